This design comes from an exercise in tuning for small area on the open sky130 flow, not from production work. Where RTL was checked, it was by simulation tests only, not by an equivalence proof against the original. The runs stand in the order in which they began. Some may have run side by side, so a run need not build on the results above it, and the first need not be the original design. The series may have gaps, and a smaller design here may also do less where the tests do not look. For runs 4 to 9 and 17, only the layout was checked, not whether the RTL still works. No activity file was given, so power comes from the tool's default toggle rates.

==> design/flow/design.v <==
module prbs(
            clk,
            rst,
            enable,
            valid,
            bit_out
            );
    parameter SEED = 0;
    output bit_out;
    input rst;
    input clk;
    input enable;
    input valid;
    reg [8 : 0] buffer;
    always@(posedge clk or negedge rst) begin
        if(!rst) begin
            buffer <= SEED;
        end
        else begin
            if (enable & valid) begin
                buffer <= {buffer[0]^buffer[4] , buffer[8:1]};
            end
        end
    end
    assign bit_out = buffer[0];
endmodule
module tx(
          clk,
          rst,
          enable,
          tx_in,
          tx_out
          );
    parameter UPSAMPLE = 4;
    parameter NCOEF = 24;
    parameter COEF = {NCOEF*COEF_NBITS{1'b0}};
    parameter COEF_NBITS = 8;
    parameter COEF_FBITS = 7;
    parameter OUT_NBITS = 8;
    parameter OUT_FBITS = 7;
    localparam BUFFER_IN_SIZE = NCOEF;
    localparam OUT_FULL_NBITS = COEF_NBITS + $clog2(BUFFER_IN_SIZE);
    localparam OUT_FULL_FBITS = COEF_FBITS;
    localparam OUT_SHIFT = OUT_NBITS - OUT_FBITS - 1;
    input clk;
    input rst;
    input enable;
    input tx_in;
    output reg[OUT_NBITS-1:0] tx_out;
    reg signed [OUT_FULL_NBITS-1:0] tx_out_full;
    reg signed [OUT_FULL_NBITS-1:0] tx_out_full_A;
    reg signed [OUT_FULL_NBITS-1:0] tx_out_full_B;
    reg [BUFFER_IN_SIZE-1:0] buffer_in;
    reg signed [COEF_NBITS-1:0] coeficients [0:NCOEF-1];
    reg [$clog2(UPSAMPLE)-1:0] conv_shift;
    reg  sat_flag;
    integer i;
    integer i_b;
    always@(posedge clk or negedge rst) 
    begin
        if(!rst) begin
            for (i=0; i<NCOEF; i=i+1) begin
                coeficients[i] <= COEF[COEF_NBITS*NCOEF -1 -i*COEF_NBITS -: COEF_NBITS];
            end
            conv_shift <= 0;
            buffer_in <= {BUFFER_IN_SIZE{1'b0}};
        end
        else begin
            if (enable) begin
                if (conv_shift == UPSAMPLE-1)
                    conv_shift <= 0;
                else
                    conv_shift <= (conv_shift+1'b1);
                buffer_in <= {tx_in, buffer_in[BUFFER_IN_SIZE-1:1]};
            end
            else begin
                conv_shift <= conv_shift;
                buffer_in <= buffer_in;
            end
        end
    end
    always@(posedge clk or negedge rst)
    begin
        if (!rst) begin
            tx_out_full <= {OUT_FULL_NBITS{1'b0}};
        end
        else
            if(enable)
                tx_out_full <= tx_out_full_A + tx_out_full_B;
            else
                tx_out_full <= tx_out_full;
    end
    always@* 
    begin
        tx_out_full_A = {OUT_FULL_NBITS{1'b0}};
        tx_out_full_B = {OUT_FULL_NBITS{1'b0}};
        for (i=0; i<(NCOEF/UPSAMPLE)/2; i=i+1) begin
            if(buffer_in[BUFFER_IN_SIZE-1-(i*UPSAMPLE+conv_shift)])
                tx_out_full_A = tx_out_full_A + coeficients[i*UPSAMPLE+conv_shift];
            else
                tx_out_full_A = tx_out_full_A - coeficients[i*UPSAMPLE+conv_shift];
            i_b = i+(NCOEF/UPSAMPLE)/2;
            if(buffer_in[BUFFER_IN_SIZE-1-(i_b*UPSAMPLE+conv_shift)])
                tx_out_full_B = tx_out_full_B + coeficients[i_b*UPSAMPLE+conv_shift];
            else
                tx_out_full_B = tx_out_full_B - coeficients[i_b*UPSAMPLE+conv_shift];
        end
    end
    always@*
    begin
        sat_flag = 0;
        for (i=OUT_FULL_FBITS+OUT_SHIFT; i<OUT_FULL_NBITS-1; i=i+1)
            if(tx_out_full[i]^tx_out_full[i+1])
                sat_flag = 1;
        if (sat_flag) begin
            if (tx_out_full[OUT_FULL_NBITS-1])
                tx_out = {1'b1, {OUT_NBITS-1{1'b0}}};
            else
                tx_out = {1'b0, {OUT_NBITS-1{1'b1}}};
        end
        else 
            tx_out = tx_out_full[OUT_FULL_FBITS+OUT_SHIFT : OUT_FULL_FBITS - OUT_FBITS];
    end
endmodule
module rx(
          clk,
          rst,
          enable,
          rx_in,
          phase_in,
          rx_out,
          rx_bit_out
          );
    parameter UPSAMPLE = 4;
    parameter NCOEF = 24;
    parameter COEF = {NCOEF*COEF_NBITS{1'b0}};
    parameter COEF_NBITS = 8;
    parameter COEF_FBITS = 7;
    parameter DATA_NBITS = 8;
    parameter OUT_NBITS = 8;
    parameter OUT_FBITS = 7;
    localparam BUFFER_IN_SIZE = NCOEF;
    localparam MULT_NBITS = 2*COEF_NBITS;
    localparam OUT_FULL_NBITS = 2*COEF_NBITS + $clog2(BUFFER_IN_SIZE);
    localparam OUT_FULL_FBITS = 2*COEF_FBITS;
    localparam OUT_SHIFT = OUT_NBITS - OUT_FBITS - 1;
    input clk;
    input rst;
    input enable;
    input signed [DATA_NBITS-1:0] rx_in;
    input [$clog2(UPSAMPLE)-1:0] phase_in;
    output reg signed [OUT_NBITS - 1 : 0] rx_out;
    output reg rx_bit_out;
    reg  sat_flag;
    reg  signed [OUT_FULL_NBITS - 1 : 0] rx_out_full;
    reg signed [OUT_FULL_NBITS-1:0] filter_buffer [NCOEF-1:0];
    reg signed [MULT_NBITS-1:0] multiplication [NCOEF-1:0];
    reg signed [COEF_NBITS-1:0] coeficients [NCOEF-1:0];
    reg [$clog2(UPSAMPLE)-1:0] clk_counter;
    integer i;
    always@(posedge clk or negedge rst) 
    begin
        if(!rst) begin
            for (i=0; i<NCOEF; i=i+1) begin
                coeficients[i] <= COEF[COEF_NBITS*NCOEF -1 -i*COEF_NBITS  -: COEF_NBITS];
            end
            clk_counter <= 0;
            for(i=0; i<NCOEF; i=i+1) begin
                filter_buffer[i] <= {OUT_FULL_NBITS{1'b0}};
            end
            for(i=0; i<NCOEF; i=i+1) begin
             multiplication[i] <= {OUT_FULL_NBITS{1'b0}};
            end
            rx_out_full <= 0;
            rx_bit_out <= 0;
        end
        else begin
            if (enable) begin
                if (clk_counter == UPSAMPLE-1) 
                    clk_counter <= 0;
                else
                    clk_counter <= clk_counter+1;
                for (i=0; i<NCOEF; i=i+1) begin
                    multiplication[i] <= rx_in*coeficients[i];
                end
                filter_buffer[0] <= multiplication[0];
                for(i=1; i<NCOEF; i=i+1) begin
                    filter_buffer[i] <= filter_buffer[i-1]+multiplication[i];
                end
                if (clk_counter == phase_in) begin
                    rx_bit_out <= ~filter_buffer[NCOEF-1][OUT_FULL_NBITS-1];
                end
                rx_out_full <= filter_buffer[NCOEF-1];
            end
            else begin
                clk_counter <= clk_counter;
                for (i=0; i<NCOEF; i=i+1) begin
                    multiplication[i] <= multiplication[i];
                    filter_buffer[i] <= filter_buffer[i];
                end
                rx_bit_out <= rx_bit_out;
                rx_out_full <= rx_out_full;
            end
        end
    end
    always@*
    begin
        sat_flag = 0;
        for (i=OUT_FULL_FBITS+OUT_SHIFT; i<OUT_FULL_NBITS-1; i=i+1)
            if(rx_out_full[i]^rx_out_full[i+1])
                sat_flag = 1;
        if (sat_flag) begin
            if (rx_out_full[OUT_FULL_NBITS-1])
                rx_out = {1'b1, {OUT_NBITS-1{1'b0}}};
            else
                rx_out = {1'b0, {OUT_NBITS-1{1'b1}}};
        end
        else 
            rx_out = rx_out_full[OUT_FULL_FBITS+OUT_SHIFT : OUT_FULL_FBITS - OUT_FBITS];
    end
endmodule
module ber(
           clk,
           rst,
           enable,
           valid,
           sx,
           dx,
           error_flag,
           error_count,
           bit_count
           );
    parameter SEQ_LEN = 1022;
    parameter REG_LEN = 64;
    localparam SHIFT_LEN = $clog2(SEQ_LEN);
    input clk;
    input rst;
    input enable;
    input valid;
    input sx;
    input dx;
    output error_flag;
    output reg [REG_LEN-1:0] error_count;
    output reg [REG_LEN-1:0] bit_count;
    reg [REG_LEN-1:0] min_error_count;
    reg [SHIFT_LEN-1:0] shift;
    reg [SHIFT_LEN-1:0] min_shift;
    reg [SHIFT_LEN-1:0] counter;
    reg [SEQ_LEN-1:0] buffer_in;
    reg adapt_flag;
    assign error_flag = (error_count != 0);
    always@(posedge clk or negedge rst)
    begin
        if (!rst) begin
            error_count <= {REG_LEN{1'b0}};
            bit_count <= {REG_LEN{1'b0}};
            min_error_count <= {REG_LEN{1'b1}};
            shift <= {SHIFT_LEN{1'b0}};
            min_shift <= {SHIFT_LEN{1'b0}};
            counter <= {SHIFT_LEN{1'b0}};
            buffer_in <= {SEQ_LEN{1'b0}};
            adapt_flag <= 1;
        end
        else begin
            if (enable & valid) begin
                buffer_in <= {sx, buffer_in[SEQ_LEN-1:1]};
                if (adapt_flag) begin
                    if (counter < SEQ_LEN) begin
                        error_count <= error_count + (buffer_in[SEQ_LEN-1-shift] ^ dx);
                        counter <= counter + 1;
                    end
                    else begin
                        if (error_count < min_error_count) begin
                            min_error_count <= error_count;
                            min_shift <= shift;
                        end
                        counter <= 0;
                        error_count <= 0;
                        shift <= shift + 1;
                    end
                    if (shift == SEQ_LEN) begin
                        adapt_flag <= 0;
                        error_count <= 0;
                    end
                end
                else begin
                    error_count <= error_count + (buffer_in[SEQ_LEN-1-min_shift] ^ dx);
                    bit_count <= bit_count + 1;
                end
            end
        end
    end
endmodule
module dsp(
           rst,
           clk,
           i_enable_tx,
           i_enable_rx,
           i_enable_ber,
           i_phase,
           o_error_count_r,
           o_error_count_i,
           o_bit_count_r,
           o_bit_count_i,
           o_tx,
           o_rx,
           o_led
           );
    parameter SEED_R = 9'h1AA;
    parameter SEED_I = 9'h1FE;
    localparam REG_COUNT_LEN = 64;
    localparam UPSAMPLE = 4;
    input rst;
    input clk;
    input i_enable_tx;
    input i_enable_rx;
    input i_enable_ber;
    input [1:0] i_phase;
    output [REG_COUNT_LEN - 1 : 0] o_error_count_r;
    output [REG_COUNT_LEN - 1 : 0] o_error_count_i;
    output [REG_COUNT_LEN - 1 : 0] o_bit_count_r;
    output [REG_COUNT_LEN - 1 : 0] o_bit_count_i;
    output [15:0] o_tx;
    output [15:0] o_rx;
    output [3:0] o_led;
    wire error_flag_r;
    wire prbs_out_r;
    wire [7:0] tx_out_r;
    wire [7:0] rx_out_r;
    wire rx_bit_out_r;
    wire error_flag_i;
    wire prbs_out_i;
    wire [7:0] tx_out_i;
    wire [7:0] rx_out_i;
    wire rx_bit_out_i;
    reg [1:0] clk_counter;
    reg enable_prbs;
    reg valid_prbs;
    reg valid_ber;
    reg [1:0] phase;
    reg ber_rst;
    reg enable_tx;
    reg enable_rx;
    assign o_led[0] = enable_tx;
    assign o_led[1] = enable_rx;
    assign o_led[2] = 1'b0; 
    assign o_led[3] = ~(error_flag_r | error_flag_i);
    assign o_tx = {tx_out_r, tx_out_i};
    assign o_rx = {rx_out_r, rx_out_i};  
    localparam COEF = {8'h0, 8'hfe, 8'hff, 8'h0, 8'h2, 8'h0, 8'hfb, 8'hf5,
                        8'hf9, 8'ha, 8'h25, 8'h3e, 8'h48, 8'h3e, 8'h25, 8'ha, 
                        8'hf9, 8'hf5,8'hfb, 8'h0, 8'h2, 8'h0, 8'hff, 8'hfe};
    always @ (posedge clk or negedge rst) begin
        if (!rst) begin
            clk_counter <= 0;
            valid_prbs <= 0;
            valid_ber <= 0;
            phase <= 0;
            ber_rst <= 0;
            enable_tx <= 0;
            enable_rx <= 0;
        end
        else begin
            clk_counter <= clk_counter+1;
            if (clk_counter == 0) begin
                valid_prbs <= 1;
                valid_ber <= 1;
            end
            else begin
                valid_prbs <= 0;
                valid_ber <= 0;
            end
            phase <= i_phase;
            enable_tx <= i_enable_tx;
            enable_rx <= i_enable_rx;
            if ((i_phase != phase)) begin
                ber_rst <= 0;
            end
            else if ((enable_rx == 0) && (i_enable_rx == 1)) begin
                ber_rst <= 0;
            end
            else begin
                ber_rst <= 1;
            end
         end
    end
    prbs
        #(
        .SEED (SEED_R)
        )
    prbs_r(
        .clk (clk),
        .rst (rst),
        .enable (enable_tx),
        .valid (valid_prbs),
        .bit_out (prbs_out_r)
        );
    tx
        #(
        .COEF(COEF)
        )
    tx_r(
        .clk (clk),
        .rst (rst),
        .enable (enable_tx),
        .tx_in (prbs_out_r),
        .tx_out (tx_out_r)
        );
    rx
        #(
        .COEF(COEF)
        )
    rx_r(
        .clk (clk),
        .rst (rst),
        .enable (enable_rx),
        .rx_in (tx_out_r),
        .phase_in (phase),
        .rx_out (rx_out_r),
        .rx_bit_out (rx_bit_out_r)
        );
    ber
        #(
        .REG_LEN(REG_COUNT_LEN)
        )
    ber_r(
        .clk (clk),
        .rst (ber_rst),
        .enable (i_enable_ber),
        .valid (valid_ber),
        .sx (prbs_out_r),
        .dx (rx_bit_out_r),
        .error_count (o_error_count_r),
        .bit_count (o_bit_count_r),
        .error_flag (error_flag_r)
        );
    prbs
        #(
        .SEED (SEED_I)
        )
    prbs_i(
        .clk (clk),
        .rst (rst),
        .enable (enable_tx),
        .valid (valid_prbs),
        .bit_out (prbs_out_i)
        );
    tx
        #(
        .COEF(COEF)
        )
    tx_i(
        .clk (clk),
        .rst (rst),
        .enable (enable_tx),
        .tx_in (prbs_out_i),
        .tx_out (tx_out_i)
        );
    rx
        #(
        .COEF(COEF)
        )
    rx_i(
        .clk (clk),
        .rst (rst),
        .enable (enable_rx),
        .rx_in (tx_out_i),
        .phase_in (phase),
        .rx_out (rx_out_i),
        .rx_bit_out (rx_bit_out_i)
        );
    ber
        #(
        .REG_LEN(REG_COUNT_LEN)
        )
    ber_i(
        .clk (clk),
        .rst (ber_rst),
        .enable (i_enable_ber),
        .valid (valid_ber),
        .sx (prbs_out_i),
        .dx (rx_bit_out_i),
        .error_count (o_error_count_i),
        .bit_count (o_bit_count_i),
        .error_flag (error_flag_i)
        );
endmodule
==> design/flow/run.sh <==
#!/bin/bash
# synth_recipe.tcl (not shown) runs the flow's synth.tcl, then flattens the netlist and writes it again
# the make line also repeats each setting of config.mk as NAME=value (left out here)
make -C /OpenROAD-flow-scripts/flow DESIGN_CONFIG=/design/flow/config.mk WORK_HOME=/design/flow/orfs CLKGATE_MAP_FILE= SYNTH_SCRIPT=/design/flow/synth_recipe.tcl finish
==> design/flow/config.mk <==
export PLATFORM = sky130hd
export DESIGN_NAME = dsp
export DESIGN_NICKNAME = dsp
export VERILOG_FILES = /design/flow/design.v
export SDC_FILE = /design/flow/constraint.sdc
export NUM_CORES = 4
export LEC_CHECK = 0
export CAP_MARGIN = 20
export CORE_MARGIN = 2
export CORE_UTILIZATION = 40
export SLEW_MARGIN = 20
==> design/flow/constraint.sdc <==
create_clock -name core_clock -period 8.0 [get_ports {clk}]
set_input_delay 1.6000 -clock core_clock [delete_from_list [all_inputs] [get_ports {clk}]]
set_output_delay 1.6000 -clock core_clock [all_outputs]
set_load 0.01 [all_outputs]
==> summary.txt, run 1 <==
# TYPE chip_impl_metric gauge
chip_impl_metric{name="depth_of_the_worst_register_to_register_path",unit=""} 21
chip_impl_metric{name="path_clk_slew",unit="ns"} 0.06
chip_impl_metric{name="postSynthCellCount",unit=""} 23700
chip_impl_metric{name="num-nets-final",unit=""} 24800
chip_impl_info{name="yosys.area.top_type",value="sky130_fd_sc_hd__dfrtp_1"} 1
chip_impl_metric{name="final_max_slew_viol_count",unit=""} 0
chip_impl_metric{name="synth-edff-count",unit=""} 0
chip_impl_metric{name="count_of_different_cell_masters_after_synthesis",unit=""} 106
chip_impl_metric{name="sequential_cell_area",unit="um2"} 93600
chip_impl_metric{name="seq_area_frac_synth",unit="%"} 41.0
chip_impl_metric{name="timing.final.hold_violations",unit=""} 0
chip_impl_metric{name="htree_levels",unit=""} 5
chip_impl_metric{name="fin_crit_sh",unit="%"} 89.4
chip_impl_metric{name="holdBufCountCts",unit=""} 0
chip_impl_metric{name="final_util",unit="%"} 44.6
chip_impl_metric{name="final-instance-count-excl-fill",unit=""} 31400
chip_impl_metric{name="critPathMaxFanout",unit=""} 54
chip_impl_metric{name="crit_arrival",unit="ns"} 7.98
chip_impl_metric{name="final_antenna_net_count",unit=""} 0
chip_impl_metric{name="die_y",unit="um"} 759
chip_impl_info{name="endpoint_kind",value="flop"} 1
chip_impl_info{name="start_point_of_the_worst_min_delay_path",value="ber_i.buffer_in[34]$_DFFE_PN0P_"} 1
chip_impl_metric{name="fin_crit",unit="ns"} 7.16
chip_impl_metric{name="routabilityCongestion",unit=""} 0.925
chip_impl_metric{name="drc_errors",unit=""} 0
chip_impl_info{name="yosys-top-cells-count",value="sky130_fd_sc_hd__nand2_1, sky130_fd_sc_hd__dfrtp_1, sky130_fd_sc_hd__ha_1"} 1
chip_impl_metric{name="placed_cells_incl_taps",unit=""} 30600
chip_impl_metric{name="power_leakage",unit="nW"} 117
chip_impl_metric{name="die-area",unit="um2"} 576000
chip_impl_info{name="synth_area_leaders",value="sky130_fd_sc_hd__dfrtp_1, sky130_fd_sc_hd__nand2_1, sky130_fd_sc_hd__mux4_2"} 1
chip_impl_metric{name="final_tns_setup",unit="ns"} 0
chip_impl_metric{name="number_of_instances_on_the_worst_hold_path",unit=""} 2
chip_impl_metric{name="initial_standard_cell_utilization_of_the_core",unit="%"} 40.1
chip_impl_metric{name="site_row_count",unit=""} 277
chip_impl_metric{name="drtIter0Drc",unit=""} 16800
chip_impl_metric{name="cts_resized",unit=""} 0
chip_impl_metric{name="max_slew_margin",unit="%"} 9.77
chip_impl_metric{name="setup_violators_final",unit=""} 0
chip_impl_info{name="synth_ff_type",value="sky130_fd_sc_hd__dfrtp_1"} 1
chip_impl_metric{name="cap_viol_max_count",unit=""} 0
chip_impl_info{name="rsz_0062_raised_after_global_routing",value="false"} 1
chip_impl_metric{name="first_global_vias",unit=""} 176000
chip_impl_metric{name="async_flop_share",unit="%"} 100
chip_impl_metric{name="num_vias",unit=""} 179000
chip_impl_info{name="run_status",value="finished clean"} 1
chip_impl_info{name="yosysMostFrequentCell",value="sky130_fd_sc_hd__nand2_1"} 1
chip_impl_metric{name="cts.path.max_buffers",unit=""} 4
chip_impl_metric{name="ios",unit=""} 299
chip_impl_metric{name="drt-vias-per-instance",unit=""} 5.70
chip_impl_info{name="worst-setup-path-type",value="flop to flop"} 1
chip_impl_metric{name="post-place-ws",unit="ns"} 0.977
chip_impl_metric{name="dp_hpwl",unit="mm"} 469
chip_impl_metric{name="multiInputGateArea",unit="um2"} 126000
chip_impl_metric{name="grt_first_pass_wirelength",unit="mm"} 1070
chip_impl_metric{name="post_cts_setup_buffer_count",unit=""} 0
chip_impl_metric{name="final.setup.worst_slack",unit="ns"} 0.844
chip_impl_metric{name="io_buffer_count",unit=""} 297
chip_impl_metric{name="yosys_warnings",unit=""} 10
chip_impl_metric{name="areaGrowthSynthToFinish",unit="%"} 11.3
chip_impl_metric{name="detailedRoute.firstPassIterationCount",unit=""} 8
chip_impl_metric{name="worst_ir_drop_vdd",unit="V"} 0.000779
chip_impl_metric{name="clock_insertion_delay_worst_skew",unit="ns"} 1.07
chip_impl_metric{name="ys_ff_latch",unit=""} 3732
chip_impl_info{name="r2r_start",value="ber_r.min_shift[1]$_DFFE_PN0P_"} 1
chip_impl_metric{name="fillers",unit=""} 53500
chip_impl_info{name="crit_path_start",value="ber_r.min_shift[1]$_DFFE_PN0P_"} 1
chip_impl_metric{name="clock-sinks",unit=""} 3732
chip_impl_metric{name="cts_inserted_buffers",unit=""} 433
chip_impl_metric{name="route.final.wire_length",unit="mm"} 688
chip_impl_metric{name="die_width",unit="um"} 759
chip_impl_info{name="path_category_of_the_worst_min_delay_check",value="flop to flop"} 1
chip_impl_metric{name="grt_start_max_net_pins",unit=""} 233
chip_impl_info{name="cts_tree",value="built"} 1
chip_impl_metric{name="grt_usage",unit="%"} 23.4
chip_impl_metric{name="grt-ovfl-total",unit=""} 0
chip_impl_metric{name="worstMarginPinSlew",unit="ns"} 1.35
chip_impl_metric{name="fmax",unit="GHz"} 0.140
chip_impl_metric{name="initial_antenna_violation_count",unit=""} 13
chip_impl_metric{name="postSynthAreaPerCell",unit="um2"} 9.62
chip_impl_info{name="ctsRootBufferMaster",value="sky130_fd_sc_hd__clkbuf_16"} 1
chip_impl_metric{name="final.setup_skew",unit="ns"} 0.120
chip_impl_info{name="timing.critical_path.from_type",value="flop"} 1
chip_impl_metric{name="layout-drive-gt1-share",unit="%"} 13.7
chip_impl_metric{name="core_area",unit="um2"} 568000
chip_impl_metric{name="reg2reg_setup_slack",unit="ns"} 0.84
chip_impl_metric{name="p_per_area",unit="nW/um2"} 415
chip_impl_metric{name="netlist_area",unit="um2"} 228000
chip_impl_metric{name="worst-endpoint-required",unit="ns"} 8.83
chip_impl_metric{name="post-synth-top-area-fraction",unit="%"} 39.4
chip_impl_metric{name="avgRoutedWirePerCell",unit="um"} 22.0
## placed cells by master (no fill, tap or decap), types with 87 or more instances in the layout
cell                              count
sky130_fd_sc_hd__o22ai_1             94
sky130_fd_sc_hd__o21ai_0            708
sky130_fd_sc_hd__and2_1             124
sky130_fd_sc_hd__xor2_1             227
sky130_fd_sc_hd__nand2b_1            87
sky130_fd_sc_hd__mux2i_1            453
sky130_fd_sc_hd__xnor2_1            699
sky130_fd_sc_hd__mux4_2             927
sky130_fd_sc_hd__nor2_1             774
sky130_fd_sc_hd__nand2_1           7160
sky130_fd_sc_hd__nor3_1             295
sky130_fd_sc_hd__nand3_1            428
sky130_fd_sc_hd__a22oi_1            123
sky130_fd_sc_hd__mux2_2             945
sky130_fd_sc_hd__a21oi_1            861
sky130_fd_sc_hd__o21a_1              91
sky130_fd_sc_hd__fa_1               132
sky130_fd_sc_hd__a21o_1             296
sky130_fd_sc_hd__a31oi_1            146
sky130_fd_sc_hd__nor2b_1            137
sky130_fd_sc_hd__clkdlybuf4s50_1    296
sky130_fd_sc_hd__dfrtp_1           3577
sky130_fd_sc_hd__clkbuf_1            95
sky130_fd_sc_hd__ha_1              1170
sky130_fd_sc_hd__o31ai_1            142
sky130_fd_sc_hd__nand4_1            170
sky130_fd_sc_hd__inv_1              708
sky130_fd_sc_hd__clkbuf_16          437
sky130_fd_sc_hd__dfstp_2            143
sky130_fd_sc_hd__buf_4              306
sky130_fd_sc_hd__o221ai_1           113
sky130_fd_sc_hd__clkbuf_8           100
sky130_fd_sc_hd__o2111ai_1          125
sky130_fd_sc_hd__nor4_1             107
sky130_fd_sc_hd__and3_1             142
sky130_fd_sc_hd__or3_1              113
sky130_fd_sc_hd__a211oi_1           153
## state kept, by name (all words and copies together) (netlist names), 13 cells and up
register	count
ber_i.buffer_in	1022
ber_r.buffer_in	1022
rx_i.filter_buffer	460
rx_r.filter_buffer	460
rx_i.multiplication	92
rx_r.multiplication	92
ber_i.bit_count	64
ber_i.error_count	64
ber_i.min_error_count	64
ber_r.bit_count	64
ber_r.error_count	64
ber_r.min_error_count	64
tx_i.buffer_in	24
tx_r.buffer_in	24
rx_i.rx_out_full	14
rx_r.rx_out_full	14
tx_i.tx_out_full	13
tx_r.tx_out_full	13
## per-stage QoR
| step | power, mW | instance area [um2] | hold WS (ns) |
|---|---|---|---|
| floorplan | 69.8 | 228000 | 0.386 |
| global route | 114 | 254000 | 0.455 |
| CTS | 106 | 254000 | 0.418 |
| finish | 105 | 254000 | 0.395 |
| global placement | 82.8 | 239000 | 0.397 |
| detailed placement | 83.9 | 239000 | 0.411 |
## report_power, final
group / leakage (nW) / total (mW) / switching (mW) / internal [mW]
registers: 48.5 / 25.2 / 2.72 / 22.5
logic: 61.3 / 59.0 / 32.0 / 27.0
clock network: 7.33 / 21.0 / 8.59 / 12.4
## routing by layer
metal	track usage [%]	part of all wire, %	routed length [um]	up-vias
met5	0	0.0029	20	-
li1	-	-	-	82600
met2	36.1	44	304000	5885
met4	8.22	3.9	26900	2
met1	32.5	44	300000	89000
met3	5.33	8.4	58100	1291
## critical path, stage by stage, from the launching register on
cell,delay [ns]
sky130_fd_sc_hd__dfrtp_4,0.52
sky130_fd_sc_hd__ha_4,1.06
sky130_fd_sc_hd__nand2b_1,0.80
sky130_fd_sc_hd__o221ai_1,0.25
sky130_fd_sc_hd__o22ai_1,0.23
sky130_fd_sc_hd__a211oi_1,0.07
sky130_fd_sc_hd__a21oi_1,0.27
sky130_fd_sc_hd__nand2_1,0.09
sky130_fd_sc_hd__a21oi_1,0.30
sky130_fd_sc_hd__o21ai_0,0.36
sky130_fd_sc_hd__nor4_2,0.79
sky130_fd_sc_hd__buf_4,0.27
sky130_fd_sc_hd__xnor2_1,0.12
sky130_fd_sc_hd__ha_1,0.21
sky130_fd_sc_hd__and3_1,0.25
sky130_fd_sc_hd__nand3_1,0.16
sky130_fd_sc_hd__nor4_1,0.40
sky130_fd_sc_hd__and2_1,0.28
sky130_fd_sc_hd__mux2i_1,0.21
sky130_fd_sc_hd__nor2_1,0.05
sky130_fd_sc_hd__a21oi_1,0.14
sky130_fd_sc_hd__o31ai_1,0.09
## cell families after synthesis
kind of cell,Yosys count,share of synthesized area [%]
adders and majority gates,1306,7.60
other,1,0.00164
buffers and inverters,2058,3.73
DFF,3732,41.0
AOI/OAI and AO/OA,3551,10.3
xor gates and xnor gates,951,3.68
muxes,2325,15.8
and+or+nand+nor,9771,17.9
## worst paths after layout
| kind | endpoint |
|---|---|
| min in group asynchronous | ber_i.buffer_in[966]$_DFFE_PN0P_ |
| worst min-delay path | ber_i.buffer_in[33]$_DFFE_PN0P_ |
| worst min register to register | ber_i.buffer_in[33]$_DFFE_PN0P_ |
| worst max register to register | ber_r.error_count[27]$_DFFE_PN0P_ |
| max in group asynchronous | ber_r.buffer_in[947]$_DFFE_PN0P_ |
| worst max-delay path | ber_r.error_count[27]$_DFFE_PN0P_ |
## final cells by class
cell class	instances	share of cell area (%)
clock inverters	159	0.896
repair buffers	671	2.61
diodes	6	0.00592
inverters	718	1.07
clock buffers	632	4.99
well taps	7533	3.71
flip-flops and latches	3732	36.9
multi-input cells	17900	49.8
==> run 2, diff against run 1 <==
==> design/flow/design.v (replaced) <==
module prbs(
            clk,
            rst,
            enable,
            valid,
            bit_out
            );
    parameter SEED = 9'h0;
    output bit_out;
    input rst;
    input clk;
    input enable;
    input valid;
    reg [8:0] buffer;
    always @(posedge clk or negedge rst) begin
        if (!rst)
            buffer <= SEED;
        else if (enable & valid)
            buffer <= {buffer[0] ^ buffer[4], buffer[8:1]};
    end
    assign bit_out = buffer[0];
endmodule
module tx(
          clk,
          rst,
          enable,
          tx_in,
          tx_out
          );
    input clk;
    input rst;
    input enable;
    input tx_in;
    output [7:0] tx_out;
    reg [1:0] cs;        
    reg       pb;        
    reg [5:0] w;         
    reg       started;   
    always @(posedge clk or negedge rst) begin
        if (!rst) begin
            cs <= 2'd0;
            pb <= 1'b0;
            w <= 6'd0;
            started <= 1'b0;
        end
        else if (enable) begin
            cs <= cs + 2'd1;
            started <= 1'b1;
            if (cs == 2'd3)
                pb <= tx_in;
            if (cs == 2'd0)
                w <= {w[4:0], pb};
        end
    end
    wire [1:0] c = cs - 2'd1;
    function signed [7:0] tap;
        input [2:0] i;
        input [1:0] ph;
        reg [4:0] k;
        begin
            k = {i[2:0], 2'b00} + ph;
            case (k)
                5'd0:  tap = 8'sd0;    5'd1:  tap = -8'sd2;   5'd2:  tap = -8'sd1;   5'd3:  tap = 8'sd0;
                5'd4:  tap = 8'sd2;    5'd5:  tap = 8'sd0;    5'd6:  tap = -8'sd5;   5'd7:  tap = -8'sd11;
                5'd8:  tap = -8'sd7;   5'd9:  tap = 8'sd10;   5'd10: tap = 8'sd37;   5'd11: tap = 8'sd62;
                5'd12: tap = 8'sd72;   5'd13: tap = 8'sd62;   5'd14: tap = 8'sd37;   5'd15: tap = 8'sd10;
                5'd16: tap = -8'sd7;   5'd17: tap = -8'sd11;  5'd18: tap = -8'sd5;   5'd19: tap = 8'sd0;
                5'd20: tap = 8'sd2;    5'd21: tap = 8'sd0;    5'd22: tap = -8'sd1;   default: tap = -8'sd2;
            endcase
        end
    endfunction
    reg signed [7:0] sum;
    integer i;
    always @* begin
        sum = 8'sd0;
        for (i = 0; i < 6; i = i + 1)
            if (w[i])
                sum = sum + tap(i, c);
            else
                sum = sum - tap(i, c);
    end
    assign tx_out = started ? sum : 8'd0;
endmodule
module rx(
          clk,
          rst,
          enable,
          rx_in,
          phase_in,
          rx_out,
          rx_bit_out
          );
    input clk;
    input rst;
    input enable;
    input signed [7:0] rx_in;
    input [1:0] phase_in;
    output reg [7:0] rx_out;
    output reg rx_bit_out;
    reg [8*24-1:0] xl;
    reg [1:0] clk_counter;
    wire signed [15:0] xs [0:23];
    genvar g;
    generate
        for (g = 0; g < 24; g = g + 1) begin : g_x
            assign xs[g] = {{8{xl[8*g+7]}}, xl[8*g +: 8]};
        end
    endgenerate
    wire signed [15:0] s =
          72 * xs[12]
        + 62 * (xs[11] + xs[13])
        + 37 * (xs[10] + xs[14])
        + 10 * (xs[9]  + xs[15])
        -  7 * (xs[8]  + xs[16])
        - 11 * (xs[7]  + xs[17])
        -  5 * (xs[6]  + xs[18])
        +  2 * (xs[4]  + xs[20])
        -      (xs[2]  + xs[22])
        -  2 * (xs[1]  + xs[23]);
    wire sat = (s[15:14] != {2{s[15]}});
    wire [7:0] sat_out = sat ? (s[15] ? 8'h80 : 8'h7f) : s[14:7];
    always @(posedge clk or negedge rst) begin
        if (!rst) begin
            xl <= {8*24{1'b0}};
            clk_counter <= 2'd0;
            rx_out <= 8'd0;
            rx_bit_out <= 1'b0;
        end
        else if (enable) begin
            xl <= {xl[8*23-1:0], rx_in};
            clk_counter <= clk_counter + 2'd1;
            rx_out <= sat_out;
            if (clk_counter == phase_in)
                rx_bit_out <= ~s[15];
        end
    end
endmodule
module ber(
           clk,
           rst,
           enable,
           valid,
           cc,
           sx_r,
           dx_r,
           sx_i,
           dx_i,
           error_count_r,
           error_count_i,
           bit_count
           );
    parameter SEQ_LEN = 1022;
    localparam AW = $clog2(SEQ_LEN);
    localparam NR = (1 << AW) / 4;
    input clk;
    input rst;
    input enable;
    input valid;
    input [1:0] cc;         
    input sx_r;
    input dx_r;
    input sx_i;
    input dx_i;
    output [63:0] error_count_r;
    output [63:0] error_count_i;
    output reg [63:0] bit_count;
    reg [AW-1:0] counter;
    reg [AW-1:0] shift;
    reg [AW-1:0] wl;
    reg adapt;
    wire step = enable & valid;
    wire counter_full = (counter == SEQ_LEN);
    wire end_adapt = (shift == SEQ_LEN);
    always @(posedge clk or negedge rst) begin
        if (!rst) begin
            counter <= {AW{1'b0}};
            shift <= {AW{1'b0}};
            wl <= {AW{1'b0}};
            adapt <= 1'b1;
            bit_count <= 64'd0;
        end
        else if (step) begin
            wl <= wl + 1'b1;
            if (adapt) begin
                if (!counter_full)
                    counter <= counter + 1'b1;
                else begin
                    counter <= {AW{1'b0}};
                    shift <= shift + 1'b1;
                end
                if (end_adapt)
                    adapt <= 1'b0;
            end
            else
                bit_count <= bit_count + 64'd1;
        end
    end
    wire [NR-1:0] we;
    wire wpass = ((wl[1:0] + cc) == 2'd0);
    genvar k;
    generate
        for (k = 0; k < NR; k = k + 1) begin : g_we
            assign we[k] = wpass & (wl[AW-1:2] == k);
        end
    endgenerate
    ber_lane #(.SEQ_LEN(SEQ_LEN)) lane_r (
        .clk (clk), .rst (rst), .step (step), .cc (cc), .adapt (adapt),
        .shift (shift), .counter_full (counter_full), .end_adapt (end_adapt),
        .wl (wl), .we (we), .sx (sx_r), .dx (dx_r), .error_count (error_count_r));
    ber_lane #(.SEQ_LEN(SEQ_LEN)) lane_i (
        .clk (clk), .rst (rst), .step (step), .cc (cc), .adapt (adapt),
        .shift (shift), .counter_full (counter_full), .end_adapt (end_adapt),
        .wl (wl), .we (we), .sx (sx_i), .dx (dx_i), .error_count (error_count_i));
endmodule
module ber_lane(
                clk,
                rst,
                step,
                cc,
                adapt,
                shift,
                counter_full,
                end_adapt,
                wl,
                we,
                sx,
                dx,
                error_count
                );
    parameter SEQ_LEN = 1022;
    localparam AW = $clog2(SEQ_LEN);
    localparam NR = (1 << AW) / 4;
    input clk;
    input rst;
    input step;
    input [1:0] cc;
    input adapt;
    input [AW-1:0] shift;
    input counter_full;
    input end_adapt;
    input [AW-1:0] wl;
    input [NR-1:0] we;
    input sx;
    input dx;
    output reg [63:0] error_count;
    reg [4*NR-1:0] q;
    reg wd;
    reg rd;
    reg [AW-1:0] min_error_count;
    reg [AW-1:0] min_shift;
    integer i;
    always @(posedge clk) begin
        for (i = 0; i < NR; i = i + 1)
            q[4*i +: 4] <= {q[4*i +: 3], we[i] ? wd : q[4*i+3]};
    end
    wire [AW-1:0] s = adapt ? shift : min_shift;
    wire [AW-1:0] a = wl - s;
    wire [NR-1:0] q3;
    genvar k;
    generate
        for (k = 0; k < NR; k = k + 1) begin : g_q3
            assign q3[k] = q[4*k+3];
        end
    endgenerate
    wire q3_sel = q3[a[AW-1:2]];
    wire rpass = ((a[1:0] + cc) == 2'd0);
    always @(posedge clk) begin
        if (rpass)
            rd <= q3_sel;
    end
    wire bit_d = (s == {AW{1'b0}}) ? wd : (rpass ? q3_sel : rd);
    wire e = bit_d ^ dx;
    wire [AW-1:0] ec_lo = error_count[AW-1:0];
    wire clr = adapt & (counter_full | end_adapt);
    wire inc = e & ~(adapt & counter_full);
    wire carry = inc & (&ec_lo);
    always @(posedge clk or negedge rst) begin
        if (!rst) begin
            error_count <= 64'd0;
            wd <= 1'b0;
            min_error_count <= {AW{1'b1}};
            min_shift <= {AW{1'b0}};
        end
        else if (step) begin
            wd <= sx;
            error_count[AW-1:0] <= clr ? {AW{1'b0}} : ec_lo + inc;
            error_count[63:AW] <= error_count[63:AW] + carry;
            if (adapt & counter_full & (ec_lo < min_error_count)) begin
                min_error_count <= ec_lo;
                min_shift <= shift;
            end
        end
    end
endmodule
module dsp(
           rst,
           clk,
           i_enable_tx,
           i_enable_rx,
           i_enable_ber,
           i_phase,
           o_error_count_r,
           o_error_count_i,
           o_bit_count_r,
           o_bit_count_i,
           o_tx,
           o_rx,
           o_led
           );
    input rst;
    input clk;
    input i_enable_tx;
    input i_enable_rx;
    input i_enable_ber;
    input [1:0] i_phase;
    output [63:0] o_error_count_r;
    output [63:0] o_error_count_i;
    output [63:0] o_bit_count_r;
    output [63:0] o_bit_count_i;
    output [15:0] o_tx;
    output [15:0] o_rx;
    output [3:0] o_led;
    wire prbs_out_r;
    wire [7:0] tx_out_r;
    wire [7:0] rx_out_r;
    wire rx_bit_out_r;
    wire prbs_out_i;
    wire [7:0] tx_out_i;
    wire [7:0] rx_out_i;
    wire rx_bit_out_i;
    wire [63:0] bit_count;
    reg [1:0] clk_counter;
    reg [1:0] phase;
    reg ber_rst;
    reg enable_tx;
    reg enable_rx;
    wire valid = (clk_counter == 2'd1);
    assign o_led[0] = enable_tx;
    assign o_led[1] = enable_rx;
    assign o_led[2] = 1'b0;
    assign o_led[3] = ~((|o_error_count_r) | (|o_error_count_i));
    assign o_tx = {tx_out_r, tx_out_i};
    assign o_rx = {rx_out_r, rx_out_i};
    assign o_bit_count_r = bit_count;
    assign o_bit_count_i = bit_count;
    always @(posedge clk or negedge rst) begin
        if (!rst) begin
            clk_counter <= 2'd0;
            phase <= 2'd0;
            ber_rst <= 1'b0;
            enable_tx <= 1'b0;
            enable_rx <= 1'b0;
        end
        else begin
            clk_counter <= clk_counter + 2'd1;
            phase <= i_phase;
            enable_tx <= i_enable_tx;
            enable_rx <= i_enable_rx;
            ber_rst <= !((i_phase != phase) || (!enable_rx && i_enable_rx));
        end
    end
    prbs #(.SEED (9'h1AA)) prbs_r (
        .clk (clk), .rst (rst), .enable (enable_tx), .valid (valid),
        .bit_out (prbs_out_r));
    prbs #(.SEED (9'h1FE)) prbs_i (
        .clk (clk), .rst (rst), .enable (enable_tx), .valid (valid),
        .bit_out (prbs_out_i));
    tx tx_r (
        .clk (clk), .rst (rst), .enable (enable_tx), .tx_in (prbs_out_r),
        .tx_out (tx_out_r));
    tx tx_i (
        .clk (clk), .rst (rst), .enable (enable_tx), .tx_in (prbs_out_i),
        .tx_out (tx_out_i));
    rx rx_r (
        .clk (clk), .rst (rst), .enable (enable_rx), .rx_in (tx_out_r),
        .phase_in (phase), .rx_out (rx_out_r), .rx_bit_out (rx_bit_out_r));
    rx rx_i (
        .clk (clk), .rst (rst), .enable (enable_rx), .rx_in (tx_out_i),
        .phase_in (phase), .rx_out (rx_out_i), .rx_bit_out (rx_bit_out_i));
    ber ber0 (
        .clk (clk), .rst (ber_rst), .enable (i_enable_ber), .valid (valid),
        .cc (clk_counter),
        .sx_r (prbs_out_r), .dx_r (rx_bit_out_r),
        .sx_i (prbs_out_i), .dx_i (rx_bit_out_i),
        .error_count_r (o_error_count_r), .error_count_i (o_error_count_i),
        .bit_count (bit_count));
endmodule
==> summary.txt, run 2 <==
# TYPE chip_impl_metric gauge
chip_impl_info{name="run_status",value="finished with violations"} 1
chip_impl_info{name="so_faults",value="negative setup slack"} 1
chip_impl_metric{name="async_flop_share",unit="%"} 25.9
chip_impl_metric{name="clock_insertion_delay_worst_skew",unit="ns"} 0.87
chip_impl_metric{name="final_antenna_net_count",unit=""} 0
chip_impl_info{name="worst-setup-path-type",value="flop to flop"} 1
chip_impl_metric{name="postSynthCellCount",unit=""} 8321
chip_impl_info{name="start_point_of_the_worst_min_delay_path",value="ber0.lane_i.q[838]$_DFF_P_"} 1
chip_impl_metric{name="whs",unit="ns"} 0.293
chip_impl_info{name="ctsRootBufferMaster",value="sky130_fd_sc_hd__clkbuf_16"} 1
chip_impl_metric{name="setup_violators_final",unit=""} 18
chip_impl_metric{name="site_row_count",unit=""} 190
chip_impl_metric{name="multiInputGateArea",unit="um2"} 45900
chip_impl_metric{name="routabilityCongestion",unit=""} 0.882
chip_impl_metric{name="timing.final.hold_violations",unit=""} 0
chip_impl_metric{name="avgRoutedWirePerCell",unit="um"} 18.6
chip_impl_metric{name="final.setup.worst_slack",unit="ns"} -2.48
chip_impl_metric{name="post-synth-top-area-fraction",unit="%"} 38.0
chip_impl_metric{name="htree_levels",unit=""} 5
chip_impl_metric{name="ys_ff_latch",unit=""} 2765
chip_impl_metric{name="fillers",unit=""} 23400
chip_impl_metric{name="clock-sinks",unit=""} 2765
chip_impl_metric{name="crit_arrival",unit="ns"} 11.17
chip_impl_metric{name="route.final.wire_length",unit="mm"} 245
chip_impl_metric{name="worst_path_largest_cell_delay",unit="ns"} 0.54
chip_impl_metric{name="cts_inserted_buffers",unit=""} 289
chip_impl_info{name="synth_area_leaders",value="sky130_fd_sc_hd__dfxtp_1, sky130_fd_sc_hd__dfrtp_1, sky130_fd_sc_hd__mux2_2"} 1
chip_impl_metric{name="initial_standard_cell_utilization_of_the_core",unit="%"} 40.2
chip_impl_metric{name="die_y",unit="um"} 524
chip_impl_metric{name="drc_errors",unit=""} 0
chip_impl_metric{name="die_width",unit="um"} 524
chip_impl_metric{name="initial_antenna_violation_count",unit=""} 4
chip_impl_metric{name="final.setup_skew",unit="ns"} 0.0985
chip_impl_metric{name="layout-drive-gt1-share",unit="%"} 26.4
chip_impl_metric{name="final_max_slew_viol_count",unit=""} 0
chip_impl_metric{name="critPathBufInv",unit=""} 6
chip_impl_metric{name="reg2reg_setup_slack",unit="ns"} -2.48
chip_impl_metric{name="grt_usage",unit="%"} 18.0
chip_impl_metric{name="final_util",unit="%"} 48.6
chip_impl_metric{name="post-place-ws",unit="ns"} -2.83
chip_impl_info{name="yosys-top-cells-count",value="sky130_fd_sc_hd__dfxtp_1, sky130_fd_sc_hd__mux2_2, sky130_fd_sc_hd__inv_1"} 1
chip_impl_metric{name="worstMarginPinSlew",unit="ns"} 1.12
chip_impl_metric{name="io_buffer_count",unit=""} 297
chip_impl_metric{name="core_area",unit="um2"} 268000
chip_impl_info{name="cp_common_cell",value="sky130_fd_sc_hd__fa_1"} 1
chip_impl_info{name="yosysMostFrequentCell",value="sky130_fd_sc_hd__dfxtp_1"} 1
chip_impl_info{name="r2r_start",value="rx_r.xl[104]$_DFFE_PN0P_"} 1
chip_impl_metric{name="num-nets-final",unit=""} 10400
chip_impl_metric{name="fin_crit",unit="ns"} 10.48
chip_impl_metric{name="worst-endpoint-required",unit="ns"} 8.69
chip_impl_info{name="biggestRegsByFlops",value="ber0.lane_i.q: 1024 flops, ber0.lane_r.q: 1024 flops"} 1
chip_impl_metric{name="die-area",unit="um2"} 274000
chip_impl_metric{name="grt-ovfl-total",unit=""} 0
chip_impl_metric{name="critPathMaxFanout",unit=""} 4
chip_impl_metric{name="areaGrowthSynthToFinish",unit="%"} 20.9
chip_impl_metric{name="synth-edff-count",unit=""} 0
chip_impl_metric{name="grt_start_max_net_pins",unit=""} 164
chip_impl_metric{name="first_global_vias",unit=""} 66600
chip_impl_metric{name="fmax",unit="GHz"} 0.0954
chip_impl_metric{name="seq_area_frac_synth",unit="%"} 54.6
chip_impl_metric{name="netlist_area",unit="um2"} 108000
chip_impl_metric{name="ios",unit=""} 299
chip_impl_info{name="rsz_0062_raised_after_global_routing",value="true"} 1
chip_impl_metric{name="detailedRoute.firstPassIterationCount",unit=""} 5
chip_impl_info{name="cts_tree",value="built"} 1
chip_impl_info{name="synth_ff_type",value="sky130_fd_sc_hd__dfxtp_1"} 1
chip_impl_metric{name="path_clk_slew",unit="ns"} 0.06
chip_impl_info{name="holdPathEnd",value="ber0.lane_i.q[839]$_DFF_P_"} 1
chip_impl_metric{name="sequential_cell_area",unit="um2"} 59000
chip_impl_info{name="timing.critical_path.max_delay_family",value="adder cells"} 1
chip_impl_metric{name="max_slew_margin",unit="%"} 25.3
chip_impl_metric{name="drtIter0Drc",unit=""} 2771
chip_impl_metric{name="number_of_instances_on_the_worst_hold_path",unit=""} 0
chip_impl_metric{name="cap_viol_max_count",unit=""} 0
chip_impl_info{name="slowest_cell_on_the_critical_path",value="sky130_fd_sc_hd__fa_1"} 1
chip_impl_info{name="timing.critical_path.from_type",value="flop"} 1
chip_impl_metric{name="yosys_warnings",unit=""} 7
chip_impl_metric{name="grt_first_pass_wirelength",unit="mm"} 388
chip_impl_metric{name="cts.path.max_buffers",unit=""} 4
chip_impl_metric{name="dp_hpwl",unit="mm"} 172
chip_impl_metric{name="drt-vias-per-instance",unit=""} 4.74
chip_impl_info{name="layout.cells.most_common_list",value="sky130_fd_sc_hd__dfxtp_1, sky130_fd_sc_hd__mux2_2, sky130_fd_sc_hd__inv_1, sky130_fd_sc_hd__buf_4, sky130_fd_sc_hd__dfrtp_1"} 1
chip_impl_info{name="endpoint_kind",value="flop"} 1
chip_impl_info{name="path_category_of_the_worst_min_delay_check",value="flop to flop"} 1
chip_impl_metric{name="holdBufCountCts",unit=""} 0
chip_impl_metric{name="postSynthAreaPerCell",unit="um2"} 13.0
chip_impl_info{name="yosys.area.top_type",value="sky130_fd_sc_hd__dfxtp_1"} 1
chip_impl_metric{name="count_of_different_cell_masters_after_synthesis",unit=""} 82
chip_impl_metric{name="num_vias",unit=""} 62200
chip_impl_info{name="worst_r2r_endpoint",value="rx_r.rx_bit_out$_DFFE_PN0P_"} 1
chip_impl_info{name="most_common_cell_after_layout_fill_and_taps_aside",value="sky130_fd_sc_hd__dfxtp_1"} 1
chip_impl_metric{name="depth_of_the_worst_register_to_register_path",unit=""} 42
chip_impl_metric{name="fin_crit_sh",unit="%"} 131
-- run 2: how the worst max path moves through the flow --
stage	start	to	slack, ns	cells after the start
after detailed placement	rx_r.xl[104]$_DFFE_PN0P_	rx_r.rx_out[3]$_DFFE_PN0P_	-2.83	40
final	rx_r.xl[104]$_DFFE_PN0P_	rx_r.rx_bit_out$_DFFE_PN0P_	-2.48	42
after global routing	rx_r.xl[104]$_DFFE_PN0P_	rx_r.rx_out[2]$_DFFE_PN0P_	-2.99	45
after floorplan	rx_r.xl[104]$_DFFE_PN0P_	rx_r.rx_out[6]$_DFFE_PN0P_	-2.25	44
after CTS	rx_r.xl[104]$_DFFE_PN0P_	rx_r.rx_out[2]$_DFFE_PN0P_	-2.67	45
after global placement	rx_r.xl[104]$_DFFE_PN0P_	rx_r.rx_out[3]$_DFFE_PN0P_	-2.55	39
-- run 2: cell type report --
class | count | share of cell area [%]
Timing Repair Buffer | 1042 | 6.72
Multi-Input combinational cell | 4524 | 35.1
Antenna cell | 2 | 0.00383
Inverter | 742 | 2.14
Clock inverter | 96 | 0.959
Clock buffer | 413 | 6.45
Tap cell | 3552 | 3.40
Sequential cell | 2765 | 45.2
-- run 2: cell families (layout without fill, tap and decap cells) --
kind of cell             after synthesis  in the layout  share of synthesized area (%)
AND/OR/NAND/NOR                     1174           1174                           5.06
flip-flops                          2765           2765                           54.6
XOR/XNOR                             544            544                           4.56
adder cells (fa/ha/maj)             1000           1000                           14.4
multiplexers                        1225           1225                           14.0
AO/OA/AOI/OAI                        580            580                           3.43
buffers and inverters               1032           2293                           3.90
other                                  1              3                        0.00347
-- run 2: stage by stage --
step	setup TNS [ns]	cell area, um2	std cells
5_1_grt	-44.56	131000	13100
3_3_place_gp	-38.44	120000	12600
4_1_cts	-38.90	130000	13100
3_5_place_dp	-43.50	120000	12600
2_1_floorplan	-31.43	108000	8321
6_report	-36.51	131000	13100
-- run 2: repair_timing --
| item | in CTS | in global routing |
|---|---|---|
| pin swaps | 64 | 58 |
| endpoints found under the hold margin | 0 | 0 |
| buffers inserted | 15 | 7 |
| setup endpoints to repair | 21 | 27 |
| gates resized for setup | 79 | 63 |
-- run 2: per-layer routing --
layer  track usage, %  vias up  wire length (um)
met5                0        -                10
met4             4.57        2              5510
met3             2.25      322              8160
met2             29.9      864            116000
met1             24.7    31200            115000
li1                 -    29900                 -
Power of run 2 is left out: the tool's default activity adds up to more than one toggle a clock period on the data nets, which glitch-free logic cannot reach.
==> run 3, diff against run 2 <==
==> design/flow/design.v (replaced) <==
module prbs(
            clk,
            rst,
            enable,
            valid,
            bit_out
            );
    parameter SEED = 9'h0;
    output bit_out;
    input rst;
    input clk;
    input enable;
    input valid;
    reg [8:0] buffer;
    always @(posedge clk or negedge rst) begin
        if (!rst)
            buffer <= SEED;
        else if (enable & valid)
            buffer <= {buffer[0] ^ buffer[4], buffer[8:1]};
    end
    assign bit_out = buffer[0];
endmodule
module tx(
          clk,
          rst,
          enable,
          cs,
          started,
          tx_in,
          tx_out
          );
    input clk;
    input rst;
    input enable;
    input [1:0] cs;
    input started;
    input tx_in;
    output [7:0] tx_out;
    reg       pb;        
    reg [5:0] w;         
    always @(posedge clk or negedge rst) begin
        if (!rst) begin
            pb <= 1'b0;
            w <= 6'd0;
        end
        else if (enable) begin
            if (cs == 2'd3)
                pb <= tx_in;
            if (cs == 2'd0)
                w <= {w[4:0], pb};
        end
    end
    wire [1:0] c = cs - 2'd1;
    reg [7:0] sum;
    always @* begin
        case ({c, w})
            8'd0: sum = 8'hc2;
            8'd1: sum = 8'hc2;
            8'd2: sum = 8'hc6;
            8'd3: sum = 8'hc6;
            8'd4: sum = 8'hb4;
            8'd5: sum = 8'hb4;
            8'd6: sum = 8'hb8;
            8'd7: sum = 8'hb8;
            8'd8: sum = 8'h52;
            8'd9: sum = 8'h52;
            8'd10: sum = 8'h56;
            8'd11: sum = 8'h56;
            8'd12: sum = 8'h44;
            8'd13: sum = 8'h44;
            8'd14: sum = 8'h48;
            8'd15: sum = 8'h48;
            8'd16: sum = 8'hb4;
            8'd17: sum = 8'hb4;
            8'd18: sum = 8'hb8;
            8'd19: sum = 8'hb8;
            8'd20: sum = 8'ha6;
            8'd21: sum = 8'ha6;
            8'd22: sum = 8'haa;
            8'd23: sum = 8'haa;
            8'd24: sum = 8'h44;
            8'd25: sum = 8'h44;
            8'd26: sum = 8'h48;
            8'd27: sum = 8'h48;
            8'd28: sum = 8'h36;
            8'd29: sum = 8'h36;
            8'd30: sum = 8'h3a;
            8'd31: sum = 8'h3a;
            8'd32: sum = 8'hc6;
            8'd33: sum = 8'hc6;
            8'd34: sum = 8'hca;
            8'd35: sum = 8'hca;
            8'd36: sum = 8'hb8;
            8'd37: sum = 8'hb8;
            8'd38: sum = 8'hbc;
            8'd39: sum = 8'hbc;
            8'd40: sum = 8'h56;
            8'd41: sum = 8'h56;
            8'd42: sum = 8'h5a;
            8'd43: sum = 8'h5a;
            8'd44: sum = 8'h48;
            8'd45: sum = 8'h48;
            8'd46: sum = 8'h4c;
            8'd47: sum = 8'h4c;
            8'd48: sum = 8'hb8;
            8'd49: sum = 8'hb8;
            8'd50: sum = 8'hbc;
            8'd51: sum = 8'hbc;
            8'd52: sum = 8'haa;
            8'd53: sum = 8'haa;
            8'd54: sum = 8'hae;
            8'd55: sum = 8'hae;
            8'd56: sum = 8'h48;
            8'd57: sum = 8'h48;
            8'd58: sum = 8'h4c;
            8'd59: sum = 8'h4c;
            8'd60: sum = 8'h3a;
            8'd61: sum = 8'h3a;
            8'd62: sum = 8'h3e;
            8'd63: sum = 8'h3e;
            8'd64: sum = 8'hc5;
            8'd65: sum = 8'hc1;
            8'd66: sum = 8'hc5;
            8'd67: sum = 8'hc1;
            8'd68: sum = 8'hd9;
            8'd69: sum = 8'hd5;
            8'd70: sum = 8'hd9;
            8'd71: sum = 8'hd5;
            8'd72: sum = 8'h41;
            8'd73: sum = 8'h3d;
            8'd74: sum = 8'h41;
            8'd75: sum = 8'h3d;
            8'd76: sum = 8'h55;
            8'd77: sum = 8'h51;
            8'd78: sum = 8'h55;
            8'd79: sum = 8'h51;
            8'd80: sum = 8'haf;
            8'd81: sum = 8'hab;
            8'd82: sum = 8'haf;
            8'd83: sum = 8'hab;
            8'd84: sum = 8'hc3;
            8'd85: sum = 8'hbf;
            8'd86: sum = 8'hc3;
            8'd87: sum = 8'hbf;
            8'd88: sum = 8'h2b;
            8'd89: sum = 8'h27;
            8'd90: sum = 8'h2b;
            8'd91: sum = 8'h27;
            8'd92: sum = 8'h3f;
            8'd93: sum = 8'h3b;
            8'd94: sum = 8'h3f;
            8'd95: sum = 8'h3b;
            8'd96: sum = 8'hc5;
            8'd97: sum = 8'hc1;
            8'd98: sum = 8'hc5;
            8'd99: sum = 8'hc1;
            8'd100: sum = 8'hd9;
            8'd101: sum = 8'hd5;
            8'd102: sum = 8'hd9;
            8'd103: sum = 8'hd5;
            8'd104: sum = 8'h41;
            8'd105: sum = 8'h3d;
            8'd106: sum = 8'h41;
            8'd107: sum = 8'h3d;
            8'd108: sum = 8'h55;
            8'd109: sum = 8'h51;
            8'd110: sum = 8'h55;
            8'd111: sum = 8'h51;
            8'd112: sum = 8'haf;
            8'd113: sum = 8'hab;
            8'd114: sum = 8'haf;
            8'd115: sum = 8'hab;
            8'd116: sum = 8'hc3;
            8'd117: sum = 8'hbf;
            8'd118: sum = 8'hc3;
            8'd119: sum = 8'hbf;
            8'd120: sum = 8'h2b;
            8'd121: sum = 8'h27;
            8'd122: sum = 8'h2b;
            8'd123: sum = 8'h27;
            8'd124: sum = 8'h3f;
            8'd125: sum = 8'h3b;
            8'd126: sum = 8'h3f;
            8'd127: sum = 8'h3b;
            8'd128: sum = 8'hc2;
            8'd129: sum = 8'hc0;
            8'd130: sum = 8'hb8;
            8'd131: sum = 8'hb6;
            8'd132: sum = 8'h0c;
            8'd133: sum = 8'h0a;
            8'd134: sum = 8'h02;
            8'd135: sum = 8'h00;
            8'd136: sum = 8'h0c;
            8'd137: sum = 8'h0a;
            8'd138: sum = 8'h02;
            8'd139: sum = 8'h00;
            8'd140: sum = 8'h56;
            8'd141: sum = 8'h54;
            8'd142: sum = 8'h4c;
            8'd143: sum = 8'h4a;
            8'd144: sum = 8'hb8;
            8'd145: sum = 8'hb6;
            8'd146: sum = 8'hae;
            8'd147: sum = 8'hac;
            8'd148: sum = 8'h02;
            8'd149: sum = 8'h00;
            8'd150: sum = 8'hf8;
            8'd151: sum = 8'hf6;
            8'd152: sum = 8'h02;
            8'd153: sum = 8'h00;
            8'd154: sum = 8'hf8;
            8'd155: sum = 8'hf6;
            8'd156: sum = 8'h4c;
            8'd157: sum = 8'h4a;
            8'd158: sum = 8'h42;
            8'd159: sum = 8'h40;
            8'd160: sum = 8'hc0;
            8'd161: sum = 8'hbe;
            8'd162: sum = 8'hb6;
            8'd163: sum = 8'hb4;
            8'd164: sum = 8'h0a;
            8'd165: sum = 8'h08;
            8'd166: sum = 8'h00;
            8'd167: sum = 8'hfe;
            8'd168: sum = 8'h0a;
            8'd169: sum = 8'h08;
            8'd170: sum = 8'h00;
            8'd171: sum = 8'hfe;
            8'd172: sum = 8'h54;
            8'd173: sum = 8'h52;
            8'd174: sum = 8'h4a;
            8'd175: sum = 8'h48;
            8'd176: sum = 8'hb6;
            8'd177: sum = 8'hb4;
            8'd178: sum = 8'hac;
            8'd179: sum = 8'haa;
            8'd180: sum = 8'h00;
            8'd181: sum = 8'hfe;
            8'd182: sum = 8'hf6;
            8'd183: sum = 8'hf4;
            8'd184: sum = 8'h00;
            8'd185: sum = 8'hfe;
            8'd186: sum = 8'hf6;
            8'd187: sum = 8'hf4;
            8'd188: sum = 8'h4a;
            8'd189: sum = 8'h48;
            8'd190: sum = 8'h40;
            8'd191: sum = 8'h3e;
            8'd192: sum = 8'hc5;
            8'd193: sum = 8'hc5;
            8'd194: sum = 8'haf;
            8'd195: sum = 8'haf;
            8'd196: sum = 8'h41;
            8'd197: sum = 8'h41;
            8'd198: sum = 8'h2b;
            8'd199: sum = 8'h2b;
            8'd200: sum = 8'hd9;
            8'd201: sum = 8'hd9;
            8'd202: sum = 8'hc3;
            8'd203: sum = 8'hc3;
            8'd204: sum = 8'h55;
            8'd205: sum = 8'h55;
            8'd206: sum = 8'h3f;
            8'd207: sum = 8'h3f;
            8'd208: sum = 8'hc5;
            8'd209: sum = 8'hc5;
            8'd210: sum = 8'haf;
            8'd211: sum = 8'haf;
            8'd212: sum = 8'h41;
            8'd213: sum = 8'h41;
            8'd214: sum = 8'h2b;
            8'd215: sum = 8'h2b;
            8'd216: sum = 8'hd9;
            8'd217: sum = 8'hd9;
            8'd218: sum = 8'hc3;
            8'd219: sum = 8'hc3;
            8'd220: sum = 8'h55;
            8'd221: sum = 8'h55;
            8'd222: sum = 8'h3f;
            8'd223: sum = 8'h3f;
            8'd224: sum = 8'hc1;
            8'd225: sum = 8'hc1;
            8'd226: sum = 8'hab;
            8'd227: sum = 8'hab;
            8'd228: sum = 8'h3d;
            8'd229: sum = 8'h3d;
            8'd230: sum = 8'h27;
            8'd231: sum = 8'h27;
            8'd232: sum = 8'hd5;
            8'd233: sum = 8'hd5;
            8'd234: sum = 8'hbf;
            8'd235: sum = 8'hbf;
            8'd236: sum = 8'h51;
            8'd237: sum = 8'h51;
            8'd238: sum = 8'h3b;
            8'd239: sum = 8'h3b;
            8'd240: sum = 8'hc1;
            8'd241: sum = 8'hc1;
            8'd242: sum = 8'hab;
            8'd243: sum = 8'hab;
            8'd244: sum = 8'h3d;
            8'd245: sum = 8'h3d;
            8'd246: sum = 8'h27;
            8'd247: sum = 8'h27;
            8'd248: sum = 8'hd5;
            8'd249: sum = 8'hd5;
            8'd250: sum = 8'hbf;
            8'd251: sum = 8'hbf;
            8'd252: sum = 8'h51;
            8'd253: sum = 8'h51;
            8'd254: sum = 8'h3b;
            8'd255: sum = 8'h3b;
            default: sum = 8'h00;
        endcase
    end
    assign tx_out = started ? sum : 8'd0;
endmodule
module rx(
          clk,
          rst,
          enable,
          rx_in,
          sample,
          rx_out,
          rx_bit_out
          );
    input clk;
    input rst;
    input enable;
    input signed [7:0] rx_in;
    input sample;        
    output reg [7:0] rx_out;
    output reg rx_bit_out;
    reg [8*24-1:0] xl;
    wire [7:0] u0 = {~xl[7], xl[6:0]};
    wire [7:0] u1 = {~xl[15], xl[14:8]};
    wire [7:0] u2 = {~xl[23], xl[22:16]};
    wire [7:0] u3 = {~xl[31], xl[30:24]};
    wire [7:0] u4 = {~xl[39], xl[38:32]};
    wire [7:0] u5 = {~xl[47], xl[46:40]};
    wire [7:0] u6 = {~xl[55], xl[54:48]};
    wire [7:0] u7 = {~xl[63], xl[62:56]};
    wire [7:0] u8 = {~xl[71], xl[70:64]};
    wire [7:0] u9 = {~xl[79], xl[78:72]};
    wire [7:0] u10 = {~xl[87], xl[86:80]};
    wire [7:0] u11 = {~xl[95], xl[94:88]};
    wire [7:0] u12 = {~xl[103], xl[102:96]};
    wire [7:0] u13 = {~xl[111], xl[110:104]};
    wire [7:0] u14 = {~xl[119], xl[118:112]};
    wire [7:0] u15 = {~xl[127], xl[126:120]};
    wire [7:0] u16 = {~xl[135], xl[134:128]};
    wire [7:0] u17 = {~xl[143], xl[142:136]};
    wire [7:0] u18 = {~xl[151], xl[150:144]};
    wire [7:0] u19 = {~xl[159], xl[158:152]};
    wire [7:0] u20 = {~xl[167], xl[166:160]};
    wire [7:0] u21 = {~xl[175], xl[174:168]};
    wire [7:0] u22 = {~xl[183], xl[182:176]};
    wire [7:0] u23 = {~xl[191], xl[190:184]};
    wire [8:0] p6 = u6 + u18;
    wire [8:0] p7 = u7 + u17;
    wire [8:0] p8 = u8 + u16;
    wire [8:0] p9 = u9 + u15;
    wire [8:0] p10 = u10 + u14;
    wire [8:0] p11 = u11 + u13;
    wire s1, c2;
    rx_fa u_s1 (.a(1'b1), .b(~u22[0]), .c(~u2[0]), .s(s1), .co(c2));
    wire s3, c4;
    rx_fa u_s3 (.a(s1), .b(p10[0]), .c(p7[0]), .s(s3), .co(c4));
    wire s5, c6;
    rx_fa u_s5 (.a(p8[0]), .b(~p6[0]), .c(s3), .s(s5), .co(c6));
    wire s7, c8;
    rx_fa u_s7 (.a(u20[0]), .b(u4[0]), .c(~u1[0]), .s(s7), .co(c8));
    wire s9, c10;
    rx_fa u_s9 (.a(~u22[1]), .b(~u23[0]), .c(~u2[1]), .s(s9), .co(c10));
    wire s11, c12;
    rx_fa u_s11 (.a(c2), .b(s7), .c(s9), .s(s11), .co(c12));
    wire s13, c14;
    rx_fa u_s13 (.a(s11), .b(p10[1]), .c(p7[1]), .s(s13), .co(c14));
    wire s15, c16;
    rx_fa u_s15 (.a(p8[1]), .b(p9[0]), .c(~p11[0]), .s(s15), .co(c16));
    wire s17, c18;
    rx_fa u_s17 (.a(~p6[1]), .b(c4), .c(s13), .s(s17), .co(c18));
    wire s19, c20;
    rx_fa u_s19 (.a(s15), .b(c6), .c(s17), .s(s19), .co(c20));
    wire s21, c22;
    rx_fa u_s21 (.a(1'b1), .b(u20[1]), .c(u4[1]), .s(s21), .co(c22));
    wire s23, c24;
    rx_fa u_s23 (.a(~u1[1]), .b(~u22[2]), .c(~u23[1]), .s(s23), .co(c24));
    wire s25, c26;
    rx_fa u_s25 (.a(~u2[2]), .b(c10), .c(c8), .s(s25), .co(c26));
    wire s27, c28;
    rx_fa u_s27 (.a(s21), .b(s23), .c(c12), .s(s27), .co(c28));
    wire s29, c30;
    rx_fa u_s29 (.a(s25), .b(p10[0]), .c(p10[2]), .s(s29), .co(c30));
    wire s31, c32;
    rx_fa u_s31 (.a(p7[0]), .b(p7[2]), .c(p8[2]), .s(s31), .co(c32));
    wire s33, c34;
    rx_fa u_s33 (.a(p9[1]), .b(~p11[1]), .c(~p6[0]), .s(s33), .co(c34));
    wire s35, c36;
    rx_fa u_s35 (.a(~p6[2]), .b(s27), .c(c14), .s(s35), .co(c36));
    wire s37, c38;
    rx_fa u_s37 (.a(c16), .b(s29), .c(s31), .s(s37), .co(c38));
    wire s39, c40;
    rx_fa u_s39 (.a(s33), .b(c18), .c(s35), .s(s39), .co(c40));
    wire s41, c42;
    rx_fa u_s41 (.a(s37), .b(c20), .c(s39), .s(s41), .co(c42));
    wire s43, c44;
    rx_fa u_s43 (.a(u12[0]), .b(u20[2]), .c(u4[2]), .s(s43), .co(c44));
    wire s45, c46;
    rx_fa u_s45 (.a(~u1[2]), .b(~u22[3]), .c(~u23[2]), .s(s45), .co(c46));
    wire s47, c48;
    rx_fa u_s47 (.a(~u2[3]), .b(c22), .c(c24), .s(s47), .co(c48));
    wire s49, c50;
    rx_fa u_s49 (.a(s43), .b(s45), .c(c26), .s(s49), .co(c50));
    wire s51, c52;
    rx_fa u_s51 (.a(s47), .b(p10[1]), .c(p10[3]), .s(s51), .co(c52));
    wire s53, c54;
    rx_fa u_s53 (.a(p7[1]), .b(p7[3]), .c(p8[3]), .s(s53), .co(c54));
    wire s55, c56;
    rx_fa u_s55 (.a(p9[0]), .b(p9[2]), .c(~p11[2]), .s(s55), .co(c56));
    wire s57, c58;
    rx_fa u_s57 (.a(~p6[1]), .b(~p6[3]), .c(~p8[0]), .s(s57), .co(c58));
    wire s59, c60;
    rx_fa u_s59 (.a(c28), .b(s49), .c(c30), .s(s59), .co(c60));
    wire s61, c62;
    rx_fa u_s61 (.a(c32), .b(c34), .c(s51), .s(s61), .co(c62));
    wire s63, c64;
    rx_fa u_s63 (.a(s53), .b(s55), .c(s57), .s(s63), .co(c64));
    wire s65, c66;
    rx_fa u_s65 (.a(c36), .b(c38), .c(s59), .s(s65), .co(c66));
    wire s67, c68;
    rx_fa u_s67 (.a(s61), .b(s63), .c(c40), .s(s67), .co(c68));
    wire s69, c70;
    rx_fa u_s69 (.a(s65), .b(c42), .c(s67), .s(s69), .co(c70));
    wire s71, c72;
    rx_fa u_s71 (.a(u12[1]), .b(u20[3]), .c(u4[3]), .s(s71), .co(c72));
    wire s73, c74;
    rx_fa u_s73 (.a(~u1[3]), .b(~u22[4]), .c(~u23[3]), .s(s73), .co(c74));
    wire s75, c76;
    rx_fa u_s75 (.a(~u2[4]), .b(c44), .c(c46), .s(s75), .co(c76));
    wire s77, c78;
    rx_fa u_s77 (.a(s71), .b(s73), .c(c48), .s(s77), .co(c78));
    wire s79, c80;
    rx_fa u_s79 (.a(s75), .b(p10[2]), .c(p10[4]), .s(s79), .co(c80));
    wire s81, c82;
    rx_fa u_s81 (.a(p7[2]), .b(p7[4]), .c(p8[4]), .s(s81), .co(c82));
    wire s83, c84;
    rx_fa u_s83 (.a(p9[1]), .b(p9[3]), .c(~p11[3]), .s(s83), .co(c84));
    wire s85, c86;
    rx_fa u_s85 (.a(~p6[2]), .b(~p6[4]), .c(~p7[0]), .s(s85), .co(c86));
    wire s87, c88;
    rx_fa u_s87 (.a(~p8[1]), .b(c50), .c(s77), .s(s87), .co(c88));
    wire s89, c90;
    rx_fa u_s89 (.a(c52), .b(c54), .c(c56), .s(s89), .co(c90));
    wire s91, c92;
    rx_fa u_s91 (.a(c58), .b(s79), .c(s81), .s(s91), .co(c92));
    wire s93, c94;
    rx_fa u_s93 (.a(s83), .b(s85), .c(s87), .s(s93), .co(c94));
    wire s95, c96;
    rx_fa u_s95 (.a(c60), .b(c62), .c(c64), .s(s95), .co(c96));
    wire s97, c98;
    rx_fa u_s97 (.a(s89), .b(s91), .c(s93), .s(s97), .co(c98));
    wire s99, c100;
    rx_fa u_s99 (.a(c66), .b(s95), .c(s97), .s(s99), .co(c100));
    wire s101, c102;
    rx_fa u_s101 (.a(c68), .b(s99), .c(c70), .s(s101), .co(c102));
    wire s103, c104;
    rx_fa u_s103 (.a(1'b1), .b(u12[2]), .c(u20[4]), .s(s103), .co(c104));
    wire s105, c106;
    rx_fa u_s105 (.a(u4[4]), .b(~u1[4]), .c(~u22[5]), .s(s105), .co(c106));
    wire s107, c108;
    rx_fa u_s107 (.a(~u23[4]), .b(~u2[5]), .c(c72), .s(s107), .co(c108));
    wire s109, c110;
    rx_fa u_s109 (.a(c74), .b(s103), .c(s105), .s(s109), .co(c110));
    wire s111, c112;
    rx_fa u_s111 (.a(c76), .b(s107), .c(s109), .s(s111), .co(c112));
    wire s113, c114;
    rx_fa u_s113 (.a(p10[0]), .b(p10[3]), .c(p10[5]), .s(s113), .co(c114));
    wire s115, c116;
    rx_fa u_s115 (.a(p7[3]), .b(p7[5]), .c(p8[5]), .s(s115), .co(c116));
    wire s117, c118;
    rx_fa u_s117 (.a(p9[2]), .b(p9[4]), .c(~p11[4]), .s(s117), .co(c118));
    wire s119, c120;
    rx_fa u_s119 (.a(~p6[3]), .b(~p6[5]), .c(~p7[1]), .s(s119), .co(c120));
    wire s121, c122;
    rx_fa u_s121 (.a(~p8[2]), .b(c78), .c(s111), .s(s121), .co(c122));
    wire s123, c124;
    rx_fa u_s123 (.a(c80), .b(c82), .c(c84), .s(s123), .co(c124));
    wire s125, c126;
    rx_fa u_s125 (.a(c86), .b(s113), .c(s115), .s(s125), .co(c126));
    wire s127, c128;
    rx_fa u_s127 (.a(s117), .b(s119), .c(c88), .s(s127), .co(c128));
    wire s129, c130;
    rx_fa u_s129 (.a(s121), .b(c90), .c(c92), .s(s129), .co(c130));
    wire s131, c132;
    rx_fa u_s131 (.a(s123), .b(s125), .c(c94), .s(s131), .co(c132));
    wire s133, c134;
    rx_fa u_s133 (.a(s127), .b(c96), .c(s129), .s(s133), .co(c134));
    wire s135, c136;
    rx_fa u_s135 (.a(c98), .b(s131), .c(s133), .s(s135), .co(c136));
    wire s137, c138;
    rx_fa u_s137 (.a(c100), .b(s135), .c(c102), .s(s137), .co(c138));
    wire s139, c140;
    rx_fa u_s139 (.a(u12[0]), .b(u12[3]), .c(u20[5]), .s(s139), .co(c140));
    wire s141, c142;
    rx_fa u_s141 (.a(u4[5]), .b(~u1[5]), .c(~u22[6]), .s(s141), .co(c142));
    wire s143, c144;
    rx_fa u_s143 (.a(~u23[5]), .b(~u2[6]), .c(c104), .s(s143), .co(c144));
    wire s145, c146;
    rx_fa u_s145 (.a(c106), .b(s139), .c(s141), .s(s145), .co(c146));
    wire s147, c148;
    rx_fa u_s147 (.a(c108), .b(s143), .c(c110), .s(s147), .co(c148));
    wire s149, c150;
    rx_fa u_s149 (.a(s145), .b(p10[1]), .c(p10[4]), .s(s149), .co(c150));
    wire s151, c152;
    rx_fa u_s151 (.a(p10[6]), .b(p11[0]), .c(p7[4]), .s(s151), .co(c152));
    wire s153, c154;
    rx_fa u_s153 (.a(p7[6]), .b(p8[6]), .c(p9[3]), .s(s153), .co(c154));
    wire s155, c156;
    rx_fa u_s155 (.a(p9[5]), .b(~p11[5]), .c(~p6[4]), .s(s155), .co(c156));
    wire s157, c158;
    rx_fa u_s157 (.a(~p6[6]), .b(~p7[2]), .c(~p8[3]), .s(s157), .co(c158));
    wire s159, c160;
    rx_fa u_s159 (.a(c112), .b(s147), .c(c114), .s(s159), .co(c160));
    wire s161, c162;
    rx_fa u_s161 (.a(c116), .b(c118), .c(c120), .s(s161), .co(c162));
    wire s163, c164;
    rx_fa u_s163 (.a(s149), .b(s151), .c(s153), .s(s163), .co(c164));
    wire s165, c166;
    rx_fa u_s165 (.a(s155), .b(s157), .c(c122), .s(s165), .co(c166));
    wire s167, c168;
    rx_fa u_s167 (.a(c124), .b(c126), .c(s159), .s(s167), .co(c168));
    wire s169, c170;
    rx_fa u_s169 (.a(s161), .b(s163), .c(c128), .s(s169), .co(c170));
    wire s171, c172;
    rx_fa u_s171 (.a(s165), .b(c130), .c(s167), .s(s171), .co(c172));
    wire s173, c174;
    rx_fa u_s173 (.a(c132), .b(s169), .c(c134), .s(s173), .co(c174));
    wire s175, c176;
    rx_fa u_s175 (.a(s171), .b(c136), .c(s173), .s(s175), .co(c176));
    wire s177, c178;
    rx_fa u_s177 (.a(u12[1]), .b(u12[4]), .c(u20[6]), .s(s177), .co(c178));
    wire s179, c180;
    rx_fa u_s179 (.a(u4[6]), .b(~u1[6]), .c(~u22[7]), .s(s179), .co(c180));
    wire s181, c182;
    rx_fa u_s181 (.a(~u23[6]), .b(~u2[7]), .c(c140), .s(s181), .co(c182));
    wire s183, c184;
    rx_fa u_s183 (.a(c142), .b(s177), .c(s179), .s(s183), .co(c184));
    wire s185, c186;
    rx_fa u_s185 (.a(c144), .b(s181), .c(c146), .s(s185), .co(c186));
    wire s187, c188;
    rx_fa u_s187 (.a(s183), .b(p10[2]), .c(p10[5]), .s(s187), .co(c188));
    wire s189, c190;
    rx_fa u_s189 (.a(p10[7]), .b(p11[1]), .c(p7[5]), .s(s189), .co(c190));
    wire s191, c192;
    rx_fa u_s191 (.a(p7[7]), .b(p8[7]), .c(p9[4]), .s(s191), .co(c192));
    wire s193, c194;
    rx_fa u_s193 (.a(p9[6]), .b(~p11[6]), .c(~p6[5]), .s(s193), .co(c194));
    wire s195, c196;
    rx_fa u_s195 (.a(~p6[7]), .b(~p7[3]), .c(~p8[4]), .s(s195), .co(c196));
    wire s197, c198;
    rx_fa u_s197 (.a(c148), .b(s185), .c(c150), .s(s197), .co(c198));
    wire s199, c200;
    rx_fa u_s199 (.a(c152), .b(c154), .c(c156), .s(s199), .co(c200));
    wire s201, c202;
    rx_fa u_s201 (.a(c158), .b(s187), .c(s189), .s(s201), .co(c202));
    wire s203, c204;
    rx_fa u_s203 (.a(s191), .b(s193), .c(s195), .s(s203), .co(c204));
    wire s205, c206;
    rx_fa u_s205 (.a(c160), .b(c162), .c(c164), .s(s205), .co(c206));
    wire s207, c208;
    rx_fa u_s207 (.a(s197), .b(s199), .c(s201), .s(s207), .co(c208));
    wire s209, c210;
    rx_fa u_s209 (.a(s203), .b(c166), .c(c168), .s(s209), .co(c210));
    wire s211, c212;
    rx_fa u_s211 (.a(s205), .b(s207), .c(c170), .s(s211), .co(c212));
    wire s213, c214;
    rx_fa u_s213 (.a(c172), .b(s209), .c(s211), .s(s213), .co(c214));
    wire s215, c216;
    rx_fa u_s215 (.a(c174), .b(s213), .c(c176), .s(s215), .co(c216));
    wire s217, c218;
    rx_fa u_s217 (.a(1'b1), .b(u12[2]), .c(u12[5]), .s(s217), .co(c218));
    wire s219, c220;
    rx_fa u_s219 (.a(u20[7]), .b(u4[7]), .c(~u1[7]), .s(s219), .co(c220));
    wire s221, c222;
    rx_fa u_s221 (.a(~u23[7]), .b(c178), .c(c180), .s(s221), .co(c222));
    wire s223, c224;
    rx_fa u_s223 (.a(s217), .b(s219), .c(c182), .s(s223), .co(c224));
    wire s225, c226;
    rx_fa u_s225 (.a(c184), .b(s221), .c(p10[3]), .s(s225), .co(c226));
    wire s227, c228;
    rx_fa u_s227 (.a(p10[6]), .b(p10[8]), .c(p11[2]), .s(s227), .co(c228));
    wire s229, c230;
    rx_fa u_s229 (.a(p7[6]), .b(p7[8]), .c(p8[8]), .s(s229), .co(c230));
    wire s231, c232;
    rx_fa u_s231 (.a(p9[5]), .b(p9[7]), .c(~p11[7]), .s(s231), .co(c232));
    wire s233, c234;
    rx_fa u_s233 (.a(~p6[6]), .b(~p6[8]), .c(~p7[4]), .s(s233), .co(c234));
    wire s235, c236;
    rx_fa u_s235 (.a(~p8[5]), .b(s223), .c(c186), .s(s235), .co(c236));
    wire s237, c238;
    rx_fa u_s237 (.a(c188), .b(c190), .c(c192), .s(s237), .co(c238));
    wire s239, c240;
    rx_fa u_s239 (.a(c194), .b(c196), .c(s225), .s(s239), .co(c240));
    wire s241, c242;
    rx_fa u_s241 (.a(s227), .b(s229), .c(s231), .s(s241), .co(c242));
    wire s243, c244;
    rx_fa u_s243 (.a(s233), .b(s235), .c(c198), .s(s243), .co(c244));
    wire s245, c246;
    rx_fa u_s245 (.a(c200), .b(c202), .c(s237), .s(s245), .co(c246));
    wire s247, c248;
    rx_fa u_s247 (.a(c204), .b(s239), .c(s241), .s(s247), .co(c248));
    wire s249, c250;
    rx_fa u_s249 (.a(s243), .b(c206), .c(c208), .s(s249), .co(c250));
    wire s251, c252;
    rx_fa u_s251 (.a(s245), .b(s247), .c(c210), .s(s251), .co(c252));
    wire s253, c254;
    rx_fa u_s253 (.a(s249), .b(c212), .c(s251), .s(s253), .co(c254));
    wire s255, c256;
    rx_fa u_s255 (.a(c214), .b(s253), .c(c216), .s(s255), .co(c256));
    wire s257, c258;
    rx_fa u_s257 (.a(1'b1), .b(u12[3]), .c(u12[6]), .s(s257), .co(c258));
    wire s259, c260;
    rx_fa u_s259 (.a(c218), .b(c220), .c(s257), .s(s259), .co(c260));
    wire s261, c262;
    rx_fa u_s261 (.a(c222), .b(s259), .c(p10[4]), .s(s261), .co(c262));
    wire s263, c264;
    rx_fa u_s263 (.a(p10[7]), .b(p11[3]), .c(p7[7]), .s(s263), .co(c264));
    wire s265, c266;
    rx_fa u_s265 (.a(p9[6]), .b(p9[8]), .c(~p11[8]), .s(s265), .co(c266));
    wire s267, c268;
    rx_fa u_s267 (.a(~p6[7]), .b(~p7[5]), .c(~p8[6]), .s(s267), .co(c268));
    wire s269, c270;
    rx_fa u_s269 (.a(c224), .b(c226), .c(c228), .s(s269), .co(c270));
    wire s271, c272;
    rx_fa u_s271 (.a(c230), .b(c232), .c(c234), .s(s271), .co(c272));
    wire s273, c274;
    rx_fa u_s273 (.a(s261), .b(s263), .c(s265), .s(s273), .co(c274));
    wire s275, c276;
    rx_fa u_s275 (.a(s267), .b(c236), .c(c238), .s(s275), .co(c276));
    wire s277, c278;
    rx_fa u_s277 (.a(c240), .b(s269), .c(c242), .s(s277), .co(c278));
    wire s279, c280;
    rx_fa u_s279 (.a(s271), .b(s273), .c(c244), .s(s279), .co(c280));
    wire s281, c282;
    rx_fa u_s281 (.a(s275), .b(c246), .c(c248), .s(s281), .co(c282));
    wire s283, c284;
    rx_fa u_s283 (.a(s277), .b(s279), .c(c250), .s(s283), .co(c284));
    wire s285, c286;
    rx_fa u_s285 (.a(s281), .b(c252), .c(s283), .s(s285), .co(c286));
    wire s287, c288;
    rx_fa u_s287 (.a(c254), .b(s285), .c(c256), .s(s287), .co(c288));
    wire s289, c290;
    rx_fa u_s289 (.a(u12[4]), .b(u12[7]), .c(c258), .s(s289), .co(c290));
    wire s291, c292;
    rx_fa u_s291 (.a(c260), .b(s289), .c(p10[5]), .s(s291), .co(c292));
    wire s293, c294;
    rx_fa u_s293 (.a(p10[8]), .b(p11[4]), .c(p7[8]), .s(s293), .co(c294));
    wire s295, c296;
    rx_fa u_s295 (.a(p9[7]), .b(~p6[8]), .c(~p7[6]), .s(s295), .co(c296));
    wire s297, c298;
    rx_fa u_s297 (.a(~p8[7]), .b(c262), .c(c264), .s(s297), .co(c298));
    wire s299, c300;
    rx_fa u_s299 (.a(c266), .b(c268), .c(s291), .s(s299), .co(c300));
    wire s301, c302;
    rx_fa u_s301 (.a(s293), .b(s295), .c(c270), .s(s301), .co(c302));
    wire s303, c304;
    rx_fa u_s303 (.a(c272), .b(s297), .c(c274), .s(s303), .co(c304));
    wire s305, c306;
    rx_fa u_s305 (.a(s299), .b(c276), .c(s301), .s(s305), .co(c306));
    wire s307, c308;
    rx_fa u_s307 (.a(c278), .b(s303), .c(c280), .s(s307), .co(c308));
    wire s309, c310;
    rx_fa u_s309 (.a(s305), .b(c282), .c(s307), .s(s309), .co(c310));
    wire s311, c312;
    rx_fa u_s311 (.a(c284), .b(s309), .c(c286), .s(s311), .co(c312));
    wire s313, c314;
    rx_fa u_s313 (.a(u12[5]), .b(c290), .c(p10[6]), .s(s313), .co(c314));
    wire s315, c316;
    rx_fa u_s315 (.a(p11[5]), .b(p9[8]), .c(~p7[7]), .s(s315), .co(c316));
    wire s317, c318;
    rx_fa u_s317 (.a(~p8[8]), .b(c292), .c(c294), .s(s317), .co(c318));
    wire s319, c320;
    rx_fa u_s319 (.a(c296), .b(s313), .c(s315), .s(s319), .co(c320));
    wire s321, c322;
    rx_fa u_s321 (.a(c298), .b(c300), .c(s317), .s(s321), .co(c322));
    wire s323, c324;
    rx_fa u_s323 (.a(s319), .b(c302), .c(c304), .s(s323), .co(c324));
    wire s325, c326;
    rx_fa u_s325 (.a(s321), .b(c306), .c(s323), .s(s325), .co(c326));
    wire s327, c328;
    rx_fa u_s327 (.a(c308), .b(s325), .c(c310), .s(s327), .co(c328));
    wire s329, c330;
    rx_fa u_s329 (.a(u12[6]), .b(p10[7]), .c(p11[6]), .s(s329), .co(c330));
    wire s331, c332;
    rx_fa u_s331 (.a(~p7[8]), .b(c314), .c(c316), .s(s331), .co(c332));
    wire s333, c334;
    rx_fa u_s333 (.a(s329), .b(c318), .c(c320), .s(s333), .co(c334));
    wire s335, c336;
    rx_fa u_s335 (.a(s331), .b(c322), .c(s333), .s(s335), .co(c336));
    wire s337, c338;
    rx_fa u_s337 (.a(c324), .b(s335), .c(c326), .s(s337), .co(c338));
    wire s339, c340;
    rx_fa u_s339 (.a(u12[7]), .b(p10[8]), .c(p11[7]), .s(s339), .co(c340));
    wire s341, c342;
    rx_fa u_s341 (.a(c330), .b(s339), .c(c332), .s(s341), .co(c342));
    wire s343, c344;
    rx_fa u_s343 (.a(c334), .b(s341), .c(c336), .s(s343), .co(c344));
    wire s345, c346;
    rx_fa u_s345 (.a(1'b1), .b(p11[8]), .c(c340), .s(s345), .co(c346));
    wire s347, c348;
    rx_fa u_s347 (.a(s345), .b(c342), .c(c344), .s(s347), .co(c348));
    wire [15:0] ra = {c346, s347, c338, c328, c312, c288, s287, s255, s215, c138, s137, s101, s69, s41, s19, s5};
    wire [15:0] rb = {c348, 1'b0, s343, s337, s327, s311, 1'b0, 1'b0, 1'b0, s175, 1'b0, 1'b0, 1'b0, 1'b0, 1'b0, 1'b0};
    wire [15:0] s = ra + rb;
    wire sat = (s[15:14] != {2{s[15]}});
    wire [7:0] sat_out = sat ? (s[15] ? 8'h80 : 8'h7f) : s[14:7];
    always @(posedge clk or negedge rst) begin
        if (!rst) begin
            xl <= {8*24{1'b0}};
            rx_out <= 8'd0;
            rx_bit_out <= 1'b0;
        end
        else if (enable) begin
            xl <= {xl[8*23-1:0], rx_in};
            rx_out <= sat_out;
            if (sample)
                rx_bit_out <= ~s[15];
        end
    end
endmodule
module rx_fa(a, b, c, s, co);
    input a, b, c;
    output s, co;
    assign s = a ^ b ^ c;
    assign co = (a & b) | (a & c) | (b & c);
endmodule
module rx_ha(a, b, s, co);
    input a, b;
    output s, co;
    assign s = a ^ b;
    assign co = a & b;
endmodule
module ber(
           clk,
           rst,
           enable,
           valid,
           sx_r,
           dx_r,
           sx_i,
           dx_i,
           error_count_r,
           error_count_i,
           bit_count
           );
    parameter SEQ_LEN = 1022;
    parameter R = 32;                   
    localparam AW = $clog2(SEQ_LEN);    
    localparam RB = $clog2(R);          
    localparam CB = RB - 2;             
    localparam NC = 1 << CB;
    localparam NG = 1 << (AW - CB - RB);
    localparam NR = NG * NC;            
    input clk;
    input rst;
    input enable;
    input valid;
    input sx_r;
    input dx_r;
    input sx_i;
    input dx_i;
    output [63:0] error_count_r;
    output [63:0] error_count_i;
    output reg [63:0] bit_count;
    reg [AW-1:0] counter;
    reg [AW-1:0] shift;
    reg [AW-1:0] wl;
    reg [RB-1:0] t;         
    reg adapt;
    wire step = enable & valid;
    wire [63:0] bit_count_inc;
    ber_inc inc_bc (.q (bit_count), .inc (1'b1), .d (bit_count_inc));
    wire counter_full = (counter == SEQ_LEN);
    wire end_adapt = (shift == SEQ_LEN);
    wire adapt_next = adapt & ~end_adapt;
    wire [AW-1:0] shift_next = shift + (adapt & counter_full);
    wire [AW-1:0] wl_next = wl + 1'b1;
    always @(posedge clk or negedge rst) begin
        if (!rst)
            t <= {RB{1'b0}};
        else
            t <= t + 1'b1;
    end
    always @(posedge clk or negedge rst) begin
        if (!rst) begin
            counter <= {AW{1'b0}};
            shift <= {AW{1'b0}};
            wl <= {AW{1'b0}};
            adapt <= 1'b1;
            bit_count <= 64'd0;
        end
        else if (step) begin
            wl <= wl_next;
            if (adapt) begin
                if (!counter_full)
                    counter <= counter + 1'b1;
                else begin
                    counter <= {AW{1'b0}};
                    shift <= shift + 1'b1;
                end
                if (end_adapt)
                    adapt <= 1'b0;
            end
            else
                bit_count <= bit_count_inc;
        end
    end
    wire [AW-CB-1:0] blk0 = wl[AW-1:CB];
    wire [AW-CB-1:0] blk1 = wl[AW-1:CB] - 1'b1;
    wire pass0 = (blk0[RB-1:0] == ~t);
    wire pass1 = (blk1[RB-1:0] == ~t);
    wire [NR-1:0] we;
    genvar gg, cc_;
    generate
        for (gg = 0; gg < NG; gg = gg + 1) begin : g_we_g
            for (cc_ = 0; cc_ < NC; cc_ = cc_ + 1) begin : g_we_c
                wire older = (cc_ > wl[CB-1:0]);
                assign we[gg*NC + cc_] = older ? (pass1 & (blk1[AW-CB-1:RB] == gg))
                                               : (pass0 & (blk0[AW-CB-1:RB] == gg));
            end
        end
    endgenerate
    ber_lane #(.SEQ_LEN(SEQ_LEN), .R(R)) lane_r (
        .clk (clk), .rst (rst), .step (step), .t (t), .adapt (adapt),
        .shift (shift), .counter_full (counter_full), .end_adapt (end_adapt),
        .wl_next (wl_next), .adapt_next (adapt_next), .shift_next (shift_next),
        .wl (wl), .we (we), .sx (sx_r), .dx (dx_r), .error_count (error_count_r));
    ber_lane #(.SEQ_LEN(SEQ_LEN), .R(R)) lane_i (
        .clk (clk), .rst (rst), .step (step), .t (t), .adapt (adapt),
        .shift (shift), .counter_full (counter_full), .end_adapt (end_adapt),
        .wl_next (wl_next), .adapt_next (adapt_next), .shift_next (shift_next),
        .wl (wl), .we (we), .sx (sx_i), .dx (dx_i), .error_count (error_count_i));
endmodule
module ber_lane(
                clk,
                rst,
                step,
                t,
                adapt,
                shift,
                counter_full,
                end_adapt,
                wl_next,
                adapt_next,
                shift_next,
                wl,
                we,
                sx,
                dx,
                error_count
                );
    parameter SEQ_LEN = 1022;
    parameter R = 32;
    localparam AW = $clog2(SEQ_LEN);
    localparam RB = $clog2(R);
    localparam CB = RB - 2;
    localparam NC = 1 << CB;
    localparam NG = 1 << (AW - CB - RB);
    localparam NR = NG * NC;
    input clk;
    input rst;
    input step;
    input [RB-1:0] t;
    input adapt;
    input [AW-1:0] shift;
    input counter_full;
    input end_adapt;
    input [AW-1:0] wl_next;
    input adapt_next;
    input [AW-1:0] shift_next;
    input [AW-1:0] wl;
    input [NR-1:0] we;
    input sx;
    input dx;
    output reg [63:0] error_count;
    reg [R*NR-1:0] q;
    reg [NC-1:0] wd;
    reg rd;
    reg [AW-1:0] min_error_count;
    reg [AW-1:0] min_shift;
    integer i;
    always @(posedge clk) begin
        for (i = 0; i < NR; i = i + 1)
            q[R*i +: R] <= {q[R*i +: R-1], we[i] ? wd[i % NC] : q[R*i+R-1]};
    end
    wire [AW-1:0] s = adapt ? shift : min_shift;
    wire [AW-1:0] s_next = adapt_next ? shift_next : min_shift;
    reg [AW-1:0] a;
    always @(posedge clk) begin
        if (step)
            a <= wl_next - s_next;
    end
    wire [CB-1:0] ac = a[CB-1:0];
    wire [RB-1:0] am = a[CB+RB-1:CB];
    wire [AW-CB-RB-1:0] ag = a[AW-1:CB+RB];
    wire [RB-1:0] pos = am + t;                
    wire rpass = (pos[1:0] == 2'b11);          
    localparam NP = R / 4;
    wire [NR*NP-1:0] rq;
    genvar k, j;
    generate
        for (k = 0; k < NR; k = k + 1) begin : g_rq
            for (j = 0; j < NP; j = j + 1) begin : g_rqj
                assign rq[k*NP + j] = q[R*k + 4*j + 3];
            end
        end
    endgenerate
    wire rq_sel;
    ber_sel #(.N (NR*NP)) sel_rq (.d (rq), .s ({ag, ac, pos[RB-1:2]}), .y (rq_sel));
    always @(posedge clk) begin
        if (rpass)
            rd <= rq_sel;
    end
    wire bit_d = (s < NC) ? wd[wl[CB-1:0] - s[CB-1:0]] : (rpass ? rq_sel : rd);
    wire e = bit_d ^ dx;
    wire [AW-1:0] ec_lo = error_count[AW-1:0];
    wire clr = adapt & (counter_full | end_adapt);
    wire inc = e & ~(adapt & counter_full);
    wire [63:0] ec_inc;
    ber_inc inc_ec (.q (error_count), .inc (inc), .d (ec_inc));
    wire [AW-1:0] wn = wl + 1'b1;
    always @(posedge clk or negedge rst) begin
        if (!rst) begin
            error_count <= 64'd0;
            wd <= {NC{1'b0}};
            min_error_count <= {AW{1'b1}};
            min_shift <= {AW{1'b0}};
        end
        else if (step) begin
            wd[wn[CB-1:0]] <= sx;
            error_count[AW-1:0] <= clr ? {AW{1'b0}} : ec_inc[AW-1:0];
            error_count[63:AW] <= ec_inc[63:AW];
            if (adapt & counter_full & (ec_lo < min_error_count)) begin
                min_error_count <= ec_lo;
                min_shift <= shift;
            end
        end
    end
endmodule
module ber_inc(q, inc, d);
    input [63:0] q;
    input inc;
    output [63:0] d;
    wire [7:0] all1;      
    wire [8:0] below;     
    wire [64:0] c;
    assign below[0] = 1'b1;
    genvar b, i;
    generate
        for (b = 0; b < 8; b = b + 1) begin : g_blk
            assign all1[b] = &q[8*b +: 8];
            assign below[b+1] = below[b] & all1[b];
            assign c[8*b] = inc & below[b];
            for (i = 0; i < 8; i = i + 1) begin : g_bit
                assign d[8*b+i] = q[8*b+i] ^ c[8*b+i];
                if (i < 7) begin : g_c
                    assign c[8*b+i+1] = c[8*b+i] & q[8*b+i];
                end
            end
        end
    endgenerate
endmodule
module ber_sel(d, s, y);
    parameter N = 256;
    localparam SB = $clog2(N);
    input [N-1:0] d;
    input [SB-1:0] s;
    output y;
    generate
        if (N == 4) begin : g_leaf
            ber_mux4 m (.d (d), .s (s), .y (y));
        end
        else begin : g_node
            wire [3:0] part;
            genvar i;
            for (i = 0; i < 4; i = i + 1) begin : g_part
                ber_sel #(.N (N / 4)) sub (.d (d[i*(N/4) +: N/4]), .s (s[SB-3:0]), .y (part[i]));
            end
            ber_mux4 m (.d (part), .s (s[SB-1:SB-2]), .y (y));
        end
    endgenerate
endmodule
module ber_mux4(d, s, y);
    input [3:0] d;
    input [1:0] s;
    output y;
    assign y = s[1] ? (s[0] ? d[3] : d[2]) : (s[0] ? d[1] : d[0]);
endmodule
module dsp(
           rst,
           clk,
           i_enable_tx,
           i_enable_rx,
           i_enable_ber,
           i_phase,
           o_error_count_r,
           o_error_count_i,
           o_bit_count_r,
           o_bit_count_i,
           o_tx,
           o_rx,
           o_led
           );
    input rst;
    input clk;
    input i_enable_tx;
    input i_enable_rx;
    input i_enable_ber;
    input [1:0] i_phase;
    output [63:0] o_error_count_r;
    output [63:0] o_error_count_i;
    output [63:0] o_bit_count_r;
    output [63:0] o_bit_count_i;
    output [15:0] o_tx;
    output [15:0] o_rx;
    output [3:0] o_led;
    wire prbs_out_r;
    wire [7:0] tx_out_r;
    wire [7:0] rx_out_r;
    wire rx_bit_out_r;
    wire prbs_out_i;
    wire [7:0] tx_out_i;
    wire [7:0] rx_out_i;
    wire rx_bit_out_i;
    wire [63:0] bit_count;
    reg [1:0] clk_counter;
    reg [1:0] phase;
    reg ber_rst;
    reg enable_tx;
    reg enable_rx;
    reg [1:0] tx_cs;        
    reg tx_started;         
    reg [1:0] rx_cc;        
    wire valid = (clk_counter == 2'd1);
    assign o_led[0] = enable_tx;
    assign o_led[1] = enable_rx;
    assign o_led[2] = 1'b0;
    assign o_led[3] = ~((|o_error_count_r) | (|o_error_count_i));
    assign o_tx = {tx_out_r, tx_out_i};
    assign o_rx = {rx_out_r, rx_out_i};
    assign o_bit_count_r = bit_count;
    assign o_bit_count_i = bit_count;
    always @(posedge clk or negedge rst) begin
        if (!rst) begin
            clk_counter <= 2'd0;
            phase <= 2'd0;
            ber_rst <= 1'b0;
            enable_tx <= 1'b0;
            enable_rx <= 1'b0;
            tx_cs <= 2'd0;
            tx_started <= 1'b0;
            rx_cc <= 2'd0;
        end
        else begin
            clk_counter <= clk_counter + 2'd1;
            phase <= i_phase;
            enable_tx <= i_enable_tx;
            enable_rx <= i_enable_rx;
            ber_rst <= !((i_phase != phase) || (!enable_rx && i_enable_rx));
            if (enable_tx) begin
                tx_cs <= tx_cs + 2'd1;
                tx_started <= 1'b1;
            end
            if (enable_rx)
                rx_cc <= rx_cc + 2'd1;
        end
    end
    prbs #(.SEED (9'h1AA)) prbs_r (
        .clk (clk), .rst (rst), .enable (enable_tx), .valid (valid),
        .bit_out (prbs_out_r));
    prbs #(.SEED (9'h1FE)) prbs_i (
        .clk (clk), .rst (rst), .enable (enable_tx), .valid (valid),
        .bit_out (prbs_out_i));
    tx tx_r (
        .clk (clk), .rst (rst), .enable (enable_tx), .cs (tx_cs), .started (tx_started), .tx_in (prbs_out_r),
        .tx_out (tx_out_r));
    tx tx_i (
        .clk (clk), .rst (rst), .enable (enable_tx), .cs (tx_cs), .started (tx_started), .tx_in (prbs_out_i),
        .tx_out (tx_out_i));
    rx rx_r (
        .clk (clk), .rst (rst), .enable (enable_rx), .rx_in (tx_out_r),
        .sample (rx_cc == phase), .rx_out (rx_out_r), .rx_bit_out (rx_bit_out_r));
    rx rx_i (
        .clk (clk), .rst (rst), .enable (enable_rx), .rx_in (tx_out_i),
        .sample (rx_cc == phase), .rx_out (rx_out_i), .rx_bit_out (rx_bit_out_i));
    ber ber0 (
        .clk (clk), .rst (ber_rst), .enable (i_enable_ber), .valid (valid),
        .sx_r (prbs_out_r), .dx_r (rx_bit_out_r),
        .sx_i (prbs_out_i), .dx_i (rx_bit_out_i),
        .error_count_r (o_error_count_r), .error_count_i (o_error_count_i),
        .bit_count (bit_count));
endmodule
--- a/design/flow/config.mk
+++ b/design/flow/config.mk
@@ -7,5 +7,6 @@
 export LEC_CHECK = 0
 export CAP_MARGIN = 20
 export CORE_MARGIN = 2
-export CORE_UTILIZATION = 40
+export CORE_UTILIZATION = 55
 export SLEW_MARGIN = 20
+export SYNTH_HIERARCHICAL = 1
==> summary.txt, run 3 <==
# TYPE chip_impl_metric gauge
chip_impl_metric{name="routabilityCongestion",unit=""} 0.882
chip_impl_metric{name="grt_start_max_net_pins",unit=""} 202
chip_impl_metric{name="drt-vias-per-instance",unit=""} 5.24
chip_impl_metric{name="ys_ff_latch",unit=""} 2800
chip_impl_info{name="yosys.area.top_type",value="sky130_fd_sc_hd__dfxtp_1"} 1
chip_impl_info{name="rsz_0062_raised_after_global_routing",value="false"} 1
chip_impl_metric{name="die_y",unit="um"} 423
chip_impl_metric{name="synth-edff-count",unit=""} 20
chip_impl_info{name="worst-setup-path-type",value="flop to flop"} 1
chip_impl_metric{name="drtIter0Drc",unit=""} 2828
chip_impl_metric{name="avgRoutedWirePerCell",unit="um"} 20.2
chip_impl_info{name="ctsRootBufferMaster",value="sky130_fd_sc_hd__clkbuf_16"} 1
chip_impl_metric{name="crit_arrival",unit="ns"} 8.25
chip_impl_metric{name="drc_errors",unit=""} 0
chip_impl_info{name="biggestRegsByFlops",value="ber0.lane_i.q: 1024 flops, ber0.lane_r.q: 1024 flops"} 1
chip_impl_metric{name="final_tns_setup",unit="ns"} 0
chip_impl_metric{name="critPathMaxFanout",unit=""} 7
chip_impl_metric{name="io_buffer_count",unit=""} 297
chip_impl_metric{name="die_width",unit="um"} 423
chip_impl_metric{name="final_max_slew_viol_count",unit=""} 0
chip_impl_metric{name="ios",unit=""} 299
chip_impl_metric{name="cts_inserted_buffers",unit=""} 287
chip_impl_info{name="timing.critical_path.from_type",value="flop"} 1
chip_impl_metric{name="fin_crit_sh",unit="%"} 94.3
chip_impl_metric{name="worstMarginPinSlew",unit="ns"} 1.13
chip_impl_metric{name="netlist_area",unit="um2"} 96400
chip_impl_metric{name="cts.path.max_buffers",unit=""} 4
chip_impl_info{name="synth_ff_type",value="sky130_fd_sc_hd__dfxtp_1"} 1
chip_impl_info{name="cts_tree",value="built"} 1
chip_impl_metric{name="first_global_vias",unit=""} 52300
chip_impl_metric{name="postSynthCellCount",unit=""} 6625
chip_impl_metric{name="site_row_count",unit=""} 153
chip_impl_metric{name="core_area",unit="um2"} 174000
chip_impl_metric{name="htree_levels",unit=""} 5
chip_impl_metric{name="async_flop_share",unit="%"} 26.1
chip_impl_metric{name="final_util",unit="%"} 63.7
chip_impl_metric{name="dp_hpwl",unit="mm"} 133
chip_impl_metric{name="fmax",unit="GHz"} 0.133
chip_impl_metric{name="final_antenna_net_count",unit=""} 0
chip_impl_metric{name="initial_standard_cell_utilization_of_the_core",unit="%"} 55.4
chip_impl_info{name="path_category_of_the_worst_min_delay_check",value="flop to async pin"} 1
chip_impl_metric{name="postSynthAreaPerCell",unit="um2"} 14.5
chip_impl_info{name="layout.cells.most_common_list",value="sky130_fd_sc_hd__dfxtp_1, sky130_fd_sc_hd__dfrtp_1, sky130_fd_sc_hd__mux2_2, sky130_fd_sc_hd__ha_1, sky130_fd_sc_hd__fa_1"} 1
chip_impl_info{name="endpoint_kind",value="flop"} 1
chip_impl_metric{name="num_vias",unit=""} 50000
chip_impl_metric{name="post_cts_setup_buffer_count",unit=""} 0
chip_impl_metric{name="num-nets-final",unit=""} 7795
chip_impl_info{name="most_common_cell_after_layout_fill_and_taps_aside",value="sky130_fd_sc_hd__dfxtp_1"} 1
chip_impl_metric{name="yosys_warnings",unit=""} 13
chip_impl_metric{name="path_clk_slew",unit="ns"} 0.06
chip_impl_metric{name="fillers",unit=""} 13100
chip_impl_metric{name="fin_crit",unit="ns"} 7.54
chip_impl_metric{name="setup_violators_final",unit=""} 0
chip_impl_metric{name="clock_insertion_delay_worst_skew",unit="ns"} 0.92
chip_impl_info{name="yosys-top-cells-count",value="sky130_fd_sc_hd__dfxtp_1, sky130_fd_sc_hd__dfrtp_1, sky130_fd_sc_hd__mux2_2"} 1
chip_impl_metric{name="grt-ovfl-total",unit=""} 0
chip_impl_metric{name="detailedRoute.firstPassIterationCount",unit=""} 5
chip_impl_metric{name="cap_viol_max_count",unit=""} 0
chip_impl_metric{name="route.final.wire_length",unit="mm"} 193
chip_impl_metric{name="worst-endpoint-required",unit="ns"} 8.71
chip_impl_metric{name="grt_usage",unit="%"} 22.1
chip_impl_metric{name="post-synth-top-area-fraction",unit="%"} 42.6
chip_impl_info{name="yosysMostFrequentCell",value="sky130_fd_sc_hd__dfxtp_1"} 1
chip_impl_metric{name="max_slew_margin",unit="%"} 24.6
chip_impl_metric{name="layout-drive-gt1-share",unit="%"} 17.9
chip_impl_metric{name="cts_resized",unit=""} 0
chip_impl_metric{name="die-area",unit="um2"} 179000
chip_impl_metric{name="areaGrowthSynthToFinish",unit="%"} 15.0
chip_impl_info{name="run_status",value="finished clean"} 1
chip_impl_metric{name="count_of_different_cell_masters_after_synthesis",unit=""} 91
chip_impl_metric{name="timing.final.hold_violations",unit=""} 0
chip_impl_metric{name="grt_first_pass_wirelength",unit="mm"} 306
chip_impl_metric{name="seq_area_frac_synth",unit="%"} 62.2
chip_impl_metric{name="holdBufCountCts",unit=""} 0
chip_impl_metric{name="final.setup_skew",unit="ns"} 0.0731
chip_impl_metric{name="initial_antenna_violation_count",unit=""} 4
chip_impl_metric{name="clock-sinks",unit=""} 2800
chip_impl_info{name="synth_area_leaders",value="sky130_fd_sc_hd__dfxtp_1, sky130_fd_sc_hd__dfrtp_1, sky130_fd_sc_hd__fa_1"} 1
-- run 3: cell count changes after synthesis, moves of 65 or more --
cell,delta
sky130_fd_sc_hd__a21oi_1,-82
sky130_fd_sc_hd__xnor2_1,-276
sky130_fd_sc_hd__nand2_1,-176
sky130_fd_sc_hd__clkbuf_1,-117
sky130_fd_sc_hd__o21bai_1,-75
sky130_fd_sc_hd__ha_1,-192
sky130_fd_sc_hd__nor2_1,-123
sky130_fd_sc_hd__o21ai_0,+107
sky130_fd_sc_hd__mux2_2,-445
sky130_fd_sc_hd__buf_2,+65
sky130_fd_sc_hd__inv_1,-496
-- run 3: kinds of logic after synthesis --
logic type | Yosys count | synth area share, %
compound gates | 608 | 4.08
xor+xnor | 227 | 2.10
fa+ha+maj | 767 | 12.8
buf+inv | 509 | 2.40
flops | 2800 | 62.2
mux | 809 | 11.5
other cells | 4 | 0.0156
simple gates | 901 | 4.91
-- run 3: path summary, 6_finish.rpt --
kind,startpoint,end,slack [ns],cells past startpoint
setup / recovery,rx_r.xl[56]$_DFFE_PN0P_,rx_r.rx_out[5]$_DFFE_PN0P_,0.46,22
hold / removal,ber_rst$_DFF_PN0_,ber0.lane_r.wd[4]$_DFFE_PN0P_,0.26,0
setup reg to reg,rx_r.xl[56]$_DFFE_PN0P_,rx_r.rx_out[5]$_DFFE_PN0P_,0.46,22
hold reg to reg,ber_rst$_DFF_PN0_,ber0.lane_r.wd[4]$_DFFE_PN0P_,0.26,0
max in group asynchronous,rst,rx_i.xl[111]$_DFFE_PN0P_,5.77,3
min in group core_clock,ber0.lane_i.q[633]$_DFF_P_,ber0.lane_i.q[634]$_DFF_P_,0.26,0
-- run 3: cell type report --
class                           instances  area (um2)  share of cell area [%]
Sequential cell                      2800       60000                    54.1
Multi-Input combinational cell       3327       34300                    30.9
Clock buffer                          419        8480                    7.66
Timing Repair Buffer                  353        3580                    3.24
Tap cell                             2325        2910                    2.63
Inverter                              252         951                   0.858
Clock inverter                         63         623                   0.563
Antenna cell                            2        5.00                 0.00452
-- run 3: through the flow --
| stage | std cells | instance area [um2] | setup slack, ns | hold WS [ns] |
|---|---|---|---|---|
| global route | 9540 | 111000 | 0.00840 | 0.258 |
| CTS | 9536 | 111000 | 0.361 | 0.252 |
| finish | 9541 | 111000 | 0.458 | 0.256 |
| detailed placement | 9054 | 102000 | 0.421 | 0.312 |
| global placement | 9054 | 102000 | 0.553 | 0.310 |
| floorplan | 6636 | 96500 | 0.00674 | 0.310 |
-- run 3: worst max-delay path: stages, from the launching register on --
cell                       delay (ns)
sky130_fd_sc_hd__dfrtp_1         0.40
sky130_fd_sc_hd__ha_1            0.23
sky130_fd_sc_hd__fa_1            0.41
sky130_fd_sc_hd__a21o_1          0.22
sky130_fd_sc_hd__a21oi_1         0.23
sky130_fd_sc_hd__o21ai_0         0.10
sky130_fd_sc_hd__a21oi_1         0.27
sky130_fd_sc_hd__xnor2_1         0.21
sky130_fd_sc_hd__fa_1            0.47
sky130_fd_sc_hd__fa_1            0.57
sky130_fd_sc_hd__fa_1            0.47
sky130_fd_sc_hd__fa_1            0.58
sky130_fd_sc_hd__fa_1            0.45
sky130_fd_sc_hd__fa_1            0.43
sky130_fd_sc_hd__fa_1            0.39
sky130_fd_sc_hd__fa_1            0.38
sky130_fd_sc_hd__ha_1            0.23
sky130_fd_sc_hd__a21oi_2         0.18
sky130_fd_sc_hd__nor3b_4         0.26
sky130_fd_sc_hd__a21o_4          0.19
sky130_fd_sc_hd__o31ai_2         0.08
sky130_fd_sc_hd__a311oi_4        0.46
sky130_fd_sc_hd__o22ai_1         0.17
-- run 3: per-module statistics from Yosys (local to each module, per instance), excerpt --
module | cells inside | times used | flip-flops and latches
rx | 809 | 2 | 201
ber | 410 | 1 | 100
tx | 227 | 2 | 7
dsp | 141 | 1 | 12
ber_inc | 94 | 3 | 0
ber_mux4 | 1 | 170 | 0
rx_fa | 1 | 348 | 0
-- run 3: per-layer routing --
metal  track usage (%)  vias to the layer above  wire [um]
li1                  -                    23600          -
met3              4.82                      294      10100
met4              6.27                        0       4510
met2              32.3                     1045      83600
met5                 0                        -          0
met1              33.1                    25000      94900
Power of run 3 is left out for the same reason.
==> run 4, diff against run 3 <==
--- a/design/flow/design.v
+++ b/design/flow/design.v
@@ -3,10 +3,13 @@
             rst,
             enable,
             valid,
-            bit_out
+            bit_out_r,
+            bit_out_i
             );
-    parameter SEED = 9'h0;
-    output bit_out;
+    parameter SEED = 9'h1AA;
+    parameter [8:0] MASK_I = 9'b111010101;
+    output bit_out_r;
+    output bit_out_i;
     input rst;
     input clk;
     input enable;
@@ -18,7 +21,8 @@
         else if (enable & valid)
             buffer <= {buffer[0] ^ buffer[4], buffer[8:1]};
     end
-    assign bit_out = buffer[0];
+    assign bit_out_r = buffer[0];
+    assign bit_out_i = ^(buffer & MASK_I);
 endmodule
 module tx(
           clk,
@@ -746,6 +750,7 @@
            rst,
            enable,
            valid,
+           t,
            sx_r,
            dx_r,
            sx_i,
@@ -766,21 +771,25 @@
     input rst;
     input enable;
     input valid;
+    input [RB-1:0] t;       
     input sx_r;
     input dx_r;
     input sx_i;
     input dx_i;
     output [63:0] error_count_r;
     output [63:0] error_count_i;
-    output reg [63:0] bit_count;
+    output [63:0] bit_count;
     reg [AW-1:0] counter;
     reg [AW-1:0] shift;
     reg [AW-1:0] wl;
-    reg [RB-1:0] t;         
     reg adapt;
     wire step = enable & valid;
-    wire [63:0] bit_count_inc;
-    ber_inc inc_bc (.q (bit_count), .inc (1'b1), .d (bit_count_inc));
+    localparam integer NAD = SEQ_LEN * (SEQ_LEN + 1) + 1;
+    localparam [AW-1:0] WL0 = (1 << AW) - (NAD % (1 << AW));
+    reg [63-AW:0] bc_hi;
+    wire [63-AW:0] bc_hi_inc;
+    ber_inc #(.W (64 - AW)) inc_bc (.q (bc_hi), .inc (step & ~adapt & (&wl)), .d (bc_hi_inc));
+    assign bit_count = {bc_hi, adapt ? {AW{1'b0}} : wl};
     wire counter_full = (counter == SEQ_LEN);
     wire end_adapt = (shift == SEQ_LEN);
     wire adapt_next = adapt & ~end_adapt;
@@ -788,17 +797,16 @@
     wire [AW-1:0] wl_next = wl + 1'b1;
     always @(posedge clk or negedge rst) begin
         if (!rst)
-            t <= {RB{1'b0}};
+            bc_hi <= {64-AW{1'b0}};
         else
-            t <= t + 1'b1;
+            bc_hi <= bc_hi_inc;
     end
     always @(posedge clk or negedge rst) begin
         if (!rst) begin
             counter <= {AW{1'b0}};
             shift <= {AW{1'b0}};
-            wl <= {AW{1'b0}};
+            wl <= WL0;
             adapt <= 1'b1;
-            bit_count <= 64'd0;
         end
         else if (step) begin
             wl <= wl_next;
@@ -812,8 +820,6 @@
                 if (end_adapt)
                     adapt <= 1'b0;
             end
-            else
-                bit_count <= bit_count_inc;
         end
     end
     wire [AW-CB-1:0] blk0 = wl[AW-1:CB];
@@ -925,22 +931,27 @@
     wire bit_d = (s < NC) ? wd[wl[CB-1:0] - s[CB-1:0]] : (rpass ? rq_sel : rd);
     wire e = bit_d ^ dx;
     wire [AW-1:0] ec_lo = error_count[AW-1:0];
-    wire clr = adapt & (counter_full | end_adapt);
-    wire inc = e & ~(adapt & counter_full);
+    wire clr = step & adapt & (counter_full | end_adapt);
+    wire inc = step & e & ~(adapt & counter_full);
     wire [63:0] ec_inc;
-    ber_inc inc_ec (.q (error_count), .inc (inc), .d (ec_inc));
+    ber_inc #(.W (64)) inc_ec (.q (error_count), .inc (inc), .d (ec_inc));
+    always @(posedge clk or negedge rst) begin
+        if (!rst)
+            error_count <= 64'd0;
+        else begin
+            error_count[AW-1:0] <= clr ? {AW{1'b0}} : ec_inc[AW-1:0];
+            error_count[63:AW] <= ec_inc[63:AW];
+        end
+    end
     wire [AW-1:0] wn = wl + 1'b1;
     always @(posedge clk or negedge rst) begin
         if (!rst) begin
-            error_count <= 64'd0;
             wd <= {NC{1'b0}};
             min_error_count <= {AW{1'b1}};
             min_shift <= {AW{1'b0}};
         end
         else if (step) begin
             wd[wn[CB-1:0]] <= sx;
-            error_count[AW-1:0] <= clr ? {AW{1'b0}} : ec_inc[AW-1:0];
-            error_count[63:AW] <= ec_inc[63:AW];
             if (adapt & counter_full & (ec_lo < min_error_count)) begin
                 min_error_count <= ec_lo;
                 min_shift <= shift;
@@ -949,27 +960,32 @@
     end
 endmodule
 module ber_inc(q, inc, d);
-    input [63:0] q;
+    parameter W = 64;
+    localparam NB = (W + 7) / 8;
+    input [W-1:0] q;
     input inc;
-    output [63:0] d;
-    wire [7:0] all1;      
-    wire [8:0] below;     
-    wire [64:0] c;
+    output [W-1:0] d;
+    wire [8*NB-1:0] qx = {{8*NB-W{1'b0}}, q};
+    wire [8*NB-1:0] dx;
+    wire [NB-1:0] all1;      
+    wire [NB:0] below;       
+    wire [8*NB:0] c;
     assign below[0] = 1'b1;
     genvar b, i;
     generate
-        for (b = 0; b < 8; b = b + 1) begin : g_blk
-            assign all1[b] = &q[8*b +: 8];
+        for (b = 0; b < NB; b = b + 1) begin : g_blk
+            assign all1[b] = &qx[8*b +: 8];
             assign below[b+1] = below[b] & all1[b];
             assign c[8*b] = inc & below[b];
             for (i = 0; i < 8; i = i + 1) begin : g_bit
-                assign d[8*b+i] = q[8*b+i] ^ c[8*b+i];
+                assign dx[8*b+i] = qx[8*b+i] ^ c[8*b+i];
                 if (i < 7) begin : g_c
-                    assign c[8*b+i+1] = c[8*b+i] & q[8*b+i];
+                    assign c[8*b+i+1] = c[8*b+i] & qx[8*b+i];
                 end
             end
         end
     endgenerate
+    assign d = dx[W-1:0];
 endmodule
 module ber_sel(d, s, y);
     parameter N = 256;
@@ -978,9 +994,12 @@
     input [SB-1:0] s;
     output y;
     generate
-        if (N == 4) begin : g_leaf
+        if (N == 4) begin : g_leaf4
             ber_mux4 m (.d (d), .s (s), .y (y));
         end
+        else if (N == 2) begin : g_leaf2
+            assign y = s[0] ? d[1] : d[0];
+        end
         else begin : g_node
             wire [3:0] part;
             genvar i;
@@ -1034,7 +1053,7 @@
     wire [7:0] rx_out_i;
     wire rx_bit_out_i;
     wire [63:0] bit_count;
-    reg [1:0] clk_counter;
+    reg [4:0] clk_counter;      
     reg [1:0] phase;
     reg ber_rst;
     reg enable_tx;
@@ -1042,7 +1061,7 @@
     reg [1:0] tx_cs;        
     reg tx_started;         
     reg [1:0] rx_cc;        
-    wire valid = (clk_counter == 2'd1);
+    wire valid = (clk_counter[1:0] == 2'd1);
     assign o_led[0] = enable_tx;
     assign o_led[1] = enable_rx;
     assign o_led[2] = 1'b0;
@@ -1053,7 +1072,7 @@
     assign o_bit_count_i = bit_count;
     always @(posedge clk or negedge rst) begin
         if (!rst) begin
-            clk_counter <= 2'd0;
+            clk_counter <= 5'd0;
             phase <= 2'd0;
             ber_rst <= 1'b0;
             enable_tx <= 1'b0;
@@ -1063,7 +1082,7 @@
             rx_cc <= 2'd0;
         end
         else begin
-            clk_counter <= clk_counter + 2'd1;
+            clk_counter <= clk_counter + 5'd1;
             phase <= i_phase;
             enable_tx <= i_enable_tx;
             enable_rx <= i_enable_rx;
@@ -1076,12 +1095,9 @@
                 rx_cc <= rx_cc + 2'd1;
         end
     end
-    prbs #(.SEED (9'h1AA)) prbs_r (
-        .clk (clk), .rst (rst), .enable (enable_tx), .valid (valid),
-        .bit_out (prbs_out_r));
-    prbs #(.SEED (9'h1FE)) prbs_i (
+    prbs #(.SEED (9'h1AA), .MASK_I (9'b111010101)) prbs0 (
         .clk (clk), .rst (rst), .enable (enable_tx), .valid (valid),
-        .bit_out (prbs_out_i));
+        .bit_out_r (prbs_out_r), .bit_out_i (prbs_out_i));
     tx tx_r (
         .clk (clk), .rst (rst), .enable (enable_tx), .cs (tx_cs), .started (tx_started), .tx_in (prbs_out_r),
         .tx_out (tx_out_r));
@@ -1096,6 +1112,7 @@
         .sample (rx_cc == phase), .rx_out (rx_out_i), .rx_bit_out (rx_bit_out_i));
     ber ber0 (
         .clk (clk), .rst (ber_rst), .enable (i_enable_ber), .valid (valid),
+        .t (clk_counter),
         .sx_r (prbs_out_r), .dx_r (rx_bit_out_r),
         .sx_i (prbs_out_i), .dx_i (rx_bit_out_i),
         .error_count_r (o_error_count_r), .error_count_i (o_error_count_i),
--- a/design/flow/config.mk
+++ b/design/flow/config.mk
@@ -8,5 +8,8 @@
 export CAP_MARGIN = 20
 export CORE_MARGIN = 2
 export CORE_UTILIZATION = 55
+export CTS_BUF_LIST = sky130_fd_sc_hd__clkbuf_16 sky130_fd_sc_hd__clkbuf_8
+export CTS_CLUSTER_DIAMETER = 50
+export CTS_CLUSTER_SIZE = 24
 export SLEW_MARGIN = 20
 export SYNTH_HIERARCHICAL = 1
==> summary.txt, run 4 <==
# TYPE chip_impl_metric gauge
chip_impl_info{name="cts_tree",value="built"} 1
chip_impl_metric{name="final_max_slew_viol_count",unit=""} 0
chip_impl_metric{name="worstMarginPinSlew",unit="ns"} 1.09
chip_impl_metric{name="async_flop_share",unit="%"} 25.5
chip_impl_metric{name="netlist_area",unit="um2"} 93500
chip_impl_metric{name="holdBufCountCts",unit=""} 0
chip_impl_metric{name="ys_ff_latch",unit=""} 2779
chip_impl_metric{name="detailedRoute.firstPassIterationCount",unit=""} 8
chip_impl_metric{name="cts_resized",unit=""} 0
chip_impl_metric{name="crit_arrival",unit="ns"} 8.24
chip_impl_metric{name="num-nets-final",unit=""} 7447
chip_impl_info{name="worst-setup-path-type",value="flop to flop"} 1
chip_impl_info{name="crit_path_cell_trace",value="ha_1, a21oi_1, xnor2_4, buf_4, mux4_2, mux4_2, mux4_2, mux4_2, mux2_2, nor3b_1, o21a_1, a211o_1, nand3_1, or3_1, nor4_2, ha_1, ha_1, ha_1, ha_1, ha_1, ha_1, ha_1, xor2_1"} 1
chip_impl_metric{name="io_buffer_count",unit=""} 297
chip_impl_metric{name="postSynthCellCount",unit=""} 6372
chip_impl_info{name="yosysMostFrequentCell",value="sky130_fd_sc_hd__dfxtp_1"} 1
chip_impl_metric{name="grt_start_max_net_pins",unit=""} 198
chip_impl_info{name="synth_area_leaders",value="sky130_fd_sc_hd__dfxtp_1, sky130_fd_sc_hd__dfrtp_1, sky130_fd_sc_hd__fa_1"} 1
chip_impl_metric{name="ios",unit=""} 299
chip_impl_info{name="most_common_cell_after_layout_fill_and_taps_aside",value="sky130_fd_sc_hd__dfxtp_1"} 1
chip_impl_info{name="run_status",value="finished clean"} 1
chip_impl_metric{name="dp_hpwl",unit="mm"} 128
chip_impl_metric{name="fin_crit_sh",unit="%"} 94.2
chip_impl_metric{name="fillers",unit=""} 12900
chip_impl_metric{name="synth-edff-count",unit=""} 20
chip_impl_metric{name="die-area",unit="um2"} 173000
chip_impl_metric{name="final_tns_setup",unit="ns"} 0
chip_impl_metric{name="final.setup_skew",unit="ns"} 0.0479
chip_impl_metric{name="fin_crit",unit="ns"} 7.53
chip_impl_info{name="path_category_of_the_worst_min_delay_check",value="flop to async pin"} 1
chip_impl_metric{name="critPathMaxFanout",unit=""} 17
chip_impl_metric{name="yosys_warnings",unit=""} 12
chip_impl_info{name="ctsRootBufferMaster",value="sky130_fd_sc_hd__clkbuf_16"} 1
chip_impl_metric{name="cts.path.max_buffers",unit=""} 3
chip_impl_info{name="endpoint_kind",value="flop"} 1
chip_impl_info{name="cp_common_cell",value="sky130_fd_sc_hd__ha_1"} 1
chip_impl_metric{name="areaGrowthSynthToFinish",unit="%"} 12.5
chip_impl_metric{name="initial_standard_cell_utilization_of_the_core",unit="%"} 55.3
chip_impl_metric{name="timing.final.hold_violations",unit=""} 0
chip_impl_metric{name="drtIter0Drc",unit=""} 2731
chip_impl_info{name="synth_ff_type",value="sky130_fd_sc_hd__dfxtp_1"} 1
chip_impl_metric{name="route.final.wire_length",unit="mm"} 182
chip_impl_info{name="timing.critical_path.max_delay_family",value="multiplexers"} 1
chip_impl_metric{name="post-synth-top-area-fraction",unit="%"} 43.9
chip_impl_metric{name="clock_insertion_delay_worst_skew",unit="ns"} 0.86
chip_impl_info{name="yosys.area.top_type",value="sky130_fd_sc_hd__dfxtp_1"} 1
chip_impl_metric{name="final_antenna_net_count",unit=""} 0
chip_impl_metric{name="critPathBufInv",unit=""} 1
chip_impl_metric{name="cap_viol_max_count",unit=""} 0
chip_impl_metric{name="core_area",unit="um2"} 169000
chip_impl_metric{name="worst_path_largest_cell_delay",unit="ns"} 0.80
chip_impl_metric{name="path_clk_slew",unit="ns"} 0.09
chip_impl_metric{name="drt-vias-per-instance",unit=""} 5.29
chip_impl_info{name="layout.cells.most_common_list",value="sky130_fd_sc_hd__dfxtp_1, sky130_fd_sc_hd__dfrtp_1, sky130_fd_sc_hd__ha_1, sky130_fd_sc_hd__mux2_2, sky130_fd_sc_hd__fa_1"} 1
chip_impl_metric{name="setup_violators_final",unit=""} 0
chip_impl_info{name="biggestRegsByFlops",value="ber0.lane_i.q: 1024 flops, ber0.lane_r.q: 1024 flops"} 1
chip_impl_metric{name="site_row_count",unit=""} 151
chip_impl_metric{name="grt_first_pass_wirelength",unit="mm"} 289
chip_impl_metric{name="whs",unit="ns"} 0.245
chip_impl_info{name="timing.critical_path.from_type",value="flop"} 1
chip_impl_metric{name="max_slew_margin",unit="%"} 26.8
chip_impl_info{name="yosys-top-cells-count",value="sky130_fd_sc_hd__dfxtp_1, sky130_fd_sc_hd__dfrtp_1, sky130_fd_sc_hd__ha_1"} 1
chip_impl_metric{name="die_y",unit="um"} 416
chip_impl_metric{name="drc_errors",unit=""} 0
chip_impl_metric{name="htree_levels",unit=""} 4
chip_impl_metric{name="post_cts_setup_buffer_count",unit=""} 0
chip_impl_metric{name="die_width",unit="um"} 416
chip_impl_metric{name="postSynthAreaPerCell",unit="um2"} 14.7
chip_impl_info{name="rsz_0062_raised_after_global_routing",value="false"} 1
chip_impl_metric{name="avgRoutedWirePerCell",unit="um"} 20.1
chip_impl_metric{name="first_global_vias",unit=""} 49100
chip_impl_metric{name="seq_area_frac_synth",unit="%"} 63.5
chip_impl_metric{name="count_of_different_cell_masters_after_synthesis",unit=""} 93
chip_impl_metric{name="fmax",unit="GHz"} 0.133
chip_impl_metric{name="layout-drive-gt1-share",unit="%"} 15.4
chip_impl_metric{name="cts_inserted_buffers",unit=""} 187
chip_impl_metric{name="worst-endpoint-required",unit="ns"} 8.70
chip_impl_metric{name="initial_antenna_violation_count",unit=""} 4
chip_impl_info{name="slowest_cell_on_the_critical_path",value="sky130_fd_sc_hd__xnor2_4"} 1
chip_impl_metric{name="grt-ovfl-total",unit=""} 0
chip_impl_metric{name="clock-sinks",unit=""} 2779
chip_impl_metric{name="num_vias",unit=""} 47800
chip_impl_metric{name="grt_usage",unit="%"} 21.5
chip_impl_metric{name="routabilityCongestion",unit=""} 0.851
## run 4: kinds of logic (layout without fill, tap and decap cells)
logic type / after synthesis / after routing / share of synthesized area (%)
flops: 2779 / 2779 / 63.5
simple gates: 924 / 924 / 4.99
fa+ha+maj: 759 / 759 / 13.1
mux: 607 / 607 / 9.37
compound gates: 601 / 601 / 4.36
buf+inv: 467 / 911 / 2.38
xor+xnor: 232 / 232 / 2.24
other cells: 3 / 15 / 0.0120
## run 4: per-module statistics from Yosys, one instance, submodules excluded, a selection
module    copies in the design  flip-flops and latches
tx                           2                       7
rx_fa                      348                       0
ber_mux4                   170                       0
ber                          1                      85
rx                           2                     201
dsp                          1                      15
## run 4: cell type report
cell class	instances	area, um2	share of cell area, %
flip-flops and latches	2779	59400	56.5
multi-input cells	3136	32000	30.4
clock buffers	203	4960	4.71
repair buffers	351	3560	3.38
well taps	2218	2780	2.64
clock inverters	129	1620	1.54
inverters	228	856	0.813
diodes	2	5.00	0.00476
## run 4: final timing paths
kind / to / cells after the start / slack, ns / from
worst max-delay path: ber0.lane_r.error_count[63]$_DFF_PN0_ / 23 / 0.47 / clk_counter[2]$_DFF_PN0_
worst min-delay path: ber0.lane_i.wd[5]$_DFFE_PN0P_ / 0 / 0.24 / ber_rst$_DFF_PN0_
max in group asynchronous: ber0.bc_hi[1]$_DFF_PN0_ / 3 / 5.65 / ber_rst$_DFF_PN0_
min in group core_clock: ber0.lane_i.q[183]$_DFF_P_ / 0 / 0.31 / ber0.lane_i.q[182]$_DFF_P_
worst min register to register: ber0.lane_i.wd[5]$_DFFE_PN0P_ / 0 / 0.24 / ber_rst$_DFF_PN0_
worst max register to register: ber0.lane_r.error_count[63]$_DFF_PN0_ / 23 / 0.47 / clk_counter[2]$_DFF_PN0_
## run 4: per-stage QoR
stage	util (%)	area [um2]	std cells	worst slack, ns
after floorplan	-	93600	6382	0.224
after global placement	58.3	98600	8709	0.548
after detailed placement	58.3	98600	8709	0.475
after CTS	62.2	105000	9041	0.426
after global routing	62.2	105000	9044	0.110
final	62.2	105000	9046	0.467
## run 4: metal layers
| metal | track usage, % | wire, um |
|---|---|---|
| met1 | 32.0 | 88200 |
| met3 | 3.76 | 8020 |
| met4 | 4.98 | 3260 |
| met2 | 32.9 | 82700 |
| met5 | 0 | 0 |
Power of run 4 is left out for the same reason.
==> run 5, diff against run 4 <==
--- a/design/flow/design.v
+++ b/design/flow/design.v
@@ -55,269 +55,113 @@
         end
     end
     wire [1:0] c = cs - 2'd1;
-    reg [7:0] sum;
+    wire [1:0] s24 = w[2] + w[4];
+    wire [1:0] s15 = w[1] + w[5];
+    wire [1:0] s23 = w[2] + w[3];
+    wire [1:0] s14 = w[1] + w[4];
+    wire [1:0] s05 = w[0] + w[5];
+    wire [6:0] g0, g2, go;
+    tx_fe0 u_f0 (.w3 (w[3]), .s24 (s24), .s15 (s15), .f (g0));
+    tx_fe2 u_f2 (.s23 (s23), .s14 (s14), .s05 (s05), .f (g2));
+    tx_fo u_fo (.a (c[1] ? w[2] : w[3]), .b (c[1] ? w[3] : w[2]),
+                .d (c[1] ? w[1] : w[4]), .e (c[1] ? w[5] : w[0]), .f (go));
+    wire [7:0] sum = {c[0] ? go : (c[1] ? g2 : g0), c[0]};
+    assign tx_out = started ? sum : 8'd0;
+endmodule
+module tx_fo(a, b, d, e, f);
+    input a;
+    input b;
+    input d;
+    input e;
+    output reg [6:0] f;
     always @* begin
-        case ({c, w})
-            8'd0: sum = 8'hc2;
-            8'd1: sum = 8'hc2;
-            8'd2: sum = 8'hc6;
-            8'd3: sum = 8'hc6;
-            8'd4: sum = 8'hb4;
-            8'd5: sum = 8'hb4;
-            8'd6: sum = 8'hb8;
-            8'd7: sum = 8'hb8;
-            8'd8: sum = 8'h52;
-            8'd9: sum = 8'h52;
-            8'd10: sum = 8'h56;
-            8'd11: sum = 8'h56;
-            8'd12: sum = 8'h44;
-            8'd13: sum = 8'h44;
-            8'd14: sum = 8'h48;
-            8'd15: sum = 8'h48;
-            8'd16: sum = 8'hb4;
-            8'd17: sum = 8'hb4;
-            8'd18: sum = 8'hb8;
-            8'd19: sum = 8'hb8;
-            8'd20: sum = 8'ha6;
-            8'd21: sum = 8'ha6;
-            8'd22: sum = 8'haa;
-            8'd23: sum = 8'haa;
-            8'd24: sum = 8'h44;
-            8'd25: sum = 8'h44;
-            8'd26: sum = 8'h48;
-            8'd27: sum = 8'h48;
-            8'd28: sum = 8'h36;
-            8'd29: sum = 8'h36;
-            8'd30: sum = 8'h3a;
-            8'd31: sum = 8'h3a;
-            8'd32: sum = 8'hc6;
-            8'd33: sum = 8'hc6;
-            8'd34: sum = 8'hca;
-            8'd35: sum = 8'hca;
-            8'd36: sum = 8'hb8;
-            8'd37: sum = 8'hb8;
-            8'd38: sum = 8'hbc;
-            8'd39: sum = 8'hbc;
-            8'd40: sum = 8'h56;
-            8'd41: sum = 8'h56;
-            8'd42: sum = 8'h5a;
-            8'd43: sum = 8'h5a;
-            8'd44: sum = 8'h48;
-            8'd45: sum = 8'h48;
-            8'd46: sum = 8'h4c;
-            8'd47: sum = 8'h4c;
-            8'd48: sum = 8'hb8;
-            8'd49: sum = 8'hb8;
-            8'd50: sum = 8'hbc;
-            8'd51: sum = 8'hbc;
-            8'd52: sum = 8'haa;
-            8'd53: sum = 8'haa;
-            8'd54: sum = 8'hae;
-            8'd55: sum = 8'hae;
-            8'd56: sum = 8'h48;
-            8'd57: sum = 8'h48;
-            8'd58: sum = 8'h4c;
-            8'd59: sum = 8'h4c;
-            8'd60: sum = 8'h3a;
-            8'd61: sum = 8'h3a;
-            8'd62: sum = 8'h3e;
-            8'd63: sum = 8'h3e;
-            8'd64: sum = 8'hc5;
-            8'd65: sum = 8'hc1;
-            8'd66: sum = 8'hc5;
-            8'd67: sum = 8'hc1;
-            8'd68: sum = 8'hd9;
-            8'd69: sum = 8'hd5;
-            8'd70: sum = 8'hd9;
-            8'd71: sum = 8'hd5;
-            8'd72: sum = 8'h41;
-            8'd73: sum = 8'h3d;
-            8'd74: sum = 8'h41;
-            8'd75: sum = 8'h3d;
-            8'd76: sum = 8'h55;
-            8'd77: sum = 8'h51;
-            8'd78: sum = 8'h55;
-            8'd79: sum = 8'h51;
-            8'd80: sum = 8'haf;
-            8'd81: sum = 8'hab;
-            8'd82: sum = 8'haf;
-            8'd83: sum = 8'hab;
-            8'd84: sum = 8'hc3;
-            8'd85: sum = 8'hbf;
-            8'd86: sum = 8'hc3;
-            8'd87: sum = 8'hbf;
-            8'd88: sum = 8'h2b;
-            8'd89: sum = 8'h27;
-            8'd90: sum = 8'h2b;
-            8'd91: sum = 8'h27;
-            8'd92: sum = 8'h3f;
-            8'd93: sum = 8'h3b;
-            8'd94: sum = 8'h3f;
-            8'd95: sum = 8'h3b;
-            8'd96: sum = 8'hc5;
-            8'd97: sum = 8'hc1;
-            8'd98: sum = 8'hc5;
-            8'd99: sum = 8'hc1;
-            8'd100: sum = 8'hd9;
-            8'd101: sum = 8'hd5;
-            8'd102: sum = 8'hd9;
-            8'd103: sum = 8'hd5;
-            8'd104: sum = 8'h41;
-            8'd105: sum = 8'h3d;
-            8'd106: sum = 8'h41;
-            8'd107: sum = 8'h3d;
-            8'd108: sum = 8'h55;
-            8'd109: sum = 8'h51;
-            8'd110: sum = 8'h55;
-            8'd111: sum = 8'h51;
-            8'd112: sum = 8'haf;
-            8'd113: sum = 8'hab;
-            8'd114: sum = 8'haf;
-            8'd115: sum = 8'hab;
-            8'd116: sum = 8'hc3;
-            8'd117: sum = 8'hbf;
-            8'd118: sum = 8'hc3;
-            8'd119: sum = 8'hbf;
-            8'd120: sum = 8'h2b;
-            8'd121: sum = 8'h27;
-            8'd122: sum = 8'h2b;
-            8'd123: sum = 8'h27;
-            8'd124: sum = 8'h3f;
-            8'd125: sum = 8'h3b;
-            8'd126: sum = 8'h3f;
-            8'd127: sum = 8'h3b;
-            8'd128: sum = 8'hc2;
-            8'd129: sum = 8'hc0;
-            8'd130: sum = 8'hb8;
-            8'd131: sum = 8'hb6;
-            8'd132: sum = 8'h0c;
-            8'd133: sum = 8'h0a;
-            8'd134: sum = 8'h02;
-            8'd135: sum = 8'h00;
-            8'd136: sum = 8'h0c;
-            8'd137: sum = 8'h0a;
-            8'd138: sum = 8'h02;
-            8'd139: sum = 8'h00;
-            8'd140: sum = 8'h56;
-            8'd141: sum = 8'h54;
-            8'd142: sum = 8'h4c;
-            8'd143: sum = 8'h4a;
-            8'd144: sum = 8'hb8;
-            8'd145: sum = 8'hb6;
-            8'd146: sum = 8'hae;
-            8'd147: sum = 8'hac;
-            8'd148: sum = 8'h02;
-            8'd149: sum = 8'h00;
-            8'd150: sum = 8'hf8;
-            8'd151: sum = 8'hf6;
-            8'd152: sum = 8'h02;
-            8'd153: sum = 8'h00;
-            8'd154: sum = 8'hf8;
-            8'd155: sum = 8'hf6;
-            8'd156: sum = 8'h4c;
-            8'd157: sum = 8'h4a;
-            8'd158: sum = 8'h42;
-            8'd159: sum = 8'h40;
-            8'd160: sum = 8'hc0;
-            8'd161: sum = 8'hbe;
-            8'd162: sum = 8'hb6;
-            8'd163: sum = 8'hb4;
-            8'd164: sum = 8'h0a;
-            8'd165: sum = 8'h08;
-            8'd166: sum = 8'h00;
-            8'd167: sum = 8'hfe;
-            8'd168: sum = 8'h0a;
-            8'd169: sum = 8'h08;
-            8'd170: sum = 8'h00;
-            8'd171: sum = 8'hfe;
-            8'd172: sum = 8'h54;
-            8'd173: sum = 8'h52;
-            8'd174: sum = 8'h4a;
-            8'd175: sum = 8'h48;
-            8'd176: sum = 8'hb6;
-            8'd177: sum = 8'hb4;
-            8'd178: sum = 8'hac;
-            8'd179: sum = 8'haa;
-            8'd180: sum = 8'h00;
-            8'd181: sum = 8'hfe;
-            8'd182: sum = 8'hf6;
-            8'd183: sum = 8'hf4;
-            8'd184: sum = 8'h00;
-            8'd185: sum = 8'hfe;
-            8'd186: sum = 8'hf6;
-            8'd187: sum = 8'hf4;
-            8'd188: sum = 8'h4a;
-            8'd189: sum = 8'h48;
-            8'd190: sum = 8'h40;
-            8'd191: sum = 8'h3e;
-            8'd192: sum = 8'hc5;
-            8'd193: sum = 8'hc5;
-            8'd194: sum = 8'haf;
-            8'd195: sum = 8'haf;
-            8'd196: sum = 8'h41;
-            8'd197: sum = 8'h41;
-            8'd198: sum = 8'h2b;
-            8'd199: sum = 8'h2b;
-            8'd200: sum = 8'hd9;
-            8'd201: sum = 8'hd9;
-            8'd202: sum = 8'hc3;
-            8'd203: sum = 8'hc3;
-            8'd204: sum = 8'h55;
-            8'd205: sum = 8'h55;
-            8'd206: sum = 8'h3f;
-            8'd207: sum = 8'h3f;
-            8'd208: sum = 8'hc5;
-            8'd209: sum = 8'hc5;
-            8'd210: sum = 8'haf;
-            8'd211: sum = 8'haf;
-            8'd212: sum = 8'h41;
-            8'd213: sum = 8'h41;
-            8'd214: sum = 8'h2b;
-            8'd215: sum = 8'h2b;
-            8'd216: sum = 8'hd9;
-            8'd217: sum = 8'hd9;
-            8'd218: sum = 8'hc3;
-            8'd219: sum = 8'hc3;
-            8'd220: sum = 8'h55;
-            8'd221: sum = 8'h55;
-            8'd222: sum = 8'h3f;
-            8'd223: sum = 8'h3f;
-            8'd224: sum = 8'hc1;
-            8'd225: sum = 8'hc1;
-            8'd226: sum = 8'hab;
-            8'd227: sum = 8'hab;
-            8'd228: sum = 8'h3d;
-            8'd229: sum = 8'h3d;
-            8'd230: sum = 8'h27;
-            8'd231: sum = 8'h27;
-            8'd232: sum = 8'hd5;
-            8'd233: sum = 8'hd5;
-            8'd234: sum = 8'hbf;
-            8'd235: sum = 8'hbf;
-            8'd236: sum = 8'h51;
-            8'd237: sum = 8'h51;
-            8'd238: sum = 8'h3b;
-            8'd239: sum = 8'h3b;
-            8'd240: sum = 8'hc1;
-            8'd241: sum = 8'hc1;
-            8'd242: sum = 8'hab;
-            8'd243: sum = 8'hab;
-            8'd244: sum = 8'h3d;
-            8'd245: sum = 8'h3d;
-            8'd246: sum = 8'h27;
-            8'd247: sum = 8'h27;
-            8'd248: sum = 8'hd5;
-            8'd249: sum = 8'hd5;
-            8'd250: sum = 8'hbf;
-            8'd251: sum = 8'hbf;
-            8'd252: sum = 8'h51;
-            8'd253: sum = 8'h51;
-            8'd254: sum = 8'h3b;
-            8'd255: sum = 8'h3b;
-            default: sum = 8'h00;
+        case ({a, b, d, e})
+            4'd0: f = 7'h62;
+            4'd1: f = 7'h60;
+            4'd2: f = 7'h57;
+            4'd3: f = 7'h55;
+            4'd4: f = 7'h6c;
+            4'd5: f = 7'h6a;
+            4'd6: f = 7'h61;
+            4'd7: f = 7'h5f;
+            4'd8: f = 7'h20;
+            4'd9: f = 7'h1e;
+            4'd10: f = 7'h15;
+            4'd11: f = 7'h13;
+            4'd12: f = 7'h2a;
+            4'd13: f = 7'h28;
+            4'd14: f = 7'h1f;
+            4'd15: f = 7'h1d;
+            default: f = 7'h00;
+        endcase
+    end
+endmodule
+module tx_fe0(w3, s24, s15, f);
+    input w3;
+    input [1:0] s24;
+    input [1:0] s15;
+    output reg [6:0] f;
+    always @* begin
+        case ({w3, s24, s15})
+            5'd0: f = 7'h61;
+            5'd1: f = 7'h63;
+            5'd2: f = 7'h65;
+            5'd4: f = 7'h5a;
+            5'd5: f = 7'h5c;
+            5'd6: f = 7'h5e;
+            5'd8: f = 7'h53;
+            5'd9: f = 7'h55;
+            5'd10: f = 7'h57;
+            5'd16: f = 7'h29;
+            5'd17: f = 7'h2b;
+            5'd18: f = 7'h2d;
+            5'd20: f = 7'h22;
+            5'd21: f = 7'h24;
+            5'd22: f = 7'h26;
+            5'd24: f = 7'h1b;
+            5'd25: f = 7'h1d;
+            5'd26: f = 7'h1f;
+            default: f = 7'h00;
+        endcase
+    end
+endmodule
+module tx_fe2(s23, s14, s05, f);
+    input [1:0] s23;
+    input [1:0] s14;
+    input [1:0] s05;
+    output reg [6:0] f;
+    always @* begin
+        case ({s23, s14, s05})
+            6'd0: f = 7'h61;
+            6'd1: f = 7'h60;
+            6'd2: f = 7'h5f;
+            6'd4: f = 7'h5c;
+            6'd5: f = 7'h5b;
+            6'd6: f = 7'h5a;
+            6'd8: f = 7'h57;
+            6'd9: f = 7'h56;
+            6'd10: f = 7'h55;
+            6'd16: f = 7'h06;
+            6'd17: f = 7'h05;
+            6'd18: f = 7'h04;
+            6'd20: f = 7'h01;
+            6'd21: f = 7'h00;
+            6'd22: f = 7'h7f;
+            6'd24: f = 7'h7c;
+            6'd25: f = 7'h7b;
+            6'd26: f = 7'h7a;
+            6'd32: f = 7'h2b;
+            6'd33: f = 7'h2a;
+            6'd34: f = 7'h29;
+            6'd36: f = 7'h26;
+            6'd37: f = 7'h25;
+            6'd38: f = 7'h24;
+            6'd40: f = 7'h21;
+            6'd41: f = 7'h20;
+            6'd42: f = 7'h1f;
+            default: f = 7'h00;
         endcase
     end
-    assign tx_out = started ? sum : 8'd0;
 endmodule
 module rx(
           clk,
==> design/flow/config.mk (replaced) <==
export PLATFORM = sky130hd
export DESIGN_NAME = dsp
export DESIGN_NICKNAME = dsp
export VERILOG_FILES = /design/flow/design.v
export SDC_FILE = /design/flow/constraint.sdc
export NUM_CORES = 4
export LEC_CHECK = 0
export CAP_MARGIN = 20
export CORE_MARGIN = 2
export CORE_UTILIZATION = 55
export CTS_BUF_LIST = sky130_fd_sc_hd__clkbuf_8
export CTS_CLUSTER_DIAMETER = 40
export CTS_CLUSTER_SIZE = 16
export SLEW_MARGIN = 20
export SYNTH_HIERARCHICAL = 1
==> summary.txt, run 5 <==
# TYPE chip_impl_metric gauge
chip_impl_metric{name="summed_area_of_non_filler_cells_in_the_final_layout",unit="um2"} 106000
chip_impl_info{name="ctsRootBufferMaster",value="sky130_fd_sc_hd__clkbuf_8"} 1
chip_impl_metric{name="io_buffer_count",unit=""} 297
chip_impl_metric{name="layout-drive-gt1-share",unit="%"} 18.6
chip_impl_metric{name="fillers",unit=""} 13000
chip_impl_metric{name="max_slew_margin",unit="%"} 29.9
chip_impl_metric{name="final.setup_skew",unit="ns"} 0.0985
chip_impl_metric{name="detailedRoute.firstPassIterationCount",unit=""} 7
chip_impl_metric{name="use_met2",unit="%"} 32.0
chip_impl_metric{name="count_of_different_cell_masters_after_synthesis",unit=""} 99
chip_impl_metric{name="drt-vias-per-instance",unit=""} 5.21
chip_impl_metric{name="die_y",unit="um"} 416
chip_impl_info{name="cts_tree",value="built"} 1
chip_impl_info{name="layout.cells.most_common_list",value="sky130_fd_sc_hd__dfxtp_1, sky130_fd_sc_hd__dfrtp_1, sky130_fd_sc_hd__mux2_2, sky130_fd_sc_hd__ha_1, sky130_fd_sc_hd__fa_1"} 1
chip_impl_metric{name="first_global_vias",unit=""} 49800
chip_impl_metric{name="postSynthAreaPerCell",unit="um2"} 14.8
chip_impl_metric{name="grt_start_max_net_pins",unit=""} 207
chip_impl_metric{name="initial_standard_cell_utilization_of_the_core",unit="%"} 55.2
chip_impl_metric{name="cts_resized",unit=""} 0
chip_impl_metric{name="avgRoutedWirePerCell",unit="um"} 19.6
chip_impl_metric{name="path_clk_slew",unit="ns"} 0.09
chip_impl_metric{name="clock-sinks",unit=""} 2779
chip_impl_info{name="rsz_0062_raised_after_global_routing",value="false"} 1
chip_impl_metric{name="num_vias",unit=""} 48000
chip_impl_info{name="timing.critical_path.from_type",value="flop"} 1
chip_impl_info{name="path_category_of_the_worst_min_delay_check",value="flop to async pin"} 1
chip_impl_metric{name="ys_ff_latch",unit=""} 2779
chip_impl_metric{name="final_max_slew_viol_count",unit=""} 0
chip_impl_metric{name="areaGrowthSynthToFinish",unit="%"} 13.5
chip_impl_metric{name="final_tns_setup",unit="ns"} 0
chip_impl_metric{name="worst-endpoint-required",unit="ns"} 8.92
chip_impl_metric{name="netlist_area",unit="um2"} 93200
chip_impl_info{name="biggestRegsByFlops",value="ber0.lane_i.q: 1024 flops, ber0.lane_r.q: 1024 flops"} 1
chip_impl_metric{name="timing.final.hold_violations",unit=""} 0
chip_impl_info{name="yosys.area.top_type",value="sky130_fd_sc_hd__dfxtp_1"} 1
chip_impl_info{name="endpoint_kind",value="flop"} 1
chip_impl_info{name="worst-setup-path-type",value="flop to flop"} 1
chip_impl_metric{name="grt_usage",unit="%"} 21.3
chip_impl_metric{name="sequential_cell_area",unit="um2"} 59400
chip_impl_metric{name="fin_crit",unit="ns"} 7.56
chip_impl_metric{name="global_route.usage.met3",unit="%"} 4.36
chip_impl_metric{name="route.final.wire_length",unit="mm"} 181
chip_impl_metric{name="crit_arrival",unit="ns"} 8.48
chip_impl_metric{name="cts.path.max_buffers",unit=""} 4
chip_impl_metric{name="async_flop_share",unit="%"} 25.5
chip_impl_info{name="grt-busiest-layer",value="met2"} 1
chip_impl_info{name="yosys-top-cells-count",value="sky130_fd_sc_hd__dfxtp_1, sky130_fd_sc_hd__dfrtp_1, sky130_fd_sc_hd__mux2_2"} 1
chip_impl_metric{name="yosys_warnings",unit=""} 15
chip_impl_info{name="worst_r2r_endpoint",value="rx_i.rx_out[0]$_DFFE_PN0P_"} 1
chip_impl_metric{name="initial_antenna_violation_count",unit=""} 6
chip_impl_metric{name="final_antenna_net_count",unit=""} 0
chip_impl_info{name="run_status",value="finished clean"} 1
chip_impl_metric{name="synth-edff-count",unit=""} 20
chip_impl_metric{name="routabilityCongestion",unit=""} 0.866
chip_impl_metric{name="reg2reg_setup_slack",unit="ns"} 0.44
chip_impl_metric{name="core_area",unit="um2"} 169000
chip_impl_metric{name="die-area",unit="um2"} 173000
chip_impl_metric{name="dp_hpwl",unit="mm"} 126
chip_impl_metric{name="postSynthCellCount",unit=""} 6283
chip_impl_metric{name="seq_area_frac_synth",unit="%"} 63.8
chip_impl_info{name="r2r_start",value="rx_i.xl[80]$_DFFE_PN0P_"} 1
chip_impl_info{name="synth_area_leaders",value="sky130_fd_sc_hd__dfxtp_1, sky130_fd_sc_hd__dfrtp_1, sky130_fd_sc_hd__fa_1"} 1
chip_impl_metric{name="depth_of_the_worst_register_to_register_path",unit=""} 22
chip_impl_metric{name="critPathMaxFanout",unit=""} 3
chip_impl_metric{name="drtIter0Drc",unit=""} 2605
chip_impl_metric{name="clock_insertion_delay_worst_skew",unit="ns"} 1.04
chip_impl_metric{name="fmax",unit="GHz"} 0.132
chip_impl_metric{name="site_row_count",unit=""} 151
chip_impl_metric{name="drc_errors",unit=""} 0
chip_impl_metric{name="cts_inserted_buffers",unit=""} 336
chip_impl_metric{name="fin_crit_sh",unit="%"} 94.5
chip_impl_metric{name="num-nets-final",unit=""} 7505
chip_impl_metric{name="post_cts_setup_buffer_count",unit=""} 0
chip_impl_metric{name="holdBufCountCts",unit=""} 0
chip_impl_metric{name="ios",unit=""} 299
chip_impl_metric{name="worstMarginPinSlew",unit="ns"} 1.05
chip_impl_metric{name="cap_viol_max_count",unit=""} 0
chip_impl_info{name="most_common_cell_after_layout_fill_and_taps_aside",value="sky130_fd_sc_hd__dfxtp_1"} 1
chip_impl_metric{name="grt_first_pass_wirelength",unit="mm"} 287
chip_impl_metric{name="multiInputGateArea",unit="um2"} 31800
chip_impl_info{name="synth_ff_type",value="sky130_fd_sc_hd__dfxtp_1"} 1
chip_impl_metric{name="grt-ovfl-total",unit=""} 0
chip_impl_metric{name="htree_levels",unit=""} 5
chip_impl_metric{name="grtUsageMet1",unit="%"} 31.1
chip_impl_metric{name="die_width",unit="um"} 416
chip_impl_metric{name="post-synth-top-area-fraction",unit="%"} 44.0
chip_impl_metric{name="dpl_cell_area",unit="um2"} 98300
chip_impl_metric{name="setup_violators_final",unit=""} 0
chip_impl_info{name="yosysMostFrequentCell",value="sky130_fd_sc_hd__dfxtp_1"} 1
run 5: cell types whose count changed after synthesis, sizes merged, moves of 16 or more:
cell   delta
nand2    -56
inv      -16
o21ai    -36
mux2     +18
run 5: cell type report:
class	count	share of cell area (%)
antenna	4	0.00947
clock buffer	365	4.75
clock inverter	217	2.29
inverter	212	0.753
multi-input combinational	3077	30.1
sequential	2779	56.2
tap	2218	2.62
timing repair buffer	349	3.30
run 5: critical path: stages, from the launching register on:
cell and delay, ns:
sky130_fd_sc_hd__dfrtp_1 0.39, sky130_fd_sc_hd__ha_1 0.26, sky130_fd_sc_hd__fa_1 0.47, sky130_fd_sc_hd__a21o_1 0.17
sky130_fd_sc_hd__a21oi_1 0.32, sky130_fd_sc_hd__o21bai_1 0.10, sky130_fd_sc_hd__a21oi_1 0.23, sky130_fd_sc_hd__xnor2_1 0.32
sky130_fd_sc_hd__fa_1 0.52, sky130_fd_sc_hd__fa_1 0.42, sky130_fd_sc_hd__fa_1 0.47, sky130_fd_sc_hd__fa_1 0.56
sky130_fd_sc_hd__fa_1 0.44, sky130_fd_sc_hd__fa_1 0.42, sky130_fd_sc_hd__fa_1 0.40, sky130_fd_sc_hd__fa_1 0.39
sky130_fd_sc_hd__ha_1 0.35, sky130_fd_sc_hd__nand3_2 0.12, sky130_fd_sc_hd__o21ai_0 0.18, sky130_fd_sc_hd__o2111ai_1 0.21
sky130_fd_sc_hd__xor2_1 0.19, sky130_fd_sc_hd__o211ai_1 0.29, sky130_fd_sc_hd__o221a_2 0.25
run 5: logic make-up (layout without fill, tap and decap cells):
logic type	count (synthesis)	in the layout	synth area share, %
buf+inv	437	1143	2.28
other cells	3	17	0.0121
flops	2779	2779	63.8
xor+xnor	228	228	2.18
simple gates	917	917	5.18
mux	637	637	9.72
compound gates	539	539	3.92
fa+ha+maj	743	743	12.9
run 5: how the worst max path moves through the flow:
stage,slack [ns],cells after the start,from,to
finish,0.44,22,rx_i.xl[80]$_DFFE_PN0P_,rx_i.rx_out[0]$_DFFE_PN0P_
global route,0.03,22,rx_i.xl[80]$_DFFE_PN0P_,rx_i.rx_out[0]$_DFFE_PN0P_
CTS,0.39,22,rx_i.xl[80]$_DFFE_PN0P_,rx_i.rx_out[0]$_DFFE_PN0P_
detailed placement,0.41,22,rx_i.xl[80]$_DFFE_PN0P_,rx_i.rx_out[4]$_DFFE_PN0P_
global placement,0.54,22,rx_r.xl[80]$_DFFE_PN0P_,rx_r.rx_out[0]$_DFFE_PN0P_
floorplan,0.23,23,clk_counter[0]$_DFF_PN0_,ber0.lane_i.error_count[39]$_DFF_PN0_
run 5: Yosys stat by module, one instance, submodules excluded, a selection:
module / cell area (um2) / cells / copies in the design
ber_mux4: 22.5 / 1 / 170
tx: 573 / 53 / 2
tx_fe0: 150 / 21 / 2
tx_fe2: 474 / 64 / 2
ber: 3950 / 354 / 1
rx_fa: 20.0 / 1 / 348
rx: 9740 / 821 / 2
tx_fo: 221 / 30 / 2
dsp: 1330 / 150 / 1
run 5: through the flow:
step | hold slack [ns] | std cells | util, % | setup WS [ns]
3_5_place_dp | 0.280 | 8635 | 58.2 | 0.413
4_1_cts | 0.239 | 9217 | 62.6 | 0.388
6_report | 0.219 | 9221 | 62.6 | 0.440
5_1_grt | 0.250 | 9218 | 62.6 | 0.0275
3_3_place_gp | 0.285 | 8635 | 58.2 | 0.539
2_1_floorplan | 0.310 | 6293 | - | 0.225
run 5: layer usage:
metal  routed length [um]  up-vias
met1                86600    24000
met3                 8460      373
met2                80300      992
met4                 5650        0
met5                    0        -
li1                     -    22600
Power of run 5 is left out for the same reason.
==> run 6, diff against run 5 <==
==> design/flow/flow/run.sh (new file) <==
#!/bin/bash
# Layout: the standard ORFS flow (standard.sh), with two changes to how
# the layout is built: the clock tree uses sink clusters of up to 24
# flip-flops and no dummy loads, and the port buffers are the smallest
# buffer cell.  Every tool's output stays in orfs/logs; make's own output
# goes to flow_make.log in this folder.
set -euo pipefail
export CTS_ARGS="-sink_clustering_enable -repair_clock_nets -sink_clustering_size 24 -sink_clustering_max_diameter 50 -buf_list {sky130_fd_sc_hd__clkbuf_16 sky130_fd_sc_hd__clkbuf_8} -dont_use_dummy_load"
export BUFFER_PORTS_ARGS="-buffer_cell sky130_fd_sc_hd__buf_1"
bash standard.sh > flow_make.log 2>&1
==> design/flow/standard.sh (new file) <==
#!/bin/bash
# synth_recipe.tcl (not shown) runs the flow's synth.tcl, then flattens the netlist and writes it again
# the make line also repeats each setting of config.mk as NAME=value (left out here)
make -C /OpenROAD-flow-scripts/flow DESIGN_CONFIG=/design/flow/config.mk WORK_HOME=/design/flow/orfs CLKGATE_MAP_FILE= SYNTH_SCRIPT=/design/flow/synth_recipe.tcl "${@:-finish}"
--- a/design/flow/config.mk
+++ b/design/flow/config.mk
@@ -8,8 +8,5 @@
 export CAP_MARGIN = 20
 export CORE_MARGIN = 2
 export CORE_UTILIZATION = 55
-export CTS_BUF_LIST = sky130_fd_sc_hd__clkbuf_8
-export CTS_CLUSTER_DIAMETER = 40
-export CTS_CLUSTER_SIZE = 16
 export SLEW_MARGIN = 20
 export SYNTH_HIERARCHICAL = 1
removed: design/flow/run.sh
==> summary.txt, run 6 <==
# TYPE chip_impl_metric gauge
chip_impl_metric{name="grt_start_max_net_pins",unit=""} 167
chip_impl_metric{name="postSynthCellCount",unit=""} 6283
chip_impl_info{name="crit_path_start",value="rx_r.xl[80]$_DFFE_PN0P_"} 1
chip_impl_metric{name="holdBufCountCts",unit=""} 0
chip_impl_metric{name="final_tns_setup",unit="ns"} 0
chip_impl_info{name="rsz_0062_raised_after_global_routing",value="false"} 1
chip_impl_metric{name="post_cts_setup_buffer_count",unit=""} 0
chip_impl_metric{name="die_width",unit="um"} 416
chip_impl_metric{name="cap_viol_max_count",unit=""} 0
chip_impl_info{name="timing.critical_path.to",value="rx_r.rx_out[6]$_DFFE_PN0P_"} 1
chip_impl_metric{name="whs",unit="ns"} 0.209
chip_impl_metric{name="final.setup_skew",unit="ns"} 0.0940
chip_impl_metric{name="die-area",unit="um2"} 173000
chip_impl_metric{name="fillers",unit=""} 13300
chip_impl_metric{name="core_area",unit="um2"} 169000
chip_impl_metric{name="path_clk_slew",unit="ns"} 0.09
chip_impl_metric{name="cts_resized",unit=""} 0
chip_impl_metric{name="initial_antenna_violation_count",unit=""} 5
chip_impl_metric{name="fin_crit",unit="ns"} 7.53
chip_impl_metric{name="setup_violators_final",unit=""} 0
chip_impl_metric{name="clock-sinks",unit=""} 2779
chip_impl_metric{name="ios",unit=""} 299
chip_impl_metric{name="htree_levels",unit=""} 4
chip_impl_metric{name="multiplexer_share_of_the_synthesized_area",unit="%"} 9.72
chip_impl_info{name="ctsRootBufferMaster",value="sky130_fd_sc_hd__clkbuf_16"} 1
chip_impl_metric{name="fmax",unit="GHz"} 0.133
chip_impl_metric{name="die_y",unit="um"} 416
chip_impl_metric{name="drc_errors",unit=""} 0
chip_impl_metric{name="netlist_area",unit="um2"} 93200
chip_impl_metric{name="timing.final.hold_violations",unit=""} 0
chip_impl_info{name="combinational_family_with_the_most_area_after_synthesis",value="adder cells"} 1
chip_impl_metric{name="drt-vias-per-instance",unit=""} 5.29
chip_impl_info{name="most_common_cell_after_layout_fill_and_taps_aside",value="sky130_fd_sc_hd__dfxtp_1"} 1
chip_impl_metric{name="dpl_cell_area",unit="um2"} 96400
chip_impl_info{name="r2r_start",value="rx_r.xl[80]$_DFFE_PN0P_"} 1
chip_impl_metric{name="cts_inserted_buffers",unit=""} 194
chip_impl_metric{name="areaGrowthSynthToFinish",unit="%"} 8.72
chip_impl_info{name="layout.cells.most_common_list",value="sky130_fd_sc_hd__dfxtp_1, sky130_fd_sc_hd__dfrtp_1, sky130_fd_sc_hd__mux2_2, sky130_fd_sc_hd__ha_1, sky130_fd_sc_hd__fa_1"} 1
chip_impl_metric{name="yosys_warnings",unit=""} 15
chip_impl_metric{name="grt-ovfl-total",unit=""} 0
chip_impl_metric{name="ys_ff_latch",unit=""} 2779
chip_impl_metric{name="worst-endpoint-required",unit="ns"} 8.68
chip_impl_info{name="cts_tree",value="built"} 1
chip_impl_metric{name="post_synth_and_or_nand_nor_area_fraction",unit="%"} 5.18
chip_impl_metric{name="max_slew_margin",unit="%"} 29.6
chip_impl_metric{name="summed_area_of_non_filler_cells_in_the_final_layout",unit="um2"} 101000
chip_impl_metric{name="num-nets-final",unit=""} 7366
chip_impl_metric{name="grt_usage",unit="%"} 20.8
chip_impl_metric{name="count_of_different_cell_masters_after_synthesis",unit=""} 99
chip_impl_metric{name="first_global_vias",unit=""} 47900
chip_impl_metric{name="synth_fa_ha_area_share",unit="%"} 12.9
chip_impl_info{name="run_status",value="finished clean"} 1
chip_impl_info{name="yosysMostFrequentCell",value="sky130_fd_sc_hd__dfxtp_1"} 1
chip_impl_metric{name="num_vias",unit=""} 46800
chip_impl_metric{name="post-synth-top-area-fraction",unit="%"} 44.0
chip_impl_metric{name="crit_arrival",unit="ns"} 8.21
chip_impl_metric{name="layout-drive-gt1-share",unit="%"} 14.2
chip_impl_metric{name="synth-edff-count",unit=""} 20
chip_impl_metric{name="yosys.area_share.xor_xnor",unit="%"} 2.18
chip_impl_metric{name="final_antenna_net_count",unit=""} 0
chip_impl_info{name="yosys-top-cells-count",value="sky130_fd_sc_hd__dfxtp_1, sky130_fd_sc_hd__dfrtp_1, sky130_fd_sc_hd__mux2_2"} 1
chip_impl_metric{name="route.final.wire_length",unit="mm"} 176
chip_impl_metric{name="io_buffer_count",unit=""} 297
chip_impl_metric{name="depth_of_the_worst_register_to_register_path",unit=""} 22
chip_impl_metric{name="routabilityCongestion",unit=""} 0.872
chip_impl_metric{name="antennaDiodeCount",unit=""} 0
chip_impl_metric{name="final_max_slew_viol_count",unit=""} 0
chip_impl_metric{name="fraction_of_the_mapped_netlist_area_in_compound_gates",unit="%"} 3.92
chip_impl_metric{name="dp_hpwl",unit="mm"} 125
chip_impl_metric{name="critPathMaxFanout",unit=""} 4
chip_impl_metric{name="detailedRoute.firstPassIterationCount",unit=""} 5
chip_impl_metric{name="cts.path.max_buffers",unit=""} 3
chip_impl_metric{name="postSynthAreaPerCell",unit="um2"} 14.8
chip_impl_metric{name="site_row_count",unit=""} 151
chip_impl_metric{name="fin_crit_sh",unit="%"} 94.1
chip_impl_info{name="synth_area_leaders",value="sky130_fd_sc_hd__dfxtp_1, sky130_fd_sc_hd__dfrtp_1, sky130_fd_sc_hd__fa_1"} 1
chip_impl_info{name="path_category_of_the_worst_min_delay_check",value="flop to async pin"} 1
chip_impl_info{name="yosys.area.top_type",value="sky130_fd_sc_hd__dfxtp_1"} 1
chip_impl_info{name="synth_ff_type",value="sky130_fd_sc_hd__dfxtp_1"} 1
chip_impl_metric{name="seq_area_frac_synth",unit="%"} 63.8
chip_impl_info{name="worst_r2r_endpoint",value="rx_r.rx_out[6]$_DFFE_PN0P_"} 1
chip_impl_metric{name="reg2reg_setup_slack",unit="ns"} 0.47
chip_impl_info{name="worst-setup-path-type",value="flop to flop"} 1
chip_impl_metric{name="async_flop_share",unit="%"} 25.5
chip_impl_metric{name="worstMarginPinSlew",unit="ns"} 1.05
chip_impl_metric{name="grt_first_pass_wirelength",unit="mm"} 280
chip_impl_metric{name="avgRoutedWirePerCell",unit="um"} 19.9
chip_impl_metric{name="initial_standard_cell_utilization_of_the_core",unit="%"} 55.2
chip_impl_metric{name="clock_insertion_delay_worst_skew",unit="ns"} 0.83
chip_impl_info{name="timing.critical_path.from_type",value="flop"} 1
chip_impl_metric{name="drtIter0Drc",unit=""} 2937
chip_impl_info{name="endpoint_kind",value="flop"} 1
chip_impl_info{name="biggestRegsByFlops",value="ber0.lane_i.q: 1024 flops, ber0.lane_r.q: 1024 flops"} 1
[run 6: cell types whose count changed in the layout (fill, tap and decap cells not counted), moves of 31 or more]
cell and change:
sky130_fd_sc_hd__clkinvlp_4 -42, sky130_fd_sc_hd__bufinv_16 -31, sky130_fd_sc_hd__clkbuf_16 +194, sky130_fd_sc_hd__clkdlybuf4s50_1 -296, sky130_fd_sc_hd__inv_6 -54, sky130_fd_sc_hd__buf_1 +296, sky130_fd_sc_hd__clkbuf_8 -365
[run 6: kinds of logic (layout without fill, tap and decap cells)]
| family | Yosys count | after routing |
|---|---|---|
| flip-flops | 2779 | 2779 |
| AND/OR/NAND/NOR | 917 | 917 |
| adder cells (fa/ha/maj) | 743 | 743 |
| multiplexers | 637 | 637 |
| AO/OA/AOI/OAI | 539 | 539 |
| buffers and inverters | 437 | 758 |
| XOR/XNOR | 228 | 228 |
| other | 3 | 13 |
[run 6: through the flow]
step	util (%)	cells	setup slack [ns]
final	60.0	8832	0.472
after global routing	60.0	8832	0.0441
after CTS	60.0	8831	0.428
after detailed placement	57.1	8637	0.464
after global placement	57.1	8636	0.551
after floorplan	-	6293	0.225
[run 6: modules after synthesis, one instance, submodules excluded, excerpt]
| module | flops+latches | times used | cells | area, um2 |
|---|---|---|---|---|
| tx_fo | 0 | 2 | 30 | 221 |
| tx_fe2 | 0 | 2 | 64 | 474 |
| rx | 201 | 2 | 821 | 9740 |
| tx | 7 | 2 | 53 | 573 |
| rx_fa | 0 | 348 | 1 | 20.0 |
| dsp | 15 | 1 | 150 | 1330 |
| ber_mux4 | 0 | 170 | 1 | 22.5 |
| ber | 85 | 1 | 354 | 3950 |
| tx_fe0 | 0 | 2 | 21 | 150 |
[run 6: layer usage]
layer	global-route usage, %	share of wire, %	wire length, um	vias up
li1	-	-	-	22100
met1	31.0	49	85800	23600
met2	31.9	45	79400	797
met3	3.32	3.8	6740	247
met4	4.93	2.1	3700	0
met5	0	0	0	-
[run 6: final cells by class]
class                      instances  area, um2  share of cell area [%]
multi-input combinational       3077      31800                    31.4
sequential                      2779      59400                    58.7
inverter                         212        796                   0.785
clock buffer                     194       4850                    4.79
timing repair buffer             352       1640                    1.62
tap                             2218       2780                    2.74
[run 6: worst max-delay path, cell delays in order (launching register included)]
cell	delay (ns)
sky130_fd_sc_hd__dfrtp_1	0.39
sky130_fd_sc_hd__ha_1	0.24
sky130_fd_sc_hd__fa_1	0.46
sky130_fd_sc_hd__a21o_1	0.20
sky130_fd_sc_hd__a21oi_1	0.23
sky130_fd_sc_hd__o21bai_1	0.09
sky130_fd_sc_hd__a21oi_1	0.25
sky130_fd_sc_hd__xnor2_1	0.34
sky130_fd_sc_hd__fa_1	0.53
sky130_fd_sc_hd__fa_1	0.43
sky130_fd_sc_hd__fa_1	0.48
sky130_fd_sc_hd__fa_1	0.57
sky130_fd_sc_hd__fa_1	0.44
sky130_fd_sc_hd__fa_1	0.42
sky130_fd_sc_hd__fa_1	0.40
sky130_fd_sc_hd__fa_1	0.37
sky130_fd_sc_hd__ha_1	0.36
sky130_fd_sc_hd__nand4_1	0.14
sky130_fd_sc_hd__a21o_1	0.22
sky130_fd_sc_hd__and2_4	0.16
sky130_fd_sc_hd__a211o_1	0.22
sky130_fd_sc_hd__a211o_1	0.29
sky130_fd_sc_hd__a31oi_1	0.18
[run 6: worst min path at each step]
stage	startpoint	to	slack (ns)
6_report	ber_rst$_DFF_PN0_	ber0.lane_i.wd[2]$_DFFE_PN0P_	0.21
5_1_grt	ber_rst$_DFF_PN0_	ber0.lane_i.wd[2]$_DFFE_PN0P_	0.23
4_1_cts	ber_rst$_DFF_PN0_	ber0.lane_i.wd[6]$_DFFE_PN0P_	0.23
3_5_place_dp	ber_rst$_DFF_PN0_	ber0.lane_i.wd[6]$_DFFE_PN0P_	0.28
3_3_place_gp	ber_rst$_DFF_PN0_	ber0.lane_i.wd[2]$_DFFE_PN0P_	0.28
2_1_floorplan	ber0.lane_i.q[1000]$_DFF_P_	ber0.lane_i.q[1001]$_DFF_P_	0.31
Power of run 6 is left out for the same reason.
==> run 7, diff against run 6 <==
==> design/flow/flow/run.sh (replaced) <==
#!/bin/bash
# Layout: the standard ORFS flow (standard.sh), with two changes to how
# the layout is built: the clock tree uses sink clusters of up to 30
# flip-flops and no dummy loads, and the port buffers are the smallest
# buffer cell.  Every tool's output stays in orfs/logs; make's own output
# goes to flow_make.log in this folder.
set -euo pipefail
export CTS_ARGS="-sink_clustering_enable -repair_clock_nets -sink_clustering_size 30 -sink_clustering_max_diameter 50 -buf_list {sky130_fd_sc_hd__clkbuf_16 sky130_fd_sc_hd__clkbuf_8} -dont_use_dummy_load"
export BUFFER_PORTS_ARGS="-buffer_cell sky130_fd_sc_hd__buf_1"
bash standard.sh > flow_make.log 2>&1
==> summary.txt, run 7 <==
# TYPE chip_impl_metric gauge
chip_impl_info{name="synth_area_leaders",value="sky130_fd_sc_hd__dfxtp_1, sky130_fd_sc_hd__dfrtp_1, sky130_fd_sc_hd__fa_1"} 1
chip_impl_metric{name="post_synth_and_or_nand_nor_area_fraction",unit="%"} 5.18
chip_impl_metric{name="worstMarginPinSlew",unit="ns"} 1.11
chip_impl_info{name="combinational_family_with_the_most_area_after_synthesis",value="adder cells"} 1
chip_impl_metric{name="holdBufCountCts",unit=""} 0
chip_impl_metric{name="final.setup_skew",unit="ns"} 0.101
chip_impl_metric{name="synth_fa_ha_area_share",unit="%"} 12.9
chip_impl_info{name="timing.critical_path.from_type",value="flop"} 1
chip_impl_metric{name="route.final.wire_length",unit="mm"} 175
chip_impl_metric{name="fin_crit",unit="ns"} 7.53
chip_impl_metric{name="ios",unit=""} 299
chip_impl_metric{name="fmax",unit="GHz"} 0.133
chip_impl_metric{name="timing.final.hold_violations",unit=""} 0
chip_impl_metric{name="drt-vias-per-instance",unit=""} 5.28
chip_impl_metric{name="routabilityCongestion",unit=""} 0.872
chip_impl_metric{name="htree_levels",unit=""} 4
chip_impl_info{name="synth_ff_type",value="sky130_fd_sc_hd__dfxtp_1"} 1
chip_impl_info{name="layout.cells.most_common_list",value="sky130_fd_sc_hd__dfxtp_1, sky130_fd_sc_hd__dfrtp_1, sky130_fd_sc_hd__mux2_2, sky130_fd_sc_hd__ha_1, sky130_fd_sc_hd__fa_1"} 1
chip_impl_metric{name="die-area",unit="um2"} 173000
chip_impl_metric{name="multiplexer_share_of_the_synthesized_area",unit="%"} 9.72
chip_impl_info{name="most_common_cell_after_layout_fill_and_taps_aside",value="sky130_fd_sc_hd__dfxtp_1"} 1
chip_impl_info{name="cts_tree",value="built"} 1
chip_impl_metric{name="drc_errors",unit=""} 0
chip_impl_metric{name="fin_crit_sh",unit="%"} 94.2
chip_impl_metric{name="io_buffer_count",unit=""} 297
chip_impl_metric{name="yosys.area_share.xor_xnor",unit="%"} 2.18
chip_impl_metric{name="ys_ff_latch",unit=""} 2779
chip_impl_metric{name="path_clk_slew",unit="ns"} 0.10
chip_impl_metric{name="cts.path.max_buffers",unit=""} 3
chip_impl_info{name="run_status",value="finished clean"} 1
chip_impl_info{name="path_category_of_the_worst_min_delay_check",value="flop to async pin"} 1
chip_impl_metric{name="die_y",unit="um"} 416
chip_impl_metric{name="critPathMaxFanout",unit=""} 3
chip_impl_metric{name="areaGrowthSynthToFinish",unit="%"} 8.58
chip_impl_metric{name="synth-edff-count",unit=""} 20
chip_impl_metric{name="grt_usage",unit="%"} 20.7
chip_impl_metric{name="count_of_different_cell_masters_after_synthesis",unit=""} 99
chip_impl_info{name="yosysMostFrequentCell",value="sky130_fd_sc_hd__dfxtp_1"} 1
chip_impl_metric{name="setup_violators_final",unit=""} 0
chip_impl_info{name="yosys.area.top_type",value="sky130_fd_sc_hd__dfxtp_1"} 1
chip_impl_metric{name="layout-drive-gt1-share",unit="%"} 14.1
chip_impl_metric{name="antennaDiodeCount",unit=""} 0
chip_impl_metric{name="drtIter0Drc",unit=""} 2890
chip_impl_metric{name="placed_cells_incl_taps",unit=""} 8637
chip_impl_metric{name="final_tns_setup",unit="ns"} 0
chip_impl_metric{name="netlist_area",unit="um2"} 93200
chip_impl_metric{name="grt-ovfl-total",unit=""} 0
chip_impl_metric{name="site_row_count",unit=""} 151
chip_impl_metric{name="worst_path_largest_cell_delay",unit="ns"} 0.56
chip_impl_info{name="crit_path_cell_trace",value="ha_1, fa_1, a21o_1, a21oi_1, o21bai_1, a21oi_1, xnor2_1, fa_1, fa_1, fa_1, fa_1, fa_1, fa_1, fa_1, fa_1, ha_1, nand3_2, o21ai_0, o2111ai_1, xor2_1, o211ai_1, o221a_2"} 1
chip_impl_metric{name="grt_start_max_net_pins",unit=""} 167
chip_impl_metric{name="seq_area_frac_synth",unit="%"} 63.8
chip_impl_metric{name="postSynthAreaPerCell",unit="um2"} 14.8
chip_impl_metric{name="yosys_warnings",unit=""} 15
chip_impl_metric{name="core_area",unit="um2"} 169000
chip_impl_metric{name="post_cts_setup_buffer_count",unit=""} 0
chip_impl_metric{name="final.setup.worst_slack",unit="ns"} 0.467
chip_impl_metric{name="final_max_slew_viol_count",unit=""} 0
chip_impl_metric{name="cap_viol_max_count",unit=""} 0
chip_impl_info{name="yosys-top-cells-count",value="sky130_fd_sc_hd__dfxtp_1, sky130_fd_sc_hd__dfrtp_1, sky130_fd_sc_hd__mux2_2"} 1
chip_impl_info{name="ctsRootBufferMaster",value="sky130_fd_sc_hd__clkbuf_16"} 1
chip_impl_metric{name="final-instance-count-excl-fill",unit=""} 8826
chip_impl_metric{name="cts_resized",unit=""} 0
chip_impl_metric{name="max_slew_margin",unit="%"} 25.9
chip_impl_metric{name="post-synth-top-area-fraction",unit="%"} 44.0
chip_impl_metric{name="final_util",unit="%"} 59.9
chip_impl_metric{name="postSynthCellCount",unit=""} 6283
chip_impl_metric{name="dp_hpwl",unit="mm"} 125
chip_impl_metric{name="async_flop_share",unit="%"} 25.5
chip_impl_metric{name="worst-endpoint-required",unit="ns"} 8.65
chip_impl_metric{name="cts_inserted_buffers",unit=""} 189
chip_impl_metric{name="avgRoutedWirePerCell",unit="um"} 19.9
chip_impl_metric{name="initial_standard_cell_utilization_of_the_core",unit="%"} 55.2
chip_impl_metric{name="crit_arrival",unit="ns"} 8.19
chip_impl_metric{name="num-nets-final",unit=""} 7360
chip_impl_info{name="worst-setup-path-type",value="flop to flop"} 1
chip_impl_metric{name="final_antenna_net_count",unit=""} 0
chip_impl_metric{name="grt_first_pass_wirelength",unit="mm"} 280
chip_impl_info{name="biggestRegsByFlops",value="ber0.lane_i.q: 1024 flops, ber0.lane_r.q: 1024 flops"} 1
chip_impl_info{name="cp_common_cell",value="sky130_fd_sc_hd__fa_1"} 1
chip_impl_metric{name="clock-sinks",unit=""} 2779
chip_impl_metric{name="die_width",unit="um"} 416
chip_impl_metric{name="fraction_of_the_mapped_netlist_area_in_compound_gates",unit="%"} 3.92
chip_impl_metric{name="first_global_vias",unit=""} 47800
chip_impl_metric{name="initial_antenna_violation_count",unit=""} 5
chip_impl_metric{name="detailedRoute.firstPassIterationCount",unit=""} 5
chip_impl_info{name="slowest_cell_on_the_critical_path",value="sky130_fd_sc_hd__fa_1"} 1
chip_impl_metric{name="post-place-ws",unit="ns"} 0.464
chip_impl_info{name="endpoint_kind",value="flop"} 1
chip_impl_metric{name="clock_insertion_delay_worst_skew",unit="ns"} 0.85
chip_impl_info{name="rsz_0062_raised_after_global_routing",value="false"} 1
chip_impl_metric{name="num_vias",unit=""} 46600
[run 7: routing by layer]
| metal | global-route usage (%) | vias up | routed length [um] |
|---|---|---|---|
| met5 | 0 | - | 0 |
| met4 | 4.86 | 0 | 3620 |
| met3 | 3.34 | 238 | 6850 |
| met2 | 32.0 | 787 | 79300 |
| met1 | 30.9 | 23500 | 85600 |
| li1 | - | 22100 | - |
[run 7: kinds of logic (layout without fill, tap and decap cells)]
group / Yosys count / in the layout
DFF: 2779 / 2779
other: 3 / 13
xor gates and xnor gates: 228 / 228
AOI/OAI and AO/OA: 539 / 539
buffers and inverters: 437 / 752
and+or+nand+nor: 917 / 917
muxes: 637 / 637
adders and majority gates: 743 / 743
[run 7: path summary, 6_finish.rpt]
path                                       startpoint                            end  depth (start not counted)  slack (ns)
max                           rx_i.xl[80]$_DFFE_PN0P_     rx_i.rx_out[5]$_DFFE_PN0P_                         22        0.47
min                                 ber_rst$_DFF_PN0_  ber0.lane_i.wd[4]$_DFFE_PN0P_                          0        0.18
max reg2reg                   rx_i.xl[80]$_DFFE_PN0P_     rx_i.rx_out[5]$_DFFE_PN0P_                         22        0.47
min reg2reg                         ber_rst$_DFF_PN0_  ber0.lane_i.wd[4]$_DFFE_PN0P_                          0        0.18
max in group asynchronous                         rst        rx_i.xl[78]$_DFFE_PN0P_                          3        5.46
min in group core_clock    ber0.lane_i.q[738]$_DFF_P_     ber0.lane_i.q[739]$_DFF_P_                          0        0.24
[run 7: modules after synthesis (local to each module, per instance), excerpt]
module	cell area, um2	cells inside	flops+latches	copies in the design
tx_fe0	150	21	0	2
tx_fe2	474	64	0	2
tx	573	53	7	2
rx_fa	20.0	1	0	348
tx_fo	221	30	0	2
ber	3950	354	85	1
[run 7: critical path, delay by kind of cell (launching register included)]
kind,cells,cell delay [ns]
AOI/OAI and AO/OA,8,1.67
and+or+nand+nor,1,0.11
adders and majority gates,11,4.69
xor gates and xnor gates,2,0.52
DFF,1,0.39
[run 7: area by class of cell]
| type | instances | area [um2] |
|---|---|---|
| clock buffers | 189 | 4730 |
| repair buffers | 351 | 1630 |
| flip-flops and latches | 2779 | 59400 |
| inverters | 212 | 796 |
| well taps | 2218 | 2780 |
| fillers | 13300 | 67700 |
| multi-input cells | 3077 | 31800 |
[run 7: through the flow]
step	area [um2]	hold WS [ns]
global placement	96400	0.280
detailed placement	96400	0.283
finish	101000	0.180
floorplan	93300	0.310
global route	101000	0.221
CTS	101000	0.214
Power of run 7 is left out for the same reason.
==> run 8, diff against run 7 <==
==> design/flow/flow/run.sh (replaced) <==
#!/bin/bash
# Layout: the standard ORFS flow (standard.sh), with two changes to how
# the layout is built: the clock tree uses sink clusters of up to 16
# flip-flops and no dummy loads, and the port buffers are the smallest
# buffer cell.  Every tool's output stays in orfs/logs; make's own output
# goes to flow_make.log in this folder.
set -euo pipefail
export CTS_ARGS="-sink_clustering_enable -repair_clock_nets -sink_clustering_size 16 -sink_clustering_max_diameter 40 -buf_list {sky130_fd_sc_hd__clkbuf_8} -dont_use_dummy_load"
export BUFFER_PORTS_ARGS="-buffer_cell sky130_fd_sc_hd__buf_1"
bash standard.sh > flow_make.log 2>&1
==> summary.txt, run 8 <==
# TYPE chip_impl_metric gauge
chip_impl_metric{name="routabilityCongestion",unit=""} 0.872
chip_impl_metric{name="avgRoutedWirePerCell",unit="um"} 19.8
chip_impl_metric{name="netlist_area",unit="um2"} 93200
chip_impl_metric{name="ys_ff_latch",unit=""} 2779
chip_impl_metric{name="worst_path_largest_cell_delay",unit="ns"} 0.57
chip_impl_metric{name="final_antenna_net_count",unit=""} 0
chip_impl_metric{name="detailedRoute.firstPassIterationCount",unit=""} 7
chip_impl_metric{name="drt-vias-per-instance",unit=""} 5.28
chip_impl_info{name="worst_r2r_endpoint",value="rx_r.rx_out[6]$_DFFE_PN0P_"} 1
chip_impl_info{name="biggestRegsByFlops",value="ber0.lane_i.q: 1024 flops, ber0.lane_r.q: 1024 flops"} 1
chip_impl_metric{name="site_row_count",unit=""} 151
chip_impl_metric{name="drtIter0Drc",unit=""} 2709
chip_impl_metric{name="route.final.wire_length",unit="mm"} 177
chip_impl_metric{name="dp_hpwl",unit="mm"} 125
chip_impl_metric{name="drc_errors",unit=""} 0
chip_impl_metric{name="grt_start_max_net_pins",unit=""} 167
chip_impl_metric{name="fraction_of_the_mapped_netlist_area_in_compound_gates",unit="%"} 3.92
chip_impl_metric{name="fin_crit_sh",unit="%"} 94.0
chip_impl_metric{name="crit_arrival",unit="ns"} 8.37
chip_impl_info{name="yosys-top-cells-count",value="sky130_fd_sc_hd__dfxtp_1, sky130_fd_sc_hd__dfrtp_1, sky130_fd_sc_hd__mux2_2"} 1
chip_impl_metric{name="core_area",unit="um2"} 169000
chip_impl_info{name="synth_ff_type",value="sky130_fd_sc_hd__dfxtp_1"} 1
chip_impl_info{name="cp_common_cell",value="sky130_fd_sc_hd__fa_1"} 1
chip_impl_metric{name="cts_resized",unit=""} 0
chip_impl_metric{name="yosys_warnings",unit=""} 15
chip_impl_metric{name="worst-endpoint-required",unit="ns"} 8.84
chip_impl_metric{name="htree_levels",unit=""} 5
chip_impl_info{name="endpoint_kind",value="flop"} 1
chip_impl_metric{name="num-nets-final",unit=""} 7497
chip_impl_metric{name="initial_standard_cell_utilization_of_the_core",unit="%"} 55.2
chip_impl_metric{name="multiplexer_share_of_the_synthesized_area",unit="%"} 9.72
chip_impl_info{name="ctsRootBufferMaster",value="sky130_fd_sc_hd__clkbuf_8"} 1
chip_impl_metric{name="depth_of_the_worst_register_to_register_path",unit=""} 22
chip_impl_metric{name="final.setup_skew",unit="ns"} 0.116
chip_impl_metric{name="final.setup.worst_slack",unit="ns"} 0.477
chip_impl_metric{name="critPathMaxFanout",unit=""} 4
chip_impl_metric{name="async_flop_share",unit="%"} 25.5
chip_impl_metric{name="post_synth_and_or_nand_nor_area_fraction",unit="%"} 5.18
chip_impl_metric{name="max_slew_margin",unit="%"} 24.7
chip_impl_info{name="yosys.area.top_type",value="sky130_fd_sc_hd__dfxtp_1"} 1
chip_impl_metric{name="synth-edff-count",unit=""} 20
chip_impl_metric{name="timing.critical_path.depth",unit=""} 22
chip_impl_info{name="layout.cells.most_common_list",value="sky130_fd_sc_hd__dfxtp_1, sky130_fd_sc_hd__dfrtp_1, sky130_fd_sc_hd__mux2_2, sky130_fd_sc_hd__ha_1, sky130_fd_sc_hd__fa_1"} 1
chip_impl_metric{name="first_global_vias",unit=""} 49100
chip_impl_metric{name="count_of_different_cell_masters_after_synthesis",unit=""} 99
chip_impl_info{name="most_common_cell_after_layout_fill_and_taps_aside",value="sky130_fd_sc_hd__dfxtp_1"} 1
chip_impl_metric{name="postSynthCellCount",unit=""} 6283
chip_impl_metric{name="final_max_slew_viol_count",unit=""} 0
chip_impl_info{name="crit_path_cell_trace",value="ha_1, fa_1, a21o_1, a21oi_1, o21bai_1, a21oi_1, xnor2_1, fa_1, fa_1, fa_1, fa_1, fa_1, fa_1, fa_1, fa_1, ha_1, nand4_1, a21o_1, and2_4, a211o_1, a211o_1, a31oi_1"} 1
chip_impl_info{name="timing.critical_path.from_type",value="flop"} 1
chip_impl_metric{name="yosys.area_share.xor_xnor",unit="%"} 2.18
chip_impl_metric{name="io_buffer_count",unit=""} 297
chip_impl_metric{name="fmax",unit="GHz"} 0.133
chip_impl_metric{name="seq_area_frac_synth",unit="%"} 63.8
chip_impl_metric{name="areaGrowthSynthToFinish",unit="%"} 8.33
chip_impl_info{name="worst-setup-path-type",value="flop to flop"} 1
chip_impl_metric{name="die-area",unit="um2"} 173000
chip_impl_info{name="run_status",value="finished clean"} 1
chip_impl_metric{name="synth_fa_ha_area_share",unit="%"} 12.9
chip_impl_metric{name="die_y",unit="um"} 416
chip_impl_metric{name="ios",unit=""} 299
chip_impl_metric{name="postSynthAreaPerCell",unit="um2"} 14.8
chip_impl_info{name="combinational_family_with_the_most_area_after_synthesis",value="adder cells"} 1
chip_impl_metric{name="reg2reg_setup_slack",unit="ns"} 0.48
chip_impl_metric{name="layout-drive-gt1-share",unit="%"} 15.8
chip_impl_metric{name="grt_first_pass_wirelength",unit="mm"} 282
chip_impl_metric{name="cts.path.max_buffers",unit=""} 4
chip_impl_info{name="slowest_cell_on_the_critical_path",value="sky130_fd_sc_hd__fa_1"} 1
chip_impl_info{name="synth_area_leaders",value="sky130_fd_sc_hd__dfxtp_1, sky130_fd_sc_hd__dfrtp_1, sky130_fd_sc_hd__fa_1"} 1
chip_impl_info{name="r2r_start",value="rx_r.xl[80]$_DFFE_PN0P_"} 1
chip_impl_metric{name="initial_antenna_violation_count",unit=""} 5
chip_impl_metric{name="path_clk_slew",unit="ns"} 0.09
chip_impl_info{name="cts_tree",value="built"} 1
chip_impl_metric{name="grt_usage",unit="%"} 20.9
chip_impl_metric{name="clock_insertion_delay_worst_skew",unit="ns"} 1.04
chip_impl_metric{name="clock-sinks",unit=""} 2779
chip_impl_info{name="rsz_0062_raised_after_global_routing",value="false"} 1
chip_impl_info{name="path_category_of_the_worst_min_delay_check",value="flop to async pin"} 1
chip_impl_metric{name="setup_violators_final",unit=""} 0
chip_impl_metric{name="placed_cells_incl_taps",unit=""} 8637
chip_impl_metric{name="post-place-ws",unit="ns"} 0.464
chip_impl_metric{name="grt-ovfl-total",unit=""} 0
chip_impl_metric{name="post_cts_setup_buffer_count",unit=""} 0
chip_impl_metric{name="die_width",unit="um"} 416
chip_impl_info{name="yosysMostFrequentCell",value="sky130_fd_sc_hd__dfxtp_1"} 1
chip_impl_info{name="timing.critical_path.max_delay_family",value="adder cells"} 1
chip_impl_metric{name="holdBufCountCts",unit=""} 0
chip_impl_metric{name="cts_inserted_buffers",unit=""} 326
chip_impl_metric{name="post-synth-top-area-fraction",unit="%"} 44.0
chip_impl_metric{name="timing.final.hold_violations",unit=""} 0
chip_impl_metric{name="fin_crit",unit="ns"} 7.52
chip_impl_metric{name="num_vias",unit=""} 47300
chip_impl_metric{name="critPathBufInv",unit=""} 0
chip_impl_metric{name="cap_viol_max_count",unit=""} 0
chip_impl_metric{name="final-instance-count-excl-fill",unit=""} 8966
chip_impl_metric{name="final_tns_setup",unit="ns"} 0
chip_impl_metric{name="final_util",unit="%"} 59.8
chip_impl_metric{name="worstMarginPinSlew",unit="ns"} 1.13
[run 8: changes by cell type in the layout (fill, tap and decap cells not counted), sizes merged]
cell,previous run,this run
clkbuf,190,327
diode,0,3
[run 8: area by class of cell]
type / instances / area [um2]
Clock buffer: 326 / 4490
Multi-Input combinational cell: 3077 / 31800
Tap cell: 2218 / 2780
Timing Repair Buffer: 351 / 1630
Fill cell: 13400 / 68000
Inverter: 212 / 796
Sequential cell: 2779 / 59400
Antenna cell: 3 / 7.51
[run 8: cell families after synthesis]
family / count (synthesis)
buf+inv: 437
flops: 2779
other cells: 3
fa+ha+maj: 743
simple gates: 917
xor+xnor: 228
mux: 637
compound gates: 539
[run 8: how the worst max path moves through the flow]
stage	startpoint	endpoint	slack [ns]
after global routing	rx_i.xl[80]$_DFFE_PN0P_	rx_i.rx_out[4]$_DFFE_PN0P_	0.09
after floorplan	clk_counter[0]$_DFF_PN0_	ber0.lane_i.error_count[39]$_DFF_PN0_	0.23
after CTS	rx_r.xl[80]$_DFFE_PN0P_	rx_r.rx_out[6]$_DFFE_PN0P_	0.46
after detailed placement	rx_i.xl[80]$_DFFE_PN0P_	rx_i.rx_out[5]$_DFFE_PN0P_	0.46
final	rx_r.xl[80]$_DFFE_PN0P_	rx_r.rx_out[6]$_DFFE_PN0P_	0.48
after global placement	rx_i.xl[80]$_DFFE_PN0P_	rx_i.rx_out[6]$_DFFE_PN0P_	0.55
[run 8: per-stage QoR]
stage	hold WS, ns	area, um2
CTS	0.192	101000
floorplan	0.310	93300
detailed placement	0.283	96400
global route	0.215	101000
finish	0.172	101000
global placement	0.280	96400
[run 8: worst reg2reg max path: cells and delay by family, from the launching register on]
| family | cells | cell delay [ns] |
|---|---|---|
| XOR/XNOR | 1 | 0.34 |
| flip-flops | 1 | 0.39 |
| adder cells (fa/ha/maj) | 11 | 4.69 |
| AO/OA/AOI/OAI | 8 | 1.68 |
| AND/OR/NAND/NOR | 2 | 0.30 |
[run 8: Yosys stat by module (local to each module, per instance), excerpt]
module    copies in the design  cell area [um2]  flip-flops and latches
rx                           2             9740                     201
ber                          1             3950                      85
dsp                          1             1330                      15
tx                           2              573                       7
tx_fe2                       2              474                       0
tx_fo                        2              221                       0
tx_fe0                       2              150                       0
ber_mux4                   170             22.5                       0
rx_fa                      348             20.0                       0
[run 8: per-layer routing]
| metal | up-vias | GRT usage, % | routed length [um] |
|---|---|---|---|
| li1 | 22300 | - | - |
| met1 | 23800 | 30.8 | 85500 |
| met2 | 949 | 31.9 | 80000 |
| met3 | 261 | 4.09 | 8130 |
| met4 | 0 | 5.80 | 3760 |
| met5 | - | 0 | 0 |
Power of run 8 is left out for the same reason.
==> run 9, diff against run 8 <==
--- a/design/flow/design.v
+++ b/design/flow/design.v
@@ -735,7 +735,9 @@
     input dx;
     output reg [63:0] error_count;
     reg [R*NR-1:0] q;
-    reg [NC-1:0] wd;
+    reg [NC-1:0] wd_n;      
+    reg wd_c0;
+    wire [NC-1:0] wd;
     reg rd;
     reg [AW-1:0] min_error_count;
     reg [AW-1:0] min_shift;
@@ -788,18 +790,38 @@
         end
     end
     wire [AW-1:0] wn = wl + 1'b1;
+    localparam integer NAD = SEQ_LEN * (SEQ_LEN + 1) + 1;
+    localparam integer C0 = ((1 << AW) - (NAD % (1 << AW))) % NC;
+    genvar g;
+    generate
+        for (g = 0; g < NC; g = g + 1) begin : g_wd
+            if (g == C0) begin : g_r
+                assign wd[g] = wd_c0;
+            end
+            else begin : g_n
+                assign wd[g] = wd_n[g];
+            end
+        end
+    endgenerate
     always @(posedge clk or negedge rst) begin
         if (!rst) begin
-            wd <= {NC{1'b0}};
+            wd_c0 <= 1'b0;
             min_error_count <= {AW{1'b1}};
-            min_shift <= {AW{1'b0}};
         end
         else if (step) begin
-            wd[wn[CB-1:0]] <= sx;
-            if (adapt & counter_full & (ec_lo < min_error_count)) begin
+            if (wn[CB-1:0] == C0)
+                wd_c0 <= sx;
+            if (adapt & counter_full & (ec_lo < min_error_count))
                 min_error_count <= ec_lo;
+        end
+    end
+    always @(posedge clk) begin
+        if (step) begin
+            for (i = 0; i < NC; i = i + 1)
+                if (i != C0 && wn[CB-1:0] == i)
+                    wd_n[i] <= sx;
+            if (adapt & counter_full & (ec_lo < min_error_count))
                 min_shift <= shift;
-            end
         end
     end
 endmodule
==> design/flow/flow/run.sh (replaced) <==
#!/bin/bash
# Layout: the standard ORFS flow (standard.sh), with two changes to how
# the layout is built: the clock tree uses sink clusters of up to 24
# flip-flops and no dummy loads, and the port buffers are the smallest
# buffer cell.  Every tool's output stays in orfs/logs; make's own output
# goes to flow_make.log in this folder.
set -euo pipefail
export CTS_ARGS="-sink_clustering_enable -repair_clock_nets -sink_clustering_size 24 -sink_clustering_max_diameter 50 -buf_list {sky130_fd_sc_hd__clkbuf_16 sky130_fd_sc_hd__clkbuf_8} -dont_use_dummy_load"
export BUFFER_PORTS_ARGS="-buffer_cell sky130_fd_sc_hd__buf_1"
bash standard.sh > flow_make.log 2>&1
--- a/design/flow/config.mk
+++ b/design/flow/config.mk
@@ -7,6 +7,6 @@
 export LEC_CHECK = 0
 export CAP_MARGIN = 20
 export CORE_MARGIN = 2
-export CORE_UTILIZATION = 55
+export CORE_UTILIZATION = 68
 export SLEW_MARGIN = 20
 export SYNTH_HIERARCHICAL = 1
==> summary.txt, run 9 <==
# TYPE chip_impl_metric gauge
chip_impl_metric{name="io_buffer_count",unit=""} 297
chip_impl_info{name="cp_common_cell",value="sky130_fd_sc_hd__fa_1"} 1
chip_impl_metric{name="drc_errors",unit=""} 0
chip_impl_metric{name="sequential_cell_area",unit="um2"} 59600
chip_impl_metric{name="max_slew_margin",unit="%"} 26.1
chip_impl_metric{name="num_vias",unit=""} 45200
chip_impl_metric{name="die_y",unit="um"} 371
chip_impl_metric{name="timing.final.hold_violations",unit=""} 0
chip_impl_metric{name="critPathMaxFanout",unit=""} 4
chip_impl_info{name="yosysMostFrequentCell",value="sky130_fd_sc_hd__dfxtp_1"} 1
chip_impl_metric{name="placed_cells_incl_taps",unit=""} 7973
chip_impl_metric{name="ios",unit=""} 299
chip_impl_metric{name="antennaDiodeCount",unit=""} 0
chip_impl_metric{name="route.final.wire_length",unit="mm"} 170
chip_impl_metric{name="avgRoutedWirePerCell",unit="um"} 20.9
chip_impl_metric{name="fin_crit_sh",unit="%"} 96.6
chip_impl_metric{name="multiInputGateArea",unit="um2"} 30400
chip_impl_info{name="synth_area_leaders",value="sky130_fd_sc_hd__dfxtp_1, sky130_fd_sc_hd__dfrtp_1, sky130_fd_sc_hd__fa_1"} 1
chip_impl_metric{name="final_antenna_net_count",unit=""} 0
chip_impl_metric{name="synth-edff-count",unit=""} 54
chip_impl_metric{name="cts.path.max_buffers",unit=""} 3
chip_impl_metric{name="htree_levels",unit=""} 4
chip_impl_metric{name="setup_violators_final",unit=""} 0
chip_impl_metric{name="holdBufCountCts",unit=""} 0
chip_impl_metric{name="met1_length",unit="mm"} 79.5
chip_impl_metric{name="netlist_area",unit="um2"} 91800
chip_impl_metric{name="routabilityCongestion",unit=""} 0.903
chip_impl_metric{name="dp_hpwl",unit="mm"} 119
chip_impl_metric{name="crit_arrival",unit="ns"} 8.37
chip_impl_metric{name="grt-ovfl-total",unit=""} 0
chip_impl_metric{name="count_of_different_cell_masters_after_synthesis",unit=""} 97
chip_impl_metric{name="first_global_vias",unit=""} 47200
chip_impl_metric{name="fin_crit",unit="ns"} 7.73
chip_impl_info{name="yosys-top-cells-count",value="sky130_fd_sc_hd__dfxtp_1, sky130_fd_sc_hd__dfrtp_1, sky130_fd_sc_hd__mux2_2"} 1
chip_impl_metric{name="cts_inserted_buffers",unit=""} 178
chip_impl_metric{name="post-place-ws",unit="ns"} 0.161
chip_impl_metric{name="async_flop_share",unit="%"} 24.3
chip_impl_info{name="crit_path_cell_trace",value="ha_1, fa_1, a21o_1, a21oi_1, o21ai_0, a21oi_2, xnor2_2, fa_1, fa_1, fa_1, fa_1, fa_1, fa_1, fa_1, fa_1, ha_1, and4_1, a221o_2, a21oi_2, xor2_1, o2111ai_1, a32o_1"} 1
chip_impl_metric{name="grt_start_max_net_pins",unit=""} 151
chip_impl_info{name="most_common_cell_after_layout_fill_and_taps_aside",value="sky130_fd_sc_hd__dfxtp_1"} 1
chip_impl_info{name="top_signal_layer_used",value="met5"} 1
chip_impl_info{name="endpoint_kind",value="flop"} 1
chip_impl_metric{name="post_cts_setup_buffer_count",unit=""} 0
chip_impl_metric{name="whs",unit="ns"} 0.276
chip_impl_info{name="yosys.area.top_type",value="sky130_fd_sc_hd__dfxtp_1"} 1
chip_impl_info{name="r2r_start",value="rx_r.xl[56]$_DFFE_PN0P_"} 1
chip_impl_metric{name="final.setup_skew",unit="ns"} 0.0932
chip_impl_metric{name="die-area",unit="um2"} 138000
chip_impl_metric{name="layout-drive-gt1-share",unit="%"} 14.5
chip_impl_metric{name="cap_viol_max_count",unit=""} 0
chip_impl_metric{name="path_clk_slew",unit="ns"} 0.08
chip_impl_metric{name="postSynthCellCount",unit=""} 6036
chip_impl_metric{name="met2RoutedLength",unit="mm"} 80.3
chip_impl_metric{name="site_row_count",unit=""} 134
chip_impl_info{name="layout.cells.most_common_list",value="sky130_fd_sc_hd__dfxtp_1, sky130_fd_sc_hd__dfrtp_1, sky130_fd_sc_hd__mux2_2, sky130_fd_sc_hd__ha_1, sky130_fd_sc_hd__fa_1"} 1
chip_impl_metric{name="final-instance-count-excl-fill",unit=""} 8151
chip_impl_metric{name="worstMarginPinSlew",unit="ns"} 1.10
chip_impl_metric{name="initial_standard_cell_utilization_of_the_core",unit="%"} 68.6
chip_impl_info{name="biggestRegsByFlops",value="ber0.lane_i.q: 1024 flops, ber0.lane_r.q: 1024 flops"} 1
chip_impl_metric{name="depth_of_the_worst_register_to_register_path",unit=""} 22
chip_impl_info{name="synth_ff_type",value="sky130_fd_sc_hd__dfxtp_1"} 1
chip_impl_metric{name="post-synth-top-area-fraction",unit="%"} 44.7
chip_impl_metric{name="seq_area_frac_synth",unit="%"} 64.9
chip_impl_metric{name="clock-sinks",unit=""} 2779
chip_impl_metric{name="postSynthAreaPerCell",unit="um2"} 15.2
chip_impl_metric{name="drt-vias-per-instance",unit=""} 5.54
chip_impl_metric{name="die_width",unit="um"} 371
chip_impl_info{name="timing.critical_path.from_type",value="flop"} 1
chip_impl_metric{name="final.setup.worst_slack",unit="ns"} 0.269
chip_impl_metric{name="initial_antenna_violation_count",unit=""} 2
chip_impl_metric{name="ys_ff_latch",unit=""} 2779
chip_impl_info{name="run_status",value="finished clean"} 1
chip_impl_info{name="cts_tree",value="built"} 1
chip_impl_metric{name="num-nets-final",unit=""} 7127
chip_impl_metric{name="grt_usage",unit="%"} 25.5
chip_impl_info{name="worst_r2r_endpoint",value="rx_r.rx_out[6]$_DFFE_PN0P_"} 1
chip_impl_metric{name="areaGrowthSynthToFinish",unit="%"} 8.00
chip_impl_info{name="path_category_of_the_worst_min_delay_check",value="flop to flop"} 1
chip_impl_metric{name="core_area",unit="um2"} 134000
chip_impl_metric{name="number_of_instances_on_the_worst_hold_path",unit=""} 0
chip_impl_metric{name="fillers",unit=""} 8501
chip_impl_metric{name="cts_resized",unit=""} 0
chip_impl_metric{name="final_max_slew_viol_count",unit=""} 0
chip_impl_metric{name="reg2reg_setup_slack",unit="ns"} 0.27
chip_impl_metric{name="yosys_warnings",unit=""} 15
chip_impl_metric{name="fmax",unit="GHz"} 0.129
chip_impl_metric{name="summed_area_of_non_filler_cells_in_the_final_layout",unit="um2"} 99200
chip_impl_metric{name="clock_insertion_delay_worst_skew",unit="ns"} 0.82
chip_impl_metric{name="met3_length",unit="mm"} 6.75
chip_impl_info{name="start_point_of_the_worst_min_delay_path",value="ber0.lane_i.q[752]$_DFF_P_"} 1
chip_impl_info{name="worst-setup-path-type",value="flop to flop"} 1
chip_impl_metric{name="worst_path_largest_cell_delay",unit="ns"} 0.56
chip_impl_metric{name="grt_first_pass_wirelength",unit="mm"} 270
chip_impl_metric{name="worst-endpoint-required",unit="ns"} 8.64
chip_impl_metric{name="drtIter0Drc",unit=""} 2769
chip_impl_info{name="ctsRootBufferMaster",value="sky130_fd_sc_hd__clkbuf_16"} 1
chip_impl_info{name="slowest_cell_on_the_critical_path",value="sky130_fd_sc_hd__fa_1"} 1
chip_impl_info{name="holdPathEnd",value="ber0.lane_i.q[753]$_DFF_P_"} 1
chip_impl_metric{name="detailedRoute.firstPassIterationCount",unit=""} 6
chip_impl_metric{name="dpl_cell_area",unit="um2"} 94600
[run 9: metal layers]
metal / vias up / global-route usage, %
li1: 21200 / -
met3: 265 / 3.89
met1: 22900 / 37.5
met2: 871 / 40.1
met4: 2 / 6.41
met5: - / 0
[run 9: modules after synthesis (local to each module, per instance), excerpt]
module / cell area, um2 / flip-flops and latches
tx_fo: 221 / 0
ber_mux4: 22.5 / 0
tx: 573 / 7
rx_fa: 20.0 / 0
tx_fe2: 419 / 0
rx: 9670 / 201
tx_fe0: 150 / 0
dsp: 1330 / 15
ber: 3950 / 85
[run 9: final cells by class]
| class | instances | share of cell area, % |
|---|---|---|
| Clock buffer | 178 | 4.49 |
| Sequential cell | 2779 | 60.1 |
| Tap cell | 1768 | 2.23 |
| Multi-Input combinational cell | 2844 | 30.6 |
| Timing Repair Buffer | 350 | 1.69 |
| Inverter | 232 | 0.878 |
[run 9: worst max-delay path by stage]
| stage | start | endpoint | slack (ns) | cells past startpoint |
|---|---|---|---|---|
| 6_report | rx_r.xl[56]$_DFFE_PN0P_ | rx_r.rx_out[6]$_DFFE_PN0P_ | 0.27 | 22 |
| 5_1_grt | rx_r.xl[56]$_DFFE_PN0P_ | rx_r.rx_out[6]$_DFFE_PN0P_ | -0.03 | 22 |
| 4_1_cts | rx_i.xl[56]$_DFFE_PN0P_ | rx_i.rx_out[1]$_DFFE_PN0P_ | 0.14 | 23 |
| 3_5_place_dp | rx_r.xl[56]$_DFFE_PN0P_ | rx_r.rx_out[1]$_DFFE_PN0P_ | 0.16 | 22 |
| 3_3_place_gp | rx_r.xl[80]$_DFFE_PN0P_ | rx_r.rx_out[3]$_DFFE_PN0P_ | 0.29 | 22 |
| 2_1_floorplan | clk_counter[0]$_DFF_PN0_ | ber0.lane_i.error_count[39]$_DFF_PN0_ | 0.22 | 23 |
[run 9: through the flow]
| step | util, % | TNS (ns) |
|---|---|---|
| floorplan | - | 0 |
| global placement | 70.7 | 0 |
| detailed placement | 70.7 | 0 |
| CTS | 74.1 | 0 |
| global route | 74.1 | -0.0394 |
| finish | 74.1 | 0 |
[run 9: worst max-delay path: cells and delay by family, from the launching register on]
family | cells | cell delay, ns
fa+ha+maj | 11 | 4.71
compound gates | 8 | 1.94
flops | 1 | 0.39
xor+xnor | 2 | 0.38
simple gates | 1 | 0.21
[run 9: cells by family (layout without fill, tap and decap cells)]
| family | Yosys count | count (layout) | share of synthesized area, % |
|---|---|---|---|
| other | 3 | 13 | 0.0123 |
| adder cells (fa/ha/maj) | 735 | 735 | 13.0 |
| XOR/XNOR | 218 | 218 | 2.14 |
| AO/OA/AOI/OAI | 515 | 515 | 3.75 |
| flip-flops | 2779 | 2779 | 64.9 |
| multiplexers | 635 | 635 | 9.84 |
| buffers and inverters | 423 | 760 | 2.29 |
| AND/OR/NAND/NOR | 728 | 728 | 4.07 |
Power of run 9 is left out for the same reason.
==> run 10, diff against run 9 <==
--- a/design/flow/design.v
+++ b/design/flow/design.v
@@ -204,48 +204,108 @@
     wire [7:0] u21 = {~xl[175], xl[174:168]};
     wire [7:0] u22 = {~xl[183], xl[182:176]};
     wire [7:0] u23 = {~xl[191], xl[190:184]};
-    wire [8:0] p6 = u6 + u18;
-    wire [8:0] p7 = u7 + u17;
-    wire [8:0] p8 = u8 + u16;
-    wire [8:0] p9 = u9 + u15;
-    wire [8:0] p10 = u10 + u14;
-    wire [8:0] p11 = u11 + u13;
+    wire [8:0] p6;
+    wire [7:0] p6_c;
+    rx_ha u_p6_0 (.a(u6[0]), .b(u18[0]), .s(p6[0]), .co(p6_c[0]));
+    rx_fa u_p6_1 (.a(u6[1]), .b(u18[1]), .c(p6_c[0]), .s(p6[1]), .co(p6_c[1]));
+    rx_fa u_p6_2 (.a(u6[2]), .b(u18[2]), .c(p6_c[1]), .s(p6[2]), .co(p6_c[2]));
+    rx_fa u_p6_3 (.a(u6[3]), .b(u18[3]), .c(p6_c[2]), .s(p6[3]), .co(p6_c[3]));
+    rx_fa u_p6_4 (.a(u6[4]), .b(u18[4]), .c(p6_c[3]), .s(p6[4]), .co(p6_c[4]));
+    rx_fa u_p6_5 (.a(u6[5]), .b(u18[5]), .c(p6_c[4]), .s(p6[5]), .co(p6_c[5]));
+    rx_fa u_p6_6 (.a(u6[6]), .b(u18[6]), .c(p6_c[5]), .s(p6[6]), .co(p6_c[6]));
+    rx_fa u_p6_7 (.a(u6[7]), .b(u18[7]), .c(p6_c[6]), .s(p6[7]), .co(p6_c[7]));
+    assign p6[8] = p6_c[7];
+    wire [8:0] p7;
+    wire [7:0] p7_c;
+    rx_ha u_p7_0 (.a(u7[0]), .b(u17[0]), .s(p7[0]), .co(p7_c[0]));
+    rx_fa u_p7_1 (.a(u7[1]), .b(u17[1]), .c(p7_c[0]), .s(p7[1]), .co(p7_c[1]));
+    rx_fa u_p7_2 (.a(u7[2]), .b(u17[2]), .c(p7_c[1]), .s(p7[2]), .co(p7_c[2]));
+    rx_fa u_p7_3 (.a(u7[3]), .b(u17[3]), .c(p7_c[2]), .s(p7[3]), .co(p7_c[3]));
+    rx_fa u_p7_4 (.a(u7[4]), .b(u17[4]), .c(p7_c[3]), .s(p7[4]), .co(p7_c[4]));
+    rx_fa u_p7_5 (.a(u7[5]), .b(u17[5]), .c(p7_c[4]), .s(p7[5]), .co(p7_c[5]));
+    rx_fa u_p7_6 (.a(u7[6]), .b(u17[6]), .c(p7_c[5]), .s(p7[6]), .co(p7_c[6]));
+    rx_fa u_p7_7 (.a(u7[7]), .b(u17[7]), .c(p7_c[6]), .s(p7[7]), .co(p7_c[7]));
+    assign p7[8] = p7_c[7];
+    wire [8:0] p8;
+    wire [7:0] p8_c;
+    rx_ha u_p8_0 (.a(u8[0]), .b(u16[0]), .s(p8[0]), .co(p8_c[0]));
+    rx_fa u_p8_1 (.a(u8[1]), .b(u16[1]), .c(p8_c[0]), .s(p8[1]), .co(p8_c[1]));
+    rx_fa u_p8_2 (.a(u8[2]), .b(u16[2]), .c(p8_c[1]), .s(p8[2]), .co(p8_c[2]));
+    rx_fa u_p8_3 (.a(u8[3]), .b(u16[3]), .c(p8_c[2]), .s(p8[3]), .co(p8_c[3]));
+    rx_fa u_p8_4 (.a(u8[4]), .b(u16[4]), .c(p8_c[3]), .s(p8[4]), .co(p8_c[4]));
+    rx_fa u_p8_5 (.a(u8[5]), .b(u16[5]), .c(p8_c[4]), .s(p8[5]), .co(p8_c[5]));
+    rx_fa u_p8_6 (.a(u8[6]), .b(u16[6]), .c(p8_c[5]), .s(p8[6]), .co(p8_c[6]));
+    rx_fa u_p8_7 (.a(u8[7]), .b(u16[7]), .c(p8_c[6]), .s(p8[7]), .co(p8_c[7]));
+    assign p8[8] = p8_c[7];
+    wire [8:0] p9;
+    wire [7:0] p9_c;
+    rx_ha u_p9_0 (.a(u9[0]), .b(u15[0]), .s(p9[0]), .co(p9_c[0]));
+    rx_fa u_p9_1 (.a(u9[1]), .b(u15[1]), .c(p9_c[0]), .s(p9[1]), .co(p9_c[1]));
+    rx_fa u_p9_2 (.a(u9[2]), .b(u15[2]), .c(p9_c[1]), .s(p9[2]), .co(p9_c[2]));
+    rx_fa u_p9_3 (.a(u9[3]), .b(u15[3]), .c(p9_c[2]), .s(p9[3]), .co(p9_c[3]));
+    rx_fa u_p9_4 (.a(u9[4]), .b(u15[4]), .c(p9_c[3]), .s(p9[4]), .co(p9_c[4]));
+    rx_fa u_p9_5 (.a(u9[5]), .b(u15[5]), .c(p9_c[4]), .s(p9[5]), .co(p9_c[5]));
+    rx_fa u_p9_6 (.a(u9[6]), .b(u15[6]), .c(p9_c[5]), .s(p9[6]), .co(p9_c[6]));
+    rx_fa u_p9_7 (.a(u9[7]), .b(u15[7]), .c(p9_c[6]), .s(p9[7]), .co(p9_c[7]));
+    assign p9[8] = p9_c[7];
+    wire [8:0] p10;
+    wire [7:0] p10_c;
+    rx_ha u_p10_0 (.a(u10[0]), .b(u14[0]), .s(p10[0]), .co(p10_c[0]));
+    rx_fa u_p10_1 (.a(u10[1]), .b(u14[1]), .c(p10_c[0]), .s(p10[1]), .co(p10_c[1]));
+    rx_fa u_p10_2 (.a(u10[2]), .b(u14[2]), .c(p10_c[1]), .s(p10[2]), .co(p10_c[2]));
+    rx_fa u_p10_3 (.a(u10[3]), .b(u14[3]), .c(p10_c[2]), .s(p10[3]), .co(p10_c[3]));
+    rx_fa u_p10_4 (.a(u10[4]), .b(u14[4]), .c(p10_c[3]), .s(p10[4]), .co(p10_c[4]));
+    rx_fa u_p10_5 (.a(u10[5]), .b(u14[5]), .c(p10_c[4]), .s(p10[5]), .co(p10_c[5]));
+    rx_fa u_p10_6 (.a(u10[6]), .b(u14[6]), .c(p10_c[5]), .s(p10[6]), .co(p10_c[6]));
+    rx_fa u_p10_7 (.a(u10[7]), .b(u14[7]), .c(p10_c[6]), .s(p10[7]), .co(p10_c[7]));
+    assign p10[8] = p10_c[7];
+    wire [8:0] p11;
+    wire [7:0] p11_c;
+    rx_ha u_p11_0 (.a(u11[0]), .b(u13[0]), .s(p11[0]), .co(p11_c[0]));
+    rx_fa u_p11_1 (.a(u11[1]), .b(u13[1]), .c(p11_c[0]), .s(p11[1]), .co(p11_c[1]));
+    rx_fa u_p11_2 (.a(u11[2]), .b(u13[2]), .c(p11_c[1]), .s(p11[2]), .co(p11_c[2]));
+    rx_fa u_p11_3 (.a(u11[3]), .b(u13[3]), .c(p11_c[2]), .s(p11[3]), .co(p11_c[3]));
+    rx_fa u_p11_4 (.a(u11[4]), .b(u13[4]), .c(p11_c[3]), .s(p11[4]), .co(p11_c[4]));
+    rx_fa u_p11_5 (.a(u11[5]), .b(u13[5]), .c(p11_c[4]), .s(p11[5]), .co(p11_c[5]));
+    rx_fa u_p11_6 (.a(u11[6]), .b(u13[6]), .c(p11_c[5]), .s(p11[6]), .co(p11_c[6]));
+    rx_fa u_p11_7 (.a(u11[7]), .b(u13[7]), .c(p11_c[6]), .s(p11[7]), .co(p11_c[7]));
+    assign p11[8] = p11_c[7];
     wire s1, c2;
     rx_fa u_s1 (.a(1'b1), .b(~u22[0]), .c(~u2[0]), .s(s1), .co(c2));
     wire s3, c4;
-    rx_fa u_s3 (.a(s1), .b(p10[0]), .c(p7[0]), .s(s3), .co(c4));
+    rx_fa u_s3 (.a(p10[0]), .b(p7[0]), .c(p8[0]), .s(s3), .co(c4));
     wire s5, c6;
-    rx_fa u_s5 (.a(p8[0]), .b(~p6[0]), .c(s3), .s(s5), .co(c6));
+    rx_fa u_s5 (.a(~p6[0]), .b(s1), .c(s3), .s(s5), .co(c6));
     wire s7, c8;
     rx_fa u_s7 (.a(u20[0]), .b(u4[0]), .c(~u1[0]), .s(s7), .co(c8));
     wire s9, c10;
     rx_fa u_s9 (.a(~u22[1]), .b(~u23[0]), .c(~u2[1]), .s(s9), .co(c10));
     wire s11, c12;
-    rx_fa u_s11 (.a(c2), .b(s7), .c(s9), .s(s11), .co(c12));
+    rx_fa u_s11 (.a(p9[0]), .b(~p11[0]), .c(c2), .s(s11), .co(c12));
     wire s13, c14;
-    rx_fa u_s13 (.a(s11), .b(p10[1]), .c(p7[1]), .s(s13), .co(c14));
+    rx_fa u_s13 (.a(s7), .b(s9), .c(p10[1]), .s(s13), .co(c14));
     wire s15, c16;
-    rx_fa u_s15 (.a(p8[1]), .b(p9[0]), .c(~p11[0]), .s(s15), .co(c16));
+    rx_fa u_s15 (.a(p7[1]), .b(p8[1]), .c(c4), .s(s15), .co(c16));
     wire s17, c18;
-    rx_fa u_s17 (.a(~p6[1]), .b(c4), .c(s13), .s(s17), .co(c18));
+    rx_fa u_s17 (.a(~p6[1]), .b(s11), .c(s13), .s(s17), .co(c18));
     wire s19, c20;
-    rx_fa u_s19 (.a(s15), .b(c6), .c(s17), .s(s19), .co(c20));
+    rx_fa u_s19 (.a(c6), .b(s15), .c(s17), .s(s19), .co(c20));
     wire s21, c22;
     rx_fa u_s21 (.a(1'b1), .b(u20[1]), .c(u4[1]), .s(s21), .co(c22));
     wire s23, c24;
     rx_fa u_s23 (.a(~u1[1]), .b(~u22[2]), .c(~u23[1]), .s(s23), .co(c24));
     wire s25, c26;
-    rx_fa u_s25 (.a(~u2[2]), .b(c10), .c(c8), .s(s25), .co(c26));
+    rx_fa u_s25 (.a(~u2[2]), .b(p10[0]), .c(p7[0]), .s(s25), .co(c26));
     wire s27, c28;
-    rx_fa u_s27 (.a(s21), .b(s23), .c(c12), .s(s27), .co(c28));
+    rx_fa u_s27 (.a(~p6[0]), .b(c10), .c(c8), .s(s27), .co(c28));
     wire s29, c30;
-    rx_fa u_s29 (.a(s25), .b(p10[0]), .c(p10[2]), .s(s29), .co(c30));
+    rx_fa u_s29 (.a(s21), .b(s23), .c(p9[1]), .s(s29), .co(c30));
     wire s31, c32;
-    rx_fa u_s31 (.a(p7[0]), .b(p7[2]), .c(p8[2]), .s(s31), .co(c32));
+    rx_fa u_s31 (.a(~p11[1]), .b(s25), .c(c12), .s(s31), .co(c32));
     wire s33, c34;
-    rx_fa u_s33 (.a(p9[1]), .b(~p11[1]), .c(~p6[0]), .s(s33), .co(c34));
+    rx_fa u_s33 (.a(s27), .b(p10[2]), .c(p7[2]), .s(s33), .co(c34));
     wire s35, c36;
-    rx_fa u_s35 (.a(~p6[2]), .b(s27), .c(c14), .s(s35), .co(c36));
+    rx_fa u_s35 (.a(p8[2]), .b(c14), .c(~p6[2]), .s(s35), .co(c36));
     wire s37, c38;
     rx_fa u_s37 (.a(c16), .b(s29), .c(s31), .s(s37), .co(c38));
     wire s39, c40;
@@ -257,27 +317,27 @@
     wire s45, c46;
     rx_fa u_s45 (.a(~u1[2]), .b(~u22[3]), .c(~u23[2]), .s(s45), .co(c46));
     wire s47, c48;
-    rx_fa u_s47 (.a(~u2[3]), .b(c22), .c(c24), .s(s47), .co(c48));
+    rx_fa u_s47 (.a(~u2[3]), .b(p9[0]), .c(~p8[0]), .s(s47), .co(c48));
     wire s49, c50;
-    rx_fa u_s49 (.a(s43), .b(s45), .c(c26), .s(s49), .co(c50));
+    rx_fa u_s49 (.a(c22), .b(c24), .c(s43), .s(s49), .co(c50));
     wire s51, c52;
-    rx_fa u_s51 (.a(s47), .b(p10[1]), .c(p10[3]), .s(s51), .co(c52));
+    rx_fa u_s51 (.a(s45), .b(p10[1]), .c(p7[1]), .s(s51), .co(c52));
     wire s53, c54;
-    rx_fa u_s53 (.a(p7[1]), .b(p7[3]), .c(p8[3]), .s(s53), .co(c54));
+    rx_fa u_s53 (.a(c26), .b(~p6[1]), .c(s47), .s(s53), .co(c54));
     wire s55, c56;
-    rx_fa u_s55 (.a(p9[0]), .b(p9[2]), .c(~p11[2]), .s(s55), .co(c56));
+    rx_fa u_s55 (.a(c28), .b(s49), .c(p9[2]), .s(s55), .co(c56));
     wire s57, c58;
-    rx_fa u_s57 (.a(~p6[1]), .b(~p6[3]), .c(~p8[0]), .s(s57), .co(c58));
+    rx_fa u_s57 (.a(c30), .b(~p11[2]), .c(s51), .s(s57), .co(c58));
     wire s59, c60;
-    rx_fa u_s59 (.a(c28), .b(s49), .c(c30), .s(s59), .co(c60));
+    rx_fa u_s59 (.a(s53), .b(c32), .c(p10[3]), .s(s59), .co(c60));
     wire s61, c62;
-    rx_fa u_s61 (.a(c32), .b(c34), .c(s51), .s(s61), .co(c62));
+    rx_fa u_s61 (.a(p7[3]), .b(p8[3]), .c(c34), .s(s61), .co(c62));
     wire s63, c64;
-    rx_fa u_s63 (.a(s53), .b(s55), .c(s57), .s(s63), .co(c64));
+    rx_fa u_s63 (.a(~p6[3]), .b(c36), .c(s55), .s(s63), .co(c64));
     wire s65, c66;
-    rx_fa u_s65 (.a(c36), .b(c38), .c(s59), .s(s65), .co(c66));
+    rx_fa u_s65 (.a(s57), .b(c38), .c(s59), .s(s65), .co(c66));
     wire s67, c68;
-    rx_fa u_s67 (.a(s61), .b(s63), .c(c40), .s(s67), .co(c68));
+    rx_fa u_s67 (.a(s61), .b(c40), .c(s63), .s(s67), .co(c68));
     wire s69, c70;
     rx_fa u_s69 (.a(s65), .b(c42), .c(s67), .s(s69), .co(c70));
     wire s71, c72;
@@ -285,107 +345,107 @@
     wire s73, c74;
     rx_fa u_s73 (.a(~u1[3]), .b(~u22[4]), .c(~u23[3]), .s(s73), .co(c74));
     wire s75, c76;
-    rx_fa u_s75 (.a(~u2[4]), .b(c44), .c(c46), .s(s75), .co(c76));
+    rx_fa u_s75 (.a(~u2[4]), .b(~p7[0]), .c(c44), .s(s75), .co(c76));
     wire s77, c78;
-    rx_fa u_s77 (.a(s71), .b(s73), .c(c48), .s(s77), .co(c78));
+    rx_fa u_s77 (.a(c46), .b(s71), .c(s73), .s(s77), .co(c78));
     wire s79, c80;
-    rx_fa u_s79 (.a(s75), .b(p10[2]), .c(p10[4]), .s(s79), .co(c80));
+    rx_fa u_s79 (.a(p9[1]), .b(~p8[1]), .c(c48), .s(s79), .co(c80));
     wire s81, c82;
-    rx_fa u_s81 (.a(p7[2]), .b(p7[4]), .c(p8[4]), .s(s81), .co(c82));
+    rx_fa u_s81 (.a(c50), .b(s75), .c(s77), .s(s81), .co(c82));
     wire s83, c84;
-    rx_fa u_s83 (.a(p9[1]), .b(p9[3]), .c(~p11[3]), .s(s83), .co(c84));
+    rx_fa u_s83 (.a(p10[2]), .b(p7[2]), .c(c52), .s(s83), .co(c84));
     wire s85, c86;
-    rx_fa u_s85 (.a(~p6[2]), .b(~p6[4]), .c(~p7[0]), .s(s85), .co(c86));
+    rx_fa u_s85 (.a(~p6[2]), .b(c54), .c(s79), .s(s85), .co(c86));
     wire s87, c88;
-    rx_fa u_s87 (.a(~p8[1]), .b(c50), .c(s77), .s(s87), .co(c88));
+    rx_fa u_s87 (.a(p9[3]), .b(c56), .c(s81), .s(s87), .co(c88));
     wire s89, c90;
-    rx_fa u_s89 (.a(c52), .b(c54), .c(c56), .s(s89), .co(c90));
+    rx_fa u_s89 (.a(~p11[3]), .b(c58), .c(s83), .s(s89), .co(c90));
     wire s91, c92;
-    rx_fa u_s91 (.a(c58), .b(s79), .c(s81), .s(s91), .co(c92));
+    rx_fa u_s91 (.a(s85), .b(p10[4]), .c(p7[4]), .s(s91), .co(c92));
     wire s93, c94;
-    rx_fa u_s93 (.a(s83), .b(s85), .c(s87), .s(s93), .co(c94));
+    rx_fa u_s93 (.a(p8[4]), .b(~p6[4]), .c(c60), .s(s93), .co(c94));
     wire s95, c96;
-    rx_fa u_s95 (.a(c60), .b(c62), .c(c64), .s(s95), .co(c96));
+    rx_fa u_s95 (.a(c62), .b(c64), .c(s87), .s(s95), .co(c96));
     wire s97, c98;
-    rx_fa u_s97 (.a(s89), .b(s91), .c(s93), .s(s97), .co(c98));
+    rx_fa u_s97 (.a(s89), .b(s91), .c(c66), .s(s97), .co(c98));
     wire s99, c100;
-    rx_fa u_s99 (.a(c66), .b(s95), .c(s97), .s(s99), .co(c100));
+    rx_fa u_s99 (.a(s93), .b(s95), .c(c68), .s(s99), .co(c100));
     wire s101, c102;
-    rx_fa u_s101 (.a(c68), .b(s99), .c(c70), .s(s101), .co(c102));
+    rx_fa u_s101 (.a(s97), .b(c70), .c(s99), .s(s101), .co(c102));
     wire s103, c104;
     rx_fa u_s103 (.a(1'b1), .b(u12[2]), .c(u20[4]), .s(s103), .co(c104));
     wire s105, c106;
     rx_fa u_s105 (.a(u4[4]), .b(~u1[4]), .c(~u22[5]), .s(s105), .co(c106));
     wire s107, c108;
-    rx_fa u_s107 (.a(~u23[4]), .b(~u2[5]), .c(c72), .s(s107), .co(c108));
+    rx_fa u_s107 (.a(~u23[4]), .b(~u2[5]), .c(p10[0]), .s(s107), .co(c108));
     wire s109, c110;
-    rx_fa u_s109 (.a(c74), .b(s103), .c(s105), .s(s109), .co(c110));
+    rx_fa u_s109 (.a(c72), .b(c74), .c(s103), .s(s109), .co(c110));
     wire s111, c112;
-    rx_fa u_s111 (.a(c76), .b(s107), .c(s109), .s(s111), .co(c112));
+    rx_fa u_s111 (.a(s105), .b(~p7[1]), .c(s107), .s(s111), .co(c112));
     wire s113, c114;
-    rx_fa u_s113 (.a(p10[0]), .b(p10[3]), .c(p10[5]), .s(s113), .co(c114));
+    rx_fa u_s113 (.a(c76), .b(c78), .c(s109), .s(s113), .co(c114));
     wire s115, c116;
-    rx_fa u_s115 (.a(p7[3]), .b(p7[5]), .c(p8[5]), .s(s115), .co(c116));
+    rx_fa u_s115 (.a(p9[2]), .b(~p8[2]), .c(c80), .s(s115), .co(c116));
     wire s117, c118;
-    rx_fa u_s117 (.a(p9[2]), .b(p9[4]), .c(~p11[4]), .s(s117), .co(c118));
+    rx_fa u_s117 (.a(s111), .b(c82), .c(p10[3]), .s(s117), .co(c118));
     wire s119, c120;
-    rx_fa u_s119 (.a(~p6[3]), .b(~p6[5]), .c(~p7[1]), .s(s119), .co(c120));
+    rx_fa u_s119 (.a(p7[3]), .b(s113), .c(~p6[3]), .s(s119), .co(c120));
     wire s121, c122;
-    rx_fa u_s121 (.a(~p8[2]), .b(c78), .c(s111), .s(s121), .co(c122));
+    rx_fa u_s121 (.a(c84), .b(s115), .c(c86), .s(s121), .co(c122));
     wire s123, c124;
-    rx_fa u_s123 (.a(c80), .b(c82), .c(c84), .s(s123), .co(c124));
+    rx_fa u_s123 (.a(p9[4]), .b(~p11[4]), .c(c88), .s(s123), .co(c124));
     wire s125, c126;
-    rx_fa u_s125 (.a(c86), .b(s113), .c(s115), .s(s125), .co(c126));
+    rx_fa u_s125 (.a(s117), .b(s119), .c(c90), .s(s125), .co(c126));
     wire s127, c128;
-    rx_fa u_s127 (.a(s117), .b(s119), .c(c88), .s(s127), .co(c128));
+    rx_fa u_s127 (.a(s121), .b(p10[5]), .c(p7[5]), .s(s127), .co(c128));
     wire s129, c130;
-    rx_fa u_s129 (.a(s121), .b(c90), .c(c92), .s(s129), .co(c130));
+    rx_fa u_s129 (.a(p8[5]), .b(~p6[5]), .c(c92), .s(s129), .co(c130));
     wire s131, c132;
-    rx_fa u_s131 (.a(s123), .b(s125), .c(c94), .s(s131), .co(c132));
+    rx_fa u_s131 (.a(c94), .b(c96), .c(s123), .s(s131), .co(c132));
     wire s133, c134;
-    rx_fa u_s133 (.a(s127), .b(c96), .c(s129), .s(s133), .co(c134));
+    rx_fa u_s133 (.a(s125), .b(s127), .c(s129), .s(s133), .co(c134));
     wire s135, c136;
-    rx_fa u_s135 (.a(c98), .b(s131), .c(s133), .s(s135), .co(c136));
+    rx_fa u_s135 (.a(c98), .b(s131), .c(c100), .s(s135), .co(c136));
     wire s137, c138;
-    rx_fa u_s137 (.a(c100), .b(s135), .c(c102), .s(s137), .co(c138));
+    rx_fa u_s137 (.a(s133), .b(c102), .c(s135), .s(s137), .co(c138));
     wire s139, c140;
     rx_fa u_s139 (.a(u12[0]), .b(u12[3]), .c(u20[5]), .s(s139), .co(c140));
     wire s141, c142;
     rx_fa u_s141 (.a(u4[5]), .b(~u1[5]), .c(~u22[6]), .s(s141), .co(c142));
     wire s143, c144;
-    rx_fa u_s143 (.a(~u23[5]), .b(~u2[6]), .c(c104), .s(s143), .co(c144));
+    rx_fa u_s143 (.a(~u23[5]), .b(~u2[6]), .c(p11[0]), .s(s143), .co(c144));
     wire s145, c146;
-    rx_fa u_s145 (.a(c106), .b(s139), .c(s141), .s(s145), .co(c146));
+    rx_fa u_s145 (.a(c104), .b(c106), .c(s139), .s(s145), .co(c146));
     wire s147, c148;
-    rx_fa u_s147 (.a(c108), .b(s143), .c(c110), .s(s147), .co(c148));
+    rx_fa u_s147 (.a(s141), .b(p10[1]), .c(c108), .s(s147), .co(c148));
     wire s149, c150;
-    rx_fa u_s149 (.a(s145), .b(p10[1]), .c(p10[4]), .s(s149), .co(c150));
+    rx_fa u_s149 (.a(s143), .b(c110), .c(s145), .s(s149), .co(c150));
     wire s151, c152;
-    rx_fa u_s151 (.a(p10[6]), .b(p11[0]), .c(p7[4]), .s(s151), .co(c152));
+    rx_fa u_s151 (.a(~p7[2]), .b(c112), .c(s147), .s(s151), .co(c152));
     wire s153, c154;
-    rx_fa u_s153 (.a(p7[6]), .b(p8[6]), .c(p9[3]), .s(s153), .co(c154));
+    rx_fa u_s153 (.a(c114), .b(p9[3]), .c(s149), .s(s153), .co(c154));
     wire s155, c156;
-    rx_fa u_s155 (.a(p9[5]), .b(~p11[5]), .c(~p6[4]), .s(s155), .co(c156));
+    rx_fa u_s155 (.a(~p8[3]), .b(c116), .c(s151), .s(s155), .co(c156));
     wire s157, c158;
-    rx_fa u_s157 (.a(~p6[6]), .b(~p7[2]), .c(~p8[3]), .s(s157), .co(c158));
+    rx_fa u_s157 (.a(p10[4]), .b(p7[4]), .c(~p6[4]), .s(s157), .co(c158));
     wire s159, c160;
-    rx_fa u_s159 (.a(c112), .b(s147), .c(c114), .s(s159), .co(c160));
+    rx_fa u_s159 (.a(c118), .b(c120), .c(s153), .s(s159), .co(c160));
     wire s161, c162;
-    rx_fa u_s161 (.a(c116), .b(c118), .c(c120), .s(s161), .co(c162));
+    rx_fa u_s161 (.a(c122), .b(s155), .c(p9[5]), .s(s161), .co(c162));
     wire s163, c164;
-    rx_fa u_s163 (.a(s149), .b(s151), .c(s153), .s(s163), .co(c164));
+    rx_fa u_s163 (.a(~p11[5]), .b(s157), .c(c124), .s(s163), .co(c164));
     wire s165, c166;
-    rx_fa u_s165 (.a(s155), .b(s157), .c(c122), .s(s165), .co(c166));
+    rx_fa u_s165 (.a(s159), .b(c126), .c(p10[6]), .s(s165), .co(c166));
     wire s167, c168;
-    rx_fa u_s167 (.a(c124), .b(c126), .c(s159), .s(s167), .co(c168));
+    rx_fa u_s167 (.a(p7[6]), .b(p8[6]), .c(c128), .s(s167), .co(c168));
     wire s169, c170;
-    rx_fa u_s169 (.a(s161), .b(s163), .c(c128), .s(s169), .co(c170));
+    rx_fa u_s169 (.a(~p6[6]), .b(s161), .c(c130), .s(s169), .co(c170));
     wire s171, c172;
-    rx_fa u_s171 (.a(s165), .b(c130), .c(s167), .s(s171), .co(c172));
+    rx_fa u_s171 (.a(c132), .b(s163), .c(s165), .s(s171), .co(c172));
     wire s173, c174;
-    rx_fa u_s173 (.a(c132), .b(s169), .c(c134), .s(s173), .co(c174));
+    rx_fa u_s173 (.a(s167), .b(c134), .c(s169), .s(s173), .co(c174));
     wire s175, c176;
-    rx_fa u_s175 (.a(s171), .b(c136), .c(s173), .s(s175), .co(c176));
+    rx_fa u_s175 (.a(c136), .b(s171), .c(s173), .s(s175), .co(c176));
     wire s177, c178;
     rx_fa u_s177 (.a(u12[1]), .b(u12[4]), .c(u20[6]), .s(s177), .co(c178));
     wire s179, c180;
@@ -395,37 +455,37 @@
     wire s183, c184;
     rx_fa u_s183 (.a(c142), .b(s177), .c(s179), .s(s183), .co(c184));
     wire s185, c186;
-    rx_fa u_s185 (.a(c144), .b(s181), .c(c146), .s(s185), .co(c186));
+    rx_fa u_s185 (.a(p11[1]), .b(c144), .c(c146), .s(s185), .co(c186));
     wire s187, c188;
-    rx_fa u_s187 (.a(s183), .b(p10[2]), .c(p10[5]), .s(s187), .co(c188));
+    rx_fa u_s187 (.a(s181), .b(s183), .c(p10[2]), .s(s187), .co(c188));
     wire s189, c190;
-    rx_fa u_s189 (.a(p10[7]), .b(p11[1]), .c(p7[5]), .s(s189), .co(c190));
+    rx_fa u_s189 (.a(c148), .b(c150), .c(s185), .s(s189), .co(c190));
     wire s191, c192;
-    rx_fa u_s191 (.a(p7[7]), .b(p8[7]), .c(p9[4]), .s(s191), .co(c192));
+    rx_fa u_s191 (.a(~p7[3]), .b(s187), .c(c152), .s(s191), .co(c192));
     wire s193, c194;
-    rx_fa u_s193 (.a(p9[6]), .b(~p11[6]), .c(~p6[5]), .s(s193), .co(c194));
+    rx_fa u_s193 (.a(p9[4]), .b(s189), .c(~p8[4]), .s(s193), .co(c194));
     wire s195, c196;
-    rx_fa u_s195 (.a(~p6[7]), .b(~p7[3]), .c(~p8[4]), .s(s195), .co(c196));
+    rx_fa u_s195 (.a(c154), .b(c156), .c(s191), .s(s195), .co(c196));
     wire s197, c198;
-    rx_fa u_s197 (.a(c148), .b(s185), .c(c150), .s(s197), .co(c198));
+    rx_fa u_s197 (.a(p10[5]), .b(p7[5]), .c(~p6[5]), .s(s197), .co(c198));
     wire s199, c200;
-    rx_fa u_s199 (.a(c152), .b(c154), .c(c156), .s(s199), .co(c200));
+    rx_fa u_s199 (.a(c158), .b(s193), .c(c160), .s(s199), .co(c200));
     wire s201, c202;
-    rx_fa u_s201 (.a(c158), .b(s187), .c(s189), .s(s201), .co(c202));
+    rx_fa u_s201 (.a(s195), .b(p9[6]), .c(c162), .s(s201), .co(c202));
     wire s203, c204;
-    rx_fa u_s203 (.a(s191), .b(s193), .c(s195), .s(s203), .co(c204));
+    rx_fa u_s203 (.a(~p11[6]), .b(s197), .c(c164), .s(s203), .co(c204));
     wire s205, c206;
-    rx_fa u_s205 (.a(c160), .b(c162), .c(c164), .s(s205), .co(c206));
+    rx_fa u_s205 (.a(s199), .b(p10[7]), .c(p7[7]), .s(s205), .co(c206));
     wire s207, c208;
-    rx_fa u_s207 (.a(s197), .b(s199), .c(s201), .s(s207), .co(c208));
+    rx_fa u_s207 (.a(p8[7]), .b(~p6[7]), .c(c166), .s(s207), .co(c208));
     wire s209, c210;
-    rx_fa u_s209 (.a(s203), .b(c166), .c(c168), .s(s209), .co(c210));
+    rx_fa u_s209 (.a(c168), .b(s201), .c(c170), .s(s209), .co(c210));
     wire s211, c212;
-    rx_fa u_s211 (.a(s205), .b(s207), .c(c170), .s(s211), .co(c212));
+    rx_fa u_s211 (.a(s203), .b(s205), .c(c172), .s(s211), .co(c212));
     wire s213, c214;
-    rx_fa u_s213 (.a(c172), .b(s209), .c(s211), .s(s213), .co(c214));
+    rx_fa u_s213 (.a(s207), .b(c174), .c(s209), .s(s213), .co(c214));
     wire s215, c216;
-    rx_fa u_s215 (.a(c174), .b(s213), .c(c176), .s(s215), .co(c216));
+    rx_fa u_s215 (.a(s211), .b(c176), .c(s213), .s(s215), .co(c216));
     wire s217, c218;
     rx_fa u_s217 (.a(1'b1), .b(u12[2]), .c(u12[5]), .s(s217), .co(c218));
     wire s219, c220;
@@ -435,129 +495,129 @@
     wire s223, c224;
     rx_fa u_s223 (.a(s217), .b(s219), .c(c182), .s(s223), .co(c224));
     wire s225, c226;
-    rx_fa u_s225 (.a(c184), .b(s221), .c(p10[3]), .s(s225), .co(c226));
+    rx_fa u_s225 (.a(c184), .b(s221), .c(p11[2]), .s(s225), .co(c226));
     wire s227, c228;
-    rx_fa u_s227 (.a(p10[6]), .b(p10[8]), .c(p11[2]), .s(s227), .co(c228));
+    rx_fa u_s227 (.a(c186), .b(s223), .c(p10[3]), .s(s227), .co(c228));
     wire s229, c230;
-    rx_fa u_s229 (.a(p7[6]), .b(p7[8]), .c(p8[8]), .s(s229), .co(c230));
+    rx_fa u_s229 (.a(c188), .b(s225), .c(c190), .s(s229), .co(c230));
     wire s231, c232;
-    rx_fa u_s231 (.a(p9[5]), .b(p9[7]), .c(~p11[7]), .s(s231), .co(c232));
+    rx_fa u_s231 (.a(~p7[4]), .b(s227), .c(c192), .s(s231), .co(c232));
     wire s233, c234;
-    rx_fa u_s233 (.a(~p6[6]), .b(~p6[8]), .c(~p7[4]), .s(s233), .co(c234));
+    rx_fa u_s233 (.a(p9[5]), .b(~p8[5]), .c(c194), .s(s233), .co(c234));
     wire s235, c236;
-    rx_fa u_s235 (.a(~p8[5]), .b(s223), .c(c186), .s(s235), .co(c236));
+    rx_fa u_s235 (.a(s229), .b(c196), .c(s231), .s(s235), .co(c236));
     wire s237, c238;
-    rx_fa u_s237 (.a(c188), .b(c190), .c(c192), .s(s237), .co(c238));
+    rx_fa u_s237 (.a(p10[6]), .b(p7[6]), .c(~p6[6]), .s(s237), .co(c238));
     wire s239, c240;
-    rx_fa u_s239 (.a(c194), .b(c196), .c(s225), .s(s239), .co(c240));
+    rx_fa u_s239 (.a(c198), .b(s233), .c(c200), .s(s239), .co(c240));
     wire s241, c242;
-    rx_fa u_s241 (.a(s227), .b(s229), .c(s231), .s(s241), .co(c242));
+    rx_fa u_s241 (.a(p9[7]), .b(s235), .c(~p11[7]), .s(s241), .co(c242));
     wire s243, c244;
-    rx_fa u_s243 (.a(s233), .b(s235), .c(c198), .s(s243), .co(c244));
+    rx_fa u_s243 (.a(c202), .b(s237), .c(c204), .s(s243), .co(c244));
     wire s245, c246;
-    rx_fa u_s245 (.a(c200), .b(c202), .c(s237), .s(s245), .co(c246));
+    rx_fa u_s245 (.a(s239), .b(p10[8]), .c(p7[8]), .s(s245), .co(c246));
     wire s247, c248;
-    rx_fa u_s247 (.a(c204), .b(s239), .c(s241), .s(s247), .co(c248));
+    rx_fa u_s247 (.a(p8[8]), .b(~p6[8]), .c(c206), .s(s247), .co(c248));
     wire s249, c250;
-    rx_fa u_s249 (.a(s243), .b(c206), .c(c208), .s(s249), .co(c250));
+    rx_fa u_s249 (.a(c208), .b(s241), .c(c210), .s(s249), .co(c250));
     wire s251, c252;
-    rx_fa u_s251 (.a(s245), .b(s247), .c(c210), .s(s251), .co(c252));
+    rx_fa u_s251 (.a(s243), .b(s245), .c(s247), .s(s251), .co(c252));
     wire s253, c254;
-    rx_fa u_s253 (.a(s249), .b(c212), .c(s251), .s(s253), .co(c254));
+    rx_fa u_s253 (.a(c212), .b(c214), .c(s249), .s(s253), .co(c254));
     wire s255, c256;
-    rx_fa u_s255 (.a(c214), .b(s253), .c(c216), .s(s255), .co(c256));
+    rx_fa u_s255 (.a(s251), .b(c216), .c(s253), .s(s255), .co(c256));
     wire s257, c258;
     rx_fa u_s257 (.a(1'b1), .b(u12[3]), .c(u12[6]), .s(s257), .co(c258));
     wire s259, c260;
     rx_fa u_s259 (.a(c218), .b(c220), .c(s257), .s(s259), .co(c260));
     wire s261, c262;
-    rx_fa u_s261 (.a(c222), .b(s259), .c(p10[4]), .s(s261), .co(c262));
+    rx_fa u_s261 (.a(c222), .b(s259), .c(c224), .s(s261), .co(c262));
     wire s263, c264;
-    rx_fa u_s263 (.a(p10[7]), .b(p11[3]), .c(p7[7]), .s(s263), .co(c264));
+    rx_fa u_s263 (.a(p11[3]), .b(c226), .c(s261), .s(s263), .co(c264));
     wire s265, c266;
-    rx_fa u_s265 (.a(p9[6]), .b(p9[8]), .c(~p11[8]), .s(s265), .co(c266));
+    rx_fa u_s265 (.a(p10[4]), .b(c228), .c(~p7[5]), .s(s265), .co(c266));
     wire s267, c268;
-    rx_fa u_s267 (.a(~p6[7]), .b(~p7[5]), .c(~p8[6]), .s(s267), .co(c268));
+    rx_fa u_s267 (.a(c230), .b(s263), .c(c232), .s(s267), .co(c268));
     wire s269, c270;
-    rx_fa u_s269 (.a(c224), .b(c226), .c(c228), .s(s269), .co(c270));
+    rx_fa u_s269 (.a(p9[6]), .b(~p8[6]), .c(s265), .s(s269), .co(c270));
     wire s271, c272;
-    rx_fa u_s271 (.a(c230), .b(c232), .c(c234), .s(s271), .co(c272));
+    rx_fa u_s271 (.a(c234), .b(c236), .c(p10[7]), .s(s271), .co(c272));
     wire s273, c274;
-    rx_fa u_s273 (.a(s261), .b(s263), .c(s265), .s(s273), .co(c274));
+    rx_fa u_s273 (.a(p7[7]), .b(s267), .c(~p6[7]), .s(s273), .co(c274));
     wire s275, c276;
-    rx_fa u_s275 (.a(s267), .b(c236), .c(c238), .s(s275), .co(c276));
+    rx_fa u_s275 (.a(c238), .b(s269), .c(c240), .s(s275), .co(c276));
     wire s277, c278;
-    rx_fa u_s277 (.a(c240), .b(s269), .c(c242), .s(s277), .co(c278));
+    rx_fa u_s277 (.a(p9[8]), .b(~p11[8]), .c(c242), .s(s277), .co(c278));
     wire s279, c280;
     rx_fa u_s279 (.a(s271), .b(s273), .c(c244), .s(s279), .co(c280));
     wire s281, c282;
     rx_fa u_s281 (.a(s275), .b(c246), .c(c248), .s(s281), .co(c282));
     wire s283, c284;
-    rx_fa u_s283 (.a(s277), .b(s279), .c(c250), .s(s283), .co(c284));
+    rx_fa u_s283 (.a(s277), .b(c250), .c(s279), .s(s283), .co(c284));
     wire s285, c286;
-    rx_fa u_s285 (.a(s281), .b(c252), .c(s283), .s(s285), .co(c286));
+    rx_fa u_s285 (.a(c252), .b(s281), .c(c254), .s(s285), .co(c286));
     wire s287, c288;
-    rx_fa u_s287 (.a(c254), .b(s285), .c(c256), .s(s287), .co(c288));
+    rx_fa u_s287 (.a(s283), .b(c256), .c(s285), .s(s287), .co(c288));
     wire s289, c290;
     rx_fa u_s289 (.a(u12[4]), .b(u12[7]), .c(c258), .s(s289), .co(c290));
     wire s291, c292;
-    rx_fa u_s291 (.a(c260), .b(s289), .c(p10[5]), .s(s291), .co(c292));
+    rx_fa u_s291 (.a(c260), .b(s289), .c(c262), .s(s291), .co(c292));
     wire s293, c294;
-    rx_fa u_s293 (.a(p10[8]), .b(p11[4]), .c(p7[8]), .s(s293), .co(c294));
+    rx_fa u_s293 (.a(p11[4]), .b(p10[5]), .c(s291), .s(s293), .co(c294));
     wire s295, c296;
-    rx_fa u_s295 (.a(p9[7]), .b(~p6[8]), .c(~p7[6]), .s(s295), .co(c296));
+    rx_fa u_s295 (.a(c264), .b(~p7[6]), .c(c266), .s(s295), .co(c296));
     wire s297, c298;
-    rx_fa u_s297 (.a(~p8[7]), .b(c262), .c(c264), .s(s297), .co(c298));
+    rx_fa u_s297 (.a(s293), .b(c268), .c(p9[7]), .s(s297), .co(c298));
     wire s299, c300;
-    rx_fa u_s299 (.a(c266), .b(c268), .c(s291), .s(s299), .co(c300));
+    rx_fa u_s299 (.a(~p8[7]), .b(c270), .c(s295), .s(s299), .co(c300));
     wire s301, c302;
-    rx_fa u_s301 (.a(s293), .b(s295), .c(c270), .s(s301), .co(c302));
+    rx_fa u_s301 (.a(p10[8]), .b(p7[8]), .c(~p6[8]), .s(s301), .co(c302));
     wire s303, c304;
-    rx_fa u_s303 (.a(c272), .b(s297), .c(c274), .s(s303), .co(c304));
+    rx_fa u_s303 (.a(c272), .b(c274), .c(s297), .s(s303), .co(c304));
     wire s305, c306;
-    rx_fa u_s305 (.a(s299), .b(c276), .c(s301), .s(s305), .co(c306));
+    rx_fa u_s305 (.a(c276), .b(s299), .c(c278), .s(s305), .co(c306));
     wire s307, c308;
-    rx_fa u_s307 (.a(c278), .b(s303), .c(c280), .s(s307), .co(c308));
+    rx_fa u_s307 (.a(s301), .b(s303), .c(c280), .s(s307), .co(c308));
     wire s309, c310;
-    rx_fa u_s309 (.a(s305), .b(c282), .c(s307), .s(s309), .co(c310));
+    rx_fa u_s309 (.a(c282), .b(s305), .c(c284), .s(s309), .co(c310));
     wire s311, c312;
-    rx_fa u_s311 (.a(c284), .b(s309), .c(c286), .s(s311), .co(c312));
+    rx_fa u_s311 (.a(s307), .b(c286), .c(s309), .s(s311), .co(c312));
     wire s313, c314;
-    rx_fa u_s313 (.a(u12[5]), .b(c290), .c(p10[6]), .s(s313), .co(c314));
+    rx_fa u_s313 (.a(u12[5]), .b(c290), .c(c292), .s(s313), .co(c314));
     wire s315, c316;
-    rx_fa u_s315 (.a(p11[5]), .b(p9[8]), .c(~p7[7]), .s(s315), .co(c316));
+    rx_fa u_s315 (.a(p11[5]), .b(p10[6]), .c(c294), .s(s315), .co(c316));
     wire s317, c318;
-    rx_fa u_s317 (.a(~p8[8]), .b(c292), .c(c294), .s(s317), .co(c318));
+    rx_fa u_s317 (.a(s313), .b(~p7[7]), .c(c296), .s(s317), .co(c318));
     wire s319, c320;
-    rx_fa u_s319 (.a(c296), .b(s313), .c(s315), .s(s319), .co(c320));
+    rx_fa u_s319 (.a(s315), .b(p9[8]), .c(~p8[8]), .s(s319), .co(c320));
     wire s321, c322;
     rx_fa u_s321 (.a(c298), .b(c300), .c(s317), .s(s321), .co(c322));
     wire s323, c324;
-    rx_fa u_s323 (.a(s319), .b(c302), .c(c304), .s(s323), .co(c324));
+    rx_fa u_s323 (.a(c302), .b(c304), .c(s319), .s(s323), .co(c324));
     wire s325, c326;
     rx_fa u_s325 (.a(s321), .b(c306), .c(s323), .s(s325), .co(c326));
     wire s327, c328;
     rx_fa u_s327 (.a(c308), .b(s325), .c(c310), .s(s327), .co(c328));
     wire s329, c330;
-    rx_fa u_s329 (.a(u12[6]), .b(p10[7]), .c(p11[6]), .s(s329), .co(c330));
+    rx_fa u_s329 (.a(u12[6]), .b(c314), .c(p11[6]), .s(s329), .co(c330));
     wire s331, c332;
-    rx_fa u_s331 (.a(~p7[8]), .b(c314), .c(c316), .s(s331), .co(c332));
+    rx_fa u_s331 (.a(p10[7]), .b(c316), .c(s329), .s(s331), .co(c332));
     wire s333, c334;
-    rx_fa u_s333 (.a(s329), .b(c318), .c(c320), .s(s333), .co(c334));
+    rx_fa u_s333 (.a(~p7[8]), .b(c318), .c(s331), .s(s333), .co(c334));
     wire s335, c336;
-    rx_fa u_s335 (.a(s331), .b(c322), .c(s333), .s(s335), .co(c336));
+    rx_fa u_s335 (.a(c320), .b(c322), .c(s333), .s(s335), .co(c336));
     wire s337, c338;
     rx_fa u_s337 (.a(c324), .b(s335), .c(c326), .s(s337), .co(c338));
     wire s339, c340;
-    rx_fa u_s339 (.a(u12[7]), .b(p10[8]), .c(p11[7]), .s(s339), .co(c340));
+    rx_fa u_s339 (.a(u12[7]), .b(p11[7]), .c(c330), .s(s339), .co(c340));
     wire s341, c342;
-    rx_fa u_s341 (.a(c330), .b(s339), .c(c332), .s(s341), .co(c342));
+    rx_fa u_s341 (.a(p10[8]), .b(c332), .c(s339), .s(s341), .co(c342));
     wire s343, c344;
-    rx_fa u_s343 (.a(c334), .b(s341), .c(c336), .s(s343), .co(c344));
+    rx_fa u_s343 (.a(s341), .b(c334), .c(c336), .s(s343), .co(c344));
     wire s345, c346;
     rx_fa u_s345 (.a(1'b1), .b(p11[8]), .c(c340), .s(s345), .co(c346));
     wire s347, c348;
-    rx_fa u_s347 (.a(s345), .b(c342), .c(c344), .s(s347), .co(c348));
+    rx_fa u_s347 (.a(c342), .b(s345), .c(c344), .s(s347), .co(c348));
     wire [15:0] ra = {c346, s347, c338, c328, c312, c288, s287, s255, s215, c138, s137, s101, s69, s41, s19, s5};
     wire [15:0] rb = {c348, 1'b0, s343, s337, s327, s311, 1'b0, 1'b0, 1'b0, s175, 1'b0, 1'b0, 1'b0, 1'b0, 1'b0, 1'b0};
     wire [15:0] s = ra + rb;
--- a/design/flow/config.mk
+++ b/design/flow/config.mk
@@ -7,6 +7,6 @@
 export LEC_CHECK = 0
 export CAP_MARGIN = 20
 export CORE_MARGIN = 2
-export CORE_UTILIZATION = 68
+export CORE_UTILIZATION = 55
 export SLEW_MARGIN = 20
 export SYNTH_HIERARCHICAL = 1
==> summary.txt, run 10 <==
# TYPE chip_impl_metric gauge
chip_impl_metric{name="max_slew_margin",unit="%"} 28.5
chip_impl_info{name="crit_path_start",value="rx_r.xl[80]$_DFFE_PN0P_"} 1
chip_impl_metric{name="areaGrowthSynthToFinish",unit="%"} 8.88
chip_impl_info{name="run_status",value="finished clean"} 1
chip_impl_metric{name="final_antenna_net_count",unit=""} 0
chip_impl_metric{name="layout-drive-gt1-share",unit="%"} 15.2
chip_impl_info{name="most_common_cell_after_layout_fill_and_taps_aside",value="sky130_fd_sc_hd__dfxtp_1"} 1
chip_impl_info{name="synth_area_leaders",value="sky130_fd_sc_hd__dfxtp_1, sky130_fd_sc_hd__dfrtp_1, sky130_fd_sc_hd__fa_1"} 1
chip_impl_metric{name="initial_antenna_violation_count",unit=""} 5
chip_impl_metric{name="reg2reg_setup_slack",unit="ns"} 0.31
chip_impl_metric{name="critPathMaxFanout",unit=""} 9
chip_impl_metric{name="htree_levels",unit=""} 4
chip_impl_info{name="synth_ff_type",value="sky130_fd_sc_hd__dfxtp_1"} 1
chip_impl_info{name="yosys.area.top_type",value="sky130_fd_sc_hd__dfxtp_1"} 1
chip_impl_metric{name="dp_hpwl",unit="mm"} 118
chip_impl_info{name="cts_tree",value="built"} 1
chip_impl_info{name="timing.critical_path.to",value="rx_r.rx_out[5]$_DFFE_PN0P_"} 1
chip_impl_metric{name="async_flop_share",unit="%"} 24.3
chip_impl_metric{name="initial_standard_cell_utilization_of_the_core",unit="%"} 55.6
chip_impl_metric{name="drc_errors",unit=""} 0
chip_impl_metric{name="drt-vias-per-instance",unit=""} 5.21
chip_impl_metric{name="holdBufCountCts",unit=""} 0
chip_impl_metric{name="grt_usage",unit="%"} 20.2
chip_impl_metric{name="io_buffer_count",unit=""} 297
chip_impl_info{name="yosys-top-cells-count",value="sky130_fd_sc_hd__dfxtp_1, sky130_fd_sc_hd__dfrtp_1, sky130_fd_sc_hd__fa_1"} 1
chip_impl_info{name="ctsRootBufferMaster",value="sky130_fd_sc_hd__clkbuf_16"} 1
chip_impl_metric{name="die-area",unit="um2"} 168000
chip_impl_info{name="biggestRegsByFlops",value="ber0.lane_i.q: 1024 flops, ber0.lane_r.q: 1024 flops"} 1
chip_impl_metric{name="netlist_area",unit="um2"} 90600
chip_impl_info{name="layout.cells.most_common_list",value="sky130_fd_sc_hd__dfxtp_1, sky130_fd_sc_hd__dfrtp_1, sky130_fd_sc_hd__fa_1, sky130_fd_sc_hd__mux2_2, sky130_fd_sc_hd__buf_1"} 1
chip_impl_metric{name="die_y",unit="um"} 410
chip_impl_info{name="endpoint_kind",value="flop"} 1
chip_impl_info{name="yosysMostFrequentCell",value="sky130_fd_sc_hd__dfxtp_1"} 1
chip_impl_metric{name="num-nets-final",unit=""} 6874
chip_impl_metric{name="routabilityCongestion",unit=""} 0.870
chip_impl_metric{name="path_clk_slew",unit="ns"} 0.06
chip_impl_metric{name="summed_area_of_non_filler_cells_in_the_final_layout",unit="um2"} 98700
chip_impl_info{name="crit_path_cell_trace",value="ha_1, fa_1, fa_1, fa_1, fa_1, fa_1, fa_1, fa_1, fa_1, fa_1, fa_1, fa_1, fa_1, ha_1, a21oi_2, mux2_4, a41oi_4, a41oi_1, o31ai_1"} 1
chip_impl_metric{name="num_vias",unit=""} 43300
chip_impl_info{name="path_category_of_the_worst_min_delay_check",value="flop to async pin"} 1
chip_impl_metric{name="grt_first_pass_wirelength",unit="mm"} 262
chip_impl_metric{name="whs",unit="ns"} 0.251
chip_impl_info{name="timing.critical_path.max_delay_family",value="adder cells"} 1
chip_impl_metric{name="final_util",unit="%"} 60.5
chip_impl_metric{name="ios",unit=""} 299
chip_impl_metric{name="worst_path_largest_cell_delay",unit="ns"} 0.54
chip_impl_metric{name="postSynthCellCount",unit=""} 5789
chip_impl_metric{name="avgRoutedWirePerCell",unit="um"} 19.9
chip_impl_metric{name="final_tns_setup",unit="ns"} 0
chip_impl_metric{name="crit_arrival",unit="ns"} 8.34
chip_impl_metric{name="fillers",unit=""} 12600
chip_impl_metric{name="ys_ff_latch",unit=""} 2779
chip_impl_metric{name="final_max_slew_viol_count",unit=""} 0
chip_impl_metric{name="post_cts_setup_buffer_count",unit=""} 0
chip_impl_metric{name="timing.critical_path.depth",unit=""} 19
chip_impl_metric{name="dpl_cell_area",unit="um2"} 94000
chip_impl_metric{name="final.setup_skew",unit="ns"} 0.101
chip_impl_metric{name="grt_start_max_net_pins",unit=""} 186
chip_impl_metric{name="site_row_count",unit=""} 148
chip_impl_metric{name="seq_area_frac_synth",unit="%"} 65.7
chip_impl_info{name="worst-setup-path-type",value="flop to flop"} 1
chip_impl_metric{name="first_global_vias",unit=""} 45000
chip_impl_metric{name="core_area",unit="um2"} 163000
chip_impl_metric{name="worstMarginPinSlew",unit="ns"} 1.04
chip_impl_info{name="r2r_start",value="rx_r.xl[80]$_DFFE_PN0P_"} 1
chip_impl_metric{name="count_of_different_cell_masters_after_synthesis",unit=""} 96
chip_impl_info{name="slowest_cell_on_the_critical_path",value="sky130_fd_sc_hd__fa_1"} 1
chip_impl_metric{name="fin_crit",unit="ns"} 7.69
chip_impl_metric{name="detailedRoute.firstPassIterationCount",unit=""} 5
chip_impl_metric{name="grt-ovfl-total",unit=""} 0
chip_impl_metric{name="post-synth-top-area-fraction",unit="%"} 45.3
chip_impl_metric{name="drtIter0Drc",unit=""} 2425
chip_impl_metric{name="cts_resized",unit=""} 0
chip_impl_metric{name="cts.path.max_buffers",unit=""} 3
chip_impl_metric{name="clock-sinks",unit=""} 2779
chip_impl_metric{name="postSynthAreaPerCell",unit="um2"} 15.7
chip_impl_metric{name="fin_crit_sh",unit="%"} 96.1
chip_impl_metric{name="depth_of_the_worst_register_to_register_path",unit=""} 19
chip_impl_metric{name="route.final.wire_length",unit="mm"} 166
chip_impl_metric{name="clock_insertion_delay_worst_skew",unit="ns"} 0.85
chip_impl_metric{name="cts_inserted_buffers",unit=""} 186
chip_impl_metric{name="synth-edff-count",unit=""} 54
chip_impl_info{name="worst_r2r_endpoint",value="rx_r.rx_out[5]$_DFFE_PN0P_"} 1
chip_impl_metric{name="yosys_warnings",unit=""} 15
chip_impl_metric{name="fmax",unit="GHz"} 0.130
chip_impl_metric{name="worst-endpoint-required",unit="ns"} 8.65
chip_impl_metric{name="setup_violators_final",unit=""} 0
chip_impl_info{name="rsz_0062_raised_after_global_routing",value="false"} 1
chip_impl_metric{name="cap_viol_max_count",unit=""} 0
chip_impl_info{name="cp_common_cell",value="sky130_fd_sc_hd__fa_1"} 1
chip_impl_metric{name="die_width",unit="um"} 410
chip_impl_info{name="timing.critical_path.from_type",value="flop"} 1
chip_impl_metric{name="critPathBufInv",unit=""} 0
chip_impl_metric{name="timing.final.hold_violations",unit=""} 0
-- run 10: worst reg2reg max path, cell delays in order (launching register included) --
cell and delay, ns:
sky130_fd_sc_hd__dfrtp_1 0.38, sky130_fd_sc_hd__ha_1 0.23, sky130_fd_sc_hd__fa_1 0.41, sky130_fd_sc_hd__fa_1 0.40, sky130_fd_sc_hd__fa_1 0.41, sky130_fd_sc_hd__fa_1 0.40
sky130_fd_sc_hd__fa_1 0.40, sky130_fd_sc_hd__fa_1 0.41, sky130_fd_sc_hd__fa_1 0.54, sky130_fd_sc_hd__fa_1 0.43, sky130_fd_sc_hd__fa_1 0.48, sky130_fd_sc_hd__fa_1 0.53
sky130_fd_sc_hd__fa_1 0.44, sky130_fd_sc_hd__fa_1 0.40, sky130_fd_sc_hd__ha_1 0.27, sky130_fd_sc_hd__a21oi_2 0.33, sky130_fd_sc_hd__mux2_4 0.35, sky130_fd_sc_hd__a41oi_4 0.34
sky130_fd_sc_hd__a41oi_1 0.16, sky130_fd_sc_hd__o31ai_1 0.24
-- run 10: worst min-delay path by stage --
stage,to,cells past startpoint,slack (ns)
2_1_floorplan,ber0.lane_i.q[1001]$_DFF_P_,0,0.31
3_3_place_gp,ber0.lane_i.error_count[40]$_DFF_PN0_,0,0.27
3_5_place_dp,ber0.lane_i.error_count[40]$_DFF_PN0_,0,0.27
4_1_cts,ber0.lane_r.q[497]$_DFF_P_,0,0.26
5_1_grt,ber0.lane_r.q[482]$_DFF_P_,0,0.26
6_report,ber0.lane_i.error_count[40]$_DFF_PN0_,0,0.25
-- run 10: area by class of cell --
| class | instances | area, um2 | area share [%] |
|---|---|---|---|
| Multi-Input combinational cell | 2594 | 29200 | 29.6 |
| Timing Repair Buffer | 345 | 1600 | 1.63 |
| Tap cell | 2175 | 2720 | 2.76 |
| Antenna cell | 2 | 5.00 | 0.00507 |
| Clock buffer | 186 | 4650 | 4.72 |
| Inverter | 238 | 893 | 0.905 |
| Sequential cell | 2779 | 59600 | 60.4 |
-- run 10: metrics by stage --
step | worst slack (ns) | instances
after floorplan | 0.100 | 5799
final | 0.314 | 8319
after global placement | 0.307 | 8131
after detailed placement | 0.171 | 8131
after global routing | 0.00463 | 8317
after CTS | 0.144 | 8317
-- run 10: kinds of logic (layout without fill, tap and decap cells) --
| group | count (synthesis) | count (layout) | share of synthesized area (%) |
|---|---|---|---|
| AO/OA/AOI/OAI | 400 | 400 | 3.02 |
| XOR/XNOR | 132 | 132 | 1.29 |
| adder cells (fa/ha/maj) | 723 | 723 | 13.6 |
| buffers and inverters | 426 | 769 | 2.25 |
| flip-flops | 2779 | 2779 | 65.7 |
| multiplexers | 637 | 637 | 10.0 |
| other | 3 | 15 | 0.0124 |
| AND/OR/NAND/NOR | 689 | 689 | 4.06 |
-- run 10: Yosys stat by module, one instance, submodules excluded, excerpt --
module | flip-flops and latches | cells inside | times used | area, um2
dsp | 15 | 150 | 1 | 1330
tx_fe0 | 0 | 21 | 2 | 150
ber | 85 | 358 | 1 | 3950
tx_fo | 0 | 30 | 2 | 221
rx | 201 | 629 | 2 | 8150
ber_mux4 | 0 | 1 | 170 | 22.5
tx | 7 | 53 | 2 | 573
tx_fe2 | 0 | 64 | 2 | 419
rx_fa | 0 | 1 | 432 | 20.0
rx_ha | 0 | 1 | 12 | 12.5
-- run 10: layer usage --
| metal | global-route usage, % | up-vias | routed length (um) |
|---|---|---|---|
| met2 | 31.0 | 816 | 74900 |
| met4 | 5.24 | 0 | 3690 |
| met3 | 3.71 | 235 | 7390 |
| met1 | 29.9 | 22000 | 79600 |
| li1 | - | 20300 | - |
| met5 | 0 | - | 0 |
Power of run 10 is left out for the same reason.
==> run 11, diff against run 10 <==
==> design/flow/flow/run.sh (replaced) <==
#!/bin/bash
# Layout: the standard ORFS flow (standard.sh), with two changes to how
# the layout is built: the clock tree uses sink clusters of up to 22
# flip-flops and no dummy loads, and the port buffers are the smallest
# buffer cell.  Every tool's output stays in orfs/logs; make's own output
# goes to flow_make.log in this folder.
set -euo pipefail
export CTS_ARGS="-sink_clustering_enable -repair_clock_nets -sink_clustering_size 22 -sink_clustering_max_diameter 60 -buf_list {sky130_fd_sc_hd__clkbuf_8} -dont_use_dummy_load"
export BUFFER_PORTS_ARGS="-buffer_cell sky130_fd_sc_hd__buf_1"
bash standard.sh > flow_make.log 2>&1
==> summary.txt, run 11 <==
# TYPE chip_impl_metric gauge
chip_impl_info{name="layout.cells.most_common_list",value="sky130_fd_sc_hd__dfxtp_1, sky130_fd_sc_hd__dfrtp_1, sky130_fd_sc_hd__fa_1, sky130_fd_sc_hd__mux2_2, sky130_fd_sc_hd__buf_1"} 1
chip_impl_info{name="yosys-top-cells-count",value="sky130_fd_sc_hd__dfxtp_1, sky130_fd_sc_hd__dfrtp_1, sky130_fd_sc_hd__fa_1"} 1
chip_impl_metric{name="postSynthAreaPerCell",unit="um2"} 15.7
chip_impl_metric{name="ys_ff_latch",unit=""} 2779
chip_impl_metric{name="cts_inserted_buffers",unit=""} 170
chip_impl_metric{name="final_antenna_net_count",unit=""} 0
chip_impl_metric{name="synth-edff-count",unit=""} 54
chip_impl_metric{name="grt_start_max_net_pins",unit=""} 186
chip_impl_info{name="synth_ff_type",value="sky130_fd_sc_hd__dfxtp_1"} 1
chip_impl_metric{name="multiInputGateArea",unit="um2"} 29200
chip_impl_metric{name="fin_crit",unit="ns"} 7.68
chip_impl_metric{name="grt-ovfl-total",unit=""} 0
chip_impl_info{name="yosys.area.top_type",value="sky130_fd_sc_hd__dfxtp_1"} 1
chip_impl_metric{name="max_slew_margin",unit="%"} 24.1
chip_impl_metric{name="fmax",unit="GHz"} 0.130
chip_impl_metric{name="io_buffer_count",unit=""} 297
chip_impl_metric{name="post-place-ws",unit="ns"} 0.171
chip_impl_metric{name="setup_violators_final",unit=""} 0
chip_impl_metric{name="yosys_warnings",unit=""} 15
chip_impl_metric{name="initial_standard_cell_utilization_of_the_core",unit="%"} 55.6
chip_impl_info{name="run_status",value="finished clean"} 1
chip_impl_metric{name="detailedRoute.firstPassIterationCount",unit=""} 7
chip_impl_metric{name="areaGrowthSynthToFinish",unit="%"} 6.37
chip_impl_metric{name="sequential_cell_area",unit="um2"} 59600
chip_impl_info{name="biggestRegsByFlops",value="ber0.lane_i.q: 1024 flops, ber0.lane_r.q: 1024 flops"} 1
chip_impl_metric{name="clock_insertion_delay_worst_skew",unit="ns"} 0.97
chip_impl_metric{name="route.final.wire_length",unit="mm"} 165
chip_impl_info{name="yosysMostFrequentCell",value="sky130_fd_sc_hd__dfxtp_1"} 1
chip_impl_metric{name="worstMarginPinSlew",unit="ns"} 1.13
chip_impl_metric{name="num_vias",unit=""} 43100
chip_impl_metric{name="netlist_area",unit="um2"} 90600
chip_impl_info{name="endpoint_kind",value="flop"} 1
chip_impl_metric{name="num-nets-final",unit=""} 6860
chip_impl_metric{name="path_clk_slew",unit="ns"} 0.10
chip_impl_metric{name="routabilityCongestion",unit=""} 0.870
chip_impl_info{name="worst-setup-path-type",value="flop to flop"} 1
chip_impl_metric{name="final_max_slew_viol_count",unit=""} 0
chip_impl_info{name="path_category_of_the_worst_min_delay_check",value="flop to async pin"} 1
chip_impl_metric{name="drt-vias-per-instance",unit=""} 5.19
chip_impl_info{name="r2r_start",value="rx_r.xl[56]$_DFFE_PN0P_"} 1
chip_impl_metric{name="async_flop_share",unit="%"} 24.3
chip_impl_info{name="timing.critical_path.from_type",value="flop"} 1
chip_impl_metric{name="post-synth-top-area-fraction",unit="%"} 45.3
chip_impl_metric{name="grt_usage",unit="%"} 20.1
chip_impl_info{name="most_common_cell_after_layout_fill_and_taps_aside",value="sky130_fd_sc_hd__dfxtp_1"} 1
chip_impl_metric{name="cap_viol_max_count",unit=""} 0
chip_impl_metric{name="drc_errors",unit=""} 0
chip_impl_metric{name="final.setup_skew",unit="ns"} 0.110
chip_impl_metric{name="ios",unit=""} 299
chip_impl_info{name="rsz_0062_raised_after_global_routing",value="true"} 1
chip_impl_info{name="ctsRootBufferMaster",value="sky130_fd_sc_hd__clkbuf_8"} 1
chip_impl_metric{name="die_y",unit="um"} 410
chip_impl_metric{name="whs",unit="ns"} 0.216
chip_impl_info{name="synth_area_leaders",value="sky130_fd_sc_hd__dfxtp_1, sky130_fd_sc_hd__dfrtp_1, sky130_fd_sc_hd__fa_1"} 1
chip_impl_metric{name="initial_antenna_violation_count",unit=""} 7
chip_impl_metric{name="site_row_count",unit=""} 148
chip_impl_metric{name="drtIter0Drc",unit=""} 2411
chip_impl_metric{name="seq_area_frac_synth",unit="%"} 65.7
chip_impl_metric{name="final_util",unit="%"} 59.1
chip_impl_metric{name="first_global_vias",unit=""} 44600
chip_impl_metric{name="critPathMaxFanout",unit=""} 8
chip_impl_metric{name="final.setup.worst_slack",unit="ns"} 0.323
chip_impl_metric{name="grt_first_pass_wirelength",unit="mm"} 261
chip_impl_metric{name="final_tns_setup",unit="ns"} 0
chip_impl_metric{name="cts.path.max_buffers",unit=""} 3
chip_impl_metric{name="htree_levels",unit=""} 4
chip_impl_metric{name="worst-endpoint-required",unit="ns"} 8.74
chip_impl_info{name="cts_tree",value="built"} 1
chip_impl_info{name="crit_path_start",value="rx_r.xl[56]$_DFFE_PN0P_"} 1
chip_impl_metric{name="die_width",unit="um"} 410
chip_impl_metric{name="die-area",unit="um2"} 168000
chip_impl_metric{name="fillers",unit=""} 12900
chip_impl_metric{name="avgRoutedWirePerCell",unit="um"} 19.9
chip_impl_metric{name="timing.final.hold_violations",unit=""} 0
chip_impl_metric{name="count_of_different_cell_masters_after_synthesis",unit=""} 96
chip_impl_metric{name="dp_hpwl",unit="mm"} 118
chip_impl_metric{name="core_area",unit="um2"} 163000
chip_impl_metric{name="clock-sinks",unit=""} 2779
chip_impl_metric{name="crit_arrival",unit="ns"} 8.41
chip_impl_metric{name="fin_crit_sh",unit="%"} 96.0
chip_impl_metric{name="holdBufCountCts",unit=""} 0
chip_impl_metric{name="layout-drive-gt1-share",unit="%"} 15.0
chip_impl_metric{name="postSynthCellCount",unit=""} 5789
## run 11: cell counts after synthesis
No cell type changed its count.
## run 11: cell families (layout without fill, tap and decap cells)
family	after synthesis	after routing	synth area share (%)
compound gates	400	400	3.02
other cells	3	17	0.0124
simple gates	689	689	4.06
buf+inv	426	755	2.25
xor+xnor	132	132	1.29
fa+ha+maj	723	723	13.6
flops	2779	2779	65.7
mux	637	637	10.0
## run 11: timing repair
action,4_1_cts,5_1_grt
hold endpoints to repair,0,0
endpoints found under the setup margin,0,15
resized for setup,0,12
buffers inserted,0,2
## run 11: path summary, 6_finish.rpt
path	end	slack, ns	cells after the start
max in group asynchronous	enable_rx$_DFF_PN0_	5.72	2
min	ber0.lane_i.error_count[6]$_DFF_PN0_	0.22	0
min in group core_clock	ber0.lane_i.q[950]$_DFF_P_	0.27	0
max	rx_r.rx_out[5]$_DFFE_PN0P_	0.32	19
max reg2reg	rx_r.rx_out[5]$_DFFE_PN0P_	0.32	19
min reg2reg	ber0.lane_i.error_count[6]$_DFF_PN0_	0.22	0
## run 11: critical path, stage by stage, from the launching register on
cell                       delay [ns]
sky130_fd_sc_hd__dfrtp_1         0.40
sky130_fd_sc_hd__ha_1            0.21
sky130_fd_sc_hd__fa_1            0.61
sky130_fd_sc_hd__inv_1           0.09
sky130_fd_sc_hd__fa_1            0.42
sky130_fd_sc_hd__fa_1            0.48
sky130_fd_sc_hd__fa_1            0.42
sky130_fd_sc_hd__fa_1            0.44
sky130_fd_sc_hd__fa_1            0.48
sky130_fd_sc_hd__fa_1            0.44
sky130_fd_sc_hd__fa_1            0.48
sky130_fd_sc_hd__fa_1            0.53
sky130_fd_sc_hd__fa_1            0.44
sky130_fd_sc_hd__fa_1            0.40
sky130_fd_sc_hd__ha_1            0.39
sky130_fd_sc_hd__a211oi_1        0.28
sky130_fd_sc_hd__o22ai_1         0.19
sky130_fd_sc_hd__or3_4           0.46
sky130_fd_sc_hd__a22oi_2         0.22
sky130_fd_sc_hd__o31ai_1         0.10
## run 11: cell type report
class | count | share of cell area (%)
diodes | 4 | 0.0104
repair buffers | 347 | 1.68
well taps | 2175 | 2.82
multi-input cells | 2594 | 30.3
clock buffers | 170 | 2.43
flip-flops and latches | 2779 | 61.8
inverters | 238 | 0.927
## run 11: stage by stage
stage,instances,area [um2]
floorplan,5799,90700
global placement,8131,94000
detailed placement,8131,94000
CTS,8301,96300
global route,8305,96400
finish,8307,96400
## run 11: modules after synthesis, one instance, submodules excluded, excerpt
| module | cell area, um2 | cells inside | flops+latches | copies in the design |
|---|---|---|---|---|
| tx_fo | 221 | 30 | 0 | 2 |
| tx_fe2 | 419 | 64 | 0 | 2 |
| ber | 3950 | 358 | 85 | 1 |
| ber_mux4 | 22.5 | 1 | 0 | 170 |
| rx | 8150 | 629 | 201 | 2 |
| rx_fa | 20.0 | 1 | 0 | 432 |
| tx_fe0 | 150 | 21 | 0 | 2 |
| dsp | 1330 | 150 | 15 | 1 |
| rx_ha | 12.5 | 1 | 0 | 12 |
| tx | 573 | 53 | 7 | 2 |
## run 11: metal layers
| layer | track usage (%) | vias to the layer above | routed length [um] | share of wire [%] |
|---|---|---|---|---|
| met5 | 0 | - | 10 | 0.0060 |
| met1 | 29.9 | 21900 | 79900 | 48 |
| met3 | 3.65 | 249 | 7070 | 4.3 |
| met4 | 5.60 | 2 | 4210 | 2.5 |
| li1 | - | 20200 | - | - |
| met2 | 30.6 | 782 | 74100 | 45 |
Power of run 11 is left out for the same reason.
==> run 12, diff against run 11 <==
==> design/flow/flow/run.sh (replaced) <==
#!/bin/bash
# Layout: the standard ORFS flow (standard.sh), with two changes to how
# the layout is built: the clock tree uses sink clusters of up to 18
# flip-flops and no dummy loads, and the port buffers are the smallest
# buffer cell.  Every tool's output stays in orfs/logs; make's own output
# goes to flow_make.log in this folder.
set -euo pipefail
export CTS_ARGS="-sink_clustering_enable -repair_clock_nets -sink_clustering_size 18 -sink_clustering_max_diameter 50 -buf_list {sky130_fd_sc_hd__clkbuf_8} -dont_use_dummy_load"
export BUFFER_PORTS_ARGS="-buffer_cell sky130_fd_sc_hd__buf_1"
bash standard.sh > flow_make.log 2>&1
==> summary.txt, run 12 <==
# TYPE chip_impl_metric gauge
chip_impl_metric{name="yosys_warnings",unit=""} 15
chip_impl_info{name="holdPathEnd",value="ber0.lane_r.q[755]$_DFF_P_"} 1
chip_impl_metric{name="number_of_instances_on_the_worst_hold_path",unit=""} 0
chip_impl_info{name="yosysMostFrequentCell",value="sky130_fd_sc_hd__dfxtp_1"} 1
chip_impl_metric{name="io_buffer_count",unit=""} 297
chip_impl_metric{name="drc_errors",unit=""} 0
chip_impl_metric{name="dp_hpwl",unit="mm"} 118
chip_impl_metric{name="post-synth-top-area-fraction",unit="%"} 45.3
chip_impl_metric{name="route.final.wire_length",unit="mm"} 166
chip_impl_metric{name="grt-ovfl-total",unit=""} 0
chip_impl_metric{name="clock_insertion_delay_worst_skew",unit="ns"} 0.99
chip_impl_metric{name="final_max_slew_viol_count",unit=""} 0
chip_impl_info{name="biggestRegsByFlops",value="ber0.lane_i.q: 1024 flops, ber0.lane_r.q: 1024 flops"} 1
chip_impl_info{name="timing.critical_path.from_type",value="flop"} 1
chip_impl_metric{name="num_vias",unit=""} 43400
chip_impl_metric{name="ios",unit=""} 299
chip_impl_metric{name="core_area",unit="um2"} 163000
chip_impl_metric{name="summed_area_of_non_filler_cells_in_the_final_layout",unit="um2"} 96900
chip_impl_metric{name="clock-sinks",unit=""} 2779
chip_impl_metric{name="detailedRoute.firstPassIterationCount",unit=""} 5
chip_impl_info{name="synth_ff_type",value="sky130_fd_sc_hd__dfxtp_1"} 1
chip_impl_metric{name="postSynthCellCount",unit=""} 5789
chip_impl_info{name="cts_tree",value="built"} 1
chip_impl_info{name="synth_area_leaders",value="sky130_fd_sc_hd__dfxtp_1, sky130_fd_sc_hd__dfrtp_1, sky130_fd_sc_hd__fa_1"} 1
chip_impl_info{name="r2r_start",value="rx_r.xl[80]$_DFFE_PN0P_"} 1
chip_impl_metric{name="grt_first_pass_wirelength",unit="mm"} 262
chip_impl_info{name="run_status",value="finished clean"} 1
chip_impl_metric{name="final.setup_skew",unit="ns"} 0.107
chip_impl_metric{name="setup_violators_final",unit=""} 0
chip_impl_metric{name="cts.path.max_buffers",unit=""} 3
chip_impl_metric{name="timing.final.hold_violations",unit=""} 0
chip_impl_info{name="endpoint_kind",value="flop"} 1
chip_impl_metric{name="routabilityCongestion",unit=""} 0.870
chip_impl_metric{name="site_row_count",unit=""} 148
chip_impl_metric{name="postSynthAreaPerCell",unit="um2"} 15.7
chip_impl_metric{name="first_global_vias",unit=""} 45000
chip_impl_info{name="worst_r2r_endpoint",value="rx_r.rx_out[5]$_DFFE_PN0P_"} 1
chip_impl_metric{name="drt-vias-per-instance",unit=""} 5.20
chip_impl_metric{name="async_flop_share",unit="%"} 24.3
chip_impl_metric{name="final_tns_setup",unit="ns"} 0
chip_impl_metric{name="initial_antenna_violation_count",unit=""} 7
chip_impl_info{name="ctsRootBufferMaster",value="sky130_fd_sc_hd__clkbuf_8"} 1
chip_impl_metric{name="cap_viol_max_count",unit=""} 0
chip_impl_metric{name="critPathMaxFanout",unit=""} 9
chip_impl_info{name="path_category_of_the_worst_min_delay_check",value="flop to flop"} 1
chip_impl_metric{name="fin_crit_sh",unit="%"} 96.2
chip_impl_metric{name="seq_area_frac_synth",unit="%"} 65.7
chip_impl_metric{name="areaGrowthSynthToFinish",unit="%"} 6.94
chip_impl_metric{name="worst-endpoint-required",unit="ns"} 8.79
chip_impl_metric{name="depth_of_the_worst_register_to_register_path",unit=""} 19
chip_impl_metric{name="dpl_cell_area",unit="um2"} 94000
chip_impl_metric{name="die-area",unit="um2"} 168000
chip_impl_metric{name="count_of_different_cell_masters_after_synthesis",unit=""} 96
chip_impl_metric{name="reg2reg_setup_slack",unit="ns"} 0.30
chip_impl_metric{name="netlist_area",unit="um2"} 90600
chip_impl_info{name="worst-setup-path-type",value="flop to flop"} 1
chip_impl_metric{name="grt_start_max_net_pins",unit=""} 186
chip_impl_metric{name="layout-drive-gt1-share",unit="%"} 15.5
chip_impl_metric{name="fmax",unit="GHz"} 0.130
chip_impl_metric{name="cts_inserted_buffers",unit=""} 205
chip_impl_metric{name="crit_arrival",unit="ns"} 8.49
chip_impl_info{name="start_point_of_the_worst_min_delay_path",value="ber0.lane_r.q[754]$_DFF_P_"} 1
chip_impl_metric{name="whs",unit="ns"} 0.242
chip_impl_metric{name="drtIter0Drc",unit=""} 2340
chip_impl_info{name="most_common_cell_after_layout_fill_and_taps_aside",value="sky130_fd_sc_hd__dfxtp_1"} 1
chip_impl_metric{name="max_slew_margin",unit="%"} 24.6
chip_impl_metric{name="initial_standard_cell_utilization_of_the_core",unit="%"} 55.6
chip_impl_metric{name="num-nets-final",unit=""} 6897
chip_impl_metric{name="die_y",unit="um"} 410
chip_impl_metric{name="grt_usage",unit="%"} 20.2
chip_impl_metric{name="htree_levels",unit=""} 4
chip_impl_metric{name="synth-edff-count",unit=""} 54
chip_impl_metric{name="avgRoutedWirePerCell",unit="um"} 19.9
chip_impl_info{name="yosys-top-cells-count",value="sky130_fd_sc_hd__dfxtp_1, sky130_fd_sc_hd__dfrtp_1, sky130_fd_sc_hd__fa_1"} 1
chip_impl_metric{name="ys_ff_latch",unit=""} 2779
chip_impl_metric{name="path_clk_slew",unit="ns"} 0.10
chip_impl_metric{name="final_util",unit="%"} 59.4
chip_impl_info{name="layout.cells.most_common_list",value="sky130_fd_sc_hd__dfxtp_1, sky130_fd_sc_hd__dfrtp_1, sky130_fd_sc_hd__fa_1, sky130_fd_sc_hd__mux2_2, sky130_fd_sc_hd__buf_1"} 1
chip_impl_metric{name="final_antenna_net_count",unit=""} 0
chip_impl_metric{name="fin_crit",unit="ns"} 7.70
chip_impl_metric{name="holdBufCountCts",unit=""} 0
chip_impl_metric{name="worstMarginPinSlew",unit="ns"} 1.10
chip_impl_info{name="yosys.area.top_type",value="sky130_fd_sc_hd__dfxtp_1"} 1
chip_impl_metric{name="die_width",unit="um"} 410
-- run 12: cell types whose count changed in the layout (fill, tap and decap cells not counted), sizes merged --
cell and delta:
a41oi +1, clkbuf +35, buf +1
-- run 12: critical path, cell delays in order (launching register included) --
cell and delay [ns]:
sky130_fd_sc_hd__dfrtp_1 0.39, sky130_fd_sc_hd__ha_1 0.23, sky130_fd_sc_hd__fa_1 0.41, sky130_fd_sc_hd__fa_1 0.40, sky130_fd_sc_hd__fa_1 0.41, sky130_fd_sc_hd__fa_1 0.40
sky130_fd_sc_hd__fa_1 0.40, sky130_fd_sc_hd__fa_1 0.41, sky130_fd_sc_hd__fa_1 0.54, sky130_fd_sc_hd__fa_1 0.43, sky130_fd_sc_hd__fa_1 0.48, sky130_fd_sc_hd__fa_1 0.53
sky130_fd_sc_hd__fa_1 0.44, sky130_fd_sc_hd__fa_1 0.47, sky130_fd_sc_hd__ha_1 0.39, sky130_fd_sc_hd__a21oi_2 0.31, sky130_fd_sc_hd__o22ai_1 0.18, sky130_fd_sc_hd__a31oi_4 0.33
sky130_fd_sc_hd__a41oi_1 0.16, sky130_fd_sc_hd__o31ai_1 0.25
-- run 12: logic make-up (layout without fill, tap and decap cells) --
group	count (synthesis)	in the layout	synth area share [%]
AND/OR/NAND/NOR	689	689	4.06
adder cells (fa/ha/maj)	723	723	13.6
buffers and inverters	426	791	2.25
AO/OA/AOI/OAI	400	401	3.02
multiplexers	637	637	10.0
XOR/XNOR	132	132	1.29
flip-flops	2779	2779	65.7
other	3	17	0.0124
-- run 12: routing by layer --
layer  GRT usage [%]  vias to the layer above  part of all wire (%)
li1                -                    20300                     -
met1            29.9                    21900                    48
met2            30.8                      834                    45
met3            3.82                      268                   4.6
met4            5.53                        0                   2.5
met5               0                        -                     0
-- run 12: per-module statistics from Yosys, one instance, submodules excluded, excerpt --
| module | cell area (um2) | cells | copies in the design | flip-flops and latches |
|---|---|---|---|---|
| tx | 573 | 53 | 2 | 7 |
| tx_fo | 221 | 30 | 2 | 0 |
| rx | 8150 | 629 | 2 | 201 |
| tx_fe0 | 150 | 21 | 2 | 0 |
| ber | 3950 | 358 | 1 | 85 |
| rx_ha | 12.5 | 1 | 12 | 0 |
| tx_fe2 | 419 | 64 | 2 | 0 |
| rx_fa | 20.0 | 1 | 432 | 0 |
| dsp | 1330 | 150 | 1 | 15 |
| ber_mux4 | 22.5 | 1 | 170 | 0 |
-- run 12: timing repair --
item,4_1_cts,5_1_grt
resized for setup,0,14
endpoints found under the hold margin,0,0
buffers inserted,0,3
endpoints found under the setup margin,0,15
-- run 12: stage by stage --
| stage | setup WS [ns] | std cells |
|---|---|---|
| 2_1_floorplan | 0.100 | 5799 |
| 3_3_place_gp | 0.307 | 8131 |
| 3_5_place_dp | 0.171 | 8131 |
| 4_1_cts | 0.114 | 8336 |
| 5_1_grt | -0.0303 | 8342 |
| 6_report | 0.304 | 8344 |
-- run 12: area by class of cell --
class / instances / area (um2)
Multi-Input combinational cell: 2595 / 29300
Clock buffer: 205 / 2820
Fill cell: 12800 / 66200
Tap cell: 2175 / 2720
Inverter: 238 / 893
Sequential cell: 2779 / 59600
Timing Repair Buffer: 348 / 1630
Antenna cell: 4 / 10.0
-- run 12: how the worst max path moves through the flow --
stage	from	end	slack [ns]
final	rx_r.xl[80]$_DFFE_PN0P_	rx_r.rx_out[5]$_DFFE_PN0P_	0.30
after global routing	rx_r.xl[56]$_DFFE_PN0P_	rx_r.rx_out[5]$_DFFE_PN0P_	-0.03
after CTS	rx_i.xl[56]$_DFFE_PN0P_	rx_i.rx_out[5]$_DFFE_PN0P_	0.11
after detailed placement	rx_i.xl[80]$_DFFE_PN0P_	rx_i.rx_out[5]$_DFFE_PN0P_	0.17
after global placement	rx_r.xl[72]$_DFFE_PN0P_	rx_r.rx_out[6]$_DFFE_PN0P_	0.31
after floorplan	clk_counter[0]$_DFF_PN0_	ber0.lane_r.error_count[47]$_DFF_PN0_	0.10
Power of run 12 is left out for the same reason.
==> run 13, diff against run 12 <==
--- a/design/flow/design.v
+++ b/design/flow/design.v
@@ -683,7 +683,6 @@
     output [63:0] error_count_r;
     output [63:0] error_count_i;
     output [63:0] bit_count;
-    reg [AW-1:0] counter;
     reg [AW-1:0] shift;
     reg [AW-1:0] wl;
     reg adapt;
@@ -694,6 +693,7 @@
     wire [63-AW:0] bc_hi_inc;
     ber_inc #(.W (64 - AW)) inc_bc (.q (bc_hi), .inc (step & ~adapt & (&wl)), .d (bc_hi_inc));
     assign bit_count = {bc_hi, adapt ? {AW{1'b0}} : wl};
+    wire [AW-1:0] counter = wl - WL0 - (SEQ_LEN + 1) * shift;
     wire counter_full = (counter == SEQ_LEN);
     wire end_adapt = (shift == SEQ_LEN);
     wire adapt_next = adapt & ~end_adapt;
@@ -707,7 +707,6 @@
     end
     always @(posedge clk or negedge rst) begin
         if (!rst) begin
-            counter <= {AW{1'b0}};
             shift <= {AW{1'b0}};
             wl <= WL0;
             adapt <= 1'b1;
@@ -715,12 +714,8 @@
         else if (step) begin
             wl <= wl_next;
             if (adapt) begin
-                if (!counter_full)
-                    counter <= counter + 1'b1;
-                else begin
-                    counter <= {AW{1'b0}};
+                if (counter_full)
                     shift <= shift + 1'b1;
-                end
                 if (end_adapt)
                     adapt <= 1'b0;
             end
==> summary.txt, run 13 <==
# TYPE chip_impl_metric gauge
chip_impl_metric{name="netlist_area",unit="um2"} 90700
chip_impl_metric{name="die_width",unit="um"} 410
chip_impl_metric{name="io_buffer_count",unit=""} 297
chip_impl_metric{name="postSynthAreaPerCell",unit="um2"} 15.6
chip_impl_metric{name="die-area",unit="um2"} 168000
chip_impl_metric{name="drtIter0Drc",unit=""} 2722
chip_impl_metric{name="first_global_vias",unit=""} 45300
chip_impl_metric{name="yosys_warnings",unit=""} 15
chip_impl_metric{name="grt-ovfl-total",unit=""} 0
chip_impl_metric{name="count_of_different_cell_masters_after_synthesis",unit=""} 100
chip_impl_metric{name="post-synth-top-area-fraction",unit="%"} 45.2
chip_impl_metric{name="core_area",unit="um2"} 164000
chip_impl_metric{name="final.setup_skew",unit="ns"} 0.142
chip_impl_metric{name="final_max_slew_viol_count",unit=""} 0
chip_impl_metric{name="drt-vias-per-instance",unit=""} 5.17
chip_impl_metric{name="die_y",unit="um"} 410
chip_impl_metric{name="timing.final.hold_violations",unit=""} 0
chip_impl_metric{name="cts_resized",unit=""} 0
chip_impl_info{name="run_status",value="finished clean"} 1
chip_impl_metric{name="postSynthCellCount",unit=""} 5824
chip_impl_info{name="layout.cells.most_common_list",value="sky130_fd_sc_hd__dfxtp_1, sky130_fd_sc_hd__dfrtp_1, sky130_fd_sc_hd__fa_1, sky130_fd_sc_hd__mux2_2, sky130_fd_sc_hd__ha_1"} 1
chip_impl_metric{name="critPathMaxFanout",unit=""} 9
chip_impl_metric{name="post_cts_setup_buffer_count",unit=""} 0
chip_impl_info{name="rsz_0062_raised_after_global_routing",value="false"} 1
chip_impl_metric{name="initial_antenna_violation_count",unit=""} 3
chip_impl_metric{name="cts.path.max_buffers",unit=""} 3
chip_impl_metric{name="num_vias",unit=""} 43400
chip_impl_info{name="synth_area_leaders",value="sky130_fd_sc_hd__dfxtp_1, sky130_fd_sc_hd__dfrtp_1, sky130_fd_sc_hd__fa_1"} 1
chip_impl_info{name="yosysMostFrequentCell",value="sky130_fd_sc_hd__dfxtp_1"} 1
chip_impl_metric{name="initial_standard_cell_utilization_of_the_core",unit="%"} 55.2
chip_impl_metric{name="synth-edff-count",unit=""} 54
chip_impl_metric{name="avgRoutedWirePerCell",unit="um"} 19.6
chip_impl_info{name="yosys-top-cells-count",value="sky130_fd_sc_hd__dfxtp_1, sky130_fd_sc_hd__dfrtp_1, sky130_fd_sc_hd__fa_1"} 1
chip_impl_metric{name="crit_arrival",unit="ns"} 8.48
chip_impl_info{name="path_category_of_the_worst_min_delay_check",value="flop to async pin"} 1
chip_impl_metric{name="clock_insertion_delay_worst_skew",unit="ns"} 0.98
chip_impl_metric{name="grt_usage",unit="%"} 20.1
chip_impl_metric{name="layout-drive-gt1-share",unit="%"} 15.3
chip_impl_metric{name="cts_inserted_buffers",unit=""} 211
chip_impl_info{name="timing.critical_path.from_type",value="flop"} 1
chip_impl_metric{name="fin_crit_sh",unit="%"} 96.1
chip_impl_info{name="cts_tree",value="built"} 1
chip_impl_info{name="yosys.area.top_type",value="sky130_fd_sc_hd__dfxtp_1"} 1
chip_impl_metric{name="async_flop_share",unit="%"} 24.0
chip_impl_info{name="biggestRegsByFlops",value="ber0.lane_i.q: 1024 flops, ber0.lane_r.q: 1024 flops"} 1
chip_impl_metric{name="routabilityCongestion",unit=""} 0.863
chip_impl_metric{name="cap_viol_max_count",unit=""} 0
chip_impl_metric{name="fmax",unit="GHz"} 0.130
chip_impl_metric{name="holdBufCountCts",unit=""} 0
chip_impl_metric{name="detailedRoute.firstPassIterationCount",unit=""} 6
chip_impl_metric{name="site_row_count",unit=""} 149
chip_impl_metric{name="worst-endpoint-required",unit="ns"} 8.79
chip_impl_metric{name="final.setup.worst_slack",unit="ns"} 0.311
chip_impl_info{name="synth_ff_type",value="sky130_fd_sc_hd__dfxtp_1"} 1
chip_impl_metric{name="drc_errors",unit=""} 0
chip_impl_metric{name="grt_start_max_net_pins",unit=""} 169
chip_impl_metric{name="fin_crit",unit="ns"} 7.69
chip_impl_metric{name="grt_first_pass_wirelength",unit="mm"} 262
chip_impl_metric{name="path_clk_slew",unit="ns"} 0.08
chip_impl_metric{name="dp_hpwl",unit="mm"} 118
chip_impl_metric{name="max_slew_margin",unit="%"} 24.8
chip_impl_metric{name="worstMarginPinSlew",unit="ns"} 1.12
chip_impl_metric{name="clock-sinks",unit=""} 2769
chip_impl_metric{name="ys_ff_latch",unit=""} 2769
chip_impl_metric{name="htree_levels",unit=""} 4
chip_impl_info{name="most_common_cell_after_layout_fill_and_taps_aside",value="sky130_fd_sc_hd__dfxtp_1"} 1
chip_impl_metric{name="post-place-ws",unit="ns"} 0.181
chip_impl_metric{name="ios",unit=""} 299
chip_impl_metric{name="setup_violators_final",unit=""} 0
chip_impl_metric{name="num-nets-final",unit=""} 6956
chip_impl_info{name="ctsRootBufferMaster",value="sky130_fd_sc_hd__clkbuf_8"} 1
chip_impl_info{name="worst-setup-path-type",value="flop to flop"} 1
chip_impl_metric{name="seq_area_frac_synth",unit="%"} 65.4
chip_impl_metric{name="final_tns_setup",unit="ns"} 0
chip_impl_metric{name="final_antenna_net_count",unit=""} 0
chip_impl_metric{name="route.final.wire_length",unit="mm"} 165
chip_impl_metric{name="areaGrowthSynthToFinish",unit="%"} 7.05
chip_impl_info{name="endpoint_kind",value="flop"} 1
run 13: changes by cell type after synthesis, sizes merged, moves of 5 or more:
cell,previous run,this run
o31ai,24,36
inv,236,259
mux2i,56,43
dfrtp,640,630
buf,134,127
nor4,56,49
nor4b,1,6
clkbuf,54,60
nor2,111,106
ha,285,304
nand2,178,185
run 13: routing by layer:
metal	vias up	part of all wire, %	track usage (%)	routed length [um]
met1	21900	48	29.6	79300
met2	785	45	30.8	74100
met4	0	2.4	5.62	4010
met3	260	4.4	3.79	7170
met5	-	0	0	0
li1	20400	-	-	-
run 13: cell type report:
class | instances | area, um2
Clock buffer | 211 | 2900
Fill cell | 12900 | 67300
Sequential cell | 2769 | 59400
Inverter | 262 | 983
Tap cell | 2189 | 2740
Timing Repair Buffer | 345 | 1630
Antenna cell | 4 | 10.0
Multi-Input combinational cell | 2616 | 29500
run 13: per-module statistics from Yosys, one instance, submodules excluded, excerpt:
module,flip-flops and latches,cells,times used
rx,201,629,2
ber,75,396,1
dsp,15,150,1
tx,7,53,2
tx_fe2,0,64,2
tx_fo,0,30,2
tx_fe0,0,21,2
ber_mux4,0,1,170
rx_fa,0,1,432
rx_ha,0,1,12
run 13: kinds of logic (layout without fill, tap and decap cells):
family / Yosys count / after routing / share of synthesized area [%]
DFF: 2769 / 2769 / 65.4
buffers and inverters: 449 / 818 / 2.32
AOI/OAI and AO/OA: 411 / 411 / 3.10
and+or+nand+nor: 691 / 691 / 4.05
adders and majority gates: 744 / 744 / 13.9
other: 3 / 17 / 0.0124
muxes: 623 / 623 / 9.84
xor gates and xnor gates: 134 / 134 / 1.34
run 13: worst paths after layout:
kind	slack, ns	from	to	depth (start not counted)
worst max-delay path	0.31	rx_r.xl[48]$_DFFE_PN0P_	rx_r.rx_out[5]$_DFFE_PN0P_	20
max in group asynchronous	5.67	ber_rst$_DFF_PN0_	ber0.bc_hi[10]$_DFF_PN0_	2
min in group core_clock	0.25	ber0.lane_r.q[942]$_DFF_P_	ber0.lane_r.q[943]$_DFF_P_	0
worst min register to register	0.18	ber_rst$_DFF_PN0_	ber0.lane_r.wd_c0$_DFFE_PN0P_	0
worst max register to register	0.31	rx_r.xl[48]$_DFFE_PN0P_	rx_r.rx_out[5]$_DFFE_PN0P_	20
worst min-delay path	0.18	ber_rst$_DFF_PN0_	ber0.lane_r.wd_c0$_DFFE_PN0P_	0
run 13: through the flow:
stage               util [%]  hold slack (ns)  instance area, um2  instances
finish                  59.1            0.184               97100       8396
global route            59.1            0.209               97100       8394
global placement        57.2            0.200               94100       8180
CTS                     59.0            0.204               97000       8391
detailed placement      57.2            0.196               94100       8180
floorplan                  -            0.310               90800       5834
run 13: worst max-delay path, stage by stage (launching register included):
cell and delay [ns]:
sky130_fd_sc_hd__dfrtp_1 0.39, sky130_fd_sc_hd__ha_1 0.21, sky130_fd_sc_hd__fa_1 0.40, sky130_fd_sc_hd__fa_1 0.39, sky130_fd_sc_hd__fa_1 0.44, sky130_fd_sc_hd__fa_1 0.45, sky130_fd_sc_hd__fa_1 0.42, sky130_fd_sc_hd__fa_1 0.39
sky130_fd_sc_hd__fa_1 0.48, sky130_fd_sc_hd__inv_1 0.08, sky130_fd_sc_hd__fa_1 0.39, sky130_fd_sc_hd__fa_1 0.44, sky130_fd_sc_hd__fa_1 0.53, sky130_fd_sc_hd__fa_1 0.43, sky130_fd_sc_hd__fa_1 0.40, sky130_fd_sc_hd__ha_1 0.28
sky130_fd_sc_hd__a21oi_2 0.34, sky130_fd_sc_hd__mux2_4 0.35, sky130_fd_sc_hd__a41oi_4 0.33, sky130_fd_sc_hd__a41oi_1 0.17, sky130_fd_sc_hd__o31ai_1 0.25
Power of run 13 is left out for the same reason.
==> run 14, diff against run 13 <==
--- a/design/flow/config.mk
+++ b/design/flow/config.mk
@@ -7,6 +7,6 @@
 export LEC_CHECK = 0
 export CAP_MARGIN = 20
 export CORE_MARGIN = 2
-export CORE_UTILIZATION = 55
+export CORE_UTILIZATION = 75
 export SLEW_MARGIN = 20
 export SYNTH_HIERARCHICAL = 1
==> summary.txt, run 14 <==
# TYPE chip_impl_metric gauge
chip_impl_metric{name="core_area",unit="um2"} 120000
chip_impl_metric{name="reg2reg_setup_slack",unit="ns"} 0.23
chip_impl_metric{name="grtUsageMet1",unit="%"} 40.7
chip_impl_metric{name="final.setup_skew",unit="ns"} 0.119
chip_impl_metric{name="worstMarginPinSlew",unit="ns"} 1.12
chip_impl_metric{name="initial_antenna_violation_count",unit=""} 7
chip_impl_metric{name="grt_first_pass_wirelength",unit="mm"} 272
chip_impl_info{name="grt-busiest-layer",value="met2"} 1
chip_impl_info{name="timing.critical_path.max_delay_family",value="adder cells"} 1
chip_impl_metric{name="setup_violators_final",unit=""} 0
chip_impl_metric{name="count_of_different_cell_masters_after_synthesis",unit=""} 100
chip_impl_metric{name="cts_inserted_buffers",unit=""} 194
chip_impl_metric{name="die_y",unit="um"} 352
chip_impl_metric{name="timing.final.hold_violations",unit=""} 0
chip_impl_info{name="endpoint_kind",value="flop"} 1
chip_impl_metric{name="worst_path_largest_cell_delay",unit="ns"} 0.62
chip_impl_metric{name="grt-ovfl-total",unit=""} 0
chip_impl_metric{name="clock-sinks",unit=""} 2769
chip_impl_metric{name="die-area",unit="um2"} 124000
chip_impl_info{name="start_point_of_the_worst_min_delay_path",value="ber0.lane_i.q[678]$_DFF_P_"} 1
chip_impl_metric{name="yosys_warnings",unit=""} 15
chip_impl_metric{name="route.final.wire_length",unit="mm"} 174
chip_impl_metric{name="max_slew_margin",unit="%"} 25.1
chip_impl_metric{name="placed_cells_incl_taps",unit=""} 7595
chip_impl_metric{name="cts.path.max_buffers",unit=""} 3
chip_impl_metric{name="io_buffer_count",unit=""} 297
chip_impl_info{name="run_status",value="finished clean"} 1
chip_impl_metric{name="fmax",unit="GHz"} 0.129
chip_impl_metric{name="drc_errors",unit=""} 0
chip_impl_info{name="rsz_0062_raised_after_global_routing",value="true"} 1
chip_impl_metric{name="post-synth-top-area-fraction",unit="%"} 45.2
chip_impl_info{name="yosys-top-cells-count",value="sky130_fd_sc_hd__dfxtp_1, sky130_fd_sc_hd__dfrtp_1, sky130_fd_sc_hd__fa_1"} 1
chip_impl_info{name="ctsRootBufferMaster",value="sky130_fd_sc_hd__clkbuf_8"} 1
chip_impl_info{name="r2r_start",value="rx_i.xl[64]$_DFFE_PN0P_"} 1
chip_impl_metric{name="num_vias",unit=""} 44900
chip_impl_info{name="path_category_of_the_worst_min_delay_check",value="flop to flop"} 1
chip_impl_metric{name="die_width",unit="um"} 352
chip_impl_metric{name="drtIter0Drc",unit=""} 3047
chip_impl_metric{name="first_global_vias",unit=""} 47600
chip_impl_info{name="cts_tree",value="built"} 1
chip_impl_info{name="slowest_cell_on_the_critical_path",value="sky130_fd_sc_hd__fa_1"} 1
chip_impl_metric{name="dp_hpwl",unit="mm"} 122
chip_impl_metric{name="critPathBufInv",unit=""} 0
chip_impl_metric{name="fin_crit",unit="ns"} 7.77
chip_impl_metric{name="routabilityCongestion",unit=""} 0.914
chip_impl_metric{name="critPathMaxFanout",unit=""} 6
chip_impl_metric{name="final_max_slew_viol_count",unit=""} 0
chip_impl_metric{name="worst-endpoint-required",unit="ns"} 8.76
chip_impl_info{name="timing.critical_path.from_type",value="flop"} 1
chip_impl_info{name="layout.cells.most_common_list",value="sky130_fd_sc_hd__dfxtp_1, sky130_fd_sc_hd__dfrtp_1, sky130_fd_sc_hd__fa_1, sky130_fd_sc_hd__mux2_2, sky130_fd_sc_hd__ha_1"} 1
chip_impl_metric{name="ios",unit=""} 299
chip_impl_info{name="yosys.area.top_type",value="sky130_fd_sc_hd__dfxtp_1"} 1
chip_impl_metric{name="final_antenna_net_count",unit=""} 0
chip_impl_metric{name="final_util",unit="%"} 80.1
chip_impl_metric{name="num-nets-final",unit=""} 6931
chip_impl_metric{name="depth_of_the_worst_register_to_register_path",unit=""} 19
chip_impl_metric{name="clock_insertion_delay_worst_skew",unit="ns"} 0.97
chip_impl_metric{name="grt_start_max_net_pins",unit=""} 241
chip_impl_metric{name="avgRoutedWirePerCell",unit="um"} 22.3
chip_impl_metric{name="final.setup.worst_slack",unit="ns"} 0.228
chip_impl_metric{name="areaGrowthSynthToFinish",unit="%"} 5.98
chip_impl_info{name="synth_ff_type",value="sky130_fd_sc_hd__dfxtp_1"} 1
chip_impl_metric{name="final-instance-count-excl-fill",unit=""} 7795
chip_impl_metric{name="global_route.usage.met3",unit="%"} 4.68
chip_impl_metric{name="fin_crit_sh",unit="%"} 97.1
chip_impl_info{name="yosysMostFrequentCell",value="sky130_fd_sc_hd__dfxtp_1"} 1
chip_impl_metric{name="fillers",unit=""} 6325
chip_impl_info{name="holdPathEnd",value="ber0.lane_i.q[679]$_DFF_P_"} 1
chip_impl_metric{name="initial_standard_cell_utilization_of_the_core",unit="%"} 75.6
chip_impl_metric{name="netlist_area",unit="um2"} 90700
chip_impl_info{name="cp_common_cell",value="sky130_fd_sc_hd__fa_1"} 1
chip_impl_metric{name="sequential_cell_area",unit="um2"} 59400
chip_impl_metric{name="postSynthAreaPerCell",unit="um2"} 15.6
chip_impl_metric{name="postSynthCellCount",unit=""} 5824
chip_impl_info{name="worst_r2r_endpoint",value="rx_i.rx_bit_out$_DFFE_PN0P_"} 1
chip_impl_info{name="most_common_cell_after_layout_fill_and_taps_aside",value="sky130_fd_sc_hd__dfxtp_1"} 1
chip_impl_metric{name="path_clk_slew",unit="ns"} 0.10
chip_impl_metric{name="crit_arrival",unit="ns"} 8.53
chip_impl_info{name="worst-setup-path-type",value="flop to flop"} 1
chip_impl_metric{name="multiInputGateArea",unit="um2"} 29500
chip_impl_metric{name="layout-drive-gt1-share",unit="%"} 15.0
chip_impl_metric{name="async_flop_share",unit="%"} 24.0
chip_impl_metric{name="holdBufCountCts",unit=""} 0
chip_impl_metric{name="use_met2",unit="%"} 47.6
chip_impl_metric{name="ys_ff_latch",unit=""} 2769
chip_impl_metric{name="cap_viol_max_count",unit=""} 0
chip_impl_metric{name="site_row_count",unit=""} 127
chip_impl_info{name="crit_path_cell_trace",value="ha_1, fa_1, fa_1, fa_1, fa_1, fa_1, fa_1, fa_1, fa_1, fa_1, fa_1, fa_1, fa_1, ha_1, nand4_2, nor3_4, nor3_1, or2_1, mux2_2"} 1
chip_impl_metric{name="detailedRoute.firstPassIterationCount",unit=""} 5
chip_impl_info{name="biggestRegsByFlops",value="ber0.lane_i.q: 1024 flops, ber0.lane_r.q: 1024 flops"} 1
chip_impl_metric{name="htree_levels",unit=""} 4
chip_impl_metric{name="number_of_instances_on_the_worst_hold_path",unit=""} 0
chip_impl_info{name="synth_area_leaders",value="sky130_fd_sc_hd__dfxtp_1, sky130_fd_sc_hd__dfrtp_1, sky130_fd_sc_hd__fa_1"} 1
chip_impl_metric{name="drt-vias-per-instance",unit=""} 5.76
chip_impl_metric{name="synth-edff-count",unit=""} 54
chip_impl_metric{name="seq_area_frac_synth",unit="%"} 65.4
chip_impl_metric{name="post-place-ws",unit="ns"} 0.163
chip_impl_metric{name="grt_usage",unit="%"} 29.1
chip_impl_metric{name="post_cts_setup_buffer_count",unit=""} 0
[run 14: cell counts after synthesis]
No cell type changed its count.
[run 14: cells by family (layout without fill, tap and decap cells)]
logic type	after synthesis	in the layout	synth area share [%]
AO/OA/AOI/OAI	411	411	3.10
XOR/XNOR	134	134	1.34
adder cells (fa/ha/maj)	744	744	13.9
buffers and inverters	449	793	2.32
flip-flops	2769	2769	65.4
multiplexers	623	623	9.84
other	3	18	0.0124
AND/OR/NAND/NOR	691	691	4.05
[run 14: routing by layer]
layer / up-vias / routed length [um]
met5: - / 0
met4: 0 / 5240
met3: 343 / 8610
met2: 1198 / 84900
met1: 23000 / 74700
li1: 20400 / -
[run 14: area by class of cell]
cell class,instances,share of cell area [%]
antenna,5,0.0130
inverter,262,1.02
clock buffer,194,2.78
multi-input combinational,2616,30.7
sequential,2769,61.7
timing repair buffer,337,1.64
tap,1612,2.10
[run 14: through the flow]
stage                     instance area, um2  hold WS [ns]  setup TNS (ns)
after floorplan                        90800         0.310               0
after global placement                 93300         0.310               0
after detailed placement               93300         0.312               0
after CTS                              96000         0.252               0
after global routing                   96100         0.249         -0.0574
final                                  96100         0.266               0
[run 14: worst max-delay path by stage]
stage / to / cells after the start / slack (ns) / startpoint
final: rx_i.rx_bit_out$_DFFE_PN0P_ / 19 / 0.23 / rx_i.xl[64]$_DFFE_PN0P_
after global routing: rx_i.rx_bit_out$_DFFE_PN0P_ / 19 / -0.03 / rx_i.xl[56]$_DFFE_PN0P_
after CTS: rx_i.rx_out[4]$_DFFE_PN0P_ / 19 / 0.14 / rx_i.xl[64]$_DFFE_PN0P_
after detailed placement: rx_i.rx_out[2]$_DFFE_PN0P_ / 19 / 0.16 / rx_i.xl[64]$_DFFE_PN0P_
after global placement: rx_i.rx_out[4]$_DFFE_PN0P_ / 19 / 0.37 / rx_i.xl[64]$_DFFE_PN0P_
after floorplan: ber0.lane_i.error_count[47]$_DFF_PN0_ / 23 / 0.10 / clk_counter[0]$_DFF_PN0_
[run 14: per-module statistics from Yosys, one instance, submodules excluded, excerpt]
module    area (um2)  times used  cells inside  flip-flops and latches
rx              8150           2           629                     201
tx_fe2           419           2            64                       0
ber_mux4        22.5         170             1                       0
rx_ha           12.5          12             1                       0
tx               573           2            53                       7
dsp             1330           1           150                      15
tx_fe0           150           2            21                       0
tx_fo            221           2            30                       0
ber             4070           1           396                      75
rx_fa           20.0         432             1                       0
[run 14: worst register-to-register path: stages (launching register included)]
cell	delay, ns
sky130_fd_sc_hd__dfrtp_1	0.42
sky130_fd_sc_hd__ha_1	0.24
sky130_fd_sc_hd__fa_1	0.41
sky130_fd_sc_hd__fa_1	0.40
sky130_fd_sc_hd__fa_1	0.46
sky130_fd_sc_hd__fa_1	0.43
sky130_fd_sc_hd__fa_1	0.43
sky130_fd_sc_hd__fa_1	0.62
sky130_fd_sc_hd__fa_1	0.48
sky130_fd_sc_hd__fa_1	0.45
sky130_fd_sc_hd__fa_1	0.43
sky130_fd_sc_hd__fa_1	0.42
sky130_fd_sc_hd__fa_1	0.40
sky130_fd_sc_hd__fa_1	0.43
sky130_fd_sc_hd__ha_1	0.44
sky130_fd_sc_hd__nand4_2	0.22
sky130_fd_sc_hd__nor3_4	0.29
sky130_fd_sc_hd__nor3_1	0.13
sky130_fd_sc_hd__or2_1	0.28
sky130_fd_sc_hd__mux2_2	0.27
[run 14: timing repair]
item	in CTS	in global routing
hold endpoints to repair	0	0
endpoints found under the setup margin	0	14
resized for setup	0	12
Power of run 14 is left out for the same reason.
==> run 15, diff against run 14 <==
--- a/design/flow/config.mk
+++ b/design/flow/config.mk
@@ -7,6 +7,6 @@
 export LEC_CHECK = 0
 export CAP_MARGIN = 20
 export CORE_MARGIN = 2
-export CORE_UTILIZATION = 75
+export CORE_UTILIZATION = 68
 export SLEW_MARGIN = 20
 export SYNTH_HIERARCHICAL = 1
==> summary.txt, run 15 <==
# TYPE chip_impl_metric gauge
chip_impl_info{name="run_status",value="finished clean"} 1
chip_impl_metric{name="reg2reg_setup_slack",unit="ns"} 0.33
chip_impl_metric{name="final.setup_skew",unit="ns"} 0.136
chip_impl_metric{name="initial_standard_cell_utilization_of_the_core",unit="%"} 68.2
chip_impl_metric{name="post-synth-top-area-fraction",unit="%"} 45.2
chip_impl_metric{name="final_antenna_net_count",unit=""} 0
chip_impl_metric{name="die_width",unit="um"} 369
chip_impl_metric{name="worst-endpoint-required",unit="ns"} 8.69
chip_impl_metric{name="fin_crit",unit="ns"} 7.67
chip_impl_metric{name="layout-drive-gt1-share",unit="%"} 15.1
chip_impl_metric{name="final_max_slew_viol_count",unit=""} 0
chip_impl_info{name="biggestRegsByFlops",value="ber0.lane_i.q: 1024 flops, ber0.lane_r.q: 1024 flops"} 1
chip_impl_info{name="cts_tree",value="built"} 1
chip_impl_metric{name="yosys_warnings",unit=""} 15
chip_impl_metric{name="async_flop_share",unit="%"} 24.0
chip_impl_metric{name="grt_start_max_net_pins",unit=""} 236
chip_impl_info{name="endpoint_kind",value="flop"} 1
chip_impl_metric{name="fin_crit_sh",unit="%"} 95.8
chip_impl_metric{name="count_of_different_cell_masters_after_synthesis",unit=""} 100
chip_impl_metric{name="core_area",unit="um2"} 133000
chip_impl_metric{name="postSynthCellCount",unit=""} 5824
chip_impl_metric{name="num_vias",unit=""} 43700
chip_impl_info{name="synth_ff_type",value="sky130_fd_sc_hd__dfxtp_1"} 1
chip_impl_metric{name="cap_viol_max_count",unit=""} 0
chip_impl_metric{name="multiplexer_share_of_the_synthesized_area",unit="%"} 9.84
chip_impl_info{name="yosys.area.top_type",value="sky130_fd_sc_hd__dfxtp_1"} 1
chip_impl_metric{name="synth_fa_ha_area_share",unit="%"} 13.9
chip_impl_metric{name="drtIter0Drc",unit=""} 2418
chip_impl_info{name="yosysMostFrequentCell",value="sky130_fd_sc_hd__dfxtp_1"} 1
chip_impl_metric{name="holdBufCountCts",unit=""} 0
chip_impl_metric{name="postSynthAreaPerCell",unit="um2"} 15.6
chip_impl_metric{name="crit_arrival",unit="ns"} 8.35
chip_impl_metric{name="yosys.area_share.xor_xnor",unit="%"} 1.34
chip_impl_metric{name="grt-ovfl-total",unit=""} 0
chip_impl_metric{name="seq_area_frac_synth",unit="%"} 65.4
chip_impl_metric{name="areaGrowthSynthToFinish",unit="%"} 6.22
chip_impl_metric{name="post_synth_and_or_nand_nor_area_fraction",unit="%"} 4.05
chip_impl_metric{name="timing.final.hold_violations",unit=""} 0
chip_impl_metric{name="post_cts_setup_buffer_count",unit=""} 0
chip_impl_metric{name="die_y",unit="um"} 369
chip_impl_metric{name="avgRoutedWirePerCell",unit="um"} 20.5
chip_impl_metric{name="setup_violators_final",unit=""} 0
chip_impl_metric{name="drc_errors",unit=""} 0
chip_impl_info{name="synth_area_leaders",value="sky130_fd_sc_hd__dfxtp_1, sky130_fd_sc_hd__dfrtp_1, sky130_fd_sc_hd__fa_1"} 1
chip_impl_metric{name="io_buffer_count",unit=""} 297
chip_impl_info{name="most_common_cell_after_layout_fill_and_taps_aside",value="sky130_fd_sc_hd__dfxtp_1"} 1
chip_impl_metric{name="netlist_area",unit="um2"} 90700
chip_impl_metric{name="htree_levels",unit=""} 4
chip_impl_metric{name="initial_antenna_violation_count",unit=""} 6
chip_impl_metric{name="critPathMaxFanout",unit=""} 8
chip_impl_metric{name="site_row_count",unit=""} 134
chip_impl_metric{name="drt-vias-per-instance",unit=""} 5.50
chip_impl_info{name="path_category_of_the_worst_min_delay_check",value="flop to flop"} 1
chip_impl_metric{name="routabilityCongestion",unit=""} 0.890
chip_impl_metric{name="fmax",unit="GHz"} 0.130
chip_impl_info{name="ctsRootBufferMaster",value="sky130_fd_sc_hd__clkbuf_8"} 1
chip_impl_metric{name="route.final.wire_length",unit="mm"} 163
chip_impl_info{name="rsz_0062_raised_after_global_routing",value="false"} 1
chip_impl_metric{name="synth-edff-count",unit=""} 54
chip_impl_info{name="yosys-top-cells-count",value="sky130_fd_sc_hd__dfxtp_1, sky130_fd_sc_hd__dfrtp_1, sky130_fd_sc_hd__fa_1"} 1
chip_impl_metric{name="final_tns_setup",unit="ns"} 0
chip_impl_info{name="layout.cells.most_common_list",value="sky130_fd_sc_hd__dfxtp_1, sky130_fd_sc_hd__dfrtp_1, sky130_fd_sc_hd__fa_1, sky130_fd_sc_hd__mux2_2, sky130_fd_sc_hd__ha_1"} 1
chip_impl_metric{name="num-nets-final",unit=""} 6937
chip_impl_metric{name="cts.path.max_buffers",unit=""} 3
chip_impl_metric{name="worstMarginPinSlew",unit="ns"} 1.15
chip_impl_info{name="worst-setup-path-type",value="flop to flop"} 1
chip_impl_info{name="combinational_family_with_the_most_area_after_synthesis",value="adder cells"} 1
chip_impl_metric{name="grt_usage",unit="%"} 24.8
chip_impl_metric{name="clock_insertion_delay_worst_skew",unit="ns"} 0.96
chip_impl_metric{name="fillers",unit=""} 8650
chip_impl_metric{name="detailedRoute.firstPassIterationCount",unit=""} 5
chip_impl_metric{name="fraction_of_the_mapped_netlist_area_in_compound_gates",unit="%"} 3.10
chip_impl_metric{name="grt_first_pass_wirelength",unit="mm"} 260
chip_impl_metric{name="ys_ff_latch",unit=""} 2769
chip_impl_metric{name="cts_inserted_buffers",unit=""} 197
chip_impl_metric{name="path_clk_slew",unit="ns"} 0.10
chip_impl_metric{name="die-area",unit="um2"} 136000
chip_impl_metric{name="dp_hpwl",unit="mm"} 115
chip_impl_metric{name="ios",unit=""} 299
chip_impl_metric{name="clock-sinks",unit=""} 2769
chip_impl_metric{name="cts_resized",unit=""} 0
chip_impl_metric{name="max_slew_margin",unit="%"} 22.7
chip_impl_info{name="timing.critical_path.from_type",value="flop"} 1
chip_impl_metric{name="first_global_vias",unit=""} 45700
==> run 15: cell counts after synthesis <==
No cell type changed its count.
==> run 15: modules after synthesis, one instance, submodules excluded, excerpt <==
module    flip-flops and latches  cell area (um2)  cells inside  times used
dsp                           15             1330           150           1
tx_fo                          0              221            30           2
ber_mux4                       0             22.5             1         170
tx_fe0                         0              150            21           2
tx_fe2                         0              419            64           2
rx                           201             8150           629           2
ber                           75             4070           396           1
rx_fa                          0             20.0             1         432
==> run 15: worst paths after layout <==
| check | cells after the start | from | end |
|---|---|---|---|
| worst max-delay path | 20 | rx_i.xl[48]$_DFFE_PN0P_ | rx_i.rx_out[0]$_DFFE_PN0P_ |
| worst min-delay path | 0 | ber0.lane_i.q[1002]$_DFF_P_ | ber0.lane_i.q[1003]$_DFF_P_ |
| worst max register to register | 20 | rx_i.xl[48]$_DFFE_PN0P_ | rx_i.rx_out[0]$_DFFE_PN0P_ |
| worst min register to register | 0 | ber0.lane_i.q[1002]$_DFF_P_ | ber0.lane_i.q[1003]$_DFF_P_ |
| max in group asynchronous | 2 | rst | enable_rx$_DFF_PN0_ |
| min in group asynchronous | 0 | ber_rst$_DFF_PN0_ | ber0.lane_r.error_count[37]$_DFF_PN0_ |
==> run 15: critical path, cell delays in order, from the launching register on <==
cell	delay, ns
sky130_fd_sc_hd__dfrtp_1	0.41
sky130_fd_sc_hd__ha_1	0.22
sky130_fd_sc_hd__fa_1	0.38
sky130_fd_sc_hd__fa_1	0.42
sky130_fd_sc_hd__fa_1	0.42
sky130_fd_sc_hd__fa_1	0.43
sky130_fd_sc_hd__fa_1	0.43
sky130_fd_sc_hd__fa_1	0.39
sky130_fd_sc_hd__fa_1	0.49
sky130_fd_sc_hd__inv_1	0.07
sky130_fd_sc_hd__fa_1	0.39
sky130_fd_sc_hd__fa_1	0.43
sky130_fd_sc_hd__fa_1	0.53
sky130_fd_sc_hd__fa_1	0.43
sky130_fd_sc_hd__fa_1	0.40
sky130_fd_sc_hd__ha_1	0.40
sky130_fd_sc_hd__a211oi_1	0.29
sky130_fd_sc_hd__o22ai_1	0.19
sky130_fd_sc_hd__or3_4	0.45
sky130_fd_sc_hd__a22oi_2	0.22
sky130_fd_sc_hd__o31ai_1	0.09
==> run 15: logic make-up (layout without fill, tap and decap cells) <==
group | after synthesis | after routing
buffers and inverters | 449 | 799
AOI/OAI and AO/OA | 411 | 411
adders and majority gates | 744 | 744
and+or+nand+nor | 691 | 691
xor gates and xnor gates | 134 | 134
other | 3 | 15
muxes | 623 | 623
DFF | 2769 | 2769
==> run 15: area by class of cell <==
| cell class | count | area [um2] | area share (%) |
|---|---|---|---|
| Sequential cell | 2769 | 59400 | 61.6 |
| Multi-Input combinational cell | 2616 | 29500 | 30.6 |
| Clock buffer | 197 | 2710 | 2.81 |
| Tap cell | 1768 | 2210 | 2.30 |
| Timing Repair Buffer | 340 | 1580 | 1.64 |
| Inverter | 262 | 983 | 1.02 |
| Antenna cell | 2 | 5.00 | 0.00519 |
==> run 15: per-stage QoR <==
stage	setup WS [ns]	std cells	utilization (%)	hold slack, ns	cell area (um2)
6_report	0.334	7954	72.5	0.257	96300
5_1_grt	0.0116	7953	72.5	0.236	96300
4_1_cts	0.172	7952	72.4	0.235	96200
3_5_place_dp	0.207	7755	70.3	0.312	93500
3_3_place_gp	0.361	7755	70.3	0.309	93500
2_1_floorplan	0.104	5834	-	0.310	90800
==> run 15: metal layers <==
metal / GRT usage, % / up-vias / share of wire [%]
li1: - / 20400 / -
met5: 0 / - / 0
met1: 35.8 / 22200 / 46
met2: 38.4 / 950 / 46
met4: 7.37 / 0 / 2.8
met3: 5.01 / 287 / 5.2
Power of run 15 is left out for the same reason.
==> run 16, diff against run 15 <==
==> design/flow/flow/run.sh (replaced) <==
#!/bin/bash
# Layout: the standard ORFS flow (standard.sh), with two changes to how
# the layout is built: the clock tree uses sink clusters of up to 20
# flip-flops and no dummy loads, and the port buffers are the smallest
# buffer cell.  Every tool's output stays in orfs/logs; make's own output
# goes to flow_make.log in this folder.
set -euo pipefail
export CTS_ARGS="-sink_clustering_enable -repair_clock_nets -sink_clustering_size 20 -sink_clustering_max_diameter 50 -buf_list {sky130_fd_sc_hd__clkbuf_8} -dont_use_dummy_load"
export BUFFER_PORTS_ARGS="-buffer_cell sky130_fd_sc_hd__buf_1"
bash standard.sh > flow_make.log 2>&1
==> summary.txt, run 16 <==
# TYPE chip_impl_metric gauge
chip_impl_info{name="run_status",value="finished clean"} 1
chip_impl_info{name="ctsRootBufferMaster",value="sky130_fd_sc_hd__clkbuf_8"} 1
chip_impl_info{name="yosys.area.top_type",value="sky130_fd_sc_hd__dfxtp_1"} 1
chip_impl_metric{name="final_tns_setup",unit="ns"} 0
chip_impl_metric{name="dp_hpwl",unit="mm"} 115
chip_impl_metric{name="postSynthAreaPerCell",unit="um2"} 15.6
chip_impl_metric{name="worstMarginPinSlew",unit="ns"} 1.11
chip_impl_metric{name="htree_levels",unit=""} 4
chip_impl_metric{name="critPathMaxFanout",unit=""} 6
chip_impl_metric{name="summed_area_of_non_filler_cells_in_the_final_layout",unit="um2"} 96200
chip_impl_metric{name="netlist_area",unit="um2"} 90700
chip_impl_metric{name="grt_first_pass_wirelength",unit="mm"} 258
chip_impl_metric{name="path_clk_slew",unit="ns"} 0.11
chip_impl_metric{name="post-synth-top-area-fraction",unit="%"} 45.2
chip_impl_metric{name="num-nets-final",unit=""} 6928
chip_impl_info{name="yosysMostFrequentCell",value="sky130_fd_sc_hd__dfxtp_1"} 1
chip_impl_metric{name="fin_crit_sh",unit="%"} 95.9
chip_impl_info{name="path_category_of_the_worst_min_delay_check",value="flop to flop"} 1
chip_impl_metric{name="timing.critical_path.depth",unit=""} 19
chip_impl_metric{name="whs",unit="ns"} 0.269
chip_impl_metric{name="site_row_count",unit=""} 134
chip_impl_metric{name="max_slew_margin",unit="%"} 25.3
chip_impl_metric{name="drtIter0Drc",unit=""} 2374
chip_impl_metric{name="io_buffer_count",unit=""} 297
chip_impl_metric{name="clock_insertion_delay_worst_skew",unit="ns"} 0.96
chip_impl_metric{name="seq_area_frac_synth",unit="%"} 65.4
chip_impl_metric{name="ios",unit=""} 299
chip_impl_info{name="cts_tree",value="built"} 1
chip_impl_metric{name="initial_antenna_violation_count",unit=""} 6
chip_impl_metric{name="crit_arrival",unit="ns"} 8.39
chip_impl_metric{name="dpl_cell_area",unit="um2"} 93500
chip_impl_metric{name="num_vias",unit=""} 43600
chip_impl_info{name="most_common_cell_after_layout_fill_and_taps_aside",value="sky130_fd_sc_hd__dfxtp_1"} 1
chip_impl_metric{name="setup_violators_final",unit=""} 0
chip_impl_metric{name="first_global_vias",unit=""} 45500
chip_impl_metric{name="die-area",unit="um2"} 136000
chip_impl_info{name="layout.cells.most_common_list",value="sky130_fd_sc_hd__dfxtp_1, sky130_fd_sc_hd__dfrtp_1, sky130_fd_sc_hd__fa_1, sky130_fd_sc_hd__mux2_2, sky130_fd_sc_hd__ha_1"} 1
chip_impl_metric{name="final_antenna_net_count",unit=""} 0
chip_impl_metric{name="async_flop_share",unit="%"} 24.0
chip_impl_metric{name="grt_usage",unit="%"} 24.6
chip_impl_metric{name="clock-sinks",unit=""} 2769
chip_impl_metric{name="detailedRoute.firstPassIterationCount",unit=""} 7
chip_impl_metric{name="final.setup_skew",unit="ns"} 0.129
chip_impl_metric{name="reg2reg_setup_slack",unit="ns"} 0.33
chip_impl_metric{name="die_y",unit="um"} 369
chip_impl_metric{name="route.final.wire_length",unit="mm"} 162
chip_impl_metric{name="cts.path.max_buffers",unit=""} 3
chip_impl_metric{name="worst-endpoint-required",unit="ns"} 8.72
chip_impl_metric{name="initial_standard_cell_utilization_of_the_core",unit="%"} 68.2
chip_impl_info{name="crit_path_cell_trace",value="ha_1, fa_1, fa_1, fa_1, fa_1, fa_1, fa_1, fa_1, fa_1, fa_1, fa_1, fa_1, fa_1, ha_2, nand4_2, nor3_4, nor3_1, or2_1, mux2_2"} 1
chip_impl_info{name="timing.critical_path.to",value="rx_r.rx_bit_out$_DFFE_PN0P_"} 1
chip_impl_metric{name="holdBufCountCts",unit=""} 0
chip_impl_metric{name="fin_crit",unit="ns"} 7.67
chip_impl_metric{name="final_max_slew_viol_count",unit=""} 0
chip_impl_metric{name="cap_viol_max_count",unit=""} 0
chip_impl_metric{name="cts_inserted_buffers",unit=""} 188
chip_impl_info{name="biggestRegsByFlops",value="ber0.lane_i.q: 1024 flops, ber0.lane_r.q: 1024 flops"} 1
chip_impl_info{name="timing.critical_path.from_type",value="flop"} 1
chip_impl_metric{name="post_cts_setup_buffer_count",unit=""} 0
chip_impl_info{name="crit_path_start",value="rx_r.xl[120]$_DFFE_PN0P_"} 1
chip_impl_metric{name="routabilityCongestion",unit=""} 0.890
chip_impl_metric{name="grt_start_max_net_pins",unit=""} 236
chip_impl_info{name="synth_area_leaders",value="sky130_fd_sc_hd__dfxtp_1, sky130_fd_sc_hd__dfrtp_1, sky130_fd_sc_hd__fa_1"} 1
chip_impl_info{name="worst_r2r_endpoint",value="rx_r.rx_bit_out$_DFFE_PN0P_"} 1
chip_impl_metric{name="fmax",unit="GHz"} 0.130
chip_impl_info{name="timing.critical_path.max_delay_family",value="adder cells"} 1
chip_impl_metric{name="critPathBufInv",unit=""} 0
chip_impl_metric{name="avgRoutedWirePerCell",unit="um"} 20.4
chip_impl_info{name="endpoint_kind",value="flop"} 1
chip_impl_info{name="rsz_0062_raised_after_global_routing",value="false"} 1
chip_impl_metric{name="die_width",unit="um"} 369
chip_impl_metric{name="count_of_different_cell_masters_after_synthesis",unit=""} 100
chip_impl_metric{name="grt-ovfl-total",unit=""} 0
chip_impl_info{name="worst-setup-path-type",value="flop to flop"} 1
chip_impl_metric{name="synth-edff-count",unit=""} 54
chip_impl_metric{name="depth_of_the_worst_register_to_register_path",unit=""} 19
chip_impl_metric{name="number_of_instances_on_the_worst_hold_path",unit=""} 0
chip_impl_info{name="synth_ff_type",value="sky130_fd_sc_hd__dfxtp_1"} 1
chip_impl_metric{name="drc_errors",unit=""} 0
chip_impl_metric{name="ys_ff_latch",unit=""} 2769
chip_impl_metric{name="cts_resized",unit=""} 0
chip_impl_info{name="r2r_start",value="rx_r.xl[120]$_DFFE_PN0P_"} 1
chip_impl_info{name="cp_common_cell",value="sky130_fd_sc_hd__fa_1"} 1
chip_impl_metric{name="timing.final.hold_violations",unit=""} 0
chip_impl_metric{name="layout-drive-gt1-share",unit="%"} 15.0
chip_impl_metric{name="worst_path_largest_cell_delay",unit="ns"} 0.58
chip_impl_info{name="yosys-top-cells-count",value="sky130_fd_sc_hd__dfxtp_1, sky130_fd_sc_hd__dfrtp_1, sky130_fd_sc_hd__fa_1"} 1
chip_impl_metric{name="core_area",unit="um2"} 133000
chip_impl_info{name="slowest_cell_on_the_critical_path",value="sky130_fd_sc_hd__fa_1"} 1
chip_impl_metric{name="areaGrowthSynthToFinish",unit="%"} 6.10
chip_impl_metric{name="yosys_warnings",unit=""} 15
chip_impl_metric{name="drt-vias-per-instance",unit=""} 5.49
chip_impl_metric{name="postSynthCellCount",unit=""} 5824
[run 16: cell types whose count changed in the layout (fill, tap and decap cells not counted), sizes merged]
cell and change:
clkbuf -9, diode -1
[run 16: worst min-delay path by stage]
| stage | start | end | slack, ns |
|---|---|---|---|
| after global routing | ber0.lane_r.q[154]$_DFF_P_ | ber0.lane_r.q[155]$_DFF_P_ | 0.26 |
| after CTS | ber0.lane_r.q[154]$_DFF_P_ | ber0.lane_r.q[155]$_DFF_P_ | 0.25 |
| final | ber0.lane_r.q[154]$_DFF_P_ | ber0.lane_r.q[155]$_DFF_P_ | 0.27 |
| after floorplan | ber0.lane_i.q[1000]$_DFF_P_ | ber0.lane_i.q[1001]$_DFF_P_ | 0.31 |
| after detailed placement | ber0.lane_i.q[22]$_DFF_P_ | ber0.lane_i.q[23]$_DFF_P_ | 0.31 |
| after global placement | ber0.lane_i.q[1006]$_DFF_P_ | ber0.lane_i.q[1007]$_DFF_P_ | 0.31 |
[run 16: area by class of cell]
cell class | instances | area [um2]
antenna | 1 | 2.50
timing repair buffer | 340 | 1580
inverter | 262 | 983
sequential | 2769 | 59400
multi-input combinational | 2616 | 29500
fill | 8690 | 36700
tap | 1768 | 2210
clock buffer | 188 | 2590
[run 16: per-layer routing]
layer | share of wire, % | GRT usage (%) | wire length, um
met1 | 46 | 35.8 | 74600
met2 | 46 | 38.1 | 75300
met3 | 4.8 | 4.61 | 7710
met4 | 2.7 | 7.47 | 4430
met5 | 0 | 0 | 0
[run 16: logic make-up after synthesis]
logic type / count (synthesis) / synth area share (%)
other cells: 3 / 0.0124
flops: 2769 / 65.4
fa+ha+maj: 744 / 13.9
compound gates: 411 / 3.10
simple gates: 691 / 4.05
mux: 623 / 9.84
xor+xnor: 134 / 1.34
buf+inv: 449 / 2.32
[run 16: through the flow]
step | std cells | setup slack, ns | util [%]
global route | 7944 | 0.00517 | 72.4
CTS | 7943 | 0.149 | 72.3
global placement | 7755 | 0.361 | 70.3
finish | 7944 | 0.328 | 72.4
detailed placement | 7755 | 0.207 | 70.3
floorplan | 5834 | 0.104 | -
[run 16: worst register-to-register path, stage by stage (launching register included)]
cell	delay (ns)
sky130_fd_sc_hd__dfrtp_1	0.41
sky130_fd_sc_hd__ha_1	0.20
sky130_fd_sc_hd__fa_1	0.41
sky130_fd_sc_hd__fa_1	0.40
sky130_fd_sc_hd__fa_1	0.39
sky130_fd_sc_hd__fa_1	0.42
sky130_fd_sc_hd__fa_1	0.39
sky130_fd_sc_hd__fa_1	0.42
sky130_fd_sc_hd__fa_1	0.58
sky130_fd_sc_hd__fa_1	0.45
sky130_fd_sc_hd__fa_1	0.43
sky130_fd_sc_hd__fa_1	0.54
sky130_fd_sc_hd__fa_1	0.45
sky130_fd_sc_hd__fa_1	0.48
sky130_fd_sc_hd__ha_2	0.42
sky130_fd_sc_hd__nand4_2	0.19
sky130_fd_sc_hd__nor3_4	0.27
sky130_fd_sc_hd__nor3_1	0.11
sky130_fd_sc_hd__or2_1	0.26
sky130_fd_sc_hd__mux2_2	0.27
[run 16: per-module statistics from Yosys (local to each module, per instance), excerpt]
module,flops+latches,cells inside
tx,7,53
ber_mux4,0,1
tx_fe0,0,21
ber,75,396
rx_fa,0,1
tx_fo,0,30
rx,201,629
rx_ha,0,1
tx_fe2,0,64
dsp,15,150
Power of run 16 is left out for the same reason.
==> run 17, diff against run 16 <==
--- a/design/flow/design.v
+++ b/design/flow/design.v
@@ -129,39 +129,8 @@
     input [1:0] s23;
     input [1:0] s14;
     input [1:0] s05;
-    output reg [6:0] f;
-    always @* begin
-        case ({s23, s14, s05})
-            6'd0: f = 7'h61;
-            6'd1: f = 7'h60;
-            6'd2: f = 7'h5f;
-            6'd4: f = 7'h5c;
-            6'd5: f = 7'h5b;
-            6'd6: f = 7'h5a;
-            6'd8: f = 7'h57;
-            6'd9: f = 7'h56;
-            6'd10: f = 7'h55;
-            6'd16: f = 7'h06;
-            6'd17: f = 7'h05;
-            6'd18: f = 7'h04;
-            6'd20: f = 7'h01;
-            6'd21: f = 7'h00;
-            6'd22: f = 7'h7f;
-            6'd24: f = 7'h7c;
-            6'd25: f = 7'h7b;
-            6'd26: f = 7'h7a;
-            6'd32: f = 7'h2b;
-            6'd33: f = 7'h2a;
-            6'd34: f = 7'h29;
-            6'd36: f = 7'h26;
-            6'd37: f = 7'h25;
-            6'd38: f = 7'h24;
-            6'd40: f = 7'h21;
-            6'd41: f = 7'h20;
-            6'd42: f = 7'h1f;
-            default: f = 7'h00;
-        endcase
-    end
+    output [6:0] f;
+    assign f = 7'd37 * s23 - 7'd5 * s14 - s05 - 7'd31;
 endmodule
 module rx(
           clk,
==> design/flow/flow/run.sh (replaced) <==
#!/bin/bash
# Layout: the standard ORFS flow (standard.sh), with two changes to how
# the layout is built: the clock tree uses sink clusters of up to 18
# flip-flops and no dummy loads, and the port buffers are the smallest
# buffer cell.  Every tool's output stays in orfs/logs; make's own output
# goes to flow_make.log in this folder.
set -euo pipefail
export CTS_ARGS="-sink_clustering_enable -repair_clock_nets -sink_clustering_size 18 -sink_clustering_max_diameter 50 -buf_list {sky130_fd_sc_hd__clkbuf_8} -dont_use_dummy_load"
export BUFFER_PORTS_ARGS="-buffer_cell sky130_fd_sc_hd__buf_1"
bash standard.sh > flow_make.log 2>&1
==> summary.txt, run 17 <==
# TYPE chip_impl_metric gauge
chip_impl_info{name="top_signal_layer_used",value="met5"} 1
chip_impl_metric{name="grt_usage",unit="%"} 24.7
chip_impl_metric{name="post-synth-top-area-fraction",unit="%"} 45.4
chip_impl_info{name="endpoint_kind",value="flop"} 1
chip_impl_metric{name="postSynthCellCount",unit=""} 5745
chip_impl_metric{name="post_synth_and_or_nand_nor_area_fraction",unit="%"} 3.74
chip_impl_info{name="yosys-top-cells-count",value="sky130_fd_sc_hd__dfxtp_1, sky130_fd_sc_hd__dfrtp_1, sky130_fd_sc_hd__fa_1"} 1
chip_impl_metric{name="htree_levels",unit=""} 4
chip_impl_metric{name="worstMarginPinSlew",unit="ns"} 1.15
chip_impl_metric{name="ys_ff_latch",unit=""} 2769
chip_impl_metric{name="drc_errors",unit=""} 0
chip_impl_metric{name="die_width",unit="um"} 369
chip_impl_info{name="synth_ff_type",value="sky130_fd_sc_hd__dfxtp_1"} 1
chip_impl_metric{name="fin_crit_sh",unit="%"} 96.6
chip_impl_metric{name="die_y",unit="um"} 369
chip_impl_metric{name="ios",unit=""} 299
chip_impl_metric{name="cts.path.max_buffers",unit=""} 3
chip_impl_metric{name="yosys.area_share.xor_xnor",unit="%"} 1.39
chip_impl_metric{name="drt-vias-per-instance",unit=""} 5.48
chip_impl_metric{name="route.final.wire_length",unit="mm"} 162
chip_impl_metric{name="die-area",unit="um2"} 136000
chip_impl_metric{name="met3_length",unit="mm"} 7.08
chip_impl_metric{name="setup_violators_final",unit=""} 0
chip_impl_metric{name="final_antenna_net_count",unit=""} 0
chip_impl_info{name="timing.critical_path.from_type",value="flop"} 1
chip_impl_metric{name="netlist_area",unit="um2"} 90500
chip_impl_info{name="ctsRootBufferMaster",value="sky130_fd_sc_hd__clkbuf_8"} 1
chip_impl_metric{name="synth-edff-count",unit=""} 54
chip_impl_metric{name="num_vias",unit=""} 43200
chip_impl_metric{name="first_global_vias",unit=""} 45500
chip_impl_info{name="worst-setup-path-type",value="flop to flop"} 1
chip_impl_info{name="run_status",value="finished clean"} 1
chip_impl_metric{name="final-instance-count-excl-fill",unit=""} 7877
chip_impl_metric{name="dp_hpwl",unit="mm"} 117
chip_impl_metric{name="whs",unit="ns"} 0.246
chip_impl_metric{name="fmax",unit="GHz"} 0.129
chip_impl_metric{name="met1_length",unit="mm"} 75.1
chip_impl_metric{name="layout-drive-gt1-share",unit="%"} 15.2
chip_impl_metric{name="num-nets-final",unit=""} 6886
chip_impl_metric{name="worst-endpoint-required",unit="ns"} 8.72
chip_impl_metric{name="grt_start_max_net_pins",unit=""} 241
chip_impl_metric{name="path_clk_slew",unit="ns"} 0.10
chip_impl_info{name="path_category_of_the_worst_min_delay_check",value="flop to flop"} 1
chip_impl_info{name="most_common_cell_after_layout_fill_and_taps_aside",value="sky130_fd_sc_hd__dfxtp_1"} 1
chip_impl_metric{name="grt-ovfl-total",unit=""} 0
chip_impl_info{name="layout.cells.most_common_list",value="sky130_fd_sc_hd__dfxtp_1, sky130_fd_sc_hd__dfrtp_1, sky130_fd_sc_hd__fa_1, sky130_fd_sc_hd__mux2_2, sky130_fd_sc_hd__ha_1"} 1
chip_impl_metric{name="crit_arrival",unit="ns"} 8.44
chip_impl_metric{name="seq_area_frac_synth",unit="%"} 65.6
chip_impl_metric{name="post_cts_setup_buffer_count",unit=""} 0
chip_impl_info{name="rsz_0062_raised_after_global_routing",value="true"} 1
chip_impl_metric{name="count_of_different_cell_masters_after_synthesis",unit=""} 89
chip_impl_metric{name="final_tns_setup",unit="ns"} 0
chip_impl_metric{name="met2RoutedLength",unit="mm"} 75.5
chip_impl_info{name="cts_tree",value="built"} 1
chip_impl_metric{name="fraction_of_the_mapped_netlist_area_in_compound_gates",unit="%"} 2.51
chip_impl_metric{name="core_area",unit="um2"} 132000
chip_impl_metric{name="yosys_warnings",unit=""} 14
chip_impl_metric{name="initial_antenna_violation_count",unit=""} 8
chip_impl_info{name="combinational_family_with_the_most_area_after_synthesis",value="adder cells"} 1
chip_impl_metric{name="fin_crit",unit="ns"} 7.72
chip_impl_metric{name="clock_insertion_delay_worst_skew",unit="ns"} 0.93
chip_impl_info{name="synth_area_leaders",value="sky130_fd_sc_hd__dfxtp_1, sky130_fd_sc_hd__dfrtp_1, sky130_fd_sc_hd__fa_1"} 1
chip_impl_metric{name="site_row_count",unit=""} 133
chip_impl_info{name="yosysMostFrequentCell",value="sky130_fd_sc_hd__dfxtp_1"} 1
chip_impl_metric{name="synth_fa_ha_area_share",unit="%"} 14.2
chip_impl_metric{name="clock-sinks",unit=""} 2769
chip_impl_metric{name="avgRoutedWirePerCell",unit="um"} 20.5
chip_impl_metric{name="cts_inserted_buffers",unit=""} 199
chip_impl_metric{name="grt_first_pass_wirelength",unit="mm"} 258
chip_impl_metric{name="placed_cells_incl_taps",unit=""} 7672
chip_impl_metric{name="routabilityCongestion",unit=""} 0.880
chip_impl_metric{name="async_flop_share",unit="%"} 24.0
chip_impl_metric{name="io_buffer_count",unit=""} 297
chip_impl_metric{name="final_max_slew_viol_count",unit=""} 0
chip_impl_metric{name="critPathMaxFanout",unit=""} 6
chip_impl_metric{name="initial_standard_cell_utilization_of_the_core",unit="%"} 68.7
chip_impl_metric{name="holdBufCountCts",unit=""} 0
chip_impl_metric{name="final.setup_skew",unit="ns"} 0.126
chip_impl_metric{name="cap_viol_max_count",unit=""} 0
chip_impl_info{name="biggestRegsByFlops",value="ber0.lane_i.q: 1024 flops, ber0.lane_r.q: 1024 flops"} 1
chip_impl_metric{name="areaGrowthSynthToFinish",unit="%"} 6.27
chip_impl_metric{name="multiplexer_share_of_the_synthesized_area",unit="%"} 10.2
chip_impl_metric{name="detailedRoute.firstPassIterationCount",unit=""} 5
chip_impl_info{name="yosys.area.top_type",value="sky130_fd_sc_hd__dfxtp_1"} 1
chip_impl_metric{name="postSynthAreaPerCell",unit="um2"} 15.7
chip_impl_metric{name="drtIter0Drc",unit=""} 2720
chip_impl_metric{name="max_slew_margin",unit="%"} 23.2
chip_impl_metric{name="timing.final.hold_violations",unit=""} 0
-- run 17: changes by cell type in the layout (fill, tap and decap cells not counted), sizes merged, moves of 8 or more --
cell and delta:
nand4 -20, and4 +12, o31ai -31, o21ai -11
clkbuf +11, mux2i +31, xnor2 +8, ha +10
nand2 -35, inv +18
-- run 17: path summary, 6_finish.rpt --
| check | to | depth (start not counted) | slack (ns) | from |
|---|---|---|---|---|
| setup / recovery | rx_r.rx_bit_out$_DFFE_PN0P_ | 19 | 0.28 | rx_r.xl[120]$_DFFE_PN0P_ |
| hold reg to reg | ber0.lane_r.q[698]$_DFF_P_ | 0 | 0.25 | ber0.lane_r.q[697]$_DFF_P_ |
| min in group asynchronous | ber0.lane_r.wd_c0$_DFFE_PN0P_ | 0 | 0.30 | ber_rst$_DFF_PN0_ |
| hold / removal | ber0.lane_r.q[698]$_DFF_P_ | 0 | 0.25 | ber0.lane_r.q[697]$_DFF_P_ |
| max in group asynchronous | rx_i.xl[111]$_DFFE_PN0P_ | 3 | 5.39 | rst |
| setup reg to reg | rx_r.rx_bit_out$_DFFE_PN0P_ | 19 | 0.28 | rx_r.xl[120]$_DFFE_PN0P_ |
-- run 17: through the flow --
step / setup slack [ns] / area (um2) / util (%)
2_1_floorplan: 0.230 / 90600 / -
3_3_place_gp: 0.280 / 93300 / 70.8
3_5_place_dp: 0.206 / 93300 / 70.8
4_1_cts: 0.208 / 96000 / 72.9
5_1_grt: -0.121 / 96100 / 72.9
6_report: 0.276 / 96100 / 73.0
-- run 17: cell families (layout without fill, tap and decap cells) --
group,Yosys count,in the layout
AO/OA/AOI/OAI,337,337
XOR/XNOR,142,142
adder cells (fa/ha/maj),760,760
buffers and inverters,456,818
flip-flops,2769,2769
multiplexers,653,653
other,3,18
AND/OR/NAND/NOR,625,625
-- run 17: critical path, stage by stage, from the launching register on --
cell and delay, ns:
sky130_fd_sc_hd__dfrtp_1 0.40, sky130_fd_sc_hd__ha_1 0.21, sky130_fd_sc_hd__fa_1 0.43, sky130_fd_sc_hd__fa_1 0.40
sky130_fd_sc_hd__fa_1 0.40, sky130_fd_sc_hd__fa_1 0.41, sky130_fd_sc_hd__fa_1 0.40, sky130_fd_sc_hd__fa_1 0.41
sky130_fd_sc_hd__fa_1 0.57, sky130_fd_sc_hd__fa_1 0.45, sky130_fd_sc_hd__fa_1 0.42, sky130_fd_sc_hd__fa_1 0.53
sky130_fd_sc_hd__fa_1 0.44, sky130_fd_sc_hd__fa_1 0.47, sky130_fd_sc_hd__ha_1 0.44, sky130_fd_sc_hd__nand4_2 0.21
sky130_fd_sc_hd__nor3_2 0.36, sky130_fd_sc_hd__nor3_1 0.14, sky130_fd_sc_hd__or2_1 0.24, sky130_fd_sc_hd__mux2_2 0.26
-- run 17: repair_timing --
item,4_1_cts,5_1_grt
hold endpoints to repair,0,0
endpoints found under the setup margin,0,10
resized for setup,0,10
-- run 17: layout make-up --
type | count | area, um2
flip-flops and latches | 2769 | 59400
fillers | 8526 | 35600
multi-input cells | 2530 | 29200
clock buffers | 199 | 2740
well taps | 1755 | 2200
repair buffers | 342 | 1610
inverters | 277 | 1040
diodes | 5 | 12.5
-- run 17: routing by layer --
metal / up-vias / track usage [%]
met5: - / 0
met4: 2 / 6.68
met3: 286 / 4.09
met2: 930 / 38.4
met1: 21900 / 36.4
li1: 20000 / -
-- run 17: per-module statistics from Yosys (local to each module, per instance), a selection --
module,area [um2],cells,flip-flops and latches
rx,8150,629,201
tx_fe2,315,35,0
tx,569,53,7
rx_fa,20.0,1,0
tx_fe0,150,21,0
ber_mux4,22.5,1,0
tx_fo,221,30,0
dsp,1330,150,15
rx_ha,12.5,1,0
ber,4000,371,75
Power of run 17 is left out for the same reason.
==> run 18, diff against run 17 <==
--- a/design/flow/design.v
+++ b/design/flow/design.v
@@ -883,6 +883,22 @@
     input [N-1:0] d;
     input [SB-1:0] s;
     output y;
+    wire [3:0] oh = {s[1:0] == 2'd3, s[1:0] == 2'd2, s[1:0] == 2'd1, s[1:0] == 2'd0};
+    wire [N/4-1:0] l1;
+    genvar i;
+    generate
+        for (i = 0; i < N / 4; i = i + 1) begin : g_l1
+            ber_ao4 m (.d (d[4*i +: 4]), .oh (oh), .y (l1[i]));
+        end
+    endgenerate
+    ber_tree #(.N (N / 4)) t (.d (l1), .s (s[SB-1:2]), .y (y));
+endmodule
+module ber_tree(d, s, y);
+    parameter N = 64;
+    localparam SB = $clog2(N);
+    input [N-1:0] d;
+    input [SB-1:0] s;
+    output y;
     generate
         if (N == 4) begin : g_leaf4
             ber_mux4 m (.d (d), .s (s), .y (y));
@@ -894,12 +910,18 @@
             wire [3:0] part;
             genvar i;
             for (i = 0; i < 4; i = i + 1) begin : g_part
-                ber_sel #(.N (N / 4)) sub (.d (d[i*(N/4) +: N/4]), .s (s[SB-3:0]), .y (part[i]));
+                ber_tree #(.N (N / 4)) sub (.d (d[i*(N/4) +: N/4]), .s (s[SB-3:0]), .y (part[i]));
             end
             ber_mux4 m (.d (part), .s (s[SB-1:SB-2]), .y (y));
         end
     endgenerate
 endmodule
+module ber_ao4(d, oh, y);
+    input [3:0] d;
+    input [3:0] oh;
+    output y;
+    assign y = |(d & oh);
+endmodule
 module ber_mux4(d, s, y);
     input [3:0] d;
     input [1:0] s;
==> summary.txt, run 18 <==
# TYPE chip_impl_metric gauge
chip_impl_metric{name="summed_area_of_non_filler_cells_in_the_final_layout",unit="um2"} 95700
chip_impl_metric{name="fmax",unit="GHz"} 0.130
chip_impl_metric{name="setup_violators_final",unit=""} 0
chip_impl_metric{name="ys_ff_latch",unit=""} 2769
chip_impl_metric{name="dpl_cell_area",unit="um2"} 92900
chip_impl_metric{name="max_slew_margin",unit="%"} 24.0
chip_impl_info{name="cts_tree",value="built"} 1
chip_impl_metric{name="drt-vias-per-instance",unit=""} 5.54
chip_impl_info{name="timing.critical_path.from_type",value="flop"} 1
chip_impl_metric{name="post_cts_setup_buffer_count",unit=""} 0
chip_impl_info{name="ctsRootBufferMaster",value="sky130_fd_sc_hd__clkbuf_8"} 1
chip_impl_metric{name="cts.path.max_buffers",unit=""} 3
chip_impl_metric{name="initial_antenna_violation_count",unit=""} 5
chip_impl_metric{name="fin_crit_sh",unit="%"} 96.0
chip_impl_metric{name="seq_area_frac_synth",unit="%"} 65.8
chip_impl_metric{name="post-synth-top-area-fraction",unit="%"} 45.5
chip_impl_metric{name="die-area",unit="um2"} 136000
chip_impl_metric{name="critPathMaxFanout",unit=""} 9
chip_impl_metric{name="fin_crit",unit="ns"} 7.68
chip_impl_metric{name="route.final.wire_length",unit="mm"} 172
chip_impl_metric{name="initial_standard_cell_utilization_of_the_core",unit="%"} 68.5
chip_impl_info{name="yosysMostFrequentCell",value="sky130_fd_sc_hd__dfxtp_1"} 1
chip_impl_metric{name="grt_start_max_net_pins",unit=""} 194
chip_impl_metric{name="grt_usage",unit="%"} 26.1
chip_impl_metric{name="site_row_count",unit=""} 133
chip_impl_metric{name="count_of_different_cell_masters_after_synthesis",unit=""} 105
chip_impl_metric{name="ios",unit=""} 299
chip_impl_metric{name="timing.final.hold_violations",unit=""} 0
chip_impl_info{name="run_status",value="finished clean"} 1
chip_impl_metric{name="routabilityCongestion",unit=""} 0.881
chip_impl_metric{name="grt-ovfl-total",unit=""} 0
chip_impl_metric{name="worst-endpoint-required",unit="ns"} 8.77
chip_impl_metric{name="num_vias",unit=""} 45200
chip_impl_metric{name="drtIter0Drc",unit=""} 2818
chip_impl_metric{name="layout-drive-gt1-share",unit="%"} 12.9
chip_impl_metric{name="clock_insertion_delay_worst_skew",unit="ns"} 0.95
chip_impl_metric{name="holdBufCountCts",unit=""} 0
chip_impl_metric{name="drc_errors",unit=""} 0
chip_impl_metric{name="grt_first_pass_wirelength",unit="mm"} 272
chip_impl_info{name="yosys-top-cells-count",value="sky130_fd_sc_hd__dfxtp_1, sky130_fd_sc_hd__dfrtp_1, sky130_fd_sc_hd__fa_1"} 1
chip_impl_metric{name="postSynthAreaPerCell",unit="um2"} 15.0
chip_impl_metric{name="detailedRoute.firstPassIterationCount",unit=""} 7
chip_impl_metric{name="num-nets-final",unit=""} 7163
chip_impl_metric{name="avgRoutedWirePerCell",unit="um"} 21.1
chip_impl_metric{name="cts_resized",unit=""} 0
chip_impl_info{name="yosys.area.top_type",value="sky130_fd_sc_hd__dfxtp_1"} 1
chip_impl_info{name="worst-setup-path-type",value="flop to flop"} 1
chip_impl_info{name="path_category_of_the_worst_min_delay_check",value="flop to flop"} 1
chip_impl_info{name="endpoint_kind",value="flop"} 1
chip_impl_metric{name="htree_levels",unit=""} 4
chip_impl_metric{name="core_area",unit="um2"} 132000
chip_impl_metric{name="die_y",unit="um"} 368
chip_impl_info{name="biggestRegsByFlops",value="ber0.lane_i.q: 1024 flops, ber0.lane_r.q: 1024 flops"} 1
chip_impl_metric{name="cap_viol_max_count",unit=""} 0
chip_impl_metric{name="final_antenna_net_count",unit=""} 0
chip_impl_metric{name="synth-edff-count",unit=""} 54
chip_impl_metric{name="clock-sinks",unit=""} 2769
chip_impl_metric{name="final_max_slew_viol_count",unit=""} 0
chip_impl_metric{name="worstMarginPinSlew",unit="ns"} 1.13
chip_impl_metric{name="yosys_warnings",unit=""} 14
chip_impl_metric{name="netlist_area",unit="um2"} 90200
chip_impl_metric{name="crit_arrival",unit="ns"} 8.45
chip_impl_info{name="layout.cells.most_common_list",value="sky130_fd_sc_hd__dfxtp_1, sky130_fd_sc_hd__dfrtp_1, sky130_fd_sc_hd__fa_1, sky130_fd_sc_hd__mux2_2, sky130_fd_sc_hd__ha_1"} 1
chip_impl_metric{name="die_width",unit="um"} 368
chip_impl_metric{name="fillers",unit=""} 8558
chip_impl_info{name="synth_ff_type",value="sky130_fd_sc_hd__dfxtp_1"} 1
chip_impl_metric{name="cts_inserted_buffers",unit=""} 198
chip_impl_metric{name="postSynthCellCount",unit=""} 6027
chip_impl_info{name="synth_area_leaders",value="sky130_fd_sc_hd__dfxtp_1, sky130_fd_sc_hd__dfrtp_1, sky130_fd_sc_hd__fa_1"} 1
chip_impl_metric{name="async_flop_share",unit="%"} 24.0
chip_impl_metric{name="dp_hpwl",unit="mm"} 122
chip_impl_metric{name="io_buffer_count",unit=""} 297
chip_impl_metric{name="path_clk_slew",unit="ns"} 0.10
chip_impl_metric{name="areaGrowthSynthToFinish",unit="%"} 6.12
chip_impl_metric{name="final.setup_skew",unit="ns"} 0.157
chip_impl_info{name="most_common_cell_after_layout_fill_and_taps_aside",value="sky130_fd_sc_hd__dfxtp_1"} 1
chip_impl_metric{name="first_global_vias",unit=""} 46800
## run 18: cell count changes after synthesis, sizes merged, moves of 26 or more
cell	change
nand3	+27
nand2	+124
mux2i	-27
a22oi	+256
o21ai	+26
mux4	-128
## run 18: layer usage
layer	track usage (%)	vias up	wire length [um]
met3	3.71	205	7030
met2	41.5	953	81400
met4	5.58	0	2890
li1	-	21000	-
met5	0	-	0
met1	38.7	23000	81100
## run 18: modules after synthesis (local to each module, per instance), excerpt
module	cells	flops+latches	cell area [um2]	copies in the design
tx_fo	30	0	221	2
dsp	150	15	1330	1
ber_mux4	1	0	22.5	42
tx	53	7	569	2
rx	629	201	8150	2
rx_ha	1	0	12.5	12
tx_fe2	35	0	315	2
## run 18: stage by stage
step                setup TNS (ns)  hold slack (ns)  instances  setup WS (ns)  util (%)
floorplan                        0            0.310       6037          0.713         -
global placement                 0            0.310       7951          0.319      70.6
detailed placement               0            0.312       7951          0.174      70.6
CTS                              0            0.260       8149          0.182      72.7
global route              -0.00552            0.263       8154       -0.00552      72.7
finish                           0            0.257       8155          0.323      72.7
## run 18: cell families after synthesis
| group | synth area share [%] |
|---|---|
| AO/OA/AOI/OAI | 4.94 |
| buffers and inverters | 2.40 |
| AND/OR/NAND/NOR | 4.47 |
| XOR/XNOR | 1.42 |
| other | 0.0125 |
| multiplexers | 6.72 |
| adder cells (fa/ha/maj) | 14.3 |
| flip-flops | 65.8 |
## run 18: worst paths after layout
path	cells past startpoint	from	endpoint	slack, ns
max in group asynchronous	3	rst	enable_rx$_DFF_PN0_	5.64
setup reg to reg	19	rx_i.xl[112]$_DFFE_PN0P_	rx_i.rx_out[5]$_DFFE_PN0P_	0.32
min in group asynchronous	0	ber_rst$_DFF_PN0_	ber0.lane_r.error_count[31]$_DFF_PN0_	0.37
setup / recovery	19	rx_i.xl[112]$_DFFE_PN0P_	rx_i.rx_out[5]$_DFFE_PN0P_	0.32
hold / removal	0	ber0.lane_r.q[950]$_DFF_P_	ber0.lane_r.q[951]$_DFF_P_	0.26
hold reg to reg	0	ber0.lane_r.q[950]$_DFF_P_	ber0.lane_r.q[951]$_DFF_P_	0.26
## run 18: layout make-up
class	instances	area, um2	area share [%]
Sequential cell	2769	59400	62.0
Timing Repair Buffer	338	1530	1.59
Multi-Input combinational cell	2808	28900	30.1
Antenna cell	6	15.0	0.0157
Inverter	281	1060	1.11
Tap cell	1755	2200	2.29
Clock buffer	198	2730	2.85
## run 18: critical path, stage by stage (launching register included)
cell and delay [ns]:
sky130_fd_sc_hd__dfrtp_1 0.41, sky130_fd_sc_hd__ha_1 0.22, sky130_fd_sc_hd__fa_1 0.39, sky130_fd_sc_hd__fa_1 0.40
sky130_fd_sc_hd__fa_1 0.40, sky130_fd_sc_hd__fa_1 0.39, sky130_fd_sc_hd__fa_1 0.40, sky130_fd_sc_hd__fa_1 0.39
sky130_fd_sc_hd__fa_1 0.55, sky130_fd_sc_hd__fa_1 0.45, sky130_fd_sc_hd__fa_1 0.47, sky130_fd_sc_hd__fa_1 0.54
sky130_fd_sc_hd__fa_1 0.44, sky130_fd_sc_hd__fa_1 0.40, sky130_fd_sc_hd__ha_1 0.27, sky130_fd_sc_hd__a21oi_2 0.35
sky130_fd_sc_hd__mux2_4 0.35, sky130_fd_sc_hd__a41oi_4 0.35, sky130_fd_sc_hd__a41oi_1 0.18, sky130_fd_sc_hd__o31ai_1 0.22
Power of run 18 is left out for the same reason.
==> run 19, diff against run 18 <==
--- a/design/flow/design.v
+++ b/design/flow/design.v
@@ -883,15 +883,25 @@
     input [N-1:0] d;
     input [SB-1:0] s;
     output y;
-    wire [3:0] oh = {s[1:0] == 2'd3, s[1:0] == 2'd2, s[1:0] == 2'd1, s[1:0] == 2'd0};
+    wire [3:0] oh1 = {s[1:0] == 2'd3, s[1:0] == 2'd2, s[1:0] == 2'd1, s[1:0] == 2'd0};
+    wire [3:0] oh2 = {s[3:2] == 2'd3, s[3:2] == 2'd2, s[3:2] == 2'd1, s[3:2] == 2'd0};
     wire [N/4-1:0] l1;
+    wire [N/16-1:0] l2;
     genvar i;
     generate
         for (i = 0; i < N / 4; i = i + 1) begin : g_l1
-            ber_ao4 m (.d (d[4*i +: 4]), .oh (oh), .y (l1[i]));
+            ber_ao4 m (.d (d[4*i +: 4]), .oh (oh1), .y (l1[i]));
+        end
+        for (i = 0; i < N / 16; i = i + 1) begin : g_l2
+            ber_ao4 m (.d (l1[4*i +: 4]), .oh (oh2), .y (l2[i]));
+        end
+        if (N == 16) begin : g_one
+            assign y = l2[0];
+        end
+        else begin : g_more
+            ber_tree #(.N (N / 16)) t (.d (l2), .s (s[SB-1:4]), .y (y));
         end
     endgenerate
-    ber_tree #(.N (N / 4)) t (.d (l1), .s (s[SB-1:2]), .y (y));
 endmodule
 module ber_tree(d, s, y);
     parameter N = 64;
==> summary.txt, run 19 <==
# TYPE chip_impl_metric gauge
chip_impl_metric{name="fin_crit_sh",unit="%"} 97.0
chip_impl_metric{name="summed_area_of_non_filler_cells_in_the_final_layout",unit="um2"} 95700
chip_impl_metric{name="whs",unit="ns"} 0.227
chip_impl_metric{name="count_of_different_cell_masters_after_synthesis",unit=""} 105
chip_impl_info{name="layout.cells.most_common_list",value="sky130_fd_sc_hd__dfxtp_1, sky130_fd_sc_hd__dfrtp_1, sky130_fd_sc_hd__fa_1, sky130_fd_sc_hd__mux2_2, sky130_fd_sc_hd__a22oi_1"} 1
chip_impl_metric{name="post-place-ws",unit="ns"} 0.166
chip_impl_metric{name="critPathMaxFanout",unit=""} 9
chip_impl_metric{name="final_util",unit="%"} 72.8
chip_impl_info{name="run_status",value="finished clean"} 1
chip_impl_metric{name="num-nets-final",unit=""} 7237
chip_impl_metric{name="ios",unit=""} 299
chip_impl_metric{name="max_slew_margin",unit="%"} 16.7
chip_impl_metric{name="die_width",unit="um"} 368
chip_impl_metric{name="postSynthAreaPerCell",unit="um2"} 14.8
chip_impl_metric{name="grt_usage",unit="%"} 25.5
chip_impl_metric{name="htree_levels",unit=""} 4
chip_impl_metric{name="fmax",unit="GHz"} 0.129
chip_impl_metric{name="fillers",unit=""} 8711
chip_impl_metric{name="worstMarginPinSlew",unit="ns"} 1.24
chip_impl_metric{name="io_buffer_count",unit=""} 297
chip_impl_metric{name="layout-drive-gt1-share",unit="%"} 12.5
chip_impl_metric{name="routabilityCongestion",unit=""} 0.882
chip_impl_metric{name="drc_errors",unit=""} 0
chip_impl_info{name="yosysMostFrequentCell",value="sky130_fd_sc_hd__dfxtp_1"} 1
chip_impl_metric{name="areaGrowthSynthToFinish",unit="%"} 6.18
chip_impl_info{name="yosys-top-cells-count",value="sky130_fd_sc_hd__dfxtp_1, sky130_fd_sc_hd__dfrtp_1, sky130_fd_sc_hd__fa_1"} 1
chip_impl_metric{name="depth_of_the_worst_register_to_register_path",unit=""} 19
chip_impl_metric{name="holdBufCountCts",unit=""} 0
chip_impl_metric{name="final_antenna_net_count",unit=""} 0
chip_impl_metric{name="postSynthCellCount",unit=""} 6099
chip_impl_metric{name="netlist_area",unit="um2"} 90200
chip_impl_metric{name="num_vias",unit=""} 45500
chip_impl_info{name="top_signal_layer_used",value="met4"} 1
chip_impl_metric{name="met2RoutedLength",unit="mm"} 79.1
chip_impl_metric{name="die-area",unit="um2"} 136000
chip_impl_metric{name="met3_length",unit="mm"} 7.73
chip_impl_info{name="holdPathEnd",value="ber0.lane_i.q[719]$_DFF_P_"} 1
chip_impl_metric{name="yosys_warnings",unit=""} 14
chip_impl_metric{name="seq_area_frac_synth",unit="%"} 65.8
chip_impl_metric{name="initial_antenna_violation_count",unit=""} 6
chip_impl_metric{name="clock-sinks",unit=""} 2769
chip_impl_info{name="start_point_of_the_worst_min_delay_path",value="ber0.lane_i.q[718]$_DFF_P_"} 1
chip_impl_info{name="yosys.area.top_type",value="sky130_fd_sc_hd__dfxtp_1"} 1
chip_impl_info{name="timing.critical_path.from_type",value="flop"} 1
chip_impl_metric{name="number_of_instances_on_the_worst_hold_path",unit=""} 0
chip_impl_info{name="worst-setup-path-type",value="flop to flop"} 1
chip_impl_info{name="cts_tree",value="built"} 1
chip_impl_info{name="endpoint_kind",value="flop"} 1
chip_impl_metric{name="fin_crit",unit="ns"} 7.76
chip_impl_info{name="most_common_cell_after_layout_fill_and_taps_aside",value="sky130_fd_sc_hd__dfxtp_1"} 1
chip_impl_metric{name="detailedRoute.firstPassIterationCount",unit=""} 5
chip_impl_metric{name="initial_standard_cell_utilization_of_the_core",unit="%"} 68.6
chip_impl_info{name="worst_r2r_endpoint",value="rx_r.rx_out[4]$_DFFE_PN0P_"} 1
chip_impl_metric{name="async_flop_share",unit="%"} 24.0
chip_impl_metric{name="ys_ff_latch",unit=""} 2769
chip_impl_metric{name="final_max_slew_viol_count",unit=""} 0
chip_impl_info{name="synth_area_leaders",value="sky130_fd_sc_hd__dfxtp_1, sky130_fd_sc_hd__dfrtp_1, sky130_fd_sc_hd__fa_1"} 1
chip_impl_info{name="rsz_0062_raised_after_global_routing",value="true"} 1
chip_impl_metric{name="core_area",unit="um2"} 131000
chip_impl_info{name="path_category_of_the_worst_min_delay_check",value="flop to flop"} 1
chip_impl_metric{name="dp_hpwl",unit="mm"} 119
chip_impl_metric{name="cts_inserted_buffers",unit=""} 197
chip_impl_info{name="r2r_start",value="rx_r.xl[72]$_DFFE_PN0P_"} 1
chip_impl_metric{name="final.setup_skew",unit="ns"} 0.158
chip_impl_metric{name="route.final.wire_length",unit="mm"} 169
chip_impl_metric{name="met1_length",unit="mm"} 76.3
chip_impl_metric{name="worst-endpoint-required",unit="ns"} 8.75
chip_impl_metric{name="avgRoutedWirePerCell",unit="um"} 20.5
chip_impl_metric{name="cts.path.max_buffers",unit=""} 3
chip_impl_metric{name="first_global_vias",unit=""} 47100
chip_impl_metric{name="die_y",unit="um"} 368
chip_impl_metric{name="grt_start_max_net_pins",unit=""} 194
chip_impl_metric{name="drtIter0Drc",unit=""} 2913
chip_impl_metric{name="reg2reg_setup_slack",unit="ns"} 0.24
chip_impl_metric{name="path_clk_slew",unit="ns"} 0.10
chip_impl_metric{name="dpl_cell_area",unit="um2"} 92900
chip_impl_metric{name="clock_insertion_delay_worst_skew",unit="ns"} 0.97
chip_impl_metric{name="site_row_count",unit=""} 133
chip_impl_metric{name="timing.final.hold_violations",unit=""} 0
chip_impl_metric{name="synth-edff-count",unit=""} 54
chip_impl_metric{name="crit_arrival",unit="ns"} 8.51
chip_impl_metric{name="drt-vias-per-instance",unit=""} 5.53
chip_impl_info{name="synth_ff_type",value="sky130_fd_sc_hd__dfxtp_1"} 1
chip_impl_metric{name="setup_violators_final",unit=""} 0
chip_impl_metric{name="final.setup.worst_slack",unit="ns"} 0.241
chip_impl_info{name="ctsRootBufferMaster",value="sky130_fd_sc_hd__clkbuf_8"} 1
chip_impl_metric{name="grt-ovfl-total",unit=""} 0
chip_impl_metric{name="post-synth-top-area-fraction",unit="%"} 45.5
chip_impl_info{name="biggestRegsByFlops",value="ber0.lane_i.q: 1024 flops, ber0.lane_r.q: 1024 flops"} 1
chip_impl_metric{name="cap_viol_max_count",unit=""} 0
chip_impl_metric{name="grt_first_pass_wirelength",unit="mm"} 266
## run 19: changes by cell type after synthesis
| cell | change |
|---|---|
| sky130_fd_sc_hd__and2b_2 | +6 |
| sky130_fd_sc_hd__and2_2 | +2 |
| sky130_fd_sc_hd__nor2_1 | +2 |
| sky130_fd_sc_hd__a22oi_1 | +64 |
| sky130_fd_sc_hd__nand2_1 | +32 |
| sky130_fd_sc_hd__mux4_2 | -32 |
| sky130_fd_sc_hd__nor2b_1 | -2 |
## run 19: per-stage QoR
stage	std cells	TNS, ns
final	8230	0
after global routing	8226	-0.0209
after CTS	8223	0
after detailed placement	8026	0
after global placement	8026	0
after floorplan	6109	0
## run 19: timing repair
item | CTS | global route
setup endpoints to repair | 0 | 14
setup buffers | 0 | 0
gates resized for setup | 0 | 15
## run 19: area by class of cell
cell class,instances,area (um2),share of cell area (%)
Tap cell,1755,2200,2.29
Sequential cell,2769,59400,62.0
Clock buffer,197,2710,2.83
Inverter,281,1060,1.11
Timing Repair Buffer,341,1570,1.64
Antenna cell,7,17.5,0.0183
Multi-Input combinational cell,2880,28800,30.1
## run 19: worst max-delay path by stage
stage	start	to	cells past startpoint	slack, ns
3_5_place_dp	rx_r.xl[80]$_DFFE_PN0P_	rx_r.rx_out[0]$_DFFE_PN0P_	19	0.17
3_3_place_gp	rx_r.xl[80]$_DFFE_PN0P_	rx_r.rx_out[6]$_DFFE_PN0P_	19	0.28
6_report	rx_r.xl[72]$_DFFE_PN0P_	rx_r.rx_out[4]$_DFFE_PN0P_	19	0.24
2_1_floorplan	rx_i.xl[80]$_DFFE_PN0P_	rx_i.rx_out[6]$_DFFE_PN0P_	21	0.71
5_1_grt	rx_i.xl[136]$_DFFE_PN0P_	rx_i.rx_out[6]$_DFFE_PN0P_	19	-0.01
4_1_cts	rx_r.xl[80]$_DFFE_PN0P_	rx_r.rx_out[6]$_DFFE_PN0P_	19	0.09
## run 19: critical path, cell delays in order, from the launching register on
cell,delay (ns)
sky130_fd_sc_hd__dfrtp_1,0.42
sky130_fd_sc_hd__ha_1,0.24
sky130_fd_sc_hd__fa_1,0.39
sky130_fd_sc_hd__fa_1,0.42
sky130_fd_sc_hd__fa_1,0.41
sky130_fd_sc_hd__fa_1,0.40
sky130_fd_sc_hd__fa_1,0.42
sky130_fd_sc_hd__fa_1,0.40
sky130_fd_sc_hd__fa_1,0.57
sky130_fd_sc_hd__fa_1,0.45
sky130_fd_sc_hd__fa_1,0.42
sky130_fd_sc_hd__fa_1,0.48
sky130_fd_sc_hd__fa_1,0.38
sky130_fd_sc_hd__fa_1,0.37
sky130_fd_sc_hd__ha_1,0.40
sky130_fd_sc_hd__a21oi_2,0.35
sky130_fd_sc_hd__mux2_4,0.35
sky130_fd_sc_hd__a41oi_4,0.34
sky130_fd_sc_hd__o2111ai_2,0.26
sky130_fd_sc_hd__nand4_1,0.15
## run 19: layer usage
| metal | up-vias | track usage [%] |
|---|---|---|
| li1 | 21300 | - |
| met1 | 23000 | 35.9 |
| met2 | 987 | 40.5 |
| met3 | 296 | 4.34 |
| met4 | 0 | 8.62 |
| met5 | - | 0 |
## run 19: kinds of logic (layout without fill, tap and decap cells)
group,after synthesis,after routing,share of synthesized area [%]
buffers and inverters,460,819,2.40
xor gates and xnor gates,141,141,1.42
adders and majority gates,760,760,14.3
and+or+nand+nor,811,811,4.67
other,3,20,0.0125
muxes,465,465,5.93
AOI/OAI and AO/OA,690,690,5.48
DFF,2769,2769,65.8
## run 19: Yosys stat by module, one instance, submodules excluded, excerpt
module / cell area, um2 / cells inside / flops+latches / copies in the design
ber: 4160 / 391 / 75 / 1
ber_ao4: 18.8 / 3 / 0 / 160
ber_mux4: 22.5 / 1 / 0 / 10
dsp: 1330 / 150 / 15 / 1
rx: 8150 / 629 / 201 / 2
rx_fa: 20.0 / 1 / 0 / 432
rx_ha: 12.5 / 1 / 0 / 12
tx_fe0: 150 / 21 / 0 / 2
tx_fe2: 315 / 35 / 0 / 2
tx_fo: 221 / 30 / 0 / 2
Power of run 19 is left out for the same reason.

## what the ideal ports hide
In the flow no input, the clock included, has a driving cell. The finished layouts below were timed again as built, in two steps.
Step 1 assumes that a clkbuf_16 drives the clock port and a buf_2 every other input.
Step 2 adds t to the input delays and takes it off the output delays; t is the mean of the earliest and latest rising clock arrival at the registers after step 1. Input paths then give back, and output paths get back, about the clock's delay inside the block.
a / b / c = ideal / step 1 / step 2; a / b = the first two.
run | t, ns | setup WS [ns] | worst setup path at the end | worst slew at a driven data input, ns
run 1 | 1.136 | 0.844 / 0.844 / 0.844 | register to register | 0.12
run 2 | 0.907 | -2.480 / -2.480 / -2.480 | register to register | 0.08
run 3 | 0.960 | 0.458 / 0.458 / 0.458 | register to register | 0.12
run 4 | 0.909 | 0.467 / 0.467 / 0.467 | register to register | 0.05
run 5 | 1.067 | 0.440 / 0.440 / 0.440 | register to register | 0.05
run 6 | 0.866 | 0.472 / 0.472 / 0.472 | register to register | 0.12
run 7 | 0.872 | 0.467 / 0.467 / 0.467 | register to register | 0.12
run 8 | 1.054 | 0.477 / 0.477 / 0.477 | register to register | 0.11
run 9 | 0.847 | 0.269 / 0.269 / 0.269 | register to register | 0.09
run 10 | 0.872 | 0.314 / 0.314 / 0.314 | register to register | 0.09
run 11 | 0.991 | 0.323 / 0.323 / 0.323 | register to register | 0.09
run 12 | 1.006 | 0.304 / 0.304 / 0.304 | register to register | 0.09
run 13 | 0.991 | 0.311 / 0.311 / 0.311 | register to register | 0.05
run 14 | 0.986 | 0.228 / 0.228 / 0.228 | register to register | 0.05
run 15 | 0.965 | 0.334 / 0.334 / 0.334 | register to register | 0.05
run 16 | 0.960 | 0.328 / 0.328 / 0.328 | register to register | 0.05
run 17 | 0.957 | 0.276 / 0.276 / 0.276 | register to register | 0.16
run 18 | 0.957 | 0.323 / 0.323 / 0.323 | register to register | 0.04
run 19 | 0.960 | 0.241 / 0.241 / 0.241 | register to register | 0.03
